Context: an optimization exercise on an open-source flow, tuned for small area and a short achievable clock period. The choices shown serve that exercise and are no tape-out recipe. RTL that was checked went through simulation tests only; none was proved equivalent to the original. The runs stand in the order in which they began. Some may have run side by side, so a run need not build on the results above it, and the first need not be the original design. Some runs may be left out. An edit can pass the tests and still lose a function that they never use. Only the layout flow was run in runs 2, 3, 7 to 10, 12 to 14, 16, 19, 23 to 28, 31 and 32; the RTL was not checked for function there.

[flow/design.v]
module fadd_stage1(
  input wire [31:0] s,
  input wire [31:0] t,
  output wire [31:0] g,
  output wire [31:0] l,
  output wire [26:0] one_mantissa_d_27bit,
  output wire for_sticky
);
wire [0:0] sign_s, sign_t, sign_d;
wire [7:0] exponent_s, exponent_t, exponent_d;
wire [22:0] mantissa_s, mantissa_t, mantissa_d;
assign sign_s = s[31:31];
assign sign_t = t[31:31];
assign exponent_s = s[30:23];
assign exponent_t = t[30:23];
assign mantissa_s = s[22:0];
assign mantissa_t = t[22:0];
wire s_greater_than_t;
assign s_greater_than_t = ({exponent_s, mantissa_s} > {exponent_t, mantissa_t}) ? 1 : 0;
assign g = s_greater_than_t ? s : t;
assign l = s_greater_than_t ? t : s;
wire is_add;
assign is_add = (sign_s == sign_t) ? 1 : 0;
wire [0:0] sign_g, sign_l;
wire [7:0] exponent_g, exponent_l;
wire [22:0] mantissa_g, mantissa_l;
assign sign_g = s_greater_than_t ? sign_s : sign_t;
assign sign_l = s_greater_than_t ? sign_t : sign_s;
assign exponent_g = s_greater_than_t ? exponent_s : exponent_t;
assign exponent_l = s_greater_than_t ? exponent_t : exponent_s;
assign mantissa_g = s_greater_than_t ? mantissa_s : mantissa_t;
assign mantissa_l = s_greater_than_t ? mantissa_t : mantissa_s;
wire [24:0] one_mantissa_g, one_mantissa_l;
assign one_mantissa_g = {2'b01, mantissa_g};
assign one_mantissa_l = {2'b01, mantissa_l};
wire [7:0] relative_scale;
wire [4:0] pre_shift;
wire [55:0] one_mantissa_g_56bit, one_mantissa_l_56bit, one_mantissa_d_56bit;
wire [26:0] one_mantissa_g_27bit, one_mantissa_l_27bit;
assign relative_scale = exponent_g - exponent_l;
assign pre_shift =  (relative_scale > 8'b00011001) ? 5'b11111 : relative_scale[4:0];
assign one_mantissa_g_56bit = {one_mantissa_g, 31'b0};
assign one_mantissa_l_56bit = {one_mantissa_l, 31'b0} >> pre_shift;
assign one_mantissa_g_27bit = one_mantissa_g_56bit[55:29];
assign one_mantissa_l_27bit = one_mantissa_l_56bit[55:29];
assign one_mantissa_d_27bit =
  is_add ? one_mantissa_g_27bit + one_mantissa_l_27bit : one_mantissa_g_27bit - one_mantissa_l_27bit; 
assign for_sticky = |(one_mantissa_l_56bit[28:0]);
endmodule
module fadd_stage2(
  input wire [31:0] s,
  input wire [31:0] t,
  input wire [26:0] one_mantissa_d_27bit,
  input wire for_sticky,
  output wire [22:0] one_mantissa_d_scaled,
  output wire [4:0] shift,
  output wire [4:0] shift_left,
  output wire shift_right,
  output wire [3:0] for_round
);
wire [0:0] sign_s, sign_t, sign_d;
wire [7:0] exponent_s, exponent_t, exponent_d;
wire [22:0] mantissa_s, mantissa_t, mantissa_d;
assign sign_s = s[31:31];
assign sign_t = t[31:31];
assign exponent_s = s[30:23];
assign exponent_t = t[30:23];
assign mantissa_s = s[22:0];
assign mantissa_t = t[22:0];
wire s_greater_than_t;
assign s_greater_than_t = ({exponent_s, mantissa_s} > {exponent_t, mantissa_t}) ? 1 : 0;
wire [7:0] exponent_g, exponent_l;
assign exponent_g = s_greater_than_t ? exponent_s : exponent_t;
assign exponent_l = s_greater_than_t ? exponent_t : exponent_s;
wire is_add;
assign is_add = (sign_s == sign_t) ? 1'b1 : 1'b0;
wire [7:0] relative_scale;
assign relative_scale = exponent_g - exponent_l;
assign shift = 
    (one_mantissa_d_27bit[25:25] == 1'b1) ? 0 :
    (one_mantissa_d_27bit[24:24] == 1'b1) ? 1 :
    (one_mantissa_d_27bit[23:23] == 1'b1) ? 2 :
    (one_mantissa_d_27bit[22:22] == 1'b1) ? 3 :
    (one_mantissa_d_27bit[21:21] == 1'b1) ? 4 :
    (one_mantissa_d_27bit[20:20] == 1'b1) ? 5 :
    (one_mantissa_d_27bit[19:19] == 1'b1) ? 6 :
    (one_mantissa_d_27bit[18:18] == 1'b1) ? 7 :
    (one_mantissa_d_27bit[17:17] == 1'b1) ? 8 :
    (one_mantissa_d_27bit[16:16] == 1'b1) ? 9 :
    (one_mantissa_d_27bit[15:15] == 1'b1) ? 10 :
    (one_mantissa_d_27bit[14:14] == 1'b1) ? 11 :
    (one_mantissa_d_27bit[13:13] == 1'b1) ? 12 :
    (one_mantissa_d_27bit[12:12] == 1'b1) ? 13 :
    (one_mantissa_d_27bit[11:11] == 1'b1) ? 14 :
    (one_mantissa_d_27bit[10:10] == 1'b1) ? 15 :
    (one_mantissa_d_27bit[9:9] == 1'b1) ? 16 :
    (one_mantissa_d_27bit[8:8] == 1'b1) ? 17 :
    (one_mantissa_d_27bit[7:7] == 1'b1) ? 18 :
    (one_mantissa_d_27bit[6:6] == 1'b1) ? 19 :
    (one_mantissa_d_27bit[5:5] == 1'b1) ? 20 :
    (one_mantissa_d_27bit[4:4] == 1'b1) ? 21 :
    (one_mantissa_d_27bit[3:3] == 1'b1) ? 22 :
    (one_mantissa_d_27bit[2:2] == 1'b1) ? 23 :
    (one_mantissa_d_27bit[1:1] == 1'b1) ? 24 :
    (one_mantissa_d_27bit[0:0] == 1'b1) ? 25 : 26;
assign shift_right = one_mantissa_d_27bit[26:26];
assign shift_left =
    shift >= exponent_g ? exponent_g - 8'd1 : shift;
wire [55:0] d_concat_l;
wire [55:0] d_concat_l_shift;
wire [55:0] one_mantissa_d_56bit;
assign d_concat_l =
  { one_mantissa_d_27bit, 29'd0 };
assign one_mantissa_d_56bit =
  is_add ? d_concat_l >> shift_right : d_concat_l << shift_left;
wire ulp, guard, round, sticky, dropped;
assign dropped = one_mantissa_d_27bit[0:0];
assign ulp = one_mantissa_d_56bit[31:31];
assign guard = one_mantissa_d_56bit[30:30];
assign round = one_mantissa_d_56bit[29:29];
assign sticky = for_sticky || (shift_right && dropped);
assign one_mantissa_d_scaled = one_mantissa_d_56bit[53:31];
assign for_round = {ulp, guard, round, sticky};
endmodule
module fadd_stage3(
    input wire [31:0] s,
    input wire [31:0] t,
    input wire [22:0] one_mantissa_d_scaled,
    input wire [4:0] shift,
    input wire [4:0] shift_left,
    input wire shift_right,
    input wire [3:0] for_round,
    output wire [31:0] d
);
wire [0:0] sign_s, sign_t, sign_d;
wire [7:0] exponent_s, exponent_t, exponent_d;
wire [22:0] mantissa_s, mantissa_t, mantissa_d;
assign sign_s = s[31:31];
assign sign_t = t[31:31];
assign exponent_s = s[30:23];
assign exponent_t = t[30:23];
assign mantissa_s = s[22:0];
assign mantissa_t = t[22:0];
wire s_greater_than_t;
assign s_greater_than_t = ({exponent_s, mantissa_s} > {exponent_t, mantissa_t}) ? 1 : 0;
wire sign_g;
wire [7:0] exponent_g, exponent_l;
assign sign_g = s_greater_than_t ? sign_s : sign_t;
assign exponent_g = s_greater_than_t ? exponent_s : exponent_t;
assign exponent_l = s_greater_than_t ? exponent_t : exponent_s;
wire is_add;
assign is_add = (sign_s == sign_t) ? 1'b1 : 1'b0;
wire [7:0] relative_scale;
assign relative_scale = exponent_g - exponent_l;
wire ulp, guard, round, sticky, flag;
wire [23:0] mantissa_d_rounded;  
wire carry_round;
assign ulp = for_round[3:3];
assign guard = for_round[2:2];
assign round = for_round[1:1];
assign sticky = for_round[0:0];
assign flag =
    (ulp && guard && (~round) && (~sticky)) ||
    (guard && (~round) && sticky && (sign_s == sign_t)) ||
    (guard && round);
assign mantissa_d_rounded = {1'b0,one_mantissa_d_scaled} + {23'b0, flag};
assign carry_round = mantissa_d_rounded[23:23];
assign sign_d = sign_g;
assign mantissa_d = mantissa_d_rounded[22:0];
assign exponent_d =
is_add ? 
    exponent_g + {7'b0, shift_right} + {7'b0, carry_round}
:
    exponent_g - {3'b0, shift_left} + {7'b0, carry_round};
wire s_is_nan;
assign s_is_nan =
    exponent_s == 8'd255 && mantissa_s != 8'd0;
wire t_is_nan;
assign t_is_nan =
    exponent_t == 8'd255 && mantissa_t != 8'd0;
wire s_is_inf;
assign s_is_inf =
    exponent_s == 8'd255 && mantissa_s == 8'd0;
wire t_is_inf;
assign t_is_inf =
    exponent_t == 8'd255 && mantissa_t == 8'd0;
wire d_is_inf;
assign d_is_inf =
    exponent_d == 8'd255 && shift_right == 1'b1;
wire s_is_zero;
assign s_is_zero =
    exponent_s == 8'd0 && mantissa_s == 8'd0;
wire t_is_zero;
assign t_is_zero =
    exponent_t == 8'd0 && mantissa_t == 8'd0;
wire d_is_s, d_is_t, d_is_zero;
assign d_is_s =
    t_is_zero || (s_greater_than_t && relative_scale > 8'b00011000);
assign d_is_t =
    s_is_zero || (~s_greater_than_t && relative_scale > 8'b00011000);
assign d_is_zero =
    (sign_s != sign_t) && (exponent_s == exponent_t) && (mantissa_s == mantissa_t);
wire d_is_denormalized;
assign d_is_denormalized = 
    ~is_add && (shift_left < shift);
assign d = 
    t_is_nan ? {sign_t, 8'd255, mantissa_t} :
    s_is_nan ? {sign_s, 8'd255, mantissa_s} :
    s_is_inf && t_is_inf ? (sign_s == sign_t ? {sign_s, 8'd255, 23'd0} : {1'b0, 8'd255, 1'b1, 22'd0}) :
    s_is_inf ? {sign_s, 8'd255, 23'd0} :
    t_is_inf ? {sign_t, 8'd255, 23'd0} :
    d_is_inf ? {sign_d, 8'd255, 23'b0} :
    d_is_s ? {sign_s, exponent_s, mantissa_s} :
    d_is_t ? {sign_t, exponent_t, mantissa_t} :
    d_is_zero ? {1'b0, 8'b0, 23'b0} :
    d_is_denormalized ? {sign_d, 8'd0, mantissa_d} :
    {sign_d, exponent_d, mantissa_d};
endmodule
module fadd(
  input wire clk,
  input wire [31:0] s,
  input wire [31:0] t,
  output wire [31:0] d
);
wire [31:0] wire_g1, wire_g2, wire_g3;
reg [31:0] reg_g1, reg_g2, reg_g3;
wire [31:0] wire_l1, wire_l2, wire_l3;
reg [31:0] reg_l1, reg_l2, reg_l3;
wire [26:0] wire_one_mantissa_d_27bit1, wire_one_mantissa_d_27bit2;
reg [26:0] reg_one_mantissa_d_27bit1, reg_one_mantissa_d_27bit2;
wire wire_for_sticky1, wire_for_sticky2;
reg reg_for_sticky1, reg_for_sticky2;
wire [22:0] wire_one_mantissa_d_scaled2, wire_one_mantissa_d_scaled3;
reg [22:0] reg_one_mantissa_d_scaled2, reg_one_mantissa_d_scaled3;
wire [4:0] wire_shift2, wire_shift3;
reg [4:0] reg_shift2, reg_shift3;
wire [4:0] wire_shift_left2, wire_shift_left3;
reg [4:0] reg_shift_left2, reg_shift_left3;
wire wire_shift_right2, wire_shift_right3;
reg reg_shift_right2, reg_shift_right3;
wire [3:0] wire_for_round2, wire_for_round3;
reg [3:0] reg_for_round2, reg_for_round3;
fadd_stage1 u1(s, t, wire_g1, wire_l1, wire_one_mantissa_d_27bit1, wire_for_sticky1);
fadd_stage2 u2(wire_g2, wire_l2, wire_one_mantissa_d_27bit2, wire_for_sticky2, wire_one_mantissa_d_scaled2, wire_shift2, wire_shift_left2, wire_shift_right2, wire_for_round2);
fadd_stage3 u3(wire_g3, wire_l3, wire_one_mantissa_d_scaled3, wire_shift3, wire_shift_left3, wire_shift_right3, wire_for_round3, d);
assign wire_g2 = reg_g2;
assign wire_g3 = reg_g3;
assign wire_l2 = reg_l2;
assign wire_l3 = reg_l3;
assign wire_one_mantissa_d_27bit2 = reg_one_mantissa_d_27bit2;
assign wire_for_sticky2 = reg_for_sticky2; 
assign wire_one_mantissa_d_scaled3 = reg_one_mantissa_d_scaled3;
assign wire_shift3 = reg_shift3;
assign wire_shift_left3 = reg_shift_left3;
assign wire_shift_right3 = reg_shift_right3;
assign wire_for_round3 = reg_for_round3;
always @(posedge clk) begin
  reg_g3 <= wire_g2;
  reg_l3 <= wire_l2;
end
always @(posedge clk) begin
  reg_g2 <= wire_g1;
  reg_l2 <= wire_l1;
end
always @(posedge clk) begin
  reg_one_mantissa_d_27bit2 <= wire_one_mantissa_d_27bit1;
  reg_for_sticky2 <= wire_for_sticky1;
  reg_one_mantissa_d_scaled3 <= wire_one_mantissa_d_scaled2;
  reg_shift3 <= wire_shift2;
  reg_shift_left3 <= wire_shift_left2;
  reg_shift_right3 <= wire_shift_right2;
  reg_for_round3 <= wire_for_round2;
end
endmodule
module fmul_stage1(
  input wire [31:0] s,
  input wire [31:0] t,
  output wire [47:0] mantissa
);
wire [23:0] one_mantissa_s, one_mantissa_t;
assign one_mantissa_s = {1'b1, s[22:0]};
assign one_mantissa_t = {1'b1, t[22:0]};
assign mantissa = {24'b0, one_mantissa_s} * {24'b0, one_mantissa_t};
endmodule
module fmul_stage2(
  input wire [31:0] s,
  input wire [31:0] t,
  input wire [47:0] one_mantissa_d_48bit,
  output wire [31:0] d,
  output wire overflow,
  output wire underflow
);
wire [0:0] sign_s, sign_t, sign_d;
wire [7:0] exponent_s, exponent_t, exponent_d;
wire [22:0] mantissa_s, mantissa_t, mantissa_d;
assign sign_s = s[31:31];
assign sign_t = t[31:31];
assign exponent_s = s[30:23];
assign exponent_t = t[30:23];
assign mantissa_s = s[22:0];
assign mantissa_t = t[22:0];
wire carry;
assign carry = one_mantissa_d_48bit[47:47];
wire [7:0] shift;
wire shift_left;
wire [4:0] shift_right;
assign shift = 
    (one_mantissa_d_48bit[47:47] == 1'b1) ? 0 :
    (one_mantissa_d_48bit[46:46] == 1'b1) ? 0 :
    (one_mantissa_d_48bit[45:45] == 1'b1) ? 1 :
    (one_mantissa_d_48bit[44:44] == 1'b1) ? 2 :
    (one_mantissa_d_48bit[43:43] == 1'b1) ? 3 :
    (one_mantissa_d_48bit[42:42] == 1'b1) ? 4 :
    (one_mantissa_d_48bit[41:41] == 1'b1) ? 5 :
    (one_mantissa_d_48bit[40:40] == 1'b1) ? 6 :
    (one_mantissa_d_48bit[39:39] == 1'b1) ? 7 :
    (one_mantissa_d_48bit[38:38] == 1'b1) ? 8 :
    (one_mantissa_d_48bit[37:37] == 1'b1) ? 9 :
    (one_mantissa_d_48bit[36:36] == 1'b1) ? 10 :
    (one_mantissa_d_48bit[35:35] == 1'b1) ? 11 :
    (one_mantissa_d_48bit[34:34] == 1'b1) ? 12 :
    (one_mantissa_d_48bit[33:33] == 1'b1) ? 13 :
    (one_mantissa_d_48bit[32:32] == 1'b1) ? 14 :
    (one_mantissa_d_48bit[31:31] == 1'b1) ? 15 :
    (one_mantissa_d_48bit[30:30] == 1'b1) ? 16 :
    (one_mantissa_d_48bit[29:29] == 1'b1) ? 17 :
    (one_mantissa_d_48bit[28:28] == 1'b1) ? 18 :
    (one_mantissa_d_48bit[27:27] == 1'b1) ? 19 :
    (one_mantissa_d_48bit[26:26] == 1'b1) ? 20 :
    (one_mantissa_d_48bit[25:25] == 1'b1) ? 21 :
    (one_mantissa_d_48bit[24:24] == 1'b1) ? 22 : 23;
assign shift_right = 5'd0;
assign shift_left =
    {1'b0, exponent_s} + {1'b0, exponent_t} < {1'b0, shift} + 9'd127 ? 8'd0 : shift;
wire [47:0] tmp;
wire [47:0] one_mantissa_d_scaled;
assign tmp = one_mantissa_d_48bit >> shift_right;
assign one_mantissa_d_scaled = tmp << shift_left;
wire [23:0] one_mantissa_d_24bit;
assign one_mantissa_d_24bit =
    carry == 1'b1 ?
    one_mantissa_d_scaled[47:24]:
    one_mantissa_d_scaled[46:23];
wire [23:0] one_mantissa_d;
wire ulp, guard, round, sticky, flag;
assign ulp = (carry == 1'b1) ?
    one_mantissa_d_scaled[24:24] :
    one_mantissa_d_scaled[23:23];
assign guard = (carry == 1'b1) ?
    one_mantissa_d_scaled[23:23] :
    one_mantissa_d_scaled[22:22];
assign round = (carry == 1'b1) ?
    one_mantissa_d_scaled[22:22] :
    one_mantissa_d_scaled[21:21];
assign sticky = (carry == 1'b1) ?
    |(one_mantissa_d_scaled[21:0]) :
    |(one_mantissa_d_scaled[20:0]); 
assign flag = 
    (ulp && guard && (~round) && (~sticky)) ||
    (guard && (~round) && sticky) ||
    (guard && round);
assign one_mantissa_d = one_mantissa_d_24bit + {23'b0, flag};
assign overflow = 
    ({1'b0, exponent_s} + {1'b0, exponent_t} + {8'd0, carry} >= 9'b011111111 + 9'b001111111);
assign underflow = 
    {1'b0, exponent_s} + {1'b0, exponent_t} < 9'b001111111;
assign sign_d = (sign_s == sign_t) ? 0 : 1;
assign exponent_d =
    overflow ?
        8'b11111111
    : underflow ?
        8'b00000000
    : exponent_s + exponent_t + {7'b0, carry} - 8'b01111111 - shift_left;
assign mantissa_d =
    overflow ?
        23'b0
    : underflow ?
        23'b0
    : one_mantissa_d[22:0];
wire s_is_nan;
assign s_is_nan =
    exponent_s == 8'd255 && mantissa_s != 8'd0;
wire t_is_nan;
assign t_is_nan =
    exponent_t == 8'd255 && mantissa_t != 8'd0;
wire s_is_inf;
assign s_is_inf =
    exponent_s == 8'd255 && mantissa_s == 8'd0;
wire t_is_inf;
assign t_is_inf =
    exponent_t == 8'd255 && mantissa_t == 8'd0;
wire s_is_zero;
assign s_is_zero =
    exponent_s == 8'd0 && mantissa_s == 8'd0;
wire t_is_zero;
assign t_is_zero =
    exponent_t == 8'd0 && mantissa_t == 8'd0;
assign d = 
    s_is_nan ?
        {sign_s, exponent_s, 1'b1, mantissa_s[21:0]}
    : t_is_nan ?
        {sign_t, exponent_t, 1'b1, mantissa_t[21:0]}
    : s_is_inf || t_is_inf ?
        {sign_d, 8'd255, 23'b0}
    : s_is_zero ?
        {sign_d, exponent_s, mantissa_s}
    : t_is_zero ?
        {sign_d, exponent_t, mantissa_t}
    : overflow ?
        {sign_d, 8'd255, 23'b0}
    : underflow ?
        {sign_d, 8'd0, 23'b0} 
    : {sign_d, exponent_d, mantissa_d};
endmodule
module fmul(
  input wire clk,
  input wire [31:0] s,
  input wire [31:0] t,
  output wire [31:0] d,
  output wire overflow,
  output wire underflow
);
reg [31:0] s1_reg, t1_reg, s2_reg, t2_reg;
reg [47:0] mantissa1_reg, mantissa2_reg;
wire [47:0] mantissa0;
fmul_stage1 u1(s, t, mantissa0);
fmul_stage2 u2(s2_reg,t2_reg,mantissa2_reg,d,overflow,underflow);
always @(posedge clk) begin
  s1_reg <= s;
  t1_reg <= t;
  s2_reg <= s1_reg;
  t2_reg <= t1_reg;
  mantissa1_reg <= mantissa0;
  mantissa2_reg <= mantissa1_reg;
end
endmodule
module fpu_addmul(
  input  wire        clk,
  input  wire        op,      
  input  wire [31:0] s,
  input  wire [31:0] t,
  output wire [31:0] d
);
wire [31:0] d_add, d_mul;
wire        mul_overflow, mul_underflow;
reg         op1, op2;
fadd u_add(.clk(clk), .s(s), .t(t), .d(d_add));
fmul u_mul(.clk(clk), .s(s), .t(t), .d(d_mul), .overflow(mul_overflow), .underflow(mul_underflow));
always @(posedge clk) begin
  op1 <= op;
  op2 <= op1;
end
assign d = op2 ? d_mul : d_add;
endmodule
[flow/run.sh]
#!/bin/bash
# synth_recipe.tcl (not shown) runs the flow's synth.tcl, then flattens the netlist and writes it again
# the make line also repeats each setting of config.mk as NAME=value (left out here)
make -C /OpenROAD-flow-scripts/flow DESIGN_CONFIG=/design/flow/config.mk WORK_HOME=/design/flow/orfs CLKGATE_MAP_FILE= SYNTH_SCRIPT=/design/flow/synth_recipe.tcl finish
[flow/config.mk]
export PLATFORM = sky130hd
export DESIGN_NAME = fpu_addmul
export DESIGN_NICKNAME = fpu_addmul
export VERILOG_FILES = /design/flow/design.v
export SDC_FILE = /design/flow/constraint.sdc
export NUM_CORES = 4
export LEC_CHECK = 0
export CAP_MARGIN = 20
export CORE_MARGIN = 2
export CORE_UTILIZATION = 40
export SLEW_MARGIN = 20
[flow/constraint.sdc]
create_clock -name core_clock -period 13.0 [get_ports {clk}]
set_input_delay 2.6000 -clock core_clock [delete_from_list [all_inputs] [get_ports {clk}]]
set_output_delay 2.6000 -clock core_clock [all_outputs]
set_load 0.01 [all_outputs]
==> reports/metrics.yaml, run 1 <==
synth_ff_type: "dfxtp_1"
rsz0062_at_grt: "no"
die_w_um: 331
relSlewSlack: 0.142
clk_latency_ns: 0.61
setup_tns_ns: 0
crit_required_ns: 13.53
cts_num_sinks: 419
cts_resized: 0
numCtsBuffers: 44
async_flop_share: 0
skew_ns: 0.0452
vias_per_cell: 5.55
cp_common_cell: "a21oi_1"
nFillCells: 10500
area_growth_syn_to_layout_pct: 11.5
r2r_start: "u_add.reg_l2[24]"
cp-end-kind: "flop"
place_congestion: 1.02
reg2reg_depth: 30
vias: 36200
rows: 120
drt_iter0_markers: 3028
critPathMaxFanout: 18
holdPathStages: 0
syn_area_um2: 42900
clockBufferDepth: 3
wl_per_cell_um: 23.0
wl_um: 150000
ant_nets: 0
cp_slowest_stage_delay_ns: 0.50
grt_first_pass_wirelength_um: 227000
cts_tree: "built"
period_share: 0.929
crit_type: "in2reg"
placed_cells: 6431
setup_viol_count_final: 0
cp_slowest_cell: "o21bai_1"
grt_usage: 0.271
utilization: 0.448
die_h_um: 331
antenna_found_initial: 7
syn_area_per_cell_um2: 8.63
synth_seq_cells: 419
hold_path_class: "reg2reg"
cts_hold_buf: 0
drv_cap: 0
drc: 0
status: "complete, no violations"
postCtsSetupBuffers: 0
dieArea_um2: 110000
htreeDepth: 2
cp.arrival_ns: 12.62
yosysSeqAreaShare: 0.196
port_buffers: 97
fin_nets: 6028
final-hold-violation-count: 0
syn_inst: 4971
initial_core_util: 0.402
synth_edf_count: 0
cts.clk_slew.worst_paths_ns: 0.06
reg2reg_setup_slack_ns: 5.44
r2r-end: "u_add.reg_one_mantissa_d_scaled3[13]"
hp-start: "u_mul.t1_reg[28]"
ys_warn_count: 3
start_kind: "input port"
core_um2: 107000
cts_root_buf: "clkbuf_16"
min_period_ns: 12.08
drt_pass1_iterations: 8
drive_gt1_frac: 0.0665
gr-total-overflow: 0
grt_max_degree: 53
fmax_ghz: 0.0828
hold_end: "u_mul.t2_reg[28]"
slew_viol_final: 0
dpl.hpwl_um: 119000
fin_cells: 6516
worst_slew_pin_slew_ns: 1.27
pin_count: 98
synth_cell_types: 95
first_global_vias: 36400
-- cells in the mapped netlist, types with 97 or more instances --
| cell type | n | area, µm² |
|---|---|---|
| dfxtp_1 | 419 | 8390 |
| and2_1 | 230 | 1440 |
| nor2_1 | 226 | 848 |
| o21ai_0 | 168 | 841 |
| fa_1 | 489 | 9790 |
| xnor2_1 | 97 | 850 |
| ha_1 | 399 | 4990 |
| mux2i_1 | 154 | 1540 |
| inv_1 | 785 | 2950 |
| nand2_1 | 593 | 2230 |
| a21oi_1 | 229 | 1150 |
| clkbuf_1 | 190 | 713 |
-- worst max-delay path by stage --
stage / from / to / slack (ns) / cells after the start
floorplan: t[26] / u_add.reg_one_mantissa_d_27bit2[25] / 0.94 / 49
global placement: s[29] / u_add.reg_one_mantissa_d_27bit2[25] / 0.51 / 46
detailed placement: t[28] / u_add.reg_one_mantissa_d_27bit2[25] / 0.39 / 47
CTS: t[28] / u_add.reg_one_mantissa_d_27bit2[25] / 0.99 / 47
global route: t[28] / u_add.reg_one_mantissa_d_27bit2[25] / 0.18 / 47
finish: t[28] / u_add.reg_one_mantissa_d_27bit2[25] / 0.92 / 47
-- area by class of cell --
cell class / count / area [µm²] / share of cell area
well taps: 1403 / 1760 / 0.0367
flip-flops and latches: 419 / 8390 / 0.175
repair buffers: 272 / 2310 / 0.0483
diodes: 3 / 7.51 / 0.000157
clock buffers: 51 / 1160 / 0.0242
multi-input cells: 3548 / 30800 / 0.644
clock inverters: 31 / 432 / 0.00903
inverters: 789 / 2960 / 0.0619
-- worst max-delay path: cells and delay by family --
family                   cells  cell delay [ns]
AO/OA/AOI/OAI               26             5.17
AND/OR/NAND/NOR             11             2.42
buffers and inverters        5             1.03
adder cells (fa/ha/maj)      3             0.97
multiplexers                 1             0.28
XOR/XNOR                     1             0.11
-- layout by cell type, fill, tap and decap left out, drive strengths merged, types with 47 or more instances in the layout --
master	n
fa	489
a21oi	231
nand3	78
dfxtp	419
clkdlybuf4s50	97
and2	230
ha	399
nor3	72
mux2i	154
nand4	49
xnor2	97
nor4	47
a21o	65
inv	798
nor2	226
clkbuf	51
buf	175
nand2	594
o21ai	179
-- metrics by stage --
stage | hold WS [ns] | area (µm²) | worst slack (ns)
finish | 0.309 | 47800 | 0.917
global route | 0.320 | 47800 | 0.178
CTS | 0.320 | 47800 | 0.993
detailed placement | 0.312 | 46200 | 0.395
global placement | 0.310 | 46200 | 0.513
floorplan | 0.310 | 42900 | 0.944
-- layer usage --
layer	share of wire	wire length, µm	GRT usage	up-vias
met4	0.056	8370	0.126	2
met2	0.46	68500	0.450	1492
met1	0.41	61500	0.346	17700
met5	0.000060	9	0	-
li1	-	-	-	16600
met3	0.077	11500	0.0418	397
-- logic make-up after synthesis --
group / synth area share
buf+inv: 0.0882
xor+xnor: 0.0290
flops: 0.196
mux: 0.0421
fa+ha+maj: 0.345
compound gates: 0.136
simple gates: 0.164
Power of run 1 is not shown: the default activity estimate is doubtful for this run.
==> run 2: changes to the inputs <==
==> flow/design.v (replaced) <==
module fadd_core(
  input  wire [31:0] g,
  input  wire [31:0] l,
  input  wire [4:0]  rs,
  input  wire        big,
  output wire        sign,
  output wire [7:0]  exp,
  output wire [22:0] man,
  output wire        flag,
  output wire        inc,
  output wire        infchk
);
wire [7:0]  eg = g[30:23], el = l[30:23];
wire [22:0] mg = g[22:0],  ml = l[22:0];
wire        is_add = g[31] == l[31];
wire [50:0] lsh = {1'b0, 1'b1, ml, 2'b00, 24'd0} >> rs;
wire [26:0] l27 = lsh[50:24];
wire        sticky0 = |lsh[23:0];
wire [26:0] g27 = {1'b0, 1'b1, mg, 2'b00};
wire [26:0] d27 = is_add ? g27 + l27 : g27 - l27;
wire        sr = d27[26];
reg [4:0] shift;
integer i;
always @* begin
  shift = 5'd26;
  for (i = 0; i <= 25; i = i + 1)
    if (d27[i]) shift = 5'd25 - i[4:0];
end
wire [7:0] egm1 = eg - 8'd1;
wire [4:0] sl = ({3'b0, shift} >= eg) ? egm1[4:0] : shift;
wire [24:0] w = is_add ? (sr ? d27[25:1] : d27[24:0]) : (d27[24:0] << sl);
wire ulp = w[2], guard = w[1], round = w[0];
wire st = sticky0 | (sr & d27[0]);
wire nflag = is_add ? guard & (round | st | ulp) : guard & (round | (ulp & ~st));
wire denorm = ~is_add & (sl < shift);
wire [7:0] nexp = is_add ? eg + {7'd0, sr} : (denorm ? 8'd0 : eg - {3'd0, sl});
wire g_max = eg == 8'd255, l_max = el == 8'd255;
wire g_nan = g_max & (mg != 23'd0), l_nan = l_max & (ml != 23'd0);
wire g_inf = g_max & (mg == 23'd0), l_inf = l_max & (ml == 23'd0);
wire l_zero = l[30:0] == 31'd0;
wire d_zero = ~is_add & (g[30:0] == l[30:0]);
reg [31:0] sv;
reg        special;
always @* begin
  special = 1'b1;
  sv = g;
  if (l_nan) sv = l;
  else if (g_nan) sv = g;
  else if (g_inf & l_inf) sv = is_add ? {g[31], 8'd255, 23'd0} : 32'h7fc00000;
  else if (g_inf) sv = {g[31], 8'd255, 23'd0};
  else if (l_zero | big) sv = g;
  else if (d_zero) sv = 32'd0;
  else special = 1'b0;
end
assign sign   = special ? sv[31]    : g[31];
assign exp    = special ? sv[30:23] : nexp;
assign man    = special ? sv[22:0]  : w[24:2];
assign flag   = ~special & nflag;
assign inc    = ~special & ~denorm;
assign infchk = ~special & sr;
endmodule
module fmul_core(
  input  wire [31:0] g,
  input  wire [31:0] l,
  input  wire        sgt,
  output wire        sign,
  output wire [7:0]  exp,
  output wire [22:0] man,
  output wire        flag
);
wire [7:0]  eg = g[30:23], el = l[30:23];
wire [22:0] mg = g[22:0],  ml = l[22:0];
wire [47:0] ra, rb;
mul24 u_m(.x(mg), .y(ml), .ra(ra), .rb(rb));
wire [47:0] p = ra + rb;
wire carry = p[47];
wire [22:0] nman = carry ? p[46:24] : p[45:23];
wire ulp   = carry ? p[24] : p[23];
wire guard = carry ? p[23] : p[22];
wire round = carry ? p[22] : p[21];
wire st    = carry ? |p[21:0] : |p[20:0];
wire nflag = guard & (round | st | ulp);
wire [8:0] esum = {1'b0, eg} + {1'b0, el};
wire [8:0] esumc = esum + {8'd0, carry};
wire overflow = esumc >= 9'd382;
wire underflow = esum < 9'd127;
wire [7:0] nexp = esumc[7:0] - 8'd127;
wire psign = g[31] ^ l[31];
wire g_max = eg == 8'd255, l_max = el == 8'd255;
wire g_nan = g_max & (mg != 23'd0), l_nan = l_max & (ml != 23'd0);
wire g_inf = g_max & (mg == 23'd0), l_inf = l_max & (ml == 23'd0);
wire g_zero = g[30:0] == 31'd0, l_zero = l[30:0] == 31'd0;
wire [31:0] nan_src = (l_nan & ~sgt) ? l : g;
reg [31:0] sv;
reg        special;
always @* begin
  special = 1'b1;
  sv = {psign, 8'd0, 23'd0};
  if (g_nan) sv = {nan_src[31], 8'd255, 1'b1, nan_src[21:0]};
  else if (g_inf | l_inf | overflow) sv = {psign, 8'd255, 23'd0};
  else if (g_zero | l_zero | underflow) sv = {psign, 8'd0, 23'd0};
  else special = 1'b0;
end
assign sign = special ? sv[31]    : psign;
assign exp  = special ? sv[30:23] : nexp;
assign man  = special ? sv[22:0]  : nman;
assign flag = ~special & nflag;
endmodule
module mul24(
  input  wire [22:0] x,
  input  wire [22:0] y,
  output wire [47:0] ra,
  output wire [47:0] rb
);
wire one0 = y[0];
wire two0 = y[1] & ~y[0];
wire neg0 = y[1];
wire pp0_0 = ((x[0] & one0)) ^ neg0;
wire pp0_1;
mbpp u_pp0_1(.a(x[1]), .b(x[0]), .one(one0), .two(two0), .neg(neg0), .pp(pp0_1));
wire pp0_2;
mbpp u_pp0_2(.a(x[2]), .b(x[1]), .one(one0), .two(two0), .neg(neg0), .pp(pp0_2));
wire pp0_3;
mbpp u_pp0_3(.a(x[3]), .b(x[2]), .one(one0), .two(two0), .neg(neg0), .pp(pp0_3));
wire pp0_4;
mbpp u_pp0_4(.a(x[4]), .b(x[3]), .one(one0), .two(two0), .neg(neg0), .pp(pp0_4));
wire pp0_5;
mbpp u_pp0_5(.a(x[5]), .b(x[4]), .one(one0), .two(two0), .neg(neg0), .pp(pp0_5));
wire pp0_6;
mbpp u_pp0_6(.a(x[6]), .b(x[5]), .one(one0), .two(two0), .neg(neg0), .pp(pp0_6));
wire pp0_7;
mbpp u_pp0_7(.a(x[7]), .b(x[6]), .one(one0), .two(two0), .neg(neg0), .pp(pp0_7));
wire pp0_8;
mbpp u_pp0_8(.a(x[8]), .b(x[7]), .one(one0), .two(two0), .neg(neg0), .pp(pp0_8));
wire pp0_9;
mbpp u_pp0_9(.a(x[9]), .b(x[8]), .one(one0), .two(two0), .neg(neg0), .pp(pp0_9));
wire pp0_10;
mbpp u_pp0_10(.a(x[10]), .b(x[9]), .one(one0), .two(two0), .neg(neg0), .pp(pp0_10));
wire pp0_11;
mbpp u_pp0_11(.a(x[11]), .b(x[10]), .one(one0), .two(two0), .neg(neg0), .pp(pp0_11));
wire pp0_12;
mbpp u_pp0_12(.a(x[12]), .b(x[11]), .one(one0), .two(two0), .neg(neg0), .pp(pp0_12));
wire pp0_13;
mbpp u_pp0_13(.a(x[13]), .b(x[12]), .one(one0), .two(two0), .neg(neg0), .pp(pp0_13));
wire pp0_14;
mbpp u_pp0_14(.a(x[14]), .b(x[13]), .one(one0), .two(two0), .neg(neg0), .pp(pp0_14));
wire pp0_15;
mbpp u_pp0_15(.a(x[15]), .b(x[14]), .one(one0), .two(two0), .neg(neg0), .pp(pp0_15));
wire pp0_16;
mbpp u_pp0_16(.a(x[16]), .b(x[15]), .one(one0), .two(two0), .neg(neg0), .pp(pp0_16));
wire pp0_17;
mbpp u_pp0_17(.a(x[17]), .b(x[16]), .one(one0), .two(two0), .neg(neg0), .pp(pp0_17));
wire pp0_18;
mbpp u_pp0_18(.a(x[18]), .b(x[17]), .one(one0), .two(two0), .neg(neg0), .pp(pp0_18));
wire pp0_19;
mbpp u_pp0_19(.a(x[19]), .b(x[18]), .one(one0), .two(two0), .neg(neg0), .pp(pp0_19));
wire pp0_20;
mbpp u_pp0_20(.a(x[20]), .b(x[19]), .one(one0), .two(two0), .neg(neg0), .pp(pp0_20));
wire pp0_21;
mbpp u_pp0_21(.a(x[21]), .b(x[20]), .one(one0), .two(two0), .neg(neg0), .pp(pp0_21));
wire pp0_22;
mbpp u_pp0_22(.a(x[22]), .b(x[21]), .one(one0), .two(two0), .neg(neg0), .pp(pp0_22));
wire pp0_23 = (one0 | (x[22] & two0)) ^ neg0;
wire pp0_24 = (two0) ^ neg0;
wire one1 = y[2] ^ y[1];
wire two1 = (y[3] & ~y[2] & ~y[1]) | (~y[3] & y[2] & y[1]);
wire neg1 = y[3];
wire pp1_0 = ((x[0] & one1)) ^ neg1;
wire pp1_1;
mbpp u_pp1_1(.a(x[1]), .b(x[0]), .one(one1), .two(two1), .neg(neg1), .pp(pp1_1));
wire pp1_2;
mbpp u_pp1_2(.a(x[2]), .b(x[1]), .one(one1), .two(two1), .neg(neg1), .pp(pp1_2));
wire pp1_3;
mbpp u_pp1_3(.a(x[3]), .b(x[2]), .one(one1), .two(two1), .neg(neg1), .pp(pp1_3));
wire pp1_4;
mbpp u_pp1_4(.a(x[4]), .b(x[3]), .one(one1), .two(two1), .neg(neg1), .pp(pp1_4));
wire pp1_5;
mbpp u_pp1_5(.a(x[5]), .b(x[4]), .one(one1), .two(two1), .neg(neg1), .pp(pp1_5));
wire pp1_6;
mbpp u_pp1_6(.a(x[6]), .b(x[5]), .one(one1), .two(two1), .neg(neg1), .pp(pp1_6));
wire pp1_7;
mbpp u_pp1_7(.a(x[7]), .b(x[6]), .one(one1), .two(two1), .neg(neg1), .pp(pp1_7));
wire pp1_8;
mbpp u_pp1_8(.a(x[8]), .b(x[7]), .one(one1), .two(two1), .neg(neg1), .pp(pp1_8));
wire pp1_9;
mbpp u_pp1_9(.a(x[9]), .b(x[8]), .one(one1), .two(two1), .neg(neg1), .pp(pp1_9));
wire pp1_10;
mbpp u_pp1_10(.a(x[10]), .b(x[9]), .one(one1), .two(two1), .neg(neg1), .pp(pp1_10));
wire pp1_11;
mbpp u_pp1_11(.a(x[11]), .b(x[10]), .one(one1), .two(two1), .neg(neg1), .pp(pp1_11));
wire pp1_12;
mbpp u_pp1_12(.a(x[12]), .b(x[11]), .one(one1), .two(two1), .neg(neg1), .pp(pp1_12));
wire pp1_13;
mbpp u_pp1_13(.a(x[13]), .b(x[12]), .one(one1), .two(two1), .neg(neg1), .pp(pp1_13));
wire pp1_14;
mbpp u_pp1_14(.a(x[14]), .b(x[13]), .one(one1), .two(two1), .neg(neg1), .pp(pp1_14));
wire pp1_15;
mbpp u_pp1_15(.a(x[15]), .b(x[14]), .one(one1), .two(two1), .neg(neg1), .pp(pp1_15));
wire pp1_16;
mbpp u_pp1_16(.a(x[16]), .b(x[15]), .one(one1), .two(two1), .neg(neg1), .pp(pp1_16));
wire pp1_17;
mbpp u_pp1_17(.a(x[17]), .b(x[16]), .one(one1), .two(two1), .neg(neg1), .pp(pp1_17));
wire pp1_18;
mbpp u_pp1_18(.a(x[18]), .b(x[17]), .one(one1), .two(two1), .neg(neg1), .pp(pp1_18));
wire pp1_19;
mbpp u_pp1_19(.a(x[19]), .b(x[18]), .one(one1), .two(two1), .neg(neg1), .pp(pp1_19));
wire pp1_20;
mbpp u_pp1_20(.a(x[20]), .b(x[19]), .one(one1), .two(two1), .neg(neg1), .pp(pp1_20));
wire pp1_21;
mbpp u_pp1_21(.a(x[21]), .b(x[20]), .one(one1), .two(two1), .neg(neg1), .pp(pp1_21));
wire pp1_22;
mbpp u_pp1_22(.a(x[22]), .b(x[21]), .one(one1), .two(two1), .neg(neg1), .pp(pp1_22));
wire pp1_23 = (one1 | (x[22] & two1)) ^ neg1;
wire pp1_24 = (two1) ^ neg1;
wire one2 = y[4] ^ y[3];
wire two2 = (y[5] & ~y[4] & ~y[3]) | (~y[5] & y[4] & y[3]);
wire neg2 = y[5];
wire pp2_0 = ((x[0] & one2)) ^ neg2;
wire pp2_1;
mbpp u_pp2_1(.a(x[1]), .b(x[0]), .one(one2), .two(two2), .neg(neg2), .pp(pp2_1));
wire pp2_2;
mbpp u_pp2_2(.a(x[2]), .b(x[1]), .one(one2), .two(two2), .neg(neg2), .pp(pp2_2));
wire pp2_3;
mbpp u_pp2_3(.a(x[3]), .b(x[2]), .one(one2), .two(two2), .neg(neg2), .pp(pp2_3));
wire pp2_4;
mbpp u_pp2_4(.a(x[4]), .b(x[3]), .one(one2), .two(two2), .neg(neg2), .pp(pp2_4));
wire pp2_5;
mbpp u_pp2_5(.a(x[5]), .b(x[4]), .one(one2), .two(two2), .neg(neg2), .pp(pp2_5));
wire pp2_6;
mbpp u_pp2_6(.a(x[6]), .b(x[5]), .one(one2), .two(two2), .neg(neg2), .pp(pp2_6));
wire pp2_7;
mbpp u_pp2_7(.a(x[7]), .b(x[6]), .one(one2), .two(two2), .neg(neg2), .pp(pp2_7));
wire pp2_8;
mbpp u_pp2_8(.a(x[8]), .b(x[7]), .one(one2), .two(two2), .neg(neg2), .pp(pp2_8));
wire pp2_9;
mbpp u_pp2_9(.a(x[9]), .b(x[8]), .one(one2), .two(two2), .neg(neg2), .pp(pp2_9));
wire pp2_10;
mbpp u_pp2_10(.a(x[10]), .b(x[9]), .one(one2), .two(two2), .neg(neg2), .pp(pp2_10));
wire pp2_11;
mbpp u_pp2_11(.a(x[11]), .b(x[10]), .one(one2), .two(two2), .neg(neg2), .pp(pp2_11));
wire pp2_12;
mbpp u_pp2_12(.a(x[12]), .b(x[11]), .one(one2), .two(two2), .neg(neg2), .pp(pp2_12));
wire pp2_13;
mbpp u_pp2_13(.a(x[13]), .b(x[12]), .one(one2), .two(two2), .neg(neg2), .pp(pp2_13));
wire pp2_14;
mbpp u_pp2_14(.a(x[14]), .b(x[13]), .one(one2), .two(two2), .neg(neg2), .pp(pp2_14));
wire pp2_15;
mbpp u_pp2_15(.a(x[15]), .b(x[14]), .one(one2), .two(two2), .neg(neg2), .pp(pp2_15));
wire pp2_16;
mbpp u_pp2_16(.a(x[16]), .b(x[15]), .one(one2), .two(two2), .neg(neg2), .pp(pp2_16));
wire pp2_17;
mbpp u_pp2_17(.a(x[17]), .b(x[16]), .one(one2), .two(two2), .neg(neg2), .pp(pp2_17));
wire pp2_18;
mbpp u_pp2_18(.a(x[18]), .b(x[17]), .one(one2), .two(two2), .neg(neg2), .pp(pp2_18));
wire pp2_19;
mbpp u_pp2_19(.a(x[19]), .b(x[18]), .one(one2), .two(two2), .neg(neg2), .pp(pp2_19));
wire pp2_20;
mbpp u_pp2_20(.a(x[20]), .b(x[19]), .one(one2), .two(two2), .neg(neg2), .pp(pp2_20));
wire pp2_21;
mbpp u_pp2_21(.a(x[21]), .b(x[20]), .one(one2), .two(two2), .neg(neg2), .pp(pp2_21));
wire pp2_22;
mbpp u_pp2_22(.a(x[22]), .b(x[21]), .one(one2), .two(two2), .neg(neg2), .pp(pp2_22));
wire pp2_23 = (one2 | (x[22] & two2)) ^ neg2;
wire pp2_24 = (two2) ^ neg2;
wire one3 = y[6] ^ y[5];
wire two3 = (y[7] & ~y[6] & ~y[5]) | (~y[7] & y[6] & y[5]);
wire neg3 = y[7];
wire pp3_0 = ((x[0] & one3)) ^ neg3;
wire pp3_1;
mbpp u_pp3_1(.a(x[1]), .b(x[0]), .one(one3), .two(two3), .neg(neg3), .pp(pp3_1));
wire pp3_2;
mbpp u_pp3_2(.a(x[2]), .b(x[1]), .one(one3), .two(two3), .neg(neg3), .pp(pp3_2));
wire pp3_3;
mbpp u_pp3_3(.a(x[3]), .b(x[2]), .one(one3), .two(two3), .neg(neg3), .pp(pp3_3));
wire pp3_4;
mbpp u_pp3_4(.a(x[4]), .b(x[3]), .one(one3), .two(two3), .neg(neg3), .pp(pp3_4));
wire pp3_5;
mbpp u_pp3_5(.a(x[5]), .b(x[4]), .one(one3), .two(two3), .neg(neg3), .pp(pp3_5));
wire pp3_6;
mbpp u_pp3_6(.a(x[6]), .b(x[5]), .one(one3), .two(two3), .neg(neg3), .pp(pp3_6));
wire pp3_7;
mbpp u_pp3_7(.a(x[7]), .b(x[6]), .one(one3), .two(two3), .neg(neg3), .pp(pp3_7));
wire pp3_8;
mbpp u_pp3_8(.a(x[8]), .b(x[7]), .one(one3), .two(two3), .neg(neg3), .pp(pp3_8));
wire pp3_9;
mbpp u_pp3_9(.a(x[9]), .b(x[8]), .one(one3), .two(two3), .neg(neg3), .pp(pp3_9));
wire pp3_10;
mbpp u_pp3_10(.a(x[10]), .b(x[9]), .one(one3), .two(two3), .neg(neg3), .pp(pp3_10));
wire pp3_11;
mbpp u_pp3_11(.a(x[11]), .b(x[10]), .one(one3), .two(two3), .neg(neg3), .pp(pp3_11));
wire pp3_12;
mbpp u_pp3_12(.a(x[12]), .b(x[11]), .one(one3), .two(two3), .neg(neg3), .pp(pp3_12));
wire pp3_13;
mbpp u_pp3_13(.a(x[13]), .b(x[12]), .one(one3), .two(two3), .neg(neg3), .pp(pp3_13));
wire pp3_14;
mbpp u_pp3_14(.a(x[14]), .b(x[13]), .one(one3), .two(two3), .neg(neg3), .pp(pp3_14));
wire pp3_15;
mbpp u_pp3_15(.a(x[15]), .b(x[14]), .one(one3), .two(two3), .neg(neg3), .pp(pp3_15));
wire pp3_16;
mbpp u_pp3_16(.a(x[16]), .b(x[15]), .one(one3), .two(two3), .neg(neg3), .pp(pp3_16));
wire pp3_17;
mbpp u_pp3_17(.a(x[17]), .b(x[16]), .one(one3), .two(two3), .neg(neg3), .pp(pp3_17));
wire pp3_18;
mbpp u_pp3_18(.a(x[18]), .b(x[17]), .one(one3), .two(two3), .neg(neg3), .pp(pp3_18));
wire pp3_19;
mbpp u_pp3_19(.a(x[19]), .b(x[18]), .one(one3), .two(two3), .neg(neg3), .pp(pp3_19));
wire pp3_20;
mbpp u_pp3_20(.a(x[20]), .b(x[19]), .one(one3), .two(two3), .neg(neg3), .pp(pp3_20));
wire pp3_21;
mbpp u_pp3_21(.a(x[21]), .b(x[20]), .one(one3), .two(two3), .neg(neg3), .pp(pp3_21));
wire pp3_22;
mbpp u_pp3_22(.a(x[22]), .b(x[21]), .one(one3), .two(two3), .neg(neg3), .pp(pp3_22));
wire pp3_23 = (one3 | (x[22] & two3)) ^ neg3;
wire pp3_24 = (two3) ^ neg3;
wire one4 = y[8] ^ y[7];
wire two4 = (y[9] & ~y[8] & ~y[7]) | (~y[9] & y[8] & y[7]);
wire neg4 = y[9];
wire pp4_0 = ((x[0] & one4)) ^ neg4;
wire pp4_1;
mbpp u_pp4_1(.a(x[1]), .b(x[0]), .one(one4), .two(two4), .neg(neg4), .pp(pp4_1));
wire pp4_2;
mbpp u_pp4_2(.a(x[2]), .b(x[1]), .one(one4), .two(two4), .neg(neg4), .pp(pp4_2));
wire pp4_3;
mbpp u_pp4_3(.a(x[3]), .b(x[2]), .one(one4), .two(two4), .neg(neg4), .pp(pp4_3));
wire pp4_4;
mbpp u_pp4_4(.a(x[4]), .b(x[3]), .one(one4), .two(two4), .neg(neg4), .pp(pp4_4));
wire pp4_5;
mbpp u_pp4_5(.a(x[5]), .b(x[4]), .one(one4), .two(two4), .neg(neg4), .pp(pp4_5));
wire pp4_6;
mbpp u_pp4_6(.a(x[6]), .b(x[5]), .one(one4), .two(two4), .neg(neg4), .pp(pp4_6));
wire pp4_7;
mbpp u_pp4_7(.a(x[7]), .b(x[6]), .one(one4), .two(two4), .neg(neg4), .pp(pp4_7));
wire pp4_8;
mbpp u_pp4_8(.a(x[8]), .b(x[7]), .one(one4), .two(two4), .neg(neg4), .pp(pp4_8));
wire pp4_9;
mbpp u_pp4_9(.a(x[9]), .b(x[8]), .one(one4), .two(two4), .neg(neg4), .pp(pp4_9));
wire pp4_10;
mbpp u_pp4_10(.a(x[10]), .b(x[9]), .one(one4), .two(two4), .neg(neg4), .pp(pp4_10));
wire pp4_11;
mbpp u_pp4_11(.a(x[11]), .b(x[10]), .one(one4), .two(two4), .neg(neg4), .pp(pp4_11));
wire pp4_12;
mbpp u_pp4_12(.a(x[12]), .b(x[11]), .one(one4), .two(two4), .neg(neg4), .pp(pp4_12));
wire pp4_13;
mbpp u_pp4_13(.a(x[13]), .b(x[12]), .one(one4), .two(two4), .neg(neg4), .pp(pp4_13));
wire pp4_14;
mbpp u_pp4_14(.a(x[14]), .b(x[13]), .one(one4), .two(two4), .neg(neg4), .pp(pp4_14));
wire pp4_15;
mbpp u_pp4_15(.a(x[15]), .b(x[14]), .one(one4), .two(two4), .neg(neg4), .pp(pp4_15));
wire pp4_16;
mbpp u_pp4_16(.a(x[16]), .b(x[15]), .one(one4), .two(two4), .neg(neg4), .pp(pp4_16));
wire pp4_17;
mbpp u_pp4_17(.a(x[17]), .b(x[16]), .one(one4), .two(two4), .neg(neg4), .pp(pp4_17));
wire pp4_18;
mbpp u_pp4_18(.a(x[18]), .b(x[17]), .one(one4), .two(two4), .neg(neg4), .pp(pp4_18));
wire pp4_19;
mbpp u_pp4_19(.a(x[19]), .b(x[18]), .one(one4), .two(two4), .neg(neg4), .pp(pp4_19));
wire pp4_20;
mbpp u_pp4_20(.a(x[20]), .b(x[19]), .one(one4), .two(two4), .neg(neg4), .pp(pp4_20));
wire pp4_21;
mbpp u_pp4_21(.a(x[21]), .b(x[20]), .one(one4), .two(two4), .neg(neg4), .pp(pp4_21));
wire pp4_22;
mbpp u_pp4_22(.a(x[22]), .b(x[21]), .one(one4), .two(two4), .neg(neg4), .pp(pp4_22));
wire pp4_23 = (one4 | (x[22] & two4)) ^ neg4;
wire pp4_24 = (two4) ^ neg4;
wire one5 = y[10] ^ y[9];
wire two5 = (y[11] & ~y[10] & ~y[9]) | (~y[11] & y[10] & y[9]);
wire neg5 = y[11];
wire pp5_0 = ((x[0] & one5)) ^ neg5;
wire pp5_1;
mbpp u_pp5_1(.a(x[1]), .b(x[0]), .one(one5), .two(two5), .neg(neg5), .pp(pp5_1));
wire pp5_2;
mbpp u_pp5_2(.a(x[2]), .b(x[1]), .one(one5), .two(two5), .neg(neg5), .pp(pp5_2));
wire pp5_3;
mbpp u_pp5_3(.a(x[3]), .b(x[2]), .one(one5), .two(two5), .neg(neg5), .pp(pp5_3));
wire pp5_4;
mbpp u_pp5_4(.a(x[4]), .b(x[3]), .one(one5), .two(two5), .neg(neg5), .pp(pp5_4));
wire pp5_5;
mbpp u_pp5_5(.a(x[5]), .b(x[4]), .one(one5), .two(two5), .neg(neg5), .pp(pp5_5));
wire pp5_6;
mbpp u_pp5_6(.a(x[6]), .b(x[5]), .one(one5), .two(two5), .neg(neg5), .pp(pp5_6));
wire pp5_7;
mbpp u_pp5_7(.a(x[7]), .b(x[6]), .one(one5), .two(two5), .neg(neg5), .pp(pp5_7));
wire pp5_8;
mbpp u_pp5_8(.a(x[8]), .b(x[7]), .one(one5), .two(two5), .neg(neg5), .pp(pp5_8));
wire pp5_9;
mbpp u_pp5_9(.a(x[9]), .b(x[8]), .one(one5), .two(two5), .neg(neg5), .pp(pp5_9));
wire pp5_10;
mbpp u_pp5_10(.a(x[10]), .b(x[9]), .one(one5), .two(two5), .neg(neg5), .pp(pp5_10));
wire pp5_11;
mbpp u_pp5_11(.a(x[11]), .b(x[10]), .one(one5), .two(two5), .neg(neg5), .pp(pp5_11));
wire pp5_12;
mbpp u_pp5_12(.a(x[12]), .b(x[11]), .one(one5), .two(two5), .neg(neg5), .pp(pp5_12));
wire pp5_13;
mbpp u_pp5_13(.a(x[13]), .b(x[12]), .one(one5), .two(two5), .neg(neg5), .pp(pp5_13));
wire pp5_14;
mbpp u_pp5_14(.a(x[14]), .b(x[13]), .one(one5), .two(two5), .neg(neg5), .pp(pp5_14));
wire pp5_15;
mbpp u_pp5_15(.a(x[15]), .b(x[14]), .one(one5), .two(two5), .neg(neg5), .pp(pp5_15));
wire pp5_16;
mbpp u_pp5_16(.a(x[16]), .b(x[15]), .one(one5), .two(two5), .neg(neg5), .pp(pp5_16));
wire pp5_17;
mbpp u_pp5_17(.a(x[17]), .b(x[16]), .one(one5), .two(two5), .neg(neg5), .pp(pp5_17));
wire pp5_18;
mbpp u_pp5_18(.a(x[18]), .b(x[17]), .one(one5), .two(two5), .neg(neg5), .pp(pp5_18));
wire pp5_19;
mbpp u_pp5_19(.a(x[19]), .b(x[18]), .one(one5), .two(two5), .neg(neg5), .pp(pp5_19));
wire pp5_20;
mbpp u_pp5_20(.a(x[20]), .b(x[19]), .one(one5), .two(two5), .neg(neg5), .pp(pp5_20));
wire pp5_21;
mbpp u_pp5_21(.a(x[21]), .b(x[20]), .one(one5), .two(two5), .neg(neg5), .pp(pp5_21));
wire pp5_22;
mbpp u_pp5_22(.a(x[22]), .b(x[21]), .one(one5), .two(two5), .neg(neg5), .pp(pp5_22));
wire pp5_23 = (one5 | (x[22] & two5)) ^ neg5;
wire pp5_24 = (two5) ^ neg5;
wire one6 = y[12] ^ y[11];
wire two6 = (y[13] & ~y[12] & ~y[11]) | (~y[13] & y[12] & y[11]);
wire neg6 = y[13];
wire pp6_0 = ((x[0] & one6)) ^ neg6;
wire pp6_1;
mbpp u_pp6_1(.a(x[1]), .b(x[0]), .one(one6), .two(two6), .neg(neg6), .pp(pp6_1));
wire pp6_2;
mbpp u_pp6_2(.a(x[2]), .b(x[1]), .one(one6), .two(two6), .neg(neg6), .pp(pp6_2));
wire pp6_3;
mbpp u_pp6_3(.a(x[3]), .b(x[2]), .one(one6), .two(two6), .neg(neg6), .pp(pp6_3));
wire pp6_4;
mbpp u_pp6_4(.a(x[4]), .b(x[3]), .one(one6), .two(two6), .neg(neg6), .pp(pp6_4));
wire pp6_5;
mbpp u_pp6_5(.a(x[5]), .b(x[4]), .one(one6), .two(two6), .neg(neg6), .pp(pp6_5));
wire pp6_6;
mbpp u_pp6_6(.a(x[6]), .b(x[5]), .one(one6), .two(two6), .neg(neg6), .pp(pp6_6));
wire pp6_7;
mbpp u_pp6_7(.a(x[7]), .b(x[6]), .one(one6), .two(two6), .neg(neg6), .pp(pp6_7));
wire pp6_8;
mbpp u_pp6_8(.a(x[8]), .b(x[7]), .one(one6), .two(two6), .neg(neg6), .pp(pp6_8));
wire pp6_9;
mbpp u_pp6_9(.a(x[9]), .b(x[8]), .one(one6), .two(two6), .neg(neg6), .pp(pp6_9));
wire pp6_10;
mbpp u_pp6_10(.a(x[10]), .b(x[9]), .one(one6), .two(two6), .neg(neg6), .pp(pp6_10));
wire pp6_11;
mbpp u_pp6_11(.a(x[11]), .b(x[10]), .one(one6), .two(two6), .neg(neg6), .pp(pp6_11));
wire pp6_12;
mbpp u_pp6_12(.a(x[12]), .b(x[11]), .one(one6), .two(two6), .neg(neg6), .pp(pp6_12));
wire pp6_13;
mbpp u_pp6_13(.a(x[13]), .b(x[12]), .one(one6), .two(two6), .neg(neg6), .pp(pp6_13));
wire pp6_14;
mbpp u_pp6_14(.a(x[14]), .b(x[13]), .one(one6), .two(two6), .neg(neg6), .pp(pp6_14));
wire pp6_15;
mbpp u_pp6_15(.a(x[15]), .b(x[14]), .one(one6), .two(two6), .neg(neg6), .pp(pp6_15));
wire pp6_16;
mbpp u_pp6_16(.a(x[16]), .b(x[15]), .one(one6), .two(two6), .neg(neg6), .pp(pp6_16));
wire pp6_17;
mbpp u_pp6_17(.a(x[17]), .b(x[16]), .one(one6), .two(two6), .neg(neg6), .pp(pp6_17));
wire pp6_18;
mbpp u_pp6_18(.a(x[18]), .b(x[17]), .one(one6), .two(two6), .neg(neg6), .pp(pp6_18));
wire pp6_19;
mbpp u_pp6_19(.a(x[19]), .b(x[18]), .one(one6), .two(two6), .neg(neg6), .pp(pp6_19));
wire pp6_20;
mbpp u_pp6_20(.a(x[20]), .b(x[19]), .one(one6), .two(two6), .neg(neg6), .pp(pp6_20));
wire pp6_21;
mbpp u_pp6_21(.a(x[21]), .b(x[20]), .one(one6), .two(two6), .neg(neg6), .pp(pp6_21));
wire pp6_22;
mbpp u_pp6_22(.a(x[22]), .b(x[21]), .one(one6), .two(two6), .neg(neg6), .pp(pp6_22));
wire pp6_23 = (one6 | (x[22] & two6)) ^ neg6;
wire pp6_24 = (two6) ^ neg6;
wire one7 = y[14] ^ y[13];
wire two7 = (y[15] & ~y[14] & ~y[13]) | (~y[15] & y[14] & y[13]);
wire neg7 = y[15];
wire pp7_0 = ((x[0] & one7)) ^ neg7;
wire pp7_1;
mbpp u_pp7_1(.a(x[1]), .b(x[0]), .one(one7), .two(two7), .neg(neg7), .pp(pp7_1));
wire pp7_2;
mbpp u_pp7_2(.a(x[2]), .b(x[1]), .one(one7), .two(two7), .neg(neg7), .pp(pp7_2));
wire pp7_3;
mbpp u_pp7_3(.a(x[3]), .b(x[2]), .one(one7), .two(two7), .neg(neg7), .pp(pp7_3));
wire pp7_4;
mbpp u_pp7_4(.a(x[4]), .b(x[3]), .one(one7), .two(two7), .neg(neg7), .pp(pp7_4));
wire pp7_5;
mbpp u_pp7_5(.a(x[5]), .b(x[4]), .one(one7), .two(two7), .neg(neg7), .pp(pp7_5));
wire pp7_6;
mbpp u_pp7_6(.a(x[6]), .b(x[5]), .one(one7), .two(two7), .neg(neg7), .pp(pp7_6));
wire pp7_7;
mbpp u_pp7_7(.a(x[7]), .b(x[6]), .one(one7), .two(two7), .neg(neg7), .pp(pp7_7));
wire pp7_8;
mbpp u_pp7_8(.a(x[8]), .b(x[7]), .one(one7), .two(two7), .neg(neg7), .pp(pp7_8));
wire pp7_9;
mbpp u_pp7_9(.a(x[9]), .b(x[8]), .one(one7), .two(two7), .neg(neg7), .pp(pp7_9));
wire pp7_10;
mbpp u_pp7_10(.a(x[10]), .b(x[9]), .one(one7), .two(two7), .neg(neg7), .pp(pp7_10));
wire pp7_11;
mbpp u_pp7_11(.a(x[11]), .b(x[10]), .one(one7), .two(two7), .neg(neg7), .pp(pp7_11));
wire pp7_12;
mbpp u_pp7_12(.a(x[12]), .b(x[11]), .one(one7), .two(two7), .neg(neg7), .pp(pp7_12));
wire pp7_13;
mbpp u_pp7_13(.a(x[13]), .b(x[12]), .one(one7), .two(two7), .neg(neg7), .pp(pp7_13));
wire pp7_14;
mbpp u_pp7_14(.a(x[14]), .b(x[13]), .one(one7), .two(two7), .neg(neg7), .pp(pp7_14));
wire pp7_15;
mbpp u_pp7_15(.a(x[15]), .b(x[14]), .one(one7), .two(two7), .neg(neg7), .pp(pp7_15));
wire pp7_16;
mbpp u_pp7_16(.a(x[16]), .b(x[15]), .one(one7), .two(two7), .neg(neg7), .pp(pp7_16));
wire pp7_17;
mbpp u_pp7_17(.a(x[17]), .b(x[16]), .one(one7), .two(two7), .neg(neg7), .pp(pp7_17));
wire pp7_18;
mbpp u_pp7_18(.a(x[18]), .b(x[17]), .one(one7), .two(two7), .neg(neg7), .pp(pp7_18));
wire pp7_19;
mbpp u_pp7_19(.a(x[19]), .b(x[18]), .one(one7), .two(two7), .neg(neg7), .pp(pp7_19));
wire pp7_20;
mbpp u_pp7_20(.a(x[20]), .b(x[19]), .one(one7), .two(two7), .neg(neg7), .pp(pp7_20));
wire pp7_21;
mbpp u_pp7_21(.a(x[21]), .b(x[20]), .one(one7), .two(two7), .neg(neg7), .pp(pp7_21));
wire pp7_22;
mbpp u_pp7_22(.a(x[22]), .b(x[21]), .one(one7), .two(two7), .neg(neg7), .pp(pp7_22));
wire pp7_23 = (one7 | (x[22] & two7)) ^ neg7;
wire pp7_24 = (two7) ^ neg7;
wire one8 = y[16] ^ y[15];
wire two8 = (y[17] & ~y[16] & ~y[15]) | (~y[17] & y[16] & y[15]);
wire neg8 = y[17];
wire pp8_0 = ((x[0] & one8)) ^ neg8;
wire pp8_1;
mbpp u_pp8_1(.a(x[1]), .b(x[0]), .one(one8), .two(two8), .neg(neg8), .pp(pp8_1));
wire pp8_2;
mbpp u_pp8_2(.a(x[2]), .b(x[1]), .one(one8), .two(two8), .neg(neg8), .pp(pp8_2));
wire pp8_3;
mbpp u_pp8_3(.a(x[3]), .b(x[2]), .one(one8), .two(two8), .neg(neg8), .pp(pp8_3));
wire pp8_4;
mbpp u_pp8_4(.a(x[4]), .b(x[3]), .one(one8), .two(two8), .neg(neg8), .pp(pp8_4));
wire pp8_5;
mbpp u_pp8_5(.a(x[5]), .b(x[4]), .one(one8), .two(two8), .neg(neg8), .pp(pp8_5));
wire pp8_6;
mbpp u_pp8_6(.a(x[6]), .b(x[5]), .one(one8), .two(two8), .neg(neg8), .pp(pp8_6));
wire pp8_7;
mbpp u_pp8_7(.a(x[7]), .b(x[6]), .one(one8), .two(two8), .neg(neg8), .pp(pp8_7));
wire pp8_8;
mbpp u_pp8_8(.a(x[8]), .b(x[7]), .one(one8), .two(two8), .neg(neg8), .pp(pp8_8));
wire pp8_9;
mbpp u_pp8_9(.a(x[9]), .b(x[8]), .one(one8), .two(two8), .neg(neg8), .pp(pp8_9));
wire pp8_10;
mbpp u_pp8_10(.a(x[10]), .b(x[9]), .one(one8), .two(two8), .neg(neg8), .pp(pp8_10));
wire pp8_11;
mbpp u_pp8_11(.a(x[11]), .b(x[10]), .one(one8), .two(two8), .neg(neg8), .pp(pp8_11));
wire pp8_12;
mbpp u_pp8_12(.a(x[12]), .b(x[11]), .one(one8), .two(two8), .neg(neg8), .pp(pp8_12));
wire pp8_13;
mbpp u_pp8_13(.a(x[13]), .b(x[12]), .one(one8), .two(two8), .neg(neg8), .pp(pp8_13));
wire pp8_14;
mbpp u_pp8_14(.a(x[14]), .b(x[13]), .one(one8), .two(two8), .neg(neg8), .pp(pp8_14));
wire pp8_15;
mbpp u_pp8_15(.a(x[15]), .b(x[14]), .one(one8), .two(two8), .neg(neg8), .pp(pp8_15));
wire pp8_16;
mbpp u_pp8_16(.a(x[16]), .b(x[15]), .one(one8), .two(two8), .neg(neg8), .pp(pp8_16));
wire pp8_17;
mbpp u_pp8_17(.a(x[17]), .b(x[16]), .one(one8), .two(two8), .neg(neg8), .pp(pp8_17));
wire pp8_18;
mbpp u_pp8_18(.a(x[18]), .b(x[17]), .one(one8), .two(two8), .neg(neg8), .pp(pp8_18));
wire pp8_19;
mbpp u_pp8_19(.a(x[19]), .b(x[18]), .one(one8), .two(two8), .neg(neg8), .pp(pp8_19));
wire pp8_20;
mbpp u_pp8_20(.a(x[20]), .b(x[19]), .one(one8), .two(two8), .neg(neg8), .pp(pp8_20));
wire pp8_21;
mbpp u_pp8_21(.a(x[21]), .b(x[20]), .one(one8), .two(two8), .neg(neg8), .pp(pp8_21));
wire pp8_22;
mbpp u_pp8_22(.a(x[22]), .b(x[21]), .one(one8), .two(two8), .neg(neg8), .pp(pp8_22));
wire pp8_23 = (one8 | (x[22] & two8)) ^ neg8;
wire pp8_24 = (two8) ^ neg8;
wire one9 = y[18] ^ y[17];
wire two9 = (y[19] & ~y[18] & ~y[17]) | (~y[19] & y[18] & y[17]);
wire neg9 = y[19];
wire pp9_0 = ((x[0] & one9)) ^ neg9;
wire pp9_1;
mbpp u_pp9_1(.a(x[1]), .b(x[0]), .one(one9), .two(two9), .neg(neg9), .pp(pp9_1));
wire pp9_2;
mbpp u_pp9_2(.a(x[2]), .b(x[1]), .one(one9), .two(two9), .neg(neg9), .pp(pp9_2));
wire pp9_3;
mbpp u_pp9_3(.a(x[3]), .b(x[2]), .one(one9), .two(two9), .neg(neg9), .pp(pp9_3));
wire pp9_4;
mbpp u_pp9_4(.a(x[4]), .b(x[3]), .one(one9), .two(two9), .neg(neg9), .pp(pp9_4));
wire pp9_5;
mbpp u_pp9_5(.a(x[5]), .b(x[4]), .one(one9), .two(two9), .neg(neg9), .pp(pp9_5));
wire pp9_6;
mbpp u_pp9_6(.a(x[6]), .b(x[5]), .one(one9), .two(two9), .neg(neg9), .pp(pp9_6));
wire pp9_7;
mbpp u_pp9_7(.a(x[7]), .b(x[6]), .one(one9), .two(two9), .neg(neg9), .pp(pp9_7));
wire pp9_8;
mbpp u_pp9_8(.a(x[8]), .b(x[7]), .one(one9), .two(two9), .neg(neg9), .pp(pp9_8));
wire pp9_9;
mbpp u_pp9_9(.a(x[9]), .b(x[8]), .one(one9), .two(two9), .neg(neg9), .pp(pp9_9));
wire pp9_10;
mbpp u_pp9_10(.a(x[10]), .b(x[9]), .one(one9), .two(two9), .neg(neg9), .pp(pp9_10));
wire pp9_11;
mbpp u_pp9_11(.a(x[11]), .b(x[10]), .one(one9), .two(two9), .neg(neg9), .pp(pp9_11));
wire pp9_12;
mbpp u_pp9_12(.a(x[12]), .b(x[11]), .one(one9), .two(two9), .neg(neg9), .pp(pp9_12));
wire pp9_13;
mbpp u_pp9_13(.a(x[13]), .b(x[12]), .one(one9), .two(two9), .neg(neg9), .pp(pp9_13));
wire pp9_14;
mbpp u_pp9_14(.a(x[14]), .b(x[13]), .one(one9), .two(two9), .neg(neg9), .pp(pp9_14));
wire pp9_15;
mbpp u_pp9_15(.a(x[15]), .b(x[14]), .one(one9), .two(two9), .neg(neg9), .pp(pp9_15));
wire pp9_16;
mbpp u_pp9_16(.a(x[16]), .b(x[15]), .one(one9), .two(two9), .neg(neg9), .pp(pp9_16));
wire pp9_17;
mbpp u_pp9_17(.a(x[17]), .b(x[16]), .one(one9), .two(two9), .neg(neg9), .pp(pp9_17));
wire pp9_18;
mbpp u_pp9_18(.a(x[18]), .b(x[17]), .one(one9), .two(two9), .neg(neg9), .pp(pp9_18));
wire pp9_19;
mbpp u_pp9_19(.a(x[19]), .b(x[18]), .one(one9), .two(two9), .neg(neg9), .pp(pp9_19));
wire pp9_20;
mbpp u_pp9_20(.a(x[20]), .b(x[19]), .one(one9), .two(two9), .neg(neg9), .pp(pp9_20));
wire pp9_21;
mbpp u_pp9_21(.a(x[21]), .b(x[20]), .one(one9), .two(two9), .neg(neg9), .pp(pp9_21));
wire pp9_22;
mbpp u_pp9_22(.a(x[22]), .b(x[21]), .one(one9), .two(two9), .neg(neg9), .pp(pp9_22));
wire pp9_23 = (one9 | (x[22] & two9)) ^ neg9;
wire pp9_24 = (two9) ^ neg9;
wire one10 = y[20] ^ y[19];
wire two10 = (y[21] & ~y[20] & ~y[19]) | (~y[21] & y[20] & y[19]);
wire neg10 = y[21];
wire pp10_0 = ((x[0] & one10)) ^ neg10;
wire pp10_1;
mbpp u_pp10_1(.a(x[1]), .b(x[0]), .one(one10), .two(two10), .neg(neg10), .pp(pp10_1));
wire pp10_2;
mbpp u_pp10_2(.a(x[2]), .b(x[1]), .one(one10), .two(two10), .neg(neg10), .pp(pp10_2));
wire pp10_3;
mbpp u_pp10_3(.a(x[3]), .b(x[2]), .one(one10), .two(two10), .neg(neg10), .pp(pp10_3));
wire pp10_4;
mbpp u_pp10_4(.a(x[4]), .b(x[3]), .one(one10), .two(two10), .neg(neg10), .pp(pp10_4));
wire pp10_5;
mbpp u_pp10_5(.a(x[5]), .b(x[4]), .one(one10), .two(two10), .neg(neg10), .pp(pp10_5));
wire pp10_6;
mbpp u_pp10_6(.a(x[6]), .b(x[5]), .one(one10), .two(two10), .neg(neg10), .pp(pp10_6));
wire pp10_7;
mbpp u_pp10_7(.a(x[7]), .b(x[6]), .one(one10), .two(two10), .neg(neg10), .pp(pp10_7));
wire pp10_8;
mbpp u_pp10_8(.a(x[8]), .b(x[7]), .one(one10), .two(two10), .neg(neg10), .pp(pp10_8));
wire pp10_9;
mbpp u_pp10_9(.a(x[9]), .b(x[8]), .one(one10), .two(two10), .neg(neg10), .pp(pp10_9));
wire pp10_10;
mbpp u_pp10_10(.a(x[10]), .b(x[9]), .one(one10), .two(two10), .neg(neg10), .pp(pp10_10));
wire pp10_11;
mbpp u_pp10_11(.a(x[11]), .b(x[10]), .one(one10), .two(two10), .neg(neg10), .pp(pp10_11));
wire pp10_12;
mbpp u_pp10_12(.a(x[12]), .b(x[11]), .one(one10), .two(two10), .neg(neg10), .pp(pp10_12));
wire pp10_13;
mbpp u_pp10_13(.a(x[13]), .b(x[12]), .one(one10), .two(two10), .neg(neg10), .pp(pp10_13));
wire pp10_14;
mbpp u_pp10_14(.a(x[14]), .b(x[13]), .one(one10), .two(two10), .neg(neg10), .pp(pp10_14));
wire pp10_15;
mbpp u_pp10_15(.a(x[15]), .b(x[14]), .one(one10), .two(two10), .neg(neg10), .pp(pp10_15));
wire pp10_16;
mbpp u_pp10_16(.a(x[16]), .b(x[15]), .one(one10), .two(two10), .neg(neg10), .pp(pp10_16));
wire pp10_17;
mbpp u_pp10_17(.a(x[17]), .b(x[16]), .one(one10), .two(two10), .neg(neg10), .pp(pp10_17));
wire pp10_18;
mbpp u_pp10_18(.a(x[18]), .b(x[17]), .one(one10), .two(two10), .neg(neg10), .pp(pp10_18));
wire pp10_19;
mbpp u_pp10_19(.a(x[19]), .b(x[18]), .one(one10), .two(two10), .neg(neg10), .pp(pp10_19));
wire pp10_20;
mbpp u_pp10_20(.a(x[20]), .b(x[19]), .one(one10), .two(two10), .neg(neg10), .pp(pp10_20));
wire pp10_21;
mbpp u_pp10_21(.a(x[21]), .b(x[20]), .one(one10), .two(two10), .neg(neg10), .pp(pp10_21));
wire pp10_22;
mbpp u_pp10_22(.a(x[22]), .b(x[21]), .one(one10), .two(two10), .neg(neg10), .pp(pp10_22));
wire pp10_23 = (one10 | (x[22] & two10)) ^ neg10;
wire pp10_24 = (two10) ^ neg10;
wire one11 = y[22] ^ y[21];
wire two11 = ~y[22] & ~y[21];
wire pp11_0 = ~((x[0] & one11));
wire pp11_1;
mbppn u_pp11_1(.a(x[1]), .b(x[0]), .one(one11), .two(two11), .pp(pp11_1));
wire pp11_2;
mbppn u_pp11_2(.a(x[2]), .b(x[1]), .one(one11), .two(two11), .pp(pp11_2));
wire pp11_3;
mbppn u_pp11_3(.a(x[3]), .b(x[2]), .one(one11), .two(two11), .pp(pp11_3));
wire pp11_4;
mbppn u_pp11_4(.a(x[4]), .b(x[3]), .one(one11), .two(two11), .pp(pp11_4));
wire pp11_5;
mbppn u_pp11_5(.a(x[5]), .b(x[4]), .one(one11), .two(two11), .pp(pp11_5));
wire pp11_6;
mbppn u_pp11_6(.a(x[6]), .b(x[5]), .one(one11), .two(two11), .pp(pp11_6));
wire pp11_7;
mbppn u_pp11_7(.a(x[7]), .b(x[6]), .one(one11), .two(two11), .pp(pp11_7));
wire pp11_8;
mbppn u_pp11_8(.a(x[8]), .b(x[7]), .one(one11), .two(two11), .pp(pp11_8));
wire pp11_9;
mbppn u_pp11_9(.a(x[9]), .b(x[8]), .one(one11), .two(two11), .pp(pp11_9));
wire pp11_10;
mbppn u_pp11_10(.a(x[10]), .b(x[9]), .one(one11), .two(two11), .pp(pp11_10));
wire pp11_11;
mbppn u_pp11_11(.a(x[11]), .b(x[10]), .one(one11), .two(two11), .pp(pp11_11));
wire pp11_12;
mbppn u_pp11_12(.a(x[12]), .b(x[11]), .one(one11), .two(two11), .pp(pp11_12));
wire pp11_13;
mbppn u_pp11_13(.a(x[13]), .b(x[12]), .one(one11), .two(two11), .pp(pp11_13));
wire pp11_14;
mbppn u_pp11_14(.a(x[14]), .b(x[13]), .one(one11), .two(two11), .pp(pp11_14));
wire pp11_15;
mbppn u_pp11_15(.a(x[15]), .b(x[14]), .one(one11), .two(two11), .pp(pp11_15));
wire pp11_16;
mbppn u_pp11_16(.a(x[16]), .b(x[15]), .one(one11), .two(two11), .pp(pp11_16));
wire pp11_17;
mbppn u_pp11_17(.a(x[17]), .b(x[16]), .one(one11), .two(two11), .pp(pp11_17));
wire pp11_18;
mbppn u_pp11_18(.a(x[18]), .b(x[17]), .one(one11), .two(two11), .pp(pp11_18));
wire pp11_19;
mbppn u_pp11_19(.a(x[19]), .b(x[18]), .one(one11), .two(two11), .pp(pp11_19));
wire pp11_20;
mbppn u_pp11_20(.a(x[20]), .b(x[19]), .one(one11), .two(two11), .pp(pp11_20));
wire pp11_21;
mbppn u_pp11_21(.a(x[21]), .b(x[20]), .one(one11), .two(two11), .pp(pp11_21));
wire pp11_22;
mbppn u_pp11_22(.a(x[22]), .b(x[21]), .one(one11), .two(two11), .pp(pp11_22));
wire pp11_23 = ~(one11 | (x[22] & two11));
wire pp11_24 = ~(two11);
wire s1, c2;
mha u_s1(.a(pp0_16), .b(pp1_14), .s(s1), .co(c2));
wire s3, c4;
mha u_s3(.a(pp0_17), .b(pp1_15), .s(s3), .co(c4));
wire s5, c6;
mfa u_s5(.a(pp0_18), .b(pp1_16), .c(pp2_14), .s(s5), .co(c6));
wire s7, c8;
mha u_s7(.a(pp3_12), .b(pp4_10), .s(s7), .co(c8));
wire s9, c10;
mfa u_s9(.a(pp0_19), .b(pp1_17), .c(pp2_15), .s(s9), .co(c10));
wire s11, c12;
mha u_s11(.a(pp3_13), .b(pp4_11), .s(s11), .co(c12));
wire s13, c14;
mfa u_s13(.a(pp0_20), .b(pp1_18), .c(pp2_16), .s(s13), .co(c14));
wire s15, c16;
mfa u_s15(.a(pp3_14), .b(pp4_12), .c(pp5_10), .s(s15), .co(c16));
wire s17, c18;
mha u_s17(.a(pp6_8), .b(pp7_6), .s(s17), .co(c18));
wire s19, c20;
mfa u_s19(.a(pp0_21), .b(pp1_19), .c(pp2_17), .s(s19), .co(c20));
wire s21, c22;
mfa u_s21(.a(pp3_15), .b(pp4_13), .c(pp5_11), .s(s21), .co(c22));
wire s23, c24;
mha u_s23(.a(pp6_9), .b(pp7_7), .s(s23), .co(c24));
wire s25 = ~(pp0_22 ^ pp1_20);
wire c26 = pp0_22 | pp1_20;
wire s27, c28;
mfa u_s27(.a(pp2_18), .b(pp3_16), .c(pp4_14), .s(s27), .co(c28));
wire s29, c30;
mfa u_s29(.a(pp5_12), .b(pp6_10), .c(pp7_8), .s(s29), .co(c30));
wire s31, c32;
mha u_s31(.a(pp8_6), .b(pp9_4), .s(s31), .co(c32));
wire s33, c34;
mfa u_s33(.a(pp0_23), .b(pp1_21), .c(pp2_19), .s(s33), .co(c34));
wire s35, c36;
mfa u_s35(.a(pp3_17), .b(pp4_15), .c(pp5_13), .s(s35), .co(c36));
wire s37, c38;
mfa u_s37(.a(pp6_11), .b(pp7_9), .c(pp8_7), .s(s37), .co(c38));
wire s39, c40;
mha u_s39(.a(pp9_5), .b(pp10_3), .s(s39), .co(c40));
wire s41, c42;
mfa u_s41(.a(pp0_24), .b(pp1_22), .c(pp2_20), .s(s41), .co(c42));
wire s43, c44;
mfa u_s43(.a(pp3_18), .b(pp4_16), .c(pp5_14), .s(s43), .co(c44));
wire s45, c46;
mfa u_s45(.a(pp6_12), .b(pp7_10), .c(pp8_8), .s(s45), .co(c46));
wire s47, c48;
mfa u_s47(.a(pp9_6), .b(pp10_4), .c(pp11_2), .s(s47), .co(c48));
wire s49, c50;
mfa u_s49(.a(neg0), .b(pp1_23), .c(pp2_21), .s(s49), .co(c50));
wire s51, c52;
mfa u_s51(.a(pp3_19), .b(pp4_17), .c(pp5_15), .s(s51), .co(c52));
wire s53, c54;
mfa u_s53(.a(pp6_13), .b(pp7_11), .c(pp8_9), .s(s53), .co(c54));
wire s55, c56;
mfa u_s55(.a(pp9_7), .b(pp10_5), .c(pp11_3), .s(s55), .co(c56));
wire s57, c58;
mfa u_s57(.a(neg0), .b(pp1_24), .c(pp2_22), .s(s57), .co(c58));
wire s59, c60;
mfa u_s59(.a(pp3_20), .b(pp4_18), .c(pp5_16), .s(s59), .co(c60));
wire s61, c62;
mfa u_s61(.a(pp6_14), .b(pp7_12), .c(pp8_10), .s(s61), .co(c62));
wire s63, c64;
mfa u_s63(.a(pp9_8), .b(pp10_6), .c(pp11_4), .s(s63), .co(c64));
wire s65, c66;
mfa u_s65(.a(~neg0), .b(~neg1), .c(pp2_23), .s(s65), .co(c66));
wire s67, c68;
mfa u_s67(.a(pp3_21), .b(pp4_19), .c(pp5_17), .s(s67), .co(c68));
wire s69, c70;
mfa u_s69(.a(pp6_15), .b(pp7_13), .c(pp8_11), .s(s69), .co(c70));
wire s71, c72;
mfa u_s71(.a(pp9_9), .b(pp10_7), .c(pp11_5), .s(s71), .co(c72));
wire s73 = ~(pp2_24 ^ pp3_22);
wire c74 = pp2_24 | pp3_22;
wire s75, c76;
mfa u_s75(.a(pp4_20), .b(pp5_18), .c(pp6_16), .s(s75), .co(c76));
wire s77, c78;
mfa u_s77(.a(pp7_14), .b(pp8_12), .c(pp9_10), .s(s77), .co(c78));
wire s79, c80;
mha u_s79(.a(pp10_8), .b(pp11_6), .s(s79), .co(c80));
wire s81, c82;
mfa u_s81(.a(~neg2), .b(pp3_23), .c(pp4_21), .s(s81), .co(c82));
wire s83, c84;
mfa u_s83(.a(pp5_19), .b(pp6_17), .c(pp7_15), .s(s83), .co(c84));
wire s85, c86;
mfa u_s85(.a(pp8_13), .b(pp9_11), .c(pp10_9), .s(s85), .co(c86));
wire s87 = ~(pp3_24 ^ pp4_22);
wire c88 = pp3_24 | pp4_22;
wire s89, c90;
mfa u_s89(.a(pp5_20), .b(pp6_18), .c(pp7_16), .s(s89), .co(c90));
wire s91, c92;
mha u_s91(.a(pp8_14), .b(pp9_12), .s(s91), .co(c92));
wire s93, c94;
mfa u_s93(.a(~neg3), .b(pp4_23), .c(pp5_21), .s(s93), .co(c94));
wire s95, c96;
mfa u_s95(.a(pp6_19), .b(pp7_17), .c(pp8_15), .s(s95), .co(c96));
wire s97 = ~(pp4_24 ^ pp5_22);
wire c98 = pp4_24 | pp5_22;
wire s99, c100;
mha u_s99(.a(pp6_20), .b(pp7_18), .s(s99), .co(c100));
wire s101, c102;
mfa u_s101(.a(~neg4), .b(pp5_23), .c(pp6_21), .s(s101), .co(c102));
wire s103 = ~pp5_24;
wire c104 = pp5_24;
wire s105, c106;
mha u_s105(.a(pp0_10), .b(pp1_8), .s(s105), .co(c106));
wire s107, c108;
mha u_s107(.a(pp0_11), .b(pp1_9), .s(s107), .co(c108));
wire s109, c110;
mfa u_s109(.a(pp0_12), .b(pp1_10), .c(pp2_8), .s(s109), .co(c110));
wire s111, c112;
mha u_s111(.a(pp3_6), .b(pp4_4), .s(s111), .co(c112));
wire s113, c114;
mfa u_s113(.a(pp0_13), .b(pp1_11), .c(pp2_9), .s(s113), .co(c114));
wire s115, c116;
mha u_s115(.a(pp3_7), .b(pp4_5), .s(s115), .co(c116));
wire s117, c118;
mfa u_s117(.a(pp0_14), .b(pp1_12), .c(pp2_10), .s(s117), .co(c118));
wire s119, c120;
mfa u_s119(.a(pp3_8), .b(pp4_6), .c(pp5_4), .s(s119), .co(c120));
wire s121, c122;
mha u_s121(.a(pp6_2), .b(pp7_0), .s(s121), .co(c122));
wire s123, c124;
mfa u_s123(.a(pp0_15), .b(pp1_13), .c(pp2_11), .s(s123), .co(c124));
wire s125, c126;
mfa u_s125(.a(pp3_9), .b(pp4_7), .c(pp5_5), .s(s125), .co(c126));
wire s127, c128;
mha u_s127(.a(pp6_3), .b(pp7_1), .s(s127), .co(c128));
wire s129, c130;
mfa u_s129(.a(s1), .b(pp2_12), .c(pp3_10), .s(s129), .co(c130));
wire s131, c132;
mfa u_s131(.a(pp4_8), .b(pp5_6), .c(pp6_4), .s(s131), .co(c132));
wire s133, c134;
mfa u_s133(.a(pp7_2), .b(pp8_0), .c(neg8), .s(s133), .co(c134));
wire s135, c136;
mfa u_s135(.a(c2), .b(s3), .c(pp2_13), .s(s135), .co(c136));
wire s137, c138;
mfa u_s137(.a(pp3_11), .b(pp4_9), .c(pp5_7), .s(s137), .co(c138));
wire s139, c140;
mfa u_s139(.a(pp6_5), .b(pp7_3), .c(pp8_1), .s(s139), .co(c140));
wire s141, c142;
mfa u_s141(.a(c4), .b(s5), .c(s7), .s(s141), .co(c142));
wire s143, c144;
mfa u_s143(.a(pp5_8), .b(pp6_6), .c(pp7_4), .s(s143), .co(c144));
wire s145, c146;
mfa u_s145(.a(pp8_2), .b(pp9_0), .c(neg9), .s(s145), .co(c146));
wire s147, c148;
mfa u_s147(.a(c6), .b(c8), .c(s9), .s(s147), .co(c148));
wire s149, c150;
mfa u_s149(.a(s11), .b(pp5_9), .c(pp6_7), .s(s149), .co(c150));
wire s151, c152;
mfa u_s151(.a(pp7_5), .b(pp8_3), .c(pp9_1), .s(s151), .co(c152));
wire s153, c154;
mfa u_s153(.a(c10), .b(c12), .c(s13), .s(s153), .co(c154));
wire s155, c156;
mfa u_s155(.a(s15), .b(s17), .c(pp8_4), .s(s155), .co(c156));
wire s157, c158;
mfa u_s157(.a(pp9_2), .b(pp10_0), .c(neg10), .s(s157), .co(c158));
wire s159, c160;
mfa u_s159(.a(c14), .b(c16), .c(c18), .s(s159), .co(c160));
wire s161, c162;
mfa u_s161(.a(s19), .b(s21), .c(s23), .s(s161), .co(c162));
wire s163, c164;
mfa u_s163(.a(pp8_5), .b(pp9_3), .c(pp10_1), .s(s163), .co(c164));
wire s165, c166;
mfa u_s165(.a(c20), .b(c22), .c(c24), .s(s165), .co(c166));
wire s167, c168;
mfa u_s167(.a(s25), .b(s27), .c(s29), .s(s167), .co(c168));
wire s169, c170;
mfa u_s169(.a(s31), .b(pp10_2), .c(pp11_0), .s(s169), .co(c170));
wire s171, c172;
mfa u_s171(.a(c26), .b(c28), .c(c30), .s(s171), .co(c172));
wire s173, c174;
mfa u_s173(.a(c32), .b(s33), .c(s35), .s(s173), .co(c174));
wire s175, c176;
mfa u_s175(.a(s37), .b(s39), .c(pp11_1), .s(s175), .co(c176));
wire s177, c178;
mfa u_s177(.a(c34), .b(c36), .c(c38), .s(s177), .co(c178));
wire s179, c180;
mfa u_s179(.a(c40), .b(s41), .c(s43), .s(s179), .co(c180));
wire s181, c182;
mfa u_s181(.a(s45), .b(s47), .c(x[0]), .s(s181), .co(c182));
wire s183, c184;
mfa u_s183(.a(c42), .b(c44), .c(c46), .s(s183), .co(c184));
wire s185, c186;
mfa u_s185(.a(c48), .b(s49), .c(s51), .s(s185), .co(c186));
wire s187, c188;
mfa u_s187(.a(s53), .b(s55), .c(x[1]), .s(s187), .co(c188));
wire s189, c190;
mfa u_s189(.a(c50), .b(c52), .c(c54), .s(s189), .co(c190));
wire s191, c192;
mfa u_s191(.a(c56), .b(s57), .c(s59), .s(s191), .co(c192));
wire s193, c194;
mfa u_s193(.a(s61), .b(s63), .c(x[2]), .s(s193), .co(c194));
wire s195, c196;
mfa u_s195(.a(c58), .b(c60), .c(c62), .s(s195), .co(c196));
wire s197, c198;
mfa u_s197(.a(c64), .b(s65), .c(s67), .s(s197), .co(c198));
wire s199, c200;
mfa u_s199(.a(s69), .b(s71), .c(x[3]), .s(s199), .co(c200));
wire s201, c202;
mfa u_s201(.a(c66), .b(c68), .c(c70), .s(s201), .co(c202));
wire s203, c204;
mfa u_s203(.a(c72), .b(s73), .c(s75), .s(s203), .co(c204));
wire s205, c206;
mfa u_s205(.a(s77), .b(s79), .c(x[4]), .s(s205), .co(c206));
wire s207, c208;
mfa u_s207(.a(c74), .b(c76), .c(c78), .s(s207), .co(c208));
wire s209, c210;
mfa u_s209(.a(c80), .b(s81), .c(s83), .s(s209), .co(c210));
wire s211, c212;
mfa u_s211(.a(s85), .b(pp11_7), .c(x[5]), .s(s211), .co(c212));
wire s213, c214;
mfa u_s213(.a(c82), .b(c84), .c(c86), .s(s213), .co(c214));
wire s215, c216;
mfa u_s215(.a(s87), .b(s89), .c(s91), .s(s215), .co(c216));
wire s217, c218;
mfa u_s217(.a(pp10_10), .b(pp11_8), .c(x[6]), .s(s217), .co(c218));
wire s219, c220;
mfa u_s219(.a(c88), .b(c90), .c(c92), .s(s219), .co(c220));
wire s221, c222;
mfa u_s221(.a(s93), .b(s95), .c(pp9_13), .s(s221), .co(c222));
wire s223, c224;
mfa u_s223(.a(pp10_11), .b(pp11_9), .c(x[7]), .s(s223), .co(c224));
wire s225, c226;
mfa u_s225(.a(c94), .b(c96), .c(s97), .s(s225), .co(c226));
wire s227, c228;
mfa u_s227(.a(s99), .b(pp8_16), .c(pp9_14), .s(s227), .co(c228));
wire s229, c230;
mfa u_s229(.a(pp10_12), .b(pp11_10), .c(x[8]), .s(s229), .co(c230));
wire s231, c232;
mfa u_s231(.a(c98), .b(c100), .c(s101), .s(s231), .co(c232));
wire s233, c234;
mfa u_s233(.a(pp7_19), .b(pp8_17), .c(pp9_15), .s(s233), .co(c234));
wire s235, c236;
mfa u_s235(.a(pp10_13), .b(pp11_11), .c(x[9]), .s(s235), .co(c236));
wire s237, c238;
mfa u_s237(.a(c102), .b(s103), .c(pp6_22), .s(s237), .co(c238));
wire s239, c240;
mfa u_s239(.a(pp7_20), .b(pp8_18), .c(pp9_16), .s(s239), .co(c240));
wire s241, c242;
mfa u_s241(.a(pp10_14), .b(pp11_12), .c(x[10]), .s(s241), .co(c242));
wire s243, c244;
mfa u_s243(.a(c104), .b(~neg5), .c(pp6_23), .s(s243), .co(c244));
wire s245, c246;
mfa u_s245(.a(pp7_21), .b(pp8_19), .c(pp9_17), .s(s245), .co(c246));
wire s247, c248;
mfa u_s247(.a(pp10_15), .b(pp11_13), .c(x[11]), .s(s247), .co(c248));
wire s249 = ~(pp6_24 ^ pp7_22);
wire c250 = pp6_24 | pp7_22;
wire s251, c252;
mfa u_s251(.a(pp8_20), .b(pp9_18), .c(pp10_16), .s(s251), .co(c252));
wire s253, c254;
mha u_s253(.a(pp11_14), .b(x[12]), .s(s253), .co(c254));
wire s255, c256;
mfa u_s255(.a(~neg6), .b(pp7_23), .c(pp8_21), .s(s255), .co(c256));
wire s257, c258;
mfa u_s257(.a(pp9_19), .b(pp10_17), .c(pp11_15), .s(s257), .co(c258));
wire s259 = ~(pp7_24 ^ pp8_22);
wire c260 = pp7_24 | pp8_22;
wire s261, c262;
mha u_s261(.a(pp9_20), .b(pp10_18), .s(s261), .co(c262));
wire s263, c264;
mfa u_s263(.a(~neg7), .b(pp8_23), .c(pp9_21), .s(s263), .co(c264));
wire s265 = ~pp8_24;
wire c266 = pp8_24;
wire s267, c268;
mha u_s267(.a(pp0_6), .b(pp1_4), .s(s267), .co(c268));
wire s269, c270;
mha u_s269(.a(pp0_7), .b(pp1_5), .s(s269), .co(c270));
wire s271, c272;
mfa u_s271(.a(pp0_8), .b(pp1_6), .c(pp2_4), .s(s271), .co(c272));
wire s273, c274;
mha u_s273(.a(pp3_2), .b(pp4_0), .s(s273), .co(c274));
wire s275, c276;
mfa u_s275(.a(pp0_9), .b(pp1_7), .c(pp2_5), .s(s275), .co(c276));
wire s277, c278;
mha u_s277(.a(pp3_3), .b(pp4_1), .s(s277), .co(c278));
wire s279, c280;
mfa u_s279(.a(s105), .b(pp2_6), .c(pp3_4), .s(s279), .co(c280));
wire s281, c282;
mfa u_s281(.a(pp4_2), .b(pp5_0), .c(neg5), .s(s281), .co(c282));
wire s283, c284;
mfa u_s283(.a(c106), .b(s107), .c(pp2_7), .s(s283), .co(c284));
wire s285, c286;
mfa u_s285(.a(pp3_5), .b(pp4_3), .c(pp5_1), .s(s285), .co(c286));
wire s287, c288;
mfa u_s287(.a(c108), .b(s109), .c(s111), .s(s287), .co(c288));
wire s289, c290;
mfa u_s289(.a(pp5_2), .b(pp6_0), .c(neg6), .s(s289), .co(c290));
wire s291, c292;
mfa u_s291(.a(c110), .b(c112), .c(s113), .s(s291), .co(c292));
wire s293, c294;
mfa u_s293(.a(s115), .b(pp5_3), .c(pp6_1), .s(s293), .co(c294));
wire s295, c296;
mfa u_s295(.a(c114), .b(c116), .c(s117), .s(s295), .co(c296));
wire s297, c298;
mfa u_s297(.a(s119), .b(s121), .c(neg7), .s(s297), .co(c298));
wire s299, c300;
mfa u_s299(.a(c118), .b(c120), .c(c122), .s(s299), .co(c300));
wire s301, c302;
mfa u_s301(.a(s123), .b(s125), .c(s127), .s(s301), .co(c302));
wire s303, c304;
mfa u_s303(.a(c124), .b(c126), .c(c128), .s(s303), .co(c304));
wire s305, c306;
mfa u_s305(.a(s129), .b(s131), .c(s133), .s(s305), .co(c306));
wire s307, c308;
mfa u_s307(.a(c130), .b(c132), .c(c134), .s(s307), .co(c308));
wire s309, c310;
mfa u_s309(.a(s135), .b(s137), .c(s139), .s(s309), .co(c310));
wire s311, c312;
mfa u_s311(.a(c136), .b(c138), .c(c140), .s(s311), .co(c312));
wire s313, c314;
mfa u_s313(.a(s141), .b(s143), .c(s145), .s(s313), .co(c314));
wire s315, c316;
mfa u_s315(.a(c142), .b(c144), .c(c146), .s(s315), .co(c316));
wire s317, c318;
mfa u_s317(.a(s147), .b(s149), .c(s151), .s(s317), .co(c318));
wire s319, c320;
mfa u_s319(.a(c148), .b(c150), .c(c152), .s(s319), .co(c320));
wire s321, c322;
mfa u_s321(.a(s153), .b(s155), .c(s157), .s(s321), .co(c322));
wire s323, c324;
mfa u_s323(.a(c154), .b(c156), .c(c158), .s(s323), .co(c324));
wire s325, c326;
mfa u_s325(.a(s159), .b(s161), .c(s163), .s(s325), .co(c326));
wire s327, c328;
mfa u_s327(.a(c160), .b(c162), .c(c164), .s(s327), .co(c328));
wire s329, c330;
mfa u_s329(.a(s165), .b(s167), .c(s169), .s(s329), .co(c330));
wire s331, c332;
mfa u_s331(.a(c166), .b(c168), .c(c170), .s(s331), .co(c332));
wire s333, c334;
mfa u_s333(.a(s171), .b(s173), .c(s175), .s(s333), .co(c334));
wire s335, c336;
mfa u_s335(.a(c172), .b(c174), .c(c176), .s(s335), .co(c336));
wire s337, c338;
mfa u_s337(.a(s177), .b(s179), .c(s181), .s(s337), .co(c338));
wire s339, c340;
mfa u_s339(.a(c178), .b(c180), .c(c182), .s(s339), .co(c340));
wire s341, c342;
mfa u_s341(.a(s183), .b(s185), .c(s187), .s(s341), .co(c342));
wire s343, c344;
mfa u_s343(.a(c184), .b(c186), .c(c188), .s(s343), .co(c344));
wire s345, c346;
mfa u_s345(.a(s189), .b(s191), .c(s193), .s(s345), .co(c346));
wire s347, c348;
mfa u_s347(.a(c190), .b(c192), .c(c194), .s(s347), .co(c348));
wire s349, c350;
mfa u_s349(.a(s195), .b(s197), .c(s199), .s(s349), .co(c350));
wire s351, c352;
mfa u_s351(.a(c196), .b(c198), .c(c200), .s(s351), .co(c352));
wire s353, c354;
mfa u_s353(.a(s201), .b(s203), .c(s205), .s(s353), .co(c354));
wire s355, c356;
mfa u_s355(.a(c202), .b(c204), .c(c206), .s(s355), .co(c356));
wire s357, c358;
mfa u_s357(.a(s207), .b(s209), .c(s211), .s(s357), .co(c358));
wire s359, c360;
mfa u_s359(.a(c208), .b(c210), .c(c212), .s(s359), .co(c360));
wire s361, c362;
mfa u_s361(.a(s213), .b(s215), .c(s217), .s(s361), .co(c362));
wire s363, c364;
mfa u_s363(.a(c214), .b(c216), .c(c218), .s(s363), .co(c364));
wire s365, c366;
mfa u_s365(.a(s219), .b(s221), .c(s223), .s(s365), .co(c366));
wire s367, c368;
mfa u_s367(.a(c220), .b(c222), .c(c224), .s(s367), .co(c368));
wire s369, c370;
mfa u_s369(.a(s225), .b(s227), .c(s229), .s(s369), .co(c370));
wire s371, c372;
mfa u_s371(.a(c226), .b(c228), .c(c230), .s(s371), .co(c372));
wire s373, c374;
mfa u_s373(.a(s231), .b(s233), .c(s235), .s(s373), .co(c374));
wire s375, c376;
mfa u_s375(.a(c232), .b(c234), .c(c236), .s(s375), .co(c376));
wire s377, c378;
mfa u_s377(.a(s237), .b(s239), .c(s241), .s(s377), .co(c378));
wire s379, c380;
mfa u_s379(.a(c238), .b(c240), .c(c242), .s(s379), .co(c380));
wire s381, c382;
mfa u_s381(.a(s243), .b(s245), .c(s247), .s(s381), .co(c382));
wire s383, c384;
mfa u_s383(.a(c244), .b(c246), .c(c248), .s(s383), .co(c384));
wire s385, c386;
mfa u_s385(.a(s249), .b(s251), .c(s253), .s(s385), .co(c386));
wire s387, c388;
mfa u_s387(.a(c250), .b(c252), .c(c254), .s(s387), .co(c388));
wire s389, c390;
mfa u_s389(.a(s255), .b(s257), .c(x[13]), .s(s389), .co(c390));
wire s391, c392;
mfa u_s391(.a(c256), .b(c258), .c(s259), .s(s391), .co(c392));
wire s393, c394;
mfa u_s393(.a(s261), .b(pp11_16), .c(x[14]), .s(s393), .co(c394));
wire s395, c396;
mfa u_s395(.a(c260), .b(c262), .c(s263), .s(s395), .co(c396));
wire s397, c398;
mfa u_s397(.a(pp10_19), .b(pp11_17), .c(x[15]), .s(s397), .co(c398));
wire s399, c400;
mfa u_s399(.a(c264), .b(s265), .c(pp9_22), .s(s399), .co(c400));
wire s401, c402;
mfa u_s401(.a(pp10_20), .b(pp11_18), .c(x[16]), .s(s401), .co(c402));
wire s403, c404;
mfa u_s403(.a(c266), .b(~neg8), .c(pp9_23), .s(s403), .co(c404));
wire s405, c406;
mfa u_s405(.a(pp10_21), .b(pp11_19), .c(x[17]), .s(s405), .co(c406));
wire s407 = ~(pp9_24 ^ pp10_22);
wire c408 = pp9_24 | pp10_22;
wire s409, c410;
mha u_s409(.a(pp11_20), .b(x[18]), .s(s409), .co(c410));
wire s411, c412;
mfa u_s411(.a(~neg9), .b(pp10_23), .c(pp11_21), .s(s411), .co(c412));
wire s413 = ~pp10_24;
wire c414 = pp10_24;
wire s415, c416;
mha u_s415(.a(pp0_4), .b(pp1_2), .s(s415), .co(c416));
wire s417, c418;
mha u_s417(.a(pp0_5), .b(pp1_3), .s(s417), .co(c418));
wire s419, c420;
mfa u_s419(.a(s267), .b(pp2_2), .c(pp3_0), .s(s419), .co(c420));
wire s421, c422;
mfa u_s421(.a(c268), .b(s269), .c(pp2_3), .s(s421), .co(c422));
wire s423, c424;
mfa u_s423(.a(c270), .b(s271), .c(s273), .s(s423), .co(c424));
wire s425, c426;
mfa u_s425(.a(c272), .b(c274), .c(s275), .s(s425), .co(c426));
wire s427, c428;
mfa u_s427(.a(c276), .b(c278), .c(s279), .s(s427), .co(c428));
wire s429, c430;
mfa u_s429(.a(c280), .b(c282), .c(s283), .s(s429), .co(c430));
wire s431, c432;
mfa u_s431(.a(c284), .b(c286), .c(s287), .s(s431), .co(c432));
wire s433, c434;
mfa u_s433(.a(c288), .b(c290), .c(s291), .s(s433), .co(c434));
wire s435, c436;
mfa u_s435(.a(c292), .b(c294), .c(s295), .s(s435), .co(c436));
wire s437, c438;
mfa u_s437(.a(c296), .b(c298), .c(s299), .s(s437), .co(c438));
wire s439, c440;
mfa u_s439(.a(c300), .b(c302), .c(s303), .s(s439), .co(c440));
wire s441, c442;
mfa u_s441(.a(c304), .b(c306), .c(s307), .s(s441), .co(c442));
wire s443, c444;
mfa u_s443(.a(c308), .b(c310), .c(s311), .s(s443), .co(c444));
wire s445, c446;
mfa u_s445(.a(c312), .b(c314), .c(s315), .s(s445), .co(c446));
wire s447, c448;
mfa u_s447(.a(c316), .b(c318), .c(s319), .s(s447), .co(c448));
wire s449, c450;
mfa u_s449(.a(c320), .b(c322), .c(s323), .s(s449), .co(c450));
wire s451, c452;
mfa u_s451(.a(c324), .b(c326), .c(s327), .s(s451), .co(c452));
wire s453, c454;
mfa u_s453(.a(c328), .b(c330), .c(s331), .s(s453), .co(c454));
wire s455, c456;
mfa u_s455(.a(c332), .b(c334), .c(s335), .s(s455), .co(c456));
wire s457, c458;
mfa u_s457(.a(c336), .b(c338), .c(s339), .s(s457), .co(c458));
wire s459, c460;
mfa u_s459(.a(c340), .b(c342), .c(s343), .s(s459), .co(c460));
wire s461, c462;
mfa u_s461(.a(c344), .b(c346), .c(s347), .s(s461), .co(c462));
wire s463, c464;
mfa u_s463(.a(c348), .b(c350), .c(s351), .s(s463), .co(c464));
wire s465, c466;
mfa u_s465(.a(c352), .b(c354), .c(s355), .s(s465), .co(c466));
wire s467, c468;
mfa u_s467(.a(c356), .b(c358), .c(s359), .s(s467), .co(c468));
wire s469, c470;
mfa u_s469(.a(c360), .b(c362), .c(s363), .s(s469), .co(c470));
wire s471, c472;
mfa u_s471(.a(c364), .b(c366), .c(s367), .s(s471), .co(c472));
wire s473, c474;
mfa u_s473(.a(c368), .b(c370), .c(s371), .s(s473), .co(c474));
wire s475, c476;
mfa u_s475(.a(c372), .b(c374), .c(s375), .s(s475), .co(c476));
wire s477, c478;
mfa u_s477(.a(c376), .b(c378), .c(s379), .s(s477), .co(c478));
wire s479, c480;
mfa u_s479(.a(c380), .b(c382), .c(s383), .s(s479), .co(c480));
wire s481, c482;
mfa u_s481(.a(c384), .b(c386), .c(s387), .s(s481), .co(c482));
wire s483, c484;
mfa u_s483(.a(c388), .b(c390), .c(s391), .s(s483), .co(c484));
wire s485, c486;
mfa u_s485(.a(c392), .b(c394), .c(s395), .s(s485), .co(c486));
wire s487, c488;
mfa u_s487(.a(c396), .b(c398), .c(s399), .s(s487), .co(c488));
wire s489, c490;
mfa u_s489(.a(c400), .b(c402), .c(s403), .s(s489), .co(c490));
wire s491, c492;
mfa u_s491(.a(c404), .b(c406), .c(s407), .s(s491), .co(c492));
wire s493, c494;
mfa u_s493(.a(c408), .b(c410), .c(s411), .s(s493), .co(c494));
wire s495, c496;
mfa u_s495(.a(c412), .b(s413), .c(pp11_22), .s(s495), .co(c496));
wire s497, c498;
mfa u_s497(.a(c414), .b(~neg10), .c(pp11_23), .s(s497), .co(c498));
wire s499 = ~pp11_24;
wire c500 = pp11_24;
wire s501, c502;
mha u_s501(.a(pp0_2), .b(pp1_0), .s(s501), .co(c502));
wire s503, c504;
mha u_s503(.a(pp0_3), .b(pp1_1), .s(s503), .co(c504));
wire s505, c506;
mfa u_s505(.a(s415), .b(pp2_0), .c(neg2), .s(s505), .co(c506));
wire s507, c508;
mfa u_s507(.a(c416), .b(s417), .c(pp2_1), .s(s507), .co(c508));
wire s509, c510;
mfa u_s509(.a(c418), .b(s419), .c(neg3), .s(s509), .co(c510));
wire s511, c512;
mfa u_s511(.a(c420), .b(s421), .c(pp3_1), .s(s511), .co(c512));
wire s513, c514;
mfa u_s513(.a(c422), .b(s423), .c(neg4), .s(s513), .co(c514));
wire s515, c516;
mfa u_s515(.a(c424), .b(s425), .c(s277), .s(s515), .co(c516));
wire s517, c518;
mfa u_s517(.a(c426), .b(s427), .c(s281), .s(s517), .co(c518));
wire s519, c520;
mfa u_s519(.a(c428), .b(s429), .c(s285), .s(s519), .co(c520));
wire s521, c522;
mfa u_s521(.a(c430), .b(s431), .c(s289), .s(s521), .co(c522));
wire s523, c524;
mfa u_s523(.a(c432), .b(s433), .c(s293), .s(s523), .co(c524));
wire s525, c526;
mfa u_s525(.a(c434), .b(s435), .c(s297), .s(s525), .co(c526));
wire s527, c528;
mfa u_s527(.a(c436), .b(s437), .c(s301), .s(s527), .co(c528));
wire s529, c530;
mfa u_s529(.a(c438), .b(s439), .c(s305), .s(s529), .co(c530));
wire s531, c532;
mfa u_s531(.a(c440), .b(s441), .c(s309), .s(s531), .co(c532));
wire s533, c534;
mfa u_s533(.a(c442), .b(s443), .c(s313), .s(s533), .co(c534));
wire s535, c536;
mfa u_s535(.a(c444), .b(s445), .c(s317), .s(s535), .co(c536));
wire s537, c538;
mfa u_s537(.a(c446), .b(s447), .c(s321), .s(s537), .co(c538));
wire s539, c540;
mfa u_s539(.a(c448), .b(s449), .c(s325), .s(s539), .co(c540));
wire s541, c542;
mfa u_s541(.a(c450), .b(s451), .c(s329), .s(s541), .co(c542));
wire s543, c544;
mfa u_s543(.a(c452), .b(s453), .c(s333), .s(s543), .co(c544));
wire s545, c546;
mfa u_s545(.a(c454), .b(s455), .c(s337), .s(s545), .co(c546));
wire s547, c548;
mfa u_s547(.a(c456), .b(s457), .c(s341), .s(s547), .co(c548));
wire s549, c550;
mfa u_s549(.a(c458), .b(s459), .c(s345), .s(s549), .co(c550));
wire s551, c552;
mfa u_s551(.a(c460), .b(s461), .c(s349), .s(s551), .co(c552));
wire s553, c554;
mfa u_s553(.a(c462), .b(s463), .c(s353), .s(s553), .co(c554));
wire s555, c556;
mfa u_s555(.a(c464), .b(s465), .c(s357), .s(s555), .co(c556));
wire s557, c558;
mfa u_s557(.a(c466), .b(s467), .c(s361), .s(s557), .co(c558));
wire s559, c560;
mfa u_s559(.a(c468), .b(s469), .c(s365), .s(s559), .co(c560));
wire s561, c562;
mfa u_s561(.a(c470), .b(s471), .c(s369), .s(s561), .co(c562));
wire s563, c564;
mfa u_s563(.a(c472), .b(s473), .c(s373), .s(s563), .co(c564));
wire s565, c566;
mfa u_s565(.a(c474), .b(s475), .c(s377), .s(s565), .co(c566));
wire s567, c568;
mfa u_s567(.a(c476), .b(s477), .c(s381), .s(s567), .co(c568));
wire s569, c570;
mfa u_s569(.a(c478), .b(s479), .c(s385), .s(s569), .co(c570));
wire s571, c572;
mfa u_s571(.a(c480), .b(s481), .c(s389), .s(s571), .co(c572));
wire s573, c574;
mfa u_s573(.a(c482), .b(s483), .c(s393), .s(s573), .co(c574));
wire s575, c576;
mfa u_s575(.a(c484), .b(s485), .c(s397), .s(s575), .co(c576));
wire s577, c578;
mfa u_s577(.a(c486), .b(s487), .c(s401), .s(s577), .co(c578));
wire s579, c580;
mfa u_s579(.a(c488), .b(s489), .c(s405), .s(s579), .co(c580));
wire s581, c582;
mfa u_s581(.a(c490), .b(s491), .c(s409), .s(s581), .co(c582));
wire s583, c584;
mfa u_s583(.a(c492), .b(s493), .c(x[19]), .s(s583), .co(c584));
wire s585, c586;
mfa u_s585(.a(c494), .b(s495), .c(x[20]), .s(s585), .co(c586));
wire s587, c588;
mfa u_s587(.a(c496), .b(s497), .c(x[21]), .s(s587), .co(c588));
wire s589, c590;
mfa u_s589(.a(c498), .b(s499), .c(x[22]), .s(s589), .co(c590));
wire s591 = ~c500;
wire c592 = c500;
assign ra = {c590, c588, c586, c584, c582, c580, c578, c576, c574, c572, c570, c568, c566, c564, c562, c560, c558, c556, c554, c552, c550, c548, c546, c544, c542, c540, c538, c536, c534, c532, c530, c528, c526, c524, c522, c520, c518, c516, c514, c512, c510, c508, c506, c504, c502, s501, pp0_1, pp0_0};
assign rb = {s591, s589, s587, s585, s583, s581, s579, s577, s575, s573, s571, s569, s567, s565, s563, s561, s559, s557, s555, s553, s551, s549, s547, s545, s543, s541, s539, s537, s535, s533, s531, s529, s527, s525, s523, s521, s519, s517, s515, s513, s511, s509, s507, s505, s503, neg1, 1'b0, neg0};
endmodule
module mfa(input wire a, input wire b, input wire c, output wire s, output wire co);
assign {co, s} = a + b + c;
endmodule
module mha(input wire a, input wire b, output wire s, output wire co);
assign {co, s} = a + b;
endmodule
module mbpp(input wire a, input wire b, input wire one, input wire two, input wire neg, output wire pp);
assign pp = ((a & one) | (b & two)) ^ neg;
endmodule
module mbppn(input wire a, input wire b, input wire one, input wire two, output wire pp);
assign pp = ~((a & one) | (b & two));
endmodule
module fpu_addmul(
  input  wire        clk,
  input  wire        op,      
  input  wire [31:0] s,
  input  wire [31:0] t,
  output wire [31:0] d
);
wire        sgt = s[30:0] > t[30:0];
wire [31:0] g_a = sgt ? s : t;
wire [31:0] l_a = sgt ? t : s;
wire [7:0]  rs_a = g_a[30:23] - l_a[30:23];
reg         op1, sgt1, big1;
reg  [31:0] g1, l1;
reg  [4:0]  rs1;
always @(posedge clk) begin
  op1  <= op;
  sgt1 <= sgt;
  g1   <= g_a;
  l1   <= l_a;
  rs1  <= rs_a[4:0];
  big1 <= rs_a > 8'd24;
end
wire        a_sign, a_flag, a_inc, a_infchk;
wire [7:0]  a_exp;
wire [22:0] a_man;
wire        m_sign, m_flag;
wire [7:0]  m_exp;
wire [22:0] m_man;
fadd_core u_add(.g(g1), .l(l1), .rs(rs1), .big(big1),
  .sign(a_sign), .exp(a_exp), .man(a_man), .flag(a_flag), .inc(a_inc), .infchk(a_infchk));
fmul_core u_mul(.g(g1), .l(l1), .sgt(sgt1),
  .sign(m_sign), .exp(m_exp), .man(m_man), .flag(m_flag));
reg         sign2, flag2, inc2, infchk2;
reg  [7:0]  exp2;
reg  [22:0] man2;
always @(posedge clk) begin
  sign2   <= op1 ? m_sign : a_sign;
  exp2    <= op1 ? m_exp  : a_exp;
  man2    <= op1 ? m_man  : a_man;
  flag2   <= op1 ? m_flag : a_flag;
  inc2    <= op1 ? 1'b0   : a_inc;
  infchk2 <= op1 ? 1'b0   : a_infchk;
end
wire [23:0] man_r = {1'b0, man2} + {23'd0, flag2};
wire [7:0]  exp_r = exp2 + {7'd0, inc2 & man_r[23]};
wire        inf_r = infchk2 & (exp_r == 8'd255);
assign d = {sign2, exp_r, inf_r ? 23'd0 : man_r[22:0]};
endmodule
--- a/flow/config.mk
+++ b/flow/config.mk
@@ -10,2 +10,3 @@
 export CORE_UTILIZATION = 40
 export SLEW_MARGIN = 20
+export SYNTH_HIERARCHICAL = 1
==> reports/metrics.yaml, run 2 <==
cp_slowest_cell: "dfxtp_1"
layout_common_cells: "368 x xnor2_1, 264 x a22oi_2, 260 x fa_1"
synth.most_common_cell: "xnor2_1"
cts_tree: "built"
vias_per_cell: 6.41  # +15%
place_ws_ns: 1.91  # +1.51 ns
rsz0062_at_grt: "no"
drc: 0  # unchanged
reg2reg_setup_slack_ns: 1.54  # -3.90 ns
fin_cells: 4640  # -29%
start_kind: "flop"
fmax_ghz: 0.0873  # +5.4%
worst_slew_pin_slew_ns: 1.14  # -0.135 ns
r2r-end: "exp2[7]"
synth_seq_cells: 107  # -74%
htreeDepth: 3  # +1
syn_area_per_cell_um2: 8.62  # about the same
dieArea_um2: 81000  # -26%
drt_pass1_iterations: 8  # unchanged
setup_slack_ns: 1.54  # +0.622 ns
period_share: 0.882  # -0.0478
cts.clk_slew.worst_paths_ns: 0.09  # +0.03 ns
fin_nets: 4118  # -32%
slew_viol_final: 0  # unchanged
syn_inst: 3657  # -26%
clk_latency_ns: 0.43  # -0.18 ns
initial_core_util: 0.405  # +0.00380
drive_gt1_frac: 0.169  # +0.103
antenna_found_initial: 4  # -3
synth_cell_types: 113  # +19%
holdPathStages: 2  # +2
place_congestion: 0.972  # -4.6%
numCtsBuffers: 9  # -80%
die_w_um: 285  # -14%
diodes: 0  # -3
synth-simple-area-share: 0.141  # -0.0231
synth_edf_count: 0  # unchanged
synth_fa_ha_area_frac: 0.244  # -0.101
crit_required_ns: 13.36  # -0.17 ns
die_h_um: 285  # -14%
vias: 29700  # -18%
cp_slowest_stage_delay_ns: 0.82  # +0.32 ns
ant_nets: 0  # unchanged
wl_per_cell_um: 26.1  # +13%
wl_um: 121000  # -19%
cts_root_buf: "clkbuf_16"
grt_max_degree: 69  # +30%
pin_count: 98  # unchanged
synthTopCellsByArea: "fa_1 17%, a22oi_2 10%, xnor2_1 10%"
hold_path_class: "reg2reg"
gr-total-overflow: 0  # unchanged
area_growth_syn_to_layout_pct: 6.37
first_global_vias: 29100  # -20%
rows: 102  # -15%
final_common_cell: "xnor2_1"
core_um2: 77700  # -27%
clockBufferDepth: 2  # -1
grt_first_pass_wirelength_um: 185000  # -19%
synth_common_cells: "368 x xnor2_1, 264 x a22oi_2, 260 x fa_1, 240 x nand2_1, 226 x o21ai_0"
status: "complete, no violations"
drv_cap: 0  # unchanged
r2r_start: "rs1[2]"
grt_usage: 0.294  # +0.0229
dpl.hpwl_um: 90600  # -24%
final-hold-violation-count: 0  # unchanged
synth-xor-area-share: 0.120  # +0.0912
crit_type: "reg2reg"
synth_area_leader_cell: "fa_1"
ys_warn_count: 9  # +6
skew_ns: 0.0334  # -0.0119 ns
yosysTopAreaCellShare: 0.165  # -0.0631
synth_top_family_by_area: "compound AO/OA/AOI/OAI gates"
placed_cells: 4624  # -28%
relSlewSlack: 0.235  # +0.0934
cp-end-kind: "flop"
setup_tns_ns: 0  # unchanged
cts_num_sinks: 107  # -74%
port_buffers: 97  # unchanged
drt_iter0_markers: 3251  # +7.4%
synth_ff_type: "dfxtp_1"
muxShareOfSynthArea: 0.0623  # +0.0202
hold_end: "infchk2"
reg2reg_depth: 38  # +27%
synth-compound-area-share: 0.297  # +0.161
postCtsSetupBuffers: 0  # unchanged
cts_resized: 0  # unchanged
yosysSeqAreaShare: 0.0680  # -0.128
syn_area_um2: 31500  # -27%
async_flop_share: 0  # unchanged
cp.arrival_ns: 11.82  # -0.80 ns
min_period_ns: 11.46  # -0.622 ns
nFillCells: 7695  # -27%
setup_viol_count_final: 0  # unchanged
cts_hold_buf: 0  # unchanged
hp-start: "op1"
critPathMaxFanout: 24  # +6
## run 2: metal layers
layer	part of all wire	global-route usage	vias to the layer above
li1	-	-	13300
met1	0.43	0.411	14400
met2	0.42	0.435	1739
met3	0.11	0.0769	244
met4	0.037	0.0979	2
met5	0.000066	0	-
## run 2: worst max path at each step
stage	from	end	cells after the start
after CTS	l1[3]	man2[11]	29
final	rs1[2]	exp2[7]	38
after global placement	rs1[1]	exp2[7]	38
after detailed placement	rs1[2]	exp2[7]	38
after floorplan	l1[19]	man2[10]	31
after global routing	rs1[2]	exp2[7]	38
## run 2: layout make-up
type	instances	area, µm²	area share
multi-input combinational	3120	27400	0.818
sequential	107	2190	0.0653
timing repair buffer	190	1670	0.0498
tap	1040	1300	0.0388
inverter	167	627	0.0187
clock buffer	9	225	0.00672
clock inverter	7	91.3	0.00272
## run 2: critical path: cells and delay by family (launching register included)
family                   cells  cell delay [ns]
flip-flops                   1             0.82
AND/OR/NAND/NOR             15             4.10
buffers and inverters        3             1.02
adder cells (fa/ha/maj)      4             1.38
AO/OA/AOI/OAI               13             3.10
multiplexers                 2             0.49
XOR/XNOR                     1             0.47
## run 2: per-module statistics from Yosys (local to each module, per instance)
module,cells,cell area [µm²]
mha,1,12.5
fmul_core,626,4400
mbppn,1,12.5
mul24,309,1920
mfa,1,20.0
mbpp,2,21.3
fpu_addmul,520,5010
fadd_core,1412,9290
## run 2: stage by stage
stage | cell area [µm²] | hold slack [ns] | utilization
2_1_floorplan | 31500 | 0.634 | -
3_3_place_gp | 33200 | 0.760 | 0.427
3_5_place_dp | 33200 | 0.781 | 0.427
4_1_cts | 33500 | 0.791 | 0.431
5_1_grt | 33500 | 0.818 | 0.431
6_report | 33500 | 0.793 | 0.431
## run 2: logic make-up (layout without fill, tap and decap cells)
group / count (synthesis) / count (layout)
AOI/OAI and AO/OA: 1164 / 1164
and+or+nand+nor: 893 / 893
adders and majority gates: 460 / 460
buffers and inverters: 430 / 373
xor gates and xnor gates: 427 / 427
muxes: 175 / 175
DFF: 107 / 107
other: 1 / 1
Power of run 2 is not shown: default switching activity piles up to over one toggle a cycle in this logic, so the estimate is an artifact.
## Run 3: large edit since run 2, in outline
flow/design.v: 1368 -> 1673 lines; modules unchanged: 2
  fadd_core: edited, 61 -> 63 lines
  benc: new, 17 lines
  fmul_core: edited, 47 -> 58 lines
  mul24: edited, 1200 -> 1432 lines, shown in part
  mbsel: new, 3 lines
  mbseln: new, 3 lines
  mxor: new, 3 lines
  fpu_addmul: edited, 48 -> 59 lines
  lzc32: new, 29 lines
  removed: mbpp, mbppn
==> module fadd_core, changes in run 3 <==
@@ -14,17 +14,19 @@
 wire [22:0] mg = g[22:0],  ml = l[22:0];
 wire        is_add = g[31] == l[31];
-wire [50:0] lsh = {1'b0, 1'b1, ml, 2'b00, 24'd0} >> rs;
-wire [26:0] l27 = lsh[50:24];
-wire        sticky0 = |lsh[23:0];
-wire [26:0] g27 = {1'b0, 1'b1, mg, 2'b00};
-wire [26:0] d27 = is_add ? g27 + l27 : g27 - l27;
+wire [26:0] l27 = {2'b01, ml, 2'b00} >> rs;
+wire [31:0] mlr;
+genvar k;
+generate for (k = 0; k < 23; k = k + 1) begin : rev
+  assign mlr[31-k] = ml[k];
+end endgenerate
+assign mlr[8:0] = 9'h100;
+wire [4:0] tzl;
+lzc32 u_tz(.x(mlr), .n(tzl));
+wire sticky0 = ({1'b0, tzl} + 6'd3) <= {1'b0, rs};
+wire [26:0] g27 = {2'b01, mg, 2'b00};
+wire [26:0] d27 = g27 + (is_add ? l27 : ~l27) + {26'd0, ~is_add};
 wire        sr = d27[26];
-reg [4:0] shift;
-integer i;
-always @* begin
-  shift = 5'd26;
-  for (i = 0; i <= 25; i = i + 1)
-    if (d27[i]) shift = 5'd25 - i[4:0];
-end
+wire [4:0] shift;
+lzc32 u_lz(.x({d27[25:0], 6'b100000}), .n(shift));
 wire [7:0] egm1 = eg - 8'd1;
 wire [4:0] sl = ({3'b0, shift} >= eg) ? egm1[4:0] : shift;
==> module benc as of run 3 <==
module benc(
  input  wire [22:0] m,
  output wire [11:0] none,
  output wire [11:0] ntwo,
  output wire [10:0] neg
);
wire [24:0] y = {1'b1, m, 1'b0};    
genvar j;
generate for (j = 0; j < 12; j = j + 1) begin : dig
  wire y2 = y[2*j+2], y1 = y[2*j+1], y0 = y[2*j];
  assign none[j] = ~(y1 ^ y0);
  assign ntwo[j] = ~((y2 & ~y1 & ~y0) | (~y2 & y1 & y0));
  if (j < 11) begin : n
    assign neg[j] = y2;
  end
end endgenerate
endmodule
==> module fmul_core as of run 3 <==
module fmul_core(
  input  wire [31:0] g,
  input  wire [31:0] l,
  input  wire        sgt,
  input  wire [11:0] none,
  input  wire [11:0] ntwo,
  input  wire [10:0] neg,
  output wire        sign,
  output wire [7:0]  exp,
  output wire [22:0] man,
  output wire        flag
);
wire [7:0]  eg = g[30:23], el = l[30:23];
wire [22:0] mg = g[22:0],  ml = l[22:0];
wire [47:0] ra, rb;
mul24 u_m(.x(mg), .none(none), .ntwo(ntwo), .neg(neg), .ra(ra), .rb(rb));
wire [47:0] p = ra + rb;
wire carry = p[47];
wire [31:0] mgr, mlr;
genvar k;
generate for (k = 0; k < 23; k = k + 1) begin : rev
  assign mgr[31-k] = mg[k];
  assign mlr[31-k] = ml[k];
end endgenerate
assign mgr[8:0] = 9'h100;
assign mlr[8:0] = 9'h100;
wire [4:0] tzg, tzl;
lzc32 u_tzg(.x(mgr), .n(tzg));
lzc32 u_tzl(.x(mlr), .n(tzl));
wire [5:0] tzp = {1'b0, tzg} + {1'b0, tzl};
wire st1 = tzp < 6'd22;    
wire st0 = tzp < 6'd21;    
wire flag1 = p[23] & (p[22] | st1 | p[24]);
wire flag0 = p[22] & (p[21] | st0 | p[23]);
wire [8:0] esum = {1'b0, eg} + {1'b0, el};
wire ovf1 = esum >= 9'd381;
wire ovf0 = esum >= 9'd382;
wire udf  = esum < 9'd127;
wire [7:0] nexp1 = esum[7:0] - 8'd126;
wire [7:0] nexp0 = esum[7:0] - 8'd127;
wire psign = g[31] ^ l[31];
wire g_max = eg == 8'd255, l_max = el == 8'd255;
wire g_nan = g_max & (mg != 23'd0);
wire g_inf = g_max & (mg == 23'd0), l_inf = l_max & (ml == 23'd0);
wire l_nan = l_max & (ml != 23'd0);
wire g_zero = g[30:0] == 31'd0, l_zero = l[30:0] == 31'd0;
wire [31:0] nan_src = (l_nan & ~sgt) ? l : g;
wire sp_inf  = g_inf | l_inf;
wire sp_zero = g_zero | l_zero | udf;
wire sp = g_nan | sp_inf | sp_zero;
wire ovf = carry ? ovf1 : ovf0;
assign sign = g_nan ? nan_src[31] : psign;
assign exp  = (g_nan | sp_inf | (~sp_zero & ovf)) ? 8'd255 :
              sp_zero ? 8'd0 : (carry ? nexp1 : nexp0);
assign man  = g_nan ? {1'b1, nan_src[21:0]} :
              (sp | ovf) ? 23'd0 : (carry ? p[46:24] : p[45:23]);
assign flag = ~sp & ~ovf & (carry ? flag1 : flag0);
endmodule
==> module mul24 as of run 3, first 54 of 1432 lines <==
module mul24(
  input  wire [22:0] x,
  input  wire [11:0] none,
  input  wire [11:0] ntwo,
  input  wire [10:0] neg,
  output wire [47:0] ra,
  output wire [47:0] rb
);
wire nx_0 = ~x[0];
wire nx_1 = ~x[1];
wire nx_2 = ~x[2];
wire nx_3 = ~x[3];
wire nx_4 = ~x[4];
wire nx_5 = ~x[5];
wire nx_6 = ~x[6];
wire nx_7 = ~x[7];
wire nx_8 = ~x[8];
wire nx_9 = ~x[9];
wire nx_10 = ~x[10];
wire nx_11 = ~x[11];
wire nx_12 = ~x[12];
wire nx_13 = ~x[13];
wire nx_14 = ~x[14];
wire nx_15 = ~x[15];
wire nx_16 = ~x[16];
wire nx_17 = ~x[17];
wire nx_18 = ~x[18];
wire nx_19 = ~x[19];
wire nx_20 = ~x[20];
wire nx_21 = ~x[21];
wire nx_22 = ~x[22];
wire pp0_0 = ((x[0] & ~none[0])) ^ neg[0];
wire pp0_1_m, pp0_1;
mbsel u_pp0_1m(.na(nx_1), .nb(nx_0), .none(none[0]), .ntwo(ntwo[0]), .m(pp0_1_m));
mxor u_pp0_1(.a(pp0_1_m), .b(neg[0]), .y(pp0_1));
wire pp0_2_m, pp0_2;
mbsel u_pp0_2m(.na(nx_2), .nb(nx_1), .none(none[0]), .ntwo(ntwo[0]), .m(pp0_2_m));
mxor u_pp0_2(.a(pp0_2_m), .b(neg[0]), .y(pp0_2));
wire pp0_3_m, pp0_3;
mbsel u_pp0_3m(.na(nx_3), .nb(nx_2), .none(none[0]), .ntwo(ntwo[0]), .m(pp0_3_m));
mxor u_pp0_3(.a(pp0_3_m), .b(neg[0]), .y(pp0_3));
wire pp0_4_m, pp0_4;
mbsel u_pp0_4m(.na(nx_4), .nb(nx_3), .none(none[0]), .ntwo(ntwo[0]), .m(pp0_4_m));
mxor u_pp0_4(.a(pp0_4_m), .b(neg[0]), .y(pp0_4));
wire pp0_5_m, pp0_5;
mbsel u_pp0_5m(.na(nx_5), .nb(nx_4), .none(none[0]), .ntwo(ntwo[0]), .m(pp0_5_m));
mxor u_pp0_5(.a(pp0_5_m), .b(neg[0]), .y(pp0_5));
wire pp0_6_m, pp0_6;
mbsel u_pp0_6m(.na(nx_6), .nb(nx_5), .none(none[0]), .ntwo(ntwo[0]), .m(pp0_6_m));
mxor u_pp0_6(.a(pp0_6_m), .b(neg[0]), .y(pp0_6));
wire pp0_7_m, pp0_7;
mbsel u_pp0_7m(.na(nx_7), .nb(nx_6), .none(none[0]), .ntwo(ntwo[0]), .m(pp0_7_m));
mxor u_pp0_7(.a(pp0_7_m), .b(neg[0]), .y(pp0_7));
wire pp0_8_m, pp0_8;
==> module mbsel as of run 3 <==
module mbsel(input wire na, input wire nb, input wire none, input wire ntwo, output wire m);
assign m = ~((na | none) & (nb | ntwo));
endmodule
==> module mbseln as of run 3 <==
module mbseln(input wire na, input wire nb, input wire none, input wire ntwo, output wire pp);
assign pp = (na | none) & (nb | ntwo);
endmodule
==> module mxor as of run 3 <==
module mxor(input wire a, input wire b, output wire y);
assign y = a ^ b;
endmodule
==> module fpu_addmul as of run 3 <==
module fpu_addmul(
  input  wire        clk,
  input  wire        op,      
  input  wire [31:0] s,
  input  wire [31:0] t,
  output wire [31:0] d
);
wire        sgt = s[30:0] > t[30:0];
wire [31:0] g_a = sgt ? s : t;
wire [31:0] l_a = sgt ? t : s;
wire [7:0]  dst = s[30:23] - t[30:23];
wire [7:0]  dts = t[30:23] - s[30:23];
wire [7:0]  rs_a = sgt ? dst : dts;
wire [11:0] none_s, ntwo_s, none_t, ntwo_t;
wire [10:0] neg_s, neg_t;
benc u_es(.m(s[22:0]), .none(none_s), .ntwo(ntwo_s), .neg(neg_s));
benc u_et(.m(t[22:0]), .none(none_t), .ntwo(ntwo_t), .neg(neg_t));
reg         op1, sgt1, big1;
reg  [31:0] g1, l1;
reg  [4:0]  rs1;
reg  [11:0] none1, ntwo1;
reg  [10:0] neg1;
always @(posedge clk) begin
  op1   <= op;
  sgt1  <= sgt;
  g1    <= g_a;
  l1    <= l_a;
  rs1   <= rs_a[4:0];
  big1  <= rs_a > 8'd24;
  none1 <= sgt ? none_t : none_s;
  ntwo1 <= sgt ? ntwo_t : ntwo_s;
  neg1  <= sgt ? neg_t  : neg_s;
end
wire        a_sign, a_flag, a_inc, a_infchk;
wire [7:0]  a_exp;
wire [22:0] a_man;
wire        m_sign, m_flag;
wire [7:0]  m_exp;
wire [22:0] m_man;
fadd_core u_add(.g(g1), .l(l1), .rs(rs1), .big(big1),
  .sign(a_sign), .exp(a_exp), .man(a_man), .flag(a_flag), .inc(a_inc), .infchk(a_infchk));
fmul_core u_mul(.g(g1), .l(l1), .sgt(sgt1), .none(none1), .ntwo(ntwo1), .neg(neg1),
  .sign(m_sign), .exp(m_exp), .man(m_man), .flag(m_flag));
reg         sign2, flag2, inc2, infchk2;
reg  [7:0]  exp2;
reg  [22:0] man2;
always @(posedge clk) begin
  sign2   <= op1 ? m_sign : a_sign;
  exp2    <= op1 ? m_exp  : a_exp;
  man2    <= op1 ? m_man  : a_man;
  flag2   <= op1 ? m_flag : a_flag;
  inc2    <= op1 ? 1'b0   : a_inc;
  infchk2 <= op1 ? 1'b0   : a_infchk;
end
wire [23:0] man_r = {1'b0, man2} + {23'd0, flag2};
wire [7:0]  exp_r = exp2 + {7'd0, inc2 & man_r[23]};
wire        inf_r = infchk2 & (exp_r == 8'd255);
assign d = {sign2, exp_r, inf_r ? 23'd0 : man_r[22:0]};
endmodule
==> module lzc32 as of run 3 <==
module lzc32(
  input  wire [31:0] x,
  output wire [4:0]  n
);
wire [15:0] v0; wire [15:0] p0;
wire [7:0]  v1; wire [15:0] p1;
wire [3:0]  v2; wire [11:0] p2;
wire [1:0]  v3; wire [7:0]  p3;
genvar k;
generate
  for (k = 0; k < 16; k = k + 1) begin : l0
    assign v0[k] = x[2*k+1] | x[2*k];
    assign p0[k] = ~x[2*k+1];
  end
  for (k = 0; k < 8; k = k + 1) begin : l1
    assign v1[k] = v0[2*k+1] | v0[2*k];
    assign p1[2*k+1:2*k] = v0[2*k+1] ? {1'b0, p0[2*k+1]} : {1'b1, p0[2*k]};
  end
  for (k = 0; k < 4; k = k + 1) begin : l2
    assign v2[k] = v1[2*k+1] | v1[2*k];
    assign p2[3*k+2:3*k] = v1[2*k+1] ? {1'b0, p1[4*k+3:4*k+2]} : {1'b1, p1[4*k+1:4*k]};
  end
  for (k = 0; k < 2; k = k + 1) begin : l3
    assign v3[k] = v2[2*k+1] | v2[2*k];
    assign p3[4*k+3:4*k] = v2[2*k+1] ? {1'b0, p2[6*k+5:6*k+3]} : {1'b1, p2[6*k+2:6*k]};
  end
endgenerate
assign n = v3[1] ? {1'b0, p3[7:4]} : {1'b1, p3[3:0]};
endmodule
--- a/flow/config.mk
+++ b/flow/config.mk
@@ -9,4 +9,5 @@
 export CORE_MARGIN = 2
 export CORE_UTILIZATION = 40
+export SETUP_SLACK_MARGIN = 5
 export SLEW_MARGIN = 20
 export SYNTH_HIERARCHICAL = 1
==> reports/metrics.yaml, run 3 <==
synth_seq_cells: 142  # +33%
initial_core_util: 0.403  # -0.00232
crit_type: "reg2reg"
cts_num_sinks: 142  # +33%
pin_count: 98  # unchanged
cp.arrival_ns: 8.49  # -3.33 ns
syn_inst: 3780  # +3.4%
clk_latency_ns: 0.50  # +0.07 ns
utilization: 0.463  # +0.0322
place_congestion: 1.01  # +3.8%
cts_root_buf: "clkbuf_16"
status: "complete, no violations"
ant_nets: 0  # unchanged
dieArea_um2: 78500  # -3.1%
start_kind: "flop"
syn_area_um2: 30500  # -3.2%
htreeDepth: 4  # +1
vias: 30700  # +3.1%
synthTopCellsByArea: "fa_1 17%, dfxtp_1 9.3%, xor2_1 8.8%"
numCtsBuffers: 17  # +8
clockBufferDepth: 2  # unchanged
cts_tree: "built"
fin_nets: 4463  # +8.4%
synth_ff_type: "dfxtp_1"
synth_cell_types: 107  # -5.3%
rows: 101  # -0.98%
setup_tns_ns: 0  # unchanged
yosysTopAreaCellShare: 0.171  # +0.00605
layout_common_cells: "357 x nand2_1, 305 x xor2_1, 269 x o22ai_1"
grt_max_degree: 73  # +5.8%
core_um2: 75700  # -2.6%
placed_cells: 4793  # +3.7%
drt_iter0_markers: 3481  # +7.1%
die_h_um: 280  # -1.6%
async_flop_share: 0  # unchanged
period_share: 0.625  # -0.257
area_growth_syn_to_layout_pct: 15.0
wl_um: 122000  # +0.68%
drv_cap: 0  # unchanged
hold_path_class: "reg2reg"
fin_cells: 4934  # +6.3%
grt_first_pass_wirelength_um: 184000  # -0.38%
synth_area_leader_cell: "fa_1"
wl_per_cell_um: 24.7  # -5.3%
dpl.hpwl_um: 86600  # -4.4%
grt_usage: 0.305  # +0.0115
ys_warn_count: 8  # -1
slew_viol_final: 0  # unchanged
synth.most_common_cell: "nand2_1"
gr-total-overflow: 0  # unchanged
critPathMaxFanout: 10  # -58%
synth_common_cells: "365 x nand2_1, 308 x xor2_1, 272 x o22ai_1, 261 x fa_1, 259 x nor2_1"
worst_slew_pin_slew_ns: 1.27  # +0.128 ns
syn_area_per_cell_um2: 8.07  # -6.3%
cp-end-kind: "flop"
min_period_ns: 8.12  # -3.34 ns
final-hold-violation-count: 0  # unchanged
rsz0062_at_grt: "yes"
final_common_cell: "nand2_1"
vias_per_cell: 6.22  # -3.0%
port_buffers: 97  # unchanged
drc: 0  # unchanged
yosysSeqAreaShare: 0.0932  # +0.0252
nFillCells: 7482  # -2.8%
cts.clk_slew.worst_paths_ns: 0.07  # -0.02 ns
relSlewSlack: 0.150  # -0.0857
fmax_ghz: 0.123  # +41%
drive_gt1_frac: 0.142  # -0.0271
die_w_um: 280  # -1.6%
antenna_found_initial: 4  # unchanged
setup_viol_count_final: 0  # unchanged
crit_required_ns: 13.37  # about the same
cp_slowest_stage_delay_ns: 0.67  # -0.15 ns
drt_pass1_iterations: 10  # +2
skew_ns: 0.0149  # -0.0184 ns
synth_edf_count: 0  # unchanged
first_global_vias: 29600  # +1.8%
cp_slowest_cell: "mux2i_2"
==> run 3: cell count changes in the layout (fill, tap and decap cells not counted), sizes merged, moves of 127 or more <==
cell   change
buf      +127
nand2    +127
xnor2    -224
a22oi    -267
xor2     +253
o22ai    +247
==> run 3: metal layers <==
| layer | up-vias | share of wire | track usage | wire (µm) |
|---|---|---|---|---|
| met5 | - | 0.00064 | 0.00125 | 78 |
| met4 | 6 | 0.046 | 0.122 | 5590 |
| met3 | 361 | 0.095 | 0.0618 | 11600 |
| met2 | 1768 | 0.44 | 0.476 | 53600 |
| met1 | 14700 | 0.42 | 0.412 | 50900 |
| li1 | 13800 | - | - | - |
==> run 3: logic make-up after synthesis <==
| family | count (synthesis) | synth area share |
|---|---|---|
| compound gates | 1074 | 0.228 |
| simple gates | 1051 | 0.168 |
| fa+ha+maj | 455 | 0.251 |
| xor+xnor | 455 | 0.132 |
| buf+inv | 445 | 0.0720 |
| mux | 153 | 0.0551 |
| flops | 142 | 0.0932 |
| other cells | 5 | 0.000615 |
==> run 3: modules after synthesis, one instance, submodules excluded, excerpt <==
module	flip-flops and latches	cell area, µm²	cells	times used
mxor	0	8.76	1	242
fmul_core	0	4190	605	1
benc	0	382	58	2
mha	0	12.5	1	28
mbsel	0	6.26	1	242
mul24	0	1500	223	1
fadd_core	0	7050	1077	1
lzc32	0	332	55	4
mbseln	0	8.76	1	22
fpu_addmul	142	6390	749	1
==> run 3: worst max-delay path: cells and delay by family (launching register included) <==
family	cells	cell delay, ns
AO/OA/AOI/OAI	9	1.57
XOR/XNOR	1	0.16
flip-flops	1	0.42
adder cells (fa/ha/maj)	2	0.64
buffers and inverters	6	0.73
AND/OR/NAND/NOR	9	2.11
multiplexers	6	2.36
==> run 3: cell type report <==
| cell class | instances | area (µm²) | area share |
|---|---|---|---|
| diodes | 1 | 2.50 | 0.0000713 |
| clock buffers | 18 | 429 | 0.0122 |
| clock inverters | 14 | 124 | 0.00353 |
| inverters | 198 | 805 | 0.0229 |
| multi-input cells | 3259 | 26700 | 0.762 |
| flip-flops and latches | 142 | 2880 | 0.0821 |
| well taps | 978 | 1220 | 0.0349 |
| repair buffers | 321 | 2870 | 0.0819 |
| repair inverters | 3 | 26.3 | 0.000749 |
==> run 3: path summary, 6_finish.rpt <==
check / from / endpoint / slack (ns) / depth (start not counted)
max: rs1[0] / man2[12] / 4.88 / 33
min: op1 / infchk2 / 0.79 / 2
max reg2reg: rs1[0] / man2[12] / 4.88 / 33
min reg2reg: op1 / infchk2 / 0.79 / 2
==> run 3: through the flow <==
step,hold slack [ns],instance area [µm²],worst slack (ns)
after floorplan,0.634,30900,5.01
after global placement,0.744,32500,3.28
after detailed placement,0.742,32500,3.15
after CTS,0.783,34100,5.00
after global routing,0.815,35100,4.74
final,0.789,35100,4.88
==> run 3: repair_timing <==
item	in CTS	in global routing
endpoints found under the setup margin	33	33
hold buffers	0	0
setup buffers	55	45
resized for setup	125	128
cloned	5	2
pin swaps	33	52
Power of run 3 is left out for the same reason.
==> run 4: changes to the inputs <==
--- a/flow/design.v
+++ b/flow/design.v
@@ -1,7 +1,12 @@
 module fadd_core(
   input  wire [31:0] g,
-  input  wire [31:0] l,
-  input  wire [4:0]  rs,
+  input  wire        lsign,
+  input  wire [26:0] l27,
+  input  wire        sticky0,
   input  wire        big,
+  input  wire        eqm,      
+  input  wire        lzero,
+  input  wire        lnan,
+  input  wire        linf,
   output wire        sign,
   output wire [7:0]  exp,
@@ -11,35 +16,28 @@
   output wire        infchk
 );
-wire [7:0]  eg = g[30:23], el = l[30:23];
-wire [22:0] mg = g[22:0],  ml = l[22:0];
-wire        is_add = g[31] == l[31];
-wire [26:0] l27 = {2'b01, ml, 2'b00} >> rs;
-wire [31:0] mlr;
-genvar k;
-generate for (k = 0; k < 23; k = k + 1) begin : rev
-  assign mlr[31-k] = ml[k];
-end endgenerate
-assign mlr[8:0] = 9'h100;
-wire [4:0] tzl;
-lzc32 u_tz(.x(mlr), .n(tzl));
-wire sticky0 = ({1'b0, tzl} + 6'd3) <= {1'b0, rs};
+wire [7:0]  eg = g[30:23];
+wire [22:0] mg = g[22:0];
+wire        is_add = g[31] == lsign;
 wire [26:0] g27 = {2'b01, mg, 2'b00};
 wire [26:0] d27 = g27 + (is_add ? l27 : ~l27) + {26'd0, ~is_add};
 wire        sr = d27[26];
-wire [4:0] shift;
-lzc32 u_lz(.x({d27[25:0], 6'b100000}), .n(shift));
-wire [7:0] egm1 = eg - 8'd1;
-wire [4:0] sl = ({3'b0, shift} >= eg) ? egm1[4:0] : shift;
-wire [24:0] w = is_add ? (sr ? d27[25:1] : d27[24:0]) : (d27[24:0] << sl);
+wire        eg0 = eg == 8'd0;
+wire [25:0] capbit = (eg <= 8'd26 && !eg0) ? (26'd1 << (8'd26 - eg)) : 26'd0;
+wire [4:0]  sl;
+lzc32 u_lz(.x({d27[25:0] | capbit, 6'b100000}), .n(sl));
+wire [25:0] himask = ~(capbit - 26'd1);
+wire        capped = (eg <= 8'd26) && !eg0 && ((d27[25:0] & himask) == 26'd0);
+wire [24:0] wsub = eg0 ? 25'd0 : (d27[24:0] << sl);
+wire [24:0] w = is_add ? (sr ? d27[25:1] : d27[24:0]) : wsub;
 wire ulp = w[2], guard = w[1], round = w[0];
 wire st = sticky0 | (sr & d27[0]);
 wire nflag = is_add ? guard & (round | st | ulp) : guard & (round | (ulp & ~st));
-wire denorm = ~is_add & (sl < shift);
-wire [7:0] nexp = is_add ? eg + {7'd0, sr} : (denorm ? 8'd0 : eg - {3'd0, sl});
-wire g_max = eg == 8'd255, l_max = el == 8'd255;
-wire g_nan = g_max & (mg != 23'd0), l_nan = l_max & (ml != 23'd0);
-wire g_inf = g_max & (mg == 23'd0), l_inf = l_max & (ml == 23'd0);
-wire l_zero = l[30:0] == 31'd0;
-wire d_zero = ~is_add & (g[30:0] == l[30:0]);
+wire denorm = ~is_add & capped;
+wire [7:0] nexp = is_add ? eg + {7'd0, sr} :
+                  eg0 ? 8'd225 : (capped ? 8'd0 : eg - {3'd0, sl});
+wire g_max = eg == 8'd255;
+wire g_nan = g_max & (mg != 23'd0);
+wire g_inf = g_max & (mg == 23'd0);
+wire d_zero = ~is_add & eqm;
 reg [31:0] sv;
 reg        special;
@@ -47,9 +45,9 @@
   special = 1'b1;
   sv = g;
-  if (l_nan) sv = l;
+  if (lnan) sv = {lsign, 8'd255, l27[24:2]};
   else if (g_nan) sv = g;
-  else if (g_inf & l_inf) sv = is_add ? {g[31], 8'd255, 23'd0} : 32'h7fc00000;
+  else if (g_inf & linf) sv = is_add ? {g[31], 8'd255, 23'd0} : 32'h7fc00000;
   else if (g_inf) sv = {g[31], 8'd255, 23'd0};
-  else if (l_zero | big) sv = g;
+  else if (lzero | big) sv = g;
   else if (d_zero) sv = 32'd0;
   else special = 1'b0;
@@ -81,6 +79,16 @@
 module fmul_core(
   input  wire [31:0] g,
-  input  wire [31:0] l,
+  input  wire        lsign,
+  input  wire [22:0] lman,
   input  wire        sgt,
+  input  wire        lzero,
+  input  wire        lnan,
+  input  wire        linf,
+  input  wire        st1,
+  input  wire        st0,
+  input  wire        ovf1,
+  input  wire        ovf0,
+  input  wire        udf,
+  input  wire [7:0]  nexp0,
   input  wire [11:0] none,
   input  wire [11:0] ntwo,
@@ -91,47 +99,26 @@
   output wire        flag
 );
-wire [7:0]  eg = g[30:23], el = l[30:23];
-wire [22:0] mg = g[22:0],  ml = l[22:0];
+wire [7:0]  eg = g[30:23];
+wire [22:0] mg = g[22:0];
 wire [47:0] ra, rb;
 mul24 u_m(.x(mg), .none(none), .ntwo(ntwo), .neg(neg), .ra(ra), .rb(rb));
 wire [47:0] p = ra + rb;
 wire carry = p[47];
-wire [31:0] mgr, mlr;
-genvar k;
-generate for (k = 0; k < 23; k = k + 1) begin : rev
-  assign mgr[31-k] = mg[k];
-  assign mlr[31-k] = ml[k];
-end endgenerate
-assign mgr[8:0] = 9'h100;
-assign mlr[8:0] = 9'h100;
-wire [4:0] tzg, tzl;
-lzc32 u_tzg(.x(mgr), .n(tzg));
-lzc32 u_tzl(.x(mlr), .n(tzl));
-wire [5:0] tzp = {1'b0, tzg} + {1'b0, tzl};
-wire st1 = tzp < 6'd22;    
-wire st0 = tzp < 6'd21;    
 wire flag1 = p[23] & (p[22] | st1 | p[24]);
 wire flag0 = p[22] & (p[21] | st0 | p[23]);
-wire [8:0] esum = {1'b0, eg} + {1'b0, el};
-wire ovf1 = esum >= 9'd381;
-wire ovf0 = esum >= 9'd382;
-wire udf  = esum < 9'd127;
-wire [7:0] nexp1 = esum[7:0] - 8'd126;
-wire [7:0] nexp0 = esum[7:0] - 8'd127;
-wire psign = g[31] ^ l[31];
-wire g_max = eg == 8'd255, l_max = el == 8'd255;
+wire psign = g[31] ^ lsign;
+wire g_max = eg == 8'd255;
 wire g_nan = g_max & (mg != 23'd0);
-wire g_inf = g_max & (mg == 23'd0), l_inf = l_max & (ml == 23'd0);
-wire l_nan = l_max & (ml != 23'd0);
-wire g_zero = g[30:0] == 31'd0, l_zero = l[30:0] == 31'd0;
-wire [31:0] nan_src = (l_nan & ~sgt) ? l : g;
-wire sp_inf  = g_inf | l_inf;
-wire sp_zero = g_zero | l_zero | udf;
+wire g_inf = g_max & (mg == 23'd0);
+wire nan_l = lnan & ~sgt;
+wire [22:0] nan_m = nan_l ? lman : mg;
+wire sp_inf  = g_inf | linf;
+wire sp_zero = lzero | udf;
 wire sp = g_nan | sp_inf | sp_zero;
 wire ovf = carry ? ovf1 : ovf0;
-assign sign = g_nan ? nan_src[31] : psign;
+assign sign = g_nan ? (nan_l ? lsign : g[31]) : psign;
 assign exp  = (g_nan | sp_inf | (~sp_zero & ovf)) ? 8'd255 :
-              sp_zero ? 8'd0 : (carry ? nexp1 : nexp0);
-assign man  = g_nan ? {1'b1, nan_src[21:0]} :
+              sp_zero ? 8'd0 : (carry ? nexp0 + 8'd1 : nexp0);
+assign man  = g_nan ? {1'b1, nan_m[21:0]} :
               (sp | ovf) ? 23'd0 : (carry ? p[46:24] : p[45:23]);
 assign flag = ~sp & ~ovf & (carry ? flag1 : flag0);
@@ -1591,29 +1578,68 @@
   output wire [31:0] d
 );
+wire [7:0]  es = s[30:23], et = t[30:23];
+wire [22:0] ms = s[22:0],  mt = t[22:0];
 wire        sgt = s[30:0] > t[30:0];
+wire        eqm = s[30:0] == t[30:0];
 wire [31:0] g_a = sgt ? s : t;
 wire [31:0] l_a = sgt ? t : s;
-wire [7:0]  dst = s[30:23] - t[30:23];
-wire [7:0]  dts = t[30:23] - s[30:23];
-wire [7:0]  rs_a = sgt ? dst : dts;
+wire [8:0]  dst = {1'b0, es} - {1'b0, et};
+wire [7:0]  dts = et - es;
+wire        ege = ~dst[8];                
+wire        eeq = es == et;
+wire [7:0]  rs  = ege ? dst[7:0] : dts;
+wire [22:0] ml_e = ege ? mt : ms;
+wire [26:0] l27_e = {2'b01, ml_e, 2'b00} >> rs[4:0];
+wire [26:0] l27_a = eeq ? {2'b01, l_a[22:0], 2'b00} : l27_e;
+wire [31:0] msr, mtr;
+genvar k;
+generate for (k = 0; k < 23; k = k + 1) begin : rev
+  assign msr[31-k] = ms[k];
+  assign mtr[31-k] = mt[k];
+end endgenerate
+assign msr[8:0] = 9'h100;
+assign mtr[8:0] = 9'h100;
+wire [4:0] tzs, tzt;
+lzc32 u_tzs(.x(msr), .n(tzs));
+lzc32 u_tzt(.x(mtr), .n(tzt));
+wire [4:0] tzle = ege ? tzt : tzs;
+wire       sticky_a = ({3'b0, tzle} + 8'd3) <= rs;
+wire [5:0] tzp = {1'b0, tzs} + {1'b0, tzt};
+wire [8:0] esum = {1'b0, es} + {1'b0, et};
 wire [11:0] none_s, ntwo_s, none_t, ntwo_t;
 wire [10:0] neg_s, neg_t;
-benc u_es(.m(s[22:0]), .none(none_s), .ntwo(ntwo_s), .neg(neg_s));
-benc u_et(.m(t[22:0]), .none(none_t), .ntwo(ntwo_t), .neg(neg_t));
-reg         op1, sgt1, big1;
-reg  [31:0] g1, l1;
-reg  [4:0]  rs1;
+benc u_es(.m(ms), .none(none_s), .ntwo(ntwo_s), .neg(neg_s));
+benc u_et(.m(mt), .none(none_t), .ntwo(ntwo_t), .neg(neg_t));
+wire s_zero = s[30:0] == 31'd0, t_zero = t[30:0] == 31'd0;
+wire s_nan = (es == 8'd255) & (ms != 23'd0), t_nan = (et == 8'd255) & (mt != 23'd0);
+wire s_inf = (es == 8'd255) & (ms == 23'd0), t_inf = (et == 8'd255) & (mt == 23'd0);
+reg         op1, sgt1, big1, lsign1, sticky1, eqm1;
+reg         lzero1, lnan1, linf1, mst1_1, mst0_1, ovf1_1, ovf0_1, udf1;
+reg  [31:0] g1;
+reg  [26:0] l27_1;
+reg  [7:0]  nexp0_1;
 reg  [11:0] none1, ntwo1;
 reg  [10:0] neg1;
 always @(posedge clk) begin
-  op1   <= op;
-  sgt1  <= sgt;
-  g1    <= g_a;
-  l1    <= l_a;
-  rs1   <= rs_a[4:0];
-  big1  <= rs_a > 8'd24;
-  none1 <= sgt ? none_t : none_s;
-  ntwo1 <= sgt ? ntwo_t : ntwo_s;
-  neg1  <= sgt ? neg_t  : neg_s;
+  op1     <= op;
+  sgt1    <= sgt;
+  eqm1    <= eqm;
+  g1      <= g_a;
+  lsign1  <= l_a[31];
+  l27_1   <= l27_a;
+  sticky1 <= sticky_a;
+  big1    <= rs > 8'd24;
+  lzero1  <= sgt ? t_zero : s_zero;
+  lnan1   <= sgt ? t_nan  : s_nan;
+  linf1   <= sgt ? t_inf  : s_inf;
+  mst1_1  <= tzp < 6'd22;    
+  mst0_1  <= tzp < 6'd21;    
+  ovf1_1  <= esum >= 9'd381;
+  ovf0_1  <= esum >= 9'd382;
+  udf1    <= esum < 9'd127;
+  nexp0_1 <= esum[7:0] - 8'd127;
+  none1   <= sgt ? none_t : none_s;
+  ntwo1   <= sgt ? ntwo_t : ntwo_s;
+  neg1    <= sgt ? neg_t  : neg_s;
 end
 wire        a_sign, a_flag, a_inc, a_infchk;
@@ -1623,7 +1649,11 @@
 wire [7:0]  m_exp;
 wire [22:0] m_man;
-fadd_core u_add(.g(g1), .l(l1), .rs(rs1), .big(big1),
+fadd_core u_add(.g(g1), .lsign(lsign1), .l27(l27_1), .sticky0(sticky1), .big(big1),
+  .eqm(eqm1), .lzero(lzero1), .lnan(lnan1), .linf(linf1),
   .sign(a_sign), .exp(a_exp), .man(a_man), .flag(a_flag), .inc(a_inc), .infchk(a_infchk));
-fmul_core u_mul(.g(g1), .l(l1), .sgt(sgt1), .none(none1), .ntwo(ntwo1), .neg(neg1),
+fmul_core u_mul(.g(g1), .lsign(lsign1), .lman(l27_1[24:2]), .sgt(sgt1),
+  .lzero(lzero1), .lnan(lnan1), .linf(linf1),
+  .st1(mst1_1), .st0(mst0_1), .ovf1(ovf1_1), .ovf0(ovf0_1), .udf(udf1), .nexp0(nexp0_1),
+  .none(none1), .ntwo(ntwo1), .neg(neg1),
   .sign(m_sign), .exp(m_exp), .man(m_man), .flag(m_flag));
 reg         sign2, flag2, inc2, infchk2;
==> reports/metrics.yaml, run 4 <==
yosysTopAreaCellShare: 0.167  # -0.00468
final-hold-violation-count: 0  # unchanged
synth_seq_cells: 150  # +5.6%
status: "complete, no violations"
numCtsBuffers: 17  # unchanged
cp-end-kind: "flop"
diodes: 0  # -1
period_share: 0.594  # -0.0308
start_kind: "flop"
cts_tree: "built"
synthTopCellsByArea: "fa_1 17%, dfxtp_1 9.6%, xor2_1 9.1%"
layout_common_cells: "326 x xor2_1, 263 x o22ai_1, 261 x fa_1"
pin_count: 98  # unchanged
ys_warn_count: 8  # unchanged
grt_max_degree: 70  # -4.1%
drive_gt1_frac: 0.102  # -0.0401
relSlewSlack: 0.178  # +0.0288
rsz0062_at_grt: "no"
drt_pass1_iterations: 9  # -1
synth_cell_types: 125  # +17%
utilization: 0.436  # -0.0276
dieArea_um2: 80700  # +2.8%
initial_core_util: 0.404  # +0.00118
async_flop_share: 0  # unchanged
skew_ns: 0.0176  # +0.00267 ns
cts_root_buf: "clkbuf_16"
hold_path_class: "reg2reg"
synth_area_leader_cell: "fa_1"
die_h_um: 284  # +1.4%
synth_edf_count: 0  # unchanged
drt_iter0_markers: 3729  # +7.1%
cts_hold_buf: 0  # unchanged
die_w_um: 284  # +1.4%
largest-register: "g1"
cts_num_sinks: 150  # +5.6%
holdPathStages: 3  # +1
wl_per_cell_um: 25.8  # +4.6%
vias: 30100  # -1.8%
wl_um: 123000  # +0.75%
syn_area_um2: 31400  # +2.8%
clk_latency_ns: 0.47  # -0.03 ns
final_common_cell: "xor2_1"
grt_usage: 0.296  # -0.00970
synth.most_common_cell: "xor2_1"
crit_type: "reg2reg"
first_global_vias: 29500  # -0.47%
drc: 0  # unchanged
largest_register_ffs: 32
yosysSeqAreaShare: 0.0957  # +0.00256
fmax_ghz: 0.130  # +5.2%
setup_viol_count_final: 0  # unchanged
slew_viol_final: 0  # unchanged
grt_first_pass_wirelength_um: 184000  # +0.20%
syn_area_per_cell_um2: 8.52  # +5.5%
core_um2: 77600  # +2.5%
cp.arrival_ns: 8.12  # -0.37 ns
rows: 102  # +0.99%
clockBufferDepth: 2  # unchanged
setup_slack_ns: 5.28  # +0.400 ns
synth_common_cells: "326 x xor2_1, 263 x o22ai_1, 261 x fa_1, 245 x nor2_1, 229 x nand2_1"
place_congestion: 0.982  # -2.7%
antenna_found_initial: 1  # -3
htreeDepth: 4  # unchanged
gr-total-overflow: 0  # unchanged
area_growth_syn_to_layout_pct: 7.80
min_period_ns: 7.72  # -0.400 ns
syn_inst: 3683  # -2.6%
port_buffers: 97  # unchanged
vias_per_cell: 6.33  # +1.9%
cts.clk_slew.worst_paths_ns: 0.08  # about the same
place_ws_ns: 4.74  # +1.59 ns
setup_tns_ns: 0  # unchanged
dpl.hpwl_um: 88800  # +2.5%
critPathMaxFanout: 50  # +40
synth_ff_type: "dfxtp_1"
nFillCells: 7891  # +5.5%
ant_nets: 0  # unchanged
drv_cap: 0  # unchanged
fin_nets: 4215  # -5.6%
worst_slew_pin_slew_ns: 1.23  # -0.0355 ns
crit_required_ns: 13.40  # +0.03 ns
reg2reg_depth: 24  # -27%
## run 4: cell count changes after synthesis, sizes merged, moves of 22 or more
cell / change
mux2: +40
mux2i: +47
a22oi: +22
buf: +32
nand2: -135
xnor2: -25
a21oi: -43
## run 4: cell families after synthesis
| kind of cell | Yosys count | share of synthesized area |
|---|---|---|
| AOI/OAI and AO/OA | 1038 | 0.222 |
| adders and majority gates | 448 | 0.241 |
| and+or+nand+nor | 894 | 0.145 |
| xor gates and xnor gates | 448 | 0.126 |
| other | 5 | 0.000598 |
| muxes | 258 | 0.0971 |
| DFF | 150 | 0.0957 |
| buffers and inverters | 442 | 0.0723 |
## run 4: layout make-up
class	instances	area, µm²	share of cell area
multi-input combinational	3141	26400	0.779
clock buffer	17	425	0.0126
inverter	180	689	0.0204
tap	1040	1300	0.0385
clock inverter	15	201	0.00596
sequential	150	3000	0.0888
timing repair inverter	1	5.00	0.000148
timing repair buffer	210	1840	0.0543
## run 4: final timing paths
path	start	end	slack, ns
max reg2reg	lsign1	man2[21]	5.28
min	nexp0_1[7]	exp2[7]	0.69
min reg2reg	nexp0_1[7]	exp2[7]	0.69
max	lsign1	man2[21]	5.28
## run 4: repair_timing
action / in CTS / in global routing
buffers inserted: 0 / 10
resized for setup: 2 / 10
cloned: 0 / 1
setup endpoints to repair: 5 / 21
pin swaps: 0 / 0
## run 4: per-module statistics from Yosys, one instance, submodules excluded
module | flops+latches | cells | times used
benc | 0 | 58 | 2
mbseln | 0 | 1 | 22
mha | 0 | 1 | 28
fadd_core | 0 | 900 | 1
fpu_addmul | 150 | 1023 | 1
mbsel | 0 | 1 | 242
mfa | 0 | 1 | 256
mul24 | 0 | 223 | 1
fmul_core | 0 | 466 | 1
lzc32 | 0 | 55 | 3
mxor | 0 | 1 | 242
## run 4: routing by layer
metal / GRT usage / up-vias / wire length (µm)
li1: - / 13400 / -
met1: 0.416 / 14500 / 51800
met2: 0.444 / 1899 / 52100
met3: 0.0608 / 316 / 14000
met4: 0.110 / 2 / 4620
met5: 0 / - / 13
## run 4: stage by stage
step	cells	instance area [µm²]	hold WS (ns)
2_1_floorplan	3733	31600	0.583
3_3_place_gp	4711	33000	0.640
3_5_place_dp	4711	33000	0.664
4_1_cts	4743	33700	0.683
5_1_grt	4754	33800	0.733
6_report	4754	33800	0.691
## run 4: worst max-delay path, cell delays in order (launching register included)
cell        delay, ns
dfxtp_1          0.34
ha_2             0.33
buf_6            0.42
xor2_1           0.14
ha_1             0.39
a21o_1           0.27
a211o_1          0.36
nor3_4           0.40
or3_4            0.23
a211o_1          0.42
o21ai_0          0.32
nor4_4           0.40
nand2_2          0.09
or4_1            0.57
a311oi_2         0.30
buf_4            0.34
clkinvlp_4       0.32
nor2_1           0.17
a21oi_1          0.07
mux2i_1          0.47
mux2i_1          0.29
a221o_1          0.41
o32ai_1          0.23
o31a_1           0.16
mux2_2           0.16
Power of run 4 is left out for the same reason.
==> run 5: changes to the inputs <==
==> flow/flow/run.sh (new file) <==
#!/bin/bash
set -euo pipefail
export SETUP_SLACK_MARGIN=7
bash standard.sh > standard.log 2>&1
==> flow/standard.sh (new file) <==
#!/bin/bash
# synth_recipe.tcl (not shown) runs the flow's synth.tcl, then flattens the netlist and writes it again
# the make line also repeats each setting of config.mk as NAME=value (left out here)
make -C /OpenROAD-flow-scripts/flow DESIGN_CONFIG=/design/flow/config.mk WORK_HOME=/design/flow/orfs CLKGATE_MAP_FILE= SYNTH_SCRIPT=/design/flow/synth_recipe.tcl "${@:-finish}"
--- a/flow/config.mk
+++ b/flow/config.mk
@@ -9,5 +9,4 @@
 export CORE_MARGIN = 2
 export CORE_UTILIZATION = 40
-export SETUP_SLACK_MARGIN = 5
 export SLEW_MARGIN = 20
 export SYNTH_HIERARCHICAL = 1
removed: flow/run.sh
==> reports/metrics.yaml, run 5 <==
r2r-end: "man2[21]"
drt_iter0_markers: 4125  # +11%
synth-simple-area-share: 0.145  # unchanged
vias_per_cell: 6.39  # +0.88%
reg2reg_setup_slack_ns: 6.57  # +1.28 ns
reg2reg_depth: 20  # -17%
path_delay_family: "adder cells"
start_kind: "flop"
crit_required_ns: 13.35  # -0.05 ns
gr-total-overflow: 0  # unchanged
synth-compound-area-share: 0.222  # unchanged
r2r_start: "g1[19]"
cts_root_buf: "clkbuf_16"
period_share: 0.495  # -0.0988
ant_nets: 0  # unchanged
yosysTopAreaCellShare: 0.167  # unchanged
final_common_cell: "xor2_1"
min_period_ns: 6.43  # -1.28 ns
drt_pass1_iterations: 9  # unchanged
crit_type: "reg2reg"
cts_hold_buf: 0  # unchanged
drive_gt1_frac: 0.256  # +0.154
vias: 31800  # +5.8%
place_congestion: 0.966  # -1.6%
cp.arrival_ns: 6.79  # -1.33 ns
die_w_um: 284  # unchanged
area_growth_syn_to_layout_pct: 23.6
drv_cap: 0  # unchanged
muxShareOfSynthArea: 0.0971  # unchanged
hold_path_class: "reg2reg"
cp_slowest_cell: "fa_1"
dieArea_um2: 80700  # unchanged
htreeDepth: 4  # unchanged
placed_cells: 4682  # -0.62%
relSlewSlack: 0.252  # +0.0736
synth_fa_ha_area_frac: 0.241  # unchanged
layout_common_cells: "312 x xor2_1, 240 x buf_4, 229 x o22ai_1"
grt_first_pass_wirelength_um: 195000  # +6.0%
synth_seq_cells: 150  # unchanged
fmax_ghz: 0.155  # +20%
largest_register_ffs: 32  # unchanged
cp_num_cells: 20  # -17%
cp_slowest_stage_delay_ns: 0.55  # -0.02 ns
cp-end-kind: "flop"
critPathMaxFanout: 4  # -92%
yosysSeqAreaShare: 0.0957  # unchanged
initial_core_util: 0.404  # unchanged
synth_area_leader_cell: "fa_1"
path_buf_inv: 2  # -1
port_buffers: 97  # unchanged
drc: 0  # unchanged
cts_num_sinks: 150  # unchanged
syn_area_um2: 31400  # unchanged
fin_nets: 4444  # +5.4%
synth_ff_type: "dfxtp_1"
dpl.hpwl_um: 86800  # -2.3%
async_flop_share: 0  # unchanged
synth_common_cells: "326 x xor2_1, 263 x o22ai_1, 261 x fa_1, 245 x nor2_1, 229 x nand2_1"
cts_tree: "built"
status: "complete, no violations"
first_global_vias: 30700  # +4.1%
grt_usage: 0.315  # +0.0194
clockBufferDepth: 2  # unchanged
synth_cell_types: 125  # unchanged
synth_edf_count: 0  # unchanged
synthTopCellsByArea: "fa_1 17%, dfxtp_1 9.6%, xor2_1 9.1%"
final-hold-violation-count: 0  # unchanged
skew_ns: 0.0203  # +0.00271 ns
ys_warn_count: 8  # unchanged
syn_area_per_cell_um2: 8.52  # unchanged
setup_viol_count_final: 0  # unchanged
pin_count: 98  # unchanged
synth-xor-area-share: 0.126  # unchanged
core_um2: 77600  # unchanged
setup.worst_path.start: "g1[19]"
worst_slew_pin_slew_ns: 1.12  # -0.110 ns
slew_viol_final: 0  # unchanged
wl_um: 131000  # +6.7%
die_h_um: 284  # unchanged
grt_max_degree: 66  # -5.7%
largest-register: "g1"
wl_per_cell_um: 26.2  # +1.7%
rows: 102  # unchanged
numCtsBuffers: 17  # unchanged
critPathCapture: "man2[21]"
syn_inst: 3683  # unchanged
clk_latency_ns: 0.48  # about the same
worstPathCellList: "clkinvlp_4, buf_6, o22ai_2, xor2_1, fa_1, fa_2, fa_1, fa_1, fa_1, ha_4, nand2_4, or3_4, or4b_4, o211ai_4, a221oi_4, o41ai_2, xor2_1, a222oi_1, o21ai_1, mux2_4"
setup_tns_ns: 0  # unchanged
rsz0062_at_grt: "yes"
synth_top_family_by_area: "adder cells"
synth.most_common_cell: "xor2_1"
cp_common_cell: "fa_1"
antenna_found_initial: 1  # unchanged
cts.clk_slew.worst_paths_ns: 0.07  # about the same
fin_cells: 4984  # +4.8%
-- run 5: cell counts after synthesis --
Identical to the previous run, type by type.
-- run 5: worst register-to-register path, cell delays in order, from the launching register on --
cell and delay, ns:
dfxtp_4 0.38, clkinvlp_4 0.17, buf_6 0.18, o22ai_2 0.16, xor2_1 0.21, fa_1 0.46
fa_2 0.37, fa_1 0.54, fa_1 0.45, fa_1 0.55, ha_4 0.35, nand2_4 0.06
or3_4 0.33, or4b_4 0.54, o211ai_4 0.23, a221oi_4 0.12, o41ai_2 0.30, xor2_1 0.17
a222oi_1 0.27, o21ai_1 0.20, mux2_4 0.29
-- run 5: final cells by class --
class	instances	area, µm²
Fill cell	7337	38800
Antenna cell	1	2.50
Clock inverter	14	141
Multi-Input combinational cell	3144	28600
Tap cell	1040	1300
Timing Repair inverter	19	140
Sequential cell	150	3170
Timing Repair Buffer	418	4190
Clock buffer	18	429
Inverter	180	768
-- run 5: repair_timing --
| item | in CTS | in global routing |
|---|---|---|
| pin swaps | 128 | 64 |
| resized for setup | 511 | 175 |
| setup endpoints to repair | 121 | 61 |
| buffers inserted | 209 | 34 |
| gates cloned | 26 | 0 |
| hold endpoints to repair | 0 | 0 |
-- run 5: cells by family (layout without fill, tap and decap cells) --
kind of cell	count (synthesis)	in the layout
buffers and inverters	442	649
and+or+nand+nor	894	894
adders and majority gates	448	448
AOI/OAI and AO/OA	1038	1041
DFF	150	150
other	5	56
xor gates and xnor gates	448	448
muxes	258	258
-- run 5: metrics by stage --
stage          utilization  hold WS, ns  instance area (µm²)  setup slack (ns)
2_1_floorplan            -        0.599                32200              6.93
3_3_place_gp         0.430        0.696                33300              5.14
3_5_place_dp         0.430        0.690                33400              5.03
4_1_cts              0.485        0.702                37600              6.68
5_1_grt              0.500        0.721                38800              6.50
6_report             0.500        0.699                38800              6.57
-- run 5: per-module statistics from Yosys (local to each module, per instance), a selection --
module     cells  cell area (µm²)  flops+latches
fadd_core    900             6120              0
fmul_core    466             3220              0
mul24        223             1500              0
mfa            1             20.0              0
mha            1             12.5              0
mxor           1             8.76              0
mbsel          1             6.26              0
-- run 5: how the worst min path moves through the flow --
stage / cells after the start / to / start
after global placement: 3 / sign2 / lsign1
after CTS: 3 / sign2 / lsign1
after detailed placement: 3 / sign2 / lsign1
final: 3 / sign2 / lsign1
after global routing: 3 / sign2 / lsign1
after floorplan: 3 / sign2 / lsign1
-- run 5: per-layer routing --
| metal | share of wire | vias to the layer above | global-route usage |
|---|---|---|---|
| met5 | 0 | - | 0 |
| met4 | 0.054 | 0 | 0.143 |
| met3 | 0.13 | 442 | 0.0981 |
| met2 | 0.41 | 2246 | 0.460 |
| met1 | 0.40 | 15300 | 0.424 |
| li1 | - | 13900 | - |
Power of run 5 is left out for the same reason.
==> run 6: changes to the inputs <==
--- a/flow/config.mk
+++ b/flow/config.mk
@@ -11,2 +11,3 @@
 export SLEW_MARGIN = 20
 export SYNTH_HIERARCHICAL = 1
+export TNS_END_PERCENT = 5
==> reports/metrics.yaml, run 6 <==
syn_inst: 3683  # unchanged
cts_root_buf: "clkbuf_16"
holdPathStages: 3  # unchanged
yosysTopAreaCellShare: 0.167  # unchanged
clockBufferDepth: 2  # unchanged
period_share: 0.492  # -0.00283
grt_first_pass_wirelength_um: 195000  # about the same
synthTopCellsByArea: "fa_1 17%, dfxtp_1 9.6%, xor2_1 9.1%"
cts_tree: "built"
skew_ns: 0.0178  # -0.00251 ns
grt_usage: 0.316  # +0.00146
synth_ff_type: "dfxtp_1"
hold_path_class: "reg2reg"
setup_slack_ns: 6.60  # +0.0369 ns
numCtsBuffers: 17  # unchanged
rsz0062_at_grt: "yes"
syn_area_um2: 31400  # unchanged
htreeDepth: 4  # unchanged
clk_latency_ns: 0.47  # about the same
core_um2: 77600  # unchanged
vias: 32000  # +0.46%
gr-total-overflow: 0  # unchanged
start_kind: "flop"
ant_nets: 0  # unchanged
cp-end-kind: "flop"
status: "complete, no violations"
reg2reg_depth: 21  # +5.0%
synth_common_cells: "326 x xor2_1, 263 x o22ai_1, 261 x fa_1, 245 x nor2_1, 229 x nand2_1"
final_common_cell: "xor2_1"
largest-register: "g1"
pin_count: 98  # unchanged
cts.clk_slew.worst_paths_ns: 0.07  # about the same
diodes: 0  # -1
wl_um: 134000  # +2.4%
place_ws_ns: 5.08  # +0.0492 ns
final-hold-violation-count: 0  # unchanged
ys_warn_count: 8  # unchanged
syn_area_per_cell_um2: 8.52  # unchanged
drt_iter0_markers: 4262  # +3.3%
die_w_um: 284  # unchanged
synth_cell_types: 125  # unchanged
die_h_um: 284  # unchanged
place_congestion: 0.980  # +1.5%
vias_per_cell: 6.42  # +0.54%
synth_area_leader_cell: "fa_1"
antenna_found_initial: 1  # unchanged
drc: 0  # unchanged
initial_core_util: 0.404  # unchanged
port_buffers: 97  # unchanged
wl_per_cell_um: 26.9  # +2.5%
worst_slew_pin_slew_ns: 1.13  # +0.00578 ns
drive_gt1_frac: 0.242  # -0.0143
async_flop_share: 0  # unchanged
synth.most_common_cell: "xor2_1"
synth_seq_cells: 150  # unchanged
layout_common_cells: "308 x xor2_1, 255 x buf_4, 237 x nor2_1"
critPathMaxFanout: 4  # unchanged
slew_viol_final: 0  # unchanged
drt_pass1_iterations: 9  # unchanged
setup_viol_count_final: 0  # unchanged
relSlewSlack: 0.242  # -0.00998
largest_register_ffs: 32  # unchanged
min_period_ns: 6.40  # -0.0369 ns
rows: 102  # unchanged
drv_cap: 0  # unchanged
cts_num_sinks: 150  # unchanged
setup_tns_ns: 0  # unchanged
yosysSeqAreaShare: 0.0957  # unchanged
fin_nets: 4441  # -0.068%
crit_required_ns: 13.35  # about the same
cp.arrival_ns: 6.75  # -0.04 ns
grt_max_degree: 83  # +26%
crit_type: "reg2reg"
area_growth_syn_to_layout_pct: 21.9
synth_edf_count: 0  # unchanged
dpl.hpwl_um: 87900  # +1.3%
first_global_vias: 30500  # -0.58%
fmax_ghz: 0.156  # +0.58%
dieArea_um2: 80700  # unchanged
run 6: changes by cell type in the layout (fill, tap and decap cells not counted), moves of 15 or more:
cell / before / now
nor2_1: 221 / 237
clkdlybuf4s50_1: 39 / 68
buf_4: 240 / 255
buf_6: 49 / 18
mux2_4: 26 / 9
dlymetal6s2s_1: 22 / 5
nor2_4: 23 / 4
mux2_2: 65 / 82
run 6: per-layer routing:
layer / track usage / vias to the layer above / wire, µm
li1: - / 13900 / -
met1: 0.429 / 15500 / 54100
met2: 0.463 / 2201 / 56400
met3: 0.0943 / 427 / 16800
met4: 0.141 / 2 / 6550
met5: 0 / - / 13
run 6: final cells by class:
| class | instances | area (µm²) |
|---|---|---|
| fill | 7429 | 39300 |
| multi-input combinational | 3144 | 28300 |
| timing repair buffer | 413 | 3920 |
| sequential | 150 | 3170 |
| tap | 1040 | 1300 |
| inverter | 180 | 785 |
| clock buffer | 18 | 439 |
| clock inverter | 14 | 160 |
| timing repair inverter | 21 | 158 |
run 6: logic make-up after synthesis:
family / count (synthesis) / share of synthesized area
AO/OA/AOI/OAI: 1038 / 0.222
AND/OR/NAND/NOR: 894 / 0.145
adder cells (fa/ha/maj): 448 / 0.241
XOR/XNOR: 448 / 0.126
buffers and inverters: 442 / 0.0723
multiplexers: 258 / 0.0971
flip-flops: 150 / 0.0957
other: 5 / 0.000598
run 6: through the flow:
step,cells,cell area (µm²),utilization,hold slack (ns)
4_1_cts,4904,36600,0.471,0.695
2_1_floorplan,3733,32100,-,0.599
3_3_place_gp,4680,33300,0.429,0.693
6_report,4980,38300,0.493,0.709
5_1_grt,4980,38300,0.493,0.738
3_5_place_dp,4680,33300,0.429,0.686
run 6: Yosys stat by module (local to each module, per instance), excerpt:
| module | flip-flops and latches | cell area, µm² |
|---|---|---|
| mha | 0 | 12.5 |
| fmul_core | 0 | 3220 |
| mbseln | 0 | 8.76 |
| lzc32 | 0 | 332 |
| mxor | 0 | 8.76 |
| fadd_core | 0 | 6120 |
| benc | 0 | 382 |
run 6: what timing repair did:
item	in CTS	in global routing
cloned	25	1
pin swaps	41	110
hold endpoints to repair	0	0
endpoints found under the setup margin	135	134
hold buffers	0	0
setup buffers	167	75
gates resized for setup	272	215
run 6: path summary, 6_finish.rpt:
path | from | to | slack (ns)
min | lsign1 | sign2 | 0.71
max reg2reg | g1[15] | man2[21] | 6.60
min reg2reg | lsign1 | sign2 | 0.71
max | g1[15] | man2[21] | 6.60
run 6: worst max-delay path, cell delays in order (launching register included):
cell and delay, ns:
dfxtp_4 0.41, clkinvlp_4 0.12, buf_12 0.15, buf_12 0.13
o22ai_4 0.18, xor2_2 0.17, fa_1 0.47, fa_2 0.37
fa_2 0.54, fa_1 0.44, fa_1 0.52, ha_4 0.33
nand2_2 0.08, or3_4 0.35, or4b_4 0.51, o211ai_4 0.22
a221oi_4 0.12, o41ai_4 0.29, xor2_1 0.16, a222oi_1 0.25
o21ai_1 0.19, mux2_4 0.29
Power of run 6 is left out for the same reason.
==> run 7: changes to the inputs <==
--- a/flow/design.v
+++ b/flow/design.v
@@ -1,6 +1,7 @@
 module fadd_core(
   input  wire [31:0] g,
+  input  wire        is_add,
   input  wire        lsign,
-  input  wire [26:0] l27,
+  input  wire [26:0] l27x,
   input  wire        sticky0,
   input  wire        big,
@@ -11,6 +12,9 @@
   output wire        sign,
   output wire [7:0]  exp,
+  output wire [4:0]  esub,
   output wire [22:0] man,
-  output wire        flag,
+  output wire        grd,
+  output wire        rnd,
+  output wire        st,
   output wire        inc,
   output wire        infchk
@@ -18,22 +22,17 @@
 wire [7:0]  eg = g[30:23];
 wire [22:0] mg = g[22:0];
-wire        is_add = g[31] == lsign;
-wire [26:0] g27 = {2'b01, mg, 2'b00};
-wire [26:0] d27 = g27 + (is_add ? l27 : ~l27) + {26'd0, ~is_add};
+wire [26:0] d27;
+wire        d27_c;
+skladd #(.N(27)) u_add(.a({2'b01, mg, 2'b00}), .b(l27x), .ci(~is_add), .s(d27), .co(d27_c));
 wire        sr = d27[26];
 wire        eg0 = eg == 8'd0;
-wire [25:0] capbit = (eg <= 8'd26 && !eg0) ? (26'd1 << (8'd26 - eg)) : 26'd0;
+wire        egs = eg <= 8'd26;
+wire [25:0] capbit = (egs && !eg0) ? (26'd1 << (8'd26 - eg)) : 26'd0;
 wire [4:0]  sl;
 lzc32 u_lz(.x({d27[25:0] | capbit, 6'b100000}), .n(sl));
 wire [25:0] himask = ~(capbit - 26'd1);
-wire        capped = (eg <= 8'd26) && !eg0 && ((d27[25:0] & himask) == 26'd0);
+wire        capped = egs && !eg0 && ((d27[25:0] & himask) == 26'd0);
 wire [24:0] wsub = eg0 ? 25'd0 : (d27[24:0] << sl);
 wire [24:0] w = is_add ? (sr ? d27[25:1] : d27[24:0]) : wsub;
-wire ulp = w[2], guard = w[1], round = w[0];
-wire st = sticky0 | (sr & d27[0]);
-wire nflag = is_add ? guard & (round | st | ulp) : guard & (round | (ulp & ~st));
-wire denorm = ~is_add & capped;
-wire [7:0] nexp = is_add ? eg + {7'd0, sr} :
-                  eg0 ? 8'd225 : (capped ? 8'd0 : eg - {3'd0, sl});
 wire g_max = eg == 8'd255;
 wire g_nan = g_max & (mg != 23'd0);
@@ -45,5 +44,5 @@
   special = 1'b1;
   sv = g;
-  if (lnan) sv = {lsign, 8'd255, l27[24:2]};
+  if (lnan) sv = {lsign, 8'd255, is_add ? l27x[24:2] : ~l27x[24:2]};
   else if (g_nan) sv = g;
   else if (g_inf & linf) sv = is_add ? {g[31], 8'd255, 23'd0} : 32'h7fc00000;
@@ -53,9 +52,13 @@
   else special = 1'b0;
 end
+wire [7:0] nexp = is_add ? eg + {7'd0, sr} : (eg0 ? 8'd225 : (capped ? 8'd0 : eg));
 assign sign   = special ? sv[31]    : g[31];
 assign exp    = special ? sv[30:23] : nexp;
+assign esub   = (special | is_add | eg0 | capped) ? 5'd0 : sl;
 assign man    = special ? sv[22:0]  : w[24:2];
-assign flag   = ~special & nflag;
-assign inc    = ~special & ~denorm;
+assign grd    = ~special & w[1];
+assign rnd    = w[0];
+assign st     = sticky0 | (sr & d27[0]);
+assign inc    = ~special & (is_add | ~capped);
 assign infchk = ~special & sr;
 endmodule
@@ -97,5 +100,7 @@
   output wire [7:0]  exp,
   output wire [22:0] man,
-  output wire        flag
+  output wire        grd,
+  output wire        rnd,
+  output wire        st
 );
 wire [7:0]  eg = g[30:23];
@@ -103,8 +108,8 @@
 wire [47:0] ra, rb;
 mul24 u_m(.x(mg), .none(none), .ntwo(ntwo), .neg(neg), .ra(ra), .rb(rb));
-wire [47:0] p = ra + rb;
+wire [47:0] p;
+wire        p_c;
+skladd #(.N(48)) u_cpa(.a(ra), .b(rb), .ci(1'b0), .s(p), .co(p_c));
 wire carry = p[47];
-wire flag1 = p[23] & (p[22] | st1 | p[24]);
-wire flag0 = p[22] & (p[21] | st0 | p[23]);
 wire psign = g[31] ^ lsign;
 wire g_max = eg == 8'd255;
@@ -122,5 +127,7 @@
 assign man  = g_nan ? {1'b1, nan_m[21:0]} :
               (sp | ovf) ? 23'd0 : (carry ? p[46:24] : p[45:23]);
-assign flag = ~sp & ~ovf & (carry ? flag1 : flag0);
+assign grd  = ~sp & ~ovf & (carry ? p[23] : p[22]);
+assign rnd  = carry ? p[22] : p[21];
+assign st   = carry ? st1 : st0;
 endmodule
 module mul24(
@@ -1580,13 +1587,19 @@
 wire [7:0]  es = s[30:23], et = t[30:23];
 wire [22:0] ms = s[22:0],  mt = t[22:0];
-wire        sgt = s[30:0] > t[30:0];
+wire [30:0] cmp_s;
+wire        cmp_c;
+skladd #(.N(31)) u_cmp(.a(t[30:0]), .b(~s[30:0]), .ci(1'b1), .s(cmp_s), .co(cmp_c));
+wire        sgt = ~cmp_c;                 
 wire        eqm = s[30:0] == t[30:0];
 wire [31:0] g_a = sgt ? s : t;
 wire [31:0] l_a = sgt ? t : s;
-wire [8:0]  dst = {1'b0, es} - {1'b0, et};
-wire [7:0]  dts = et - es;
-wire        ege = ~dst[8];                
+wire        is_add = s[31] == t[31];
+wire [7:0]  dst, dts;
+wire        dst_c, dts_c;
+skladd #(.N(8)) u_dst(.a(es), .b(~et), .ci(1'b1), .s(dst), .co(dst_c));
+skladd #(.N(8)) u_dts(.a(et), .b(~es), .ci(1'b1), .s(dts), .co(dts_c));
+wire        ege = dst_c;                  
 wire        eeq = es == et;
-wire [7:0]  rs  = ege ? dst[7:0] : dts;
+wire [7:0]  rs  = ege ? dst : dts;
 wire [22:0] ml_e = ege ? mt : ms;
 wire [26:0] l27_e = {2'b01, ml_e, 2'b00} >> rs[4:0];
@@ -1614,8 +1627,8 @@
 wire s_nan = (es == 8'd255) & (ms != 23'd0), t_nan = (et == 8'd255) & (mt != 23'd0);
 wire s_inf = (es == 8'd255) & (ms == 23'd0), t_inf = (et == 8'd255) & (mt == 23'd0);
-reg         op1, sgt1, big1, lsign1, sticky1, eqm1;
+reg         op1, sgt1, big1, lsign1, sticky1, eqm1, add1;
 reg         lzero1, lnan1, linf1, mst1_1, mst0_1, ovf1_1, ovf0_1, udf1;
 reg  [31:0] g1;
-reg  [26:0] l27_1;
+reg  [26:0] l27x1;
 reg  [7:0]  nexp0_1;
 reg  [11:0] none1, ntwo1;
@@ -1625,7 +1638,8 @@
   sgt1    <= sgt;
   eqm1    <= eqm;
+  add1    <= is_add;
   g1      <= g_a;
   lsign1  <= l_a[31];
-  l27_1   <= l27_a;
+  l27x1   <= is_add ? l27_a : ~l27_a;
   sticky1 <= sticky_a;
   big1    <= rs > 8'd24;
@@ -1643,34 +1657,69 @@
   neg1    <= sgt ? neg_t  : neg_s;
 end
-wire        a_sign, a_flag, a_inc, a_infchk;
+wire        a_sign, a_grd, a_rnd, a_st, a_inc, a_infchk;
 wire [7:0]  a_exp;
+wire [4:0]  a_esub;
 wire [22:0] a_man;
-wire        m_sign, m_flag;
+wire        m_sign, m_grd, m_rnd, m_st;
 wire [7:0]  m_exp;
 wire [22:0] m_man;
-fadd_core u_add(.g(g1), .lsign(lsign1), .l27(l27_1), .sticky0(sticky1), .big(big1),
-  .eqm(eqm1), .lzero(lzero1), .lnan(lnan1), .linf(linf1),
-  .sign(a_sign), .exp(a_exp), .man(a_man), .flag(a_flag), .inc(a_inc), .infchk(a_infchk));
-fmul_core u_mul(.g(g1), .lsign(lsign1), .lman(l27_1[24:2]), .sgt(sgt1),
+fadd_core u_add(.g(g1), .is_add(add1), .lsign(lsign1), .l27x(l27x1), .sticky0(sticky1),
+  .big(big1), .eqm(eqm1), .lzero(lzero1), .lnan(lnan1), .linf(linf1),
+  .sign(a_sign), .exp(a_exp), .esub(a_esub), .man(a_man), .grd(a_grd), .rnd(a_rnd),
+  .st(a_st), .inc(a_inc), .infchk(a_infchk));
+fmul_core u_mul(.g(g1), .lsign(lsign1), .lman(add1 ? l27x1[24:2] : ~l27x1[24:2]), .sgt(sgt1),
   .lzero(lzero1), .lnan(lnan1), .linf(linf1),
   .st1(mst1_1), .st0(mst0_1), .ovf1(ovf1_1), .ovf0(ovf0_1), .udf(udf1), .nexp0(nexp0_1),
   .none(none1), .ntwo(ntwo1), .neg(neg1),
-  .sign(m_sign), .exp(m_exp), .man(m_man), .flag(m_flag));
-reg         sign2, flag2, inc2, infchk2;
+  .sign(m_sign), .exp(m_exp), .man(m_man), .grd(m_grd), .rnd(m_rnd), .st(m_st));
+reg         sign2, grd2, rnd2, st2, sub2, inc2, infchk2;
 reg  [7:0]  exp2;
+reg  [4:0]  esub2;
 reg  [22:0] man2;
 always @(posedge clk) begin
   sign2   <= op1 ? m_sign : a_sign;
   exp2    <= op1 ? m_exp  : a_exp;
+  esub2   <= op1 ? 5'd0   : a_esub;
   man2    <= op1 ? m_man  : a_man;
-  flag2   <= op1 ? m_flag : a_flag;
+  grd2    <= op1 ? m_grd  : a_grd;
+  rnd2    <= op1 ? m_rnd  : a_rnd;
+  st2     <= op1 ? m_st   : a_st;
+  sub2    <= ~op1 & ~add1;
   inc2    <= op1 ? 1'b0   : a_inc;
   infchk2 <= op1 ? 1'b0   : a_infchk;
 end
-wire [23:0] man_r = {1'b0, man2} + {23'd0, flag2};
-wire [7:0]  exp_r = exp2 + {7'd0, inc2 & man_r[23]};
+wire        flag  = grd2 & (rnd2 | (sub2 ? man2[0] & ~st2 : man2[0] | st2));
+wire [23:0] man_r = {1'b0, man2} + {23'd0, flag};
+wire [7:0]  exp_r = exp2 - {3'd0, esub2} + {7'd0, inc2 & man_r[23]};
 wire        inf_r = infchk2 & (exp_r == 8'd255);
 assign d = {sign2, exp_r, inf_r ? 23'd0 : man_r[22:0]};
 endmodule
+module skladd #(parameter N = 27) (
+  input  wire [N-1:0] a,
+  input  wire [N-1:0] b,
+  input  wire         ci,
+  output wire [N-1:0] s,
+  output wire         co
+);
+localparam L = $clog2(N + 1);
+wire [N:0] g [0:L];
+wire [N:0] p [0:L];
+assign g[0] = {a & b, ci};
+assign p[0] = {a ^ b, 1'b0};
+genvar i, k;
+generate for (k = 0; k < L; k = k + 1) begin : lv
+  for (i = 0; i <= N; i = i + 1) begin : b
+    if ((i >> k) % 2 == 1) begin : m
+      assign g[k+1][i] = g[k][i] | (p[k][i] & g[k][((i >> k) << k) - 1]);
+      assign p[k+1][i] = p[k][i] & p[k][((i >> k) << k) - 1];
+    end else begin : c
+      assign g[k+1][i] = g[k][i];
+      assign p[k+1][i] = p[k][i];
+    end
+  end
+end endgenerate
+assign s  = (a ^ b) ^ g[L][N-1:0];
+assign co = g[L][N];
+endmodule
 module lzc32(
   input  wire [31:0] x,
--- a/flow/config.mk
+++ b/flow/config.mk
@@ -11,3 +11,2 @@
 export SLEW_MARGIN = 20
 export SYNTH_HIERARCHICAL = 1
-export TNS_END_PERCENT = 5
==> reports/metrics.yaml, run 7 <==
status: "complete, no violations"
dieArea_um2: 81700  # +1.2%
port_buffers: 97  # unchanged
worstPathCellList: "clkinvlp_4, buf_12, o22ai_2, xor2_1, fa_1, fa_2, fa_2, fa_2, fa_2, ha_2, and4_1, and3_4, and2_1, a221oi_4, o21ai_2, o31a_1, xor2_4, buf_12, mux2_4, or4_4, o22ai_2, mux2_2"
vias_per_cell: 6.21  # -3.4%
r2r_start: "g1[18]"
r2r-end: "man2[10]"
period_share: 0.532  # +0.0402
crit_required_ns: 13.41  # +0.06 ns
largest-register: "g1"
htreeDepth: 4  # unchanged
setup_viol_count_final: 0  # unchanged
holdPathStages: 2  # -1
slew_viol_final: 0  # unchanged
drt_iter0_markers: 3392  # -20%
cp_slowest_cell: "or4_4"
min_period_ns: 6.92  # +0.523 ns
first_global_vias: 29700  # -2.6%
gr-total-overflow: 0  # unchanged
largest_register_ffs: 32  # unchanged
dpl.hpwl_um: 81100  # -7.7%
initial_core_util: 0.403  # -0.000870
cts_num_sinks: 160  # +6.7%
cts.clk_slew.worst_paths_ns: 0.08  # about the same
antenna_found_initial: 0  # -1
fin_nets: 4395  # -1.0%
worst_slew_pin_slew_ns: 1.10  # -0.0233 ns
fmax_ghz: 0.144  # -7.6%
cts_root_buf: "clkbuf_16"
ys_warn_count: 12  # +4
syn_area_per_cell_um2: 8.82  # +3.6%
drt_pass1_iterations: 6  # -3
setup_tns_ns: 0  # unchanged
area_growth_syn_to_layout_pct: 23.1
wl_um: 126000  # -5.7%
grt_first_pass_wirelength_um: 187000  # -4.3%
die_h_um: 286  # +0.62%
rsz0062_at_grt: "yes"
hold_path_class: "reg2reg"
grt_usage: 0.298  # -0.0185
nFillCells: 7339  # -1.2%
cts_hold_buf: 0  # unchanged
drive_gt1_frac: 0.271  # +0.0294
pin_count: 98  # unchanged
syn_area_um2: 31800  # +1.3%
layout_common_cells: "294 x xor2_1, 224 x buf_4, 204 x fa_1"
core_um2: 78700  # +1.5%
relSlewSlack: 0.262  # +0.0201
syn_inst: 3600  # -2.3%
clockBufferDepth: 2  # unchanged
drc: 0  # unchanged
critPathMaxFanout: 12  # +8
drv_cap: 0  # unchanged
vias: 30600  # -4.5%
final_common_cell: "xor2_1"
skew_ns: 0.0148  # -0.00300 ns
cp-end-kind: "flop"
cp_common_cell: "fa_2"
place_congestion: 0.967  # -1.3%
cp.arrival_ns: 7.33  # +0.58 ns
reg2reg_depth: 22  # +4.8%
holdWs_ns: 0.650  # -0.0591 ns
numCtsBuffers: 17  # unchanged
cp_slowest_stage_delay_ns: 0.68  # +0.14 ns
ant_nets: 0  # unchanged
wl_per_cell_um: 25.7  # -4.6%
crit_type: "reg2reg"
grt_max_degree: 65  # -22%
setup.worst_path.start: "g1[18]"
die_w_um: 286  # +0.62%
rows: 103  # +0.98%
clk_latency_ns: 0.47  # about the same
critPathCapture: "man2[10]"
final-hold-violation-count: 0  # unchanged
cts_tree: "built"
diodes: 0  # unchanged
reg2reg_setup_slack_ns: 6.08  # -0.52 ns
start_kind: "flop"
run 7: cell types whose count changed in the layout (fill, tap and decap cells not counted), sizes merged, moves of 17 or more:
cell           previous run  this run
o22ai                   265       290
xnor2                   121       176
mux2i                   143       181
nor2                    249       181
buf                     320       337
o21ai                   198       131
a22oi                    31        10
inv                     159       199
clkdlybuf4s50            68        38
nand2                   234       162
a21oi                   181       201
run 7: cell type report:
| type | count | area (µm²) | share of cell area |
|---|---|---|---|
| sequential | 160 | 3410 | 0.0871 |
| clock buffer | 18 | 450 | 0.0115 |
| inverter | 216 | 940 | 0.0240 |
| clock inverter | 14 | 120 | 0.00307 |
| timing repair buffer | 410 | 4140 | 0.106 |
| tap | 1050 | 1310 | 0.0336 |
| multi-input combinational | 3030 | 28600 | 0.730 |
| timing repair inverter | 23 | 183 | 0.00467 |
run 7: how the worst min path moves through the flow:
stage / startpoint / end / slack [ns]
floorplan: sticky1 / st2 / 0.51
global placement: sticky1 / st2 / 0.66
detailed placement: sticky1 / st2 / 0.66
CTS: sticky1 / st2 / 0.63
global route: mst0_1 / st2 / 0.67
finish: sticky1 / st2 / 0.65
run 7: stage by stage:
stage | instance area (µm²) | std cells | setup slack [ns] | util
floorplan | 32900 | 3654 | 6.28 | -
global placement | 34300 | 4633 | 4.87 | 0.436
detailed placement | 34300 | 4633 | 4.83 | 0.436
CTS | 37700 | 4865 | 6.09 | 0.479
global route | 39100 | 4921 | 5.91 | 0.497
finish | 39100 | 4921 | 6.08 | 0.497
run 7: worst max-delay path: cells and delay by family, from the launching register on:
family                   cells  cell delay, ns
multiplexers                 2            0.54
flip-flops                   1            0.37
buffers and inverters        3            0.42
XOR/XNOR                     2            0.46
adder cells (fa/ha/maj)      6            2.75
AO/OA/AOI/OAI                5            1.03
AND/OR/NAND/NOR              4            1.25
run 7: per-layer routing:
metal / vias to the layer above / global-route usage / share of wire
met5: - / 0 / 0
met4: 0 / 0.131 / 0.051
met3: 359 / 0.0736 / 0.11
met2: 1934 / 0.446 / 0.43
met1: 14800 / 0.406 / 0.41
li1: 13500 / - / -
run 7: timing repair:
action,CTS,global route
endpoints found under the hold margin,0,0
resized for setup,403,198
gates cloned,35,2
endpoints found under the setup margin,142,96
buffers inserted,165,53
pin swaps,66,113
Power of run 7 is left out for the same reason.
==> run 8: changes to the inputs <==
--- a/flow/design.v
+++ b/flow/design.v
@@ -11,12 +11,13 @@
   input  wire        linf,
   output wire        sign,
-  output wire [7:0]  exp,
+  output wire [7:0]  e0,
   output wire [4:0]  esub,
-  output wire [22:0] man,
-  output wire        grd,
-  output wire        rnd,
-  output wire        st,
+  output wire [25:0] v,
+  output wire        rsh,
+  output wire        sta,
+  output wire        stb,
   output wire        inc,
-  output wire        infchk
+  output wire        rinc,
+  output wire        infa
 );
 wire [7:0]  eg = g[30:23];
@@ -34,5 +35,4 @@
 wire        capped = egs && !eg0 && ((d27[25:0] & himask) == 26'd0);
 wire [24:0] wsub = eg0 ? 25'd0 : (d27[24:0] << sl);
-wire [24:0] w = is_add ? (sr ? d27[25:1] : d27[24:0]) : wsub;
 wire g_max = eg == 8'd255;
 wire g_nan = g_max & (mg != 23'd0);
@@ -52,14 +52,14 @@
   else special = 1'b0;
 end
-wire [7:0] nexp = is_add ? eg + {7'd0, sr} : (eg0 ? 8'd225 : (capped ? 8'd0 : eg));
-assign sign   = special ? sv[31]    : g[31];
-assign exp    = special ? sv[30:23] : nexp;
-assign esub   = (special | is_add | eg0 | capped) ? 5'd0 : sl;
-assign man    = special ? sv[22:0]  : w[24:2];
-assign grd    = ~special & w[1];
-assign rnd    = w[0];
-assign st     = sticky0 | (sr & d27[0]);
-assign inc    = ~special & (is_add | ~capped);
-assign infchk = ~special & sr;
+assign sign = special ? sv[31] : g[31];
+assign e0   = special ? sv[30:23] : (is_add ? eg : (eg0 ? 8'd225 : (capped ? 8'd0 : eg)));
+assign esub = (special | is_add | eg0 | capped) ? 5'd0 : sl;
+assign v    = special ? {1'b0, sv[22:0], 2'b00} : (is_add ? d27[25:0] : {1'b0, wsub});
+assign rsh  = ~special & is_add & sr;
+assign sta  = sticky0;
+assign stb  = sticky0 | d27[0];
+assign inc  = ~special & (is_add | ~capped);
+assign rinc = ~special & is_add;
+assign infa = ~special & is_add;
 endmodule
 module benc(
@@ -98,9 +98,10 @@
   input  wire [10:0] neg,
   output wire        sign,
-  output wire [7:0]  exp,
-  output wire [22:0] man,
-  output wire        grd,
-  output wire        rnd,
-  output wire        st
+  output wire [7:0]  e0,
+  output wire [25:0] v,
+  output wire        rsh,
+  output wire        sta,
+  output wire        stb,
+  output wire        ovfm
 );
 wire [7:0]  eg = g[30:23];
@@ -111,5 +112,4 @@
 wire        p_c;
 skladd #(.N(48)) u_cpa(.a(ra), .b(rb), .ci(1'b0), .s(p), .co(p_c));
-wire carry = p[47];
 wire psign = g[31] ^ lsign;
 wire g_max = eg == 8'd255;
@@ -120,14 +120,12 @@
 wire sp_inf  = g_inf | linf;
 wire sp_zero = lzero | udf;
-wire sp = g_nan | sp_inf | sp_zero;
-wire ovf = carry ? ovf1 : ovf0;
+wire sp = g_nan | sp_inf | sp_zero | ovf0;
 assign sign = g_nan ? (nan_l ? lsign : g[31]) : psign;
-assign exp  = (g_nan | sp_inf | (~sp_zero & ovf)) ? 8'd255 :
-              sp_zero ? 8'd0 : (carry ? nexp0 + 8'd1 : nexp0);
-assign man  = g_nan ? {1'b1, nan_m[21:0]} :
-              (sp | ovf) ? 23'd0 : (carry ? p[46:24] : p[45:23]);
-assign grd  = ~sp & ~ovf & (carry ? p[23] : p[22]);
-assign rnd  = carry ? p[22] : p[21];
-assign st   = carry ? st1 : st0;
+assign e0   = (g_nan | sp_inf | (~sp_zero & ovf0)) ? 8'd255 : (sp_zero ? 8'd0 : nexp0);
+assign v    = g_nan ? {2'b01, nan_m[21:0], 2'b00} : (sp ? 26'd0 : p[46:21]);
+assign rsh  = ~sp & p[47];
+assign sta  = st0;
+assign stb  = st1;
+assign ovfm = ~sp & ovf1;
 endmodule
 module mul24(
@@ -1620,8 +1618,7 @@
 wire [5:0] tzp = {1'b0, tzs} + {1'b0, tzt};
 wire [8:0] esum = {1'b0, es} + {1'b0, et};
-wire [11:0] none_s, ntwo_s, none_t, ntwo_t;
-wire [10:0] neg_s, neg_t;
-benc u_es(.m(ms), .none(none_s), .ntwo(ntwo_s), .neg(neg_s));
-benc u_et(.m(mt), .none(none_t), .ntwo(ntwo_t), .neg(neg_t));
+wire [11:0] none_a, ntwo_a;
+wire [10:0] neg_a;
+benc u_enc(.m(l_a[22:0]), .none(none_a), .ntwo(ntwo_a), .neg(neg_a));
 wire s_zero = s[30:0] == 31'd0, t_zero = t[30:0] == 31'd0;
 wire s_nan = (es == 8'd255) & (ms != 23'd0), t_nan = (et == 8'd255) & (mt != 23'd0);
@@ -1653,45 +1650,53 @@
   udf1    <= esum < 9'd127;
   nexp0_1 <= esum[7:0] - 8'd127;
-  none1   <= sgt ? none_t : none_s;
-  ntwo1   <= sgt ? ntwo_t : ntwo_s;
-  neg1    <= sgt ? neg_t  : neg_s;
+  none1   <= none_a;
+  ntwo1   <= ntwo_a;
+  neg1    <= neg_a;
 end
-wire        a_sign, a_grd, a_rnd, a_st, a_inc, a_infchk;
-wire [7:0]  a_exp;
+wire        a_sign, a_rsh, a_sta, a_stb, a_inc, a_rinc, a_infa;
+wire [7:0]  a_e0;
 wire [4:0]  a_esub;
-wire [22:0] a_man;
-wire        m_sign, m_grd, m_rnd, m_st;
-wire [7:0]  m_exp;
-wire [22:0] m_man;
+wire [25:0] a_v;
+wire        m_sign, m_rsh, m_sta, m_stb, m_ovf;
+wire [7:0]  m_e0;
+wire [25:0] m_v;
 fadd_core u_add(.g(g1), .is_add(add1), .lsign(lsign1), .l27x(l27x1), .sticky0(sticky1),
   .big(big1), .eqm(eqm1), .lzero(lzero1), .lnan(lnan1), .linf(linf1),
-  .sign(a_sign), .exp(a_exp), .esub(a_esub), .man(a_man), .grd(a_grd), .rnd(a_rnd),
-  .st(a_st), .inc(a_inc), .infchk(a_infchk));
+  .sign(a_sign), .e0(a_e0), .esub(a_esub), .v(a_v), .rsh(a_rsh), .sta(a_sta), .stb(a_stb),
+  .inc(a_inc), .rinc(a_rinc), .infa(a_infa));
 fmul_core u_mul(.g(g1), .lsign(lsign1), .lman(add1 ? l27x1[24:2] : ~l27x1[24:2]), .sgt(sgt1),
   .lzero(lzero1), .lnan(lnan1), .linf(linf1),
   .st1(mst1_1), .st0(mst0_1), .ovf1(ovf1_1), .ovf0(ovf0_1), .udf(udf1), .nexp0(nexp0_1),
   .none(none1), .ntwo(ntwo1), .neg(neg1),
-  .sign(m_sign), .exp(m_exp), .man(m_man), .grd(m_grd), .rnd(m_rnd), .st(m_st));
-reg         sign2, grd2, rnd2, st2, sub2, inc2, infchk2;
-reg  [7:0]  exp2;
+  .sign(m_sign), .e0(m_e0), .v(m_v), .rsh(m_rsh), .sta(m_sta), .stb(m_stb), .ovfm(m_ovf));
+reg         sign2, rsh2, sta2, stb2, sub2, inc2, rinc2, infa2, ovfm2;
+reg  [7:0]  e02;
 reg  [4:0]  esub2;
-reg  [22:0] man2;
+reg  [25:0] v2;
 always @(posedge clk) begin
-  sign2   <= op1 ? m_sign : a_sign;
-  exp2    <= op1 ? m_exp  : a_exp;
-  esub2   <= op1 ? 5'd0   : a_esub;
-  man2    <= op1 ? m_man  : a_man;
-  grd2    <= op1 ? m_grd  : a_grd;
-  rnd2    <= op1 ? m_rnd  : a_rnd;
-  st2     <= op1 ? m_st   : a_st;
-  sub2    <= ~op1 & ~add1;
-  inc2    <= op1 ? 1'b0   : a_inc;
-  infchk2 <= op1 ? 1'b0   : a_infchk;
+  sign2 <= op1 ? m_sign : a_sign;
+  e02   <= op1 ? m_e0   : a_e0;
+  esub2 <= op1 ? 5'd0   : a_esub;
+  v2    <= op1 ? m_v    : a_v;
+  rsh2  <= op1 ? m_rsh  : a_rsh;
+  sta2  <= op1 ? m_sta  : a_sta;
+  stb2  <= op1 ? m_stb  : a_stb;
+  sub2  <= ~op1 & ~add1;
+  inc2  <= ~op1 & a_inc;
+  rinc2 <= op1 | a_rinc;
+  infa2 <= ~op1 & a_infa;
+  ovfm2 <= op1 & m_ovf;
 end
-wire        flag  = grd2 & (rnd2 | (sub2 ? man2[0] & ~st2 : man2[0] | st2));
-wire [23:0] man_r = {1'b0, man2} + {23'd0, flag};
-wire [7:0]  exp_r = exp2 - {3'd0, esub2} + {7'd0, inc2 & man_r[23]};
-wire        inf_r = infchk2 & (exp_r == 8'd255);
-assign d = {sign2, exp_r, inf_r ? 23'd0 : man_r[22:0]};
+wire [24:0] w  = rsh2 ? v2[25:1] : v2[24:0];
+wire        st = rsh2 ? stb2 : sta2;
+wire        flag  = w[1] & (w[0] | (sub2 ? w[2] & ~st : w[2] | st));
+wire [23:0] man_r = {1'b0, w[24:2]} + {23'd0, flag};
+wire        cri   = inc2 & flag & (&w[24:2]);    
+wire [7:0]  exp_b = e02 - {3'd0, esub2} + {7'd0, rsh2 & rinc2};
+wire [7:0]  exp_1 = exp_b + 8'd1;
+wire [7:0]  exp_r = cri ? exp_1 : exp_b;
+wire        is255 = cri ? (exp_b == 8'd254) : (exp_b == 8'd255);
+wire        inf_r = rsh2 & ((infa2 & is255) | ovfm2);
+assign d = {sign2, inf_r ? 8'd255 : exp_r, inf_r ? 23'd0 : man_r[22:0]};
 endmodule
 module skladd #(parameter N = 27) (
==> reports/metrics.yaml, run 8 <==
slew_viol_final: 0  # unchanged
cp.arrival_ns: 3.69  # -3.64 ns
reg2reg_setup_slack_ns: 6.81  # +0.73 ns
hold_end: "stb2"
hold_path_class: "reg2reg"
htreeDepth: 4  # unchanged
fin_nets: 4349  # -1.0%
rows: 102  # -0.97%
setup_tns_ns: 0  # unchanged
cp_slowest_stage_delay_ns: 0.57  # -0.11 ns
cts.clk_slew.worst_paths_ns: 0.07  # about the same
initial_core_util: 0.406  # +0.00252
area_growth_syn_to_layout_pct: 19.3
cts_hold_buf: 0  # unchanged
critPathMaxFanout: 4  # -8
vias: 30100  # -1.6%
grt_first_pass_wirelength_um: 181000  # -3.1%
port_buffers: 97  # unchanged
grt_usage: 0.287  # -0.0105
crit_type: "reg2out"
syn_area_per_cell_um2: 8.69  # -1.5%
numCtsBuffers: 17  # unchanged
drt_iter0_markers: 3440  # +1.4%
hp-start: "mst1_1"
cp_slowest_cell: "or4_4"
clk_latency_ns: 0.46  # about the same
diodes: 0  # unchanged
skew_ns: 0.0144  # -0.000350 ns
crit_required_ns: 10.40  # -3.01 ns
clockBufferDepth: 2  # unchanged
pin_count: 98  # unchanged
cp-end-kind: "primary output"
status: "complete, no violations"
dieArea_um2: 81100  # -0.67%
period_share: 0.484  # -0.0486
antenna_found_initial: 2  # +2
ys_warn_count: 12  # unchanged
rsz0062_at_grt: "yes"
place_congestion: 0.990  # +2.5%
final-hold-violation-count: 0  # unchanged
die_h_um: 285  # -0.33%
core_um2: 77700  # -1.3%
r2r-end: "v2[17]"
vias_per_cell: 6.18  # -0.45%
min_period_ns: 6.29  # -0.632 ns
die_w_um: 285  # -0.33%
drv_cap: 0  # unchanged
syn_area_um2: 31600  # -0.68%
r2r_start: "g1[12]"
start_kind: "flop"
largest-register: "g1"
cts_tree: "built"
fmax_ghz: 0.159  # +10%
holdPathStages: 1  # -1
layout_common_cells: "294 x xor2_1, 244 x o22ai_1, 233 x fa_1"
grt_max_degree: 49  # -25%
reg2reg_depth: 21  # -4.5%
setup_viol_count_final: 0  # unchanged
gr-total-overflow: 0  # unchanged
drt_pass1_iterations: 6  # unchanged
drc: 0  # unchanged
wl_um: 120000  # -4.7%
largest_register_ffs: 32  # unchanged
dpl.hpwl_um: 82000  # +1.1%
relSlewSlack: 0.295  # +0.0333
wl_per_cell_um: 24.7  # -3.6%
first_global_vias: 29500  # -0.98%
worstPathCellList: "buf_12, nand2_4, ha_4, inv_2, ha_4, inv_2, fa_2, o31a_1, a22o_1, nor4b_4, nand2b_4, or4_4, a32oi_2, buf_4"
ant_nets: 0  # unchanged
cts_root_buf: "clkbuf_16"
syn_inst: 3629  # +0.81%
drive_gt1_frac: 0.212  # -0.0585
worst_slew_pin_slew_ns: 1.05  # -0.0502 ns
final_common_cell: "xor2_1"
cts_num_sinks: 165  # +3.1%
run 8: worst max-delay path by stage:
| stage | start | cells after the start | endpoint | slack [ns] |
|---|---|---|---|---|
| after floorplan | s[23] | 24 | sticky1 | 6.80 |
| after global placement | t[23] | 19 | l27x1[4] | 5.21 |
| after detailed placement | t[23] | 19 | l27x1[4] | 5.17 |
| after CTS | rsh2 | 14 | d[25] | 6.71 |
| after global routing | rsh2 | 16 | d[25] | 6.53 |
| final | rsh2 | 14 | d[25] | 6.71 |
run 8: through the flow:
step | hold WS [ns] | setup WS (ns) | cells | utilization | cell area [µm²]
global placement | 0.530 | 5.21 | 4661 | 0.429 | 33400
detailed placement | 0.529 | 5.17 | 4661 | 0.429 | 33400
CTS | 0.547 | 6.71 | 4816 | 0.464 | 36100
finish | 0.572 | 6.71 | 4866 | 0.484 | 37600
floorplan | 0.508 | 6.80 | 3683 | - | 31900
global route | 0.559 | 6.53 | 4866 | 0.484 | 37600
run 8: what timing repair did:
| action | CTS | global route |
|---|---|---|
| pin swaps | 70 | 94 |
| setup buffers | 107 | 45 |
| resized for setup | 432 | 224 |
| setup endpoints to repair | 130 | 84 |
| cloned | 17 | 5 |
run 8: metal layers:
metal / vias up / routed length [µm] / global-route usage
li1: 13400 / - / -
met1: 14600 / 49900 / 0.386
met2: 1723 / 53600 / 0.450
met3: 344 / 11200 / 0.0543
met4: 2 / 5670 / 0.125
met5: - / 13 / 0
run 8: worst max-delay path: cells and delay by family, from the launching register on:
family	cells	cell delay, ns
AND/OR/NAND/NOR	4	1.07
adder cells (fa/ha/maj)	3	0.69
buffers and inverters	4	0.38
AO/OA/AOI/OAI	3	0.75
flip-flops	1	0.35
run 8: final cells by class:
class | instances | area (µm²)
Fill cell | 7308 | 40100
Multi-Input combinational cell | 3045 | 27700
Timing Repair Buffer | 359 | 3640
Sequential cell | 165 | 3420
Tap cell | 1040 | 1300
Inverter | 220 | 917
Clock buffer | 17 | 425
Clock inverter | 14 | 214
Timing Repair inverter | 6 | 46.3
Power of run 8 is left out for the same reason.
==> run 9: changes to the inputs <==
--- a/flow/design.v
+++ b/flow/design.v
@@ -1600,6 +1600,7 @@
 wire        eeq = es == et;
 wire [7:0]  rs  = ege ? dst : dts;
-wire [22:0] ml_e = ege ? mt : ms;
-wire [26:0] l27_e = {2'b01, ml_e, 2'b00} >> rs[4:0];
+wire [26:0] l27_st = {2'b01, mt, 2'b00} >> dst[4:0];    
+wire [26:0] l27_ts = {2'b01, ms, 2'b00} >> dts[4:0];    
+wire [26:0] l27_e = ege ? l27_st : l27_ts;
 wire [26:0] l27_a = eeq ? {2'b01, l_a[22:0], 2'b00} : l27_e;
 wire [31:0] msr, mtr;
@@ -1614,6 +1615,5 @@
 lzc32 u_tzs(.x(msr), .n(tzs));
 lzc32 u_tzt(.x(mtr), .n(tzt));
-wire [4:0] tzle = ege ? tzt : tzs;
-wire       sticky_a = ({3'b0, tzle} + 8'd3) <= rs;
+wire       sticky_a = ege ? ({3'b0, tzt} + 8'd3) <= dst : ({3'b0, tzs} + 8'd3) <= dts;
 wire [5:0] tzp = {1'b0, tzs} + {1'b0, tzt};
 wire [8:0] esum = {1'b0, es} + {1'b0, et};
@@ -1640,5 +1640,5 @@
   l27x1   <= is_add ? l27_a : ~l27_a;
   sticky1 <= sticky_a;
-  big1    <= rs > 8'd24;
+  big1    <= ege ? dst > 8'd24 : dts > 8'd24;
   lzero1  <= sgt ? t_zero : s_zero;
   lnan1   <= sgt ? t_nan  : s_nan;
@@ -1670,5 +1670,5 @@
   .none(none1), .ntwo(ntwo1), .neg(neg1),
   .sign(m_sign), .e0(m_e0), .v(m_v), .rsh(m_rsh), .sta(m_sta), .stb(m_stb), .ovfm(m_ovf));
-reg         sign2, rsh2, sta2, stb2, sub2, inc2, rinc2, infa2, ovfm2;
+reg         sign2, rsh2, sta2, stb2, sub2, inc2, rinc2, infa2, ovfm2, e253_2, e254_2;
 reg  [7:0]  e02;
 reg  [4:0]  esub2;
@@ -1687,4 +1687,6 @@
   infa2 <= ~op1 & a_infa;
   ovfm2 <= op1 & m_ovf;
+  e253_2 <= a_e0 == 8'd253;
+  e254_2 <= a_e0 == 8'd254;
 end
 wire [24:0] w  = rsh2 ? v2[25:1] : v2[24:0];
@@ -1693,9 +1695,12 @@
 wire [23:0] man_r = {1'b0, w[24:2]} + {23'd0, flag};
 wire        cri   = inc2 & flag & (&w[24:2]);    
-wire [7:0]  exp_b = e02 - {3'd0, esub2} + {7'd0, rsh2 & rinc2};
-wire [7:0]  exp_1 = exp_b + 8'd1;
-wire [7:0]  exp_r = cri ? exp_1 : exp_b;
-wire        is255 = cri ? (exp_b == 8'd254) : (exp_b == 8'd255);
-wire        inf_r = rsh2 & ((infa2 & is255) | ovfm2);
+wire [7:0]  e0p1  = e02 + 8'd1;
+wire [7:0]  e0p2  = e02 + 8'd2;
+wire [7:0]  e0ms  = e02 - {3'd0, esub2};
+wire [7:0]  e0ms1 = e0ms + 8'd1;
+wire        rr    = rsh2 & rinc2;
+wire [7:0]  exp_r = sub2 ? (cri ? e0ms1 : e0ms) :
+                    (rr ? (cri ? e0p2 : e0p1) : (cri ? e0p1 : e02));
+wire        inf_r = rsh2 & ((infa2 & (cri ? e253_2 : e254_2)) | ovfm2);
 assign d = {sign2, inf_r ? 8'd255 : exp_r, inf_r ? 23'd0 : man_r[22:0]};
 endmodule
--- a/flow/config.mk
+++ b/flow/config.mk
@@ -11,2 +11,3 @@
 export SLEW_MARGIN = 20
 export SYNTH_HIERARCHICAL = 1
+export TNS_END_PERCENT = 5
==> reports/metrics.yaml, run 9 <==
min_period_ns: 6.31  # +0.0196 ns
nFillCells: 7845  # +7.3%
cts.clk_slew.worst_paths_ns: 0.07  # about the same
drv_cap: 0  # unchanged
relSlewSlack: 0.310  # +0.0150
wl_um: 123000  # +2.5%
fmax_ghz: 0.159  # -0.31%
syn_area_um2: 32200  # +2.0%
fin_cells: 4983  # +2.4%
antenna_found_initial: 0  # -2
largest_register_ffs: 32  # unchanged
die_h_um: 288  # +0.99%
initial_core_util: 0.402  # -0.00440
final-hold-violation-count: 0  # unchanged
ant_nets: 0  # unchanged
cp_slowest_stage_delay_ns: 0.57  # about the same
grt_usage: 0.292  # +0.00409
start_kind: "flop"
cp.arrival_ns: 6.67  # +2.98 ns
cts_num_sinks: 167  # +1.2%
crit_required_ns: 13.36  # +2.96 ns
grt_first_pass_wirelength_um: 185000  # +1.8%
reg2reg_setup_slack_ns: 6.69  # -0.12 ns
port_buffers: 97  # unchanged
ys_warn_count: 12  # unchanged
dieArea_um2: 82800  # +2.0%
clockBufferDepth: 2  # unchanged
placed_cells: 4780  # +2.6%
worst_slew_pin_slew_ns: 1.02  # -0.0330 ns
setup_viol_count_final: 0  # unchanged
area_growth_syn_to_layout_pct: 15.7
critPathMaxFanout: 12  # +8
syn_inst: 3751  # +3.4%
vias_per_cell: 6.18  # about the same
cts_tree: "built"
cp-end-kind: "flop"
drive_gt1_frac: 0.186  # -0.0264
grt_max_degree: 56  # +14%
syn_area_per_cell_um2: 8.58  # -1.3%
drt_pass1_iterations: 6  # unchanged
vias: 30800  # +2.4%
first_global_vias: 30000  # +1.8%
period_share: 0.485  # +0.00151
cts_root_buf: "clkbuf_16"
place_congestion: 0.963  # -2.8%
clk_latency_ns: 0.50  # +0.04 ns
rows: 104  # +2.0%
cp_slowest_cell: "fa_1"
largest-register: "g1"
status: "complete, no violations"
slew_viol_final: 0  # unchanged
numCtsBuffers: 17  # unchanged
fin_nets: 4446  # +2.2%
gr-total-overflow: 0  # unchanged
drc: 0  # unchanged
rsz0062_at_grt: "yes"
worstPathCellList: "clkinvlp_4, buf_12, o22ai_2, xor2_1, fa_1, fa_2, fa_1, fa_1, fa_1, ha_4, and3_4, and2_4, a221o_1, a221o_2, nor2_4, inv_2, fa_2, xor2_2, o2bb2ai_2, mux2_4"
setup_tns_ns: 0  # unchanged
dpl.hpwl_um: 85300  # +4.1%
cp_common_cell: "fa_1"
place_ws_ns: 5.57  # +0.402 ns
pin_count: 98  # unchanged
final_common_cell: "xor2_1"
crit_type: "reg2reg"
setup_slack_ns: 6.69  # -0.0196 ns
die_w_um: 288  # +0.99%
hold_path_class: "reg2reg"
layout_common_cells: "304 x xor2_1, 253 x fa_1, 241 x nand2_1"
wl_per_cell_um: 24.8  # about the same
htreeDepth: 4  # unchanged
core_um2: 80200  # +3.1%
skew_ns: 0.0245  # +0.0101 ns
drt_iter0_markers: 3120  # -9.3%
-- run 9: changes by cell type in the layout (fill, tap and decap cells not counted), moves of 21 or more --
cell             change
o22ai_2             +28
nor2_1              +30
buf_6               -41
dfxtp_1             -23
o22ai_1             -28
dfxtp_4             +21
o21ai_0             +26
clkinvlp_4          +23
clkdlybuf4s50_1     +49
mux2i_1             -26
nand2_1             +21
a21oi_1             +43
-- run 9: final timing paths --
| kind | from | endpoint | cells after the start |
|---|---|---|---|
| worst min-delay path | mst0_1 | sta2 | 1 |
| worst max register to register | g1[14] | v2[11] | 20 |
| worst max-delay path | g1[14] | v2[11] | 20 |
| worst min register to register | mst0_1 | sta2 | 1 |
-- run 9: layout make-up --
class,instances,area (µm²),share of cell area
Antenna cell,1,2.50,0.0000672
Sequential cell,167,3550,0.0952
Clock buffer,17,425,0.0114
Timing Repair Buffer,327,3120,0.0838
Tap cell,1060,1330,0.0356
Timing Repair inverter,18,135,0.00363
Clock inverter,15,174,0.00467
Inverter,229,966,0.0259
Multi-Input combinational cell,3149,27500,0.740
-- run 9: critical path, delay by kind of cell, from the launching register on --
kind,cells,cell delay [ns]
xor+xnor,2,0.38
flops,1,0.41
mux,1,0.31
compound gates,4,1.18
simple gates,3,0.45
buf+inv,3,0.35
fa+ha+maj,7,3.10
-- run 9: metrics by stage --
stage / hold WS [ns] / util / instance area, µm²
2_1_floorplan: 0.499 / - / 32900
3_3_place_gp: 0.551 / 0.429 / 34400
3_5_place_dp: 0.552 / 0.429 / 34400
4_1_cts: 0.577 / 0.458 / 36700
5_1_grt: 0.586 / 0.464 / 37200
6_report: 0.584 / 0.464 / 37200
-- run 9: what timing repair did --
action / 4_1_cts / 5_1_grt
endpoints found under the hold margin: 0 / 0
gates resized for setup: 166 / 69
pin swaps: 31 / 34
hold buffers: 0 / 0
cloned: 24 / 2
setup buffers: 118 / 26
setup endpoints to repair: 132 / 99
-- run 9: layer usage --
metal / vias to the layer above / GRT usage / wire length, µm
met1: 14900 / 0.389 / 50500
met3: 371 / 0.0548 / 12100
met5: - / 0.00581 / 68
met4: 2 / 0.141 / 6530
met2: 1800 / 0.452 / 54100
li1: 13800 / - / -
Power of run 9 is left out for the same reason.
==> run 10: changes to the inputs <==
--- a/flow/design.v
+++ b/flow/design.v
@@ -21,15 +21,59 @@
   output wire        infa
 );
+function [48:0] skl_carry;
+  input [47:0] a;
+  input [47:0] b;
+  input        ci;
+  reg   [48:0] cg, cp;
+  integer i, k;
+  begin
+    cg = {a & b, ci};
+    cp = {a ^ b, 1'b0};
+    for (k = 0; k < 6; k = k + 1)
+      for (i = 0; i < 49; i = i + 1)
+        if (((i >> k) & 1) == 1) begin
+          cg[i] = cg[i] | (cp[i] & cg[((i >> k) << k) - 1]);
+          cp[i] = cp[i] & cp[((i >> k) << k) - 1];
+        end
+    skl_carry = cg;
+  end
+endfunction
+function [4:0] lzc32;
+  input [31:0] x;
+  reg [15:0] v0, p0;
+  reg [7:0]  v1; reg [15:0] p1;
+  reg [3:0]  v2; reg [11:0] p2;
+  reg [1:0]  v3; reg [7:0]  p3;
+  integer k;
+  begin
+    for (k = 0; k < 16; k = k + 1) begin
+      v0[k] = x[2*k+1] | x[2*k];
+      p0[k] = ~x[2*k+1];
+    end
+    for (k = 0; k < 8; k = k + 1) begin
+      v1[k] = v0[2*k+1] | v0[2*k];
+      p1[2*k+1 -: 2] = v0[2*k+1] ? {1'b0, p0[2*k+1]} : {1'b1, p0[2*k]};
+    end
+    for (k = 0; k < 4; k = k + 1) begin
+      v2[k] = v1[2*k+1] | v1[2*k];
+      p2[3*k+2 -: 3] = v1[2*k+1] ? {1'b0, p1[4*k+3 -: 2]} : {1'b1, p1[4*k+1 -: 2]};
+    end
+    for (k = 0; k < 2; k = k + 1) begin
+      v3[k] = v2[2*k+1] | v2[2*k];
+      p3[4*k+3 -: 4] = v2[2*k+1] ? {1'b0, p2[6*k+5 -: 3]} : {1'b1, p2[6*k+2 -: 3]};
+    end
+    lzc32 = v3[1] ? {1'b0, p3[7:4]} : {1'b1, p3[3:0]};
+  end
+endfunction
 wire [7:0]  eg = g[30:23];
 wire [22:0] mg = g[22:0];
-wire [26:0] d27;
-wire        d27_c;
-skladd #(.N(27)) u_add(.a({2'b01, mg, 2'b00}), .b(l27x), .ci(~is_add), .s(d27), .co(d27_c));
+wire [26:0] g27 = {2'b01, mg, 2'b00};
+wire [48:0] d27_c = skl_carry({21'd0, g27}, {21'd0, l27x}, ~is_add);
+wire [26:0] d27 = g27 ^ l27x ^ d27_c[26:0];
 wire        sr = d27[26];
 wire        eg0 = eg == 8'd0;
 wire        egs = eg <= 8'd26;
 wire [25:0] capbit = (egs && !eg0) ? (26'd1 << (8'd26 - eg)) : 26'd0;
-wire [4:0]  sl;
-lzc32 u_lz(.x({d27[25:0] | capbit, 6'b100000}), .n(sl));
+wire [4:0]  sl = lzc32({d27[25:0] | capbit, 6'b100000});
 wire [25:0] himask = ~(capbit - 26'd1);
 wire        capped = egs && !eg0 && ((d27[25:0] & himask) == 26'd0);
@@ -105,11 +149,55 @@
   output wire        ovfm
 );
+function [48:0] skl_carry;
+  input [47:0] a;
+  input [47:0] b;
+  input        ci;
+  reg   [48:0] cg, cp;
+  integer i, k;
+  begin
+    cg = {a & b, ci};
+    cp = {a ^ b, 1'b0};
+    for (k = 0; k < 6; k = k + 1)
+      for (i = 0; i < 49; i = i + 1)
+        if (((i >> k) & 1) == 1) begin
+          cg[i] = cg[i] | (cp[i] & cg[((i >> k) << k) - 1]);
+          cp[i] = cp[i] & cp[((i >> k) << k) - 1];
+        end
+    skl_carry = cg;
+  end
+endfunction
+function [4:0] lzc32;
+  input [31:0] x;
+  reg [15:0] v0, p0;
+  reg [7:0]  v1; reg [15:0] p1;
+  reg [3:0]  v2; reg [11:0] p2;
+  reg [1:0]  v3; reg [7:0]  p3;
+  integer k;
+  begin
+    for (k = 0; k < 16; k = k + 1) begin
+      v0[k] = x[2*k+1] | x[2*k];
+      p0[k] = ~x[2*k+1];
+    end
+    for (k = 0; k < 8; k = k + 1) begin
+      v1[k] = v0[2*k+1] | v0[2*k];
+      p1[2*k+1 -: 2] = v0[2*k+1] ? {1'b0, p0[2*k+1]} : {1'b1, p0[2*k]};
+    end
+    for (k = 0; k < 4; k = k + 1) begin
+      v2[k] = v1[2*k+1] | v1[2*k];
+      p2[3*k+2 -: 3] = v1[2*k+1] ? {1'b0, p1[4*k+3 -: 2]} : {1'b1, p1[4*k+1 -: 2]};
+    end
+    for (k = 0; k < 2; k = k + 1) begin
+      v3[k] = v2[2*k+1] | v2[2*k];
+      p3[4*k+3 -: 4] = v2[2*k+1] ? {1'b0, p2[6*k+5 -: 3]} : {1'b1, p2[6*k+2 -: 3]};
+    end
+    lzc32 = v3[1] ? {1'b0, p3[7:4]} : {1'b1, p3[3:0]};
+  end
+endfunction
 wire [7:0]  eg = g[30:23];
 wire [22:0] mg = g[22:0];
 wire [47:0] ra, rb;
 mul24 u_m(.x(mg), .none(none), .ntwo(ntwo), .neg(neg), .ra(ra), .rb(rb));
-wire [47:0] p;
-wire        p_c;
-skladd #(.N(48)) u_cpa(.a(ra), .b(rb), .ci(1'b0), .s(p), .co(p_c));
+wire [48:0] p_c = skl_carry(ra, rb, 1'b0);
+wire [47:0] p = ra ^ rb ^ p_c[47:0];
 wire psign = g[31] ^ lsign;
 wire g_max = eg == 8'd255;
@@ -1583,25 +1671,65 @@
   output wire [31:0] d
 );
+function [48:0] skl_carry;
+  input [47:0] a;
+  input [47:0] b;
+  input        ci;
+  reg   [48:0] cg, cp;
+  integer i, k;
+  begin
+    cg = {a & b, ci};
+    cp = {a ^ b, 1'b0};
+    for (k = 0; k < 6; k = k + 1)
+      for (i = 0; i < 49; i = i + 1)
+        if (((i >> k) & 1) == 1) begin
+          cg[i] = cg[i] | (cp[i] & cg[((i >> k) << k) - 1]);
+          cp[i] = cp[i] & cp[((i >> k) << k) - 1];
+        end
+    skl_carry = cg;
+  end
+endfunction
+function [4:0] lzc32;
+  input [31:0] x;
+  reg [15:0] v0, p0;
+  reg [7:0]  v1; reg [15:0] p1;
+  reg [3:0]  v2; reg [11:0] p2;
+  reg [1:0]  v3; reg [7:0]  p3;
+  integer k;
+  begin
+    for (k = 0; k < 16; k = k + 1) begin
+      v0[k] = x[2*k+1] | x[2*k];
+      p0[k] = ~x[2*k+1];
+    end
+    for (k = 0; k < 8; k = k + 1) begin
+      v1[k] = v0[2*k+1] | v0[2*k];
+      p1[2*k+1 -: 2] = v0[2*k+1] ? {1'b0, p0[2*k+1]} : {1'b1, p0[2*k]};
+    end
+    for (k = 0; k < 4; k = k + 1) begin
+      v2[k] = v1[2*k+1] | v1[2*k];
+      p2[3*k+2 -: 3] = v1[2*k+1] ? {1'b0, p1[4*k+3 -: 2]} : {1'b1, p1[4*k+1 -: 2]};
+    end
+    for (k = 0; k < 2; k = k + 1) begin
+      v3[k] = v2[2*k+1] | v2[2*k];
+      p3[4*k+3 -: 4] = v2[2*k+1] ? {1'b0, p2[6*k+5 -: 3]} : {1'b1, p2[6*k+2 -: 3]};
+    end
+    lzc32 = v3[1] ? {1'b0, p3[7:4]} : {1'b1, p3[3:0]};
+  end
+endfunction
 wire [7:0]  es = s[30:23], et = t[30:23];
 wire [22:0] ms = s[22:0],  mt = t[22:0];
-wire [30:0] cmp_s;
-wire        cmp_c;
-skladd #(.N(31)) u_cmp(.a(t[30:0]), .b(~s[30:0]), .ci(1'b1), .s(cmp_s), .co(cmp_c));
-wire        sgt = ~cmp_c;                 
+wire [48:0] cmp_c = skl_carry({17'd0, t[30:0]}, {17'd0, ~s[30:0]}, 1'b1);
+wire        sgt = ~cmp_c[31];             
 wire        eqm = s[30:0] == t[30:0];
 wire [31:0] g_a = sgt ? s : t;
 wire [31:0] l_a = sgt ? t : s;
 wire        is_add = s[31] == t[31];
-wire [7:0]  dst, dts;
-wire        dst_c, dts_c;
-skladd #(.N(8)) u_dst(.a(es), .b(~et), .ci(1'b1), .s(dst), .co(dst_c));
-skladd #(.N(8)) u_dts(.a(et), .b(~es), .ci(1'b1), .s(dts), .co(dts_c));
-wire        ege = dst_c;                  
-wire        eeq = es == et;
-wire [7:0]  rs  = ege ? dst : dts;
+wire [48:0] dst_c = skl_carry({40'd0, es}, {40'd0, ~et}, 1'b1);
+wire [48:0] dts_c = skl_carry({40'd0, et}, {40'd0, ~es}, 1'b1);
+wire [7:0]  dst = es ^ ~et ^ dst_c[7:0];
+wire [7:0]  dts = et ^ ~es ^ dts_c[7:0];
+wire        ege = dst_c[8];               
 wire [26:0] l27_st = {2'b01, mt, 2'b00} >> dst[4:0];    
 wire [26:0] l27_ts = {2'b01, ms, 2'b00} >> dts[4:0];    
-wire [26:0] l27_e = ege ? l27_st : l27_ts;
-wire [26:0] l27_a = eeq ? {2'b01, l_a[22:0], 2'b00} : l27_e;
+wire [26:0] l27_a  = sgt ? l27_st : l27_ts;
 wire [31:0] msr, mtr;
 genvar k;
@@ -1612,8 +1740,7 @@
 assign msr[8:0] = 9'h100;
 assign mtr[8:0] = 9'h100;
-wire [4:0] tzs, tzt;
-lzc32 u_tzs(.x(msr), .n(tzs));
-lzc32 u_tzt(.x(mtr), .n(tzt));
-wire       sticky_a = ege ? ({3'b0, tzt} + 8'd3) <= dst : ({3'b0, tzs} + 8'd3) <= dts;
+wire [4:0] tzs = lzc32(msr);
+wire [4:0] tzt = lzc32(mtr);
+wire       sticky_a = sgt ? ({3'b0, tzt} + 8'd3) <= dst : ({3'b0, tzs} + 8'd3) <= dts;
 wire [5:0] tzp = {1'b0, tzs} + {1'b0, tzt};
 wire [8:0] esum = {1'b0, es} + {1'b0, et};
@@ -1705,58 +1832,2 @@
 assign d = {sign2, inf_r ? 8'd255 : exp_r, inf_r ? 23'd0 : man_r[22:0]};
 endmodule
-module skladd #(parameter N = 27) (
-  input  wire [N-1:0] a,
-  input  wire [N-1:0] b,
-  input  wire         ci,
-  output wire [N-1:0] s,
-  output wire         co
-);
-localparam L = $clog2(N + 1);
-wire [N:0] g [0:L];
-wire [N:0] p [0:L];
-assign g[0] = {a & b, ci};
-assign p[0] = {a ^ b, 1'b0};
-genvar i, k;
-generate for (k = 0; k < L; k = k + 1) begin : lv
-  for (i = 0; i <= N; i = i + 1) begin : b
-    if ((i >> k) % 2 == 1) begin : m
-      assign g[k+1][i] = g[k][i] | (p[k][i] & g[k][((i >> k) << k) - 1]);
-      assign p[k+1][i] = p[k][i] & p[k][((i >> k) << k) - 1];
-    end else begin : c
-      assign g[k+1][i] = g[k][i];
-      assign p[k+1][i] = p[k][i];
-    end
-  end
-end endgenerate
-assign s  = (a ^ b) ^ g[L][N-1:0];
-assign co = g[L][N];
-endmodule
-module lzc32(
-  input  wire [31:0] x,
-  output wire [4:0]  n
-);
-wire [15:0] v0; wire [15:0] p0;
-wire [7:0]  v1; wire [15:0] p1;
-wire [3:0]  v2; wire [11:0] p2;
-wire [1:0]  v3; wire [7:0]  p3;
-genvar k;
-generate
-  for (k = 0; k < 16; k = k + 1) begin : l0
-    assign v0[k] = x[2*k+1] | x[2*k];
-    assign p0[k] = ~x[2*k+1];
-  end
-  for (k = 0; k < 8; k = k + 1) begin : l1
-    assign v1[k] = v0[2*k+1] | v0[2*k];
-    assign p1[2*k+1:2*k] = v0[2*k+1] ? {1'b0, p0[2*k+1]} : {1'b1, p0[2*k]};
-  end
-  for (k = 0; k < 4; k = k + 1) begin : l2
-    assign v2[k] = v1[2*k+1] | v1[2*k];
-    assign p2[3*k+2:3*k] = v1[2*k+1] ? {1'b0, p1[4*k+3:4*k+2]} : {1'b1, p1[4*k+1:4*k]};
-  end
-  for (k = 0; k < 2; k = k + 1) begin : l3
-    assign v3[k] = v2[2*k+1] | v2[2*k];
-    assign p3[4*k+3:4*k] = v2[2*k+1] ? {1'b0, p2[6*k+5:6*k+3]} : {1'b1, p2[6*k+2:6*k]};
-  end
-endgenerate
-assign n = v3[1] ? {1'b0, p3[7:4]} : {1'b1, p3[3:0]};
-endmodule
==> flow/flow/run.sh (replaced) <==
#!/bin/bash
set -euo pipefail
export SETUP_SLACK_MARGIN=7
export BUFFER_PORTS_ARGS="-buffer_cell sky130_fd_sc_hd__buf_2"
bash standard.sh > standard.log 2>&1
--- a/flow/config.mk
+++ b/flow/config.mk
@@ -8,5 +8,6 @@
 export CAP_MARGIN = 20
 export CORE_MARGIN = 2
-export CORE_UTILIZATION = 40
+export CORE_UTILIZATION = 60
+export PLACE_DENSITY = 0.72
 export SLEW_MARGIN = 20
 export SYNTH_HIERARCHICAL = 1
==> reports/metrics.yaml, run 10 <==
fin_nets: 4321  # -2.8%
syn_inst: 3735  # -0.43%
grt_usage: 0.446  # +0.154
clk_latency_ns: 0.47  # -0.03 ns
drive_gt1_frac: 0.205  # +0.0184
crit_type: "reg2reg"
wl_per_cell_um: 29.0  # +17%
drt_iter0_markers: 5240  # +68%
worst_slew_pin_slew_ns: 1.13  # +0.115 ns
skew_ns: 0.0163  # -0.00821 ns
core_um2: 52700  # -34%
vias_per_cell: 7.38  # +19%
antenna_found_initial: 2  # +2
area_growth_syn_to_layout_pct: 11.3
slew_viol_final: 0  # unchanged
setup_viol_count_final: 0  # unchanged
r2r_start: "g1[14]"
numCtsBuffers: 17  # unchanged
rsz0062_at_grt: "yes"
cts.clk_slew.worst_paths_ns: 0.07  # about the same
period_share: 0.492  # +0.00681
setup_tns_ns: 0  # unchanged
cts_root_buf: "clkbuf_16"
fmax_ghz: 0.156  # -1.4%
final_common_cell: "xor2_1"
port_buffers: 97  # unchanged
start_kind: "flop"
cts_num_sinks: 167  # unchanged
first_global_vias: 32000  # +6.8%
setup.worst_path.start: "g1[14]"
die_w_um: 235  # -18%
grt_max_degree: 90  # +61%
relSlewSlack: 0.222  # -0.0885
hold_path_class: "reg2reg"
grt_first_pass_wirelength_um: 192000  # +3.8%
pin_count: 98  # unchanged
crit_required_ns: 13.35  # about the same
drc: 0  # unchanged
hp-start: "mst1_1"
ff_latch_area_um2: 3470  # -2.1%
largest_register_ffs: 32  # unchanged
fin_area_um2: 35700  # -4.2%
dpl.hpwl_um: 87100  # +2.1%
dieArea_um2: 55300  # -33%
syn_area_um2: 32100  # -0.43%
cp-end-kind: "flop"
largest-register: "g1"
initial_core_util: 0.609  # +0.207
clockBufferDepth: 2  # unchanged
critPathMaxFanout: 5  # -7
ant_nets: 0  # unchanged
min_period_ns: 6.40  # +0.0885 ns
rows: 84  # -19%
syn_area_per_cell_um2: 8.58  # about the same
nFillCells: 4146  # -47%
gr-total-overflow: 0  # unchanged
drv_cap: 0  # unchanged
ys_warn_count: 9  # -3
place_congestion: 1.02  # +6.4%
status: "complete, no violations"
vias: 33200  # +7.7%
wl_um: 130000  # +5.5%
multi_input_area_um2: 27600  # +0.13%
die_h_um: 235  # -18%
drt_pass1_iterations: 9  # +3
htreeDepth: 4  # unchanged
layout_common_cells: "283 x xor2_1, 271 x nand2_1, 222 x o22ai_1"
dpl_cell_area_um2: 32400  # -5.8%
cp.arrival_ns: 6.75  # +0.08 ns
cts_tree: "built"
final-hold-violation-count: 0  # unchanged
run 10: cell count changes in the layout (fill, tap and decap cells not counted), sizes merged, moves of 28 or more:
cell / delta
a22oi: +31
buf: +64
clkdlybuf4s50: -72
conb: -57
inv: -40
nand2: +31
nor2: -28
nor3: +44
o211ai: +30
run 10: routing by layer:
layer  vias up  track usage  share of wire
met5         -      0.00693        0.00045
met4         4        0.258          0.074
met3       816        0.149           0.15
met2      2887        0.668           0.42
met1     15800        0.561           0.36
li1      13700            -              -
run 10: critical path, cell delays in order (launching register included):
cell and delay [ns]:
dfxtp_4 0.38, clkinvlp_4 0.21, buf_6 0.21, o22ai_1 0.18, xor2_1 0.22, fa_1 0.44, fa_1 0.54, fa_1 0.45
fa_1 0.52, ha_1 0.34, and4_1 0.23, and3_4 0.19, a221oi_4 0.53, buf_4 0.24, a2111oi_4 0.07, buf_4 0.20
buf_4 0.14, o31ai_4 0.28, nand3b_1 0.22, xnor2_2 0.24, o21ai_2 0.12, mux2_4 0.31
run 10: metrics by stage:
stage,utilization,worst slack [ns],hold WS (ns),cells
3_3_place_gp,0.615,5.55,0.570,4315
5_1_grt,0.678,6.54,0.624,4496
2_1_floorplan,-,7.01,0.499,3736
6_report,0.678,6.60,0.593,4497
3_5_place_dp,0.615,5.55,0.562,4315
4_1_cts,0.660,6.92,0.580,4466
run 10: worst paths after layout:
kind	slack [ns]	to	cells after the start
max reg2reg	6.60	v2[24]	21
min reg2reg	0.59	stb2	1
min	0.59	stb2	1
max	6.60	v2[24]	21
run 10: timing repair:
| item | CTS | global route |
|---|---|---|
| buffers inserted | 102 | 30 |
| setup endpoints to repair | 136 | 74 |
| pin swaps | 55 | 70 |
| hold buffers | 0 | 0 |
| endpoints found under the hold margin | 0 | 0 |
| gates cloned | 18 | 0 |
| resized for setup | 226 | 130 |
run 10: layout make-up:
class / instances / area share
multi-input cells: 3112 / 0.773
clock inverters: 13 / 0.00410
inverters: 189 / 0.0220
well taps: 688 / 0.0241
repair inverters: 14 / 0.00295
flip-flops and latches: 167 / 0.0973
repair buffers: 295 / 0.0645
clock buffers: 18 / 0.0123
diodes: 1 / 0.0000701
Power of run 10 is left out for the same reason.
==> run 11: changes to the inputs <==
--- a/flow/design.v
+++ b/flow/design.v
@@ -1729,7 +1729,10 @@
 wire [7:0]  dts = et ^ ~es ^ dts_c[7:0];
 wire        ege = dst_c[8];               
+wire        eeq = es == et;
+wire [7:0]  rs  = ege ? dst : dts;
 wire [26:0] l27_st = {2'b01, mt, 2'b00} >> dst[4:0];    
 wire [26:0] l27_ts = {2'b01, ms, 2'b00} >> dts[4:0];    
-wire [26:0] l27_a  = sgt ? l27_st : l27_ts;
+wire [26:0] l27_e = ege ? l27_st : l27_ts;
+wire [26:0] l27_a = eeq ? {2'b01, l_a[22:0], 2'b00} : l27_e;
 wire [31:0] msr, mtr;
 genvar k;
@@ -1742,5 +1745,5 @@
 wire [4:0] tzs = lzc32(msr);
 wire [4:0] tzt = lzc32(mtr);
-wire       sticky_a = sgt ? ({3'b0, tzt} + 8'd3) <= dst : ({3'b0, tzs} + 8'd3) <= dts;
+wire       sticky_a = ege ? ({3'b0, tzt} + 8'd3) <= dst : ({3'b0, tzs} + 8'd3) <= dts;
 wire [5:0] tzp = {1'b0, tzs} + {1'b0, tzt};
 wire [8:0] esum = {1'b0, es} + {1'b0, et};
--- a/flow/config.mk
+++ b/flow/config.mk
@@ -8,6 +8,5 @@
 export CAP_MARGIN = 20
 export CORE_MARGIN = 2
-export CORE_UTILIZATION = 60
-export PLACE_DENSITY = 0.72
+export CORE_UTILIZATION = 40
 export SLEW_MARGIN = 20
 export SYNTH_HIERARCHICAL = 1
==> reports/metrics.yaml, run 11 <==
status: "complete, no violations"
rsz0062_at_grt: "yes"
clk_latency_ns: 0.47  # about the same
fin_nets: 4335  # +0.32%
syn_inst: 3783  # +1.3%
place_congestion: 1.03  # +0.28%
cp_slowest_cell: "fa_1"
syn_area_um2: 32500  # +1.3%
pin_count: 98  # unchanged
largest-register: "g1"
largest_register_ffs: 32  # unchanged
drt_iter0_markers: 3878  # -26%
dpl.hpwl_um: 93400  # +7.2%
worstPathCellList: "clkinvlp_4, buf_4, o22ai_2, xor2_1, fa_1, fa_1, fa_1, fa_1, fa_1, ha_4, and4_4, nand3_4, or3b_4, a2111oi_4, o31ai_4, o31ai_2, xnor2_1, o21ai_1, mux2_4"
grt_first_pass_wirelength_um: 195000  # +1.8%
ys_warn_count: 9  # unchanged
hp-start: "lsign1"
setup_viol_count_final: 0  # unchanged
drt_pass1_iterations: 8  # -1
layout_common_cells: "294 x xor2_1, 238 x o22ai_1, 231 x fa_1"
crit_type: "reg2reg"
die_h_um: 289  # +23%
cts.clk_slew.worst_paths_ns: 0.08  # about the same
r2r_start: "g1[10]"
vias: 31700  # -4.4%
relSlewSlack: 0.175  # -0.0471
period_share: 0.483  # -0.00928
holdPathStages: 2  # +1
cp-end-kind: "flop"
hold_path_class: "reg2reg"
crit_required_ns: 13.36  # about the same
holdWs_ns: 0.594  # +0.000775 ns
worst_slew_pin_slew_ns: 1.22  # +0.0901 ns
gr-total-overflow: 0  # unchanged
dieArea_um2: 83500  # +51%
ant_nets: 0  # unchanged
grt_max_degree: 99  # +10%
htreeDepth: 4  # unchanged
clockBufferDepth: 2  # unchanged
path_delay_family: "adder cells"
final-hold-violation-count: 0  # unchanged
cp.arrival_ns: 6.64  # -0.11 ns
initial_core_util: 0.404  # -0.205
reg2reg_depth: 19  # -9.5%
die_w_um: 289  # +23%
drc: 0  # unchanged
rows: 104  # +24%
path_buf_inv: 2  # -3
wl_per_cell_um: 26.8  # -7.4%
cp_common_cell: "fa_1"
final_common_cell: "xor2_1"
drive_gt1_frac: 0.192  # -0.0123
hold_end: "sign2"
grt_usage: 0.306  # -0.140
min_period_ns: 6.28  # -0.121 ns
reg2reg_setup_slack_ns: 6.72  # +0.12 ns
area_growth_syn_to_layout_pct: 10.8
start_kind: "flop"
skew_ns: 0.0179  # +0.00156 ns
drv_cap: 0  # unchanged
core_um2: 80400  # +53%
antenna_found_initial: 2  # unchanged
first_global_vias: 30700  # -4.0%
numCtsBuffers: 17  # unchanged
wl_um: 131000  # +0.62%
syn_area_per_cell_um2: 8.58  # about the same
slew_viol_final: 0  # unchanged
r2r-end: "v2[23]"
cts_root_buf: "clkbuf_16"
fmax_ghz: 0.159  # +1.9%
cp_slowest_stage_delay_ns: 0.55  # about the same
setup_tns_ns: 0  # unchanged
critPathMaxFanout: 6  # +1
port_buffers: 97  # unchanged
cts_num_sinks: 167  # unchanged
cts_tree: "built"
vias_per_cell: 6.50  # -12%
-- run 11: worst max-delay path by stage --
stage / end / slack (ns) / start / cells after the start
after global routing: v2[23] / 6.60 / g1[10] / 19
after CTS: v2[23] / 6.77 / g1[17] / 21
after detailed placement: v2[10] / 5.49 / g1[18] / 18
after global placement: v2[10] / 5.46 / g1[18] / 18
after floorplan: v2[23] / 7.01 / neg1[6] / 17
final: v2[23] / 6.72 / g1[10] / 19
-- run 11: worst reg2reg max path, cell delays in order (launching register included) --
cell and delay [ns]:
dfxtp_4 0.42, clkinvlp_4 0.20, buf_4 0.19, o22ai_2 0.11
xor2_1 0.26, fa_1 0.50, fa_1 0.45, fa_1 0.52
fa_1 0.44, fa_1 0.55, ha_4 0.32, and4_4 0.24
nand3_4 0.09, or3b_4 0.45, a2111oi_4 0.48, o31ai_4 0.16
o31ai_2 0.22, xnor2_1 0.17, o21ai_1 0.11, mux2_4 0.29
-- run 11: metal layers --
metal	up-vias	part of all wire	global-route usage
li1	13900	-	-
met1	15300	0.40	0.399
met2	2022	0.45	0.485
met3	430	0.10	0.0594
met4	0	0.053	0.147
met5	-	0	0
-- run 11: final cells by class --
type / instances / area, µm²
clock buffers: 17 / 425
well taps: 1060 / 1330
diodes: 1 / 2.50
inverters: 183 / 734
repair inverters: 10 / 75.1
repair buffers: 291 / 2140
flip-flops and latches: 167 / 3460
multi-input cells: 3141 / 27600
clock inverters: 14 / 186
fillers: 7887 / 44400
-- run 11: metrics by stage --
stage	area, µm²	instances	utilization	worst slack [ns]
after floorplan	32500	3784	-	7.01
after global placement	33200	4717	0.413	5.46
after detailed placement	33200	4717	0.413	5.49
after CTS	34900	4821	0.434	6.77
after global routing	36000	4883	0.448	6.60
final	36000	4884	0.448	6.72
-- run 11: timing repair --
action | in CTS | in global routing
hold buffers | 0 | 0
pin swaps | 27 | 62
setup buffers | 62 | 61
resized for setup | 135 | 127
cloned | 11 | 1
setup endpoints to repair | 88 | 108
Power of run 11 is left out for the same reason.
--- run 12: outline of the changes from run 11 ---
flow/design.v: 1836 -> 1833 lines; modules unchanged: 8
  mul24: edited, 1432 -> 1432 lines, shown in part
  fpu_addmul: edited, 171 -> 168 lines
==> module mul24, changes in run 12, first 41 of 854 lines <==
@@ -837,11 +837,11 @@
 wire pp11_24 = ~(~ntwo[11]);
 wire s1, c2;
-mha u_s1(.a(pp0_16), .b(pp1_14), .s(s1), .co(c2));
+mha u_s1(.a(neg[8]), .b(pp0_16), .s(s1), .co(c2));
 wire s3, c4;
 mha u_s3(.a(pp0_17), .b(pp1_15), .s(s3), .co(c4));
 wire s5, c6;
-mfa u_s5(.a(pp0_18), .b(pp1_16), .c(pp2_14), .s(s5), .co(c6));
+mfa u_s5(.a(neg[9]), .b(pp0_18), .c(pp1_16), .s(s5), .co(c6));
 wire s7, c8;
-mha u_s7(.a(pp3_12), .b(pp4_10), .s(s7), .co(c8));
+mha u_s7(.a(pp2_14), .b(pp3_12), .s(s7), .co(c8));
 wire s9, c10;
 mfa u_s9(.a(pp0_19), .b(pp1_17), .c(pp2_15), .s(s9), .co(c10));
@@ -849,9 +849,9 @@
 mha u_s11(.a(pp3_13), .b(pp4_11), .s(s11), .co(c12));
 wire s13, c14;
-mfa u_s13(.a(pp0_20), .b(pp1_18), .c(pp2_16), .s(s13), .co(c14));
+mfa u_s13(.a(neg[10]), .b(pp0_20), .c(pp1_18), .s(s13), .co(c14));
 wire s15, c16;
-mfa u_s15(.a(pp3_14), .b(pp4_12), .c(pp5_10), .s(s15), .co(c16));
+mfa u_s15(.a(pp2_16), .b(pp3_14), .c(pp4_12), .s(s15), .co(c16));
 wire s17, c18;
-mha u_s17(.a(pp6_8), .b(pp7_6), .s(s17), .co(c18));
+mha u_s17(.a(pp5_10), .b(pp6_8), .s(s17), .co(c18));
 wire s19, c20;
 mfa u_s19(.a(pp0_21), .b(pp1_19), .c(pp2_17), .s(s19), .co(c20));
@@ -877,75 +877,75 @@
 mha u_s39(.a(pp9_5), .b(pp10_3), .s(s39), .co(c40));
 wire s41, c42;
-mfa u_s41(.a(pp0_24), .b(pp1_22), .c(pp2_20), .s(s41), .co(c42));
+mfa u_s41(.a(x[0]), .b(pp0_24), .c(pp1_22), .s(s41), .co(c42));
 wire s43, c44;
-mfa u_s43(.a(pp3_18), .b(pp4_16), .c(pp5_14), .s(s43), .co(c44));
+mfa u_s43(.a(pp2_20), .b(pp3_18), .c(pp4_16), .s(s43), .co(c44));
 wire s45, c46;
-mfa u_s45(.a(pp6_12), .b(pp7_10), .c(pp8_8), .s(s45), .co(c46));
+mfa u_s45(.a(pp5_14), .b(pp6_12), .c(pp7_10), .s(s45), .co(c46));
 wire s47, c48;
-mfa u_s47(.a(pp9_6), .b(pp10_4), .c(pp11_2), .s(s47), .co(c48));
==> module fpu_addmul, changes in run 12 <==
@@ -64,10 +64,7 @@
 wire [7:0]  dts = et ^ ~es ^ dts_c[7:0];
 wire        ege = dst_c[8];               
-wire        eeq = es == et;
-wire [7:0]  rs  = ege ? dst : dts;
 wire [26:0] l27_st = {2'b01, mt, 2'b00} >> dst[4:0];    
 wire [26:0] l27_ts = {2'b01, ms, 2'b00} >> dts[4:0];    
-wire [26:0] l27_e = ege ? l27_st : l27_ts;
-wire [26:0] l27_a = eeq ? {2'b01, l_a[22:0], 2'b00} : l27_e;
+wire [26:0] l27_a  = sgt ? l27_st : l27_ts;
 wire [31:0] msr, mtr;
 genvar k;
==> reports/metrics.yaml, run 12 <==
setup_tns_ns: 0  # unchanged
skew_ns: 0.0185  # +0.000632 ns
relSlewSlack: 0.221  # +0.0463
holdPathStages: 2  # unchanged
place_congestion: 1.00  # -2.6%
syn_area_per_cell_um2: 8.56  # -0.28%
nFillCells: 7629  # -3.3%
crit_required_ns: 13.36  # about the same
cts_num_sinks: 167  # unchanged
setup_viol_count_final: 0  # unchanged
layout_common_cells: "285 x xor2_1, 258 x fa_1, 248 x o22ai_1"
met1_length_um: 50300  # -3.2%
wl_per_cell_um: 25.7  # -4.1%
dpl.hpwl_um: 87600  # -6.3%
cp.arrival_ns: 6.51  # -0.13 ns
die_w_um: 285  # -1.4%
reg2reg_depth: 19  # unchanged
wl_met3_um: 13000  # -1.5%
ant_nets: 0  # unchanged
cp-end-kind: "flop"
cts_tree: "built"
drv_cap: 0  # unchanged
core_um2: 77700  # -3.4%
final_common_cell: "xor2_1"
rows: 102  # -1.9%
drt_pass1_iterations: 7  # -1
cts.clk_slew.worst_paths_ns: 0.07  # about the same
fmax_ghz: 0.163  # +2.1%
hold_path_class: "reg2reg"
pin_count: 98  # unchanged
vias: 30400  # -4.1%
syn_inst: 3687  # -2.5%
cts_root_buf: "clkbuf_16"
min_period_ns: 6.14  # -0.132 ns
first_global_vias: 29400  # -4.2%
dr_wl_met2_um: 53100  # -9.9%
dieArea_um2: 81200  # -2.8%
gr-total-overflow: 0  # unchanged
initial_core_util: 0.406  # +0.00225
critPathMaxFanout: 10  # +4
area_growth_syn_to_layout_pct: 9.85
syn_area_um2: 31600  # -2.8%
top_layer_used: "met5"
htreeDepth: 4  # unchanged
ys_warn_count: 9  # unchanged
wl_um: 122000  # -6.6%
largest-register: "g1"
die_h_um: 285  # -1.4%
drive_gt1_frac: 0.165  # -0.0275
grt_max_degree: 101  # +2.0%
start_kind: "flop"
port_buffers: 97  # unchanged
grt_first_pass_wirelength_um: 184000  # -5.7%
drt_iter0_markers: 3854  # -0.62%
fin_nets: 4226  # -2.5%
status: "complete, no violations"
slew_viol_final: 0  # unchanged
largest_register_ffs: 32  # unchanged
worst_slew_pin_slew_ns: 1.16  # -0.0672 ns
period_share: 0.473  # -0.0101
rsz0062_at_grt: "yes"
vias_per_cell: 6.40  # -1.5%
final-hold-violation-count: 0  # unchanged
antenna_found_initial: 2  # unchanged
numCtsBuffers: 17  # unchanged
cts_hold_buf: 0  # unchanged
crit_type: "reg2reg"
clockBufferDepth: 2  # unchanged
drc: 0  # unchanged
grt_usage: 0.294  # -0.0116
clk_latency_ns: 0.49  # +0.02 ns
[run 12: layer usage]
layer,track usage,vias up
li1,-,13500
met1,0.391,14700
met2,0.448,1864
met3,0.0745,340
met4,0.135,2
met5,0,-
[run 12: path summary, 6_finish.rpt]
path / start / endpoint / slack [ns]
max: g1[13] / v2[10] / 6.86
min: nexp0_1[3] / e02[3] / 0.64
max reg2reg: g1[13] / v2[10] / 6.86
min reg2reg: nexp0_1[3] / e02[3] / 0.64
[run 12: what timing repair did]
action / CTS / global route
resized for setup: 190 / 46
pin swaps: 25 / 20
setup endpoints to repair: 104 / 68
setup buffers: 61 / 10
gates cloned: 10 / 0
[run 12: cell type report]
type | instances | area (µm²) | share of cell area
flip-flops and latches | 167 | 3430 | 0.0990
repair buffers | 255 | 2040 | 0.0589
clock inverters | 14 | 136 | 0.00393
inverters | 168 | 671 | 0.0193
repair inverters | 5 | 37.5 | 0.00108
multi-input cells | 3087 | 26600 | 0.768
diodes | 1 | 2.50 | 0.0000722
clock buffers | 18 | 429 | 0.0124
well taps | 1040 | 1300 | 0.0375
[run 12: metrics by stage]
stage	area, µm²	setup slack, ns	hold WS, ns	util	cells
finish	34700	6.86	0.645	0.446	4755
global route	34700	6.78	0.675	0.446	4754
CTS	34400	6.97	0.639	0.442	4744
floorplan	31600	6.99	0.499	-	3688
detailed placement	32500	5.55	0.610	0.418	4641
global placement	32500	5.50	0.608	0.418	4641
[run 12: worst max-delay path, stage by stage (launching register included)]
cell        delay [ns]
dfxtp_4           0.41
clkinvlp_4        0.10
buf_4             0.20
o22ai_1           0.21
xor2_1            0.19
fa_1              0.47
fa_1              0.51
fa_2              0.37
fa_1              0.46
fa_1              0.50
ha_2              0.31
a21oi_4           0.23
o211ai_1          0.12
buf_4             0.18
a22oi_2           0.19
o21ai_2           0.13
fa_1              0.54
a222oi_1          0.48
inv_1             0.11
mux2_2            0.31
Power of run 12 is left out for the same reason.
==> run 13: changes to the inputs <==
--- a/flow/design.v
+++ b/flow/design.v
@@ -2,4 +2,5 @@
   input  wire [31:0] g,
   input  wire        is_add,
+  input  wire        cin,      
   input  wire        lsign,
   input  wire [26:0] l27x,
@@ -69,5 +70,5 @@
 wire [22:0] mg = g[22:0];
 wire [26:0] g27 = {2'b01, mg, 2'b00};
-wire [48:0] d27_c = skl_carry({21'd0, g27}, {21'd0, l27x}, ~is_add);
+wire [48:0] d27_c = skl_carry({21'd0, g27}, {21'd0, l27x}, cin);
 wire [26:0] d27 = g27 ^ l27x ^ d27_c[26:0];
 wire        sr = d27[26];
@@ -88,5 +89,5 @@
   special = 1'b1;
   sv = g;
-  if (lnan) sv = {lsign, 8'd255, is_add ? l27x[24:2] : ~l27x[24:2]};
+  if (lnan) sv = {lsign, 8'd255, l27x[24:2]};
   else if (g_nan) sv = g;
   else if (g_inf & linf) sv = is_add ? {g[31], 8'd255, 23'd0} : 32'h7fc00000;
@@ -1751,5 +1752,6 @@
 wire s_nan = (es == 8'd255) & (ms != 23'd0), t_nan = (et == 8'd255) & (mt != 23'd0);
 wire s_inf = (es == 8'd255) & (ms == 23'd0), t_inf = (et == 8'd255) & (mt == 23'd0);
-reg         op1, sgt1, big1, lsign1, sticky1, eqm1, add1;
+wire lnan_a = s_nan & t_nan;
+reg         op1, sgt1, big1, lsign1, sticky1, eqm1, add1, cin1;
 reg         lzero1, lnan1, linf1, mst1_1, mst0_1, ovf1_1, ovf0_1, udf1;
 reg  [31:0] g1;
@@ -1763,12 +1765,13 @@
   eqm1    <= eqm;
   add1    <= is_add;
+  cin1    <= ~is_add;           
   g1      <= g_a;
   lsign1  <= l_a[31];
-  l27x1   <= is_add ? l27_a : ~l27_a;
+  l27x1   <= (is_add | lnan_a) ? l27_a : ~l27_a;    
   sticky1 <= sticky_a;
   big1    <= ege ? dst > 8'd24 : dts > 8'd24;
-  lzero1  <= sgt ? t_zero : s_zero;
-  lnan1   <= sgt ? t_nan  : s_nan;
-  linf1   <= sgt ? t_inf  : s_inf;
+  lzero1  <= s_zero | t_zero;
+  lnan1   <= lnan_a;
+  linf1   <= (s_inf & (t_inf | t_nan)) | (t_inf & (s_inf | s_nan));
   mst1_1  <= tzp < 6'd22;    
   mst0_1  <= tzp < 6'd21;    
@@ -1788,9 +1791,9 @@
 wire [7:0]  m_e0;
 wire [25:0] m_v;
-fadd_core u_add(.g(g1), .is_add(add1), .lsign(lsign1), .l27x(l27x1), .sticky0(sticky1),
+fadd_core u_add(.g(g1), .is_add(add1), .cin(cin1), .lsign(lsign1), .l27x(l27x1), .sticky0(sticky1),
   .big(big1), .eqm(eqm1), .lzero(lzero1), .lnan(lnan1), .linf(linf1),
   .sign(a_sign), .e0(a_e0), .esub(a_esub), .v(a_v), .rsh(a_rsh), .sta(a_sta), .stb(a_stb),
   .inc(a_inc), .rinc(a_rinc), .infa(a_infa));
-fmul_core u_mul(.g(g1), .lsign(lsign1), .lman(add1 ? l27x1[24:2] : ~l27x1[24:2]), .sgt(sgt1),
+fmul_core u_mul(.g(g1), .lsign(lsign1), .lman(l27x1[24:2]), .sgt(sgt1),
   .lzero(lzero1), .lnan(lnan1), .linf(linf1),
   .st1(mst1_1), .st0(mst0_1), .ovf1(ovf1_1), .ovf0(ovf0_1), .udf(udf1), .nexp0(nexp0_1),
==> reports/metrics.yaml, run 13 <==
status: "complete, no violations"
fmax_ghz: 0.165  # +1.3%
dr_wl_met2_um: 51400  # -3.1%
final-hold-violation-count: 0  # unchanged
first_global_vias: 28700  # -2.6%
syn_inst: 3612  # -2.0%
wl_um: 120000  # -1.8%
dieArea_um2: 80000  # -1.5%
setup_slack_ns: 6.94  # +0.0795 ns
reg2reg_depth: 21  # +2
drt_pass1_iterations: 6  # -1
crit_type: "reg2out"
critPathMaxFanout: 7  # -3
largest-register: "g1"
gr-total-overflow: 0  # unchanged
cts_hold_buf: 0  # unchanged
synth_common_cells: "285 x xor2_1, 268 x fa_1, 265 x o22ai_1, 253 x nand2_1, 191 x ha_1"
port_buffers: 97  # unchanged
setup_tns_ns: 0  # unchanged
die_w_um: 283  # -0.74%
cp-end-kind: "primary output"
worst_slew_pin_slew_ns: 1.14  # -0.0146 ns
async_flop_share: 0
drive_gt1_frac: 0.193  # +0.0278
drt_iter0_markers: 3557  # -7.7%
met1_length_um: 49600  # -1.4%
ys_warn_count: 9  # unchanged
fin_nets: 4245  # +0.45%
vias_per_cell: 6.35  # -0.70%
numCtsBuffers: 17  # unchanged
place_ws_ns: 6.00  # +0.442 ns
hold_path_class: "reg2reg"
wl_met3_um: 12500  # -4.0%
syn_area_um2: 31100  # -1.5%
synth.most_common_cell: "xor2_1"
cp.arrival_ns: 3.46  # -3.05 ns
grt_usage: 0.294  # -0.000467
cts_tree: "built"
area_growth_syn_to_layout_pct: 12.8
drc: 0  # unchanged
pin_count: 98  # unchanged
synth_seq_cells: 168
holdPathStages: 1  # -1
synth_edf_count: 0
synth_area_leader_cell: "fa_1"
vias: 30300  # -0.31%
initial_core_util: 0.403  # -0.00341
start_kind: "flop"
rows: 102  # unchanged
skew_ns: 0.0144  # -0.00409 ns
reg2reg_setup_slack_ns: 6.96  # +0.10 ns
nFillCells: 7554  # -0.98%
place_congestion: 1.01  # +0.60%
clockBufferDepth: 2  # unchanged
r2r_start: "g1[0]"
cts_num_sinks: 168  # +0.60%
yosysTopAreaCellShare: 0.173
grt_first_pass_wirelength_um: 178000  # -3.0%
final_common_cell: "xor2_1"
cts.clk_slew.worst_paths_ns: 0.08  # about the same
r2r-end: "e02[0]"
cts_root_buf: "clkbuf_16"
synth_cell_types: 133
core_um2: 77200  # -0.66%
period_share: 0.467  # -0.00612
drv_cap: 0  # unchanged
top_layer_used: "met5"
min_period_ns: 6.06  # -0.0795 ns
setup_viol_count_final: 0  # unchanged
synthTopCellsByArea: "fa_1 17%, dfxtp_1 11%, xor2_1 8.0%"
clk_latency_ns: 0.47  # -0.02 ns
wl_per_cell_um: 25.2  # -2.2%
relSlewSlack: 0.237  # +0.0158
antenna_found_initial: 2  # unchanged
setup.worst_path.start: "v2[10]"
hp-start: "sticky1"
layout_common_cells: "283 x xor2_1, 251 x nand2_1, 248 x fa_1"
slew_viol_final: 0  # unchanged
synth_ff_type: "dfxtp_1"
largest_register_ffs: 32  # unchanged
die_h_um: 283  # -0.74%
rsz0062_at_grt: "yes"
yosysSeqAreaShare: 0.108
htreeDepth: 4  # unchanged
ant_nets: 0  # unchanged
dpl.hpwl_um: 85000  # -3.0%
grt_max_degree: 72  # -29%
syn_area_per_cell_um2: 8.61  # +0.55%
crit_required_ns: 10.40  # -2.96 ns
hold_end: "sta2"
[run 13: kinds of logic (layout without fill, tap and decap cells)]
kind of cell,Yosys count,count (layout),synth area share
and+or+nand+nor,876,877,0.144
muxes,183,183,0.0760
xor gates and xnor gates,424,424,0.119
other,2,4,0.000242
AOI/OAI and AO/OA,1058,1059,0.230
DFF,168,168,0.108
buffers and inverters,438,556,0.0712
adders and majority gates,463,463,0.251
[run 13: Yosys stat by module, one instance, submodules excluded]
module      times used  cells  area [µm²]
fadd_core            1    823        5510
mbseln              22      1        8.76
fmul_core            1    304        2330
mfa                256      1        20.0
mul24                1    213        1450
mbsel              242      1        6.26
mha                 28      1        12.5
benc                 1     58         382
mxor               242      1        8.76
fpu_addmul           1   1424       12100
[run 13: worst max-delay path by stage]
| stage | cells after the start | to | slack (ns) |
|---|---|---|---|
| 2_1_floorplan | 15 | d[20] | 6.93 |
| 3_3_place_gp | 12 | ntwo1[10] | 5.74 |
| 3_5_place_dp | 18 | v2[10] | 6.00 |
| 4_1_cts | 20 | v2[23] | 6.84 |
| 5_1_grt | 10 | d[25] | 6.85 |
| 6_report | 9 | d[25] | 6.94 |
[run 13: what timing repair did]
item | 4_1_cts | 5_1_grt
gates cloned | 12 | 4
pin swaps | 7 | 50
resized for setup | 108 | 180
setup endpoints to repair | 95 | 102
buffers inserted | 68 | 83
[run 13: per-stage QoR]
step,cell area [µm²],utilization,hold slack (ns),cells
detailed placement,32000,0.414,0.607,4574
global route,35100,0.454,0.646,4773
global placement,32000,0.414,0.597,4574
floorplan,31100,-,0.434,3613
finish,35100,0.454,0.626,4774
CTS,33500,0.434,0.610,4686
[run 13: metal layers]
layer | up-vias | track usage
met5 | - | 0
met4 | 2 | 0.141
met3 | 412 | 0.0641
met2 | 1861 | 0.443
met1 | 14600 | 0.398
li1 | 13400 | -
[run 13: critical path, stage by stage, from the launching register on]
cell and delay, ns:
dfxtp_1 0.54, nand3_1 0.22, a2111oi_4 0.42, and4_4 0.31
and2_4 0.15, mux2_2 0.36, a21o_2 0.30, and2_1 0.24
a211o_1 0.29, buf_2 0.15
[run 13: cell type report]
type | instances | area [µm²] | area share
inverter | 187 | 778 | 0.0222
clock buffer | 18 | 429 | 0.0122
timing repair inverter | 11 | 83.8 | 0.00239
tap | 1040 | 1300 | 0.0371
clock inverter | 14 | 146 | 0.00418
multi-input combinational | 3009 | 26300 | 0.749
antenna | 1 | 2.50 | 0.0000714
sequential | 168 | 3480 | 0.0992
timing repair buffer | 326 | 2580 | 0.0737
Power of run 13 is left out for the same reason.
==> run 14: changes to the inputs <==
--- a/flow/design.v
+++ b/flow/design.v
@@ -1733,20 +1733,28 @@
 wire [26:0] l27_ts = {2'b01, ms, 2'b00} >> dts[4:0];    
 wire [26:0] l27_a  = sgt ? l27_st : l27_ts;
-wire [31:0] msr, mtr;
-genvar k;
-generate for (k = 0; k < 23; k = k + 1) begin : rev
-  assign msr[31-k] = ms[k];
-  assign mtr[31-k] = mt[k];
-end endgenerate
-assign msr[8:0] = 9'h100;
-assign mtr[8:0] = 9'h100;
-wire [4:0] tzs = lzc32(msr);
-wire [4:0] tzt = lzc32(mtr);
-wire       sticky_a = ege ? ({3'b0, tzt} + 8'd3) <= dst : ({3'b0, tzs} + 8'd3) <= dts;
-wire [5:0] tzp = {1'b0, tzs} + {1'b0, tzt};
+reg [31:0] pos, pot;
+integer j;
+always @* begin
+  pos[0] = ms[0];
+  pot[0] = mt[0];
+  for (j = 1; j < 32; j = j + 1) begin
+    pos[j] = (j >= 23) | pos[j-1] | ms[j < 23 ? j : 0];
+    pot[j] = (j >= 23) | pot[j-1] | mt[j < 23 ? j : 0];
+  end
+end
+wire [31:0] qs = {pos[28:0], 3'b000}, qt = {pot[28:0], 3'b000};
+wire       sticky_a = ege ? qt[dst[4:0]] : qs[dts[4:0]];
+reg mst1_a, mst0_a;
+always @* begin
+  mst1_a = 1'b0;
+  mst0_a = 1'b0;
+  for (j = 0; j <= 21; j = j + 1) mst1_a = mst1_a | (pos[j] & pot[21-j]);
+  for (j = 0; j <= 20; j = j + 1) mst0_a = mst0_a | (pos[j] & pot[20-j]);
+end
 wire [8:0] esum = {1'b0, es} + {1'b0, et};
-wire [11:0] none_a, ntwo_a;
-wire [10:0] neg_a;
-benc u_enc(.m(l_a[22:0]), .none(none_a), .ntwo(ntwo_a), .neg(neg_a));
+wire [11:0] none_s, ntwo_s, none_t, ntwo_t;
+wire [10:0] neg_s, neg_t;
+benc u_es(.m(ms), .none(none_s), .ntwo(ntwo_s), .neg(neg_s));
+benc u_et(.m(mt), .none(none_t), .ntwo(ntwo_t), .neg(neg_t));
 wire s_zero = s[30:0] == 31'd0, t_zero = t[30:0] == 31'd0;
 wire s_nan = (es == 8'd255) & (ms != 23'd0), t_nan = (et == 8'd255) & (mt != 23'd0);
@@ -1774,13 +1782,13 @@
   lnan1   <= lnan_a;
   linf1   <= (s_inf & (t_inf | t_nan)) | (t_inf & (s_inf | s_nan));
-  mst1_1  <= tzp < 6'd22;    
-  mst0_1  <= tzp < 6'd21;    
+  mst1_1  <= mst1_a;
+  mst0_1  <= mst0_a;
   ovf1_1  <= esum >= 9'd381;
   ovf0_1  <= esum >= 9'd382;
   udf1    <= esum < 9'd127;
   nexp0_1 <= esum[7:0] - 8'd127;
-  none1   <= none_a;
-  ntwo1   <= ntwo_a;
-  neg1    <= neg_a;
+  none1   <= sgt ? none_t : none_s;
+  ntwo1   <= sgt ? ntwo_t : ntwo_s;
+  neg1    <= sgt ? neg_t  : neg_s;
 end
 wire        a_sign, a_rsh, a_sta, a_stb, a_inc, a_rinc, a_infa;
==> reports/metrics.yaml, run 14 <==
crit_required_ns: 13.36  # +2.96 ns
ant_nets: 0  # unchanged
synth_common_cells: "299 x xor2_1, 268 x o22ai_1, 267 x fa_1, 263 x nand2_1, 213 x nor2_1"
htreeDepth: 4  # unchanged
cts_root_buf: "clkbuf_16"
vias_per_cell: 6.37  # +0.19%
reg2reg_setup_slack_ns: 7.04  # +0.08 ns
final-hold-violation-count: 0  # unchanged
drive_gt1_frac: 0.176  # -0.0168
crit_type: "in2reg"
r2r_start: "g1[8]"
hold_end: "sign2"
initial_core_util: 0.405  # +0.00246
syn_area_um2: 31500  # +1.3%
hp-start: "lsign1"
cp-end-kind: "flop"
synth_cell_types: 129  # -3.0%
fmax_ghz: 0.167  # +1.5%
synth_area_leader_cell: "fa_1"
synth.most_common_cell: "xor2_1"
syn_inst: 3681  # +1.9%
critPathMaxFanout: 87  # +80
largest_register_ffs: 32  # unchanged
wl_per_cell_um: 25.3  # +0.37%
dpl.hpwl_um: 85300  # +0.39%
setup_tns_ns: 0  # unchanged
cts.clk_slew.worst_paths_ns: 0.07  # about the same
cts_tree: "built"
fin_nets: 4212  # -0.78%
yosysTopAreaCellShare: 0.170  # -0.00281
synth_seq_cells: 168  # unchanged
cts_num_sinks: 168  # unchanged
drt_pass1_iterations: 7  # +1
synthTopCellsByArea: "fa_1 17%, dfxtp_1 11%, xor2_1 8.3%"
area_growth_syn_to_layout_pct: 10.6
pin_count: 98  # unchanged
slew_viol_final: 0  # unchanged
holdWs_ns: 0.601  # -0.0249 ns
vias: 30300  # -0.063%
numCtsBuffers: 17  # unchanged
rsz0062_at_grt: "yes"
synth_edf_count: 0  # unchanged
status: "complete, no violations"
core_um2: 77700  # +0.66%
die_w_um: 285  # +0.63%
antenna_found_initial: 7  # +5
syn_area_per_cell_um2: 8.55  # -0.62%
die_h_um: 285  # +0.63%
min_period_ns: 5.97  # -0.0908 ns
gr-total-overflow: 0  # unchanged
setup_viol_count_final: 0  # unchanged
hold_path_class: "reg2reg"
dieArea_um2: 81000  # +1.3%
period_share: 0.460  # -0.00698
drc: 0  # unchanged
layout_common_cells: "295 x xor2_1, 262 x nand2_1, 256 x fa_1"
worst_slew_pin_slew_ns: 1.13  # -0.0138 ns
async_flop_share: 0  # unchanged
largest-register: "g1"
drt_iter0_markers: 3922  # +10%
clk_latency_ns: 0.47  # about the same
wl_um: 120000  # +0.12%
yosysSeqAreaShare: 0.107  # -0.00136
holdPathStages: 2  # +1
ys_warn_count: 9  # unchanged
reg2reg_depth: 20  # -4.8%
grt_first_pass_wirelength_um: 181000  # +1.4%
grt_max_degree: 88  # +22%
synth_ff_type: "dfxtp_1"
rows: 102  # unchanged
place_congestion: 0.995  # -1.2%
r2r-end: "v2[20]"
cp.arrival_ns: 6.33  # +2.87 ns
final_common_cell: "xor2_1"
start_kind: "input port"
drv_cap: 0  # unchanged
port_buffers: 97  # unchanged
first_global_vias: 28800  # +0.46%
skew_ns: 0.0128  # -0.00159 ns
grt_usage: 0.288  # -0.00578
clockBufferDepth: 2  # unchanged
relSlewSlack: 0.241  # +0.00398
-- run 14: final cells by class --
cell class | instances | area [µm²]
Multi-Input combinational cell | 3068 | 26500
Timing Repair Buffer | 277 | 2180
Sequential cell | 168 | 3450
Antenna cell | 2 | 5.00
Fill cell | 7641 | 42900
Tap cell | 1040 | 1300
Timing Repair inverter | 7 | 52.6
Inverter | 168 | 682
Clock buffer | 18 | 439
Clock inverter | 14 | 175
-- run 14: timing repair --
item                                    in CTS  in global routing
gates resized for setup                     82                138
buffers inserted                            36                 57
endpoints found under the setup margin     111                 95
cloned                                       7                  3
hold buffers                                 0                  0
pin swaps                                    6                 44
-- run 14: worst max-delay path: stages --
cell and delay (ns):
buf_2 0.13, inv_1 0.06, ha_1 0.58, nand4_1 0.15, nor2_1 0.40, nand4_1 0.20
a211oi_1 0.48, nor2_1 0.20, nand3_4 0.45, buf_6 0.58, mux2_2 0.41
-- run 14: routing by layer --
metal	global-route usage	wire length (µm)
met4	0.125	5650
met5	0	38
met1	0.392	50000
met3	0.0735	13700
met2	0.428	50900
-- run 14: per-module statistics from Yosys, one instance, submodules excluded --
| module | copies in the design | cells | cell area (µm²) | flops+latches |
|---|---|---|---|---|
| mbseln | 22 | 1 | 8.76 | 0 |
| mha | 28 | 1 | 12.5 | 0 |
| mbsel | 242 | 1 | 6.26 | 0 |
| mxor | 242 | 1 | 8.76 | 0 |
| benc | 2 | 58 | 382 | 0 |
| mfa | 256 | 1 | 20.0 | 0 |
| mul24 | 1 | 213 | 1450 | 0 |
| fpu_addmul | 1 | 1435 | 12100 | 168 |
| fadd_core | 1 | 823 | 5510 | 0 |
| fmul_core | 1 | 304 | 2330 | 0 |
-- run 14: cell families (layout without fill, tap and decap cells) --
| kind of cell | after synthesis | count (layout) | synth area share |
|---|---|---|---|
| and+or+nand+nor | 907 | 908 | 0.147 |
| xor gates and xnor gates | 427 | 427 | 0.119 |
| buffers and inverters | 446 | 484 | 0.0718 |
| DFF | 168 | 168 | 0.107 |
| adders and majority gates | 441 | 441 | 0.239 |
| muxes | 245 | 245 | 0.0904 |
| AOI/OAI and AO/OA | 1046 | 1046 | 0.226 |
| other | 1 | 3 | 0.000119 |
-- run 14: metrics by stage --
step | cells | setup WS [ns] | area, µm² | util
2_1_floorplan | 3681 | 6.86 | 31500 | -
3_3_place_gp | 4624 | 6.06 | 32300 | 0.416
3_5_place_dp | 4624 | 6.02 | 32300 | 0.416
4_1_cts | 4699 | 6.87 | 33600 | 0.432
5_1_grt | 4762 | 6.83 | 34800 | 0.448
6_report | 4762 | 7.03 | 34800 | 0.448
-- run 14: worst max-delay path by stage --
stage	from	endpoint	slack (ns)	cells past startpoint
5_1_grt	g1[20]	v2[23]	6.83	21
6_report	s[27]	ntwo1[8]	7.03	11
3_3_place_gp	g1[5]	v2[10]	6.06	18
2_1_floorplan	rsh2	d[18]	6.86	15
4_1_cts	g1[23]	e02[3]	6.87	18
3_5_place_dp	g1[5]	v2[10]	6.02	18
Power of run 14 is left out for the same reason.
==> run 15: changes to the inputs <==
--- a/flow/design.v
+++ b/flow/design.v
@@ -14,6 +14,8 @@
   output wire [7:0]  e0,
   output wire [4:0]  esub,
-  output wire [25:0] v,
-  output wire        rsh,
+  output wire [25:0] v,        
+  output wire [25:0] vsp,      
+  output wire        sp,
+  output wire        rsh,      
   output wire        sta,
   output wire        stb,
@@ -100,6 +102,8 @@
 assign e0   = special ? sv[30:23] : (is_add ? eg : (eg0 ? 8'd225 : (capped ? 8'd0 : eg)));
 assign esub = (special | is_add | eg0 | capped) ? 5'd0 : sl;
-assign v    = special ? {1'b0, sv[22:0], 2'b00} : (is_add ? d27[25:0] : {1'b0, wsub});
-assign rsh  = ~special & is_add & sr;
+assign v    = is_add ? d27[25:0] : {1'b0, wsub};
+assign vsp  = {1'b0, sv[22:0], 2'b00};
+assign sp   = special;
+assign rsh  = is_add & sr;
 assign sta  = sticky0;
 assign stb  = sticky0 | d27[0];
@@ -144,6 +148,8 @@
   output wire        sign,
   output wire [7:0]  e0,
-  output wire [25:0] v,
-  output wire        rsh,
+  output wire [25:0] v,        
+  output wire [25:0] vsp,      
+  output wire        sp_o,
+  output wire        rsh,      
   output wire        sta,
   output wire        stb,
@@ -212,6 +218,8 @@
 assign sign = g_nan ? (nan_l ? lsign : g[31]) : psign;
 assign e0   = (g_nan | sp_inf | (~sp_zero & ovf0)) ? 8'd255 : (sp_zero ? 8'd0 : nexp0);
-assign v    = g_nan ? {2'b01, nan_m[21:0], 2'b00} : (sp ? 26'd0 : p[46:21]);
-assign rsh  = ~sp & p[47];
+assign v    = p[46:21];
+assign vsp  = g_nan ? {2'b01, nan_m[21:0], 2'b00} : 26'd0;
+assign sp_o = sp;
+assign rsh  = p[47];
 assign sta  = st0;
 assign stb  = st1;
@@ -1795,11 +1803,13 @@
 wire [7:0]  a_e0;
 wire [4:0]  a_esub;
-wire [25:0] a_v;
+wire [25:0] a_v, a_vsp;
+wire        a_sp;
 wire        m_sign, m_rsh, m_sta, m_stb, m_ovf;
 wire [7:0]  m_e0;
-wire [25:0] m_v;
+wire [25:0] m_v, m_vsp;
+wire        m_sp;
 fadd_core u_add(.g(g1), .is_add(add1), .cin(cin1), .lsign(lsign1), .l27x(l27x1), .sticky0(sticky1),
   .big(big1), .eqm(eqm1), .lzero(lzero1), .lnan(lnan1), .linf(linf1),
-  .sign(a_sign), .e0(a_e0), .esub(a_esub), .v(a_v), .rsh(a_rsh), .sta(a_sta), .stb(a_stb),
+  .sign(a_sign), .e0(a_e0), .esub(a_esub), .v(a_v), .vsp(a_vsp), .sp(a_sp), .rsh(a_rsh), .sta(a_sta), .stb(a_stb),
   .inc(a_inc), .rinc(a_rinc), .infa(a_infa));
 fmul_core u_mul(.g(g1), .lsign(lsign1), .lman(l27x1[24:2]), .sgt(sgt1),
@@ -1807,5 +1817,6 @@
   .st1(mst1_1), .st0(mst0_1), .ovf1(ovf1_1), .ovf0(ovf0_1), .udf(udf1), .nexp0(nexp0_1),
   .none(none1), .ntwo(ntwo1), .neg(neg1),
-  .sign(m_sign), .e0(m_e0), .v(m_v), .rsh(m_rsh), .sta(m_sta), .stb(m_stb), .ovfm(m_ovf));
+  .sign(m_sign), .e0(m_e0), .v(m_v), .vsp(m_vsp), .sp_o(m_sp), .rsh(m_rsh), .sta(m_sta), .stb(m_stb), .ovfm(m_ovf));
+wire        sel_m = op1 & ~m_sp, sel_a = ~op1 & ~a_sp;
 reg         sign2, rsh2, sta2, stb2, sub2, inc2, rinc2, infa2, ovfm2, e253_2, e254_2;
 reg  [7:0]  e02;
@@ -1816,6 +1827,6 @@
   e02   <= op1 ? m_e0   : a_e0;
   esub2 <= op1 ? 5'd0   : a_esub;
-  v2    <= op1 ? m_v    : a_v;
-  rsh2  <= op1 ? m_rsh  : a_rsh;
+  v2    <= ({26{sel_m}} & m_v) | ({26{sel_a}} & a_v) | (op1 ? m_vsp : (a_sp ? a_vsp : 26'd0));
+  rsh2  <= (sel_m & m_rsh) | (sel_a & a_rsh);
   sta2  <= op1 ? m_sta  : a_sta;
   stb2  <= op1 ? m_stb  : a_stb;
==> reports/metrics.yaml, run 15 <==
status: "complete, no violations"
yosysSeqAreaShare: 0.107  # about the same
crit_type: "reg2out"
hold_path_class: "reg2reg"
clockBufferDepth: 2  # unchanged
die_w_um: 284  # about the same
slew_viol_final: 0  # unchanged
nFillCells: 7772  # +1.7%
synthTopCellsByArea: "fa_1 17%, dfxtp_1 11%, xor2_1 8.7%"
min_period_ns: 6.10  # +0.127 ns
dieArea_um2: 80900  # about the same
synth_seq_cells: 168  # unchanged
wl_um: 117000  # -2.7%
multi_input_area_um2: 26100  # -1.6%
syn_area_per_cell_um2: 8.47  # -0.98%
grt_usage: 0.280  # -0.00777
setup_slack_ns: 6.90  # -0.127 ns
largest_register_ffs: 32  # unchanged
ff_latch_area_um2: 3450  # about the same
syn_area_um2: 31500  # about the same
wl_per_cell_um: 24.8  # -1.8%
holdWs_ns: 0.659  # +0.0580 ns
rsz0062_at_grt: "yes"
relSlewSlack: 0.245  # +0.00447
start_kind: "flop"
cts_tree: "built"
synth_common_cells: "313 x xor2_1, 267 x fa_1, 262 x nand2_1, 257 x o22ai_1, 217 x a21oi_1"
cp-end-kind: "primary output"
reg2reg_setup_slack_ns: 6.93  # -0.11 ns
cts_hold_buf: 0  # unchanged
yosysTopAreaCellShare: 0.170  # about the same
crit_required_ns: 10.40  # -2.96 ns
fmax_ghz: 0.164  # -2.1%
clk_latency_ns: 0.45  # -0.02 ns
grt_first_pass_wirelength_um: 176000  # -2.6%
critPathMaxFanout: 54  # -38%
initial_core_util: 0.405  # about the same
worst_slew_pin_slew_ns: 1.12  # -0.00765 ns
synth_area_leader_cell: "fa_1"
htreeDepth: 4  # unchanged
period_share: 0.469  # +0.00980
drive_gt1_frac: 0.135  # -0.0405
drt_pass1_iterations: 6  # -1
core_um2: 77700  # unchanged
numCtsBuffers: 17  # unchanged
syn_inst: 3716  # +0.95%
drc: 0  # unchanged
final-hold-violation-count: 0  # unchanged
place_ws_ns: 6.32  # +0.293 ns
final_common_cell: "xor2_1"
setup_tns_ns: 0  # unchanged
dpl.hpwl_um: 82700  # -3.1%
drv_cap: 0  # unchanged
grt_max_degree: 83  # -5.7%
gr-total-overflow: 0  # unchanged
async_flop_share: 0  # unchanged
synth_edf_count: 0  # unchanged
rows: 102  # unchanged
cts.clk_slew.worst_paths_ns: 0.08  # about the same
area_growth_syn_to_layout_pct: 7.05
synth_cell_types: 124  # -3.9%
cts_num_sinks: 168  # unchanged
cts_root_buf: "clkbuf_16"
layout_common_cells: "313 x xor2_1, 263 x fa_1, 262 x nand2_1"
port_buffers: 97  # unchanged
largest-register: "g1"
ant_nets: 0  # unchanged
die_h_um: 284  # about the same
vias_per_cell: 6.30  # -1.1%
synth_ff_type: "dfxtp_1"
vias: 29700  # -2.0%
antenna_found_initial: 6  # -1
first_global_vias: 28700  # -0.32%
pin_count: 98  # unchanged
synth.most_common_cell: "xor2_1"
place_congestion: 0.961  # -3.5%
drt_iter0_markers: 3384  # -14%
ys_warn_count: 9  # unchanged
setup_viol_count_final: 0  # unchanged
cp.arrival_ns: 3.50  # -2.83 ns
skew_ns: 0.0185  # +0.00565 ns
fin_nets: 4173  # -0.93%
run 15: final timing paths:
| kind | startpoint | endpoint | cells after the start |
|---|---|---|---|
| worst max-delay path | rsh2 | d[7] | 9 |
| worst min-delay path | lsign1 | sign2 | 3 |
| worst max register to register | neg1[3] | v2[16] | 19 |
| worst min register to register | lsign1 | sign2 | 3 |
run 15: per-layer routing:
| metal | global-route usage | wire (µm) | vias up |
|---|---|---|---|
| met5 | 0 | 22 | - |
| met1 | 0.379 | 48900 | 14300 |
| met2 | 0.429 | 50700 | 1786 |
| met3 | 0.0618 | 12300 | 339 |
| met4 | 0.118 | 5190 | 4 |
| li1 | - | - | 13300 |
run 15: cell families after synthesis:
logic type      synth area share
flops                      0.107
compound gates             0.223
buf+inv                   0.0752
mux                       0.0801
fa+ha+maj                  0.239
xor+xnor                   0.120
other cells             0.000358
simple gates               0.156
run 15: critical path, cell delays in order (launching register included):
cell and delay [ns]:
dfxtp_2 0.34, buf_12 0.24, nand2_1 0.16, a2111oi_4 0.43
nand3_1 0.11, or4_1 0.57, a221o_1 0.34, buf_4 0.24
nor4_2 0.38, buf_2 0.19
run 15: per-module statistics from Yosys, one instance, submodules excluded:
module      flops+latches  cells inside  cell area (µm²)
fmul_core               0           261             2050
benc                    0            58              382
mul24                   0           213             1450
mbseln                  0             1             8.76
mfa                     0             1             20.0
fpu_addmul            168          1531            12600
mha                     0             1             12.5
mxor                    0             1             8.76
mbsel                   0             1             6.26
fadd_core               0           805             5350
run 15: what timing repair did:
| action | in CTS | in global routing |
|---|---|---|
| endpoints found under the setup margin | 70 | 123 |
| cloned | 3 | 2 |
| pin swaps | 3 | 9 |
| buffers inserted | 10 | 14 |
| resized for setup | 95 | 52 |
run 15: stage by stage:
stage / cell area [µm²] / util / instances
2_1_floorplan: 31500 / - / 3720
3_3_place_gp: 32200 / 0.414 / 4660
3_5_place_dp: 32200 / 0.414 / 4660
4_1_cts: 33300 / 0.428 / 4704
5_1_grt: 33700 / 0.433 / 4721
6_report: 33700 / 0.433 / 4721
run 15: cell type report:
class / count / share of cell area
tap: 1040 / 0.0386
inverter: 165 / 0.0194
clock buffer: 18 / 0.0127
timing repair buffer: 208 / 0.0454
multi-input combinational: 3105 / 0.775
sequential: 168 / 0.103
timing repair inverter: 3 / 0.000594
antenna: 1 / 0.0000743
clock inverter: 13 / 0.00561
Power of run 15 is left out for the same reason.
==> run 16: changes to the inputs <==
--- a/flow/design.v
+++ b/flow/design.v
@@ -1698,4 +1698,35 @@
   end
 endfunction
+function gt32;
+  input [31:0] a;
+  input [31:0] b;
+  reg [31:0] g0, e0;
+  reg [15:0] g1, e1;
+  reg [7:0]  g2, e2;
+  reg [3:0]  g3, e3;
+  reg [1:0]  g4, e4;
+  integer i;
+  begin
+    g0 = a & ~b;
+    e0 = ~(a ^ b);
+    for (i = 0; i < 16; i = i + 1) begin
+      g1[i] = g0[2*i+1] | (e0[2*i+1] & g0[2*i]);
+      e1[i] = e0[2*i+1] & e0[2*i];
+    end
+    for (i = 0; i < 8; i = i + 1) begin
+      g2[i] = g1[2*i+1] | (e1[2*i+1] & g1[2*i]);
+      e2[i] = e1[2*i+1] & e1[2*i];
+    end
+    for (i = 0; i < 4; i = i + 1) begin
+      g3[i] = g2[2*i+1] | (e2[2*i+1] & g2[2*i]);
+      e3[i] = e2[2*i+1] & e2[2*i];
+    end
+    for (i = 0; i < 2; i = i + 1) begin
+      g4[i] = g3[2*i+1] | (e3[2*i+1] & g3[2*i]);
+      e4[i] = e3[2*i+1] & e3[2*i];
+    end
+    gt32 = g4[1] | (e4[1] & g4[0]);
+  end
+endfunction
 function [4:0] lzc32;
   input [31:0] x;
@@ -1727,9 +1758,4 @@
 wire [7:0]  es = s[30:23], et = t[30:23];
 wire [22:0] ms = s[22:0],  mt = t[22:0];
-wire [48:0] cmp_c = skl_carry({17'd0, t[30:0]}, {17'd0, ~s[30:0]}, 1'b1);
-wire        sgt = ~cmp_c[31];             
-wire        eqm = s[30:0] == t[30:0];
-wire [31:0] g_a = sgt ? s : t;
-wire [31:0] l_a = sgt ? t : s;
 wire        is_add = s[31] == t[31];
 wire [48:0] dst_c = skl_carry({40'd0, es}, {40'd0, ~et}, 1'b1);
@@ -1738,4 +1764,9 @@
 wire [7:0]  dts = et ^ ~es ^ dts_c[7:0];
 wire        ege = dst_c[8];               
+wire        eeq = es == et;
+wire        sgt = eeq ? gt32({9'd0, ms}, {9'd0, mt}) : ege;
+wire        eqm = s[30:0] == t[30:0];
+wire [31:0] g_a = {sgt ? s[31] : t[31], ege ? es : et, sgt ? ms : mt};
+wire [31:0] l_a = sgt ? t : s;
 wire [26:0] l27_st = {2'b01, mt, 2'b00} >> dst[4:0];    
 wire [26:0] l27_ts = {2'b01, ms, 2'b00} >> dts[4:0];    
==> reports/metrics.yaml, run 16 <==
drt_pass1_iterations: 6  # unchanged
final-hold-violation-count: 0  # unchanged
diodes: 0  # -1
start_kind: "flop"
period_share: 0.466  # -0.00358
first_global_vias: 28800  # +0.17%
synth_ff_type: "dfxtp_1"
largest_register_ffs: 32  # unchanged
cts.clk_slew.worst_paths_ns: 0.07  # about the same
hold_path_class: "reg2reg"
drt_iter0_markers: 3748  # +11%
synth_area_leader_cell: "fa_1"
yosysSeqAreaShare: 0.106  # -0.000998
crit_required_ns: 13.29  # +2.89 ns
relSlewSlack: 0.198  # -0.0474
die_h_um: 286  # +0.46%
fin_nets: 4222  # +1.2%
met1_length_um: 49100  # +0.51%
vias_per_cell: 6.30  # +0.15%
largest-register: "g1"
wl_met3_um: 12300  # +0.15%
dpl.hpwl_um: 85100  # +3.0%
core_um2: 78700  # +1.3%
syn_area_per_cell_um2: 8.50  # +0.38%
grt_usage: 0.282  # +0.00152
top_layer_used: "met5"
cts_root_buf: "clkbuf_16"
clockBufferDepth: 2  # unchanged
hp-start: "sticky1"
vias: 30100  # +1.4%
setup_tns_ns: 0  # unchanged
gr-total-overflow: 0  # unchanged
grt_max_degree: 77  # -7.2%
grt_first_pass_wirelength_um: 180000  # +1.9%
cp.arrival_ns: 6.35  # +2.85 ns
nFillCells: 7751  # -0.27%
slew_viol_final: 0  # unchanged
dieArea_um2: 81700  # +0.93%
hold_end: "sta2"
setup_viol_count_final: 0  # unchanged
synth_edf_count: 0  # unchanged
drive_gt1_frac: 0.165  # +0.0299
worst_slew_pin_slew_ns: 1.19  # +0.0728 ns
place_congestion: 0.981  # +2.1%
cts_num_sinks: 168  # unchanged
wl_um: 118000  # +0.82%
crit_type: "reg2reg"
synthTopCellsByArea: "fa_1 17%, dfxtp_1 11%, xor2_1 8.5%"
r2r_start: "g1[18]"
synth.most_common_cell: "xor2_1"
pin_count: 98  # unchanged
holdPathStages: 1  # -2
ant_nets: 0  # unchanged
synth_cell_types: 123  # -0.81%
htreeDepth: 4  # unchanged
critPathMaxFanout: 21  # -61%
dpl_cell_area_um2: 32600  # +1.2%
fin_area_um2: 34700  # +3.0%
synth_seq_cells: 168  # unchanged
synth_common_cells: "307 x xor2_1, 276 x o22ai_1, 274 x nand2_1, 267 x fa_1, 204 x nor2_1"
wl_per_cell_um: 24.7  # -0.40%
placed_cells: 4688  # +0.60%
r2r-end: "v2[16]"
async_flop_share: 0  # unchanged
rows: 103  # +0.98%
numCtsBuffers: 17  # unchanged
yosysTopAreaCellShare: 0.168  # -0.00159
reg2reg_setup_slack_ns: 6.95  # +0.02 ns
area_growth_syn_to_layout_pct: 9.27
layout_common_cells: "300 x xor2_1, 271 x nand2_1, 254 x o22ai_1"
initial_core_util: 0.403  # -0.00148
final_common_cell: "xor2_1"
die_w_um: 286  # +0.46%
reg2reg_depth: 20  # +1
fin_cells: 4779  # +1.2%
syn_inst: 3737  # +0.57%
min_period_ns: 6.05  # -0.0465 ns
drc: 0  # unchanged
fmax_ghz: 0.165  # +0.77%
rsz0062_at_grt: "yes"
antenna_found_initial: 4  # -2
drv_cap: 0  # unchanged
ys_warn_count: 9  # unchanged
status: "complete, no violations"
syn_area_um2: 31800  # +0.94%
skew_ns: 0.0160  # -0.00249 ns
cts_tree: "built"
cp-end-kind: "flop"
clk_latency_ns: 0.45  # about the same
port_buffers: 97  # unchanged
dr_wl_met2_um: 52700  # +3.8%
[run 16: changes by cell type in the layout (fill, tap and decap cells not counted), sizes merged, moves of 9 or more]
cell	before	now
a21oi	224	202
buf	207	245
mux2	107	76
mux4	8	37
nand2	263	275
nand3	94	108
o211ai	27	36
o21ai	183	166
o22ai	258	277
xnor2	117	130
[run 16: routing by layer]
layer  vias up  global-route usage
met4         2              0.0991
met2      1895               0.435
met1     14500               0.393
met5         -                   0
met3       249              0.0511
li1      13500                   -
[run 16: worst max path at each step]
stage	startpoint	end	slack (ns)	depth (start not counted)
after floorplan	rsh2	d[14]	6.97	15
after global placement	g1[13]	v2[15]	6.16	21
after detailed placement	g1[13]	v2[15]	6.12	21
after CTS	g1[0]	v2[18]	6.80	23
after global routing	g1[18]	v2[16]	6.86	20
final	g1[18]	v2[16]	6.95	20
[run 16: per-module statistics from Yosys, one instance, submodules excluded]
module      cells inside  area [µm²]  flops+latches  copies in the design
benc                  58         382              0                     2
mfa                    1        20.0              0                   256
mbseln                 1        8.76              0                    22
mbsel                  1        6.26              0                   242
mxor                   1        8.76              0                   242
fmul_core            261        2050              0                     1
fadd_core            805        5350              0                     1
fpu_addmul          1552       12900            168                     1
mha                    1        12.5              0                    28
mul24                213        1450              0                     1
[run 16: what timing repair did]
action | CTS | global route
gates resized for setup | 73 | 167
cloned | 0 | 2
hold endpoints to repair | 0 | 0
hold buffers | 0 | 0
pin swaps | 9 | 49
setup buffers | 17 | 41
setup endpoints to repair | 143 | 133
[run 16: per-stage QoR]
step | hold slack, ns | util | worst slack (ns)
2_1_floorplan | 0.384 | - | 6.97
3_3_place_gp | 0.577 | 0.414 | 6.16
3_5_place_dp | 0.570 | 0.414 | 6.12
4_1_cts | 0.589 | 0.427 | 6.80
5_1_grt | 0.591 | 0.441 | 6.86
6_report | 0.602 | 0.441 | 6.95
[run 16: kinds of logic after synthesis]
family,Yosys count,synth area share
compound gates,1050,0.222
xor+xnor,438,0.121
fa+ha+maj,439,0.236
buf+inv,456,0.0729
flops,168,0.106
mux,218,0.0867
other cells,3,0.000354
simple gates,965,0.156
[run 16: worst max-delay path: stages (launching register included)]
cell and delay, ns:
dfxtp_4 0.39, clkinvlp_4 0.11, buf_6 0.20, o22ai_1 0.23, xor2_1 0.21, fa_1 0.46, fa_1 0.49, fa_2 0.43
fa_1 0.52, fa_1 0.61, ha_4 0.24, and4_1 0.21, a221o_1 0.38, a21oi_4 0.21, nand2_8 0.11, a21bo_4 0.24
a21oi_4 0.21, nor3_1 0.07, a311o_1 0.29, a21oi_2 0.20, a21oi_2 0.10
[run 16: cell type report]
cell class              instances  area (µm²)  share of cell area
repair inverters                2        13.8            0.000396
clock buffers                  17         425              0.0123
multi-input cells            3117       26800               0.771
flip-flops and latches        168        3460              0.0998
repair buffers                245        1840              0.0531
clock inverters                14         216             0.00624
inverters                     166         678              0.0195
well taps                    1050        1310              0.0378
Power of run 16 is left out for the same reason.
==> run 17: changes to the inputs <==
--- a/flow/design.v
+++ b/flow/design.v
@@ -1698,35 +1698,4 @@
   end
 endfunction
-function gt32;
-  input [31:0] a;
-  input [31:0] b;
-  reg [31:0] g0, e0;
-  reg [15:0] g1, e1;
-  reg [7:0]  g2, e2;
-  reg [3:0]  g3, e3;
-  reg [1:0]  g4, e4;
-  integer i;
-  begin
-    g0 = a & ~b;
-    e0 = ~(a ^ b);
-    for (i = 0; i < 16; i = i + 1) begin
-      g1[i] = g0[2*i+1] | (e0[2*i+1] & g0[2*i]);
-      e1[i] = e0[2*i+1] & e0[2*i];
-    end
-    for (i = 0; i < 8; i = i + 1) begin
-      g2[i] = g1[2*i+1] | (e1[2*i+1] & g1[2*i]);
-      e2[i] = e1[2*i+1] & e1[2*i];
-    end
-    for (i = 0; i < 4; i = i + 1) begin
-      g3[i] = g2[2*i+1] | (e2[2*i+1] & g2[2*i]);
-      e3[i] = e2[2*i+1] & e2[2*i];
-    end
-    for (i = 0; i < 2; i = i + 1) begin
-      g4[i] = g3[2*i+1] | (e3[2*i+1] & g3[2*i]);
-      e4[i] = e3[2*i+1] & e3[2*i];
-    end
-    gt32 = g4[1] | (e4[1] & g4[0]);
-  end
-endfunction
 function [4:0] lzc32;
   input [31:0] x;
@@ -1758,4 +1727,9 @@
 wire [7:0]  es = s[30:23], et = t[30:23];
 wire [22:0] ms = s[22:0],  mt = t[22:0];
+wire [48:0] cmp_c = skl_carry({17'd0, t[30:0]}, {17'd0, ~s[30:0]}, 1'b1);
+wire        sgt = ~cmp_c[31];             
+wire        eqm = s[30:0] == t[30:0];
+wire [31:0] g_a = sgt ? s : t;
+wire [31:0] l_a = sgt ? t : s;
 wire        is_add = s[31] == t[31];
 wire [48:0] dst_c = skl_carry({40'd0, es}, {40'd0, ~et}, 1'b1);
@@ -1764,9 +1738,4 @@
 wire [7:0]  dts = et ^ ~es ^ dts_c[7:0];
 wire        ege = dst_c[8];               
-wire        eeq = es == et;
-wire        sgt = eeq ? gt32({9'd0, ms}, {9'd0, mt}) : ege;
-wire        eqm = s[30:0] == t[30:0];
-wire [31:0] g_a = {sgt ? s[31] : t[31], ege ? es : et, sgt ? ms : mt};
-wire [31:0] l_a = sgt ? t : s;
 wire [26:0] l27_st = {2'b01, mt, 2'b00} >> dst[4:0];    
 wire [26:0] l27_ts = {2'b01, ms, 2'b00} >> dts[4:0];    
--- a/flow/config.mk
+++ b/flow/config.mk
@@ -9,4 +9,5 @@
 export CORE_MARGIN = 2
 export CORE_UTILIZATION = 40
+export CTS_BUF_LIST = sky130_fd_sc_hd__clkbuf_4 sky130_fd_sc_hd__clkbuf_8
 export SLEW_MARGIN = 20
 export SYNTH_HIERARCHICAL = 1
==> reports/metrics.yaml, run 17 <==
crit_required_ns: 13.37  # +0.08 ns
dpl.hpwl_um: 82700  # -2.9%
hold_path_class: "reg2reg"
area_growth_syn_to_layout_pct: 7.21
synth_edf_count: 0  # unchanged
async_flop_share: 0  # unchanged
synth_cell_types: 124  # +0.81%
period_share: 0.462  # -0.00385
drv_cap: 0  # unchanged
wl_per_cell_um: 24.8  # +0.28%
synth_area_leader_cell: "fa_1"
grt_usage: 0.280  # -0.00150
vias_per_cell: 6.30  # about the same
cts_hold_buf: 0  # unchanged
cts_tree: "built"
cp.arrival_ns: 6.37  # +0.02 ns
syn_area_per_cell_um2: 8.47  # -0.37%
port_buffers: 97  # unchanged
wl_um: 117000  # -0.60%
fmax_ghz: 0.167  # +0.83%
cts_num_sinks: 168  # unchanged
drt_iter0_markers: 3307  # -12%
drive_gt1_frac: 0.142  # -0.0231
cp-end-kind: "flop"
rsz0062_at_grt: "yes"
start_kind: "flop"
largest-register: "g1"
synth.most_common_cell: "xor2_1"
layout_common_cells: "311 x xor2_1, 263 x fa_1, 262 x nand2_1"
fin_nets: 4188  # -0.81%
syn_area_um2: 31500  # -0.93%
ys_warn_count: 9  # unchanged
gr-total-overflow: 0  # unchanged
final_common_cell: "xor2_1"
numCtsBuffers: 17  # unchanged
final-hold-violation-count: 0  # unchanged
drc: 0  # unchanged
synth_seq_cells: 168  # unchanged
clockBufferDepth: 2  # unchanged
vias: 29900  # -0.92%
synth_common_cells: "313 x xor2_1, 267 x fa_1, 262 x nand2_1, 257 x o22ai_1, 217 x a21oi_1"
worst_slew_pin_slew_ns: 1.09  # -0.104 ns
critPathMaxFanout: 24  # +14%
htreeDepth: 4  # unchanged
setup_viol_count_final: 0  # unchanged
min_period_ns: 6.00  # -0.0500 ns
place_congestion: 0.961  # -2.1%
crit_type: "reg2reg"
synthTopCellsByArea: "fa_1 17%, dfxtp_1 11%, xor2_1 8.7%"
pin_count: 98  # unchanged
cts.clk_slew.worst_paths_ns: 0.11  # +0.04 ns
dieArea_um2: 80900  # -0.92%
first_global_vias: 28800  # +0.024%
rows: 102  # -0.97%
antenna_found_initial: 7  # +3
grt_max_degree: 83  # +7.8%
yosysSeqAreaShare: 0.107  # +0.000998
die_w_um: 284  # -0.46%
status: "complete, no violations"
drt_pass1_iterations: 6  # unchanged
setup_tns_ns: 0  # unchanged
core_um2: 77700  # -1.3%
relSlewSlack: 0.268  # +0.0697
reg2reg_setup_slack_ns: 7.00  # +0.05 ns
slew_viol_final: 0  # unchanged
synth_ff_type: "dfxtp_1"
die_h_um: 284  # -0.46%
clk_latency_ns: 0.51  # +0.06 ns
cts_root_buf: "clkbuf_8"
initial_core_util: 0.405  # +0.00148
grt_first_pass_wirelength_um: 176000  # -1.8%
ant_nets: 0  # unchanged
syn_inst: 3716  # -0.56%
yosysTopAreaCellShare: 0.170  # +0.00159
skew_ns: 0.0239  # +0.00785 ns
largest_register_ffs: 32  # unchanged
run 17: cell types whose count changed after synthesis, sizes merged, moves of 9 or more:
| cell | before | now |
|---|---|---|
| o21ai | 166 | 183 |
| xnor2 | 130 | 117 |
| mux4 | 37 | 8 |
| o211ai | 36 | 27 |
| o22ai | 277 | 258 |
| a21oi | 202 | 224 |
| mux2 | 76 | 107 |
| nand3 | 108 | 94 |
| nand2 | 275 | 263 |
run 17: Yosys stat by module, one instance, submodules excluded:
module      cells  cell area, µm²
fadd_core     805            5350
mfa             1            20.0
fpu_addmul   1531           12600
mxor            1            8.76
mbsel           1            6.26
mha             1            12.5
mul24         213            1450
benc           58             382
mbseln          1            8.76
fmul_core     261            2050
run 17: cell type report:
type                            count  area (µm²)
Multi-Input combinational cell   3105       26200
Fill cell                        7779       44000
Timing Repair Buffer              222        1670
Inverter                          165         656
Clock inverter                     13         189
Timing Repair inverter              4        25.0
Tap cell                         1040        1300
Clock buffer                       18         241
Antenna cell                        2        5.00
Sequential cell                   168        3450
run 17: critical path: stages (launching register included):
cell	delay [ns]
dfxtp_1	0.31
buf_6	0.16
inv_1	0.09
buf_6	0.32
o22ai_1	0.13
xor2_1	0.22
fa_1	0.48
fa_1	0.48
fa_1	0.42
fa_1	0.52
fa_1	0.46
ha_4	0.31
and4_1	0.20
nand2_1	0.09
or3_4	0.43
a31o_2	0.29
nand2_4	0.14
a21bo_4	0.16
a21oi_4	0.07
a311o_1	0.32
a21oi_1	0.18
a21oi_1	0.10
run 17: kinds of logic (layout without fill, tap and decap cells):
| family | count (synthesis) | in the layout | synth area share |
|---|---|---|---|
| other cells | 3 | 9 | 0.000358 |
| simple gates | 946 | 946 | 0.156 |
| mux | 228 | 228 | 0.0801 |
| xor+xnor | 431 | 431 | 0.120 |
| fa+ha+maj | 441 | 441 | 0.239 |
| compound gates | 1051 | 1052 | 0.223 |
| buf+inv | 448 | 422 | 0.0752 |
| flops | 168 | 168 | 0.107 |
run 17: timing repair:
action | in CTS | in global routing
endpoints found under the setup margin | 64 | 123
gates cloned | 3 | 5
resized for setup | 90 | 79
pin swaps | 6 | 19
buffers inserted | 11 | 25
run 17: path summary, 6_finish.rpt:
check	start	to	depth (start not counted)
min	lsign1	sign2	3
max	g1[5]	v2[16]	21
max reg2reg	g1[5]	v2[16]	21
min reg2reg	lsign1	sign2	3
run 17: metrics by stage:
step | hold WS [ns] | area, µm² | instances | utilization | setup WS [ns]
floorplan | 0.384 | 31500 | 3720 | - | 7.07
global placement | 0.620 | 32200 | 4660 | 0.414 | 6.31
detailed placement | 0.611 | 32200 | 4660 | 0.414 | 6.32
CTS | 0.632 | 33100 | 4705 | 0.426 | 6.81
global route | 0.670 | 33700 | 4737 | 0.434 | 6.83
finish | 0.659 | 33700 | 4737 | 0.434 | 7.00
run 17: per-layer routing:
| metal | GRT usage | vias up | routed length, µm |
|---|---|---|---|
| li1 | - | 13300 | - |
| met5 | 0 | - | 18 |
| met2 | 0.428 | 1848 | 50500 |
| met4 | 0.119 | 4 | 5330 |
| met1 | 0.377 | 14400 | 48400 |
| met3 | 0.0658 | 323 | 13100 |
Power of run 17 is left out for the same reason.
==> run 18: changes to the inputs <==
==> flow/flow/run.sh (replaced) <==
#!/bin/bash
set -euo pipefail
export SETUP_SLACK_MARGIN=7.5
export BUFFER_PORTS_ARGS="-buffer_cell sky130_fd_sc_hd__buf_2"
bash standard.sh > standard.log 2>&1
==> reports/metrics.yaml, run 18 <==
path_buf_inv: 4  # +1
period_share: 0.452  # -0.0101
clk_latency_ns: 0.51  # about the same
grt_max_degree: 78  # -6.0%
port_buffers: 97  # unchanged
crit_required_ns: 13.40  # +0.03 ns
async_flop_share: 0  # unchanged
final_common_cell: "xor2_1"
vias_per_cell: 6.33  # +0.36%
min_period_ns: 5.87  # -0.131 ns
layout_common_cells: "305 x xor2_1, 260 x nand2_1, 237 x fa_1"
r2r_start: "g1[13]"
synthTopCellsByArea: "fa_1 17%, dfxtp_1 11%, xor2_1 8.7%"
path_delay_family: "simple AND/OR/NAND/NOR gates"
yosysSeqAreaShare: 0.107  # unchanged
largest-register: "g1"
rows: 102  # unchanged
yosysTopAreaCellShare: 0.170  # unchanged
wl_um: 124000  # +5.6%
critPathCapture: "l27x1[22]"
wl_per_cell_um: 25.5  # +2.9%
placed_cells: 4623  # -0.79%
dpl.hpwl_um: 84100  # +1.7%
fin_area_um2: 35900  # +6.4%
setup_viol_count_final: 0  # unchanged
final-hold-violation-count: 0  # unchanged
largest_register_ffs: 32  # unchanged
worst_slew_pin_slew_ns: 1.16  # +0.0730 ns
cp_num_cells: 12  # -43%
drc: 0  # unchanged
grt_usage: 0.297  # +0.0172
hold_path_class: "reg2reg"
critPathMaxFanout: 77  # +220%
utilization: 0.462  # +0.0277
setup.worst_path.start: "s[28]"
drt_iter0_markers: 3663  # +11%
cp-end-kind: "flop"
dpl_cell_area_um2: 32500  # +0.77%
cts_tree: "built"
synth_seq_cells: 168  # unchanged
syn_inst: 3716  # unchanged
syn_area_um2: 31500  # unchanged
relSlewSlack: 0.217  # -0.0506
cts_root_buf: "clkbuf_8"
drv_cap: 0  # unchanged
start_kind: "input port"
numCtsBuffers: 17  # unchanged
fmax_ghz: 0.170  # +2.2%
status: "complete, no violations"
cts_num_sinks: 168  # unchanged
reg2reg_setup_slack_ns: 7.13  # +0.13 ns
core_um2: 77700  # unchanged
htreeDepth: 4  # unchanged
die_w_um: 284  # unchanged
fin_cells: 4864  # +2.7%
cts.clk_slew.worst_paths_ns: 0.09  # -0.02 ns
setup_tns_ns: 0  # unchanged
pin_count: 98  # unchanged
synth_common_cells: "313 x xor2_1, 267 x fa_1, 262 x nand2_1, 257 x o22ai_1, 217 x a21oi_1"
die_h_um: 284  # unchanged
gr-total-overflow: 0  # unchanged
crit_type: "in2reg"
place_congestion: 0.994  # +3.5%
synth.most_common_cell: "xor2_1"
dieArea_um2: 80900  # unchanged
rsz0062_at_grt: "yes"
drt_pass1_iterations: 6  # unchanged
r2r-end: "v2[12]"
slew_viol_final: 0  # unchanged
skew_ns: 0.0239  # +0.00000430 ns
cp_slowest_stage_delay_ns: 0.58  # +0.06 ns
ys_warn_count: 9  # unchanged
synth_cell_types: 124  # unchanged
antenna_found_initial: 4  # -3
cp.arrival_ns: 6.28  # -0.09 ns
synth_ff_type: "dfxtp_1"
area_growth_syn_to_layout_pct: 14.1
first_global_vias: 30400  # +5.6%
synth_area_leader_cell: "fa_1"
drive_gt1_frac: 0.216  # +0.0740
syn_area_per_cell_um2: 8.47  # unchanged
clockBufferDepth: 2  # unchanged
ant_nets: 0  # unchanged
fin_nets: 4314  # +3.0%
synth_edf_count: 0  # unchanged
initial_core_util: 0.405  # unchanged
grt_first_pass_wirelength_um: 187000  # +5.7%
cp_slowest_cell: "or4_1"
hp-start: "sticky1"
reg2reg_depth: 21  # unchanged
vias: 30800  # +3.1%
cts_hold_buf: 0  # unchanged
worstPathCellList: "buf_2, inv_1, ha_1, nand3_1, or3_1, or4_1, a21oi_1, nor3_2, buf_4, buf_6, o41ai_2, xnor2_1"
-- run 18: modules after synthesis (local to each module, per instance) --
module / cell area, µm² / times used / flops+latches
fadd_core: 5350 / 1 / 0
mxor: 8.76 / 242 / 0
mha: 12.5 / 28 / 0
mfa: 20.0 / 256 / 0
fpu_addmul: 12600 / 1 / 168
mbseln: 8.76 / 22 / 0
fmul_core: 2050 / 1 / 0
mul24: 1450 / 1 / 0
benc: 382 / 2 / 0
mbsel: 6.26 / 242 / 0
-- run 18: logic make-up after synthesis --
logic type | share of synthesized area
AOI/OAI and AO/OA | 0.223
xor gates and xnor gates | 0.120
adders and majority gates | 0.239
buffers and inverters | 0.0752
DFF | 0.107
muxes | 0.0801
other | 0.000358
and+or+nand+nor | 0.156
-- run 18: worst min path at each step --
stage / cells after the start / to / slack [ns]
after floorplan: 1 / sub2 / 0.38
after global placement: 1 / sta2 / 0.62
after detailed placement: 1 / sta2 / 0.61
after CTS: 1 / sta2 / 0.64
after global routing: 1 / sta2 / 0.69
final: 1 / sta2 / 0.66
-- run 18: per-stage QoR --
stage / setup slack (ns) / hold WS, ns
after CTS: 7.12 / 0.644
after detailed placement: 6.25 / 0.611
after global routing: 7.00 / 0.689
after global placement: 5.93 / 0.625
after floorplan: 7.43 / 0.384
final: 7.13 / 0.655
-- run 18: metal layers --
layer,share of wire,GRT usage,vias to the layer above
met5,0.00022,0,-
met2,0.43,0.451,2081
met4,0.046,0.133,4
met1,0.40,0.395,14700
met3,0.12,0.0798,367
li1,-,-,13600
-- run 18: area by class of cell --
class,instances,area [µm²]
Timing Repair inverter,18,133
Inverter,165,717
Clock buffer,21,283
Antenna cell,2,5.00
Sequential cell,168,3570
Fill cell,7544,41800
Tap cell,1040,1300
Multi-Input combinational cell,3106,27000
Clock inverter,11,85.1
Timing Repair Buffer,333,2830
-- run 18: what timing repair did --
action                                  4_1_cts  5_1_grt
gates resized for setup                     174       96
pin swaps                                    48       47
setup buffers                               143       40
endpoints found under the setup margin      141      146
gates cloned                                 23        1
-- run 18: worst reg2reg max path, stage by stage, from the launching register on --
cell,delay [ns]
dfxtp_4,0.40
clkinvlp_4,0.12
buf_12,0.16
o22ai_2,0.16
xor2_1,0.23
fa_1,0.49
fa_1,0.51
fa_2,0.37
fa_1,0.48
fa_1,0.54
ha_4,0.31
and4_4,0.21
nand2_1,0.07
or3_1,0.37
a31o_2,0.24
nand2_4,0.14
buf_4,0.13
a21o_1,0.10
a21oi_1,0.07
xnor2_1,0.22
a21oi_1,0.12
a21oi_1,0.32
Power of run 18 is left out for the same reason.
==> run 19: changes to the inputs <==
--- a/flow/design.v
+++ b/flow/design.v
@@ -1738,7 +1738,9 @@
 wire [7:0]  dts = et ^ ~es ^ dts_c[7:0];
 wire        ege = dst_c[8];               
-wire [26:0] l27_st = {2'b01, mt, 2'b00} >> dst[4:0];    
-wire [26:0] l27_ts = {2'b01, ms, 2'b00} >> dts[4:0];    
-wire [26:0] l27_a  = sgt ? l27_st : l27_ts;
+wire        eeq = es == et;
+wire [4:0]  rs5 = ege ? dst[4:0] : dts[4:0];
+wire [22:0] ml_e = ege ? mt : ms;
+wire [26:0] l27_e = {2'b01, ml_e, 2'b00} >> rs5;
+wire [26:0] l27_a = eeq ? {2'b01, sgt ? mt : ms, 2'b00} : l27_e;
 reg [31:0] pos, pot;
 integer j;
==> flow/flow/run.sh (replaced) <==
#!/bin/bash
set -euo pipefail
export SETUP_SLACK_MARGIN=7
export BUFFER_PORTS_ARGS="-buffer_cell sky130_fd_sc_hd__buf_2"
bash standard.sh > standard.log 2>&1
==> reports/metrics.yaml, run 19 <==
status: "complete, no violations"
crit_required_ns: 13.39  # about the same
synth_cell_types: 121  # -2.4%
cts_tree: "built"
cts_num_sinks: 168  # unchanged
relSlewSlack: 0.195  # -0.0221
reg2reg_setup_slack_ns: 6.97  # -0.16 ns
reg2reg_depth: 22  # +4.8%
cp_slowest_cell: "fa_1"
gr-total-overflow: 0  # unchanged
rows: 102  # unchanged
grt_max_degree: 77  # -1.3%
min_period_ns: 6.03  # +0.161 ns
yosysTopAreaCellShare: 0.170  # +0.000311
cp_slowest_stage_delay_ns: 0.54  # -0.04 ns
drc: 0  # unchanged
final-hold-violation-count: 0  # unchanged
cp_common_cell: "fa_1"
fin_nets: 4186  # -3.0%
fmax_ghz: 0.166  # -2.7%
r2r_start: "g1[15]"
largest-register: "g1"
core_um2: 77600  # -0.16%
synth_edf_count: 0  # unchanged
holdWs_ns: 0.593  # -0.0622 ns
die_w_um: 284  # about the same
hold_path_class: "reg2reg"
drt_iter0_markers: 3446  # -5.9%
port_buffers: 97  # unchanged
vias_per_cell: 6.33  # about the same
wl_um: 119000  # -3.8%
antenna_found_initial: 6  # +2
syn_inst: 3670  # -1.2%
grt_first_pass_wirelength_um: 180000  # -3.3%
drt_pass1_iterations: 7  # +1
synth_common_cells: "298 x xor2_1, 267 x fa_1, 257 x o22ai_1, 206 x nand2_1, 205 x a21oi_1"
synth_seq_cells: 168  # unchanged
r2r-end: "v2[16]"
synthTopCellsByArea: "fa_1 17%, dfxtp_1 11%, xor2_1 8.3%"
crit_type: "reg2reg"
grt_usage: 0.288  # -0.00979
worstPathCellList: "buf_6, inv_1, buf_12, o22ai_1, xor2_1, fa_1, fa_1, fa_1, fa_1, fa_1, ha_4, a21oi_2, o21ai_1, a221o_1, a21oi_4, nand2_8, a21bo_4, a21oi_4, nor3_1, a311o_1, a21oi_2, a21oi_2"
cts.clk_slew.worst_paths_ns: 0.09  # about the same
drv_cap: 0  # unchanged
critPathMaxFanout: 24  # -69%
clk_latency_ns: 0.55  # +0.04 ns
syn_area_um2: 31400  # -0.18%
final_common_cell: "xor2_1"
ant_nets: 0  # unchanged
place_congestion: 0.998  # +0.39%
cp.arrival_ns: 6.42  # +0.14 ns
hold_end: "sta2"
synth_area_leader_cell: "fa_1"
setup.worst_path.start: "g1[15]"
synth_ff_type: "dfxtp_1"
drive_gt1_frac: 0.169  # -0.0474
layout_common_cells: "293 x xor2_1, 260 x fa_1, 254 x o22ai_1"
syn_area_per_cell_um2: 8.56  # +1.1%
initial_core_util: 0.405  # about the same
largest_register_ffs: 32  # unchanged
period_share: 0.464  # +0.0124
numCtsBuffers: 17  # unchanged
htreeDepth: 4  # unchanged
holdPathStages: 1  # unchanged
cp-end-kind: "flop"
slew_viol_final: 0  # unchanged
pin_count: 98  # unchanged
worst_slew_pin_slew_ns: 1.20  # +0.0352 ns
ys_warn_count: 9  # unchanged
setup_tns_ns: 0  # unchanged
start_kind: "flop"
rsz0062_at_grt: "yes"
synth.most_common_cell: "xor2_1"
wl_per_cell_um: 25.2  # -1.2%
die_h_um: 284  # about the same
skew_ns: 0.0265  # +0.00265 ns
async_flop_share: 0  # unchanged
yosysSeqAreaShare: 0.107  # +0.000196
area_growth_syn_to_layout_pct: 9.22
dieArea_um2: 80800  # -0.18%
vias: 30000  # -2.6%
setup_viol_count_final: 0  # unchanged
dpl.hpwl_um: 84400  # +0.38%
first_global_vias: 28600  # -5.8%
clockBufferDepth: 2  # unchanged
cts_root_buf: "clkbuf_8"
hp-start: "mst0_1"
==> run 19: cell type report <==
class | instances | area (µm²)
Multi-Input combinational cell | 3057 | 26500
Clock inverter | 14 | 183
Inverter | 174 | 697
Tap cell | 1040 | 1300
Timing Repair inverter | 1 | 7.51
Timing Repair Buffer | 262 | 1970
Antenna cell | 1 | 2.50
Sequential cell | 168 | 3450
Clock buffer | 17 | 234
Fill cell | 7801 | 43300
==> run 19: worst max-delay path by stage <==
stage / endpoint / depth (start not counted)
detailed placement: l27x1[4] / 18
floorplan: l27x1[4] / 19
global route: v2[16] / 22
finish: v2[16] / 22
CTS: v2[9] / 22
global placement: l27x1[4] / 18
==> run 19: critical path, delay by kind of cell (launching register included) <==
| kind | cells | cell delay (ns) |
|---|---|---|
| flops | 1 | 0.33 |
| compound gates | 10 | 2.11 |
| xor+xnor | 1 | 0.22 |
| fa+ha+maj | 6 | 2.58 |
| buf+inv | 3 | 0.42 |
| simple gates | 2 | 0.17 |
==> run 19: repair_timing <==
action	CTS	global route
endpoints found under the setup margin	143	133
pin swaps	11	28
gates resized for setup	127	95
hold buffers	0	0
setup buffers	43	28
cloned	3	0
==> run 19: per-stage QoR <==
step                      setup slack [ns]  cells  cell area [µm²]  utilization
after floorplan                       6.91   3674            31500            -
after global placement                5.14   4628            32300        0.417
after detailed placement              5.03   4628            32300        0.417
after CTS                             6.85   4705            33600        0.433
after global routing                  6.79   4734            34300        0.442
final                                 6.97   4734            34300        0.442
==> run 19: logic make-up (layout without fill, tap and decap cells) <==
family	after synthesis	in the layout	share of synthesized area
compound gates	1039	1039	0.221
simple gates	920	920	0.156
buf+inv	450	468	0.0734
fa+ha+maj	440	440	0.239
xor+xnor	422	422	0.118
mux	228	229	0.0855
flops	168	168	0.107
other cells	3	8	0.000358
==> run 19: Yosys stat by module (local to each module, per instance) <==
| module | area (µm²) | cells | copies in the design |
|---|---|---|---|
| mfa | 20.0 | 1 | 256 |
| mxor | 8.76 | 1 | 242 |
| mha | 12.5 | 1 | 28 |
| fmul_core | 2050 | 261 | 1 |
| benc | 382 | 58 | 2 |
| mbsel | 6.26 | 1 | 242 |
| fadd_core | 5350 | 805 | 1 |
| mul24 | 1450 | 213 | 1 |
| mbseln | 8.76 | 1 | 22 |
| fpu_addmul | 12500 | 1485 | 1 |
==> run 19: metal layers <==
| metal | vias to the layer above | routed length, µm | GRT usage |
|---|---|---|---|
| met4 | 0 | 5440 | 0.120 |
| met1 | 14500 | 50200 | 0.396 |
| met2 | 1716 | 52000 | 0.439 |
| li1 | 13400 | - | - |
| met3 | 319 | 11600 | 0.0551 |
| met5 | - | 0 | 0 |
Power of run 19 is left out for the same reason.
==> run 20: changes to the inputs <==
--- a/flow/design.v
+++ b/flow/design.v
@@ -1738,9 +1738,7 @@
 wire [7:0]  dts = et ^ ~es ^ dts_c[7:0];
 wire        ege = dst_c[8];               
-wire        eeq = es == et;
-wire [4:0]  rs5 = ege ? dst[4:0] : dts[4:0];
-wire [22:0] ml_e = ege ? mt : ms;
-wire [26:0] l27_e = {2'b01, ml_e, 2'b00} >> rs5;
-wire [26:0] l27_a = eeq ? {2'b01, sgt ? mt : ms, 2'b00} : l27_e;
+wire [26:0] l27_st = {2'b01, mt, 2'b00} >> dst[4:0];    
+wire [26:0] l27_ts = {2'b01, ms, 2'b00} >> dts[4:0];    
+wire [26:0] l27_a  = sgt ? l27_st : l27_ts;
 reg [31:0] pos, pot;
 integer j;
==> flow/flow/run.sh (replaced) <==
#!/bin/bash
set -euo pipefail
export SETUP_SLACK_MARGIN=6.5
export BUFFER_PORTS_ARGS="-buffer_cell sky130_fd_sc_hd__buf_2"
bash standard.sh > standard.log 2>&1
==> reports/metrics.yaml, run 20 <==
syn_area_um2: 31500  # +0.18%
yosysSeqAreaShare: 0.107  # -0.000196
vias_per_cell: 6.29  # -0.64%
die_w_um: 284  # about the same
synth_area_leader_cell: "fa_1"
holdWs_ns: 0.642  # +0.0488 ns
fin_nets: 4162  # -0.57%
slew_viol_final: 0  # unchanged
port_buffers: 97  # unchanged
hold_path_class: "reg2reg"
worst_slew_pin_slew_ns: 1.18  # -0.0189 ns
drc: 0  # unchanged
synth_ff_type: "dfxtp_1"
clk_latency_ns: 0.49  # -0.06 ns
cp_slowest_cell: "dfxtp_1"
antenna_found_initial: 9  # +3
htreeDepth: 4  # unchanged
syn_inst: 3716  # +1.3%
synth_edf_count: 0  # unchanged
yosysTopAreaCellShare: 0.170  # -0.000311
grt_usage: 0.276  # -0.0114
final_common_cell: "xor2_1"
setup_tns_ns: 0  # unchanged
fmax_ghz: 0.150  # -9.6%
cp_common_cell: "nand2_1"
grt_first_pass_wirelength_um: 174000  # -3.3%
area_growth_syn_to_layout_pct: 4.26
synth_common_cells: "313 x xor2_1, 267 x fa_1, 262 x nand2_1, 257 x o22ai_1, 217 x a21oi_1"
min_period_ns: 6.67  # +0.638 ns
cp.arrival_ns: 7.02  # +0.60 ns
syn_area_per_cell_um2: 8.47  # -1.1%
synth_seq_cells: 168  # unchanged
cp_slowest_stage_delay_ns: 0.79  # +0.25 ns
synth_cell_types: 124  # +2.5%
grt_max_degree: 90  # +17%
drt_pass1_iterations: 7  # unchanged
cts.clk_slew.worst_paths_ns: 0.10  # about the same
skew_ns: 0.0193  # -0.00723 ns
drive_gt1_frac: 0.117  # -0.0515
first_global_vias: 28300  # -1.3%
synthTopCellsByArea: "fa_1 17%, dfxtp_1 11%, xor2_1 8.7%"
nFillCells: 7836  # +0.45%
cts_tree: "built"
setup_viol_count_final: 0  # unchanged
largest-register: "g1"
place_congestion: 0.973  # -2.5%
cts_hold_buf: 0  # unchanged
core_um2: 77700  # +0.16%
start_kind: "flop"
crit_required_ns: 13.35  # -0.04 ns
initial_core_util: 0.405  # about the same
status: "complete, no violations"
critPathMaxFanout: 44  # +83%
ant_nets: 0  # unchanged
drt_iter0_markers: 3375  # -2.1%
vias: 29600  # -1.1%
ys_warn_count: 9  # unchanged
rsz0062_at_grt: "yes"
gr-total-overflow: 0  # unchanged
wl_um: 116000  # -2.5%
largest_register_ffs: 32  # unchanged
dieArea_um2: 80900  # +0.18%
cp-end-kind: "flop"
final-hold-violation-count: 0  # unchanged
cts_root_buf: "clkbuf_8"
drv_cap: 0  # unchanged
numCtsBuffers: 17  # unchanged
die_h_um: 284  # about the same
synth.most_common_cell: "xor2_1"
crit_type: "reg2reg"
pin_count: 98  # unchanged
clockBufferDepth: 2  # unchanged
cts_num_sinks: 168  # unchanged
wl_per_cell_um: 24.7  # -2.0%
period_share: 0.513  # +0.0491
utilization: 0.422  # -0.0200
relSlewSlack: 0.212  # +0.0173
async_flop_share: 0  # unchanged
dpl.hpwl_um: 82800  # -1.9%
worstPathCellList: "ha_1, o21a_1, o221ai_2, nand4_4, nand2_1, inv_1, fa_1, xor2_1, buf_4, a31o_2, o21bai_1, or3_1, nor2_2, nand2b_4, o31a_2, mux2i_1, o22ai_1, a22oi_1, nand2_1, nor2b_1, a211oi_1, a21oi_1"
rows: 102  # unchanged
layout_common_cells: "313 x xor2_1, 267 x fa_1, 262 x nand2_1"
-- run 20: final timing paths --
kind	start	to	slack, ns	cells after the start
worst max-delay path	g1[1]	v2[13]	6.33	22
worst min register to register	lsign1	sign2	0.64	3
worst max register to register	g1[1]	v2[13]	6.33	22
worst min-delay path	lsign1	sign2	0.64	3
-- run 20: metal layers --
| metal | global-route usage | wire length [µm] | up-vias |
|---|---|---|---|
| met5 | 0 | 27 | - |
| met4 | 0.108 | 4700 | 4 |
| met3 | 0.0621 | 13300 | 303 |
| met2 | 0.419 | 49700 | 1862 |
| met1 | 0.380 | 48500 | 14200 |
| li1 | - | - | 13300 |
-- run 20: repair_timing --
item	4_1_cts	5_1_grt
cloned	0	3
resized for setup	2	29
pin swaps	0	0
buffers inserted	0	13
endpoints found under the setup margin	9	42
-- run 20: worst max-delay path: cells and delay by family, from the launching register on --
family                     cells  cell delay (ns)
and+or+nand+nor                7             1.63
DFF                            1             0.79
xor gates and xnor gates       1             0.17
buffers and inverters          2             0.27
adders and majority gates      2             0.72
AOI/OAI and AO/OA              9             2.70
muxes                          1             0.24
-- run 20: per-module statistics from Yosys (local to each module, per instance) --
module	copies in the design	flip-flops and latches	cells	cell area [µm²]
fmul_core	1	0	261	2050
mfa	256	0	1	20.0
mxor	242	0	1	8.76
fpu_addmul	1	168	1531	12600
mul24	1	0	213	1450
mbseln	22	0	1	8.76
benc	2	0	58	382
mbsel	242	0	1	6.26
fadd_core	1	0	805	5350
mha	28	0	1	12.5
-- run 20: per-stage QoR --
step / setup slack (ns) / cell area (µm²) / std cells
2_1_floorplan: 6.76 / 31500 / 3720
3_3_place_gp: 6.43 / 32200 / 4661
3_5_place_dp: 6.44 / 32200 / 4662
4_1_cts: 6.46 / 32600 / 4692
5_1_grt: 6.15 / 32800 / 4710
6_report: 6.33 / 32800 / 4710
-- run 20: cells by family after synthesis --
logic type | synth area share
fa+ha+maj | 0.239
compound gates | 0.223
other cells | 0.000358
buf+inv | 0.0752
flops | 0.107
mux | 0.0801
xor+xnor | 0.120
simple gates | 0.156
-- run 20: cell type report --
type                       instances  area, µm²  share of cell area
tap                             1040       1300              0.0397
clock inverter                    12        144             0.00439
multi-input combinational       3104      25800               0.787
sequential                       168       3390               0.103
clock buffer                      18        241             0.00736
timing repair buffer             198       1250              0.0380
inverter                         165        637              0.0194
antenna                            2       5.00            0.000153
timing repair inverter             3       22.5            0.000686
Power of run 20 is left out for the same reason.
==> run 21: changes to the inputs <==
==> flow/flow/run.sh (replaced) <==
#!/bin/bash
set -euo pipefail
export SETUP_SLACK_MARGIN=7
export BUFFER_PORTS_ARGS="-buffer_cell sky130_fd_sc_hd__buf_2"
bash standard.sh > standard.log 2>&1
--- a/flow/config.mk
+++ b/flow/config.mk
@@ -12,3 +12,2 @@
 export SLEW_MARGIN = 20
 export SYNTH_HIERARCHICAL = 1
-export TNS_END_PERCENT = 5
==> reports/metrics.yaml, run 21 <==
setup_tns_ns: 0  # unchanged
synth_seq_cells: 168  # unchanged
period_share: 0.455  # -0.0580
dpl.hpwl_um: 82700  # -0.14%
drv_cap: 0  # unchanged
critPathMaxFanout: 13  # -70%
wl_per_cell_um: 24.8  # +0.39%
grt_usage: 0.281  # +0.00477
synth.most_common_cell: "xor2_1"
cts_hold_buf: 0  # unchanged
cts_num_sinks: 168  # unchanged
hold_path_class: "reg2reg"
first_global_vias: 28800  # +2.1%
relSlewSlack: 0.230  # +0.0182
synth_cell_types: 124  # unchanged
multi_input_area_um2: 26400  # +2.3%
cp_slowest_stage_delay_ns: 0.51  # -0.28 ns
die_w_um: 284  # unchanged
min_period_ns: 5.92  # -0.754 ns
ys_warn_count: 9  # unchanged
synth_edf_count: 0  # unchanged
synth_common_cells: "313 x xor2_1, 267 x fa_1, 262 x nand2_1, 257 x o22ai_1, 217 x a21oi_1"
synth_area_leader_cell: "fa_1"
yosysSeqAreaShare: 0.107  # unchanged
clockBufferDepth: 2  # unchanged
initial_core_util: 0.405  # unchanged
crit_type: "reg2reg"
final_common_cell: "xor2_1"
port_buffers: 97  # unchanged
core_um2: 77700  # unchanged
drt_pass1_iterations: 5  # -2
cts_tree: "built"
cts.clk_slew.worst_paths_ns: 0.09  # about the same
place_congestion: 0.961  # -1.2%
worstPathCellList: "clkinvlp_4, buf_12, o22ai_1, xor2_1, fa_1, fa_1, fa_2, fa_1, fa_1, ha_4, and4_1, nand2_1, or3_4, a31o_4, nand2_8, buf_4, fa_1, a21oi_1, a21oi_1"
cp.arrival_ns: 6.24  # -0.78 ns
largest_register_ffs: 32  # unchanged
cts_root_buf: "clkbuf_8"
syn_area_um2: 31500  # unchanged
synthTopCellsByArea: "fa_1 17%, dfxtp_1 11%, xor2_1 8.7%"
area_growth_syn_to_layout_pct: 9.88
setup_viol_count_final: 0  # unchanged
cp_slowest_cell: "fa_1"
crit_required_ns: 13.32  # -0.03 ns
syn_inst: 3716  # unchanged
worst_slew_pin_slew_ns: 1.15  # -0.0339 ns
layout_common_cells: "309 x xor2_1, 262 x nand2_1, 255 x fa_1"
slew_viol_final: 0  # unchanged
syn_area_per_cell_um2: 8.47  # unchanged
synth_ff_type: "dfxtp_1"
grt_first_pass_wirelength_um: 177000  # +1.4%
async_flop_share: 0  # unchanged
grt_max_degree: 83  # -7.8%
vias: 30000  # +1.4%
rows: 102  # unchanged
pin_count: 98  # unchanged
yosysTopAreaCellShare: 0.170  # unchanged
status: "complete, no violations"
ant_nets: 0  # unchanged
vias_per_cell: 6.29  # about the same
drt_iter0_markers: 3484  # +3.2%
dieArea_um2: 80900  # unchanged
drive_gt1_frac: 0.165  # +0.0473
start_kind: "flop"
cp_common_cell: "fa_1"
antenna_found_initial: 8  # -1
largest-register: "g1"
wl_um: 118000  # +1.8%
path_delay_family: "adder cells"
gr-total-overflow: 0  # unchanged
nFillCells: 7685  # -1.9%
skew_ns: 0.0235  # +0.00419 ns
path_buf_inv: 3  # +1
cp-end-kind: "flop"
rsz0062_at_grt: "yes"
ff_latch_area_um2: 3470  # +2.1%
fin_nets: 4225  # +1.5%
fmax_ghz: 0.169  # +13%
clk_latency_ns: 0.51  # +0.02 ns
final-hold-violation-count: 0  # unchanged
drc: 0  # unchanged
numCtsBuffers: 17  # unchanged
htreeDepth: 4  # unchanged
die_h_um: 284  # unchanged
## run 21: per-module statistics from Yosys (local to each module, per instance)
module      area, µm²  copies in the design  cells inside  flip-flops and latches
mul24            1450                     1           213                       0
mxor             8.76                   242             1                       0
mbsel            6.26                   242             1                       0
fmul_core        2050                     1           261                       0
mfa              20.0                   256             1                       0
fadd_core        5350                     1           805                       0
mbseln           8.76                    22             1                       0
mha              12.5                    28             1                       0
fpu_addmul      12600                     1          1531                     168
benc              382                     2            58                       0
## run 21: final cells by class
class                           count  share of cell area
Antenna cell                        2            0.000145
Clock buffer                       18             0.00698
Clock inverter                     13             0.00546
Inverter                          165              0.0197
Multi-Input combinational cell   3105               0.764
Sequential cell                   168               0.100
Tap cell                         1040              0.0376
Timing Repair Buffer              259              0.0654
Timing Repair inverter              4            0.000724
## run 21: final timing paths
check	slack, ns	startpoint	depth (start not counted)	to
worst max-delay path	7.08	g1[16]	19	v2[10]
worst min-delay path	0.65	sticky1	1	sta2
worst max register to register	7.08	g1[16]	19	v2[10]
worst min register to register	0.65	sticky1	1	sta2
## run 21: metal layers
layer	routed length, µm	GRT usage	up-vias
li1	-	-	13400
met1	49200	0.379	14400
met2	51500	0.429	1871
met3	12700	0.0657	320
met4	4910	0.119	6
met5	28	0	-
## run 21: cells by family after synthesis
family	count (synthesis)	share of synthesized area
AO/OA/AOI/OAI	1051	0.223
AND/OR/NAND/NOR	946	0.156
buffers and inverters	448	0.0752
adder cells (fa/ha/maj)	441	0.239
XOR/XNOR	431	0.120
multiplexers	228	0.0801
flip-flops	168	0.107
other	3	0.000358
## run 21: what timing repair did
action	in CTS	in global routing
buffers inserted	14	56
endpoints found under the setup margin	64	50
gates cloned	5	6
hold endpoints to repair	0	0
pin swaps	10	43
gates resized for setup	111	172
## run 21: metrics by stage
stage,hold WS (ns),util,worst slack (ns),std cells,cell area [µm²]
finish,0.655,0.445,7.08,4774,34600
global route,0.667,0.445,6.90,4774,34600
CTS,0.632,0.428,6.87,4710,33300
detailed placement,0.611,0.414,6.32,4660,32200
global placement,0.620,0.414,6.31,4660,32200
floorplan,0.384,-,7.07,3720,31500
Power of run 21 is left out for the same reason.
==> run 22: changes to the inputs <==
==> flow/flow/run.sh (replaced) <==
#!/bin/bash
set -euo pipefail
export SETUP_SLACK_MARGIN=7.25
export BUFFER_PORTS_ARGS="-buffer_cell sky130_fd_sc_hd__buf_2"
bash standard.sh > standard.log 2>&1
--- a/flow/config.mk
+++ b/flow/config.mk
@@ -12,2 +12,3 @@
 export SLEW_MARGIN = 20
 export SYNTH_HIERARCHICAL = 1
+export TNS_END_PERCENT = 5
==> reports/metrics.yaml, run 22 <==
ys_warn_count: 9  # unchanged
ant_nets: 0  # unchanged
fmax_ghz: 0.166  # -2.0%
antenna_found_initial: 6  # -2
largest-register: "g1"
synth_area_leader_cell: "fa_1"
die_w_um: 284  # unchanged
cts_num_sinks: 168  # unchanged
critPathMaxFanout: 24  # +11
placed_cells: 4655  # -0.11%
syn_area_um2: 31500  # unchanged
crit_required_ns: 13.37  # +0.05 ns
holdWs_ns: 0.642  # -0.0129 ns
min_period_ns: 6.04  # +0.120 ns
start_kind: "flop"
synth_seq_cells: 168  # unchanged
place_congestion: 0.970  # +1.0%
drc: 0  # unchanged
drv_cap: 0  # unchanged
clockBufferDepth: 2  # unchanged
period_share: 0.464  # +0.00920
cts_tree: "built"
cts.clk_slew.worst_paths_ns: 0.10  # about the same
cts_root_buf: "clkbuf_8"
crit_type: "reg2reg"
grt_max_degree: 86  # +3.6%
slew_viol_final: 0  # unchanged
skew_ns: 0.0297  # +0.00622 ns
drt_iter0_markers: 3818  # +9.6%
area_growth_syn_to_layout_pct: 10.9
rsz0062_at_grt: "yes"
drive_gt1_frac: 0.176  # +0.0111
relSlewSlack: 0.158  # -0.0724
grt_usage: 0.286  # +0.00533
htreeDepth: 4  # unchanged
gr-total-overflow: 0  # unchanged
die_h_um: 284  # unchanged
synth_edf_count: 0  # unchanged
final-hold-violation-count: 0  # unchanged
dieArea_um2: 80900  # unchanged
drt_pass1_iterations: 8  # +3
synth_common_cells: "313 x xor2_1, 267 x fa_1, 262 x nand2_1, 257 x o22ai_1, 217 x a21oi_1"
utilization: 0.449  # +0.00412
initial_core_util: 0.405  # unchanged
clk_latency_ns: 0.51  # about the same
synth_ff_type: "dfxtp_1"
yosysSeqAreaShare: 0.107  # unchanged
cp.arrival_ns: 6.41  # +0.17 ns
setup_tns_ns: 0  # unchanged
fin_cells: 4793  # +0.40%
layout_common_cells: "308 x xor2_1, 259 x nand2_1, 249 x fa_1"
vias_per_cell: 6.32  # +0.46%
pin_count: 98  # unchanged
final_common_cell: "xor2_1"
syn_inst: 3716  # unchanged
fin_nets: 4246  # +0.50%
status: "complete, no violations"
synth.most_common_cell: "xor2_1"
dpl.hpwl_um: 83900  # +1.4%
vias: 30300  # +0.86%
core_um2: 77700  # unchanged
rows: 102  # unchanged
largest_register_ffs: 32  # unchanged
nFillCells: 7647  # -0.49%
first_global_vias: 29200  # +1.1%
worst_slew_pin_slew_ns: 1.25  # +0.105 ns
wl_um: 122000  # +3.2%
port_buffers: 97  # unchanged
async_flop_share: 0  # unchanged
setup_viol_count_final: 0  # unchanged
cp-end-kind: "flop"
synth_cell_types: 124  # unchanged
syn_area_per_cell_um2: 8.47  # unchanged
numCtsBuffers: 17  # unchanged
synthTopCellsByArea: "fa_1 17%, dfxtp_1 11%, xor2_1 8.7%"
grt_first_pass_wirelength_um: 180000  # +2.0%
yosysTopAreaCellShare: 0.170  # unchanged
hold_path_class: "reg2reg"
wl_per_cell_um: 25.5  # +2.8%
run 22: critical path: stages, from the launching register on:
cell,delay (ns)
dfxtp_4,0.36
inv_1,0.06
buf_12,0.17
o22ai_1,0.21
xor2_1,0.22
fa_1,0.48
fa_1,0.59
fa_2,0.38
fa_1,0.46
fa_1,0.58
ha_4,0.24
a21o_1,0.17
a21o_1,0.17
a221o_1,0.34
a21oi_4,0.20
nand2_8,0.10
fa_1,0.44
xor2_1,0.20
a21oi_1,0.14
a21oi_1,0.38
run 22: worst paths after layout:
path / start / cells after the start / to / slack (ns)
setup / recovery: g1[21] / 19 / v2[11] / 6.96
hold / removal: lsign1 / 3 / sign2 / 0.64
setup reg to reg: g1[21] / 19 / v2[11] / 6.96
hold reg to reg: lsign1 / 3 / sign2 / 0.64
run 22: final cells by class:
cell class                      instances  area (µm²)  share of cell area
Timing Repair Buffer                  280        2480              0.0710
Inverter                              165         684              0.0196
Tap cell                             1040        1300              0.0373
Clock buffer                           17         234             0.00670
Antenna cell                            1        2.50           0.0000717
Multi-Input combinational cell       3105       26500               0.759
Timing Repair inverter                  4        26.3            0.000753
Clock inverter                         13         188             0.00538
Sequential cell                       168        3490               0.100
run 22: through the flow:
step | setup slack [ns] | cell area (µm²)
CTS | 7.10 | 33700
global route | 6.93 | 34900
global placement | 6.13 | 32200
detailed placement | 5.96 | 32200
finish | 6.96 | 34900
floorplan | 7.19 | 31500
run 22: what timing repair did:
item,CTS,global route
pin swaps,25,63
setup endpoints to repair,137,129
gates cloned,3,10
resized for setup,164,146
endpoints found under the hold margin,0,0
hold buffers,0,0
setup buffers,50,44
run 22: kinds of logic (layout without fill, tap and decap cells):
group / Yosys count / in the layout / synth area share
other: 3 / 8 / 0.000358
xor gates and xnor gates: 431 / 431 / 0.120
AOI/OAI and AO/OA: 1051 / 1052 / 0.223
adders and majority gates: 441 / 441 / 0.239
and+or+nand+nor: 946 / 946 / 0.156
muxes: 228 / 228 / 0.0801
buffers and inverters: 448 / 479 / 0.0752
DFF: 168 / 168 / 0.107
run 22: metal layers:
layer	vias to the layer above	track usage	part of all wire
met4	2	0.110	0.038
met2	1893	0.434	0.43
met1	14700	0.400	0.43
li1	13400	-	-
met5	-	0	0.00011
met3	273	0.0553	0.10
run 22: modules after synthesis, one instance, submodules excluded, a selection:
| module | cell area [µm²] | flops+latches | times used |
|---|---|---|---|
| mul24 | 1450 | 0 | 1 |
| mbsel | 6.26 | 0 | 242 |
| fpu_addmul | 12600 | 168 | 1 |
| mfa | 20.0 | 0 | 256 |
| benc | 382 | 0 | 2 |
| fmul_core | 2050 | 0 | 1 |
| mxor | 8.76 | 0 | 242 |
| fadd_core | 5350 | 0 | 1 |
| mha | 12.5 | 0 | 28 |
Power of run 22 is left out for the same reason.
==> run 23: changes to the inputs <==
--- a/flow/design.v
+++ b/flow/design.v
@@ -5,4 +5,5 @@
   input  wire        lsign,
   input  wire [26:0] l27x,
+  input  wire [22:0] lman,     
   input  wire        sticky0,
   input  wire        big,
@@ -91,5 +92,5 @@
   special = 1'b1;
   sv = g;
-  if (lnan) sv = {lsign, 8'd255, l27x[24:2]};
+  if (lnan) sv = {lsign, 8'd255, lman};
   else if (g_nan) sv = g;
   else if (g_inf & linf) sv = is_add ? {g[31], 8'd255, 23'd0} : 32'h7fc00000;
@@ -1769,8 +1770,8 @@
 wire s_inf = (es == 8'd255) & (ms == 23'd0), t_inf = (et == 8'd255) & (mt == 23'd0);
 wire lnan_a = s_nan & t_nan;
-reg         op1, sgt1, big1, lsign1, sticky1, eqm1, add1, cin1;
+reg         op1, sgt1, big1, lsign1, sticky1, eqm1, add1, cin1, inv1;
 reg         lzero1, lnan1, linf1, mst1_1, mst0_1, ovf1_1, ovf0_1, udf1;
 reg  [31:0] g1;
-reg  [26:0] l27x1;
+reg  [26:0] l27_1;
 reg  [7:0]  nexp0_1;
 reg  [11:0] none1, ntwo1;
@@ -1784,5 +1785,6 @@
   g1      <= g_a;
   lsign1  <= l_a[31];
-  l27x1   <= (is_add | lnan_a) ? l27_a : ~l27_a;    
+  l27_1   <= l27_a;
+  inv1    <= ~is_add & ~lnan_a;    
   sticky1 <= sticky_a;
   big1    <= ege ? dst > 8'd24 : dts > 8'd24;
@@ -1809,9 +1811,9 @@
 wire [25:0] m_v, m_vsp;
 wire        m_sp;
-fadd_core u_add(.g(g1), .is_add(add1), .cin(cin1), .lsign(lsign1), .l27x(l27x1), .sticky0(sticky1),
+fadd_core u_add(.g(g1), .is_add(add1), .cin(cin1), .lsign(lsign1), .l27x(l27_1 ^ {27{inv1}}), .lman(l27_1[24:2]), .sticky0(sticky1),
   .big(big1), .eqm(eqm1), .lzero(lzero1), .lnan(lnan1), .linf(linf1),
   .sign(a_sign), .e0(a_e0), .esub(a_esub), .v(a_v), .vsp(a_vsp), .sp(a_sp), .rsh(a_rsh), .sta(a_sta), .stb(a_stb),
   .inc(a_inc), .rinc(a_rinc), .infa(a_infa));
-fmul_core u_mul(.g(g1), .lsign(lsign1), .lman(l27x1[24:2]), .sgt(sgt1),
+fmul_core u_mul(.g(g1), .lsign(lsign1), .lman(l27_1[24:2]), .sgt(sgt1),
   .lzero(lzero1), .lnan(lnan1), .linf(linf1),
   .st1(mst1_1), .st0(mst0_1), .ovf1(ovf1_1), .ovf0(ovf0_1), .udf(udf1), .nexp0(nexp0_1),
==> flow/flow/run.sh (replaced) <==
#!/bin/bash
set -euo pipefail
export SETUP_SLACK_MARGIN=7
export BUFFER_PORTS_ARGS="-buffer_cell sky130_fd_sc_hd__buf_2"
bash standard.sh > standard.log 2>&1
==> reports/metrics.yaml, run 23 <==
slew_viol_final: 0  # unchanged
port_buffers: 97  # unchanged
gr-total-overflow: 0  # unchanged
layout_common_cells: "324 x xor2_1, 286 x nand2_1, 257 x fa_1"
synth_fa_ha_area_frac: 0.240  # +0.00153
drt_iter0_markers: 3508  # -8.1%
synth_common_cells: "329 x xor2_1, 290 x nand2_1, 267 x fa_1, 267 x o22ai_1, 216 x a21oi_1"
crit_required_ns: 10.40  # -2.97 ns
synth.most_common_cell: "xor2_1"
synth-xor-area-share: 0.124  # +0.00422
start_kind: "flop"
clockBufferDepth: 2  # unchanged
fin_nets: 4281  # +0.82%
muxShareOfSynthArea: 0.0634  # -0.0167
die_h_um: 283  # -0.45%
r2r-end: "v2[13]"
drv_cap: 0  # unchanged
skew_ns: 0.0264  # -0.00326 ns
nFillCells: 7834  # +2.4%
area_growth_syn_to_layout_pct: 9.66
final-hold-violation-count: 0  # unchanged
placed_cells: 4707  # +1.1%
crit_type: "reg2out"
reg2reg_setup_slack_ns: 7.08  # +0.12 ns
ys_warn_count: 9  # unchanged
core_um2: 77300  # -0.49%
largest-register: "g1"
r2r_start: "inv1"
dpl.hpwl_um: 84700  # +0.97%
cts_num_sinks: 168  # unchanged
hold_path_class: "reg2reg"
wl_um: 119000  # -2.5%
ant_nets: 0  # unchanged
vias_per_cell: 6.26  # -0.89%
place_congestion: 0.985  # +1.5%
die_w_um: 283  # -0.45%
synth_edf_count: 0  # unchanged
drive_gt1_frac: 0.154  # -0.0220
critPathCapture: "d[11]"
yosysSeqAreaShare: 0.108  # +0.000973
cts_root_buf: "clkbuf_8"
period_share: 0.463  # -0.00128
syn_inst: 3765  # +1.3%
async_flop_share: 0  # unchanged
worst_slew_pin_slew_ns: 1.08  # -0.168 ns
syn_area_per_cell_um2: 8.28  # -2.2%
first_global_vias: 29100  # -0.36%
reg2reg_depth: 24  # +5
synth-simple-area-share: 0.147  # -0.00901
wl_per_cell_um: 24.6  # -3.2%
critPathMaxFanout: 11  # -54%
synth-compound-area-share: 0.243  # +0.0201
grt_first_pass_wirelength_um: 180000  # about the same
setup_viol_count_final: 0  # unchanged
cts_tree: "built"
clk_latency_ns: 0.50  # about the same
synth_area_leader_cell: "fa_1"
cts.clk_slew.worst_paths_ns: 0.11  # about the same
cp-end-kind: "primary output"
fin_cells: 4829  # +0.75%
synth_cell_types: 118  # -4.8%
drt_pass1_iterations: 9  # +1
vias: 30200  # -0.15%
synthTopCellsByArea: "fa_1 17%, dfxtp_1 11%, xor2_1 9.2%"
numCtsBuffers: 17  # unchanged
cp.arrival_ns: 3.42  # -2.99 ns
pin_count: 98  # unchanged
htreeDepth: 4  # unchanged
grt_max_degree: 87  # +1.2%
yosysTopAreaCellShare: 0.171  # +0.00155
setup_tns_ns: 0  # unchanged
initial_core_util: 0.403  # -0.00167
synth_ff_type: "dfxtp_1"
grt_usage: 0.286  # about the same
min_period_ns: 6.02  # -0.0166 ns
drc: 0  # unchanged
fmax_ghz: 0.166  # +0.28%
synth_top_family_by_area: "compound AO/OA/AOI/OAI gates"
status: "complete, no violations"
final_common_cell: "xor2_1"
rows: 102  # unchanged
syn_area_um2: 31200  # -0.90%
antenna_found_initial: 4  # -2
relSlewSlack: 0.274  # +0.116
setup.worst_path.start: "rsh2"
synth_seq_cells: 168  # unchanged
largest_register_ffs: 32  # unchanged
dieArea_um2: 80200  # -0.89%
rsz0062_at_grt: "yes"
-- run 23: cell count changes in the layout (fill, tap and decap cells not counted), moves of 12 or more --
| cell | change |
|---|---|
| o22ai_2 | -14 |
| o21ai_1 | +45 |
| mux2_2 | -34 |
| buf_4 | +31 |
| nand2_1 | +27 |
| a211oi_1 | +12 |
| o22ai_1 | +23 |
| nor2_1 | -24 |
| mux2i_1 | -22 |
| xor2_1 | +16 |
| buf_12 | -15 |
-- run 23: cells by family (layout without fill, tap and decap cells) --
kind of cell	count (synthesis)	in the layout
AO/OA/AOI/OAI	1151	1151
XOR/XNOR	443	443
adder cells (fa/ha/maj)	439	439
buffers and inverters	465	484
flip-flops	168	168
multiplexers	174	174
other	3	8
AND/OR/NAND/NOR	922	922
-- run 23: through the flow --
stage               area, µm²  hold slack, ns   util  setup slack (ns)
finish                  34200           0.633  0.442              6.98
global route            34200           0.666  0.442              6.87
CTS                     32900           0.609  0.426              6.79
detailed placement      32100           0.598  0.415              6.25
global placement        32100           0.580  0.415              6.21
floorplan               31200           0.384      -              6.92
-- run 23: per-module statistics from Yosys, one instance, submodules excluded, a selection --
| module | copies in the design | cell area [µm²] |
|---|---|---|
| fpu_addmul | 1 | 12200 |
| benc | 2 | 382 |
| mha | 28 | 12.5 |
| mul24 | 1 | 1450 |
| fmul_core | 1 | 2050 |
| mbsel | 242 | 6.26 |
| mxor | 242 | 8.76 |
| mfa | 256 | 20.0 |
| mbseln | 22 | 8.76 |
-- run 23: worst max-delay path, cell delays in order, from the launching register on --
cell and delay [ns]:
dfxtp_4 0.37, buf_12 0.14, o21ba_4 0.21, o32ai_2 0.07, a21o_2 0.21, inv_2 0.06
ha_4 0.16, nand3_4 0.09, a2111o_1 0.51, buf_6 0.17, nor2_4 0.11, and3_4 0.20
nand2_2 0.06, a21oi_2 0.15, a211oi_2 0.05, nor3_1 0.20, buf_2 0.17
-- run 23: worst min-delay path by stage --
stage / from / slack (ns) / end / cells past startpoint
6_report: lsign1 / 0.63 / sign2 / 3
5_1_grt: ovf1_1 / 0.67 / ovfm2 / 3
4_1_cts: sticky1 / 0.61 / sta2 / 1
3_5_place_dp: lsign1 / 0.60 / sign2 / 3
3_3_place_gp: sticky1 / 0.58 / sta2 / 1
2_1_floorplan: add1 / 0.38 / sub2 / 1
-- run 23: layer usage --
| metal | global-route usage | up-vias | part of all wire |
|---|---|---|---|
| li1 | - | 13600 | - |
| met5 | 0 | - | 0.00027 |
| met2 | 0.437 | 1735 | 0.43 |
| met4 | 0.107 | 4 | 0.040 |
| met3 | 0.0654 | 309 | 0.11 |
| met1 | 0.393 | 14600 | 0.42 |
-- run 23: timing repair --
action / in CTS / in global routing
pin swaps: 7 / 47
cloned: 7 / 2
buffers inserted: 21 / 60
endpoints found under the setup margin: 104 / 109
resized for setup: 68 / 177
hold buffers: 0 / 0
-- run 23: layout make-up --
type / count / area [µm²] / area share
diodes: 1 / 2.50 / 0.0000732
clock buffers: 18 / 248 / 0.00724
clock inverters: 13 / 111 / 0.00326
inverters: 169 / 682 / 0.0199
multi-input cells: 3136 / 26200 / 0.767
flip-flops and latches: 168 / 3460 / 0.101
well taps: 1040 / 1300 / 0.0380
repair buffers: 278 / 2110 / 0.0616
repair inverters: 6 / 42.5 / 0.00124
Power of run 23 is left out for the same reason.
==> run 24: changes to the inputs <==
--- a/flow/design.v
+++ b/flow/design.v
@@ -1699,4 +1699,35 @@
   end
 endfunction
+function gt32;
+  input [31:0] a;
+  input [31:0] b;
+  reg [31:0] g0, e0;
+  reg [15:0] g1, e1;
+  reg [7:0]  g2, e2;
+  reg [3:0]  g3, e3;
+  reg [1:0]  g4, e4;
+  integer i;
+  begin
+    g0 = a & ~b;
+    e0 = ~(a ^ b);
+    for (i = 0; i < 16; i = i + 1) begin
+      g1[i] = g0[2*i+1] | (e0[2*i+1] & g0[2*i]);
+      e1[i] = e0[2*i+1] & e0[2*i];
+    end
+    for (i = 0; i < 8; i = i + 1) begin
+      g2[i] = g1[2*i+1] | (e1[2*i+1] & g1[2*i]);
+      e2[i] = e1[2*i+1] & e1[2*i];
+    end
+    for (i = 0; i < 4; i = i + 1) begin
+      g3[i] = g2[2*i+1] | (e2[2*i+1] & g2[2*i]);
+      e3[i] = e2[2*i+1] & e2[2*i];
+    end
+    for (i = 0; i < 2; i = i + 1) begin
+      g4[i] = g3[2*i+1] | (e3[2*i+1] & g3[2*i]);
+      e4[i] = e3[2*i+1] & e3[2*i];
+    end
+    gt32 = g4[1] | (e4[1] & g4[0]);
+  end
+endfunction
 function [4:0] lzc32;
   input [31:0] x;
@@ -1728,9 +1759,4 @@
 wire [7:0]  es = s[30:23], et = t[30:23];
 wire [22:0] ms = s[22:0],  mt = t[22:0];
-wire [48:0] cmp_c = skl_carry({17'd0, t[30:0]}, {17'd0, ~s[30:0]}, 1'b1);
-wire        sgt = ~cmp_c[31];             
-wire        eqm = s[30:0] == t[30:0];
-wire [31:0] g_a = sgt ? s : t;
-wire [31:0] l_a = sgt ? t : s;
 wire        is_add = s[31] == t[31];
 wire [48:0] dst_c = skl_carry({40'd0, es}, {40'd0, ~et}, 1'b1);
@@ -1739,4 +1765,9 @@
 wire [7:0]  dts = et ^ ~es ^ dts_c[7:0];
 wire        ege = dst_c[8];               
+wire        eeq = es == et;
+wire        sgt = eeq ? gt32({9'd0, ms}, {9'd0, mt}) : ege;
+wire        eqm = eeq & (ms == mt);
+wire [31:0] g_a = {sgt ? s[31] : t[31], ege ? es : et, sgt ? ms : mt};
+wire [31:0] l_a = sgt ? t : s;
 wire [26:0] l27_st = {2'b01, mt, 2'b00} >> dst[4:0];    
 wire [26:0] l27_ts = {2'b01, ms, 2'b00} >> dts[4:0];    
==> reports/metrics.yaml, run 24 <==
status: "complete, no violations"
ant_nets: 0  # unchanged
hold_path_class: "reg2reg"
place_congestion: 0.975  # -1.0%
clockBufferDepth: 2  # unchanged
port_buffers: 97  # unchanged
cts_root_buf: "clkbuf_8"
synth_top_family_by_area: "adder cells"
fin_nets: 4241  # -0.93%
cts_tree: "built"
largest_register_ffs: 32  # unchanged
min_period_ns: 6.05  # +0.0261 ns
largest-register: "g1"
pin_count: 98  # unchanged
rsz0062_at_grt: "yes"
crit_type: "reg2reg"
layout_common_cells: "321 x xor2_1, 253 x nand2_1, 252 x o22ai_1"
skew_ns: 0.0295  # +0.00304 ns
vias: 30200  # -0.066%
synth-xor-area-share: 0.121  # -0.00321
synth_fa_ha_area_frac: 0.241  # about the same
cp_common_cell: "fa_1"
period_share: 0.465  # +0.00201
vias_per_cell: 6.31  # +0.75%
synthTopCellsByArea: "fa_1 17%, dfxtp_1 11%, xor2_1 9.1%"
fin_area_um2: 34600  # +1.2%
syn_area_per_cell_um2: 8.43  # +1.8%
die_w_um: 284  # +0.16%
cts_hold_buf: 0  # unchanged
synth_seq_cells: 168  # unchanged
drive_gt1_frac: 0.176  # +0.0227
cp-end-kind: "flop"
area_growth_syn_to_layout_pct: 10.7
placed_cells: 4650  # -1.2%
fin_cells: 4790  # -0.81%
drv_cap: 0  # unchanged
muxShareOfSynthArea: 0.0765  # +0.0132
synth-compound-area-share: 0.236  # -0.00683
grt_max_degree: 83  # -4.6%
critPathMaxFanout: 16  # +5
setup_viol_count_final: 0  # unchanged
grt_first_pass_wirelength_um: 180000  # +0.14%
synth-simple-area-share: 0.145  # -0.00216
drt_iter0_markers: 3853  # +9.8%
synth.most_common_cell: "xor2_1"
dieArea_um2: 80500  # +0.33%
synth_edf_count: 0  # unchanged
initial_core_util: 0.404  # +0.000660
yosysSeqAreaShare: 0.107  # -0.000354
crit_required_ns: 13.47  # +3.07 ns
start_kind: "flop"
synth_common_cells: "324 x xor2_1, 267 x fa_1, 265 x o22ai_1, 255 x nand2_1, 219 x a21oi_1"
dpl.hpwl_um: 82900  # -2.1%
path_buf_inv: 2  # -2
place_ws_ns: 5.74  # -0.515 ns
fmax_ghz: 0.165  # -0.43%
antenna_found_initial: 4  # unchanged
gr-total-overflow: 0  # unchanged
synth_area_leader_cell: "fa_1"
setup_tns_ns: 0  # unchanged
grt_usage: 0.288  # +0.00156
wl_um: 119000  # +0.42%
yosysTopAreaCellShare: 0.171  # -0.000562
drt_pass1_iterations: 6  # -3
cp.arrival_ns: 6.52  # +3.10 ns
setup_slack_ns: 6.95  # -0.0261 ns
drc: 0  # unchanged
cp_slowest_cell: "fa_1"
numCtsBuffers: 17  # unchanged
async_flop_share: 0  # unchanged
syn_area_um2: 31300  # +0.33%
synth_cell_types: 121  # +2.5%
syn_inst: 3710  # -1.5%
rows: 102  # unchanged
cts_num_sinks: 168  # unchanged
dpl_cell_area_um2: 32200  # +0.16%
final-hold-violation-count: 0  # unchanged
cts.clk_slew.worst_paths_ns: 0.12  # about the same
relSlewSlack: 0.238  # -0.0363
die_h_um: 284  # +0.16%
worst_slew_pin_slew_ns: 1.14  # +0.0581 ns
synth_ff_type: "dfxtp_1"
worstPathCellList: "inv_1, buf_4, o22ai_1, xor2_1, ha_1, fa_1, fa_1, fa_1, ha_1, and4_1, nor4b_1, o211ai_1, nand3_2, a41oi_2, o31ai_2, a21o_1, xor2_1, a21oi_1, a21oi_2"
ys_warn_count: 9  # unchanged
wl_per_cell_um: 24.9  # +1.2%
first_global_vias: 28800  # -0.78%
nFillCells: 7739  # -1.2%
htreeDepth: 4  # unchanged
final_common_cell: "xor2_1"
cp_slowest_stage_delay_ns: 0.55  # +0.04 ns
path_delay_family: "adder cells"
slew_viol_final: 0  # unchanged
core_um2: 77500  # +0.16%
clk_latency_ns: 0.56  # +0.06 ns
-- run 24: changes by cell type after synthesis, moves of 7 or more --
cell and delta:
and2_1 +8, clkbuf_1 -15, mux2_1 -22, mux2_2 +44, mux4_2 +11, nand2_1 -35
nand3_1 -19, nor2_1 +7, nor3_1 +10, o21ai_0 +8, o21ai_1 -49
-- run 24: per-module statistics from Yosys (local to each module, per instance), excerpt --
module	copies in the design	flip-flops and latches	cells inside
mbsel	242	0	1
fadd_core	1	0	831
mbseln	22	0	1
fpu_addmul	1	168	1499
fmul_core	1	0	261
mxor	242	0	1
mha	28	0	1
mfa	256	0	1
-- run 24: final timing paths --
check | startpoint | end | slack, ns | depth (start not counted)
hold / removal | sticky1 | sta2 | 0.63 | 1
setup / recovery | g1[1] | v2[8] | 6.95 | 19
hold reg to reg | sticky1 | sta2 | 0.63 | 1
setup reg to reg | g1[1] | v2[8] | 6.95 | 19
-- run 24: logic make-up after synthesis --
kind of cell | count (synthesis)
buffers and inverters | 458
multiplexers | 201
other | 3
AO/OA/AOI/OAI | 1113
XOR/XNOR | 433
adder cells (fa/ha/maj) | 442
flip-flops | 168
AND/OR/NAND/NOR | 892
-- run 24: routing by layer --
| metal | vias up | global-route usage | wire length, µm |
|---|---|---|---|
| met5 | - | 0 | 13 |
| met4 | 2 | 0.115 | 4830 |
| met3 | 291 | 0.0585 | 12400 |
| met2 | 1833 | 0.442 | 52600 |
| met1 | 14600 | 0.395 | 49600 |
| li1 | 13500 | - | - |
-- run 24: metrics by stage --
| step | utilization | hold slack, ns |
|---|---|---|
| after floorplan | - | 0.384 |
| after global placement | 0.415 | 0.590 |
| after detailed placement | 0.415 | 0.595 |
| after CTS | 0.429 | 0.600 |
| after global routing | 0.447 | 0.608 |
| final | 0.447 | 0.628 |
-- run 24: cell type report --
class                      count  area [µm²]  share of cell area
sequential                   168        3470               0.100
inverter                     166         678              0.0196
multi-input combinational   3092       26500               0.765
timing repair buffer         287        2270              0.0656
clock inverter                14         149             0.00430
clock buffer                  18         248             0.00716
antenna                        1        2.50           0.0000723
timing repair inverter         4        30.0            0.000867
tap                         1040        1300              0.0376
-- run 24: timing repair --
action | in CTS | in global routing
hold endpoints to repair | 0 | 0
cloned | 7 | 4
pin swaps | 8 | 49
resized for setup | 97 | 180
buffers inserted | 37 | 59
setup endpoints to repair | 136 | 139
Power of run 24 is left out for the same reason.
==> run 25: changes to the inputs <==
--- a/flow/design.v
+++ b/flow/design.v
@@ -1699,35 +1699,4 @@
   end
 endfunction
-function gt32;
-  input [31:0] a;
-  input [31:0] b;
-  reg [31:0] g0, e0;
-  reg [15:0] g1, e1;
-  reg [7:0]  g2, e2;
-  reg [3:0]  g3, e3;
-  reg [1:0]  g4, e4;
-  integer i;
-  begin
-    g0 = a & ~b;
-    e0 = ~(a ^ b);
-    for (i = 0; i < 16; i = i + 1) begin
-      g1[i] = g0[2*i+1] | (e0[2*i+1] & g0[2*i]);
-      e1[i] = e0[2*i+1] & e0[2*i];
-    end
-    for (i = 0; i < 8; i = i + 1) begin
-      g2[i] = g1[2*i+1] | (e1[2*i+1] & g1[2*i]);
-      e2[i] = e1[2*i+1] & e1[2*i];
-    end
-    for (i = 0; i < 4; i = i + 1) begin
-      g3[i] = g2[2*i+1] | (e2[2*i+1] & g2[2*i]);
-      e3[i] = e2[2*i+1] & e2[2*i];
-    end
-    for (i = 0; i < 2; i = i + 1) begin
-      g4[i] = g3[2*i+1] | (e3[2*i+1] & g3[2*i]);
-      e4[i] = e3[2*i+1] & e3[2*i];
-    end
-    gt32 = g4[1] | (e4[1] & g4[0]);
-  end
-endfunction
 function [4:0] lzc32;
   input [31:0] x;
@@ -1759,4 +1728,10 @@
 wire [7:0]  es = s[30:23], et = t[30:23];
 wire [22:0] ms = s[22:0],  mt = t[22:0];
+wire [48:0] cmp_c = skl_carry({17'd0, t[30:0]}, {17'd0, ~s[30:0]}, 1'b1);
+wire        sgt = ~cmp_c[31];             
+wire        eqm = s[30:0] == t[30:0];
+wire [48:0] cmp_d = skl_carry({17'd0, s[30:0]}, {17'd0, ~t[30:0]}, 1'b1);
+wire        sge = cmp_d[31];
+wire [31:0] l_a = sgt ? t : s;
 wire        is_add = s[31] == t[31];
 wire [48:0] dst_c = skl_carry({40'd0, es}, {40'd0, ~et}, 1'b1);
@@ -1765,9 +1740,5 @@
 wire [7:0]  dts = et ^ ~es ^ dts_c[7:0];
 wire        ege = dst_c[8];               
-wire        eeq = es == et;
-wire        sgt = eeq ? gt32({9'd0, ms}, {9'd0, mt}) : ege;
-wire        eqm = eeq & (ms == mt);
-wire [31:0] g_a = {sgt ? s[31] : t[31], ege ? es : et, sgt ? ms : mt};
-wire [31:0] l_a = sgt ? t : s;
+wire [31:0] g_a = {sgt ? s[31] : t[31], ege ? es : et, sge ? ms : mt};
 wire [26:0] l27_st = {2'b01, mt, 2'b00} >> dst[4:0];    
 wire [26:0] l27_ts = {2'b01, ms, 2'b00} >> dts[4:0];    
@@ -1829,7 +1800,7 @@
   udf1    <= esum < 9'd127;
   nexp0_1 <= esum[7:0] - 8'd127;
-  none1   <= sgt ? none_t : none_s;
-  ntwo1   <= sgt ? ntwo_t : ntwo_s;
-  neg1    <= sgt ? neg_t  : neg_s;
+  none1   <= sge ? none_t : none_s;
+  ntwo1   <= sge ? ntwo_t : ntwo_s;
+  neg1    <= sge ? neg_t  : neg_s;
 end
 wire        a_sign, a_rsh, a_sta, a_stb, a_inc, a_rinc, a_infa;
==> reports/metrics.yaml, run 25 <==
final_common_cell: "xor2_1"
hold_path_class: "reg2reg"
reg2reg_depth: 21  # +2
gr-total-overflow: 0  # unchanged
crit_required_ns: 13.32  # -0.15 ns
first_global_vias: 28600  # -0.87%
setup_viol_count_final: 0  # unchanged
synthTopCellsByArea: "fa_1 17%, dfxtp_1 11%, xor2_1 9.0%"
drc: 0  # unchanged
die_h_um: 285  # +0.53%
synth_cell_types: 125  # +3.3%
clk_latency_ns: 0.50  # -0.06 ns
layout_common_cells: "314 x xor2_1, 287 x nand2_1, 254 x fa_1"
place_ws_ns: 6.16  # +0.422 ns
status: "complete, no violations"
yosysSeqAreaShare: 0.106  # -0.00114
relSlewSlack: 0.196  # -0.0422
die_w_um: 285  # +0.53%
htreeDepth: 4  # unchanged
skew_ns: 0.0238  # -0.00567 ns
fmax_ghz: 0.167  # +0.82%
period_share: 0.461  # -0.00381
dpl_cell_area_um2: 32600  # +1.3%
critPathMaxFanout: 58  # +42
pin_count: 98  # unchanged
synth.most_common_cell: "xor2_1"
cp.arrival_ns: 6.32  # -0.20 ns
async_flop_share: 0  # unchanged
crit_type: "in2reg"
drt_iter0_markers: 3584  # -7.0%
setup_slack_ns: 7.00  # +0.0495 ns
synth_ff_type: "dfxtp_1"
largest_register_ffs: 32  # unchanged
wl_per_cell_um: 24.9  # about the same
final-hold-violation-count: 0  # unchanged
dieArea_um2: 81300  # +1.1%
cts_root_buf: "clkbuf_8"
cp-end-kind: "flop"
dpl.hpwl_um: 86500  # +4.3%
port_buffers: 97  # unchanged
drt_pass1_iterations: 7  # +1
synth_area_leader_cell: "fa_1"
core_um2: 78600  # +1.5%
cts_num_sinks: 168  # unchanged
area_growth_syn_to_layout_pct: 9.76
cts.clk_slew.worst_paths_ns: 0.09  # -0.03 ns
wl_um: 120000  # +0.81%
initial_core_util: 0.402  # -0.00162
rows: 103  # +0.98%
drive_gt1_frac: 0.159  # -0.0176
syn_inst: 3769  # +1.6%
synth_common_cells: "325 x xor2_1, 288 x nand2_1, 267 x fa_1, 263 x o22ai_1, 244 x a21oi_1"
yosysTopAreaCellShare: 0.169  # -0.00181
clockBufferDepth: 2  # unchanged
min_period_ns: 6.00  # -0.0495 ns
fin_nets: 4293  # +1.2%
numCtsBuffers: 17  # unchanged
largest-register: "g1"
ant_nets: 0  # unchanged
grt_usage: 0.284  # -0.00427
antenna_found_initial: 6  # +2
slew_viol_final: 0  # unchanged
syn_area_per_cell_um2: 8.39  # -0.51%
ys_warn_count: 9  # unchanged
worst_slew_pin_slew_ns: 1.20  # +0.0563 ns
place_congestion: 1.01  # +3.7%
nFillCells: 7938  # +2.6%
grt_max_degree: 78  # -6.0%
synth_edf_count: 0  # unchanged
grt_first_pass_wirelength_um: 180000  # -0.23%
vias: 30300  # +0.36%
vias_per_cell: 6.28  # -0.43%
syn_area_um2: 31600  # +1.1%
synth_seq_cells: 168  # unchanged
start_kind: "input port"
setup_tns_ns: 0  # unchanged
holdPathStages: 1  # unchanged
fin_area_um2: 34700  # +0.25%
drv_cap: 0  # unchanged
rsz0062_at_grt: "yes"
cts_tree: "built"
run 25: cell types whose count changed in the layout (fill, tap and decap cells not counted), moves of 12 or more:
| cell | change |
|---|---|
| a211oi_1 | -17 |
| a21oi_1 | +26 |
| buf_4 | -54 |
| buf_6 | +13 |
| ha_1 | +28 |
| inv_1 | +21 |
| mux2_1 | -20 |
| nand2_1 | +34 |
| nand3_1 | +12 |
| o21ai_0 | +27 |
run 25: critical path, cell delays in order:
cell and delay, ns:
buf_2 0.29, inv_1 0.15, ha_1 0.34, nor2b_1 0.14
o21a_1 0.16, o21ai_1 0.11, a21oi_1 0.08, a2111oi_0 0.41
o221ai_1 0.40, a211oi_4 0.33, buf_4 0.69, mux2i_1 0.57
run 25: worst paths after layout:
check,slack [ns],startpoint,end
max reg2reg,7.01,g1[21],v2[25]
min,0.59,mst0_1,sta2
min reg2reg,0.59,mst0_1,sta2
max,7.00,s[1],g1[19]
run 25: timing repair:
item | 4_1_cts | 5_1_grt
cloned | 0 | 6
resized for setup | 56 | 214
pin swaps | 3 | 37
buffers inserted | 11 | 43
setup endpoints to repair | 68 | 67
hold buffers | 0 | 0
hold endpoints to repair | 0 | 0
run 25: area by class of cell:
type                    count  area [µm²]  area share
diodes                      4        10.0    0.000288
clock buffers              18         248     0.00714
clock inverters            13         203     0.00584
inverters                 182         722      0.0208
multi-input cells        3144       26700       0.770
flip-flops and latches    168        3460      0.0997
well taps                1050        1310      0.0379
repair buffers            248        2020      0.0582
repair inverters            1        8.76    0.000252
run 25: modules after synthesis, one instance, submodules excluded, excerpt:
module,flip-flops and latches,cell area [µm²],cells inside,times used
fadd_core,0,5120,807,1
mha,0,12.5,1,28
fmul_core,0,2050,261,1
fpu_addmul,168,12900,1582,1
mbsel,0,6.26,1,242
benc,0,382,58,2
mfa,0,20.0,1,256
mbseln,0,8.76,1,22
run 25: through the flow:
stage,utilization,cells,hold WS [ns]
6_report,0.442,4828,0.590
5_1_grt,0.441,4826,0.584
4_1_cts,0.424,4775,0.566
3_5_place_dp,0.415,4733,0.553
3_3_place_gp,0.414,4733,0.548
2_1_floorplan,-,3773,0.457
run 25: logic make-up after synthesis:
family,Yosys count,synth area share
adders and majority gates,467,0.248
AOI/OAI and AO/OA,1133,0.237
buffers and inverters,463,0.0732
and+or+nand+nor,914,0.145
xor gates and xnor gates,443,0.123
other,3,0.000356
DFF,168,0.106
muxes,178,0.0674
run 25: per-layer routing:
metal / routed length [µm] / part of all wire / vias to the layer above / track usage
met5: 0 / 0 / - / 0
met4: 4340 / 0.036 / 0 / 0.0923
met3: 13100 / 0.11 / 296 / 0.0546
met2: 52200 / 0.43 / 1880 / 0.431
met1: 50800 / 0.42 / 14600 / 0.403
li1: - / - / 13600 / -
Power of run 25 is left out for the same reason.
==> run 26: changes to the inputs <==
--- a/flow/design.v
+++ b/flow/design.v
@@ -1764,8 +1764,7 @@
 end
 wire [8:0] esum = {1'b0, es} + {1'b0, et};
-wire [11:0] none_s, ntwo_s, none_t, ntwo_t;
-wire [10:0] neg_s, neg_t;
-benc u_es(.m(ms), .none(none_s), .ntwo(ntwo_s), .neg(neg_s));
-benc u_et(.m(mt), .none(none_t), .ntwo(ntwo_t), .neg(neg_t));
+wire [11:0] none_a, ntwo_a;
+wire [10:0] neg_a;
+benc u_enc(.m(sge ? mt : ms), .none(none_a), .ntwo(ntwo_a), .neg(neg_a));
 wire s_zero = s[30:0] == 31'd0, t_zero = t[30:0] == 31'd0;
 wire s_nan = (es == 8'd255) & (ms != 23'd0), t_nan = (et == 8'd255) & (mt != 23'd0);
@@ -1800,7 +1799,7 @@
   udf1    <= esum < 9'd127;
   nexp0_1 <= esum[7:0] - 8'd127;
-  none1   <= sge ? none_t : none_s;
-  ntwo1   <= sge ? ntwo_t : ntwo_s;
-  neg1    <= sge ? neg_t  : neg_s;
+  none1   <= none_a;
+  ntwo1   <= ntwo_a;
+  neg1    <= neg_a;
 end
 wire        a_sign, a_rsh, a_sta, a_stb, a_inc, a_rinc, a_infa;
==> reports/metrics.yaml, run 26 <==
status: "complete, no violations"
cp_slowest_cell: "fa_1"
cts_num_sinks: 168  # unchanged
worst_slew_pin_slew_ns: 1.14  # -0.0609 ns
syn_area_um2: 31100  # -1.6%
yosysTopAreaCellShare: 0.172  # +0.00268
start_kind: "flop"
drc: 0  # unchanged
port_buffers: 97  # unchanged
core_um2: 77200  # -1.8%
nFillCells: 7627  # -3.9%
relSlewSlack: 0.237  # +0.0409
vias: 30000  # -1.0%
synth_common_cells: "328 x xor2_1, 309 x nand2_1, 267 x fa_1, 260 x o22ai_1, 243 x a21oi_1"
cts_tree: "built"
skew_ns: 0.0230  # -0.000753 ns
drv_cap: 0  # unchanged
synth_area_leader_cell: "fa_1"
grt_usage: 0.285  # +0.000833
dieArea_um2: 80100  # -1.5%
rows: 102  # -0.97%
area_growth_syn_to_layout_pct: 11.1
period_share: 0.459  # -0.00227
synth_seq_cells: 168  # unchanged
die_w_um: 283  # -0.77%
clockBufferDepth: 2  # unchanged
async_flop_share: 0  # unchanged
place_ws_ns: 5.63  # -0.531 ns
gr-total-overflow: 0  # unchanged
synth_ff_type: "dfxtp_1"
numCtsBuffers: 17  # unchanged
synth_edf_count: 0  # unchanged
dpl.hpwl_um: 84500  # -2.4%
setup_viol_count_final: 0  # unchanged
setup_tns_ns: 0  # unchanged
antenna_found_initial: 4  # -2
vias_per_cell: 6.23  # -0.92%
place_congestion: 0.999  # -1.2%
wl_um: 119000  # -1.3%
min_period_ns: 5.97  # -0.0295 ns
rsz0062_at_grt: "yes"
ant_nets: 0  # unchanged
clk_latency_ns: 0.50  # about the same
drt_iter0_markers: 3372  # -5.9%
ys_warn_count: 9  # unchanged
cp.arrival_ns: 6.36  # +0.04 ns
hold_path_class: "reg2reg"
critPathMaxFanout: 14  # -76%
final-hold-violation-count: 0  # unchanged
first_global_vias: 28800  # +0.75%
grt_max_degree: 77  # -1.3%
fmax_ghz: 0.168  # +0.49%
crit_type: "reg2reg"
path_delay_family: "adder cells"
largest_register_ffs: 32  # unchanged
cp-end-kind: "flop"
grt_first_pass_wirelength_um: 179000  # -0.72%
yosysSeqAreaShare: 0.108  # +0.00169
cts_hold_buf: 0  # unchanged
syn_inst: 3732  # -0.98%
layout_common_cells: "320 x xor2_1, 307 x nand2_1, 253 x fa_1"
pin_count: 98  # unchanged
die_h_um: 283  # -0.77%
synthTopCellsByArea: "fa_1 17%, dfxtp_1 11%, xor2_1 9.2%"
cts.clk_slew.worst_paths_ns: 0.10  # about the same
synth_cell_types: 121  # -3.2%
fin_nets: 4297  # +0.093%
slew_viol_final: 0  # unchanged
setup_slack_ns: 7.03  # +0.0295 ns
wl_per_cell_um: 24.6  # -1.2%
synth.most_common_cell: "xor2_1"
crit_required_ns: 13.40  # +0.08 ns
path_buf_inv: 3  # unchanged
cts_root_buf: "clkbuf_8"
worstPathCellList: "buf_8, clkinvlp_4, buf_4, o22ai_1, xor2_1, ha_1, fa_1, fa_1, fa_1, ha_1, and4_2, nor4b_4, o211ai_1, nand3_2, a41oi_2, o21ai_0, xor2_1, a21oi_1, a21oi_1"
htreeDepth: 4  # unchanged
cp_slowest_stage_delay_ns: 0.53  # -0.16 ns
largest-register: "g1"
initial_core_util: 0.403  # +0.000900
syn_area_per_cell_um2: 8.34  # -0.59%
final_common_cell: "xor2_1"
cp_common_cell: "fa_1"
drive_gt1_frac: 0.166  # +0.00738
drt_pass1_iterations: 6  # -1
## run 26: changes by cell type after synthesis, moves of 10 or more
cell      change
mux2i_1      +64
mux2_2       -27
o21ai_0      -23
nand2_1      +21
xnor2_1      -18
buf_4        -15
clkbuf_1     +15
and3b_1      -10
o211ai_1     +10
## run 26: repair_timing
item	4_1_cts	5_1_grt
cloned	7	5
setup buffers	21	76
pin swaps	7	34
gates resized for setup	83	206
endpoints found under the setup margin	146	71
## run 26: final cells by class
type	count	area [µm²]	area share
Multi-Input combinational cell	3116	26400	0.764
Sequential cell	168	3460	0.100
Timing Repair Buffer	282	2240	0.0648
Tap cell	1040	1300	0.0376
Inverter	178	739	0.0214
Clock buffer	18	241	0.00698
Clock inverter	14	143	0.00412
Timing Repair inverter	5	33.8	0.000976
Antenna cell	1	2.50	0.0000723
## run 26: worst paths after layout
check | start | cells after the start | slack [ns] | to
hold reg to reg | mst1_1 | 1 | 0.56 | stb2
hold / removal | mst1_1 | 1 | 0.56 | stb2
setup reg to reg | g1[3] | 19 | 7.03 | v2[5]
setup / recovery | g1[3] | 19 | 7.03 | v2[5]
## run 26: metal layers
layer  wire length (µm)  track usage
met1              51000        0.409
met2              51500        0.423
met3              12400       0.0494
met4               3970        0.108
met5                 13            0
## run 26: stage by stage
step | util | area, µm² | std cells | hold WS, ns
floorplan | - | 31200 | 3736 | 0.457
global placement | 0.415 | 32100 | 4680 | 0.534
detailed placement | 0.415 | 32100 | 4680 | 0.533
CTS | 0.427 | 33000 | 4740 | 0.543
global route | 0.448 | 34600 | 4821 | 0.555
finish | 0.448 | 34600 | 4822 | 0.562
## run 26: Yosys stat by module (local to each module, per instance)
| module | cells | flip-flops and latches |
|---|---|---|
| mfa | 1 | 0 |
| mul24 | 213 | 0 |
| fadd_core | 807 | 0 |
| mbseln | 1 | 0 |
| fpu_addmul | 1603 | 168 |
| fmul_core | 261 | 0 |
| mbsel | 1 | 0 |
| mha | 1 | 0 |
| benc | 58 | 0 |
| mxor | 1 | 0 |
## run 26: cell families after synthesis
logic type / after synthesis / synth area share
compound gates: 1089 / 0.232
xor+xnor: 428 / 0.120
fa+ha+maj: 464 / 0.251
buf+inv: 455 / 0.0713
flops: 168 / 0.108
mux: 206 / 0.0727
other cells: 3 / 0.000362
simple gates: 919 / 0.144
Power of run 26 is left out for the same reason.
==> run 27: changes to the inputs <==
--- a/flow/design.v
+++ b/flow/design.v
@@ -144,7 +144,4 @@
   input  wire        udf,
   input  wire [7:0]  nexp0,
-  input  wire [11:0] none,
-  input  wire [11:0] ntwo,
-  input  wire [10:0] neg,
   output wire        sign,
   output wire [7:0]  e0,
@@ -205,4 +202,7 @@
 wire [22:0] mg = g[22:0];
 wire [47:0] ra, rb;
+wire [11:0] none, ntwo;
+wire [10:0] neg;
+benc u_enc(.m(lman), .none(none), .ntwo(ntwo), .neg(neg));
 mul24 u_m(.x(mg), .none(none), .ntwo(ntwo), .neg(neg), .ra(ra), .rb(rb));
 wire [48:0] p_c = skl_carry(ra, rb, 1'b0);
@@ -1731,6 +1731,5 @@
 wire        sgt = ~cmp_c[31];             
 wire        eqm = s[30:0] == t[30:0];
-wire [48:0] cmp_d = skl_carry({17'd0, s[30:0]}, {17'd0, ~t[30:0]}, 1'b1);
-wire        sge = cmp_d[31];
+wire [31:0] g_a = sgt ? s : t;
 wire [31:0] l_a = sgt ? t : s;
 wire        is_add = s[31] == t[31];
@@ -1740,5 +1739,4 @@
 wire [7:0]  dts = et ^ ~es ^ dts_c[7:0];
 wire        ege = dst_c[8];               
-wire [31:0] g_a = {sgt ? s[31] : t[31], ege ? es : et, sge ? ms : mt};
 wire [26:0] l27_st = {2'b01, mt, 2'b00} >> dst[4:0];    
 wire [26:0] l27_ts = {2'b01, ms, 2'b00} >> dts[4:0];    
@@ -1764,7 +1762,4 @@
 end
 wire [8:0] esum = {1'b0, es} + {1'b0, et};
-wire [11:0] none_a, ntwo_a;
-wire [10:0] neg_a;
-benc u_enc(.m(sge ? mt : ms), .none(none_a), .ntwo(ntwo_a), .neg(neg_a));
 wire s_zero = s[30:0] == 31'd0, t_zero = t[30:0] == 31'd0;
 wire s_nan = (es == 8'd255) & (ms != 23'd0), t_nan = (et == 8'd255) & (mt != 23'd0);
@@ -1776,6 +1771,5 @@
 reg  [26:0] l27_1;
 reg  [7:0]  nexp0_1;
-reg  [11:0] none1, ntwo1;
-reg  [10:0] neg1;
+reg  [22:0] lm1;
 always @(posedge clk) begin
   op1     <= op;
@@ -1799,7 +1793,5 @@
   udf1    <= esum < 9'd127;
   nexp0_1 <= esum[7:0] - 8'd127;
-  none1   <= none_a;
-  ntwo1   <= ntwo_a;
-  neg1    <= neg_a;
+  lm1     <= l_a[22:0];
 end
 wire        a_sign, a_rsh, a_sta, a_stb, a_inc, a_rinc, a_infa;
@@ -1812,12 +1804,11 @@
 wire [25:0] m_v, m_vsp;
 wire        m_sp;
-fadd_core u_add(.g(g1), .is_add(add1), .cin(cin1), .lsign(lsign1), .l27x(l27_1 ^ {27{inv1}}), .lman(l27_1[24:2]), .sticky0(sticky1),
+fadd_core u_add(.g(g1), .is_add(add1), .cin(cin1), .lsign(lsign1), .l27x(l27_1 ^ {27{inv1}}), .lman(lm1), .sticky0(sticky1),
   .big(big1), .eqm(eqm1), .lzero(lzero1), .lnan(lnan1), .linf(linf1),
   .sign(a_sign), .e0(a_e0), .esub(a_esub), .v(a_v), .vsp(a_vsp), .sp(a_sp), .rsh(a_rsh), .sta(a_sta), .stb(a_stb),
   .inc(a_inc), .rinc(a_rinc), .infa(a_infa));
-fmul_core u_mul(.g(g1), .lsign(lsign1), .lman(l27_1[24:2]), .sgt(sgt1),
+fmul_core u_mul(.g(g1), .lsign(lsign1), .lman(lm1), .sgt(sgt1),
   .lzero(lzero1), .lnan(lnan1), .linf(linf1),
   .st1(mst1_1), .st0(mst0_1), .ovf1(ovf1_1), .ovf0(ovf0_1), .udf(udf1), .nexp0(nexp0_1),
-  .none(none1), .ntwo(ntwo1), .neg(neg1),
   .sign(m_sign), .e0(m_e0), .v(m_v), .vsp(m_vsp), .sp_o(m_sp), .rsh(m_rsh), .sta(m_sta), .stb(m_stb), .ovfm(m_ovf));
 wire        sel_m = op1 & ~m_sp, sel_a = ~op1 & ~a_sp;
==> reports/metrics.yaml, run 27 <==
status: "complete, no violations"
dpl.hpwl_um: 85400  # +1.2%
muxShareOfSynthArea: 0.0807  # +0.00798
clk_latency_ns: 0.52  # +0.02 ns
min_period_ns: 6.17  # +0.198 ns
drt_iter0_markers: 4133  # +23%
antenna_found_initial: 4  # unchanged
skew_ns: 0.0287  # +0.00561 ns
crit_required_ns: 13.36  # -0.04 ns
fmax_ghz: 0.162  # -3.2%
largest-register: "g1"
vias_per_cell: 6.36  # +2.2%
drt_pass1_iterations: 9  # +3
port_buffers: 97  # unchanged
layout_common_cells: "315 x xor2_1, 257 x nand2_1, 247 x o22ai_1"
synth_edf_count: 0  # unchanged
crit_type: "reg2reg"
final-hold-violation-count: 0  # unchanged
syn_inst: 3654  # -2.1%
place_ws_ns: 5.88  # +0.256 ns
reg2reg_depth: 23  # +4
cp-end-kind: "flop"
synth_area_leader_cell: "fa_1"
reg2reg_setup_slack_ns: 6.83  # -0.20 ns
dieArea_um2: 78900  # -1.5%
final_common_cell: "xor2_1"
hold_end: "ovfm2"
ant_nets: 0  # unchanged
cts_hold_buf: 0  # unchanged
numCtsBuffers: 17  # unchanged
cts_root_buf: "clkbuf_8"
largest_register_ffs: 32  # unchanged
worst_slew_pin_slew_ns: 1.08  # -0.0561 ns
yosysSeqAreaShare: 0.102  # -0.00617
synth_fa_ha_area_frac: 0.244  # -0.00633
r2r_start: "lm1[1]"
grt_usage: 0.305  # +0.0203
first_global_vias: 29000  # +0.82%
hp-start: "ovf1_1"
htreeDepth: 4  # unchanged
vias: 30300  # +1.1%
drv_cap: 0  # unchanged
cts_tree: "built"
core_um2: 75900  # -1.6%
synthTopCellsByArea: "fa_1 17%, dfxtp_1 10%, xor2_1 9.4%"
initial_core_util: 0.404  # +0.000475
grt_max_degree: 77  # unchanged
synth-simple-area-share: 0.145  # +0.000551
synth_top_family_by_area: "adder cells"
setup_slack_ns: 6.83  # -0.198 ns
setup_tns_ns: 0  # unchanged
grt_first_pass_wirelength_um: 183000  # +2.5%
synth-xor-area-share: 0.122  # +0.00129
relSlewSlack: 0.277  # +0.0404
yosysTopAreaCellShare: 0.174  # +0.00265
cp.arrival_ns: 6.53  # +0.17 ns
critPathMaxFanout: 6  # -8
wl_um: 123000  # +3.8%
diodes: 0  # -1
drc: 0  # unchanged
pin_count: 98  # unchanged
start_kind: "flop"
die_w_um: 281  # -0.75%
area_growth_syn_to_layout_pct: 15.2
synth-compound-area-share: 0.233  # +0.000927
period_share: 0.474  # +0.0152
slew_viol_final: 0  # unchanged
rsz0062_at_grt: "yes"
cts.clk_slew.worst_paths_ns: 0.10  # about the same
syn_area_um2: 30700  # -1.5%
wl_per_cell_um: 25.9  # +4.9%
syn_area_per_cell_um2: 8.39  # +0.58%
place_congestion: 0.964  # -3.4%
fin_nets: 4231  # -1.5%
die_h_um: 281  # -0.75%
holdPathStages: 3  # +2
synth_seq_cells: 156  # -7.1%
nFillCells: 7387  # -3.1%
synth_ff_type: "dfxtp_1"
clockBufferDepth: 2  # unchanged
rows: 101  # -0.98%
gr-total-overflow: 0  # unchanged
setup_viol_count_final: 0  # unchanged
drive_gt1_frac: 0.214  # +0.0475
ys_warn_count: 9  # unchanged
synth_common_cells: "328 x xor2_1, 275 x o22ai_1, 267 x fa_1, 260 x nand2_1, 207 x a21oi_1"
synth_cell_types: 116  # -4.1%
cts_num_sinks: 156  # -7.1%
setup.worst_path.start: "lm1[1]"
r2r-end: "v2[16]"
async_flop_share: 0  # unchanged
synth.most_common_cell: "xor2_1"
hold_path_class: "reg2reg"
[run 27: cell count changes in the layout (fill, tap and decap cells not counted), moves of 14 or more]
cell     change
dfxtp_2     +21
fa_1        -14
a31oi_1     +17
mux2i_1     -25
dfxtp_1     -33
buf_4       +36
a21oi_4     +15
fa_2        +14
nand2_1     -50
mux2_2      +44
ha_1        -28
a21oi_1     -47
buf_12      +18
nor2_1      -27
[run 27: logic make-up after synthesis]
kind of cell	after synthesis
fa+ha+maj	439
xor+xnor	426
flops	156
mux	217
buf+inv	453
compound gates	1077
other cells	3
simple gates	883
[run 27: area by class of cell]
type                            count  area [µm²]  area share
Tap cell                         1030        1290      0.0365
Timing Repair Buffer              338        3070      0.0870
Clock inverter                     14         109     0.00308
Multi-Input combinational cell   3054       26700       0.756
Sequential cell                   156        3250      0.0919
Inverter                          159         636      0.0180
Timing Repair inverter              1        5.00    0.000142
Clock buffer                       18         248     0.00701
[run 27: critical path: stages (launching register included)]
cell and delay [ns]:
dfxtp_4 0.38, buf_12 0.13, and3b_1 0.18, a21oi_4 0.16, buf_12 0.15, o21ai_1 0.09
xnor2_2 0.28, fa_1 0.49, fa_2 0.57, fa_2 0.46, fa_2 0.56, fa_2 0.47
ha_4 0.26, nand2_1 0.09, o21ai_2 0.06, a221o_1 0.35, a21oi_4 0.19, nand2_8 0.10
a21bo_4 0.24, a21oi_4 0.22, nor3_2 0.06, a311o_1 0.33, a21oi_2 0.11, a21oi_1 0.08
[run 27: what timing repair did]
action,CTS,global route
endpoints found under the setup margin,64,59
gates resized for setup,196,134
setup buffers,97,42
gates cloned,16,2
pin swaps,36,83
[run 27: per-stage QoR]
step           cell area [µm²]  hold slack, ns  instances   util
5_1_grt                  35300           0.650       4770  0.465
4_1_cts                  34400           0.642       4726  0.453
3_3_place_gp             31900           0.644       4581  0.420
3_5_place_dp             31900           0.631       4581  0.420
2_1_floorplan            31000           0.384       3658      -
6_report                 35300           0.654       4770  0.465
[run 27: worst max path at each step]
stage / depth (start not counted) / slack, ns / end
global route: 23 / 6.68 / v2[17]
floorplan: 22 / 7.00 / v2[16]
CTS: 10 / 6.90 / d[19]
finish: 23 / 6.83 / v2[16]
global placement: 21 / 5.86 / v2[23]
detailed placement: 22 / 5.88 / v2[23]
[run 27: Yosys stat by module (local to each module, per instance)]
module      flops+latches  cells  times used
mxor                    0      1         242
benc                    0     58           1
fmul_core               0    261           1
fadd_core               0    831           1
fpu_addmul            156   1501           1
mul24                   0    213           1
mbseln                  0      1          22
mha                     0      1          28
mfa                     0      1         256
mbsel                   0      1         242
[run 27: routing by layer]
layer  GRT usage  up-vias  wire (µm)
met1       0.403    14700      50400
met3      0.0758      361      12900
met4       0.135        4       6220
met5           0        -         22
met2       0.470     1874      53800
li1            -    13400          -
Power of run 27 is left out for the same reason.
==> run 28: changes to the inputs <==
--- a/flow/design.v
+++ b/flow/design.v
@@ -1731,5 +1731,6 @@
 wire        sgt = ~cmp_c[31];             
 wire        eqm = s[30:0] == t[30:0];
-wire [31:0] g_a = sgt ? s : t;
+wire [48:0] cmp_d = skl_carry({17'd0, s[30:0]}, {17'd0, ~t[30:0]}, 1'b1);
+wire        sge = cmp_d[31];
 wire [31:0] l_a = sgt ? t : s;
 wire        is_add = s[31] == t[31];
@@ -1739,4 +1740,5 @@
 wire [7:0]  dts = et ^ ~es ^ dts_c[7:0];
 wire        ege = dst_c[8];               
+wire [31:0] g_a = {sgt ? s[31] : t[31], ege ? es : et, sge ? ms : mt};
 wire [26:0] l27_st = {2'b01, mt, 2'b00} >> dst[4:0];    
 wire [26:0] l27_ts = {2'b01, ms, 2'b00} >> dts[4:0];    
@@ -1793,5 +1795,5 @@
   udf1    <= esum < 9'd127;
   nexp0_1 <= esum[7:0] - 8'd127;
-  lm1     <= l_a[22:0];
+  lm1     <= sge ? mt : ms;
 end
 wire        a_sign, a_rsh, a_sta, a_stb, a_inc, a_rinc, a_infa;
==> reports/metrics.yaml, run 28 <==
status: "complete, no violations"
area_growth_syn_to_layout_pct: 14.4
drv_cap: 0  # unchanged
die_w_um: 283  # +0.87%
start_kind: "flop"
async_flop_share: 0  # unchanged
htreeDepth: 4  # unchanged
wl_um: 125000  # +1.5%
cts_tree: "built"
rows: 102  # +0.99%
cp-end-kind: "flop"
initial_core_util: 0.403  # about the same
cp_slowest_stage_delay_ns: 0.59  # +0.02 ns
gr-total-overflow: 0  # unchanged
ys_warn_count: 9  # unchanged
synth.most_common_cell: "xor2_1"
reg2reg_depth: 23  # unchanged
syn_inst: 3710  # +1.5%
use_met3: 0.0650  # -0.0108
port_buffers: 97  # unchanged
final_common_cell: "xor2_1"
drt_pass1_iterations: 8  # -1
min_period_ns: 6.25  # +0.0870 ns
synth-simple-area-share: 0.145  # -0.000239
synth-xor-area-share: 0.120  # -0.00212
drc: 0  # unchanged
largest-register: "g1"
synth_area_leader_cell: "fa_1"
dpl.hpwl_um: 85900  # +0.49%
ant_nets: 0  # unchanged
cts_num_sinks: 156  # unchanged
yosysSeqAreaShare: 0.100  # -0.00178
cp_common_cell: "fa_1"
cts.clk_slew.worst_paths_ns: 0.11  # about the same
synth_common_cells: "322 x xor2_1, 304 x nand2_1, 277 x o22ai_1, 267 x fa_1, 231 x a21oi_1"
synth_cell_types: 118  # +1.7%
drive_gt1_frac: 0.181  # -0.0327
slew_viol_final: 0  # unchanged
synth_top_family_by_area: "adder cells"
largest_register_ffs: 32  # unchanged
cp.arrival_ns: 6.62  # +0.09 ns
hold_end: "sta2"
synth_fa_ha_area_frac: 0.251  # +0.00616
synth_edf_count: 0  # unchanged
grt_usage: 0.300  # -0.00451
muxShareOfSynthArea: 0.0774  # -0.00329
fmax_ghz: 0.160  # -1.4%
wl_per_cell_um: 25.8  # -0.30%
critPathMaxFanout: 7  # +1
fin_nets: 4331  # +2.4%
hold_path_class: "reg2reg"
syn_area_per_cell_um2: 8.41  # +0.24%
final-hold-violation-count: 0  # unchanged
synthTopCellsByArea: "fa_1 17%, dfxtp_1 10%, xor2_1 9.0%"
yosysTopAreaCellShare: 0.171  # -0.00304
die_h_um: 283  # +0.87%
r2r_start: "lm1[15]"
synth_ff_type: "dfxtp_1"
antenna_found_initial: 3  # -1
drt_iter0_markers: 3946  # -4.5%
rsz0062_at_grt: "yes"
numCtsBuffers: 17  # unchanged
cp_slowest_cell: "fa_1"
cts_root_buf: "clkbuf_8"
holdPathStages: 1  # -2
relSlewSlack: 0.211  # -0.0666
dieArea_um2: 80300  # +1.7%
clk_latency_ns: 0.52  # about the same
worstPathCellList: "buf_12, and3b_2, a21oi_4, buf_12, buf_4, o22ai_1, xor2_1, fa_1, fa_2, fa_1, fa_1, fa_1, ha_4, a21oi_2, o21ai_2, a221o_1, a21oi_4, nand2_8, buf_12, fa_1, xor2_1, a21oi_1, a21oi_1"
crit_required_ns: 13.37  # about the same
setup_tns_ns: 0  # unchanged
pin_count: 98  # unchanged
clockBufferDepth: 2  # unchanged
grt_first_pass_wirelength_um: 188000  # +2.8%
synth-compound-area-share: 0.237  # +0.00380
hp-start: "mst0_1"
busiest_layer: "met2"
period_share: 0.481  # +0.00669
layout_common_cells: "314 x xor2_1, 298 x nand2_1, 257 x o22ai_1"
gr-usage-met1: 0.409  # +0.00617
synth_seq_cells: 156  # unchanged
worst_slew_pin_slew_ns: 1.18  # +0.104 ns
reg2reg_setup_slack_ns: 6.75  # -0.09 ns
core_um2: 77300  # +1.8%
cts_hold_buf: 0  # unchanged
syn_area_um2: 31200  # +1.8%
vias: 31100  # +2.5%
holdWs_ns: 0.591  # -0.0636 ns
vias_per_cell: 6.41  # +0.69%
setup_viol_count_final: 0  # unchanged
gr-usage-met2: 0.457  # -0.0127
r2r-end: "v2[11]"
skew_ns: 0.0323  # +0.00365 ns
first_global_vias: 30100  # +3.9%
grt_max_degree: 77  # unchanged
crit_type: "reg2reg"
place_congestion: 0.987  # +2.4%
-- run 28: cell count changes in the layout (fill, tap and decap cells not counted), moves of 12 or more --
cell / change
a21oi_1: +28
nand2_1: +41
inv_1: +27
a21o_1: +16
nor2_4: -12
mux2_2: -42
ha_1: +30
mux2i_1: +18
dfxtp_1: +15
-- run 28: through the flow --
stage	setup WS, ns	cell area, µm²	cells	util
floorplan	7.00	31600	3714	-
global placement	5.69	32600	4673	0.421
detailed placement	5.71	32600	4673	0.421
CTS	6.88	35300	4832	0.456
global route	6.64	35700	4854	0.462
finish	6.75	35700	4855	0.462
-- run 28: per-module statistics from Yosys (local to each module, per instance) --
module | flops+latches | cells | cell area (µm²) | copies in the design
benc | 0 | 58 | 382 | 1
fadd_core | 0 | 807 | 5120 | 1
fmul_core | 0 | 261 | 2050 | 1
fpu_addmul | 156 | 1581 | 12900 | 1
mbsel | 0 | 1 | 6.26 | 242
mbseln | 0 | 1 | 8.76 | 22
mfa | 0 | 1 | 20.0 | 256
mha | 0 | 1 | 12.5 | 28
mul24 | 0 | 213 | 1450 | 1
mxor | 0 | 1 | 8.76 | 242
-- run 28: kinds of logic after synthesis --
kind of cell | Yosys count
AO/OA/AOI/OAI | 1103
AND/OR/NAND/NOR | 908
adder cells (fa/ha/maj) | 465
buffers and inverters | 446
XOR/XNOR | 426
multiplexers | 203
flip-flops | 156
other | 3
-- run 28: critical path, delay by kind of cell, from the launching register on --
| kind | cells | cell delay [ns] |
|---|---|---|
| AOI/OAI and AO/OA | 8 | 1.46 |
| xor gates and xnor gates | 2 | 0.36 |
| adders and majority gates | 7 | 3.05 |
| buffers and inverters | 4 | 0.54 |
| DFF | 1 | 0.37 |
| and+or+nand+nor | 2 | 0.33 |
-- run 28: per-layer routing --
layer  share of wire  wire length, µm  vias up
li1                -                -    13700
met3            0.11            14300      391
met1            0.41            51000    14900
met4           0.050             6290        0
met5               0                0        -
met2            0.43            53600     2127
-- run 28: what timing repair did --
| action | in CTS | in global routing |
|---|---|---|
| cloned | 22 | 0 |
| setup buffers | 105 | 21 |
| setup endpoints to repair | 134 | 63 |
| pin swaps | 56 | 51 |
| resized for setup | 195 | 62 |
-- run 28: cell type report --
| cell class | instances | area (µm²) |
|---|---|---|
| Antenna cell | 1 | 2.50 |
| Clock buffer | 17 | 234 |
| Clock inverter | 15 | 173 |
| Fill cell | 7580 | 41600 |
| Inverter | 180 | 702 |
| Multi-Input combinational cell | 3117 | 27100 |
| Sequential cell | 156 | 3210 |
| Tap cell | 1040 | 1300 |
| Timing Repair Buffer | 327 | 3000 |
| Timing Repair inverter | 2 | 12.5 |
-- run 28: worst max-delay path by stage --
stage | from | end | slack (ns) | cells past startpoint
floorplan | lm1[6] | v2[16] | 7.00 | 22
global placement | s[23] | l27_1[8] | 5.69 | 8
detailed placement | s[23] | l27_1[8] | 5.71 | 8
CTS | rsh2 | d[21] | 6.88 | 15
global route | lm1[15] | v2[21] | 6.64 | 24
finish | lm1[15] | v2[11] | 6.75 | 23
Power of run 28 is left out for the same reason.
==> run 29: changes to the inputs <==
==> flow/design.v: back to that of run 15 <==
--- a/flow/config.mk
+++ b/flow/config.mk
@@ -6,9 +6,9 @@
 export NUM_CORES = 4
 export LEC_CHECK = 0
-export CAP_MARGIN = 20
+export CAP_MARGIN = 10
 export CORE_MARGIN = 2
 export CORE_UTILIZATION = 40
 export CTS_BUF_LIST = sky130_fd_sc_hd__clkbuf_4 sky130_fd_sc_hd__clkbuf_8
-export SLEW_MARGIN = 20
+export SLEW_MARGIN = 10
 export SYNTH_HIERARCHICAL = 1
 export TNS_END_PERCENT = 5
==> reports/metrics.yaml, run 29 <==
status: "complete, no violations"
gr-total-overflow: 0  # unchanged
cts_hold_buf: 0  # unchanged
synth_seq_cells: 168  # +7.7%
cp-end-kind: "flop"
utilization: 0.433  # -0.0282
syn_area_um2: 31500  # +0.86%
grt_usage: 0.280  # -0.0202
final_common_cell: "xor2_1"
drv_cap: 0  # unchanged
rsz0062_at_grt: "yes"
place_ws_ns: 6.32  # +0.602 ns
placed_cells: 4660  # -0.28%
setup_viol_count_final: 0  # unchanged
synth_fa_ha_area_frac: 0.239  # -0.0118
syn_area_per_cell_um2: 8.47  # +0.70%
r2r-end: "v2[16]"
synthTopCellsByArea: "fa_1 17%, dfxtp_1 11%, xor2_1 8.7%"
crit_required_ns: 13.37  # about the same
slew_viol_final: 0  # unchanged
relSlewSlack: 0.138  # -0.0726
path_buf_inv: 3  # -1
cp_slowest_cell: "fa_1"
hold_path_class: "reg2reg"
cp.arrival_ns: 6.38  # -0.24 ns
wl_um: 117000  # -6.2%
setup_tns_ns: 0  # unchanged
muxShareOfSynthArea: 0.0801  # +0.00264
hp-start: "sticky1"
grt_first_pass_wirelength_um: 176000  # -6.3%
worst_slew_pin_slew_ns: 1.28  # +0.0971 ns
synth-compound-area-share: 0.223  # -0.0142
place_congestion: 0.961  # -2.7%
wl_per_cell_um: 24.8  # -3.8%
cp_num_cells: 21  # -8.7%
reg2reg_depth: 21  # -8.7%
core_um2: 77700  # +0.49%
multi_input_area_um2: 26100  # -3.4%
cts_tree: "built"
yosysTopAreaCellShare: 0.170  # -0.00146
die_h_um: 284  # +0.42%
reg2reg_setup_slack_ns: 6.99  # +0.24 ns
ff_latch_area_um2: 3450  # +7.7%
synth_common_cells: "313 x xor2_1, 267 x fa_1, 262 x nand2_1, 257 x o22ai_1, 217 x a21oi_1"
drt_iter0_markers: 3364  # -15%
fmax_ghz: 0.166  # +4.1%
syn_inst: 3716  # +0.16%
yosysSeqAreaShare: 0.107  # +0.00678
synth_area_leader_cell: "fa_1"
clockBufferDepth: 2  # unchanged
ys_warn_count: 9  # unchanged
clk_latency_ns: 0.51  # about the same
start_kind: "flop"
cts_num_sinks: 168  # +7.7%
first_global_vias: 28800  # -4.6%
synth.most_common_cell: "xor2_1"
dieArea_um2: 80900  # +0.85%
cts.clk_slew.worst_paths_ns: 0.11  # about the same
ant_nets: 0  # unchanged
setup.worst_path.start: "g1[5]"
async_flop_share: 0  # unchanged
period_share: 0.462  # -0.0188
rows: 102  # unchanged
min_period_ns: 6.01  # -0.244 ns
dpl.hpwl_um: 82700  # -3.7%
synth-simple-area-share: 0.156  # +0.0112
largest_register_ffs: 32  # unchanged
final-hold-violation-count: 0  # unchanged
setup_slack_ns: 6.99  # +0.244 ns
numCtsBuffers: 17  # unchanged
largest-register: "g1"
critPathMaxFanout: 24  # +17
synth-xor-area-share: 0.120  # +0.000608
cp_common_cell: "fa_1"
vias: 29800  # -4.1%
synth_cell_types: 124  # +5.1%
nFillCells: 7786  # +2.7%
synth_top_family_by_area: "adder cells"
area_growth_syn_to_layout_pct: 7.05
worstPathCellList: "buf_6, inv_1, buf_6, o22ai_1, xor2_1, fa_1, fa_1, fa_1, fa_1, fa_1, ha_4, and4_1, nand2_1, or3_4, a31o_2, nand2_4, a21bo_4, a21oi_4, a311o_1, a21oi_1, a21oi_1"
fin_cells: 4738  # -2.4%
synth_ff_type: "dfxtp_1"
path_delay_family: "adder cells"
vias_per_cell: 6.29  # -1.8%
cp_slowest_stage_delay_ns: 0.52  # -0.07 ns
grt_max_degree: 83  # +7.8%
drc: 0  # unchanged
htreeDepth: 4  # unchanged
antenna_found_initial: 7  # +4
crit_type: "reg2reg"
critPathCapture: "v2[16]"
drive_gt1_frac: 0.140  # -0.0410
fin_nets: 4188  # -3.3%
layout_common_cells: "312 x xor2_1, 263 x fa_1, 261 x nand2_1"
r2r_start: "g1[5]"
drt_pass1_iterations: 8  # unchanged
die_w_um: 284  # +0.42%
initial_core_util: 0.405  # +0.00147
synth_edf_count: 0  # unchanged
cts_root_buf: "clkbuf_8"
skew_ns: 0.0235  # -0.00883 ns
pin_count: 98  # unchanged
port_buffers: 97  # unchanged
## run 29: changes by cell type in the layout (fill, tap and decap cells not counted), moves of 23 or more
cell,change
buf_4,-70
mux2_1,+44
nand2_1,-37
nor2_1,+31
ha_1,-26
inv_1,-26
nand3_1,+23
xnor2_1,+23
## run 29: through the flow
stage	hold WS, ns	cell area (µm²)
2_1_floorplan	0.384	31500
3_3_place_gp	0.620	32200
3_5_place_dp	0.611	32200
4_1_cts	0.632	33100
5_1_grt	0.670	33700
6_report	0.636	33700
## run 29: worst min-delay path by stage
stage / end / slack [ns] / cells after the start
5_1_grt: sta2 / 0.67 / 1
4_1_cts: sta2 / 0.63 / 1
3_5_place_dp: sta2 / 0.61 / 1
6_report: sta2 / 0.64 / 1
3_3_place_gp: sign2 / 0.62 / 3
2_1_floorplan: sub2 / 0.38 / 1
## run 29: modules after synthesis (local to each module, per instance), a selection
module,area (µm²),cells inside,copies in the design,flip-flops and latches
fpu_addmul,12600,1531,1,168
mxor,8.76,1,242,0
mha,12.5,1,28,0
fadd_core,5350,805,1,0
mbseln,8.76,1,22,0
mbsel,6.26,1,242,0
mul24,1450,213,1,0
## run 29: metal layers
metal	up-vias	GRT usage	part of all wire
met5	-	0	0.0012
met4	6	0.119	0.046
met3	340	0.0658	0.11
met2	1839	0.428	0.43
met1	14300	0.377	0.41
li1	13300	-	-
## run 29: repair_timing
| item | 4_1_cts | 5_1_grt |
|---|---|---|
| gates cloned | 3 | 5 |
| endpoints found under the setup margin | 64 | 123 |
| buffers inserted | 11 | 25 |
| pin swaps | 6 | 19 |
| resized for setup | 90 | 75 |
## run 29: area by class of cell
class / instances / share of cell area
Clock buffer: 18 / 0.00717
Multi-Input combinational cell: 3105 / 0.776
Clock inverter: 13 / 0.00561
Antenna cell: 3 / 0.000223
Timing Repair inverter: 4 / 0.000743
Timing Repair Buffer: 222 / 0.0497
Sequential cell: 168 / 0.103
Inverter: 165 / 0.0195
Tap cell: 1040 / 0.0386
## run 29: cell families (layout without fill, tap and decap cells)
kind of cell    after synthesis  in the layout
xor+xnor                    431            431
fa+ha+maj                   441            441
flops                       168            168
simple gates                946            946
buf+inv                     448            422
compound gates             1051           1052
mux                         228            228
other cells                   3             10
Power of run 29 is left out for the same reason.
==> run 30: changes to the inputs <==
--- a/flow/config.mk
+++ b/flow/config.mk
@@ -6,9 +6,9 @@
 export NUM_CORES = 4
 export LEC_CHECK = 0
-export CAP_MARGIN = 10
+export CAP_MARGIN = 5
 export CORE_MARGIN = 2
 export CORE_UTILIZATION = 40
 export CTS_BUF_LIST = sky130_fd_sc_hd__clkbuf_4 sky130_fd_sc_hd__clkbuf_8
-export SLEW_MARGIN = 10
+export SLEW_MARGIN = 5
 export SYNTH_HIERARCHICAL = 1
 export TNS_END_PERCENT = 5
==> reports/metrics.yaml, run 30 <==
status: "complete, no violations"
largest_register_ffs: 32  # unchanged
cts.clk_slew.worst_paths_ns: 0.11  # about the same
final-hold-violation-count: 0  # unchanged
wl_um: 117000  # unchanged
drive_gt1_frac: 0.140  # unchanged
yosysTopAreaCellShare: 0.170  # unchanged
numCtsBuffers: 17  # unchanged
rsz0062_at_grt: "yes"
gr-total-overflow: 0  # unchanged
setup_tns_ns: 0  # unchanged
critPathMaxFanout: 24  # unchanged
grt_first_pass_wirelength_um: 176000  # unchanged
cts_tree: "built"
layout_common_cells: "312 x xor2_1, 263 x fa_1, 261 x nand2_1"
largest-register: "g1"
fin_nets: 4188  # unchanged
port_buffers: 97  # unchanged
worst_slew_pin_slew_ns: 1.28  # unchanged
grt_usage: 0.280  # unchanged
area_growth_syn_to_layout_pct: 7.05  # unchanged
pin_count: 98  # unchanged
drt_iter0_markers: 3364  # unchanged
async_flop_share: 0  # unchanged
synth_cell_types: 124  # unchanged
drc: 0  # unchanged
synth_area_leader_cell: "fa_1"
initial_core_util: 0.405  # unchanged
relSlewSlack: 0.138  # unchanged
synth_edf_count: 0  # unchanged
syn_area_um2: 31500  # unchanged
min_period_ns: 6.01  # unchanged
first_global_vias: 28800  # unchanged
clk_latency_ns: 0.51  # about the same
crit_required_ns: 13.37  # about the same
ys_warn_count: 9  # unchanged
cp-end-kind: "flop"
cp.arrival_ns: 6.38  # about the same
slew_viol_final: 0  # unchanged
synth_seq_cells: 168  # unchanged
fmax_ghz: 0.166  # unchanged
dpl.hpwl_um: 82700  # unchanged
place_congestion: 0.961  # unchanged
synth_ff_type: "dfxtp_1"
yosysSeqAreaShare: 0.107  # unchanged
die_h_um: 284  # unchanged
syn_inst: 3716  # unchanged
vias: 29800  # unchanged
synth.most_common_cell: "xor2_1"
hold_path_class: "reg2reg"
drv_cap: 0  # unchanged
crit_type: "reg2reg"
ant_nets: 0  # unchanged
start_kind: "flop"
cts_root_buf: "clkbuf_8"
dieArea_um2: 80900  # unchanged
antenna_found_initial: 7  # unchanged
synth_common_cells: "313 x xor2_1, 267 x fa_1, 262 x nand2_1, 257 x o22ai_1, 217 x a21oi_1"
synthTopCellsByArea: "fa_1 17%, dfxtp_1 11%, xor2_1 8.7%"
grt_max_degree: 83  # unchanged
drt_pass1_iterations: 8  # unchanged
cts_num_sinks: 168  # unchanged
nFillCells: 7786  # unchanged
place_ws_ns: 6.32  # unchanged
setup_viol_count_final: 0  # unchanged
period_share: 0.462  # unchanged
syn_area_per_cell_um2: 8.47  # unchanged
rows: 102  # unchanged
htreeDepth: 4  # unchanged
wl_per_cell_um: 24.8  # unchanged
core_um2: 77700  # unchanged
vias_per_cell: 6.29  # unchanged
final_common_cell: "xor2_1"
die_w_um: 284  # unchanged
skew_ns: 0.0235  # unchanged
setup_slack_ns: 6.99  # unchanged
clockBufferDepth: 2  # unchanged
run 30: cell counts in the layout (fill, tap and decap cells not counted):
No cell type changed its count.
run 30: cells by family after synthesis:
logic type / Yosys count / share of synthesized area
xor+xnor: 431 / 0.120
compound gates: 1051 / 0.223
other cells: 3 / 0.000358
flops: 168 / 0.107
buf+inv: 448 / 0.0752
simple gates: 946 / 0.156
mux: 228 / 0.0801
fa+ha+maj: 441 / 0.239
run 30: cell type report:
cell class | count | area, µm² | share of cell area
Tap cell | 1040 | 1300 | 0.0386
Inverter | 165 | 656 | 0.0195
Antenna cell | 3 | 7.51 | 0.000223
Multi-Input combinational cell | 3105 | 26100 | 0.776
Clock buffer | 18 | 241 | 0.00717
Clock inverter | 13 | 189 | 0.00561
Sequential cell | 168 | 3450 | 0.103
Timing Repair inverter | 4 | 25.0 | 0.000743
Timing Repair Buffer | 222 | 1670 | 0.0497
run 30: metrics by stage:
step                hold WS (ns)  std cells  cell area (µm²)  utilization
floorplan                  0.384       3720            31500            -
global route               0.670       4737            33700        0.433
global placement           0.620       4660            32200        0.414
detailed placement         0.611       4660            32200        0.414
CTS                        0.632       4705            33100        0.426
finish                     0.636       4738            33700        0.433
run 30: timing repair:
| action | 4_1_cts | 5_1_grt |
|---|---|---|
| buffers inserted | 11 | 25 |
| pin swaps | 6 | 19 |
| gates cloned | 3 | 5 |
| resized for setup | 90 | 75 |
| hold endpoints to repair | 0 | 0 |
| setup endpoints to repair | 64 | 123 |
| hold buffers | 0 | 0 |
run 30: metal layers:
metal	wire (µm)	share of wire	vias up	GRT usage
li1	-	-	13300	-
met1	48500	0.41	14300	0.377
met2	50500	0.43	1839	0.428
met3	12900	0.11	340	0.0658
met4	5390	0.046	6	0.119
met5	146	0.0012	-	0
run 30: per-module statistics from Yosys, one instance, submodules excluded:
module / flip-flops and latches / times used / cells / cell area [µm²]
benc: 0 / 2 / 58 / 382
fadd_core: 0 / 1 / 805 / 5350
fmul_core: 0 / 1 / 261 / 2050
fpu_addmul: 168 / 1 / 1531 / 12600
mbsel: 0 / 242 / 1 / 6.26
mbseln: 0 / 22 / 1 / 8.76
mfa: 0 / 256 / 1 / 20.0
mha: 0 / 28 / 1 / 12.5
mul24: 0 / 1 / 213 / 1450
mxor: 0 / 242 / 1 / 8.76
run 30: critical path, stage by stage (launching register included):
cell and delay, ns:
dfxtp_1 0.31, buf_6 0.17, inv_1 0.08, buf_6 0.32
o22ai_1 0.13, xor2_1 0.22, fa_1 0.47, fa_1 0.48
fa_1 0.42, fa_1 0.52, fa_1 0.46, ha_4 0.31
and4_1 0.20, nand2_1 0.09, or3_4 0.43, a31o_2 0.29
nand2_4 0.15, a21bo_4 0.16, a21oi_4 0.07, a311o_1 0.33
a21oi_1 0.18, a21oi_1 0.10
run 30: final timing paths:
| path | end | cells past startpoint | slack, ns | start |
|---|---|---|---|---|
| hold / removal | sta2 | 1 | 0.64 | sticky1 |
| setup reg to reg | v2[16] | 21 | 6.99 | g1[5] |
| setup / recovery | v2[16] | 21 | 6.99 | g1[5] |
| hold reg to reg | sta2 | 1 | 0.64 | sticky1 |
Power of run 30 is left out for the same reason.
==> run 31: changes to the inputs <==
--- a/flow/design.v
+++ b/flow/design.v
@@ -5,4 +5,5 @@
   input  wire        lsign,
   input  wire [26:0] l27x,
+  input  wire [22:0] lman,     
   input  wire        sticky0,
   input  wire        big,
@@ -91,5 +92,5 @@
   special = 1'b1;
   sv = g;
-  if (lnan) sv = {lsign, 8'd255, l27x[24:2]};
+  if (lnan) sv = {lsign, 8'd255, lman};
   else if (g_nan) sv = g;
   else if (g_inf & linf) sv = is_add ? {g[31], 8'd255, 23'd0} : 32'h7fc00000;
@@ -1769,8 +1770,8 @@
 wire s_inf = (es == 8'd255) & (ms == 23'd0), t_inf = (et == 8'd255) & (mt == 23'd0);
 wire lnan_a = s_nan & t_nan;
-reg         op1, sgt1, big1, lsign1, sticky1, eqm1, add1, cin1;
+reg         op1, sgt1, big1, lsign1, sticky1, eqm1, add1, cin1, inv1;
 reg         lzero1, lnan1, linf1, mst1_1, mst0_1, ovf1_1, ovf0_1, udf1;
 reg  [31:0] g1;
-reg  [26:0] l27x1;
+reg  [26:0] l27_1;
 reg  [7:0]  nexp0_1;
 reg  [11:0] none1, ntwo1;
@@ -1784,5 +1785,6 @@
   g1      <= g_a;
   lsign1  <= l_a[31];
-  l27x1   <= (is_add | lnan_a) ? l27_a : ~l27_a;    
+  l27_1   <= l27_a;
+  inv1    <= ~is_add & ~lnan_a;    
   sticky1 <= sticky_a;
   big1    <= ege ? dst > 8'd24 : dts > 8'd24;
@@ -1809,9 +1811,9 @@
 wire [25:0] m_v, m_vsp;
 wire        m_sp;
-fadd_core u_add(.g(g1), .is_add(add1), .cin(cin1), .lsign(lsign1), .l27x(l27x1), .sticky0(sticky1),
+fadd_core u_add(.g(g1), .is_add(add1), .cin(cin1), .lsign(lsign1), .l27x(l27_1 ^ {27{inv1}}), .lman(l27_1[24:2]), .sticky0(sticky1),
   .big(big1), .eqm(eqm1), .lzero(lzero1), .lnan(lnan1), .linf(linf1),
   .sign(a_sign), .e0(a_e0), .esub(a_esub), .v(a_v), .vsp(a_vsp), .sp(a_sp), .rsh(a_rsh), .sta(a_sta), .stb(a_stb),
   .inc(a_inc), .rinc(a_rinc), .infa(a_infa));
-fmul_core u_mul(.g(g1), .lsign(lsign1), .lman(l27x1[24:2]), .sgt(sgt1),
+fmul_core u_mul(.g(g1), .lsign(lsign1), .lman(l27_1[24:2]), .sgt(sgt1),
   .lzero(lzero1), .lnan(lnan1), .linf(linf1),
   .st1(mst1_1), .st0(mst0_1), .ovf1(ovf1_1), .ovf0(ovf0_1), .udf(udf1), .nexp0(nexp0_1),
==> flow/flow/run.sh (replaced) <==
#!/bin/bash
set -euo pipefail
export SETUP_SLACK_MARGIN=7.25
export BUFFER_PORTS_ARGS="-buffer_cell sky130_fd_sc_hd__buf_2"
bash standard.sh > standard.log 2>&1
--- a/flow/config.mk
+++ b/flow/config.mk
@@ -6,9 +6,9 @@
 export NUM_CORES = 4
 export LEC_CHECK = 0
-export CAP_MARGIN = 5
+export CAP_MARGIN = 20
 export CORE_MARGIN = 2
 export CORE_UTILIZATION = 40
 export CTS_BUF_LIST = sky130_fd_sc_hd__clkbuf_4 sky130_fd_sc_hd__clkbuf_8
-export SLEW_MARGIN = 5
+export SLEW_MARGIN = 20
 export SYNTH_HIERARCHICAL = 1
 export TNS_END_PERCENT = 5
==> reports/metrics.yaml, run 31 <==
gr-usage-met1: 0.405  # +0.0277
initial_core_util: 0.403  # -0.00167
fin_nets: 4336  # +3.5%
cts_num_sinks: 168  # unchanged
yosysTopAreaCellShare: 0.171  # +0.00155
cts_tree: "built"
pin_count: 98  # unchanged
ys_warn_count: 9  # unchanged
fmax_ghz: 0.167  # +0.66%
yosysSeqAreaShare: 0.108  # +0.000973
min_period_ns: 5.97  # -0.0393 ns
relSlewSlack: 0.296  # +0.158
cp_num_cells: 22  # +4.8%
r2r-end: "v2[21]"
synth_seq_cells: 168  # unchanged
cp.arrival_ns: 6.43  # +0.05 ns
cts.clk_slew.worst_paths_ns: 0.11  # about the same
period_share: 0.459  # -0.00302
clk_latency_ns: 0.55  # +0.04 ns
placed_cells: 4688  # +0.60%
worstPathCellList: "clkinvlp_4, buf_4, buf_4, o22ai_1, xor2_1, fa_1, fa_1, fa_1, fa_1, fa_1, ha_4, a21o_1, a21oi_2, o211ai_1, a21oi_2, nor2b_1, a211oi_4, o21bai_1, a21oi_1, xnor2_1, a21oi_1, a21oi_1"
async_flop_share: 0  # unchanged
cp-end-kind: "flop"
critPathMaxFanout: 10  # -58%
slew_viol_final: 0  # unchanged
area_growth_syn_to_layout_pct: 14.1
die_h_um: 283  # -0.45%
vias: 30800  # +3.4%
setup.worst_path.start: "g1[21]"
antenna_found_initial: 3  # -4
synth_area_leader_cell: "fa_1"
nFillCells: 7648  # -1.8%
start_kind: "flop"
drt_pass1_iterations: 6  # -2
core_um2: 77300  # -0.49%
skew_ns: 0.0246  # +0.00110 ns
busiest_layer: "met2"
wl_per_cell_um: 25.0  # +0.94%
reg2reg_depth: 22  # +4.8%
htreeDepth: 4  # unchanged
worst_slew_pin_slew_ns: 1.06  # -0.225 ns
synth_common_cells: "329 x xor2_1, 290 x nand2_1, 267 x fa_1, 267 x o22ai_1, 216 x a21oi_1"
setup_tns_ns: 0  # unchanged
drive_gt1_frac: 0.194  # +0.0539
grt_max_degree: 83  # unchanged
synth_cell_types: 118  # -4.8%
use_met3: 0.0659  # +0.000131
die_w_um: 283  # -0.45%
synth_ff_type: "dfxtp_1"
cts_root_buf: "clkbuf_8"
dieArea_um2: 80200  # -0.89%
ant_nets: 0  # unchanged
gr-usage-met2: 0.438  # +0.0100
final-hold-violation-count: 0  # unchanged
synth.most_common_cell: "xor2_1"
utilization: 0.460  # +0.0266
gr-total-overflow: 0  # unchanged
grt_first_pass_wirelength_um: 183000  # +3.5%
synthTopCellsByArea: "fa_1 17%, dfxtp_1 11%, xor2_1 9.2%"
first_global_vias: 29400  # +2.1%
synth_edf_count: 0  # unchanged
cp_slowest_stage_delay_ns: 0.60  # +0.08 ns
largest_register_ffs: 32  # unchanged
drt_iter0_markers: 3707  # +10%
drc: 0  # unchanged
status: "complete, no violations"
cp_common_cell: "fa_1"
dpl.hpwl_um: 84100  # +1.7%
rows: 102  # unchanged
setup_viol_count_final: 0  # unchanged
final_common_cell: "xor2_1"
path_buf_inv: 3  # unchanged
wl_um: 122000  # +4.1%
rsz0062_at_grt: "yes"
clockBufferDepth: 2  # unchanged
path_delay_family: "adder cells"
cp_slowest_cell: "fa_1"
drv_cap: 0  # unchanged
vias_per_cell: 6.31  # +0.33%
hold_path_class: "reg2reg"
fin_cells: 4885  # +3.1%
syn_area_per_cell_um2: 8.28  # -2.2%
numCtsBuffers: 17  # unchanged
port_buffers: 97  # unchanged
crit_required_ns: 13.46  # +0.09 ns
cts_hold_buf: 0  # unchanged
critPathCapture: "v2[21]"
syn_area_um2: 31200  # -0.90%
r2r_start: "g1[21]"
place_congestion: 0.979  # +1.9%
syn_inst: 3765  # +1.3%
reg2reg_setup_slack_ns: 7.03  # +0.04 ns
layout_common_cells: "313 x xor2_1, 286 x nand2_1, 245 x fa_1"
largest-register: "g1"
crit_type: "reg2reg"
grt_usage: 0.292  # +0.0120
-- run 31: cell types whose count changed in the layout (fill, tap and decap cells not counted), sizes merged, moves of 11 or more --
cell,change
buf,+104
o21ai,+51
mux2,-36
nand2,+28
mux2i,-20
clkinvlp,+18
nor2,-15
xor2,+15
a211oi,+12
and2,-12
o31ai,+11
-- run 31: per-layer routing --
metal	wire, µm	up-vias
li1	-	13700
met3	12700	303
met2	52500	1885
met4	5180	2
met1	51800	14900
met5	11	-
-- run 31: how the worst min path moves through the flow --
stage	cells after the start	endpoint	from	slack, ns
global placement	1	sta2	sticky1	0.59
global route	1	sta2	sticky1	0.61
detailed placement	1	sta2	sticky1	0.58
floorplan	1	sub2	add1	0.38
finish	1	sta2	sticky1	0.60
CTS	1	sta2	sticky1	0.59
-- run 31: metrics by stage --
stage	hold slack, ns	worst slack [ns]	area, µm²
floorplan	0.384	7.25	31400
global placement	0.587	6.24	32200
detailed placement	0.576	6.19	32200
CTS	0.586	7.01	34300
global route	0.606	6.90	35600
finish	0.604	7.03	35600
-- run 31: logic make-up after synthesis --
family | count (synthesis) | synth area share
xor+xnor | 443 | 0.124
flops | 168 | 0.108
fa+ha+maj | 439 | 0.240
compound gates | 1151 | 0.243
other cells | 3 | 0.000361
simple gates | 922 | 0.147
buf+inv | 465 | 0.0741
mux | 174 | 0.0633
-- run 31: per-module statistics from Yosys, one instance, submodules excluded --
module | cell area, µm² | times used
benc | 382 | 2
fadd_core | 5380 | 1
fmul_core | 2050 | 1
fpu_addmul | 12200 | 1
mbsel | 6.26 | 242
mbseln | 8.76 | 22
mfa | 20.0 | 256
mha | 12.5 | 28
mul24 | 1450 | 1
mxor | 8.76 | 242
-- run 31: layout make-up --
class	count	area [µm²]	share of cell area
tap	1040	1300	0.0366
multi-input combinational	3136	26800	0.754
timing repair buffer	328	2740	0.0771
inverter	169	716	0.0201
sequential	168	3520	0.0989
clock inverter	14	136	0.00383
clock buffer	18	241	0.00679
antenna	1	2.50	0.0000703
timing repair inverter	11	80.1	0.00225
-- run 31: what timing repair did --
item	CTS	global route
endpoints found under the setup margin	108	136
gates resized for setup	169	175
setup buffers	100	48
cloned	15	1
pin swaps	33	83
Power of run 31 is left out for the same reason.
==> run 32: changes to the inputs <==
==> flow/flow/run.sh (replaced) <==
#!/bin/bash
set -euo pipefail
export SETUP_SLACK_MARGIN=7.5
export BUFFER_PORTS_ARGS="-buffer_cell sky130_fd_sc_hd__buf_2"
bash standard.sh > standard.log 2>&1
==> reports/metrics.yaml, run 32 <==
reg2reg_depth: 20  # -9.1%
crit_required_ns: 13.38  # -0.08 ns
synth_common_cells: "329 x xor2_1, 290 x nand2_1, 267 x fa_1, 267 x o22ai_1, 216 x a21oi_1"
skew_ns: 0.0240  # -0.000593 ns
drv_cap: 0  # unchanged
worstPathCellList: "clkinvlp_4, buf_12, o22ai_4, xor2_2, fa_2, fa_1, fa_2, fa_1, fa_1, ha_4, a21oi_4, o21ai_2, a221o_1, a21oi_4, nand2_8, a21bo_4, a21oi_4, xnor2_1, a21oi_1, a21oi_1"
cp.arrival_ns: 6.28  # -0.15 ns
cp_slowest_cell: "fa_1"
cp-end-kind: "flop"
r2r_start: "g1[19]"
final_common_cell: "xor2_1"
status: "complete, no violations"
critPathCapture: "v2[14]"
core_um2: 77300  # unchanged
min_period_ns: 5.90  # -0.0683 ns
place_congestion: 0.961  # -1.8%
nFillCells: 7498  # -2.0%
syn_area_per_cell_um2: 8.28  # unchanged
ys_warn_count: 9  # unchanged
antenna_found_initial: 6  # +3
drt_pass1_iterations: 6  # unchanged
worst_slew_pin_slew_ns: 1.22  # +0.160 ns
gr-total-overflow: 0  # unchanged
synth_ff_type: "dfxtp_1"
synth_area_leader_cell: "fa_1"
grt_max_degree: 91  # +9.6%
relSlewSlack: 0.189  # -0.107
hold_path_class: "reg2reg"
synth_seq_cells: 168  # unchanged
multi_input_area_um2: 27000  # +0.49%
reg2reg_setup_slack_ns: 7.10  # +0.07 ns
start_kind: "flop"
first_global_vias: 29800  # +1.4%
fin_nets: 4353  # +0.39%
period_share: 0.454  # -0.00525
setup_tns_ns: 0  # unchanged
vias_per_cell: 6.34  # +0.41%
dieArea_um2: 80200  # unchanged
largest-register: "g1"
yosysSeqAreaShare: 0.108  # unchanged
port_buffers: 97  # unchanged
synth-xor-area-share: 0.124  # unchanged
htreeDepth: 4  # unchanged
drive_gt1_frac: 0.204  # +0.0100
syn_area_um2: 31200  # unchanged
area_growth_syn_to_layout_pct: 15.7
initial_core_util: 0.403  # unchanged
crit_type: "reg2reg"
synth-simple-area-share: 0.147  # unchanged
grt_usage: 0.299  # +0.00654
clockBufferDepth: 2  # unchanged
numCtsBuffers: 17  # unchanged
grt_first_pass_wirelength_um: 187000  # +2.1%
die_w_um: 283  # unchanged
cts_tree: "built"
layout_common_cells: "318 x xor2_1, 287 x nand2_1, 239 x fa_1"
clk_latency_ns: 0.50  # -0.05 ns
cts_num_sinks: 168  # unchanged
async_flop_share: 0  # unchanged
synth_fa_ha_area_frac: 0.240  # unchanged
synthTopCellsByArea: "fa_1 17%, dfxtp_1 11%, xor2_1 9.2%"
setup_viol_count_final: 0  # unchanged
cts.clk_slew.worst_paths_ns: 0.10  # about the same
wl_um: 125000  # +2.2%
pin_count: 98  # unchanged
synth-compound-area-share: 0.243  # unchanged
syn_inst: 3765  # unchanged
setup.worst_path.start: "g1[19]"
slew_viol_final: 0  # unchanged
cts_root_buf: "clkbuf_8"
ff_latch_area_um2: 3560  # +1.1%
rsz0062_at_grt: "yes"
vias: 31100  # +0.78%
synth.most_common_cell: "xor2_1"
wl_per_cell_um: 25.5  # +1.9%
synth_top_family_by_area: "compound AO/OA/AOI/OAI gates"
yosysTopAreaCellShare: 0.171  # unchanged
drt_iter0_markers: 3642  # -1.8%
largest_register_ffs: 32  # unchanged
cp_slowest_stage_delay_ns: 0.53  # -0.07 ns
fmax_ghz: 0.169  # +1.2%
utilization: 0.466  # +0.00628
final-hold-violation-count: 0  # unchanged
dpl.hpwl_um: 84700  # +0.76%
path_buf_inv: 2  # -1
synth_edf_count: 0  # unchanged
muxShareOfSynthArea: 0.0634  # unchanged
path_delay_family: "adder cells"
hp-start: "lsign1"
ant_nets: 0  # unchanged
die_h_um: 283  # unchanged
r2r-end: "v2[14]"
drc: 0  # unchanged
synth_cell_types: 118  # unchanged
critPathMaxFanout: 6  # -4
cp_num_cells: 20  # -9.1%
rows: 102  # unchanged
## run 32: cell types whose count changed in the layout (fill, tap and decap cells not counted), sizes merged
cell,change
clkbuf,+1
clkinv,+1
buf,+9
clkinvlp,+5
diode,+1
nor2,+1
nand2b,+1
inv,-3
bufinv,+2
## run 32: per-layer routing
metal | vias up | track usage | share of wire
met4 | 6 | 0.127 | 0.049
met1 | 14900 | 0.409 | 0.41
li1 | 13800 | - | -
met5 | - | 0 | 0.00032
met3 | 406 | 0.0607 | 0.11
met2 | 2006 | 0.456 | 0.43
## run 32: modules after synthesis (local to each module, per instance), a selection
module / times used / cells / flip-flops and latches
mbseln: 22 / 1 / 0
mha: 28 / 1 / 0
fadd_core: 1 / 831 / 0
benc: 2 / 58 / 0
mul24: 1 / 213 / 0
mfa: 256 / 1 / 0
mbsel: 242 / 1 / 0
fpu_addmul: 1 / 1554 / 168
## run 32: worst min path at each step
stage          endpoint  slack, ns  cells after the start
3_5_place_dp       sta2       0.62                      1
2_1_floorplan      sub2       0.38                      1
6_report          sign2       0.65                      3
3_3_place_gp      sign2       0.61                      3
4_1_cts            sta2       0.63                      1
5_1_grt            sta2       0.65                      1
## run 32: stage by stage
step / instances / hold slack, ns / area [µm²] / setup slack, ns
final: 4903 / 0.647 / 36100 / 7.10
after global routing: 4902 / 0.645 / 36100 / 6.98
after CTS: 4864 / 0.634 / 35200 / 7.10
after detailed placement: 4666 / 0.619 / 32300 / 6.14
after global placement: 4666 / 0.607 / 32300 / 6.18
after floorplan: 3769 / 0.384 / 31700 / 7.42
## run 32: timing repair
action	4_1_cts	5_1_grt
hold buffers	0	0
pin swaps	44	53
endpoints found under the setup margin	133	144
hold endpoints to repair	0	0
setup buffers	143	36
cloned	23	1
gates resized for setup	200	105
## run 32: tightest hold or removal path: stages (launching register included)
cell and delay (ns):
dfxtp_1 0.37, nand2_1 0.06, o21ai_0 0.06, mux2_2 0.14
## run 32: kinds of logic (layout without fill, tap and decap cells)
family / count (synthesis) / after routing
simple gates: 922 / 924
mux: 174 / 174
xor+xnor: 443 / 443
other cells: 3 / 9
flops: 168 / 168
fa+ha+maj: 439 / 439
buf+inv: 465 / 555
compound gates: 1151 / 1151
## run 32: final cells by class
| type | instances | share of cell area |
|---|---|---|
| flip-flops and latches | 168 | 0.0986 |
| repair buffers | 337 | 0.0822 |
| repair inverters | 17 | 0.00347 |
| diodes | 2 | 0.000139 |
| clock inverters | 13 | 0.00434 |
| well taps | 1040 | 0.0361 |
| inverters | 169 | 0.0200 |
| clock buffers | 19 | 0.00725 |
| multi-input cells | 3138 | 0.748 |
Power of run 32 is left out for the same reason.
==> run 33: changes to the inputs <==
--- a/flow/design.v
+++ b/flow/design.v
@@ -5,5 +5,4 @@
   input  wire        lsign,
   input  wire [26:0] l27x,
-  input  wire [22:0] lman,     
   input  wire        sticky0,
   input  wire        big,
@@ -92,5 +91,5 @@
   special = 1'b1;
   sv = g;
-  if (lnan) sv = {lsign, 8'd255, lman};
+  if (lnan) sv = {lsign, 8'd255, l27x[24:2]};
   else if (g_nan) sv = g;
   else if (g_inf & linf) sv = is_add ? {g[31], 8'd255, 23'd0} : 32'h7fc00000;
@@ -1770,8 +1769,8 @@
 wire s_inf = (es == 8'd255) & (ms == 23'd0), t_inf = (et == 8'd255) & (mt == 23'd0);
 wire lnan_a = s_nan & t_nan;
-reg         op1, sgt1, big1, lsign1, sticky1, eqm1, add1, cin1, inv1;
+reg         op1, sgt1, big1, lsign1, sticky1, eqm1, add1, cin1;
 reg         lzero1, lnan1, linf1, mst1_1, mst0_1, ovf1_1, ovf0_1, udf1;
 reg  [31:0] g1;
-reg  [26:0] l27_1;
+reg  [26:0] l27x1;
 reg  [7:0]  nexp0_1;
 reg  [11:0] none1, ntwo1;
@@ -1785,6 +1784,5 @@
   g1      <= g_a;
   lsign1  <= l_a[31];
-  l27_1   <= l27_a;
-  inv1    <= ~is_add & ~lnan_a;    
+  l27x1   <= (is_add | lnan_a) ? l27_a : ~l27_a;    
   sticky1 <= sticky_a;
   big1    <= ege ? dst > 8'd24 : dts > 8'd24;
@@ -1811,9 +1809,9 @@
 wire [25:0] m_v, m_vsp;
 wire        m_sp;
-fadd_core u_add(.g(g1), .is_add(add1), .cin(cin1), .lsign(lsign1), .l27x(l27_1 ^ {27{inv1}}), .lman(l27_1[24:2]), .sticky0(sticky1),
+fadd_core u_add(.g(g1), .is_add(add1), .cin(cin1), .lsign(lsign1), .l27x(l27x1), .sticky0(sticky1),
   .big(big1), .eqm(eqm1), .lzero(lzero1), .lnan(lnan1), .linf(linf1),
   .sign(a_sign), .e0(a_e0), .esub(a_esub), .v(a_v), .vsp(a_vsp), .sp(a_sp), .rsh(a_rsh), .sta(a_sta), .stb(a_stb),
   .inc(a_inc), .rinc(a_rinc), .infa(a_infa));
-fmul_core u_mul(.g(g1), .lsign(lsign1), .lman(l27_1[24:2]), .sgt(sgt1),
+fmul_core u_mul(.g(g1), .lsign(lsign1), .lman(l27x1[24:2]), .sgt(sgt1),
   .lzero(lzero1), .lnan(lnan1), .linf(linf1),
   .st1(mst1_1), .st0(mst0_1), .ovf1(ovf1_1), .ovf0(ovf0_1), .udf(udf1), .nexp0(nexp0_1),
==> flow/flow/run.sh (replaced) <==
#!/bin/bash
set -euo pipefail
export SETUP_SLACK_MARGIN=7
export BUFFER_PORTS_ARGS="-buffer_cell sky130_fd_sc_hd__buf_2"
bash standard.sh > standard.log 2>&1
--- a/flow/config.mk
+++ b/flow/config.mk
@@ -12,3 +12,3 @@
 export SLEW_MARGIN = 20
 export SYNTH_HIERARCHICAL = 1
-export TNS_END_PERCENT = 5
+export TNS_END_PERCENT = 1
==> reports/metrics.yaml, run 33 <==
status: "complete, no violations"
largest_register_ffs: 32  # unchanged
die_w_um: 284  # +0.45%
drive_gt1_frac: 0.136  # -0.0674
slew_viol_final: 0  # unchanged
synthTopCellsByArea: "fa_1 17%, dfxtp_1 11%, xor2_1 8.7%"
period_share: 0.463  # +0.00950
synth_edf_count: 0  # unchanged
crit_required_ns: 13.37  # about the same
grt_max_degree: 83  # -8.8%
start_kind: "flop"
synth-compound-area-share: 0.223  # -0.0201
synth_seq_cells: 168  # unchanged
synth.most_common_cell: "xor2_1"
gr-total-overflow: 0  # unchanged
setup_tns_ns: 0  # unchanged
synth-xor-area-share: 0.120  # -0.00422
place_congestion: 0.961  # about the same
synth_fa_ha_area_frac: 0.239  # -0.00153
synth_ff_type: "dfxtp_1"
largest-register: "g1"
drt_pass1_iterations: 6  # unchanged
crit_type: "reg2reg"
first_global_vias: 28700  # -3.8%
ant_nets: 0  # unchanged
cts_root_buf: "clkbuf_8"
yosysSeqAreaShare: 0.107  # -0.000973
setup_viol_count_final: 0  # unchanged
final-hold-violation-count: 0  # unchanged
cp-end-kind: "flop"
initial_core_util: 0.405  # +0.00167
setup_slack_ns: 6.97  # -0.124 ns
syn_area_um2: 31500  # +0.91%
synth_cell_types: 124  # +5.1%
layout_common_cells: "313 x xor2_1, 262 x nand2_1, 260 x fa_1"
grt_usage: 0.279  # -0.0195
vias_per_cell: 6.30  # -0.65%
cts.clk_slew.worst_paths_ns: 0.11  # about the same
vias: 29800  # -4.1%
dpl.hpwl_um: 82700  # -2.4%
wl_um: 117000  # -6.3%
async_flop_share: 0  # unchanged
dieArea_um2: 80900  # +0.90%
cts_hold_buf: 0  # unchanged
synth_area_leader_cell: "fa_1"
yosysTopAreaCellShare: 0.170  # -0.00155
clockBufferDepth: 2  # unchanged
cp.arrival_ns: 6.40  # +0.12 ns
synth_common_cells: "313 x xor2_1, 267 x fa_1, 262 x nand2_1, 257 x o22ai_1, 217 x a21oi_1"
die_h_um: 284  # +0.45%
min_period_ns: 6.03  # +0.124 ns
drv_cap: 0  # unchanged
pin_count: 98  # unchanged
area_growth_syn_to_layout_pct: 6.83
fin_nets: 4180  # -4.0%
hold_path_class: "reg2reg"
numCtsBuffers: 17  # unchanged
syn_inst: 3716  # -1.3%
critPathMaxFanout: 24  # +18
muxShareOfSynthArea: 0.0801  # +0.0167
wl_per_cell_um: 24.7  # -2.9%
reg2reg_setup_slack_ns: 6.97  # -0.12 ns
worst_slew_pin_slew_ns: 1.14  # -0.0746 ns
htreeDepth: 4  # unchanged
fmax_ghz: 0.166  # -2.0%
rows: 102  # unchanged
cts_num_sinks: 168  # unchanged
clk_latency_ns: 0.51  # about the same
rsz0062_at_grt: "yes"
synth_top_family_by_area: "adder cells"
drt_iter0_markers: 3344  # -8.2%
ys_warn_count: 9  # unchanged
skew_ns: 0.0262  # +0.00222 ns
relSlewSlack: 0.233  # +0.0442
cts_tree: "built"
drc: 0  # unchanged
final_common_cell: "xor2_1"
port_buffers: 97  # unchanged
antenna_found_initial: 7  # +1
place_ws_ns: 6.32  # +0.180 ns
synth-simple-area-share: 0.156  # +0.00901
core_um2: 77700  # +0.49%
syn_area_per_cell_um2: 8.47  # +2.2%
grt_first_pass_wirelength_um: 176000  # -5.8%
run 33: cell types whose count changed after synthesis, sizes merged, moves of 20 or more:
cell / previous run / this run
nand2: 291 / 263
mux2i: 93 / 113
clkbuf: 128 / 107
o21ai: 234 / 183
mux2: 71 / 107
run 33: cell type report:
cell class / instances / area [µm²]
repair inverters: 4 / 25.0
clock buffers: 18 / 241
well taps: 1040 / 1300
fillers: 7800 / 44100
repair buffers: 215 / 1630
flip-flops and latches: 168 / 3450
clock inverters: 13 / 189
multi-input cells: 3104 / 26100
diodes: 4 / 10.0
inverters: 165 / 659
run 33: routing by layer:
metal	track usage	wire, µm
met2	0.429	50800
met5	0	18
met1	0.376	49100
met3	0.0658	12100
met4	0.112	4990
run 33: cell families (layout without fill, tap and decap cells):
logic type / count (synthesis) / after routing
compound gates: 1051 / 1051
xor+xnor: 431 / 431
fa+ha+maj: 441 / 441
buf+inv: 448 / 415
flops: 168 / 168
mux: 228 / 228
other cells: 3 / 11
simple gates: 946 / 946
run 33: metrics by stage:
| stage | hold slack (ns) | cell area [µm²] | util | cells |
|---|---|---|---|---|
| floorplan | 0.384 | 31500 | - | 3720 |
| global placement | 0.620 | 32200 | 0.414 | 4660 |
| detailed placement | 0.611 | 32200 | 0.414 | 4660 |
| CTS | 0.632 | 32900 | 0.423 | 4700 |
| global route | 0.670 | 33600 | 0.432 | 4729 |
| finish | 0.672 | 33600 | 0.433 | 4731 |
run 33: final timing paths:
kind / start / endpoint / cells past startpoint
setup / recovery: none1[6] / v2[16] / 19
hold / removal: sticky1 / sta2 / 1
setup reg to reg: none1[6] / v2[16] / 19
hold reg to reg: sticky1 / sta2 / 1
run 33: critical path: stages (launching register included):
cell and delay [ns]:
dfxtp_1 0.34, buf_4 0.40, o22ai_1 0.18, xor2_1 0.19, fa_1 0.63, fa_1 0.45, fa_2 0.38, fa_1 0.51
fa_1 0.45, ha_4 0.31, and4_1 0.22, nand2_1 0.09, or3_4 0.43, a31o_2 0.29, nand2_4 0.15, a21bo_4 0.16
a21oi_4 0.07, a311o_1 0.33, a21oi_1 0.18, a21oi_1 0.10
run 33: timing repair:
action / CTS / global route
gates resized for setup: 49 / 105
endpoints found under the setup margin: 64 / 125
pin swaps: 0 / 16
buffers inserted: 7 / 22
cloned: 2 / 5
run 33: modules after synthesis (local to each module, per instance), excerpt:
module      area [µm²]  copies in the design  cells inside
mfa               20.0                   256             1
mxor              8.76                   242             1
mul24             1450                     1           213
fadd_core         5350                     1           805
mbsel             6.26                   242             1
mha               12.5                    28             1
fpu_addmul       12600                     1          1531
mbseln            8.76                    22             1
fmul_core         2050                     1           261
Power of run 33 is left out for the same reason.
==> run 34: changes to the inputs <==
--- a/flow/config.mk
+++ b/flow/config.mk
@@ -12,3 +12,3 @@
 export SLEW_MARGIN = 20
 export SYNTH_HIERARCHICAL = 1
-export TNS_END_PERCENT = 1
+export TNS_END_PERCENT = 20
==> reports/metrics.yaml, run 34 <==
dpl.hpwl_um: 82700  # unchanged
setup_tns_ns: 0  # unchanged
rsz0062_at_grt: "yes"
wl_met3_um: 12500  # +3.0%
dieArea_um2: 80900  # unchanged
start_kind: "flop"
syn_area_um2: 31500  # unchanged
synthTopCellsByArea: "fa_1 17%, dfxtp_1 11%, xor2_1 8.7%"
cts.clk_slew.worst_paths_ns: 0.11  # about the same
layout_common_cells: "311 x xor2_1, 261 x nand2_1, 257 x fa_1"
synth.most_common_cell: "xor2_1"
worst_slew_pin_slew_ns: 1.12  # -0.0183 ns
slew_viol_final: 0  # unchanged
nFillCells: 7741  # -0.76%
drv_cap: 0  # unchanged
grt_first_pass_wirelength_um: 177000  # +0.57%
final-hold-violation-count: 0  # unchanged
setup_viol_count_final: 0  # unchanged
top_layer_used: "met5"
ff_latch_area_um2: 3460  # +0.33%
multi_input_area_um2: 26300  # +0.66%
crit_required_ns: 10.40  # -2.97 ns
initial_core_util: 0.405  # unchanged
critPathCapture: "d[29]"
grt_max_degree: 83  # unchanged
ant_nets: 0  # unchanged
fin_nets: 4215  # +0.84%
antenna_found_initial: 7  # unchanged
numCtsBuffers: 17  # unchanged
rows: 102  # unchanged
synth_ff_type: "dfxtp_1"
die_h_um: 284  # unchanged
wl_per_cell_um: 24.8  # +0.13%
die_w_um: 284  # unchanged
crit_type: "reg2out"
cp_slowest_cell: "or4_4"
synth_edf_count: 0  # unchanged
synth_cell_types: 124  # unchanged
area_growth_syn_to_layout_pct: 8.87
largest-register: "g1"
async_flop_share: 0  # unchanged
htreeDepth: 4  # unchanged
drive_gt1_frac: 0.156  # +0.0197
drt_pass1_iterations: 7  # +1
grt_usage: 0.281  # +0.00151
yosysTopAreaCellShare: 0.170  # unchanged
port_buffers: 97  # unchanged
vias_per_cell: 6.32  # +0.28%
synth_area_leader_cell: "fa_1"
largest_register_ffs: 32  # unchanged
worstPathCellList: "buf_12, nand2b_1, a2111oi_4, nand3_1, or4_4, mux2i_1, nand4_1, mux2_1, a211o_1, buf_2"
utilization: 0.441  # +0.00827
wl_um: 118000  # +0.83%
clockBufferDepth: 2  # unchanged
gr-total-overflow: 0  # unchanged
cp_slowest_stage_delay_ns: 0.49  # -0.14 ns
clk_latency_ns: 0.51  # about the same
critPathMaxFanout: 14  # -42%
cts_tree: "built"
pin_count: 98  # unchanged
setup.worst_path.start: "rsh2"
drt_iter0_markers: 3376  # +0.96%
fmax_ghz: 0.168  # +0.99%
skew_ns: 0.0225  # -0.00367 ns
syn_inst: 3716  # unchanged
r2r_start: "g1[8]"
yosysSeqAreaShare: 0.107  # unchanged
reg2reg_setup_slack_ns: 7.05  # +0.08 ns
hold_path_class: "reg2reg"
syn_area_per_cell_um2: 8.47  # unchanged
met1_length_um: 48900  # -0.40%
relSlewSlack: 0.246  # +0.0123
cp.arrival_ns: 3.37  # -3.03 ns
cts_num_sinks: 168  # unchanged
status: "complete, no violations"
cts_hold_buf: 0  # unchanged
core_um2: 77700  # unchanged
period_share: 0.459  # -0.00452
synth_common_cells: "313 x xor2_1, 267 x fa_1, 262 x nand2_1, 257 x o22ai_1, 217 x a21oi_1"
cp-end-kind: "primary output"
fin_area_um2: 34300  # +1.9%
min_period_ns: 5.97  # -0.0588 ns
drc: 0  # unchanged
place_congestion: 0.961  # unchanged
dr_wl_met2_um: 51500  # +1.2%
cts_root_buf: "clkbuf_8"
ys_warn_count: 9  # unchanged
dpl_cell_area_um2: 32200  # unchanged
first_global_vias: 28800  # +0.60%
synth_seq_cells: 168  # unchanged
vias: 30100  # +0.98%
r2r-end: "v2[12]"
reg2reg_depth: 20  # +1
final_common_cell: "xor2_1"
[run 34: cell counts after synthesis]
Identical to the previous run, type by type.
[run 34: worst max-delay path: cells and delay by family (launching register included)]
kind | cells | cell delay, ns
AOI/OAI and AO/OA | 2 | 0.61
buffers and inverters | 2 | 0.30
muxes | 2 | 0.57
DFF | 1 | 0.39
and+or+nand+nor | 4 | 0.97
[run 34: through the flow]
step	instances	hold slack (ns)	worst slack (ns)
after floorplan	3720	0.384	7.07
after global placement	4660	0.620	6.31
after detailed placement	4660	0.611	6.32
after CTS	4707	0.632	6.84
after global routing	4764	0.667	6.88
final	4764	0.661	7.03
[run 34: worst min-delay path by stage]
stage / from / to / depth (start not counted)
after global placement: lsign1 / sign2 / 3
after CTS: sticky1 / sta2 / 1
final: lsign1 / sign2 / 3
after global routing: sticky1 / sta2 / 1
after floorplan: add1 / sub2 / 1
after detailed placement: sticky1 / sta2 / 1
[run 34: modules after synthesis (local to each module, per instance)]
module	flops+latches	cells inside
mbsel	0	1
mbseln	0	1
benc	0	58
mfa	0	1
mul24	0	213
mha	0	1
fadd_core	0	805
fmul_core	0	261
fpu_addmul	168	1531
mxor	0	1
[run 34: per-layer routing]
metal,vias up,GRT usage
met5,-,0
met4,6,0.119
met3,345,0.0658
met2,1907,0.429
met1,14400,0.378
li1,13400,-
[run 34: final cells by class]
type                            instances  area share
Antenna cell                            2    0.000146
Sequential cell                       168       0.101
Clock inverter                         13     0.00551
Timing Repair Buffer                  249      0.0607
Multi-Input combinational cell       3105       0.767
Inverter                              165      0.0196
Tap cell                             1040      0.0380
Timing Repair inverter                  4    0.000730
Clock buffer                           18     0.00705
[run 34: timing repair]
item / 4_1_cts / 5_1_grt
resized for setup: 98 / 139
pin swaps: 6 / 31
buffers inserted: 12 / 50
cloned: 4 / 5
endpoints found under the setup margin: 64 / 111
endpoints found under the hold margin: 0 / 0
[run 34: cell families (layout without fill, tap and decap cells)]
kind of cell | count (synthesis) | count (layout) | share of synthesized area
compound gates | 1051 | 1052 | 0.223
simple gates | 946 | 946 | 0.156
buf+inv | 448 | 449 | 0.0752
fa+ha+maj | 441 | 441 | 0.239
xor+xnor | 431 | 431 | 0.120
mux | 228 | 228 | 0.0801
flops | 168 | 168 | 0.107
other cells | 3 | 9 | 0.000358
Power of run 34 is left out for the same reason.

what the ideal ports hide:
Ports are ideal in the flow. The routed layouts listed here were re-timed in OpenROAD. Step 1 sets driving cells, clkbuf_16 on the clock port and buf_2 on the other inputs (assumed; they add their load-dependent delay and slew). Step 2 adds t to the input delays and takes it off the output delays; t is the mean of the earliest and latest rising clock arrival at the registers after step 1. Input paths then give back, and output paths get back, about the clock's delay inside the block. Three values: ideal ports, drivers, drivers and shift; two values: the first two.
run | t, ns | slack for setup (ns) | hold slack, ns | worst slew at a driven data input, ns
run 1 | 0.657 | 0.917 / 0.929 / 0.295 | 0.309 / 0.309 / 0.309 | 0.10
run 2 | 0.468 | 1.539 / 1.539 / 1.539 | 0.793 / 0.793 / 0.793 | 0.08
run 3 | 0.545 | 4.881 / 4.881 / 4.881 | 0.789 / 0.789 / 0.789 | 0.06
run 4 | 0.526 | 5.281 / 5.281 / 5.259 | 0.691 / 0.691 / 0.691 | 0.04
run 5 | 0.527 | 6.565 / 6.565 / 6.565 | 0.699 / 0.699 / 0.699 | 0.04
run 6 | 0.532 | 6.602 / 6.602 / 6.174 | 0.709 / 0.709 / 0.709 | 0.04
run 7 | 0.524 | 6.079 / 6.079 / 6.079 | 0.650 / 0.650 / 0.650 | 0.05
run 8 | 0.510 | 6.711 / 6.654 / 6.565 | 0.572 / 0.572 / 0.572 | 0.05
run 9 | 0.544 | 6.692 / 6.691 / 6.225 | 0.584 / 0.584 / 0.584 | 0.04
run 10 | 0.520 | 6.603 / 6.603 / 6.385 | 0.593 / 0.593 / 0.593 | 0.04
run 11 | 0.522 | 6.724 / 6.724 / 6.560 | 0.594 / 0.594 / 0.594 | 0.07
run 12 | 0.534 | 6.856 / 6.856 / 6.545 | 0.645 / 0.645 / 0.645 | 0.07
run 13 | 0.530 | 6.935 / 6.873 / 6.631 | 0.626 / 0.626 / 0.626 | 0.06
run 14 | 0.525 | 7.026 / 7.006 / 6.539 | 0.601 / 0.601 / 0.601 | 0.08
run 15 | 0.512 | 6.899 / 6.831 / 6.761 | 0.659 / 0.659 / 0.659 | 0.08
run 16 | 0.504 | 6.945 / 6.945 / 6.684 | 0.602 / 0.602 / 0.602 | 0.06
run 17 | 0.555 | 6.995 / 6.948 / 6.674 | 0.659 / 0.659 / 0.659 | 0.08
run 18 | 0.560 | 7.126 / 7.086 / 6.606 | 0.655 / 0.655 / 0.655 | 0.08
run 19 | 0.604 | 6.965 / 6.965 / 6.423 | 0.593 / 0.593 / 0.593 | 0.07
run 20 | 0.536 | 6.328 / 6.328 / 6.328 | 0.642 / 0.642 / 0.642 | 0.10
run 21 | 0.558 | 7.081 / 7.068 / 6.738 | 0.655 / 0.655 / 0.655 | 0.08
run 22 | 0.559 | 6.962 / 6.962 / 6.644 | 0.642 / 0.642 / 0.642 | 0.04
run 23 | 0.555 | 6.978 / 6.914 / 6.807 | 0.633 / 0.633 / 0.633 | 0.06
run 24 | 0.606 | 6.952 / 6.952 / 6.626 | 0.628 / 0.628 / 0.628 | 0.05
run 25 | 0.546 | 7.002 / 6.983 / 6.492 | 0.590 / 0.590 / 0.590 | 0.08
run 26 | 0.544 | 7.031 / 7.031 / 6.775 | 0.562 / 0.562 / 0.562 | 0.09
run 27 | 0.560 | 6.833 / 6.833 / 6.627 | 0.654 / 0.654 / 0.654 | 0.06
run 28 | 0.555 | 6.746 / 6.746 / 6.368 | 0.591 / 0.591 / 0.591 | 0.06
run 29 | 0.566 | 6.990 / 6.936 / 6.678 | 0.636 / 0.636 / 0.636 | 0.08
run 30 | 0.566 | 6.990 / 6.936 / 6.678 | 0.636 / 0.636 / 0.636 | 0.08
run 31 | 0.597 | 7.030 / 7.030 / 6.734 | 0.604 / 0.604 / 0.604 | 0.06
run 32 | 0.556 | 7.098 / 7.069 / 6.693 | 0.647 / 0.647 / 0.647 | 0.05
run 33 | 0.554 | 6.975 / 6.937 / 6.568 | 0.672 / 0.672 / 0.672 | 0.08
run 34 | 0.557 | 7.033 / 6.972 / 6.756 | 0.661 / 0.661 / 0.661 | 0.08
After both steps every run listed still meets setup and hold. The setup slack of run 1, which loses most, moves by +0.012 ns with the drivers and by -0.622 ns with both steps.
